Background: an optimization exercise with open tools, aiming at small area and a short achievable clock period. Do not read the settings as production practice. At most, simulation tests tie the RTL to the original design; equivalence was not proved. Runs are listed by start time; runs that overlapped did not see each other's results, and the first one shown may already differ from the original design. Not every run is shown, and edits may drop behaviour that the tests do not exercise. For runs 2 to 13, 17, 23, 25 to 28, 32, 33, 37 to 39 and 43 to 46, only the layout was checked, not whether the RTL still works. The clock cells of runs 16 to 52 come from the design's own scripts or RTL, not from TritonCTS. The clock input has no modelled driver; a real chip could not lean on it and would need a root buffer or a full tree. Power and IR drop assume default switching activity.

$ cat flow/run.sh
#!/bin/bash
# synth_recipe.tcl (not shown) runs the flow's synth.tcl, then flattens the netlist and writes it again
# the make line also repeats each setting of config.mk as NAME=value (left out here)
make -C /OpenROAD-flow-scripts/flow DESIGN_CONFIG=/design/flow/config.mk WORK_HOME=/design/flow/orfs CLKGATE_MAP_FILE= SYNTH_SCRIPT=/design/flow/synth_recipe.tcl finish
$ cat flow/config.mk
export PLATFORM = sky130hd
export DESIGN_NAME = alu_top
export DESIGN_NICKNAME = alu_top
export VERILOG_FILES = /design/flow/design.v
export SDC_FILE = /design/flow/constraint.sdc
export NUM_CORES = 4
export LEC_CHECK = 0
export CAP_MARGIN = 20
export CORE_MARGIN = 2
export CORE_UTILIZATION = 40
export SLEW_MARGIN = 20
$ cat flow/constraint.sdc
create_clock -name core_clock -period 14.5 [get_ports {clk}]
set_input_delay 2.9000 -clock core_clock [delete_from_list [all_inputs] [get_ports {clk}]]
set_output_delay 2.9000 -clock core_clock [all_outputs]
set_load 0.01 [all_outputs]
$ cat flow/design.v
module alu_top(clk, a, b, op, out, carry_out, over_flow, zero);
input clk;
input [31:0] a, b;
input [2:0] op;
output reg [31:0] out;
output reg carry_out, over_flow, zero;
reg [31:0] a_r, b_r;
reg [2:0] op_r;
wire [31:0] alu_out;
wire alu_carry_out, alu_over_flow, alu_zero;
ALU alu_core(a_r, b_r, op_r, alu_out, alu_carry_out, alu_over_flow, alu_zero);
always @(posedge clk) begin
	a_r <= a;
	b_r <= b;
	op_r <= op;
	out <= alu_out;
	carry_out <= alu_carry_out;
	over_flow <= alu_over_flow;
	zero <= alu_zero;
end
endmodule

module xorgate(a, b, out);
output[31:0] out;
input wire[31:0] a, b;
generate  
genvar index;
for (index = 0; index<32; index = index + 1)
	begin: xorgen
		xor xor1(out[index], a[index], b[index]);
	end
endgenerate
endmodule
module andgate(a, b, out);
output[31:0] out;
input[31:0] a, b;
generate  
genvar index;
for (index = 0; index<32; index = index + 1)
	begin: andgen
		and and1(out[index], a[index], b[index]);  
	end
endgenerate
endmodule
module orgate(a, b, out);
output[31:0] out;
input[31:0] a, b;
generate  
genvar index;
for (index = 0; index<32; index = index + 1)
	begin: orgen
		or or1(out[index], a[index], b[index]);
	end
endgenerate
endmodule
module adder(sum, carryout, a, b, carryin);
output sum, carryout;
input a, b, carryin;
xor sumbit(sum, a, b, carryin);
and bc(b_c, b, carryin);
and ac(a_c, a, carryin);
and ab(a_b, a, b);
or cout(carryout, b_c, a_c, a_b);
endmodule
module adder32Bit(addo, carryout, over_flow, A, B, carry_in);
output[31:0] addo;  
output carryout;  
output over_flow;  
input[31:0] A;  
input[31:0] B;  
input carry_in;
wire[31:0] carry_oarray;
adder adder_init (addo[0], carry_oarray[0], A[0], B[0], carry_in);
adder adder1 (addo[1], carry_oarray[1], A[1], B[1], carry_oarray[0]);
generate  
genvar index;
for (index = 2; index<32; index = index + 1)
	begin: add32b
	adder addergen (addo[index], carry_oarray[index], A[index], B[index], carry_oarray[index-1]);
	end
endgenerate
assign carryout = carry_oarray[31];
wire abxor, abcoutxor;
xor xor1(abxor, A[31], B[31]);
xor xor2(abcoutxor, carryout, abxor);
xor xor3(over_flow, addo[31], abcoutxor);
endmodule 
module slt(sum, overflow, slto);
input[31:0] sum;
input overflow;
output slto;
xor slt_xor(slto, sum[31], overflow);
endmodule
module structuralMultiplexer(out, mux_command, ando, oro, xoro, addo, slto);
output[31:0] out;
input[2:0] mux_command;  
input[31:0] ando;  
input[31:0] oro;  
input[31:0] xoro;  
input[31:0] addo;  
input slto;  
wire[2:0] inv_command;
wire[31:0] enableand, enableor, enablexor, enableadd;  
wire enableslt;  
not notCommand0(inv_command[0], mux_command[0]);  
not notCommand1(inv_command[1], mux_command[1]);
not notCommand2(inv_command[2], mux_command[2]);
and slt_and(enableslt, slto, inv_command[2], mux_command[1], inv_command[0]);
generate
genvar index;
for (index = 0; index<32; index = index + 1)
	begin: muxgen 
		and ando_and(enableand[index], ando[index], inv_command[2], mux_command[1], mux_command[0]);  
		and oro_and(enableor[index], oro[index], mux_command[2], inv_command[1], inv_command[0]);  
		and xoro_and(enablexor[index], xoro[index], inv_command[2], inv_command[1], mux_command[0]);  
		and addo_and(enableadd[index], addo[index], inv_command[2], inv_command[1], inv_command[0]);  
		or or1(out[index], enableand[index],  enableor[index], enablexor[index], enableadd[index], enableslt);  
	end
endgenerate
endmodule
module LUT(mux_command, a_inv, b_inv, carry_in, allow_overflow, addr);
output reg[2:0] mux_command;
output reg a_inv;
output reg b_inv;
output reg carry_in;
output reg allow_overflow;
input[2:0] addr;
always @ (addr) begin
	case(addr)
	3'd0: begin mux_command = 3'b000; a_inv = 0; b_inv = 0; carry_in = 0; allow_overflow = 1; end  
	3'd1: begin mux_command = 3'b000; a_inv = 0; b_inv = 1; carry_in = 1; allow_overflow = 1; end  
	3'd2: begin mux_command = 3'b001; a_inv = 0; b_inv = 0; carry_in = 0; allow_overflow = 1; end  
	3'd3: begin mux_command = 3'b010; a_inv = 0; b_inv = 1; carry_in = 1; allow_overflow = 0; end  
	3'd4: begin mux_command = 3'b011; a_inv = 0; b_inv = 0; carry_in = 0; allow_overflow = 1; end  
	3'd6: begin mux_command = 3'b011; a_inv = 1; b_inv = 1; carry_in = 0; allow_overflow = 1; end  
	3'd7: begin mux_command = 3'b100; a_inv = 0; b_inv = 0; carry_in = 0; allow_overflow = 1; end  
	3'd5: begin mux_command = 3'b100; a_inv = 1; b_inv = 1; carry_in = 0; allow_overflow = 1; end  
default: $display("Please check inputs");
endcase
end
endmodule
module ALU(a, b, addr, out, carry_out, over_flow, zero);
input[31:0] a, b;
input[2:0] addr;  
output[31:0] out;
output carry_out, over_flow, zero;
wire carry_in, b_inv;  
wire a_inv, allow_overflow;  
wire[2:0] mux_command;
wire[31:0] A, B;  
wire[31:0] addo, xoro, ando, oro;
wire slto;
LUT lookuptable(mux_command, a_inv, b_inv, carry_in, allow_overflow, addr);
generate
genvar index;
for (index = 0; index<32; index = index + 1)
	begin: abinv_gen
		xor a_invgen(A[index], a[index], a_inv);  
		xor b_invgen(B[index], b[index], b_inv);  
	end
endgenerate
andgate and_gate(A, B, ando);  
orgate or_gate(A, B, oro);  
xorgate xor_gate(A, B, xoro);  
adder32Bit add_gate(addo, carry_out, over_flow, A, B, carry_in);  
slt slt_gate(addo, over_flow, slto);
and allowoverflow_and(overflow, over_flow, allow_overflow);
structuralMultiplexer mux_structure(out, mux_command, ando, oro, xoro, addo, slto);
wire[31:0] equal;
generate  
genvar index1;
for (index1 = 0; index1 <32; index1 = index1+1)begin
                nor nor1(equal[index1], out[index1], 0);
end
endgenerate
and and1(zero, equal[0], equal[1], equal[2], equal[3],equal[4],equal[5],equal[6],equal[7],equal[8],equal[9],equal[10],equal[11],equal[12],equal[13],equal[14],equal[15],equal[16],equal[17],equal[18],equal[19],equal[20],equal[21],equal[22],equal[23],equal[24],equal[25],equal[26],equal[27],equal[28],equal[29],equal[30],equal[31]);
endmodule
==> results.txt, run 1 <==
final worst slack: 417.3 ps
Critical Path Most Common Cell: fa_2
Setup violations, final: 0
CTS clk-pin slew, worst paths: 60 ps
I/O Buffers: 102
worst-case vdd ir drop: 0.06425 mV
critical path fanouts, max: 3
clk sinks: 105
initial antenna violation count: 0
Unique masters post-synth: 60
htree depth: 3
Clk Latency, worst-skew pair: 350 ps
leakage: 3.606 nW
synthesized area per cell: 9.623 sq um
pwr dens: 130.9 nW/um^2
Area Growth Syn to Fin: 27.77%
NumNets Final: 912
Final Power: 0.001032 W
critical path type: flip-flop to flip-flop
total routed wirelength: 15770 microns
DIE HEIGHT: 128.2 microns
Setup WS pre-CTS: -459.0 ps
RR Endpoint: zero$_DFF_P_
CTS tree: done
vias in the first global route: 4801
Hold Path Stages: 5
main flop type after synthesis: dfxtp_1
Post-Synthesis Cells: 641
Slowest-stage cell, CP: mux4_2
global route overflow: 0
Fill cells: 1390
vias post-DR: 4679
skew final: 5.738 ps
Vias/cell: 4.988
largest stage delay on the critical path: 460 ps
R2R Setup Slk: 420 ps
status: finished clean
Worst slew margin: 0.3825
global-route wire length before repair: 24740 microns
DRC: 0
core region area: 15150 sq um
# diodes: 0
worst flop-to-flop path startpoint: alu_core.a_inv$_SDFF_PN0_
worst min-delay path startpoint: a_r[25]$_DFF_P_
fin crit period: 14080 ps
number of hold violations in the final report: 0
share of layout cells above drive strength 1: 0.1413
starting density of the core: 0.4073
synthesized cell area: 6168 sq um
Synth Register Bits: 105
Critical Path Start Type: flip-flop
Tot GR Track Use: 0.1982
post-DP HPWL: 11940 microns
die area: 16430 sq um
Final ANT Viol Nets: 0
Post CTS Setup Buffer Count: 0
register area share after synthesis: 0.3408
row count: 45
Async SR Flop Fraction: 0
worst reg2reg path depth: 41
Max Cap Viol: 0
Min-Delay Path Class: flip-flop to flip-flop
Min-Delay Endpoint: out[25]$_DFF_P_
CTS Buffer Depth: 2
GPL Wtd Cong: 0.8676
Pre-Repair DR Iteration Count: 5
Worst EP required: 14790 ps
synth warn: 6
Critical Path AT: 14380 ps
routed len/inst: 16.82 microns
Slew @ Worst Pin: 926.2 ps
Root Driver: clkbuf_16
Worst Setup End Kind: flip-flop
Ports: 103
upper clock frequency limit: 0.07101 GHz
DR iter-0 viols: 466
cts bufs inserted: 9
max-slew violation count: 0
Post-synth EDFFs: 0
Final Cycle Share: 0.9712
largest net degree at the start of global routing: 66
die width: 128.2 microns
[critical path, delay by kind of cell, from the launching register on]
kind	cells	cell delay, ps
flip-flops	1	340
AO/OA/AOI/OAI	2	580
XOR/XNOR	1	150
buffers and inverters	3	240
multiplexers	1	460
AND/OR/NAND/NOR	2	380
adder cells (fa/ha/maj)	32	11870
[state kept, by name, summed over array words and instances, names as in the netlist]
| signal | cells |
|---|---|
| over_flow | 1 |
| zero | 1 |
| carry_out | 1 |
| alu_core.add_gate.adder_init.carryin | 1 |
| alu_core.a_inv | 1 |
| alu_core.b_inv | 1 |
| alu_core.mux_structure.mux_command | 3 |
| out | 32 |
| a_r | 32 |
| b_r | 32 |
[where the power goes]
group	leakage (nW)	switching [W]	internal [W]	total, W
clock network	0.149	0.000101	0.000135	0.000236
registers	0.886	0.0000124	0.000331	0.000343
logic	2.57	0.000234	0.000219	0.000453
[cells in the final DEF, fill, tap and decap left out, types with 3 or more instances in the layout]
master,netlist,routed
or2_2,4,4
nor2b_1,5,5
o21ai_1,2,4
o21a_1,5,5
o31a_1,3,3
o21ai_0,45,43
dfxtp_1,105,99
ha_1,66,66
a222oi_1,7,7
a22oi_1,8,8
clkbuf_16,0,9
mux4_2,5,5
nand4_1,5,5
clkbuf_8,0,4
a221oi_1,3,3
nor3_1,3,3
nor2_1,32,32
inv_1,78,78
nand2_1,55,55
nand3_1,8,8
mux2_2,6,6
dfxtp_2,0,6
nand2b_1,9,8
buf_4,1,29
fa_2,0,31
a211oi_1,3,3
a21oi_1,6,6
clkdlybuf4s50_1,0,102
xor2_1,64,62
a31oi_1,5,5
[per-layer routing]
layer | wire, microns | vias to the layer above | global-route usage
li1 | - | 2293 | -
met4 | 305 | 0 | 0.06270
met5 | 0 | - | 0
met1 | 7181 | 2191 | 0.2678
met3 | 931 | 23 | 0.04174
met2 | 7355 | 172 | 0.3179
[cell type report]
class	instances	area, sq um	share of cell area
clock inverters	2	10.01	0.001270
multi-input cells	419	3707	0.4704
clock buffers	14	284.0	0.03604
well taps	188	235.2	0.02985
flip-flops and latches	105	2110	0.2677
inverters	79	296.5	0.03762
repair buffers	131	1239	0.1572
[synthesized netlist by cell type, types with 5 or more instances]
cell type	instances	share of area
a222oi_1	7	0.011
nand2b_1	9	0.0091
xor2_1	64	0.091
o21a_1	5	0.0061
fa_1	33	0.11
ha_1	66	0.13
buf_1	10	0.0061
nor2b_1	5	0.0051
clkbuf_1	17	0.010
inv_1	78	0.047
a22oi_1	8	0.0097
nor2_1	32	0.019
a21oi_1	6	0.0049
dfxtp_1	105	0.34
nand4_1	5	0.0051
mux2_2	6	0.011
a31oi_1	5	0.0051
o21ai_0	45	0.037
nand2_1	55	0.033
mux4_2	5	0.018
nand3_1	8	0.0065
buf_2	9	0.0073
[timing repair]
item | CTS | global route
hold buffers | 0 | 0
endpoints found under the setup margin | 15 | 8
resized for setup | 14 | 4
pin swaps | 3 | 10
gates cloned | 0 | 0
[stage by stage]
step / std cells / TNS, ps / utilization / hold slack [ps] / instance area [sq um]
2_1_floorplan: 641 / 0 / - / 656.9 / 6241
3_3_place_gp: 922 / -304.7 / 0.4977 / 886.2 / 7538
3_5_place_dp: 922 / -1148 / 0.4977 / 877.8 / 7538
4_1_cts: 938 / 0 / 0.5199 / 917.2 / 7874
5_1_grt: 938 / -5.740 / 0.5204 / 945.2 / 7881
6_report: 938 / 0 / 0.5204 / 919.6 / 7881
[worst max-delay path by stage]
stage,startpoint,end,cells after the start
4_1_cts,alu_core.a_inv$_SDFF_PN0_,zero$_DFF_P_,42
3_3_place_gp,a_r[0]$_DFF_P_,zero$_DFF_P_,42
2_1_floorplan,alu_core.a_inv$_SDFF_PN0_,zero$_DFF_P_,43
3_5_place_dp,a_r[0]$_DFF_P_,zero$_DFF_P_,42
5_1_grt,alu_core.a_inv$_SDFF_PN0_,zero$_DFF_P_,41
6_report,alu_core.a_inv$_SDFF_PN0_,zero$_DFF_P_,41
[cell families after synthesis]
kind of cell	synth area share
buf+inv	0.07485
simple gates	0.1000
fa+ha+maj	0.2410
flops	0.3408
compound gates	0.1150
mux	0.03610
xor+xnor	0.09229
==> run 2: changes to the inputs <==
==> flow/design.v (replaced) <==
module alu_top(clk, a, b, op, out, carry_out, over_flow, zero);
input clk;
input [31:0] a, b;
input [2:0] op;
output reg [31:0] out;
output reg carry_out, over_flow, zero;
reg [31:0] a_r, b_r;
reg [2:0] op_r;
wire [31:0] alu_out;
wire alu_carry_out, alu_over_flow, alu_zero;
ALU alu_core(a_r, b_r, op_r, alu_out, alu_carry_out, alu_over_flow, alu_zero);
always @(posedge clk) begin
	a_r <= a;
	b_r <= b;
	op_r <= op;
	out <= alu_out;
	carry_out <= alu_carry_out;
	over_flow <= alu_over_flow;
	zero <= alu_zero;
end
endmodule

module ALU(a, b, addr, out, carry_out, over_flow, zero);
input [31:0] a, b;
input [2:0] addr;
output [31:0] out;
output carry_out, over_flow, zero;
wire op0 = (addr == 3'd0), op1 = (addr == 3'd1), op2 = (addr == 3'd2), op3 = (addr == 3'd3);
wire op4 = (addr == 3'd4), op5 = (addr == 3'd5), op6 = (addr == 3'd6), op7 = (addr == 3'd7);
wire bi  = op1 | op3;
wire inv = op5 | op6;
wire ci  = bi | inv;
wire ep  = op0 | op1 | op2 | op6 | op7;
wire eg  = addr[2];
wire ec  = op0 | op1;
wire [31:0] B = b ^ {32{bi}};
wire [31:0] p = a ^ B;
wire [31:0] g = a & B;
reg [31:0] G, P;
integer l, i;
always @(*) begin
	G = g;
	P = p;
	G[0] = g[0] | (p[0] & ci);
	for (l = 0; l < 5; l = l + 1)
		for (i = (2 << l) - 1; i < 32; i = i + (2 << l)) begin
			G[i] = G[i] | (P[i] & G[i - (1 << l)]);
			P[i] = P[i] & P[i - (1 << l)];
		end
	for (l = 3; l >= 0; l = l - 1)
		for (i = 3 * (1 << l) - 1; i < 32; i = i + (2 << l)) begin
			G[i] = G[i] | (P[i] & G[i - (1 << l)]);
			P[i] = P[i] & P[i - (1 << l)];
		end
end
wire [31:0] c = {G[30:0], ci};
wire c32 = G[31];
assign carry_out = c32 ^ inv;
assign over_flow = c[31] ^ c32;
wire slt = p[31] ^ c32;
wire k = (op3 & slt) | inv;
assign out = ((p & {32{ep}}) | (g & {32{eg}})) ^ ((c & {32{ec}}) | {32{k}});
assign zero = ~|out;
endmodule
==> results.txt, run 2 <==
status: finished clean
hold bufs inserted after CTS: 0
critical path type: flip-flop to flip-flop
area leader, netlist: dfxtp_1
initial antenna violation count: 0
die width: 111.9 microns
worst-case vdd ir drop: 0.1009 mV
Ports: 103
Tot GR Track Use: 0.1822
Async SR Flop Fraction: 0
post-synth top area share: 0.4381
# diodes: 0
top-count cell post-synth: dfxtp_1
multi-input logic area: 2497 sq um
Area Growth Syn to Fin: 30.55%
skew final: 8.164 ps
DR iter-0 viols: 198
Worst slew margin: 0.3195
vias in the first global route: 3742
routed len/inst: 16.18 microns
leakage: 2.438 nW
register area share after synthesis: 0.4381
fin crit period: 5081 ps
cts bufs inserted: 9
CTS tree: done
DRC: 0
post-CTS resize count: 0
die area: 12530 sq um
Vias/cell: 5.318
Worst Setup End Kind: flip-flop
GPL Wtd Cong: 0.8102
CTS Buffer Depth: 2
DIE HEIGHT: 111.9 microns
Critical Path AT: 5360 ps
starting density of the core: 0.4082
Pre-Repair DR Iteration Count: 4
I/O Buffers: 102
Fill cells: 1045
Min-Delay Path Class: flip-flop to flip-flop
vias post-DR: 3659
NumNets Final: 640
Post CTS Setup Buffer Count: 0
number of hold violations in the final report: 0
largest cells by area after synthesis: dfxtp_1, xnor2_1, ha_1, a22oi_1, a21oi_1
synthesized cell area: 4661 sq um
Post-Synthesis Cells: 444
synth warn: 2
Sequential Area: 2042 sq um
total routed wirelength: 11130 microns
share of layout cells above drive strength 1: 0.09358
Worst EP required: 14780 ps
Synth Register Bits: 102
Top Registers: a_r x32, b_r x32, out x32
htree depth: 3
global route overflow: 0
post-DP HPWL: 8342 microns
global-route wire length before repair: 18310 microns
Final Cycle Share: 0.3504
pwr dens: 134.4 nW/um^2
Slew @ Worst Pin: 1021 ps
critical path fanouts, max: 41
Clk Latency, worst-skew pair: 340 ps
Max Cap Viol: 0
Final ANT Viol Nets: 0
row count: 39
core region area: 11420 sq um
clk sinks: 102
main flop type after synthesis: dfxtp_1
max-slew violation count: 0
synthesized area per cell: 10.50 sq um
Root Driver: clkbuf_16
Setup violations, final: 0
Unique masters post-synth: 68
RSZ-0062 raised after global routing: no
Final Power: 0.0008176 W
largest net degree at the start of global routing: 42
Post-synth top cells: dfxtp_1, xnor2_1, ha_1, a22oi_1, a21oi_1
Critical Path Start Type: flip-flop
upper clock frequency limit: 0.1968 GHz
CTS clk-pin slew, worst paths: 60 ps
setup TNS: 0 ps
Post-synth EDFFs: 0
most frequent cells in the layout: dfxtp_1, clkdlybuf4s50_1, xnor2_1
[run 2: area by class of cell]
cell class                      count  share of cell area
Tap cell                          143             0.02941
Timing Repair Buffer              105              0.1715
Clock inverter                      6             0.01008
Inverter                            6            0.003701
Multi-Input combinational cell    316              0.4104
Clock buffer                       10             0.03928
Sequential cell                   102              0.3356
[run 2: through the flow]
step | setup WS [ps] | util | area, sq um | hold slack (ps) | instances
2_1_floorplan | 9804 | - | 4661 | 654.2 | 444
3_3_place_gp | 9618 | 0.5066 | 5784 | 741.2 | 672
3_5_place_dp | 9470 | 0.5066 | 5784 | 746.9 | 672
4_1_cts | 9425 | 0.5329 | 6085 | 758.4 | 688
5_1_grt | 9038 | 0.5329 | 6085 | 812.1 | 688
6_report | 9419 | 0.5329 | 6085 | 755.9 | 688
[run 2: logic make-up after synthesis]
group | after synthesis | synth area share
simple gates | 96 | 0.1229
fa+ha+maj | 32 | 0.08591
compound gates | 126 | 0.2086
flops | 102 | 0.4381
mux | 2 | 0.004295
xor+xnor | 60 | 0.1128
buf+inv | 26 | 0.02738
[run 2: routing by layer]
| layer | global-route usage | share of wire | wire length (microns) | vias to the layer above |
|---|---|---|---|---|
| li1 | - | - | - | 1824 |
| met2 | 0.2966 | 0.47 | 5233 | 117 |
| met5 | 0 | 0 | 0 | - |
| met4 | 0.07154 | 0.022 | 246 | 0 |
| met3 | 0.04409 | 0.059 | 656 | 24 |
| met1 | 0.2343 | 0.45 | 4993 | 1694 |
[run 2: path summary, 6_finish.rpt]
check,start,to,slack (ps),depth (start not counted)
worst min register to register,op_r[0]$_DFF_P_,out[0]$_DFF_P_,760,2
worst max-delay path,op_r[2]$_DFF_P_,zero$_DFF_P_,9420,14
worst max register to register,op_r[2]$_DFF_P_,zero$_DFF_P_,9420,14
worst min-delay path,op_r[0]$_DFF_P_,out[0]$_DFF_P_,760,2
[run 2: report_power, final]
group          switching, W  internal (W)
registers         0.0000125      0.000318
clock network      0.000100      0.000138
logic              0.000122      0.000127
[run 2: critical path, cell delays in order, from the launching register on]
cell      delay (ps)
dfxtp_1          310
buf_4            390
nand2b_2         890
xnor2_1          180
ha_1             360
and3_4           200
and2_4           160
a221oi_4         280
o221ai_2         190
a22oi_4          630
nor2_2            90
xor2_1           200
or4_1            540
nor4_1           320
and4b_1          240
==> run 3: changes to the inputs <==
==> flow/flow/run.sh (new file) <==
#!/bin/bash
export BUFFER_PORTS_ARGS="-buffer_cell sky130_fd_sc_hd__buf_1"
export SETUP_SLACK_MARGIN=10.8
bash standard.sh > standard.log 2>&1
==> flow/standard.sh (new file) <==
#!/bin/bash
# synth_recipe.tcl (not shown) runs the flow's synth.tcl, then flattens the netlist and writes it again
# the make line also repeats each setting of config.mk as NAME=value (left out here)
make -C /OpenROAD-flow-scripts/flow DESIGN_CONFIG=/design/flow/config.mk WORK_HOME=/design/flow/orfs CLKGATE_MAP_FILE= SYNTH_SCRIPT=/design/flow/synth_recipe.tcl "${@:-finish}"
removed: flow/run.sh
==> results.txt, run 3 <==
status: finished clean
Worst slew margin: 0.3627
Root Driver: clkbuf_16
Setup violations, final: 0
critical path fanouts, max: 7
fin crit period: 3730 ps
Clk Latency, worst-skew pair: 350 ps
Critical Path Start Type: flip-flop
DRC: 0
CP Cell Sequence: nand2b_4, clkbuf_16, xnor2_2, ha_1, and3_4, and2_4, a221oi_4, o221ai_4, a22o_4, o21ai_0, xnor2_1, or4_4, nor4_4, and4b_1
Ports: 103
area leader, netlist: dfxtp_1
Critical Path AT: 4020 ps
Post-Synthesis Cells: 444
Post-synth top cells: dfxtp_1, xnor2_1, ha_1, a22oi_1, a21oi_1
Async SR Flop Fraction: 0
die area: 12530 sq um
cts bufs inserted: 9
row count: 39
I/O Buffers: 102
core region area: 11420 sq um
largest net degree at the start of global routing: 22
main combinational cell family by area after synthesis: compound AO/OA/AOI/OAI gates
Tot GR Track Use: 0.1915
Pre-Repair DR Iteration Count: 5
Post-Synth Adder-Cell Area: 0.08591
setup TNS: 0 ps
synth warn: 2
final worst slack: 10770 ps
hold bufs inserted after CTS: 0
vias post-DR: 3897
Slew @ Worst Pin: 937.5 ps
Worst EP required: 14790 ps
fin cells: 725
largest cells by area after synthesis: dfxtp_1, xnor2_1, ha_1, a22oi_1, a21oi_1
upper clock frequency limit: 0.2681 GHz
Synth Area in Compound Gates: 0.2086
NumNets Final: 677
Worst Setup End Kind: flip-flop
Top Registers: a_r x32, b_r x32, out x32
post-synthesis xor/xnor area fraction: 0.1128
placed cell areas: 5160 sq um
Slowest-stage cell, CP: or4_4
clk sinks: 102
die width: 111.9 microns
RSZ-0062 raised after global routing: yes
number of hold violations in the final report: 0
Synth Register Bits: 102
Vias/cell: 5.375
Area Growth Syn to Fin: 33.99%
post-DP HPWL: 8021 microns
routed len/inst: 16.78 microns
post-synth top area share: 0.4381
CTS clk-pin slew, worst paths: 70 ps
Final Cell Area: 6245 sq um
top-count cell post-synth: dfxtp_1
max-slew violation count: 0
CTS tree: done
DR iter-0 viols: 296
leakage: 2.594 nW
synthesized area per cell: 10.50 sq um
Final Cycle Share: 0.2572
DIE HEIGHT: 111.9 microns
Min-Delay Path Class: flip-flop to flip-flop
Setup WS pre-CTS: 9664 ps
initial antenna violation count: 0
main flop type after synthesis: dfxtp_1
Placed Cells: 671
Unique masters post-synth: 68
# diodes: 0
largest stage delay on the critical path: 550 ps
total routed wirelength: 12160 microns
starting density of the core: 0.4082
Post-synth EDFFs: 0
Max Cap Viol: 0
Fill cells: 1015
CTS Buffer Depth: 2
critical path type: flip-flop to flip-flop
multiplexer share of the synthesized area: 0.004295
Hold WS: 779.5 ps
skew final: 8.618 ps
Final ANT Viol Nets: 0
synthesized cell area: 4661 sq um
vias in the first global route: 3871
global-route wire length before repair: 18840 microns
fin util: 0.5469
most frequent cells in the layout: dfxtp_1, buf_1, xnor2_1
pwr dens: 135.3 nW/um^2
htree depth: 3
most common cell after layout, fill and taps aside: dfxtp_1
GPL Wtd Cong: 0.8635
Final Power: 0.0008452 W
global route overflow: 0
share of layout cells above drive strength 1: 0.2904
worst-case vdd ir drop: 0.1034 mV
simple logic cell fraction of the synthesized area: 0.1230
register area share after synthesis: 0.4381
## run 3: cell count changes in the layout (fill, tap and decap cells not counted), moves of 3 or more
cell,change
clkdlybuf4s50_1,-102
buf_1,+67
buf_4,+27
buf_2,+20
buf_6,+17
dfxtp_1,-17
dfxtp_2,+15
a21oi_1,-4
buf_12,+4
xnor2_1,-4
a21oi_2,+3
nor4_1,-3
xnor2_2,+3
## run 3: path summary, 6_finish.rpt
check / from / to / slack, ps / depth (start not counted)
max reg2reg: op_r[2]$_DFF_P_ / zero$_DFF_P_ / 10770 / 14
max: op_r[2]$_DFF_P_ / zero$_DFF_P_ / 10770 / 14
min: a_r[29]$_DFF_P_ / out[29]$_DFF_P_ / 780 / 3
min reg2reg: a_r[29]$_DFF_P_ / out[29]$_DFF_P_ / 780 / 3
## run 3: layout make-up
type | count | area, sq um | area share
clock buffer | 12 | 266.5 | 0.04268
clock inverter | 4 | 51.30 | 0.008215
inverter | 6 | 22.52 | 0.003606
multi-input combinational | 318 | 2769 | 0.4434
sequential | 102 | 2068 | 0.3312
tap | 143 | 178.9 | 0.02865
timing repair buffer | 140 | 888.4 | 0.1423
## run 3: repair_timing
action                     CTS  global route
gates cloned                 2             1
resized for setup           66            43
pin swaps                    8            29
setup endpoints to repair   70            26
setup buffers               24            11
## run 3: logic make-up (layout without fill, tap and decap cells)
kind of cell	after synthesis	count (layout)
buffers and inverters	26	162
AOI/OAI and AO/OA	126	127
adders and majority gates	32	32
muxes	2	2
and+or+nand+nor	96	97
DFF	102	102
xor gates and xnor gates	60	60
## run 3: worst max-delay path: cells and delay by family, from the launching register on
| family | cells | cell delay, ps |
|---|---|---|
| and+or+nand+nor | 6 | 1580 |
| AOI/OAI and AO/OA | 4 | 940 |
| DFF | 1 | 360 |
| adders and majority gates | 1 | 330 |
| xor gates and xnor gates | 2 | 280 |
| buffers and inverters | 1 | 190 |
## run 3: power breakdown
part | switching [W] | internal (W) | total [W]
registers | 0.0000146 | 0.000320 | 0.000335
logic | 0.000138 | 0.000125 | 0.000262
clock network | 0.0000998 | 0.000148 | 0.000248
total | 0.000252 | 0.000593 | 0.000845
## run 3: metal layers
| metal | track usage | routed length, microns | vias up | part of all wire |
|---|---|---|---|---|
| met5 | 0 | 0 | - | 0 |
| met4 | 0.08862 | 362 | 0 | 0.030 |
| met3 | 0.04845 | 690 | 23 | 0.057 |
| met2 | 0.3107 | 5830 | 138 | 0.48 |
| met1 | 0.2400 | 5280 | 1834 | 0.43 |
| li1 | - | - | 1902 | - |
==> run 4: changes to the inputs <==
==> flow/flow/run.sh (replaced) <==
#!/bin/bash
export BUFFER_PORTS_ARGS="-buffer_cell sky130_fd_sc_hd__buf_1"
bash standard.sh > standard.log 2>&1
--- a/flow/config.mk
+++ b/flow/config.mk
@@ -7,2 +7,3 @@
 export LEC_CHECK = 0
+export ABC_CLOCK_PERIOD_IN_PS = 3000
 export CAP_MARGIN = 20
==> results.txt, run 4 <==
# diodes: 0
upper clock frequency limit: 0.2007 GHz
NumNets Final: 640
area leader, netlist: dfxtp_1
post-CTS resize count: 0
Min-Delay Path Class: flip-flop to flip-flop
clk sinks: 102
initial antenna violation count: 0
CTS tree: done
routed len/inst: 15.91 microns
Synth Register Bits: 102
Slew @ Worst Pin: 1019 ps
Slowest-stage cell, CP: nand2b_2
critical path fanouts, max: 41
setup TNS: 0 ps
Post-Synthesis Cells: 444
Clk Latency, worst-skew pair: 360 ps
starting density of the core: 0.4082
die area: 12530 sq um
Max Cap Viol: 0
Unique masters post-synth: 68
post-DP HPWL: 8149 microns
vias in the first global route: 3630
RSZ-0062 raised after global routing: no
Sequential Area: 2042 sq um
top-count cell post-synth: dfxtp_1
share of layout cells above drive strength 1: 0.09358
Final Cycle Share: 0.3437
worst-case vdd ir drop: 0.1133 mV
largest cells by area after synthesis: dfxtp_1, xnor2_1, ha_1, a22oi_1, a21oi_1
CTS clk-pin slew, worst paths: 70 ps
I/O Buffers: 102
Worst slew margin: 0.3207
DR iter-0 viols: 202
row count: 39
global route overflow: 0
post-synth top area share: 0.4381
htree depth: 3
Setup WS pre-CTS: 9517 ps
largest stage delay on the critical path: 890 ps
max-slew violation count: 0
Ports: 103
number of hold violations in the final report: 0
critical path's top delay family: simple AND/OR/NAND/NOR gates
Top Registers: a_r x32, b_r x32, out x32
GPL Wtd Cong: 0.8299
Post-synth EDFFs: 0
Post CTS Setup Buffer Count: 0
leakage: 2.164 nW
pwr dens: 143.0 nW/um^2
most frequent cells in the layout: dfxtp_1, buf_1, xnor2_1
Async SR Flop Fraction: 0
hold bufs inserted after CTS: 0
Final ANT Viol Nets: 0
Vias/cell: 5.269
Critical Path Start Type: flip-flop
multi-input logic area: 2497 sq um
final worst slack: 9516 ps
global-route wire length before repair: 17920 microns
register area share after synthesis: 0.4381
CP Cell Sequence: buf_4, nand2b_2, xnor2_1, ha_1, a21o_1, a21oi_1, and4bb_2, o221ai_2, a22oi_4, nor2_2, xor2_1, or4_1, nor4_1, and4b_1
synth warn: 2
fin crit period: 4984 ps
Root Driver: clkbuf_16
cts bufs inserted: 9
skew final: 10.67 ps
Worst EP required: 14800 ps
Pre-Repair DR Iteration Count: 5
main flop type after synthesis: dfxtp_1
CTS Buffer Depth: 2
Setup violations, final: 0
Fill cells: 1108
total routed wirelength: 10950 microns
Post-synth top cells: dfxtp_1, xnor2_1, ha_1, a22oi_1, a21oi_1
Buf+Inv Stages, Crit Path: 1
synthesized cell area: 4661 sq um
die width: 111.9 microns
core region area: 11420 sq um
largest net degree at the start of global routing: 42
DRC: 0
Critical Path AT: 5280 ps
vias post-DR: 3625
DIE HEIGHT: 111.9 microns
Worst Setup End Kind: flip-flop
Tot GR Track Use: 0.1807
critical path type: flip-flop to flip-flop
Area Growth Syn to Fin: 17.21%
synthesized area per cell: 10.50 sq um
fin util: 0.4784
status: finished clean
run 4: cell types whose count changed in the layout (fill, tap and decap cells not counted), sizes merged:
| cell | delta |
|---|---|
| clkbuf | -4 |
| buf | -34 |
| a22oi | -1 |
| inv | +2 |
| nand2b | -1 |
| clkinv | +1 |
run 4: cells by family after synthesis:
group	Yosys count	share of synthesized area
DFF	102	0.4381
xor gates and xnor gates	60	0.1128
adders and majority gates	32	0.08591
muxes	2	0.004295
and+or+nand+nor	96	0.1229
buffers and inverters	26	0.02738
AOI/OAI and AO/OA	126	0.2086
run 4: final cells by class:
class / count / area share
clock buffers: 9 / 0.04123
repair buffers: 105 / 0.07421
inverters: 6 / 0.004123
flip-flops and latches: 102 / 0.3738
clock inverters: 7 / 0.01672
multi-input cells: 316 / 0.4572
well taps: 143 / 0.03275
run 4: metal layers:
layer	routed length, microns	GRT usage	vias to the layer above
met1	4945	0.2319	1670
li1	-	-	1836
met2	5284	0.2954	108
met4	161	0.06423	0
met3	554	0.04682	11
met5	0	0	-
run 4: final timing paths:
kind,startpoint,end,slack [ps],cells past startpoint
worst max-delay path,op_r[2]$_DFF_P_,zero$_DFF_P_,9520,14
worst min-delay path,op_r[0]$_DFF_P_,out[0]$_DFF_P_,760,2
worst max register to register,op_r[2]$_DFF_P_,zero$_DFF_P_,9520,14
worst min register to register,op_r[0]$_DFF_P_,out[0]$_DFF_P_,760,2
run 4: metrics by stage:
step | std cells | hold WS [ps] | cell area (sq um) | total power [W]
2_1_floorplan | 444 | 654.2 | 4661 | 0.0004784
3_5_place_dp | 672 | 754.4 | 5146 | 0.0005393
6_report | 688 | 759.7 | 5463 | 0.0007810
5_1_grt | 688 | 858.4 | 5463 | 0.0008248
3_3_place_gp | 672 | 749.8 | 5146 | 0.0005371
4_1_cts | 688 | 760.1 | 5463 | 0.0007888
run 4: tightest hold or removal path: stages (launching register included):
cell and delay (ps):
dfxtp_1 410, a21oi_1 170, a21oi_1 110
run 4: report_power, final:
part	internal, W	leakage (nW)	switching, W
combinational	0.0000820	1.15	0.000121
sequential	0.000318	0.860	0.0000129
clock	0.000138	0.151	0.000109
total	0.000538	2.16	0.000243
==> run 5: changes to the inputs <==
--- a/flow/design.v
+++ b/flow/design.v
@@ -61,4 +61,7 @@
 wire k = (op3 & slt) | inv;
-assign out = ((p & {32{ep}}) | (g & {32{eg}})) ^ ((c & {32{ec}}) | {32{k}});
-assign zero = ~|out;
+wire [31:0] L = (p & {32{ep}}) | (g & {32{eg}});
+assign out = L ^ ((c & {32{ec}}) | {32{k}});
+wire [31:0] t = {a[30:0] | B[30:0], ci};
+wire [31:0] zt = L ^ ((t & {32{ec}}) | {32{inv}});
+assign zero = ~|zt & ~(op3 & slt);
 endmodule
==> flow/flow/run.sh (replaced) <==
#!/bin/bash
export BUFFER_PORTS_ARGS="-buffer_cell sky130_fd_sc_hd__buf_1"
export SETUP_SLACK_MARGIN=10.8
bash standard.sh > standard.log 2>&1
--- a/flow/config.mk
+++ b/flow/config.mk
@@ -7,3 +7,2 @@
 export LEC_CHECK = 0
-export ABC_CLOCK_PERIOD_IN_PS = 3000
 export CAP_MARGIN = 20
@@ -11,2 +10,3 @@
 export CORE_UTILIZATION = 40
+export CTS_BUF_LIST = sky130_fd_sc_hd__clkbuf_4 sky130_fd_sc_hd__clkbuf_8
 export SLEW_MARGIN = 20
==> results.txt, run 5 <==
starting density of the core: 0.4062
worst flop-to-flop path startpoint: op_r[2]$_DFF_P_
area leader, netlist: dfxtp_1
register area share after synthesis: 0.3331
vias post-DR: 5233
DR iter-0 viols: 477
# diodes: 0
synth warn: 2
Worst Setup End Kind: output pin
pwr dens: 113.0 nW/um^2
main flop type after synthesis: dfxtp_1
Final Cycle Share: 0.2610
Area Growth Syn to Fin: 20.45%
simple logic cell fraction of the synthesized area: 0.1335
upper clock frequency limit: 0.2642 GHz
Worst EP required: 11600 ps
worst-case vdd ir drop: 0.07398 mV
Async SR Flop Fraction: 0
largest net degree at the start of global routing: 58
most common cell after layout, fill and taps aside: dfxtp_1
die area: 16330 sq um
DIE HEIGHT: 127.8 microns
CTS Buffer Depth: 2
Synth Area in Compound Gates: 0.2229
cell depth of the worst setup path: 1
CTS clk-pin slew, worst paths: 110 ps
Unique masters post-synth: 59
post-synth top area share: 0.3331
number of hold violations in the final report: 0
Synth Register Bits: 102
total routed wirelength: 16690 microns
status: finished clean
DRC: 0
top-count cell post-synth: dfxtp_1
Net Switching: 0.0002826 W
skew final: 19.85 ps
synthesized area per cell: 8.732 sq um
Clk Latency, worst-skew pair: 400 ps
worst reg2reg path depth: 17
initial antenna violation count: 0
fin util: 0.4893
post-synthesis xor/xnor area fraction: 0.1000
Post-Synthesis Cells: 702
Post-Synth Adder-Cell Area: 0.1286
Tot GR Track Use: 0.2036
leakage: 3.255 nW
post-DP HPWL: 11500 microns
max-slew violation count: 0
critical path's top delay family: flip-flops
main combinational cell family by area after synthesis: compound AO/OA/AOI/OAI gates
global-route wire length before repair: 25650 microns
htree depth: 3
vias in the first global route: 4813
Critical Path AT: 880 ps
Vias/cell: 5.307
Max Cap Viol: 0
Clock power frac: 0.230
Pre-Repair DR Iteration Count: 5
setup TNS: 0 ps
global route overflow: 0
Internal: 0.0005516 W
critical path fanouts, max: 1
RSZ-0062 raised after global routing: yes
routed len/inst: 16.93 microns
NumNets Final: 925
combinational power share: 0.352
Hold WS: 616.4 ps
core region area: 15090 sq um
die width: 127.8 microns
Post-synth top cells: dfxtp_1, inv_1, ha_1, xor2_1, o21ai_0
clk sinks: 102
Final ANT Viol Nets: 0
Ports: 103
Setup violations, final: 0
worst min-delay path startpoint: op_r[0]$_DFF_P_
Slew @ Worst Pin: 1133 ps
I/O Buffers: 102
largest stage delay on the critical path: 370 ps
multiplexer share of the synthesized area: 0.01102
Top Registers: a_r x32, b_r x32, out x32
cts bufs inserted: 9
Post-synth EDFFs: 0
Min-Delay Path Class: flip-flop to flip-flop
synthesized cell area: 6130 sq um
CP Cell Sequence: buf_6
share of layout cells above drive strength 1: 0.1867
Root Driver: clkbuf_8
Hold Path Stages: 1
CTS tree: done
Buf+Inv Stages, Crit Path: 1
Critical Path Start Type: flip-flop
switch share: 0.3388
largest cells by area after synthesis: dfxtp_1, ha_1, xor2_1, inv_1, o21ai_0
row count: 45
GPL Wtd Cong: 0.8327
Worst slew margin: 0.2444
fin crit period: 3785 ps
Slowest-stage cell, CP: dfxtp_2
hold bufs inserted after CTS: 0
critical path type: flip-flop to output pin
Critical path origin: out[20]$_DFF_P_
most frequent cells in the layout: dfxtp_1, inv_1, buf_1
Flop pwr share: 0.418
-- run 5: cell count changes in the layout (fill, tap and decap cells not counted), sizes merged, moves of 15 or more --
cell,delta
inv,+59
xnor2,-30
xor2,+40
nor3,+22
ha,+31
nand2,+15
nor2,+27
o21ai,+25
-- run 5: final cells by class --
type	count	area, sq um
tap	188	235.2
multi-input combinational	501	3841
clock inverter	4	53.80
inverter	67	251.5
sequential	102	2083
clock buffer	11	151.4
fill	1474	7706
timing repair buffer	113	767.0
-- run 5: logic make-up after synthesis --
| kind of cell | count (synthesis) |
|---|---|
| adder cells (fa/ha/maj) | 63 |
| buffers and inverters | 100 |
| XOR/XNOR | 70 |
| AO/OA/AOI/OAI | 197 |
| multiplexers | 6 |
| AND/OR/NAND/NOR | 164 |
| flip-flops | 102 |
-- run 5: path summary, 6_finish.rpt --
kind / to / slack, ps
setup / recovery: out[20] / 10720
hold / removal: out[0]$_DFF_P_ / 620
setup reg to reg: out[26]$_DFF_P_ / 10950
hold reg to reg: out[0]$_DFF_P_ / 620
-- run 5: power groups by stage --
| stage | clock (W) | combinational, W | sequential [W] |
|---|---|---|---|
| after floorplan | 0 | 0.000164 | 0.000349 |
| after global placement | 0 | 0.000240 | 0.000346 |
| after detailed placement | 0 | 0.000241 | 0.000345 |
| after CTS | 0.000198 | 0.000281 | 0.000349 |
| after global routing | 0.000208 | 0.000320 | 0.000352 |
| final | 0.000192 | 0.000293 | 0.000349 |
-- run 5: stage by stage --
stage / std cells / setup slack [ps] / area, sq um / total power, W
after floorplan: 702 / 10820 / 6136 / 0.0005131
after global placement: 965 / 9549 / 6618 / 0.0005863
after detailed placement: 965 / 9437 / 6618 / 0.0005861
after CTS: 986 / 10710 / 7203 / 0.0008283
after global routing: 986 / 10690 / 7383 / 0.0008799
final: 986 / 10720 / 7383 / 0.0008343
-- run 5: metal layers --
| metal | part of all wire | track usage | routed length (microns) | up-vias |
|---|---|---|---|---|
| li1 | - | - | - | 2632 |
| met1 | 0.47 | 0.2769 | 7770 | 2419 |
| met2 | 0.46 | 0.3224 | 7695 | 160 |
| met3 | 0.056 | 0.04800 | 943 | 22 |
| met4 | 0.017 | 0.05947 | 283 | 0 |
| met5 | 0 | 0 | 0 | - |
-- run 5: what timing repair did --
| action | in CTS | in global routing |
|---|---|---|
| cloned | 1 | 0 |
| resized for setup | 109 | 38 |
| setup endpoints to repair | 70 | 70 |
| setup buffers | 5 | 0 |
| pin swaps | 3 | 5 |
==> run 6: changes to the inputs <==
--- a/flow/config.mk
+++ b/flow/config.mk
@@ -10,3 +10,2 @@
 export CORE_UTILIZATION = 40
-export CTS_BUF_LIST = sky130_fd_sc_hd__clkbuf_4 sky130_fd_sc_hd__clkbuf_8
 export SLEW_MARGIN = 20
==> results.txt, run 6 <==
status: finished clean
Synth Register Bits: 102
row count: 45
max-slew violation count: 0
Ports: 103
Worst Setup End Kind: output pin
Top Registers: a_r x32, b_r x32, out x32
GPL Wtd Cong: 0.8327
post-DP HPWL: 11500 microns
share of layout cells above drive strength 1: 0.1903
htree depth: 3
Fill cells: 1469
RSZ-0062 raised after global routing: yes
I/O Buffers: 102
Clk Latency, worst-skew pair: 360 ps
final worst slack: 10770 ps
Pre-Repair DR Iteration Count: 6
synthesized area per cell: 8.732 sq um
post-synth top area share: 0.3331
Post-synth top cells: dfxtp_1, inv_1, ha_1, xor2_1, o21ai_0
global-route wire length before repair: 25830 microns
register area share after synthesis: 0.3331
die area: 16330 sq um
total routed wirelength: 16950 microns
critical path type: flip-flop to output pin
area leader, netlist: dfxtp_1
Final Power: 0.0008973 W
leakage: 3.327 nW
DRC: 0
initial antenna violation count: 0
Vias/cell: 5.363
Critical Path Start Type: flip-flop
vias post-DR: 5320
Tot GR Track Use: 0.2046
most common cell after layout, fill and taps aside: dfxtp_1
Root Driver: clkbuf_16
DIE HEIGHT: 127.8 microns
die width: 127.8 microns
critical path's top delay family: flip-flops
# diodes: 0
core region area: 15090 sq um
most frequent cells in the layout: dfxtp_1, inv_1, buf_1
main flop type after synthesis: dfxtp_1
Async SR Flop Fraction: 0
CP Cell Sequence: buf_6
Setup WS pre-CTS: 9437 ps
Worst EP required: 11600 ps
starting density of the core: 0.4062
Setup violations, final: 0
Post-Synthesis Cells: 702
global route overflow: 0
Slew @ Worst Pin: 1182 ps
Worst slew margin: 0.2121
Buf+Inv Stages, Crit Path: 1
largest cells by area after synthesis: dfxtp_1, ha_1, xor2_1, inv_1, o21ai_0
vias in the first global route: 4905
routed len/inst: 17.08 microns
hold bufs inserted after CTS: 0
CTS clk-pin slew, worst paths: 70 ps
CTS Buffer Depth: 2
cts bufs inserted: 9
Slowest-stage cell, CP: dfxtp_2
clk sinks: 102
largest net degree at the start of global routing: 58
worst-case vdd ir drop: 0.06844 mV
pwr dens: 119.4 nW/um^2
skew final: 15.03 ps
Post-synth EDFFs: 0
Final Cycle Share: 0.2573
Area Growth Syn to Fin: 22.62%
upper clock frequency limit: 0.2680 GHz
fin crit period: 3731 ps
Critical Path AT: 830 ps
critical path fanouts, max: 1
top-count cell post-synth: dfxtp_1
synth warn: 2
largest stage delay on the critical path: 360 ps
Final ANT Viol Nets: 0
CTS tree: done
number of hold violations in the final report: 0
NumNets Final: 931
Unique masters post-synth: 59
Max Cap Viol: 0
DR iter-0 viols: 437
setup TNS: 0 ps
Min-Delay Path Class: flip-flop to flip-flop
synthesized cell area: 6130 sq um
run 6: cell counts after synthesis:
Identical to the previous run, type by type.
run 6: through the flow:
stage	utilization	hold slack [ps]	instance area, sq um	instances
5_1_grt	0.4981	739.7	7516	992
2_1_floorplan	-	698.9	6136	702
6_report	0.4981	685.9	7516	992
4_1_cts	0.4856	615.2	7327	988
3_5_place_dp	0.4386	787.7	6618	965
3_3_place_gp	0.4386	748.0	6618	965
run 6: worst reg2reg max path: stages (launching register included):
cell,delay [ps]
dfxtp_1,330
buf_12,190
nor2b_4,220
buf_12,130
buf_12,170
xor2_1,210
inv_1,70
ha_1,350
a21oi_1,240
o21ai_2,130
nor2b_1,160
o21bai_2,190
o22a_1,200
a31oi_4,130
o21ai_0,230
nand3_1,230
and3_4,310
run 6: timing repair:
item,in CTS,in global routing
pin swaps,5,4
endpoints found under the setup margin,70,67
hold endpoints to repair,0,0
setup buffers,7,4
cloned,1,0
gates resized for setup,110,33
run 6: cell type report:
cell class                      instances  area [sq um]  share of cell area
Multi-Input combinational cell        501          3822              0.5086
Sequential cell                       102          2083              0.2772
Timing Repair Buffer                  119         817.0              0.1087
Clock buffer                           11         252.7             0.03363
Inverter                               67         251.5             0.03346
Tap cell                              188         235.2             0.03130
Clock inverter                          4         53.80            0.007158
run 6: report_power, final:
part	switching, W	internal (W)
registers	0.0000249	0.000323
logic	0.000155	0.000140
clock network	0.000111	0.000143
run 6: final timing paths:
check | from | end | slack (ps) | cells past startpoint
worst max register to register | op_r[2]$_DFF_P_ | zero$_DFF_P_ | 10920 | 16
worst min register to register | op_r[0]$_DFF_P_ | out[31]$_DFF_P_ | 690 | 2
worst min-delay path | op_r[0]$_DFF_P_ | out[31]$_DFF_P_ | 690 | 2
worst max-delay path | out[20]$_DFF_P_ | out[20] | 10770 | 1
run 6: cell families (layout without fill, tap and decap cells):
family / count (synthesis) / count (layout) / synth area share
AO/OA/AOI/OAI: 197 / 197 / 0.2229
XOR/XNOR: 70 / 70 / 0.1000
adder cells (fa/ha/maj): 63 / 63 / 0.1286
buffers and inverters: 100 / 201 / 0.07083
flip-flops: 102 / 102 / 0.3331
multiplexers: 6 / 6 / 0.01102
AND/OR/NAND/NOR: 164 / 165 / 0.1335
run 6: layer usage:
layer  GRT usage  routed length [microns]  vias up
li1            -                        -     2646
met1      0.2776                     7697     2418
met2      0.3256                     7669      225
met3     0.04048                     1201       31
met4     0.06981                      380        0
met5           0                        0        -
## Run 7: large edit since run 6, in outline
flow/design.v: 67 -> 657 lines; modules unchanged: 1
  lf_aoi21: new, 5 lines, not shown
  lf_inv: new, 5 lines, not shown
  lf_nand2: new, 5 lines, not shown
  lf_nand4: new, 5 lines, not shown
  lf_nor2: new, 5 lines, not shown
  lf_nor4: new, 5 lines, not shown
  lf_oai21: new, 5 lines, not shown
  and 4 more new or edited modules, 0 of them shown
new, not shown: flow/flow/downsize.tcl
==> flow/flow/run.sh (replaced) <==
#!/bin/bash
# The standard layout (standard.sh) with three changes to how it is made:
#  - the port buffers are sky130 buf_1 rather than the resizer's default pick;
#  - before floorplanning every combinational cell is set to drive strength 1
#    (flow/downsize.tcl), so only the resizer's timing repair sizes cells up;
#  - the timing repair aims at a setup slack margin of SETUP_MARGIN ns.
# Each tool's output goes to ORFS's own per-step logs under orfs/logs; make's
# output goes to standard.log.
export BUFFER_PORTS_ARGS="-buffer_cell sky130_fd_sc_hd__buf_1"
export SETUP_SLACK_MARGIN=${SETUP_MARGIN:-10.7}
export PRE_FLOORPLAN_TCL=$PWD/flow/downsize.tcl
bash standard.sh > standard.log 2>&1
--- a/flow/config.mk
+++ b/flow/config.mk
@@ -11 +11,2 @@
 export SLEW_MARGIN = 20
+export SYNTH_HIERARCHICAL = 1
==> results.txt, run 7 <==
critical path type: flip-flop to output pin
critical path's top delay family: flip-flops
Post-Synthesis Cells: 417
vias post-DR: 3331
largest net degree at the start of global routing: 34
Clk Latency, worst-skew pair: 360 ps
global-route wire length before repair: 14570 microns
max-slew violation count: 0
global route overflow: 0
total routed wirelength: 9104 microns
Slew @ Worst Pin: 1020 ps
htree depth: 3
DRC: 0
gr busiest metal: met2
Ports: 103
CTS Buffer Depth: 2
most frequent cells in the layout: dfxtp_1, buf_1, xnor2_1
post-DP HPWL: 6411 microns
status: finished clean
leakage: 2.032 nW
GR Layer Usage met3: 0.04279
worst-case vdd ir drop: 0.05594 mV
met1 Track Usage GR: 0.2124
RSZ-0062 raised after global routing: yes
initial antenna violation count: 0
routed len/inst: 13.16 microns
skew final: 13.48 ps
largest stage delay on the critical path: 370 ps
DR iter-0 viols: 99
Final ANT Viol Nets: 0
die area: 10740 sq um
row count: 36
Slowest-stage cell, CP: dfxtp_1
Root Driver: clkbuf_8
synth warn: 7
Worst EP required: 11600 ps
die width: 103.6 microns
hold bufs inserted after CTS: 0
Tot GR Track Use: 0.1679
most common cell after layout, fill and taps aside: dfxtp_1
Pre-Repair DR Iteration Count: 4
# diodes: 0
Worst slew margin: 0.3158
Setup violations, final: 0
final worst slack: 10730 ps
CTS clk-pin slew, worst paths: 90 ps
share of layout cells above drive strength 1: 0.1538
R2R Setup Slk: 10740 ps
critical path fanouts, max: 1
upper clock frequency limit: 0.2649 GHz
setup TNS: 0 ps
GRT met2 Usage: 0.2772
I/O Buffers: 102
number of hold violations in the final report: 0
pwr dens: 133.4 nW/um^2
DIE HEIGHT: 103.6 microns
NumNets Final: 625
Max Cap Viol: 0
Min-Delay Path Class: flip-flop to flip-flop
cts bufs inserted: 9
starting density of the core: 0.4101
clk sinks: 102
Top Registers: a_r x32, b_r x32, out x32
core region area: 9684 sq um
Critical Path Start Type: flip-flop
CTS tree: done
Final Cycle Share: 0.2603
vias in the first global route: 3249
Setup WS pre-CTS: 9589 ps
GPL Wtd Cong: 0.8465
Critical Path AT: 870 ps
Vias/cell: 4.814
fin crit period: 3774 ps
Buf+Inv Stages, Crit Path: 1
CP Cell Sequence: clkbuf_2
Worst Setup End Kind: output pin
[run 7: final timing paths]
kind | startpoint | endpoint | cells after the start
max | zero$_DFF_P_ | zero | 1
min | a_r[9]$_DFF_P_ | out[9]$_DFF_P_ | 3
max reg2reg | op_r[0]$_DFF_P_ | zero$_DFF_P_ | 19
min reg2reg | a_r[9]$_DFF_P_ | out[9]$_DFF_P_ | 3
[run 7: per-layer routing]
layer / vias to the layer above / part of all wire
li1: 1714 / -
met2: 103 / 0.49
met1: 1499 / 0.43
met4: 0 / 0.016
met3: 15 / 0.063
met5: - / 0
[run 7: metrics by stage]
| stage | cell area, sq um | power, W | std cells | hold WS, ps | util |
|---|---|---|---|---|---|
| after detailed placement | 4588 | 0.0005228 | 654 | 656.2 | 0.4738 |
| after CTS | 4881 | 0.0006800 | 673 | 671.1 | 0.5040 |
| final | 5266 | 0.0007024 | 692 | 667.0 | 0.5438 |
| after global routing | 5266 | 0.0007439 | 692 | 723.6 | 0.5438 |
| after global placement | 4588 | 0.0005204 | 654 | 650.4 | 0.4738 |
| after floorplan | 4020 | 0.0004668 | 417 | 604.0 | - |
[run 7: where the power goes]
part	internal [W]	switching, W
Clock	0.0000595	0.0000871
Sequential	0.000320	0.0000167
Combinational	0.0000923	0.000126
[run 7: timing repair]
item,CTS,global route
pin swaps,3,25
gates cloned,1,1
buffers inserted,5,18
setup endpoints to repair,34,8
gates resized for setup,12,45
[run 7: layout make-up]
type / instances / area [sq um]
repair buffers: 128 / 653.1
inverters: 13 / 48.80
fillers: 921 / 4418
clock buffers: 9 / 123.9
flip-flops and latches: 102 / 2051
well taps: 133 / 166.4
multi-input cells: 303 / 2196
clock inverters: 4 / 27.53
==> run 8: too many edits to list; what changed since run 7 <==
flow/design.v: 657 -> 827 lines; modules unchanged: 11
  ALU: edited, 585 -> 755 lines, shown in part
==> module ALU, changes in run 8, first 60 of 761 lines <==
@@ -143,8 +143,8 @@
 wire P_129;
-wire G_130;
+wire i_130;
 wire G_131;
-wire P_132;
-wire G_133;
-wire P_134;
-wire G_135;
+wire G_132;
+wire i_133;
+wire G_134;
+wire i_135;
 wire P_136;
@@ -152,5 +152,5 @@
 wire P_138;
-wire G_139;
-wire P_140;
-wire G_141;
+wire i_139;
+wire G_140;
+wire i_141;
 wire P_142;
@@ -158,32 +158,32 @@
 wire P_144;
-wire G_145;
+wire i_145;
 wire G_146;
-wire P_147;
-wire G_148;
-wire P_149;
-wire G_150;
-wire P_151;
+wire i_147;
+wire P_148;
+wire G_149;
+wire P_150;
+wire i_151;
 wire G_152;
-wire G_153;
+wire i_153;
 wire P_154;
 wire G_155;
-wire i_156;
-wire G_157;
-wire i_158;
-wire G_159;
-wire G_160;
+wire P_156;
+wire i_157;
+wire G_158;
+wire i_159;
+wire P_160;
 wire G_161;
-wire i_162;
-wire G_163;
+wire P_162;
+wire i_163;
 wire G_164;
-wire G_165;
==> results.txt, run 8 <==
DIE HEIGHT: 107.9 microns
Ports: 103
GR Layer Usage met3: 0.02663
CP Cell Sequence: buf_1
# diodes: 0
routed len/inst: 13.91 microns
upper clock frequency limit: 0.2650 GHz
critical path type: flip-flop to output pin
Pre-Repair DR Iteration Count: 4
Worst slew margin: 0.5371
most frequent cells in the layout: dfxtp_1, buf_1, o21ai_1
Setup WS pre-CTS: 9552 ps
critical path's top delay family: flip-flops
Worst EP required: 11600 ps
GPL Wtd Cong: 0.9225
Max Cap Viol: 0
CTS clk-pin slew, worst paths: 100 ps
Vias/cell: 4.837
NumNets Final: 711
die width: 107.9 microns
starting density of the core: 0.4147
number of hold violations in the final report: 0
initial antenna violation count: 0
cts bufs inserted: 9
vias post-DR: 3792
critical path fanouts, max: 1
global-route wire length before repair: 16350 microns
Final Cell Area: 6068 sq um
skew final: 10.01 ps
DRC: 0
die area: 11640 sq um
Buf+Inv Stages, Crit Path: 1
DR iter-0 viols: 100
total routed wirelength: 10910 microns
Final ANT Viol Nets: 0
setup TNS: 0 ps
post-DP HPWL: 7292 microns
Worst Setup End Kind: output pin
CTS Buffer Depth: 2
Slowest-stage cell, CP: dfxtp_1
gr busiest metal: met2
htree depth: 3
Critical Path AT: 870 ps
Min-Delay Path Class: flip-flop to flip-flop
fin util: 0.5826
row count: 37
fin crit period: 3773 ps
CTS tree: done
Slew @ Worst Pin: 680.8 ps
synth warn: 7
leakage: 2.447 nW
Post-Synthesis Cells: 502
Setup violations, final: 0
final worst slack: 10730 ps
Clk Latency, worst-skew pair: 370 ps
Top Registers: a_r x32, b_r x32, out x32
share of layout cells above drive strength 1: 0.2037
worst-case vdd ir drop: 0.05654 mV
clk sinks: 102
GRT met2 Usage: 0.3073
largest stage delay on the critical path: 350 ps
Final Cycle Share: 0.2602
pwr dens: 129.6 nW/um^2
Hold WS: 688.3 ps
status: finished clean
Critical Path Start Type: flip-flop
I/O Buffers: 102
placed cell areas: 4989 sq um
largest net degree at the start of global routing: 34
Root Driver: clkbuf_8
max-slew violation count: 0
met1 Track Usage GR: 0.2239
global route overflow: 0
vias in the first global route: 3490
most common cell after layout, fill and taps aside: dfxtp_1
RSZ-0062 raised after global routing: yes
core region area: 10420 sq um
Tot GR Track Use: 0.1818
[run 8: path summary, 6_finish.rpt]
kind	slack, ps	depth (start not counted)	endpoint	startpoint
min reg2reg	690	2	out[0]$_DFF_P_	op_r[0]$_DFF_P_
max reg2reg	10850	20	zero$_DFF_P_	op_r[0]$_DFF_P_
max	10730	1	out[18]	out[18]$_DFF_P_
min	690	2	out[0]$_DFF_P_	op_r[0]$_DFF_P_
[run 8: what timing repair did]
action                                  in CTS  in global routing
pin swaps                                    8                 17
endpoints found under the setup margin      33                  5
hold buffers                                 0                  0
cloned                                       1                  2
buffers inserted                             7                 15
gates resized for setup                     23                 76
[run 8: power by group]
part           switching, W  internal, W  leakage, nW
clock             0.0000940     0.000102        0.110
sequential        0.0000181     0.000320        0.861
combinational      0.000149     0.000103         1.48
[run 8: worst reg2reg max path, stage by stage (launching register included)]
cell and delay, ps:
dfxtp_4 380, nor2b_4 130, buf_4 150, buf_12 130, clkbuf_16 180, xor2_4 200
xnor2_2 240, o21ai_4 110, a21oi_4 210, o21ai_4 90, a21oi_4 180, o21ai_4 90
xor2_4 170, o31ai_4 210, buf_6 150, buf_4 150, a21oi_1 60, xnor2_1 190
nor4_1 330, nand4_1 130, nor2_1 110
[run 8: stage by stage]
step / std cells / power (W)
CTS: 766 / 0.0007566
floorplan: 502 / 0.0004854
finish: 784 / 0.0007867
global route: 784 / 0.0008285
global placement: 742 / 0.0005442
detailed placement: 742 / 0.0005468
[run 8: layout make-up]
cell class                      instances  area [sq um]
Inverter                               52         195.2
Multi-Input combinational cell        348          2715
Clock inverter                          5         81.33
Tap cell                              136         170.2
Clock buffer                           11         141.4
Timing Repair Buffer                  130         714.4
Fill cell                             939          4348
Sequential cell                       102          2051
[run 8: routing by layer]
layer | up-vias | wire length (microns) | share of wire
met1 | 1749 | 4710 | 0.43
met3 | 20 | 460 | 0.042
li1 | 1939 | - | -
met5 | - | 0 | 0
met2 | 84 | 5444 | 0.50
met4 | 0 | 293 | 0.027
==> run 9: too many edits to list; what changed since run 8 <==
flow/design.v: 827 -> 671 lines; modules unchanged: 11
  lf_mux2: new, 5 lines
  lf_mux2i: new, 5 lines
  ALU: edited, 755 -> 589 lines, not shown
==> module lf_mux2 as of run 9 <==
module lf_mux2(s, a, b, y);
input s, a, b;
output y;
assign y = s ? b : a;
endmodule
==> module lf_mux2i as of run 9 <==
module lf_mux2i(s, a, b, y);
input s, a, b;
output y;
assign y = ~(s ? b : a);
endmodule
--- a/flow/flow/run.sh
+++ b/flow/flow/run.sh
@@ -9,3 +9,3 @@
 export BUFFER_PORTS_ARGS="-buffer_cell sky130_fd_sc_hd__buf_1"
-export SETUP_SLACK_MARGIN=${SETUP_MARGIN:-10.7}
+export SETUP_SLACK_MARGIN=${SETUP_MARGIN:-10.5}
 export PRE_FLOORPLAN_TCL=$PWD/flow/downsize.tcl
==> results.txt, run 9 <==
status: finished clean
RSZ-0062 raised after global routing: no
Min-Delay Path Class: flip-flop to flip-flop
vias in the first global route: 3206
initial antenna violation count: 0
number of hold violations in the final report: 0
# diodes: 0
Sequential Area: 2044 sq um
global route overflow: 0
Hold Path Stages: 2
critical path fanouts, max: 1
Internal: 0.0004963 W
Critical Path Start Type: flip-flop
largest stage delay on the critical path: 360 ps
die area: 10820 sq um
Setup violations, final: 0
fin crit period: 3798 ps
most common cell after layout, fill and taps aside: buf_1
Clock power frac: 0.237
Clk Latency, worst-skew pair: 370 ps
Slowest-stage cell, CP: dfxtp_1
Tot GR Track Use: 0.1688
Critical Path AT: 900 ps
worst flop-to-flop path startpoint: op_r[2]$_DFF_P_
routed len/inst: 13.40 microns
switch share: 0.3417
skew final: 8.616 ps
critical path's top delay family: flip-flops
Fill cells: 923
Post-Synthesis Cells: 422
largest net degree at the start of global routing: 34
I/O Buffers: 102
CTS clk-pin slew, worst paths: 100 ps
Buf+Inv Stages, Crit Path: 1
combinational power share: 0.301
die width: 104.0 microns
critical path type: flip-flop to output pin
Max Cap Viol: 0
Worst Setup End Kind: output pin
NumNets Final: 610
multi-input logic area: 2042 sq um
synth warn: 7
row count: 36
pwr dens: 152.1 nW/um^2
CP Cell Sequence: buf_1
share of layout cells above drive strength 1: 0.07861
Worst slew margin: 0.2822
CTS tree: done
Vias/cell: 4.831
Pre-Repair DR Iteration Count: 4
total routed wirelength: 9115 microns
DR iter-0 viols: 135
htree depth: 3
DRC: 0
Root Driver: clkbuf_8
clk sinks: 102
worst min-delay path startpoint: op_r[2]$_DFF_P_
Min-Delay Endpoint: carry_out$_DFF_P_
most frequent cells in the layout: buf_1, dfxtp_1, xnor2_1
Ports: 103
leakage: 1.886 nW
Top Registers: a_r x32, b_r x32, out x32
upper clock frequency limit: 0.2633 GHz
core region area: 9729 sq um
Flop pwr share: 0.462
starting density of the core: 0.4113
setup TNS: 0 ps
Net Switching: 0.0002576 W
post-DP HPWL: 6491 microns
Worst EP required: 11600 ps
worst-case vdd ir drop: 0.07940 mV
Setup WS pre-CTS: 9577 ps
Slew @ Worst Pin: 1075 ps
RR Endpoint: zero$_DFF_P_
global-route wire length before repair: 14790 microns
R2R Setup Slk: 10710 ps
GPL Wtd Cong: 0.8544
vias post-DR: 3285
cts bufs inserted: 9
worst reg2reg path depth: 17
Final Cycle Share: 0.2619
final worst slack: 10700 ps
DIE HEIGHT: 104.0 microns
max-slew violation count: 0
Final ANT Viol Nets: 0
CTS Buffer Depth: 2
-- run 9: cell count changes in the layout (fill, tap and decap cells not counted), moves of 6 or more --
cell and delta:
nand2_1 -6, xor2_2 -7, a21oi_2 -6, xor2_4 -8
inv_1 -37, xnor2_2 -16, xnor2_1 +21, buf_4 -16
nor2_2 -10, xor2_1 +10, o21ai_1 -11
-- run 9: area by class of cell --
class                   instances  share of cell area
flip-flops and latches        102              0.4125
repair buffers                108             0.09139
clock buffers                  10             0.02575
clock inverters                 6             0.01414
well taps                     133             0.03358
multi-input cells             307              0.4120
inverters                      14             0.01060
-- run 9: routing by layer --
layer  track usage  vias to the layer above  part of all wire
met2        0.2862                       96              0.48
met5             0                        -                 0
met4       0.04344                        0             0.011
met1        0.2067                     1492              0.45
met3       0.05514                        8             0.059
li1              -                     1689                 -
-- run 9: through the flow --
step / util / total power, W / instances / hold slack, ps / instance area [sq um]
finish: 0.5094 / 0.0007539 / 680 / 648.1 / 4956
global route: 0.5094 / 0.0007975 / 680 / 672.0 / 4956
CTS: 0.4992 / 0.0007504 / 680 / 672.7 / 4857
detailed placement: 0.4691 / 0.0005657 / 658 / 633.1 / 4564
global placement: 0.4691 / 0.0005646 / 658 / 600.6 / 4564
floorplan: - / 0.0004974 / 422 / 527.8 / 4004
-- run 9: worst max-delay path by stage --
stage	from	end	slack, ps	cells after the start
CTS	op_r[0]$_DFF_P_	zero$_DFF_P_	10550	16
finish	out[12]$_DFF_P_	out[12]	10700	1
floorplan	op_r[0]$_DFF_P_	zero$_DFF_P_	10580	16
global placement	op_r[0]$_DFF_P_	zero$_DFF_P_	9760	16
global route	op_r[2]$_DFF_P_	zero$_DFF_P_	10510	19
detailed placement	op_r[0]$_DFF_P_	zero$_DFF_P_	9580	16
-- run 9: what timing repair did --
| action | CTS | global route |
|---|---|---|
| gates cloned | 1 | 0 |
| pin swaps | 1 | 1 |
| buffers inserted | 5 | 0 |
| setup endpoints to repair | 32 | 1 |
| gates resized for setup | 7 | 17 |
| hold buffers | 0 | 0 |
-- run 9: worst min-delay path, delay by kind of cell (launching register included) --
kind	cells	cell delay [ps]
xor gates and xnor gates	1	100
DFF	1	370
and+or+nand+nor	1	130
-- run 9: power by group through the flow --
stage	clock network [W]	logic, W	registers, W
floorplan	0	0.000128	0.000370
global placement	0	0.000209	0.000355
detailed placement	0	0.000212	0.000354
CTS	0.000183	0.000219	0.000348
global route	0.000194	0.000250	0.000353
finish	0.000179	0.000227	0.000348
==> run 10: changes to the inputs <==
--- a/flow/flow/run.sh
+++ b/flow/flow/run.sh
@@ -9,3 +9,3 @@
 export BUFFER_PORTS_ARGS="-buffer_cell sky130_fd_sc_hd__buf_1"
-export SETUP_SLACK_MARGIN=${SETUP_MARGIN:-10.5}
+export SETUP_SLACK_MARGIN=${SETUP_MARGIN:-10.7}
 export PRE_FLOORPLAN_TCL=$PWD/flow/downsize.tcl
==> results.txt, run 10 <==
NumNets Final: 625
placed cell areas: 4568 sq um
RSZ-0062 raised after global routing: yes
Min-Delay Endpoint: carry_out$_DFF_P_
pwr dens: 153.4 nW/um^2
global-route wire length before repair: 15170 microns
Root Driver: clkbuf_8
synth warn: 7
Placed Cells: 658
Buf+Inv Stages, Crit Path: 1
global route overflow: 0
initial antenna violation count: 0
Critical Path AT: 880 ps
worst reg2reg path depth: 17
routed len/inst: 13.86 microns
largest net degree at the start of global routing: 34
leakage: 2.030 nW
Min-Delay Path Class: flip-flop to flip-flop
critical path fanouts, max: 1
Final ANT Viol Nets: 0
fin util: 0.5363
die width: 104.0 microns
critical path type: flip-flop to output pin
Final Cycle Share: 0.2604
DIE HEIGHT: 104.0 microns
worst-case vdd ir drop: 0.05976 mV
Slowest-stage cell, CP: dfxtp_1
htree depth: 3
skew final: 13.52 ps
core region area: 9729 sq um
critical path's top delay family: flip-flops
Top Registers: a_r x32, b_r x32, out x32
vias in the first global route: 3292
total routed wirelength: 9635 microns
largest stage delay on the critical path: 360 ps
cts bufs inserted: 9
setup TNS: 0 ps
GPL Wtd Cong: 0.8573
final worst slack: 10720 ps
Max Cap Viol: 0
share of layout cells above drive strength 1: 0.1441
most common cell after layout, fill and taps aside: dfxtp_1
worst flop-to-flop path startpoint: op_r[2]$_DFF_P_
Pre-Repair DR Iteration Count: 4
worst min-delay path startpoint: op_r[2]$_DFF_P_
Final Cell Area: 5218 sq um
Critical Path Start Type: flip-flop
most frequent cells in the layout: dfxtp_1, buf_1, xnor2_1
CTS tree: done
Post-Synthesis Cells: 422
Clk Latency, worst-skew pair: 370 ps
upper clock frequency limit: 0.2648 GHz
status: finished clean
CTS Buffer Depth: 2
fin cells: 695
post-DP HPWL: 6372 microns
fin crit period: 3777 ps
hold bufs inserted after CTS: 0
DRC: 0
CTS clk-pin slew, worst paths: 100 ps
R2R Setup Slk: 10850 ps
Worst slew margin: 0.2625
max-slew violation count: 0
Slew @ Worst Pin: 1105 ps
row count: 36
Vias/cell: 4.954
# diodes: 0
die area: 10820 sq um
Hold Path Stages: 2
I/O Buffers: 102
CP Cell Sequence: clkbuf_2
Ports: 103
vias post-DR: 3443
number of hold violations in the final report: 0
clk sinks: 102
Setup violations, final: 0
Setup WS pre-CTS: 9780 ps
starting density of the core: 0.4113
Worst Setup End Kind: output pin
Worst EP required: 11600 ps
RR Endpoint: zero$_DFF_P_
Tot GR Track Use: 0.1730
DR iter-0 viols: 123
-- run 10: layer usage --
metal | track usage | routed length (microns)
met5 | 0 | 0
met4 | 0.06371 | 190
met3 | 0.04261 | 568
met2 | 0.2890 | 4756
met1 | 0.2164 | 4120
-- run 10: power by group --
group | switching, W | internal, W | total (W)
logic | 0.000151 | 0.0000978 | 0.000249
registers | 0.0000187 | 0.000329 | 0.000348
clock network | 0.0000958 | 0.000108 | 0.000204
total | 0.000265 | 0.000535 | 0.000801
-- run 10: worst max path at each step --
stage | slack [ps] | end | from | cells past startpoint
after detailed placement | 9780 | zero$_DFF_P_ | op_r[0]$_DFF_P_ | 16
final | 10720 | out[4] | out[4]$_DFF_P_ | 1
after global routing | 10620 | zero$_DFF_P_ | op_r[2]$_DFF_P_ | 17
after floorplan | 10730 | zero$_DFF_P_ | op_r[0]$_DFF_P_ | 16
after CTS | 10700 | out[4] | out[4]$_DFF_P_ | 1
after global placement | 10050 | zero$_DFF_P_ | op_r[0]$_DFF_P_ | 16
-- run 10: stage by stage --
stage / power, W / hold slack (ps)
finish: 0.0008006 / 640.0
global route: 0.0008420 / 681.4
CTS: 0.0007786 / 669.3
detailed placement: 0.0005665 / 613.2
global placement: 0.0005650 / 601.3
floorplan: 0.0004980 / 527.8
-- run 10: cell type report --
class / instances / area [sq um]
well taps: 133 / 166.4
clock buffers: 11 / 151.4
flip-flops and latches: 102 / 2048
repair buffers: 121 / 555.5
inverters: 14 / 52.55
fillers: 937 / 4512
clock inverters: 5 / 86.33
multi-input cells: 309 / 2157
-- run 10: what timing repair did --
item / 4_1_cts / 5_1_grt
gates resized for setup: 11 / 40
setup endpoints to repair: 34 / 8
cloned: 1 / 2
buffers inserted: 7 / 11
pin swaps: 2 / 5
-- run 10: worst min-delay path: cells and delay by family (launching register included) --
kind,cells,cell delay (ps)
flops,1,380
xor+xnor,1,90
simple gates,1,110
==> run 11: changes to the inputs <==
--- a/flow/flow/run.sh
+++ b/flow/flow/run.sh
@@ -9,3 +9,3 @@
 export BUFFER_PORTS_ARGS="-buffer_cell sky130_fd_sc_hd__buf_1"
-export SETUP_SLACK_MARGIN=${SETUP_MARGIN:-10.7}
+export SETUP_SLACK_MARGIN=${SETUP_MARGIN:-10.3}
 export PRE_FLOORPLAN_TCL=$PWD/flow/downsize.tcl
==> results.txt, run 11 <==
synth warn: 7
vias post-DR: 3336
Fill cells: 992
CTS clk-pin slew, worst paths: 90 ps
total routed wirelength: 8944 microns
Critical Path Start Type: flip-flop
Post-Synthesis Cells: 422
GPL Wtd Cong: 0.8438
htree depth: 3
cts bufs inserted: 9
routed len/inst: 13.13 microns
Slew @ Worst Pin: 688.8 ps
critical path type: flip-flop to flip-flop
die width: 104.0 microns
worst min-delay path startpoint: op_r[2]$_DFF_P_
Final Cycle Share: 0.2645
initial antenna violation count: 0
hold bufs inserted after CTS: 0
worst flop-to-flop path startpoint: op_r[2]$_DFF_P_
post-DP HPWL: 6400 microns
row count: 36
R2R Setup Slk: 10660 ps
Min-Delay Path Class: flip-flop to flip-flop
vias in the first global route: 3280
Min-Delay Endpoint: carry_out$_DFF_P_
Setup WS pre-CTS: 9342 ps
CTS Buffer Depth: 2
share of layout cells above drive strength 1: 0.06204
most frequent cells in the layout: buf_1, dfxtp_1, xnor2_1
max-slew violation count: 0
DR iter-0 viols: 140
Final Power: 0.0007344 W
I/O Buffers: 102
critical path fanouts, max: 10
Hold Path Stages: 2
Top Registers: a_r x32, b_r x32, out x32
Hold WS: 653.5 ps
leakage: 1.879 nW
core region area: 9729 sq um
Tot GR Track Use: 0.1654
RR Endpoint: zero$_DFF_P_
Ports: 103
DRC: 0
Pre-Repair DR Iteration Count: 4
RSZ-0062 raised after global routing: no
number of hold violations in the final report: 0
setup TNS: 0 ps
final worst slack: 10660 ps
worst-case vdd ir drop: 0.08105 mV
Vias/cell: 4.899
Worst Setup End Kind: flip-flop
pwr dens: 150.8 nW/um^2
NumNets Final: 611
Setup violations, final: 0
most common cell after layout, fill and taps aside: buf_1
global route overflow: 0
# diodes: 0
Worst EP required: 14800 ps
largest net degree at the start of global routing: 34
global-route wire length before repair: 14520 microns
DIE HEIGHT: 104.0 microns
Clk Latency, worst-skew pair: 360 ps
Root Driver: clkbuf_8
Max Cap Viol: 0
Critical Path AT: 4140 ps
clk sinks: 102
upper clock frequency limit: 0.2607 GHz
fin util: 0.5005
fin crit period: 3836 ps
CTS tree: done
Final ANT Viol Nets: 0
die area: 10820 sq um
worst reg2reg path depth: 17
status: finished clean
starting density of the core: 0.4113
Worst slew margin: 0.5403
skew final: 10.85 ps
## run 11: worst max-delay path, stage by stage (launching register included)
cell and delay, ps:
dfxtp_2 370, and2b_4 290, xor2_1 240, nand2_1 100
o21ai_1 120, inv_1 60, o21ai_1 260, a21oi_2 150
o21ai_2 270, a21oi_2 150, o21ai_2 160, buf_4 150
mux2i_4 390, o21ai_1 140, xor2_1 210, nor4_1 440
nand4_1 140, nor2_1 110
## run 11: repair_timing
item / 4_1_cts / 5_1_grt
hold endpoints to repair: 0 / 0
gates resized for setup: 6 / 6
pin swaps: 1 / 0
buffers inserted: 5 / 0
endpoints found under the setup margin: 32 / 1
gates cloned: 1 / 0
## run 11: cell type report
cell class / count / area (sq um) / share of cell area
Timing Repair Buffer: 109 / 467.9 / 0.09609
Multi-Input combinational cell: 307 / 1953 / 0.4011
Tap cell: 133 / 166.4 / 0.03417
Clock buffer: 12 / 155.1 / 0.03186
Sequential cell: 102 / 2044 / 0.4198
Clock inverter: 4 / 30.03 / 0.006166
Inverter: 14 / 52.55 / 0.01079
## run 11: through the flow
stage	instances	instance area (sq um)
after global routing	681	4870
final	681	4870
after CTS	680	4840
after floorplan	422	4003
after global placement	658	4563
after detailed placement	658	4563
## run 11: report_power, final
part | internal, W | total (W) | switching [W]
Combinational | 0.0000838 | 0.000221 | 0.000137
Clock | 0.0000725 | 0.000166 | 0.0000930
Sequential | 0.000329 | 0.000348 | 0.0000195
Total | 0.000485 | 0.000734 | 0.000249
## run 11: worst max-delay path by stage
stage	from	endpoint	slack, ps	depth (start not counted)
after floorplan	op_r[0]$_DFF_P_	zero$_DFF_P_	10410	16
after CTS	op_r[0]$_DFF_P_	zero$_DFF_P_	10490	15
after detailed placement	op_r[0]$_DFF_P_	zero$_DFF_P_	9340	16
after global routing	op_r[2]$_DFF_P_	zero$_DFF_P_	10380	19
after global placement	op_r[0]$_DFF_P_	zero$_DFF_P_	9470	16
final	op_r[2]$_DFF_P_	zero$_DFF_P_	10660	17
## run 11: routing by layer
metal / track usage / vias to the layer above / wire (microns)
met5: 0 / - / 0
met4: 0.06564 / 0 / 180
met3: 0.05138 / 15 / 611
met2: 0.2810 / 103 / 4256
met1: 0.1944 / 1516 / 3896
li1: - / 1702 / -
==> run 12: changes to the inputs <==
--- a/flow/flow/run.sh
+++ b/flow/flow/run.sh
@@ -9,3 +9,3 @@
 export BUFFER_PORTS_ARGS="-buffer_cell sky130_fd_sc_hd__buf_1"
-export SETUP_SLACK_MARGIN=${SETUP_MARGIN:-10.3}
+export SETUP_SLACK_MARGIN=${SETUP_MARGIN:-10.0}
 export PRE_FLOORPLAN_TCL=$PWD/flow/downsize.tcl
==> results.txt, run 12 <==
pwr dens: 153.0 nW/um^2
vias in the first global route: 3262
RSZ-0062 raised after global routing: no
htree depth: 3
global route overflow: 0
critical path fanouts, max: 21
DIE HEIGHT: 104.0 microns
# diodes: 0
largest net degree at the start of global routing: 34
largest stage delay on the critical path: 560 ps
upper clock frequency limit: 0.2399 GHz
initial antenna violation count: 0
hold bufs inserted after CTS: 0
Tot GR Track Use: 0.1739
most frequent cells in the layout: dfxtp_1, buf_1, xnor2_1
routed len/inst: 13.34 microns
Final Cell Area: 4892 sq um
DR iter-0 viols: 70
CTS clk-pin slew, worst paths: 90 ps
row count: 36
Worst Setup End Kind: flip-flop
vias post-DR: 3320
starting density of the core: 0.4113
post-DP HPWL: 6582 microns
Slowest-stage cell, CP: mux2_2
Top Registers: a_r x32, b_r x32, out x32
placed cell areas: 4563 sq um
number of hold violations in the final report: 0
Vias/cell: 4.847
synth warn: 7
total routed wirelength: 9137 microns
max-slew violation count: 0
die area: 10820 sq um
Setup violations, final: 0
fin util: 0.5028
CTS tree: done
core region area: 9729 sq um
NumNets Final: 615
CTS Buffer Depth: 2
GPL Wtd Cong: 0.8595
global-route wire length before repair: 15070 microns
skew final: 8.985 ps
share of layout cells above drive strength 1: 0.05978
Pre-Repair DR Iteration Count: 4
Min-Delay Path Class: flip-flop to flip-flop
cts bufs inserted: 9
CP Cell Sequence: and2b_4, xor2_1, nand2_1, o21ai_1, inv_1, o21ai_1, a21oi_1, o21ai_1, a21oi_2, o21ai_2, mux2_2, a21oi_1, xnor2_1, nor4_1, nand4_1, nor2_1
setup TNS: 0 ps
Root Driver: clkbuf_8
fin crit period: 4168 ps
Final ANT Viol Nets: 0
Worst slew margin: 0.3800
Critical Path Start Type: flip-flop
DRC: 0
critical path type: flip-flop to flip-flop
Clk Latency, worst-skew pair: 360 ps
clk sinks: 102
status: finished clean
Critical Path Most Common Cell: o21ai_1
worst-case vdd ir drop: 0.06426 mV
Post-Synthesis Cells: 422
Slew @ Worst Pin: 930.0 ps
Hold WS: 675.7 ps
leakage: 1.900 nW
die width: 104.0 microns
Ports: 103
I/O Buffers: 102
Worst EP required: 14810 ps
Final Cycle Share: 0.2875
Critical Path AT: 4470 ps
Max Cap Viol: 0
run 12: timing repair:
item                                    4_1_cts  5_1_grt
pin swaps                                     0        1
endpoints found under the setup margin       15        1
setup buffers                                 0        9
cloned                                        1        0
gates resized for setup                       4        2
run 12: where the power goes:
part	leakage, nW	total, W	switching [W]	internal (W)
logic	0.941	0.000221	0.000137	0.0000836
registers	0.860	0.000347	0.0000187	0.000329
clock network	0.0993	0.000180	0.0000950	0.0000853
total	1.90	0.000748	0.000251	0.000498
run 12: metrics by stage:
stage	total power, W	setup slack [ps]	std cells
floorplan	0.0004972	10020	422
global placement	0.0005636	9527	658
detailed placement	0.0005659	9330	658
CTS	0.0007501	10010	675
global route	0.0007968	10010	685
finish	0.0007485	10330	685
run 12: routing by layer:
metal  wire, microns  vias up  GRT usage  part of all wire
met5               0        -          0                 0
met4             136        0    0.06178             0.015
met3             603       12    0.05952             0.066
met2            4469      108     0.2961              0.49
met1            3927     1494     0.2034              0.43
li1                -     1706          -                 -
run 12: layout make-up:
type / instances / area, sq um
flip-flops and latches: 102 / 2042
fillers: 984 / 4837
clock buffers: 10 / 137.6
multi-input cells: 307 / 1941
inverters: 14 / 52.55
well taps: 133 / 166.4
repair buffers: 113 / 485.5
clock inverters: 6 / 67.56
run 12: final timing paths:
path | to | from | depth (start not counted) | slack [ps]
worst max-delay path | zero$_DFF_P_ | op_r[0]$_DFF_P_ | 16 | 10330
worst min-delay path | out[15]$_DFF_P_ | a_r[15]$_DFF_P_ | 3 | 680
worst max register to register | zero$_DFF_P_ | op_r[0]$_DFF_P_ | 16 | 10330
worst min register to register | out[15]$_DFF_P_ | a_r[15]$_DFF_P_ | 3 | 680
run 12: critical path: cells and delay by family, from the launching register on:
kind / cells / cell delay (ps)
buffers and inverters: 1 / 60
AND/OR/NAND/NOR: 5 / 1030
XOR/XNOR: 2 / 350
flip-flops: 1 / 500
AO/OA/AOI/OAI: 7 / 1600
multiplexers: 1 / 560
==> run 13: too many edits to list; what changed since run 12 <==
flow/design.v: 671 -> 698 lines; modules unchanged: 13
  lf_andn: new, 5 lines
  ALU: edited, 589 -> 611 lines, not shown
==> module lf_andn as of run 13 <==
module lf_andn(a, b, y);
input a, b;
output y;
assign y = ~a & b;
endmodule
--- a/flow/flow/run.sh
+++ b/flow/flow/run.sh
@@ -9,3 +9,3 @@
 export BUFFER_PORTS_ARGS="-buffer_cell sky130_fd_sc_hd__buf_1"
-export SETUP_SLACK_MARGIN=${SETUP_MARGIN:-10.0}
+export SETUP_SLACK_MARGIN=${SETUP_MARGIN:-10.5}
 export PRE_FLOORPLAN_TCL=$PWD/flow/downsize.tcl
==> results.txt, run 13 <==
setup TNS: 0 ps
Final ANT Viol Nets: 0
hold bufs inserted after CTS: 0
DRC: 0
# diodes: 0
number of hold violations in the final report: 0
max-slew violation count: 0
Clk Latency, worst-skew pair: 370 ps
Buf+Inv Stages, Crit Path: 1
Setup violations, final: 0
status: finished clean
upper clock frequency limit: 0.2638 GHz
skew final: 12.64 ps
RR Endpoint: zero$_DFF_P_
fin crit period: 3791 ps
Vias/cell: 4.851
global route overflow: 0
Post-Synthesis Cells: 432
Ports: 103
die area: 11060 sq um
combinational power share: 0.312
Worst EP required: 11600 ps
switch share: 0.3462
Clock power frac: 0.215
NumNets Final: 621
Final Cycle Share: 0.2614
RSZ-0062 raised after global routing: no
Min-Delay Path Class: flip-flop to flip-flop
global-route wire length before repair: 14720 microns
DIE HEIGHT: 105.2 microns
synth warn: 7
CTS tree: done
Critical Path AT: 890 ps
most common cell after layout, fill and taps aside: buf_1
Worst slew margin: 0.4106
multi-input logic area: 2120 sq um
share of layout cells above drive strength 1: 0.07885
Worst Setup End Kind: output pin
routed len/inst: 12.89 microns
die width: 105.2 microns
core region area: 9864 sq um
Fill cells: 971
pwr dens: 146.9 nW/um^2
Tot GR Track Use: 0.1632
DR iter-0 viols: 89
cts bufs inserted: 9
CTS Buffer Depth: 2
starting density of the core: 0.4151
worst-case vdd ir drop: 0.05941 mV
clk sinks: 102
vias post-DR: 3352
Net Switching: 0.0002547 W
Pre-Repair DR Iteration Count: 4
leakage: 1.930 nW
largest stage delay on the critical path: 360 ps
post-DP HPWL: 6540 microns
worst flop-to-flop path startpoint: op_r[0]$_DFF_P_
worst reg2reg path depth: 17
Internal: 0.0004810 W
CP Cell Sequence: buf_1
Worst setup endpoint: out[7]
Top Registers: a_r x32, b_r x32, out x32
Critical Path Start Type: flip-flop
R2R Setup Slk: 10920 ps
most frequent cells in the layout: buf_1, dfxtp_1, xnor2_1
row count: 36
Root Driver: clkbuf_8
Slew @ Worst Pin: 876.7 ps
initial antenna violation count: 0
CTS clk-pin slew, worst paths: 100 ps
I/O Buffers: 102
GPL Wtd Cong: 0.8857
Slowest-stage cell, CP: dfxtp_1
fin util: 0.5076
critical path's top delay family: flip-flops
Sequential Area: 2047 sq um
htree depth: 3
Hold WS: 678.4 ps
vias in the first global route: 3284
largest net degree at the start of global routing: 34
critical path type: flip-flop to output pin
Critical path origin: out[7]$_DFF_P_
cell depth of the worst setup path: 1
Max Cap Viol: 0
Flop pwr share: 0.473
critical path fanouts, max: 1
total routed wirelength: 8905 microns
run 13: cell count changes in the layout (fill, tap and decap cells not counted), moves of 3 or more:
cell / change
xor2_2: +4
mux2_1: +4
mux2i_1: +4
nor2b_4: +4
xor2_1: -4
a21oi_1: -3
run 13: repair_timing:
action                     4_1_cts  5_1_grt
setup endpoints to repair       34        1
pin swaps                        2        1
setup buffers                    8        0
cloned                           0        0
gates resized for setup          8       18
run 13: per-stage QoR:
stage	instances	setup WS, ps	power [W]	instance area [sq um]
floorplan	432	10640	0.0005022	4099
global placement	667	9892	0.0005675	4656
detailed placement	667	9600	0.0005691	4656
CTS	691	10560	0.0007359	4917
global route	691	10480	0.0007817	5007
finish	691	10710	0.0007357	5007
run 13: layer usage:
| metal | vias to the layer above | part of all wire | track usage | wire length [microns] |
|---|---|---|---|---|
| li1 | 1737 | - | - | - |
| met1 | 1520 | 0.47 | 0.2109 | 4185 |
| met2 | 82 | 0.47 | 0.2668 | 4151 |
| met3 | 13 | 0.050 | 0.04180 | 446 |
| met4 | 0 | 0.013 | 0.04952 | 120 |
| met5 | - | 0 | 0 | 0 |
run 13: power groups by stage:
stage / registers (W) / clock network [W] / logic, W
after floorplan: 0.000370 / 0 / 0.000133
after global placement: 0.000354 / 0 / 0.000213
after detailed placement: 0.000354 / 0 / 0.000215
after CTS: 0.000348 / 0.000164 / 0.000223
after global routing: 0.000352 / 0.000175 / 0.000254
final: 0.000348 / 0.000158 / 0.000230
run 13: layout make-up:
| class | count | share of cell area |
|---|---|---|
| multi-input cells | 316 | 0.4233 |
| flip-flops and latches | 102 | 0.4088 |
| repair buffers | 111 | 0.08996 |
| well taps | 133 | 0.03323 |
| clock buffers | 10 | 0.02549 |
| inverters | 13 | 0.01049 |
| clock inverters | 6 | 0.008746 |
run 13: worst min-delay path by stage:
stage                         start           endpoint  slack (ps)  cells after the start
finish               a_r[7]$_DFF_P_     out[7]$_DFF_P_         680                      3
global placement     a_r[7]$_DFF_P_     out[7]$_DFF_P_         650                      3
CTS                 a_r[25]$_DFF_P_    out[25]$_DFF_P_         680                      3
detailed placement  a_r[31]$_DFF_P_    out[31]$_DFF_P_         660                      3
global route         a_r[7]$_DFF_P_     out[7]$_DFF_P_         720                      3
floorplan           op_r[2]$_DFF_P_  carry_out$_DFF_P_         590                      2
==> run 14: changes to the inputs <==
--- a/flow/design.v
+++ b/flow/design.v
@@ -22,2 +22,7 @@
 
+module lf_and2(a, b, y);
+input a, b;
+output y;
+assign y = a & b;
+endmodule
 module lf_andn(a, b, y);
@@ -62,7 +67,2 @@
 endmodule
-module lf_nor4(a, b, c, d, y);
-input a, b, c, d;
-output y;
-assign y = ~(a | b | c | d);
-endmodule
 module lf_oai21(a, b, c, y);
@@ -377,2 +377,14 @@
 wire z_276;
+wire z_277;
+wire z_278;
+wire z_279;
+wire z_280;
+wire z_281;
+wire z_282;
+wire z_283;
+wire z_284;
+wire z_285;
+wire z_286;
+wire z_287;
+wire z_288;
 wire mb0;
@@ -685,13 +697,25 @@
   lf_xnor2 u297 (.a(L_265), .b(M_266), .y(out[31]));
-  lf_nor4 u298 (.a(out[0]), .b(out[1]), .c(out[2]), .d(out[3]), .y(z_267));
-  lf_nor4 u299 (.a(out[4]), .b(out[5]), .c(out[6]), .d(out[7]), .y(z_268));
-  lf_nor4 u300 (.a(out[8]), .b(out[9]), .c(out[10]), .d(out[11]), .y(z_269));
-  lf_nor4 u301 (.a(out[12]), .b(out[13]), .c(out[14]), .d(out[15]), .y(z_270));
-  lf_nor4 u302 (.a(out[16]), .b(out[17]), .c(out[18]), .d(out[19]), .y(z_271));
-  lf_nor4 u303 (.a(out[20]), .b(out[21]), .c(out[22]), .d(out[23]), .y(z_272));
-  lf_nor4 u304 (.a(out[24]), .b(out[25]), .c(out[26]), .d(out[27]), .y(z_273));
-  lf_nor4 u305 (.a(out[28]), .b(out[29]), .c(out[30]), .d(out[31]), .y(z_274));
-  lf_nand4 u306 (.a(z_267), .b(z_268), .c(z_269), .d(z_270), .y(z_275));
-  lf_nand4 u307 (.a(z_271), .b(z_272), .c(z_273), .d(z_274), .y(z_276));
-  lf_nor2 u308 (.a(z_275), .b(z_276), .y(zero));
+  lf_nor2 u298 (.a(out[0]), .b(out[1]), .y(z_267));
+  lf_nor2 u299 (.a(out[2]), .b(out[3]), .y(z_268));
+  lf_nor2 u300 (.a(out[4]), .b(out[5]), .y(z_269));
+  lf_nor2 u301 (.a(out[6]), .b(out[7]), .y(z_270));
+  lf_nor2 u302 (.a(out[8]), .b(out[9]), .y(z_271));
+  lf_nor2 u303 (.a(out[10]), .b(out[11]), .y(z_272));
+  lf_nor2 u304 (.a(out[12]), .b(out[13]), .y(z_273));
+  lf_nor2 u305 (.a(out[14]), .b(out[15]), .y(z_274));
+  lf_nor2 u306 (.a(out[16]), .b(out[17]), .y(z_275));
+  lf_nor2 u307 (.a(out[18]), .b(out[19]), .y(z_276));
+  lf_nor2 u308 (.a(out[20]), .b(out[21]), .y(z_277));
+  lf_nor2 u309 (.a(out[22]), .b(out[23]), .y(z_278));
+  lf_nor2 u310 (.a(out[24]), .b(out[25]), .y(z_279));
+  lf_nor2 u311 (.a(out[26]), .b(out[27]), .y(z_280));
+  lf_nor2 u312 (.a(out[28]), .b(out[29]), .y(z_281));
+  lf_nor2 u313 (.a(out[30]), .b(out[31]), .y(z_282));
+  lf_nand4 u314 (.a(z_267), .b(z_268), .c(z_269), .d(z_270), .y(z_283));
+  lf_nand4 u315 (.a(z_271), .b(z_272), .c(z_273), .d(z_274), .y(z_284));
+  lf_nand4 u316 (.a(z_275), .b(z_276), .c(z_277), .d(z_278), .y(z_285));
+  lf_nand4 u317 (.a(z_279), .b(z_280), .c(z_281), .d(z_282), .y(z_286));
+  lf_nor2 u318 (.a(z_283), .b(z_284), .y(z_287));
+  lf_nor2 u319 (.a(z_285), .b(z_286), .y(z_288));
+  lf_and2 u320 (.a(z_287), .b(z_288), .y(zero));
 lf_mux2 um (.s(c32), .a(m0), .b(m1), .y(mb0));   
==> results.txt, run 14 <==
Tot GR Track Use: 0.1629
# diodes: 0
critical path type: flip-flop to output pin
setup TNS: 0 ps
NumNets Final: 631
CTS Buffer Depth: 2
starting density of the core: 0.4053
Top Registers: a_r x32, b_r x32, out x32
critical path fanouts, max: 1
max-slew violation count: 0
Worst Setup End Kind: output pin
vias post-DR: 3409
most frequent cells in the layout: buf_1, dfxtp_1, xnor2_1
largest stage delay on the critical path: 360 ps
Buf+Inv Stages, Crit Path: 1
upper clock frequency limit: 0.2651 GHz
Worst slew margin: 0.3195
core region area: 10180 sq um
pwr dens: 150.8 nW/um^2
fin cells: 703
global route overflow: 0
DIE HEIGHT: 105.6 microns
Min-Delay Path Class: flip-flop to flip-flop
die area: 11150 sq um
critical path's top delay family: flip-flops
number of hold violations in the final report: 0
Slowest-stage cell, CP: dfxtp_1
multi-input logic area: 2098 sq um
worst-case vdd ir drop: 0.05638 mV
global-route wire length before repair: 14660 microns
most common cell after layout, fill and taps aside: buf_1
Max Cap Viol: 0
fin crit period: 3773 ps
DRC: 0
total routed wirelength: 9003 microns
Worst EP required: 11600 ps
Final Cycle Share: 0.2602
skew final: 13.79 ps
RSZ-0062 raised after global routing: no
GPL Wtd Cong: 0.8668
initial antenna violation count: 0
die width: 105.6 microns
Fill cells: 1011
I/O Buffers: 102
share of layout cells above drive strength 1: 0.06173
Vias/cell: 4.849
Final ANT Viol Nets: 0
Clk Latency, worst-skew pair: 360 ps
routed len/inst: 12.81 microns
row count: 37
CTS clk-pin slew, worst paths: 90 ps
Pre-Repair DR Iteration Count: 4
synth warn: 7
cts bufs inserted: 9
Sequential Area: 2044 sq um
CP Cell Sequence: buf_1
CTS tree: done
clk sinks: 102
Critical Path AT: 870 ps
Slew @ Worst Pin: 1014 ps
htree depth: 3
leakage: 1.952 nW
Setup violations, final: 0
Critical Path Start Type: flip-flop
Ports: 103
DR iter-0 viols: 97
status: finished clean
vias in the first global route: 3343
largest net degree at the start of global routing: 34
Root Driver: clkbuf_8
Placed Cells: 682
Post-Synthesis Cells: 444
hold bufs inserted after CTS: 0
post-DP HPWL: 6507 microns
==> run 14: changes by cell type in the layout (fill, tap and decap cells not counted), moves of 3 or more <==
cell,before,now
nor2_1,20,37
nor4_1,7,0
buf_4,9,5
xor2_1,42,45
xor2_2,4,1
==> run 14: per-stage QoR <==
step                power [W]  worst slack [ps]  area, sq um  hold slack, ps  utilization
floorplan           0.0005066             10680         4131           585.5            -
global placement    0.0005717              9922         4692           655.4       0.4607
detailed placement  0.0005739              9734         4692           654.8       0.4607
CTS                 0.0007595             10520         4972           670.5       0.4882
global route        0.0008025             10580         5019           707.6       0.4928
finish              0.0007569             10730         5019           671.7       0.4928
==> run 14: final cells by class <==
| type | count | share of cell area |
|---|---|---|
| well taps | 136 | 0.03391 |
| clock inverters | 5 | 0.01172 |
| flip-flops and latches | 102 | 0.4074 |
| inverters | 13 | 0.009723 |
| clock buffers | 10 | 0.02742 |
| multi-input cells | 328 | 0.4181 |
| repair buffers | 109 | 0.09175 |
==> run 14: repair_timing <==
item | 4_1_cts | 5_1_grt
resized for setup | 5 | 10
pin swaps | 1 | 1
setup endpoints to repair | 34 | 1
buffers inserted | 5 | 1
gates cloned | 0 | 0
==> run 14: layer usage <==
layer | track usage | vias to the layer above | share of wire
met4 | 0.06297 | 0 | 0.019
met1 | 0.2026 | 1545 | 0.45
li1 | - | 1754 | -
met2 | 0.2756 | 93 | 0.48
met5 | 0 | - | 0
met3 | 0.03525 | 17 | 0.047
==> run 14: final timing paths <==
check / startpoint / slack (ps) / end / depth (start not counted)
setup / recovery: out[5]$_DFF_P_ / 10730 / out[5] / 1
hold / removal: op_r[2]$_DFF_P_ / 670 / carry_out$_DFF_P_ / 2
setup reg to reg: op_r[0]$_DFF_P_ / 10900 / zero$_DFF_P_ / 16
hold reg to reg: op_r[2]$_DFF_P_ / 670 / carry_out$_DFF_P_ / 2
==> run 14: where the power goes <==
| group | internal, W | switching (W) |
|---|---|---|
| logic | 0.0000909 | 0.000142 |
| registers | 0.000329 | 0.0000189 |
| clock network | 0.0000839 | 0.0000932 |
==> run 15: changes to the inputs <==
--- a/flow/flow/run.sh
+++ b/flow/flow/run.sh
@@ -11,2 +11,3 @@
 export PRE_FLOORPLAN_TCL=$PWD/flow/downsize.tcl
+export CTS_ARGS="-sink_clustering_enable -repair_clock_nets -dont_use_dummy_load -sink_clustering_size 40 -sink_clustering_max_diameter 150"
 bash standard.sh > standard.log 2>&1
--- a/flow/config.mk
+++ b/flow/config.mk
@@ -10,2 +10,4 @@
 export CORE_UTILIZATION = 40
+export CTS_CLUSTER_DIAMETER = 150
+export CTS_CLUSTER_SIZE = 40
 export SLEW_MARGIN = 20
==> results.txt, run 15 <==
vias in the first global route: 3306
CTS Buffer Depth: 2
total routed wirelength: 8948 microns
Max Cap Viol: 0
number of hold violations in the final report: 0
Net Switching: 0.0002422 W
combinational power share: 0.324
Slowest-stage cell, CP: dfxtp_1
routed len/inst: 12.84 microns
Post-Synthesis Cells: 444
Min-Delay Path Class: flip-flop to flip-flop
largest net degree at the start of global routing: 34
global route overflow: 0
GPL Wtd Cong: 0.8668
die width: 105.6 microns
Buf+Inv Stages, Crit Path: 1
NumNets Final: 631
Top Registers: a_r x32, b_r x32, out x32
Tot GR Track Use: 0.1619
row count: 37
Critical Path Start Type: flip-flop
Final ANT Viol Nets: 0
GRT met2 Usage: 0.2737
vias post-DR: 3380
die area: 11150 sq um
Worst slew margin: 0.3193
Worst EP required: 11600 ps
setup TNS: 0 ps
met1 Track Usage GR: 0.2015
# diodes: 0
synth warn: 7
largest stage delay on the critical path: 350 ps
post-DP HPWL: 6507 microns
global-route wire length before repair: 14520 microns
switch share: 0.3376
critical path type: flip-flop to output pin
gr busiest metal: met2
Setup violations, final: 0
most frequent cells in the layout: buf_1, dfxtp_1, xnor2_1
Internal: 0.0004752 W
starting density of the core: 0.4053
DR iter-0 viols: 83
worst-case vdd ir drop: 0.05446 mV
leakage: 1.922 nW
skew final: 22.47 ps
critical path fanouts, max: 1
Worst Setup End Kind: output pin
upper clock frequency limit: 0.2660 GHz
status: finished clean
CTS tree: done
Critical Path AT: 860 ps
Pre-Repair DR Iteration Count: 4
DRC: 0
share of layout cells above drive strength 1: 0.04991
htree depth: 3
Ports: 103
Clk Latency, worst-skew pair: 360 ps
RSZ-0062 raised after global routing: no
critical path's top delay family: flip-flops
Slew @ Worst Pin: 1015 ps
Root Driver: clkbuf_8
initial antenna violation count: 0
Vias/cell: 4.849
Clock power frac: 0.192
Flop pwr share: 0.484
core region area: 10180 sq um
CTS clk-pin slew, worst paths: 80 ps
GR Layer Usage met3: 0.03711
DIE HEIGHT: 105.6 microns
max-slew violation count: 0
most common cell after layout, fill and taps aside: buf_1
cts bufs inserted: 9
pwr dens: 145.1 nW/um^2
clk sinks: 102
Setup WS pre-CTS: 9734 ps
I/O Buffers: 102
CP Cell Sequence: buf_1
final worst slack: 10740 ps
fin crit period: 3759 ps
Final Cycle Share: 0.2593
==> run 15: power by group through the flow <==
stage / clock network, W / registers, W / logic (W)
after floorplan: 0 / 0.000370 / 0.000137
after global placement: 0 / 0.000354 / 0.000218
after detailed placement: 0 / 0.000354 / 0.000220
after CTS: 0.000143 / 0.000348 / 0.000229
after global routing: 0.000152 / 0.000352 / 0.000257
final: 0.000138 / 0.000347 / 0.000232
==> run 15: timing repair <==
item / 4_1_cts / 5_1_grt
cloned: 0 / 0
pin swaps: 1 / 1
setup buffers: 5 / 1
endpoints found under the setup margin: 34 / 1
resized for setup: 5 / 9
hold buffers: 0 / 0
==> run 15: area by class of cell <==
type                            count  area [sq um]
Sequential cell                   102          2044
Tap cell                          136         170.2
Timing Repair Buffer              109         460.4
Multi-Input combinational cell    328          2095
Inverter                           13         48.80
Fill cell                        1027          5243
Clock buffer                        9         123.9
==> run 15: metal layers <==
metal	vias up	share of wire
met1	1523	0.44
met5	-	0
met3	17	0.049
met4	0	0.019
li1	1750	-
met2	90	0.49
==> run 15: worst paths after layout <==
check / end / start / cells after the start / slack (ps)
worst max-delay path: out[5] / out[5]$_DFF_P_ / 1 / 10740
worst min-delay path: out[19]$_DFF_P_ / a_r[19]$_DFF_P_ / 3 / 670
worst max register to register: zero$_DFF_P_ / op_r[0]$_DFF_P_ / 18 / 10880
worst min register to register: out[19]$_DFF_P_ / a_r[19]$_DFF_P_ / 3 / 670
==> run 15: per-stage QoR <==
stage	util	area, sq um	instances	hold WS, ps	power (W)
detailed placement	0.4607	4692	682	654.8	0.0005739
floorplan	-	4131	444	585.5	0.0005066
global placement	0.4607	4692	682	655.4	0.0005717
finish	0.4853	4942	697	672.3	0.0007174
CTS	0.4811	4900	696	670.5	0.0007197
global route	0.4853	4942	697	709.3	0.0007617
==> run 16: changes to the inputs <==
--- a/flow/flow/run.sh
+++ b/flow/flow/run.sh
@@ -5,3 +5,5 @@
 #    (flow/downsize.tcl), so only the resizer's timing repair sizes cells up;
-#  - the timing repair aims at a setup slack margin of SETUP_MARGIN ns.
+#  - the timing repair aims at a setup slack margin of SETUP_MARGIN ns;
+#  - the clock port drives MCTS_K buffers that each drive the flip-flops of
+#    one region (flow/cts_hook.tcl), instead of TritonCTS's two-level tree.
 # Each tool's output goes to ORFS's own per-step logs under orfs/logs; make's
@@ -11,3 +13,5 @@
 export PRE_FLOORPLAN_TCL=$PWD/flow/downsize.tcl
-export CTS_ARGS="-sink_clustering_enable -repair_clock_nets -dont_use_dummy_load -sink_clustering_size 40 -sink_clustering_max_diameter 150"
+export MCTS_K=${MCTS_K:-4}
+export MCTS_CELL=${MCTS_CELL:-sky130_fd_sc_hd__buf_12}
+export PRE_CTS_TCL=$PWD/flow/cts_hook.tcl
 bash standard.sh > standard.log 2>&1
==> flow/flow/cts_hook.tcl (new file) <==
# Clock distribution with one level of buffers: the clock port drives
# K buffer cells, each driving the flip-flops of one region of the
# core (the flip-flops split into K groups of equal size by position).
proc manual_cts {K {cell sky130_fd_sc_hd__clkbuf_16}} {
  set block [ord::get_db_block]
  set clknet [$block findNet clk]
  set master [[ord::get_db] findMaster $cell]
  set sinks {}
  foreach it [$clknet getITerms] {
    set inst [$it getInst]
    set xy [$inst getLocation]
    lappend sinks [list $it [lindex $xy 0] [lindex $xy 1]]
  }
  # split along the longer side of the sinks' bounding box
  set xs [lsort -integer [lmap s $sinks {lindex $s 1}]]
  set ys [lsort -integer [lmap s $sinks {lindex $s 2}]]
  set idx [expr {([lindex $xs end] - [lindex $xs 0]) >= ([lindex $ys end] - [lindex $ys 0]) ? 1 : 2}]
  set sinks [lsort -integer -index $idx $sinks]
  set n [llength $sinks]
  for {set g 0} {$g < $K} {incr g} {
    set lo [expr {$g * $n / $K}]
    set hi [expr {($g + 1) * $n / $K - 1}]
    set grp [lrange $sinks $lo $hi]
    set inst [odb::dbInst_create $block $master "clkbuf_m_$g"]
    set net [odb::dbNet_create $block "clk_m_$g"]
    $net setSigType CLOCK
    [$inst findITerm A] connect $clknet
    [$inst findITerm X] connect $net
    set sx 0; set sy 0
    foreach s $grp {
      set it [lindex $s 0]
      $it disconnect
      $it connect $net
      incr sx [lindex $s 1]; incr sy [lindex $s 2]
    }
    set m [llength $grp]
    $inst setLocation [expr {$sx / $m}] [expr {$sy / $m}]
    $inst setPlacementStatus PLACED
  }
}

# Used as the PRE_CTS hook of the standard flow: build the one-level clock
# distribution here, then let cts.tcl go on (detailed placement, timing
# repair) with TritonCTS's own tree building turned into a no-op.
manual_cts $::env(MCTS_K) $::env(MCTS_CELL)
set_propagated_clock [all_clocks]
rename clock_tree_synthesis tritoncts_clock_tree_synthesis
proc clock_tree_synthesis {args} {
  puts "cts_hook.tcl: clock_tree_synthesis skipped (one-level clock buffers built in the PRE_CTS hook)"
}
--- a/flow/config.mk
+++ b/flow/config.mk
@@ -10,4 +10,2 @@
 export CORE_UTILIZATION = 40
-export CTS_CLUSTER_DIAMETER = 150
-export CTS_CLUSTER_SIZE = 40
 export SLEW_MARGIN = 20
==> results.txt, run 16 <==
Slew @ Worst Pin: 1049 ps
Min-Delay Path Class: flip-flop to flip-flop
CP Cell Sequence: nor2b_4, buf_12, xor2_1, o21ai_1, a21oi_2, o21ai_2, a21oi_4, inv_1, a21oi_1, o21ai_1, a21oi_1, o21ai_1, a21oi_1, xnor2_1, nor2_1, nand4_1, nor2_1, and2_1
Final Power: 0.0006919 W
Final Cycle Share: 0.2498
worst-case vdd ir drop: 0.05932 mV
critical path's top delay family: compound AO/OA/AOI/OAI gates
most frequent cells in the layout: buf_1, dfxtp_1, xnor2_1
Critical Path AT: 3710 ps
core region area: 10180 sq um
DRC: 0
fin util: 0.4810
die width: 105.6 microns
Ports: 103
pwr dens: 141.2 nW/um^2
initial antenna violation count: 0
Worst EP required: 14580 ps
DR iter-0 viols: 90
GR Layer Usage met3: 0.009895
post-DP HPWL: 6507 microns
largest stage delay on the critical path: 460 ps
largest net degree at the start of global routing: 34
Vias/cell: 4.825
vias post-DR: 3339
die area: 11150 sq um
global route overflow: 0
final worst slack: 10880 ps
Clk Latency, worst-skew pair: 140 ps
vias in the first global route: 3253
Max Cap Viol: 0
setup TNS: 0 ps
leakage: 1.895 nW
row count: 37
Critical Path Start Type: flip-flop
share of layout cells above drive strength 1: 0.04137
critical path type: flip-flop to flip-flop
Worst Setup End Kind: flip-flop
Slowest-stage cell, CP: dfxtp_2
Buf+Inv Stages, Crit Path: 2
starting density of the core: 0.4053
Top Registers: a_r x32, b_r x32, out x32
Pre-Repair DR Iteration Count: 4
status: finished clean
CTS clk-pin slew, worst paths: 110 ps
routed len/inst: 12.70 microns
upper clock frequency limit: 0.2760 GHz
Final ANT Viol Nets: 0
skew final: 16.76 ps
RSZ-0062 raised after global routing: no
global-route wire length before repair: 14330 microns
critical path fanouts, max: 10
max-slew violation count: 0
I/O Buffers: 102
Fill cells: 1038
DIE HEIGHT: 105.6 microns
Worst slew margin: 0.2964
GRT met2 Usage: 0.2714
NumNets Final: 626
met1 Track Usage GR: 0.2042
number of hold violations in the final report: 0
# diodes: 0
GPL Wtd Cong: 0.8668
Post-Synthesis Cells: 444
Setup WS pre-CTS: 9734 ps
synth warn: 7
total routed wirelength: 8785 microns
Tot GR Track Use: 0.1513
fin crit period: 3623 ps
gr busiest metal: met2
Hold WS: 666.0 ps
most common cell after layout, fill and taps aside: buf_1
Setup violations, final: 0
run 16: worst reg2reg max path, stage by stage, from the launching register on:
cell     delay, ps
dfxtp_2        460
nor2b_4        260
buf_12         150
xor2_1         220
o21ai_1        140
a21oi_2        240
o21ai_2        130
a21oi_4        250
inv_1           70
a21oi_1        310
o21ai_1        170
a21oi_1        210
o21ai_1        130
a21oi_1        190
xnor2_1        120
nor2_1         120
nand4_1        130
nor2_1         140
and2_1         120
run 16: what timing repair did:
| action | in CTS | in global routing |
|---|---|---|
| hold buffers | 0 | 0 |
| pin swaps | 1 | 1 |
| setup endpoints to repair | 34 | 1 |
| gates resized for setup | 5 | 9 |
| buffers inserted | 5 | 1 |
| cloned | 0 | 0 |
| hold endpoints to repair | 0 | 0 |
run 16: per-stage QoR:
stage	instances	cell area (sq um)
after floorplan	444	4131
after global placement	682	4692
after detailed placement	682	4692
after CTS	691	4856
after global routing	692	4898
final	692	4898
run 16: routing by layer:
layer,vias up,wire [microns]
li1,1744,-
met1,1479,3966
met2,107,4223
met3,9,483
met4,0,112
met5,-,0
run 16: where the power goes:
group	internal [W]	switching, W	total [W]
Sequential	0.000329	0.0000188	0.000347
Clock	0.0000450	0.0000677	0.000113
Combinational	0.0000907	0.000141	0.000232
Total	0.000464	0.000228	0.000692
run 16: cell type report:
type	count	area, sq um	share of cell area
well taps	136	170.2	0.03474
multi-input cells	328	2095	0.4276
flip-flops and latches	102	2044	0.4174
repair buffers	109	460.4	0.09400
inverters	13	48.80	0.009962
plain buffers	4	80.08	0.01635
run 16: final timing paths:
path | from | to | slack (ps) | depth (start not counted)
min | a_r[19]$_DFF_P_ | out[19]$_DFF_P_ | 670 | 3
min reg2reg | a_r[19]$_DFF_P_ | out[19]$_DFF_P_ | 670 | 3
max | op_r[0]$_DFF_P_ | zero$_DFF_P_ | 10880 | 18
max reg2reg | op_r[0]$_DFF_P_ | zero$_DFF_P_ | 10880 | 18
==> run 17: too many edits to list; what changed since run 16 <==
flow/design.v: 722 -> 768 lines; modules unchanged: 13
  lf_nor4: new, 5 lines
  ALU: edited, 635 -> 681 lines, not shown
  removed: lf_and2
==> module lf_nor4 as of run 17 <==
module lf_nor4(a, b, c, d, y);
input a, b, c, d;
output y;
assign y = ~(a | b | c | d);
endmodule
--- a/flow/flow/run.sh
+++ b/flow/flow/run.sh
@@ -11,3 +11,3 @@
 export BUFFER_PORTS_ARGS="-buffer_cell sky130_fd_sc_hd__buf_1"
-export SETUP_SLACK_MARGIN=${SETUP_MARGIN:-10.5}
+export SETUP_SLACK_MARGIN=${SETUP_MARGIN:-10.8}
 export PRE_FLOORPLAN_TCL=$PWD/flow/downsize.tcl
==> results.txt, run 17 <==
status: finished clean
pwr dens: 136.0 nW/um^2
Slowest-stage cell, CP: dfxtp_1
Final Cycle Share: 0.2459
Worst slew margin: 0.4309
setup TNS: 0 ps
CTS clk-pin slew, worst paths: 100 ps
RR Endpoint: zero$_DFF_P_
Post-Synthesis Cells: 467
global-route wire length before repair: 14490 microns
Clk Latency, worst-skew pair: 130 ps
most common cell after layout, fill and taps aside: buf_1
leakage: 2.054 nW
Sequential Area: 2049 sq um
DR iter-0 viols: 154
RSZ-0062 raised after global routing: no
Final ANT Viol Nets: 0
global route overflow: 0
total routed wirelength: 9291 microns
max-slew violation count: 0
Worst Setup End Kind: output pin
Setup WS pre-CTS: 9849 ps
number of hold violations in the final report: 0
Critical Path Start Type: flip-flop
Pre-Repair DR Iteration Count: 4
placed cell areas: 4797 sq um
Fill cells: 1020
I/O Buffers: 102
Worst EP required: 11600 ps
fin crit period: 3565 ps
Final Cell Area: 5215 sq um
vias in the first global route: 3219
Min-Delay Endpoint: out[7]$_DFF_P_
Setup violations, final: 0
most frequent cells in the layout: buf_1, dfxtp_1, xnor2_1
initial antenna violation count: 0
Max Cap Viol: 0
CP Cell Sequence: buf_1
upper clock frequency limit: 0.2805 GHz
worst-case vdd ir drop: 0.05791 mV
die area: 11400 sq um
fin util: 0.5074
Tot GR Track Use: 0.1518
critical path fanouts, max: 1
Min-Delay Path Class: flip-flop to flip-flop
critical path type: flip-flop to output pin
share of layout cells above drive strength 1: 0.08149
Buf+Inv Stages, Crit Path: 1
row count: 37
worst flop-to-flop path startpoint: op_r[0]$_DFF_P_
hold bufs inserted after CTS: 0
Top Registers: a_r x32, b_r x32, out x32
DRC: 0
die width: 106.8 microns
# diodes: 0
starting density of the core: 0.4112
routed len/inst: 12.82 microns
multi-input logic area: 2266 sq um
final worst slack: 10930 ps
synth warn: 7
worst reg2reg path depth: 17
largest stage delay on the critical path: 360 ps
Ports: 103
Slew @ Worst Pin: 846.4 ps
post-DP HPWL: 6838 microns
skew final: 8.106 ps
Hold Path Stages: 3
Vias/cell: 4.857
Final Power: 0.0007091 W
worst min-delay path startpoint: a_r[7]$_DFF_P_
NumNets Final: 659
R2R Setup Slk: 11040 ps
critical path's top delay family: flip-flops
Critical Path AT: 670 ps
core region area: 10280 sq um
vias post-DR: 3521
DIE HEIGHT: 106.8 microns
GPL Wtd Cong: 0.8416
largest net degree at the start of global routing: 34
-- run 17: layer usage --
layer	vias to the layer above	global-route usage	wire length, microns
li1	1823	-	-
met1	1594	0.2044	4225
met2	98	0.2789	4485
met3	6	0.009119	490
met4	0	0.01206	89
met5	-	0	0
-- run 17: cell type report --
cell class	instances	share of cell area
Timing Repair Buffer	119	0.1058
Buffer	4	0.01536
Sequential cell	102	0.3930
Tap cell	136	0.03263
Inverter	26	0.01871
Multi-Input combinational cell	338	0.4345
-- run 17: worst max path at each step --
| stage | cells past startpoint | slack (ps) | endpoint | start |
|---|---|---|---|---|
| final | 1 | 10930 | zero | zero$_DFF_P_ |
| after CTS | 14 | 10810 | zero$_DFF_P_ | op_r[0]$_DFF_P_ |
| after global routing | 16 | 10780 | zero$_DFF_P_ | op_r[0]$_DFF_P_ |
| after detailed placement | 14 | 9850 | zero$_DFF_P_ | op_r[0]$_DFF_P_ |
| after global placement | 14 | 9990 | zero$_DFF_P_ | op_r[0]$_DFF_P_ |
| after floorplan | 14 | 10850 | zero$_DFF_P_ | op_r[2]$_DFF_P_ |
-- run 17: through the flow --
step                      instances  hold slack (ps)
after CTS                       716            668.1
final                           725            662.9
after floorplan                 467            595.4
after detailed placement        705            655.5
after global routing            725            707.4
after global placement          705            658.6
-- run 17: report_power, final --
group | internal (W) | total, W | switching, W
Clock | 0.0000450 | 0.000113 | 0.0000680
Sequential | 0.000328 | 0.000346 | 0.0000180
Combinational | 0.0000995 | 0.000250 | 0.000150
Total | 0.000473 | 0.000709 | 0.000236
-- run 17: timing repair --
action | in CTS | in global routing
gates resized for setup | 14 | 21
setup endpoints to repair | 33 | 1
pin swaps | 2 | 3
gates cloned | 0 | 0
setup buffers | 7 | 9
--- run 18: outline of the changes from run 17 ---
flow/design.v: 768 -> 716 lines; modules unchanged: 14
  ALU: edited, 681 -> 629 lines, not shown
--- a/flow/flow/run.sh
+++ b/flow/flow/run.sh
@@ -11,3 +11,3 @@
 export BUFFER_PORTS_ARGS="-buffer_cell sky130_fd_sc_hd__buf_1"
-export SETUP_SLACK_MARGIN=${SETUP_MARGIN:-10.8}
+export SETUP_SLACK_MARGIN=${SETUP_MARGIN:-10.65}
 export PRE_FLOORPLAN_TCL=$PWD/flow/downsize.tcl
==> results.txt, run 18 <==
setup TNS: 0 ps
Ports: 103
total routed wirelength: 9095 microns
Vias/cell: 4.793
largest net degree at the start of global routing: 34
upper clock frequency limit: 0.2795 GHz
R2R Setup Slk: 10920 ps
Max Cap Viol: 0
Setup violations, final: 0
global-route wire length before repair: 14860 microns
core region area: 10180 sq um
vias post-DR: 3350
status: finished clean
row count: 37
worst flop-to-flop path startpoint: op_r[0]$_DFF_P_
routed len/inst: 13.01 microns
Final ANT Viol Nets: 0
Worst slew margin: 0.4380
DIE HEIGHT: 105.5 microns
Final Cycle Share: 0.2468
Critical Path AT: 3630 ps
Top Registers: a_r x32, b_r x32, out x32
critical path fanouts, max: 10
post-DP HPWL: 6738 microns
max-slew violation count: 0
RR Endpoint: zero$_DFF_P_
pwr dens: 138.5 nW/um^2
Worst Setup End Kind: flip-flop
Final Power: 0.0006994 W
hold bufs inserted after CTS: 0
RSZ-0062 raised after global routing: no
most common cell after layout, fill and taps aside: buf_1
NumNets Final: 633
CTS clk-pin slew, worst paths: 100 ps
synth warn: 7
initial antenna violation count: 0
Tot GR Track Use: 0.1581
die area: 11130 sq um
global route overflow: 0
starting density of the core: 0.4047
worst-case vdd ir drop: 0.05662 mV
Slew @ Worst Pin: 834.1 ps
skew final: 12.65 ps
Min-Delay Endpoint: out[17]$_DFF_P_
worst min-delay path startpoint: a_r[17]$_DFF_P_
number of hold violations in the final report: 0
worst reg2reg path depth: 15
Worst EP required: 14560 ps
critical path type: flip-flop to flip-flop
fin crit period: 3578 ps
vias in the first global route: 3345
most frequent cells in the layout: buf_1, dfxtp_1, xnor2_1
Pre-Repair DR Iteration Count: 4
Critical path origin: op_r[0]$_DFF_P_
die width: 105.5 microns
Critical Path Start Type: flip-flop
I/O Buffers: 102
DRC: 0
Post-Synthesis Cells: 441
DR iter-0 viols: 142
Min-Delay Path Class: flip-flop to flip-flop
Hold Path Stages: 3
share of layout cells above drive strength 1: 0.07460
leakage: 1.957 nW
Clk Latency, worst-skew pair: 140 ps
GPL Wtd Cong: 0.8587
# diodes: 0
==> run 18: critical path, stage by stage, from the launching register on <==
cell	delay, ps
dfxtp_4	420
nor2b_4	300
xor2_1	310
nand2_1	140
o21ai_1	200
a21oi_1	110
o21ai_1	240
a21oi_4	90
o21ai_4	270
buf_4	160
mux2_1	390
a21oi_1	180
xnor2_1	120
nor2_1	130
nand4_1	160
nor4_2	260
==> run 18: power by group <==
group / internal (W) / total, W / switching [W]
logic: 0.0000948 / 0.000238 / 0.000143
registers: 0.000328 / 0.000348 / 0.0000197
clock network: 0.0000449 / 0.000113 / 0.0000682
total: 0.000468 / 0.000699 / 0.000231
==> run 18: layout make-up <==
| cell class | instances | area [sq um] |
|---|---|---|
| fillers | 1022 | 5136 |
| multi-input cells | 326 | 2165 |
| flip-flops and latches | 102 | 2049 |
| repair buffers | 119 | 535.5 |
| well taps | 136 | 170.2 |
| plain buffers | 4 | 80.08 |
| inverters | 12 | 48.80 |
==> run 18: what timing repair did <==
action | 4_1_cts | 5_1_grt
buffers inserted | 3 | 13
endpoints found under the hold margin | 0 | 0
gates resized for setup | 13 | 16
gates cloned | 0 | 0
endpoints found under the setup margin | 34 | 1
pin swaps | 0 | 3
==> run 18: metrics by stage <==
step	instance area, sq um	setup WS, ps	hold WS [ps]	std cells	util
6_report	5049	10920	657.9	699	0.4957
5_1_grt	5049	10650	721.0	699	0.4957
4_1_cts	4850	10670	663.9	686	0.4762
3_5_place_dp	4686	9627	651.4	679	0.4601
3_3_place_gp	4686	9867	655.3	679	0.4601
2_1_floorplan	4125	10710	585.5	441	-
==> run 18: worst max path at each step <==
stage,endpoint,slack [ps]
after global routing,zero$_DFF_P_,10650
after detailed placement,zero$_DFF_P_,9630
final,zero$_DFF_P_,10920
after floorplan,zero$_DFF_P_,10710
after global placement,zero$_DFF_P_,9870
after CTS,zero$_DFF_P_,10670
==> run 18: layer usage <==
| layer | vias to the layer above | share of wire | GRT usage |
|---|---|---|---|
| li1 | 1751 | - | - |
| met2 | 72 | 0.49 | 0.2857 |
| met5 | - | 0 | 0 |
| met1 | 1524 | 0.46 | 0.2097 |
| met4 | 0 | 0.0054 | 0.02162 |
| met3 | 3 | 0.044 | 0.01484 |
==> run 19: changes to the inputs <==
--- a/flow/flow/run.sh
+++ b/flow/flow/run.sh
@@ -11,3 +11,3 @@
 export BUFFER_PORTS_ARGS="-buffer_cell sky130_fd_sc_hd__buf_1"
-export SETUP_SLACK_MARGIN=${SETUP_MARGIN:-10.65}
+export SETUP_SLACK_MARGIN=${SETUP_MARGIN:-10.5}
 export PRE_FLOORPLAN_TCL=$PWD/flow/downsize.tcl
==> results.txt, run 19 <==
Final Cycle Share: 0.2523
fin cells: 692
NumNets Final: 626
most frequent cells in the layout: buf_1, dfxtp_1, xnor2_1
critical path fanouts, max: 10
Worst slew margin: 0.2506
Critical path origin: op_r[0]$_DFF_P_
row count: 37
global-route wire length before repair: 14880 microns
DIE HEIGHT: 105.5 microns
GPL Wtd Cong: 0.8587
I/O Buffers: 102
Setup violations, final: 0
most common cell after layout, fill and taps aside: buf_1
Placed Cells: 679
worst-case vdd ir drop: 0.05747 mV
Ports: 103
CTS clk-pin slew, worst paths: 110 ps
Tot GR Track Use: 0.1583
leakage: 1.917 nW
fin crit period: 3659 ps
global route overflow: 0
Slew @ Worst Pin: 1117 ps
starting density of the core: 0.4047
total routed wirelength: 9127 microns
routed len/inst: 13.19 microns
largest net degree at the start of global routing: 34
worst flop-to-flop path startpoint: op_r[0]$_DFF_P_
hold bufs inserted after CTS: 0
status: finished clean
post-DP HPWL: 6738 microns
skew final: 14.95 ps
share of layout cells above drive strength 1: 0.05755
core region area: 10180 sq um
Critical Path Start Type: flip-flop
Worst Setup End Kind: flip-flop
Post-Synthesis Cells: 441
worst reg2reg path depth: 15
Min-Delay Path Class: flip-flop to flip-flop
R2R Setup Slk: 10840 ps
critical path type: flip-flop to flip-flop
Max Cap Viol: 0
Final ANT Viol Nets: 0
Worst EP required: 14540 ps
DR iter-0 viols: 118
Pre-Repair DR Iteration Count: 4
RR Endpoint: zero$_DFF_P_
number of hold violations in the final report: 0
Clk Latency, worst-skew pair: 140 ps
Fill cells: 1030
die area: 11130 sq um
Final Power: 0.0006955 W
Top Registers: a_r x32, b_r x32, out x32
vias in the first global route: 3354
# diodes: 0
synth warn: 7
Worst setup endpoint: zero$_DFF_P_
placed cell areas: 4686 sq um
Critical Path AT: 3700 ps
pwr dens: 140.3 nW/um^2
setup TNS: 0 ps
vias post-DR: 3368
Final Cell Area: 4956 sq um
RSZ-0062 raised after global routing: no
die width: 105.5 microns
upper clock frequency limit: 0.2733 GHz
max-slew violation count: 0
Vias/cell: 4.867
DRC: 0
initial antenna violation count: 0
## run 19: stage by stage
step / hold slack, ps / setup slack, ps / util
6_report: 651.0 / 10840 / 0.4866
2_1_floorplan: 585.5 / 10710 / -
3_5_place_dp: 651.4 / 9627 / 0.4601
3_3_place_gp: 655.3 / 9867 / 0.4601
4_1_cts: 663.9 / 10510 / 0.4756
5_1_grt: 721.0 / 10550 / 0.4866
## run 19: where the power goes
part	internal, W	total (W)	switching (W)
combinational	0.0000914	0.000233	0.000142
clock	0.0000450	0.000114	0.0000692
sequential	0.000329	0.000348	0.0000196
total	0.000465	0.000695	0.000231
## run 19: per-layer routing
layer / track usage / part of all wire
met4: 0.02162 / 0.0078
met5: 0 / 0
met3: 0.01484 / 0.048
met2: 0.2871 / 0.49
met1: 0.2089 / 0.46
## run 19: how the worst min path moves through the flow
stage                                    to            start  slack [ps]  cells past startpoint
final                       out[17]$_DFF_P_  a_r[17]$_DFF_P_         650                      3
after detailed placement    out[19]$_DFF_P_  a_r[19]$_DFF_P_         650                      3
after global routing        out[13]$_DFF_P_  a_r[13]$_DFF_P_         720                      3
after CTS                   out[17]$_DFF_P_  a_r[17]$_DFF_P_         660                      3
after floorplan           carry_out$_DFF_P_  op_r[2]$_DFF_P_         590                      2
after global placement      out[21]$_DFF_P_  a_r[21]$_DFF_P_         660                      3
## run 19: area by class of cell
class	count	area (sq um)	share of cell area
multi-input cells	326	2143	0.4325
flip-flops and latches	102	2047	0.4130
repair buffers	112	470.5	0.09493
well taps	136	170.2	0.03433
plain buffers	4	80.08	0.01616
inverters	12	45.04	0.009089
## run 19: worst max-delay path, stage by stage, from the launching register on
cell     delay (ps)
dfxtp_4         420
nor2b_4         330
xor2_1          310
nand2_1         140
o21ai_1         200
a21oi_1         110
o21ai_1         250
a21oi_4         100
o21ai_4         290
buf_4           170
mux2_1          390
a21oi_1         190
xnor2_1         120
nor2_1          130
nand4_1         150
nor4_1          280
## run 19: timing repair
action,4_1_cts,5_1_grt
cloned,0,0
setup buffers,3,6
endpoints found under the setup margin,34,1
gates resized for setup,10,14
pin swaps,0,2
==> run 20: changes to the inputs <==
--- a/flow/flow/run.sh
+++ b/flow/flow/run.sh
@@ -11,3 +11,3 @@
 export BUFFER_PORTS_ARGS="-buffer_cell sky130_fd_sc_hd__buf_1"
-export SETUP_SLACK_MARGIN=${SETUP_MARGIN:-10.5}
+export SETUP_SLACK_MARGIN=${SETUP_MARGIN:-11.0}
 export PRE_FLOORPLAN_TCL=$PWD/flow/downsize.tcl
==> results.txt, run 20 <==
status: finished clean
I/O Buffers: 102
Top Registers: a_r x32, b_r x32, out x32
setup TNS: 0 ps
critical path fanouts, max: 1
Final Power: 0.0007580 W
final worst slack: 11020 ps
met3 routed WL: 432 microns
Worst Setup End Kind: output pin
Final ANT Viol Nets: 0
Slew @ Worst Pin: 1009 ps
global route overflow: 0
Fill cells: 967
WL met2: 4642 microns
Slowest-stage cell, CP: dfxtp_2
vias post-DR: 3416
global-route wire length before repair: 14830 microns
Pre-Repair DR Iteration Count: 4
initial antenna violation count: 0
Final Cycle Share: 0.2401
worst flop-to-flop path startpoint: op_r[0]$_DFF_P_
routed len/inst: 13.22 microns
skew final: 6.163 ps
Critical Path Start Type: flip-flop
critical path's top delay family: flip-flops
upper clock frequency limit: 0.2873 GHz
pwr dens: 137.0 nW/um^2
post-DP HPWL: 6569 microns
Vias/cell: 4.825
Setup violations, final: 0
core region area: 10180 sq um
critical path type: flip-flop to output pin
Post-Synthesis Cells: 441
Critical Path AT: 580 ps
Buf+Inv Stages, Crit Path: 1
total routed wirelength: 9361 microns
top routing layer in use: met4
fin crit period: 3481 ps
Max Cap Viol: 0
Critical path origin: out[18]$_DFF_P_
largest net degree at the start of global routing: 34
# diodes: 0
share of layout cells above drive strength 1: 0.2465
vias in the first global route: 3248
worst min-delay path startpoint: a_r[7]$_DFF_P_
CP Cell Sequence: buf_6
CTS clk-pin slew, worst paths: 100 ps
worst-case vdd ir drop: 0.06393 mV
hold bufs inserted after CTS: 0
DR iter-0 viols: 132
DRC: 0
Worst slew margin: 0.3217
GPL Wtd Cong: 0.8359
Worst EP required: 11600 ps
largest stage delay on the critical path: 340 ps
die width: 105.5 microns
number of hold violations in the final report: 0
die area: 11130 sq um
Ports: 103
DIE HEIGHT: 105.5 microns
most common cell after layout, fill and taps aside: dfxtp_1
Tot GR Track Use: 0.1559
most frequent cells in the layout: dfxtp_1, buf_1, xnor2_1
Met1 Wirelength: 4131 microns
leakage: 2.180 nW
starting density of the core: 0.4047
Setup WS pre-CTS: 10130 ps
RSZ-0062 raised after global routing: yes
NumNets Final: 642
row count: 37
synth warn: 7
Clk Latency, worst-skew pair: 130 ps
Min-Delay Path Class: flip-flop to flip-flop
max-slew violation count: 0
-- run 20: through the flow --
| stage | hold WS [ps] | cell area, sq um | utilization | instances |
|---|---|---|---|---|
| final | 663.7 | 5533 | 0.5432 | 708 |
| after floorplan | 617.7 | 4144 | - | 441 |
| after detailed placement | 656.8 | 4705 | 0.4619 | 679 |
| after global placement | 658.5 | 4705 | 0.4619 | 679 |
| after global routing | 712.3 | 5533 | 0.5432 | 708 |
| after CTS | 669.4 | 5012 | 0.4921 | 693 |
-- run 20: per-layer routing --
layer / GRT usage / vias to the layer above
li1: - / 1759
met1: 0.2114 / 1553
met2: 0.2742 / 92
met3: 0.01299 / 12
met4: 0.02820 / 0
met5: 0 / -
-- run 20: final cells by class --
cell class	instances	area, sq um	area share
multi-input cells	326	2384	0.4308
well taps	136	170.2	0.03076
repair buffers	128	778.2	0.1407
plain buffers	4	80.08	0.01447
flip-flops and latches	102	2072	0.3745
inverters	12	48.80	0.008820
-- run 20: path summary, 6_finish.rpt --
kind | cells after the start | endpoint | slack, ps
max | 1 | out[18] | 11020
min | 3 | out[7]$_DFF_P_ | 660
max reg2reg | 16 | zero$_DFF_P_ | 11120
min reg2reg | 3 | out[7]$_DFF_P_ | 660
-- run 20: what timing repair did --
action	CTS	global route
setup endpoints to repair	58	26
pin swaps	5	13
setup buffers	10	15
resized for setup	53	94
-- run 20: power by group --
| part | leakage, nW | internal (W) | total, W | switching (W) |
|---|---|---|---|---|
| Combinational | 1.28 | 0.000138 | 0.000292 | 0.000153 |
| Sequential | 0.862 | 0.000332 | 0.000354 | 0.0000214 |
| Clock | 0.0376 | 0.0000449 | 0.000113 | 0.0000677 |
| Total | 2.18 | 0.000516 | 0.000758 | 0.000242 |
==> run 21: changes to the inputs <==
--- a/flow/flow/run.sh
+++ b/flow/flow/run.sh
@@ -11,3 +11,3 @@
 export BUFFER_PORTS_ARGS="-buffer_cell sky130_fd_sc_hd__buf_1"
-export SETUP_SLACK_MARGIN=${SETUP_MARGIN:-11.0}
+export SETUP_SLACK_MARGIN=${SETUP_MARGIN:-10.9}
 export PRE_FLOORPLAN_TCL=$PWD/flow/downsize.tcl
==> results.txt, run 21 <==
status: finished clean
global-route wire length before repair: 15200 microns
synth warn: 7
starting density of the core: 0.4047
Post-Synthesis Cells: 441
Critical Path AT: 660 ps
Ports: 103
Hold Path Stages: 2
initial antenna violation count: 0
most common cell after layout, fill and taps aside: buf_1
Top Registers: a_r x32, b_r x32, out x32
die width: 105.5 microns
critical path's top delay family: flip-flops
leakage: 1.966 nW
Worst Setup End Kind: output pin
fin crit period: 3557 ps
die area: 11130 sq um
Max Cap Viol: 0
Min-Delay Path Class: flip-flop to flip-flop
Final Cycle Share: 0.2453
RSZ-0062 raised after global routing: yes
Vias/cell: 4.905
fin cells: 698
post-DP HPWL: 6692 microns
DRC: 0
setup TNS: 0 ps
total routed wirelength: 9255 microns
number of hold violations in the final report: 0
global route overflow: 0
vias post-DR: 3424
upper clock frequency limit: 0.2811 GHz
Worst slew margin: 0.4191
Buf+Inv Stages, Crit Path: 1
largest net degree at the start of global routing: 34
core region area: 10180 sq um
DIE HEIGHT: 105.5 microns
Slew @ Worst Pin: 863.9 ps
share of layout cells above drive strength 1: 0.09786
# diodes: 0
vias in the first global route: 3301
worst reg2reg path depth: 17
Slowest-stage cell, CP: dfxtp_1
NumNets Final: 632
Worst EP required: 11600 ps
routed len/inst: 13.26 microns
Setup violations, final: 0
pwr dens: 137.4 nW/um^2
top routing layer in use: met4
Critical Path Start Type: flip-flop
CP Cell Sequence: buf_1
Clk Latency, worst-skew pair: 140 ps
critical path type: flip-flop to output pin
worst-case vdd ir drop: 0.06110 mV
met3 routed WL: 479 microns
Met1 Wirelength: 4096 microns
max-slew violation count: 0
Placed Cells: 679
skew final: 12.15 ps
largest stage delay on the critical path: 370 ps
Tot GR Track Use: 0.1603
Pre-Repair DR Iteration Count: 4
Final ANT Viol Nets: 0
cell depth of the worst setup path: 1
GPL Wtd Cong: 0.8424
I/O Buffers: 102
critical path fanouts, max: 1
most frequent cells in the layout: buf_1, dfxtp_1, xnor2_1
CTS clk-pin slew, worst paths: 100 ps
row count: 37
DR iter-0 viols: 74
WL met2: 4528 microns
## run 21: cell type report
class | instances | area [sq um]
Tap cell | 136 | 170.2
Timing Repair Buffer | 118 | 520.5
Multi-Input combinational cell | 326 | 2256
Buffer | 4 | 80.08
Inverter | 12 | 48.80
Fill cell | 1008 | 5060
Sequential cell | 102 | 2049
## run 21: metrics by stage
| stage | cell area [sq um] | power (W) | setup WS [ps] | hold slack (ps) | util |
|---|---|---|---|---|---|
| 2_1_floorplan | 4128 | 0.0005065 | 10910 | 595.4 | - |
| 3_3_place_gp | 4688 | 0.0005737 | 9976 | 649.0 | 0.4603 |
| 3_5_place_dp | 4688 | 0.0005747 | 9868 | 653.0 | 0.4603 |
| 4_1_cts | 4868 | 0.0006943 | 10910 | 668.5 | 0.4780 |
| 5_1_grt | 5125 | 0.0007480 | 10820 | 709.2 | 0.5032 |
| 6_report | 5125 | 0.0007043 | 10940 | 664.9 | 0.5032 |
## run 21: power breakdown
group          total (W)  switching (W)  leakage [nW]  internal (W)
Clock           0.000112      0.0000674        0.0376     0.0000450
Combinational   0.000244       0.000148          1.07     0.0000958
Sequential      0.000348      0.0000194         0.861      0.000328
Total           0.000704       0.000235          1.97      0.000469
## run 21: what timing repair did
item                                    CTS  global route
hold buffers                              0             0
gates resized for setup                  14            33
buffers inserted                          6             9
pin swaps                                 2             3
endpoints found under the setup margin   34            14
cloned                                    0             0
## run 21: final timing paths
path / start / end / slack, ps
min reg2reg: op_r[2]$_DFF_P_ / carry_out$_DFF_P_ / 660
min: op_r[2]$_DFF_P_ / carry_out$_DFF_P_ / 660
max reg2reg: op_r[0]$_DFF_P_ / zero$_DFF_P_ / 11040
max: out[4]$_DFF_P_ / out[4] / 10940
## run 21: metal layers
metal  track usage  vias to the layer above
met5             0                        -
met2        0.2797                      106
met3       0.01237                       12
met1        0.2209                     1567
li1              -                     1739
met4       0.02632                        0
==> run 22: changes to the inputs <==
--- a/flow/flow/run.sh
+++ b/flow/flow/run.sh
@@ -11,3 +11,3 @@
 export BUFFER_PORTS_ARGS="-buffer_cell sky130_fd_sc_hd__buf_1"
-export SETUP_SLACK_MARGIN=${SETUP_MARGIN:-10.9}
+export SETUP_SLACK_MARGIN=${SETUP_MARGIN:-10.8}
 export PRE_FLOORPLAN_TCL=$PWD/flow/downsize.tcl
==> results.txt, run 22 <==
status: finished clean
Min-Delay Path Class: flip-flop to flip-flop
Vias/cell: 4.878
max-slew violation count: 0
global route overflow: 0
Fill cells: 1021
Clk Latency, worst-skew pair: 130 ps
critical path type: flip-flop to output pin
worst-case vdd ir drop: 0.06035 mV
Slowest-stage cell, CP: dfxtp_1
Tot GR Track Use: 0.1602
Final Cycle Share: 0.2458
most frequent cells in the layout: buf_1, dfxtp_1, xnor2_1
Buf+Inv Stages, Crit Path: 1
CP Cell Sequence: buf_1
global-route wire length before repair: 15170 microns
synth warn: 7
total routed wirelength: 9093 microns
Worst EP required: 11600 ps
Critical Path Start Type: flip-flop
Ports: 103
Critical Path AT: 660 ps
Max Cap Viol: 0
CTS clk-pin slew, worst paths: 100 ps
Setup WS pre-CTS: 9868 ps
Pre-Repair DR Iteration Count: 4
Top Registers: a_r x32, b_r x32, out x32
row count: 37
critical path fanouts, max: 1
DR iter-0 viols: 95
critical path's top delay family: flip-flops
core region area: 10180 sq um
RSZ-0062 raised after global routing: no
die area: 11130 sq um
vias post-DR: 3390
hold bufs inserted after CTS: 0
Sequential Area: 2049 sq um
Worst slew margin: 0.4770
Final ANT Viol Nets: 0
initial antenna violation count: 0
GPL Wtd Cong: 0.8424
Post-Synthesis Cells: 441
final worst slack: 10940 ps
fin crit period: 3564 ps
post-DP HPWL: 6692 microns
skew final: 12.62 ps
Slew @ Worst Pin: 777.9 ps
Setup violations, final: 0
largest net degree at the start of global routing: 34
# diodes: 0
NumNets Final: 629
leakage: 1.937 nW
largest stage delay on the critical path: 370 ps
starting density of the core: 0.4047
DIE HEIGHT: 105.5 microns
upper clock frequency limit: 0.2806 GHz
DRC: 0
pwr dens: 138.7 nW/um^2
number of hold violations in the final report: 0
most common cell after layout, fill and taps aside: buf_1
die width: 105.5 microns
routed len/inst: 13.08 microns
Worst Setup End Kind: output pin
I/O Buffers: 102
share of layout cells above drive strength 1: 0.08050
multi-input logic area: 2205 sq um
vias in the first global route: 3299
setup TNS: 0 ps
==> run 22: final cells by class <==
| type | instances | area share |
|---|---|---|
| plain buffers | 4 | 0.01591 |
| well taps | 136 | 0.03381 |
| flip-flops and latches | 102 | 0.4072 |
| inverters | 12 | 0.009694 |
| repair buffers | 115 | 0.09545 |
| multi-input cells | 326 | 0.4380 |
==> run 22: per-layer routing <==
metal / routed length [microns] / vias up / track usage
met5: 0 / - / 0
met4: 151 / 0 / 0.02444
met3: 463 / 10 / 0.01299
met2: 4443 / 91 / 0.2811
met1: 4035 / 1554 / 0.2198
li1: - / 1735 / -
==> run 22: final timing paths <==
| path | start | to | slack [ps] | cells after the start |
|---|---|---|---|---|
| worst min register to register | op_r[2]$_DFF_P_ | carry_out$_DFF_P_ | 660 | 2 |
| worst max register to register | op_r[0]$_DFF_P_ | zero$_DFF_P_ | 10990 | 17 |
| worst max-delay path | zero$_DFF_P_ | zero | 10940 | 1 |
| worst min-delay path | op_r[2]$_DFF_P_ | carry_out$_DFF_P_ | 660 | 2 |
==> run 22: repair_timing <==
action	in CTS	in global routing
pin swaps	1	2
setup buffers	5	7
resized for setup	14	23
endpoints found under the setup margin	34	1
hold endpoints to repair	0	0
==> run 22: where the power goes <==
group	switching (W)	internal, W	total (W)
Clock	0.0000666	0.0000450	0.000112
Combinational	0.000146	0.0000931	0.000239
Sequential	0.0000194	0.000328	0.000348
==> run 22: metrics by stage <==
stage               hold WS [ps]  cells  instance area, sq um  utilization  power (W)
floorplan                  595.4    441                  4128            -  0.0005065
global placement           649.0    679                  4688       0.4603  0.0005737
detailed placement         653.0    679                  4688       0.4603  0.0005747
CTS                        668.5    688                  4861       0.4773  0.0006935
global route               710.3    695                  5034       0.4942  0.0007429
finish                     656.9    695                  5034       0.4942  0.0006981
==> run 23: too many edits to list; what changed since run 22 <==
flow/design.v: 716 -> 708 lines; modules unchanged: 14
  ALU: edited, 629 -> 621 lines, not shown
--- a/flow/flow/run.sh
+++ b/flow/flow/run.sh
@@ -1,3 +1,3 @@
 #!/bin/bash
-# The standard layout (standard.sh) with three changes to how it is made:
+# The standard layout (standard.sh) with these changes to how it is made:
 #  - the port buffers are sky130 buf_1 rather than the resizer's default pick;
==> results.txt, run 23 <==
Critical Path Start Type: flip-flop
worst min-delay path startpoint: op_r[2]$_DFF_P_
pwr dens: 138.5 nW/um^2
post-DP HPWL: 6674 microns
synth warn: 7
Final Cycle Share: 0.2440
Critical Path AT: 640 ps
CP Cell Sequence: buf_1
RSZ-0062 raised after global routing: no
vias in the first global route: 3152
largest stage delay on the critical path: 340 ps
# diodes: 0
critical path fanouts, max: 1
Worst slew margin: 0.3931
NumNets Final: 627
starting density of the core: 0.4154
setup TNS: 0 ps
Final ANT Viol Nets: 0
global route overflow: 0
global-route wire length before repair: 14750 microns
max-slew violation count: 0
Vias/cell: 4.786
Ports: 103
Slowest-stage cell, CP: dfxtp_1
die area: 11020 sq um
Slew @ Worst Pin: 902.6 ps
Worst EP required: 11600 ps
Max Cap Viol: 0
share of layout cells above drive strength 1: 0.09156
Min-Delay Endpoint: carry_out$_DFF_P_
largest net degree at the start of global routing: 34
fin crit period: 3539 ps
Top Registers: a_r x32, b_r x32, out x32
Worst Setup End Kind: output pin
upper clock frequency limit: 0.2826 GHz
initial antenna violation count: 0
Pre-Repair DR Iteration Count: 4
status: finished clean
most common cell after layout, fill and taps aside: buf_1
most frequent cells in the layout: buf_1, dfxtp_1, xnor2_1
I/O Buffers: 102
die width: 105.0 microns
critical path type: flip-flop to output pin
Min-Delay Path Class: flip-flop to flip-flop
DR iter-0 viols: 110
skew final: 7.773 ps
worst flop-to-flop path startpoint: op_r[0]$_DFF_P_
critical path's top delay family: flip-flops
Clk Latency, worst-skew pair: 140 ps
routed len/inst: 13.36 microns
Post-Synthesis Cells: 437
worst-case vdd ir drop: 0.05822 mV
worst reg2reg path depth: 16
total routed wirelength: 9221 microns
Buf+Inv Stages, Crit Path: 1
GPL Wtd Cong: 0.8066
CTS clk-pin slew, worst paths: 100 ps
number of hold violations in the final report: 0
DRC: 0
row count: 36
leakage: 1.949 nW
RR Endpoint: zero$_DFF_P_
DIE HEIGHT: 105.0 microns
Tot GR Track Use: 0.1560
Setup violations, final: 0
Hold Path Stages: 2
vias post-DR: 3302
core region area: 9819 sq um
Final Power: 0.0007033 W
R2R Setup Slk: 11030 ps
==> run 23: cell count changes in the layout (fill, tap and decap cells not counted), moves of 2 or more <==
| cell | delta |
|---|---|
| mux2_4 | +3 |
| xor2_1 | -2 |
| mux2i_2 | +2 |
| mux2i_1 | -4 |
| mux2_2 | -2 |
| buf_4 | -3 |
| buf_12 | +2 |
| mux2_1 | -2 |
==> run 23: where the power goes <==
part           switching, W  total (W)  internal [W]  leakage [nW]
Combinational      0.000146   0.000242     0.0000964          1.05
Sequential        0.0000182   0.000347      0.000328         0.861
Clock             0.0000698   0.000115     0.0000450        0.0376
Total              0.000234   0.000703      0.000470          1.95
==> run 23: repair_timing <==
item	4_1_cts	5_1_grt
gates resized for setup	19	27
endpoints found under the hold margin	0	0
hold buffers	0	0
gates cloned	0	1
pin swaps	1	4
setup buffers	4	8
setup endpoints to repair	34	1
==> run 23: area by class of cell <==
type	instances	area [sq um]
timing repair buffer	116	514.2
sequential	102	2049
inverter	12	45.04
tap	133	166.4
fill	988	4742
buffer	4	80.08
multi-input combinational	323	2222
==> run 23: worst max path at each step <==
stage / from / end / slack [ps] / cells after the start
6_report: zero$_DFF_P_ / zero / 10960 / 1
5_1_grt: op_r[0]$_DFF_P_ / zero$_DFF_P_ / 10800 / 15
4_1_cts: op_r[0]$_DFF_P_ / zero$_DFF_P_ / 10830 / 17
3_5_place_dp: op_r[0]$_DFF_P_ / zero$_DFF_P_ / 9700 / 14
3_3_place_gp: op_r[0]$_DFF_P_ / zero$_DFF_P_ / 9880 / 14
2_1_floorplan: op_r[2]$_DFF_P_ / zero$_DFF_P_ / 10850 / 14
==> run 23: per-layer routing <==
layer	vias to the layer above	track usage	part of all wire
li1	1722	-	-
met1	1488	0.2169	0.47
met2	83	0.2732	0.47
met3	9	0.01248	0.044
met4	0	0.01619	0.014
met5	-	0	0
==> run 23: metrics by stage <==
step | instances | area [sq um] | hold slack (ps) | setup slack [ps] | utilization
floorplan | 437 | 4081 | 595.4 | 10850 | -
global placement | 673 | 4646 | 652.6 | 9877 | 0.4731
detailed placement | 673 | 4646 | 659.6 | 9699 | 0.4731
CTS | 681 | 4831 | 673.4 | 10830 | 0.4920
global route | 690 | 5077 | 681.9 | 10800 | 0.5171
finish | 690 | 5077 | 658.0 | 10960 | 0.5171
==> run 24: changes to the inputs <==
==> flow/design.v: back to that of run 18 <==
--- a/flow/flow/run.sh
+++ b/flow/flow/run.sh
@@ -1,3 +1,3 @@
 #!/bin/bash
-# The standard layout (standard.sh) with these changes to how it is made:
+# The standard layout (standard.sh) with three changes to how it is made:
 #  - the port buffers are sky130 buf_1 rather than the resizer's default pick;
--- a/flow/config.mk
+++ b/flow/config.mk
@@ -9,3 +9,4 @@
 export CORE_MARGIN = 2
-export CORE_UTILIZATION = 40
+export CORE_UTILIZATION = 65
+export PLACE_DENSITY = 0.75
 export SLEW_MARGIN = 20
==> results.txt, run 24 <==
status: finished clean
Critical Path Start Type: flip-flop
Buf+Inv Stages, Crit Path: 1
total routed wirelength: 9018 microns
synth warn: 7
GPL Wtd Cong: 0.9274
share of layout cells above drive strength 1: 0.09609
Slowest-stage cell, CP: dfxtp_1
I/O Buffers: 102
hold bufs inserted after CTS: 0
largest net degree at the start of global routing: 34
setup TNS: 0 ps
Vias/cell: 5.498
worst-case vdd ir drop: 0.09196 mV
largest stage delay on the critical path: 380 ps
routed len/inst: 14.11 microns
# diodes: 0
vias in the first global route: 3264
die width: 83.63 microns
fin util: 0.8204
DIE HEIGHT: 83.63 microns
max-slew violation count: 0
Clk Latency, worst-skew pair: 140 ps
Min-Delay Path Class: flip-flop to flip-flop
leakage: 1.981 nW
die area: 6994 sq um
met1 Track Usage GR: 0.3148
pwr dens: 138.3 nW/um^2
Top Registers: a_r x32, b_r x32, out x32
global-route wire length before repair: 14150 microns
upper clock frequency limit: 0.2790 GHz
CTS clk-pin slew, worst paths: 100 ps
Max Cap Viol: 0
critical path's top delay family: flip-flops
GR Layer Usage met3: 0.01286
Worst EP required: 11600 ps
global route overflow: 0
fin crit period: 3584 ps
Worst Setup End Kind: output pin
RSZ-0062 raised after global routing: no
vias post-DR: 3513
Hold WS: 661.1 ps
most frequent cells in the layout: buf_1, dfxtp_1, xnor2_1
GRT met2 Usage: 0.4364
initial antenna violation count: 0
row count: 29
starting density of the core: 0.6604
gr busiest metal: met2
Worst slew margin: 0.3586
Pre-Repair DR Iteration Count: 4
CP Cell Sequence: buf_1
core region area: 6241 sq um
NumNets Final: 632
number of hold violations in the final report: 0
critical path fanouts, max: 1
Post-Synthesis Cells: 441
Final Cycle Share: 0.2472
skew final: 11.12 ps
Slew @ Worst Pin: 953.9 ps
DR iter-0 viols: 215
Setup violations, final: 0
Critical Path AT: 680 ps
most common cell after layout, fill and taps aside: buf_1
Final ANT Viol Nets: 0
Ports: 103
Tot GR Track Use: 0.2373
post-DP HPWL: 6459 microns
critical path type: flip-flop to output pin
DRC: 0
Final Power: 0.0007079 W
## run 24: final timing paths
path,start,to,slack (ps),cells past startpoint
worst max-delay path,zero$_DFF_P_,zero,10920,1
worst min-delay path,op_r[2]$_DFF_P_,carry_out$_DFF_P_,660,2
worst max register to register,op_r[0]$_DFF_P_,zero$_DFF_P_,10970,16
worst min register to register,op_r[2]$_DFF_P_,carry_out$_DFF_P_,660,2
## run 24: cell type report
type | count | area [sq um]
Fill cell | 423 | 1121
Sequential cell | 102 | 2049
Multi-Input combinational cell | 326 | 2268
Buffer | 4 | 80.08
Inverter | 12 | 45.04
Timing Repair Buffer | 118 | 580.6
Tap cell | 77 | 96.34
## run 24: through the flow
stage	worst slack [ps]	cell area, sq um	cells
floorplan	10910	4128	441
global placement	10060	4614	620
detailed placement	9819	4614	620
CTS	10830	4800	629
global route	10720	5120	639
finish	10920	5120	639
## run 24: worst register-to-register path: stages (launching register included)
cell	delay (ps)
dfxtp_4	420
nor2b_4	210
buf_6	190
xor2_2	270
nand2_1	160
o21ai_1	270
a21oi_2	110
o21ai_4	130
a21oi_4	110
o21ai_4	150
buf_4	180
mux2_1	390
a21oi_1	180
xnor2_1	120
nor2_1	120
nand4_1	130
nor4_2	290
## run 24: repair_timing
action,in CTS,in global routing
resized for setup,14,32
setup buffers,5,9
endpoints found under the setup margin,34,1
pin swaps,1,4
## run 24: metal layers
layer  wire, microns  part of all wire
met3             516             0.057
met4             116             0.013
met5               0                 0
met2            4612              0.51
met1            3772              0.42
## run 24: where the power goes
| part | internal (W) | switching (W) | leakage [nW] |
|---|---|---|---|
| clock network | 0.0000450 | 0.0000691 | 0.0376 |
| logic | 0.0000994 | 0.000148 | 1.08 |
| registers | 0.000328 | 0.0000183 | 0.861 |
| total | 0.000473 | 0.000235 | 1.98 |
## Run 25: large edit since run 24, in outline
flow/design.v: 716 -> 712 lines; modules unchanged: 14
  ALU: edited, 629 -> 625 lines, not shown
--- a/flow/flow/run.sh
+++ b/flow/flow/run.sh
@@ -1,3 +1,3 @@
 #!/bin/bash
-# The standard layout (standard.sh) with three changes to how it is made:
+# The standard layout (standard.sh) with these changes to how it is made:
 #  - the port buffers are sky130 buf_1 rather than the resizer's default pick;
--- a/flow/config.mk
+++ b/flow/config.mk
@@ -9,4 +9,3 @@
 export CORE_MARGIN = 2
-export CORE_UTILIZATION = 65
-export PLACE_DENSITY = 0.75
+export CORE_UTILIZATION = 40
 export SLEW_MARGIN = 20
==> results.txt, run 25 <==
Fill cells: 972
critical path type: flip-flop to output pin
R2R Setup Slk: 10970 ps
number of hold violations in the final report: 0
setup TNS: 0 ps
Top Registers: a_r x32, b_r x32, out x32
Slew @ Worst Pin: 792.4 ps
die area: 11100 sq um
skew final: 10.83 ps
upper clock frequency limit: 0.2795 GHz
RSZ-0062 raised after global routing: no
synth warn: 7
GPL Wtd Cong: 0.8626
Vias/cell: 4.896
Setup violations, final: 0
switch share: 0.3312
max-slew violation count: 0
die width: 105.4 microns
fin crit period: 3578 ps
CTS clk-pin slew, worst paths: 100 ps
Final Power: 0.0007030 W
total routed wirelength: 9036 microns
I/O Buffers: 102
Ports: 103
DIE HEIGHT: 105.4 microns
Tot GR Track Use: 0.1532
DRC: 0
worst reg2reg path depth: 16
post-DP HPWL: 6671 microns
Flop pwr share: 0.493
Worst Setup End Kind: output pin
Min-Delay Endpoint: out[7]$_DFF_P_
NumNets Final: 628
routed len/inst: 13.08 microns
largest net degree at the start of global routing: 34
vias in the first global route: 3242
Post-Synthesis Cells: 439
Internal: 0.0004702 W
share of layout cells above drive strength 1: 0.07885
Critical Path Start Type: flip-flop
leakage: 1.957 nW
RR Endpoint: zero$_DFF_P_
most frequent cells in the layout: buf_1, dfxtp_1, xnor2_1
Max Cap Viol: 0
global route overflow: 0
row count: 36
fin util: 0.5157
status: finished clean
worst min-delay path startpoint: a_r[7]$_DFF_P_
largest stage delay on the critical path: 380 ps
hold bufs inserted after CTS: 0
pwr dens: 138.2 nW/um^2
Pre-Repair DR Iteration Count: 4
Critical Path AT: 680 ps
Min-Delay Path Class: flip-flop to flip-flop
global-route wire length before repair: 14460 microns
DR iter-0 viols: 167
Critical path origin: zero$_DFF_P_
Net Switching: 0.0002328 W
vias post-DR: 3383
Slowest-stage cell, CP: dfxtp_1
worst-case vdd ir drop: 0.06142 mV
core region area: 9864 sq um
worst flop-to-flop path startpoint: op_r[0]$_DFF_P_
Hold Path Stages: 3
starting density of the core: 0.4165
Worst EP required: 11600 ps
Clock power frac: 0.159
Clk Latency, worst-skew pair: 140 ps
most common cell after layout, fill and taps aside: buf_1
critical path fanouts, max: 1
CP Cell Sequence: buf_1
Final ANT Viol Nets: 0
critical path's top delay family: flip-flops
initial antenna violation count: 0
Worst slew margin: 0.4672
Buf+Inv Stages, Crit Path: 1
# diodes: 0
Final Cycle Share: 0.2468
combinational power share: 0.348
## run 25: routing by layer
layer  vias to the layer above  wire length (microns)  track usage
met5                         -                      0            0
met4                         0                    157      0.02952
met3                        11                    474     0.009895
met2                       101                   4415       0.2751
met1                      1541                   3989       0.2030
li1                       1730                      -            -
## run 25: stage by stage
stage / std cells / worst slack, ps / area [sq um] / hold WS (ps)
floorplan: 439 / 10860 / 4123 / 603.1
global placement: 674 / 10110 / 4679 / 655.5
detailed placement: 674 / 9967 / 4679 / 661.5
CTS: 686 / 10880 / 4907 / 672.7
global route: 691 / 10800 / 5087 / 713.9
finish: 691 / 10920 / 5087 / 666.3
## run 25: worst max path at each step
| stage | end | slack (ps) | depth (start not counted) |
|---|---|---|---|
| floorplan | zero$_DFF_P_ | 10860 | 14 |
| global placement | zero$_DFF_P_ | 10110 | 14 |
| detailed placement | zero$_DFF_P_ | 9970 | 14 |
| CTS | zero$_DFF_P_ | 10880 | 17 |
| global route | zero$_DFF_P_ | 10800 | 17 |
| finish | zero | 10920 | 1 |
## run 25: power by group through the flow
stage	Clock [W]	Sequential (W)	Combinational (W)
3_5_place_dp	0	0.000354	0.000221
4_1_cts	0.000116	0.000348	0.000233
6_report	0.000112	0.000347	0.000244
3_3_place_gp	0	0.000355	0.000219
5_1_grt	0.000127	0.000351	0.000270
2_1_floorplan	0	0.000370	0.000137
## run 25: cell type report
| cell class | count | area (sq um) | area share |
|---|---|---|---|
| flip-flops and latches | 102 | 2047 | 0.4024 |
| repair buffers | 116 | 565.5 | 0.1112 |
| well taps | 133 | 166.4 | 0.03271 |
| multi-input cells | 324 | 2183 | 0.4292 |
| plain buffers | 4 | 80.08 | 0.01574 |
| inverters | 12 | 45.04 | 0.008854 |
## run 25: what timing repair did
action | 4_1_cts | 5_1_grt
pin swaps | 2 | 5
buffers inserted | 8 | 4
endpoints found under the setup margin | 34 | 1
gates resized for setup | 9 | 20
hold endpoints to repair | 0 | 0
--- run 26: outline of the changes from run 25 ---
flow/design.v: 712 -> 760 lines; modules unchanged: 14
  ALU: edited, 625 -> 673 lines, not shown
==> results.txt, run 26 <==
status: finished clean
worst min-delay path startpoint: a_r[27]$_DFF_P_
DRC: 0
synth warn: 7
row count: 37
most frequent cells in the layout: buf_1, dfxtp_1, xnor2_1
Min-Delay Endpoint: out[27]$_DFF_P_
setup TNS: 0 ps
Net Switching: 0.0002321 W
global-route wire length before repair: 14560 microns
I/O Buffers: 102
initial antenna violation count: 0
Vias/cell: 4.791
most common cell after layout, fill and taps aside: buf_1
largest net degree at the start of global routing: 34
Critical Path Start Type: flip-flop
worst reg2reg path depth: 17
Worst EP required: 11600 ps
post-DP HPWL: 6920 microns
die area: 11290 sq um
CTS clk-pin slew, worst paths: 100 ps
leakage: 2.013 nW
upper clock frequency limit: 0.2789 GHz
critical path type: flip-flop to output pin
vias post-DR: 3445
Slowest-stage cell, CP: dfxtp_1
GPL Wtd Cong: 0.8224
Fill cells: 1025
R2R Setup Slk: 11100 ps
die width: 106.3 microns
RR Endpoint: zero$_DFF_P_
WL met2: 4442 microns
max-slew violation count: 0
Pre-Repair DR Iteration Count: 4
routed len/inst: 12.71 microns
gr busiest metal: met2
pwr dens: 137.6 nW/um^2
met3 routed WL: 401 microns
largest stage delay on the critical path: 390 ps
GRT met2 Usage: 0.2761
Ports: 103
Setup WS pre-CTS: 9880 ps
RSZ-0062 raised after global routing: no
fin crit period: 3586 ps
Post-Synthesis Cells: 463
core region area: 10230 sq um
Internal: 0.0004694 W
Buf+Inv Stages, Crit Path: 1
Flop pwr share: 0.495
Clock power frac: 0.160
Slew @ Worst Pin: 981.5 ps
Hold Path Stages: 3
Max Cap Viol: 0
worst flop-to-flop path startpoint: op_r[2]$_DFF_P_
combinational power share: 0.345
total routed wirelength: 9135 microns
Worst slew margin: 0.3327
skew final: 9.870 ps
vias in the first global route: 3255
Tot GR Track Use: 0.1526
Critical Path AT: 690 ps
NumNets Final: 653
hold bufs inserted after CTS: 0
met1 Track Usage GR: 0.2071
DR iter-0 viols: 102
CP Cell Sequence: buf_1
Top Registers: a_r x32, b_r x32, out x32
Worst Setup End Kind: output pin
starting density of the core: 0.4090
worst-case vdd ir drop: 0.05456 mV
Min-Delay Path Class: flip-flop to flip-flop
critical path fanouts, max: 1
number of hold violations in the final report: 0
GR Layer Usage met3: 0.006131
Final ANT Viol Nets: 0
# diodes: 0
Setup violations, final: 0
top routing layer in use: met4
Met1 Wirelength: 4158 microns
Final Cycle Share: 0.2473
switch share: 0.3309
share of layout cells above drive strength 1: 0.07547
global route overflow: 0
Clk Latency, worst-skew pair: 130 ps
DIE HEIGHT: 106.3 microns
final worst slack: 10910 ps
critical path's top delay family: flip-flops
[run 26: cell count changes in the layout (fill, tap and decap cells not counted), moves of 4 or more]
cell,before,now
inv_1,12,25
a21oi_1,33,40
buf_4,8,14
xor2_2,12,7
mux2_1,5,1
mux2i_1,5,1
nand2_1,44,48
[run 26: worst max path at each step]
stage / slack, ps / cells past startpoint / to / from
6_report: 10910 / 1 / zero / zero$_DFF_P_
5_1_grt: 10790 / 15 / zero$_DFF_P_ / op_r[0]$_DFF_P_
4_1_cts: 10810 / 16 / zero$_DFF_P_ / op_r[0]$_DFF_P_
3_5_place_dp: 9880 / 14 / zero$_DFF_P_ / op_r[0]$_DFF_P_
3_3_place_gp: 10000 / 14 / zero$_DFF_P_ / op_r[0]$_DFF_P_
2_1_floorplan: 10930 / 14 / zero$_DFF_P_ / op_r[2]$_DFF_P_
[run 26: cell type report]
class | count | area [sq um] | area share
Multi-Input combinational cell | 334 | 2195 | 0.4303
Timing Repair Buffer | 117 | 508.0 | 0.09961
Sequential cell | 102 | 2049 | 0.4019
Tap cell | 136 | 170.2 | 0.03337
Inverter | 26 | 97.59 | 0.01914
Buffer | 4 | 80.08 | 0.01570
[run 26: tightest hold or removal path: cells and delay by family (launching register included)]
family	cells	cell delay, ps
xor gates and xnor gates	1	140
and+or+nand+nor	1	80
DFF	1	330
AOI/OAI and AO/OA	1	70
[run 26: power by group through the flow]
stage	sequential [W]	clock, W	combinational (W)
after floorplan	0.000370	0	0.000140
after global placement	0.000355	0	0.000221
after detailed placement	0.000355	0	0.000224
after CTS	0.000349	0.000117	0.000232
after global routing	0.000352	0.000128	0.000267
final	0.000347	0.000112	0.000242
[run 26: what timing repair did]
| action | 4_1_cts | 5_1_grt |
|---|---|---|
| buffers inserted | 6 | 8 |
| gates resized for setup | 16 | 16 |
| endpoints found under the setup margin | 33 | 1 |
| pin swaps | 2 | 3 |
| gates cloned | 0 | 0 |
[run 26: per-stage QoR]
stage | instance area (sq um) | hold slack, ps | total power [W] | utilization | std cells
after global placement | 4755 | 654.1 | 0.0005764 | 0.4647 | 701
after CTS | 4956 | 673.4 | 0.0006973 | 0.4844 | 711
after detailed placement | 4755 | 650.1 | 0.0005790 | 0.4647 | 701
final | 5100 | 666.4 | 0.0007015 | 0.4985 | 719
after global routing | 5100 | 701.6 | 0.0007470 | 0.4985 | 719
after floorplan | 4194 | 595.3 | 0.0005093 | - | 463
==> run 27: too many edits to list; what changed since run 26 <==
flow/design.v: 760 -> 704 lines; modules unchanged: 14
  ALU: edited, 673 -> 617 lines, shown in part
==> module ALU, changes in run 27, first 61 of 584 lines <==
@@ -161,25 +161,25 @@
 wire P_147;
-wire i_148;
+wire G_148;
 wire G_149;
-wire G_150;
-wire i_151;
-wire G_152;
-wire i_153;
+wire P_150;
+wire G_151;
+wire P_152;
+wire G_153;
 wire P_154;
 wire G_155;
-wire P_156;
-wire i_157;
+wire G_156;
+wire P_157;
 wire G_158;
 wire i_159;
-wire P_160;
-wire G_161;
-wire P_162;
-wire i_163;
+wire G_160;
+wire i_161;
+wire G_162;
+wire G_163;
 wire G_164;
 wire i_165;
-wire P_166;
+wire G_166;
 wire G_167;
-wire P_168;
-wire G_169;
-wire i_170;
+wire G_168;
+wire i_169;
+wire G_170;
 wire G_171;
@@ -188,14 +188,14 @@
 wire G_174;
-wire G_175;
-wire P_176;
-wire i_177;
+wire i_175;
+wire G_176;
+wire G_177;
 wire G_178;
 wire i_179;
-wire P_180;
-wire i_181;
-wire G_182;
-wire i_183;
-wire P_184;
+wire G_180;
+wire G_181;
+wire i_182;
+wire G_183;
+wire G_184;
==> results.txt, run 27 <==
die width: 104.7 microns
switch share: 0.3321
pwr dens: 137.6 nW/um^2
initial antenna violation count: 0
combinational power share: 0.347
Sequential Area: 2049 sq um
Tot GR Track Use: 0.1605
largest net degree at the start of global routing: 34
DR iter-0 viols: 123
I/O Buffers: 102
skew final: 8.595 ps
fin cells: 698
Min-Delay Path Class: flip-flop to flip-flop
Critical Path Start Type: flip-flop
Buf+Inv Stages, Crit Path: 1
setup TNS: 0 ps
Worst EP required: 11600 ps
die area: 10970 sq um
max-slew violation count: 0
Final ANT Viol Nets: 0
NumNets Final: 635
critical path type: flip-flop to output pin
hold bufs inserted after CTS: 0
multi-input logic area: 2167 sq um
Min-Delay Endpoint: out[29]$_DFF_P_
most common cell after layout, fill and taps aside: buf_1
DRC: 0
worst reg2reg path depth: 18
upper clock frequency limit: 0.2800 GHz
status: finished clean
vias in the first global route: 3288
CP Cell Sequence: buf_1
Clock power frac: 0.160
R2R Setup Slk: 10990 ps
Final Cycle Share: 0.2463
core region area: 9819 sq um
most frequent cells in the layout: buf_1, dfxtp_1, xnor2_1
worst-case vdd ir drop: 0.06000 mV
RR Endpoint: zero$_DFF_P_
number of hold violations in the final report: 0
DIE HEIGHT: 104.7 microns
GPL Wtd Cong: 0.8337
routed len/inst: 13.32 microns
global route overflow: 0
leakage: 1.985 nW
Worst slew margin: 0.3572
Vias/cell: 4.861
Slew @ Worst Pin: 945.5 ps
row count: 36
share of layout cells above drive strength 1: 0.1009
worst min-delay path startpoint: a_r[29]$_DFF_P_
largest stage delay on the critical path: 360 ps
Max Cap Viol: 0
critical path fanouts, max: 1
Worst Setup End Kind: output pin
Flop pwr share: 0.494
fin crit period: 3572 ps
post-DP HPWL: 6654 microns
synth warn: 7
Setup violations, final: 0
vias post-DR: 3393
Hold Path Stages: 3
Placed Cells: 671
starting density of the core: 0.4132
Final Power: 0.0007029 W
worst flop-to-flop path startpoint: op_r[0]$_DFF_P_
CTS clk-pin slew, worst paths: 100 ps
Ports: 103
Critical Path AT: 670 ps
Slowest-stage cell, CP: dfxtp_1
Post-Synthesis Cells: 435
total routed wirelength: 9298 microns
Top Registers: a_r x32, b_r x32, out x32
Pre-Repair DR Iteration Count: 4
RSZ-0062 raised after global routing: no
critical path's top delay family: flip-flops
Net Switching: 0.0002334 W
Fill cells: 991
Internal: 0.0004695 W
# diodes: 0
Clk Latency, worst-skew pair: 130 ps
global-route wire length before repair: 14990 microns
[run 27: how the worst max path moves through the flow]
stage | depth (start not counted) | start | end
floorplan | 14 | op_r[2]$_DFF_P_ | zero$_DFF_P_
global placement | 14 | op_r[0]$_DFF_P_ | zero$_DFF_P_
detailed placement | 14 | op_r[0]$_DFF_P_ | zero$_DFF_P_
CTS | 15 | op_r[0]$_DFF_P_ | zero$_DFF_P_
global route | 18 | op_r[0]$_DFF_P_ | zero$_DFF_P_
finish | 1 | zero$_DFF_P_ | zero
[run 27: layer usage]
metal	wire (microns)	vias up	global-route usage
li1	-	1739	-
met1	4425	1543	0.2236
met2	4347	101	0.2806
met3	411	10	0.01185
met4	114	0	0.02000
met5	0	-	0
[run 27: area by class of cell]
type | count | share of cell area
plain buffers | 4 | 0.01567
repair buffers | 126 | 0.1176
inverters | 12 | 0.008817
well taps | 133 | 0.03257
multi-input cells | 321 | 0.4242
flip-flops and latches | 102 | 0.4012
[run 27: what timing repair did]
action | CTS | global route
buffers inserted | 3 | 19
gates resized for setup | 17 | 21
pin swaps | 1 | 2
endpoints found under the setup margin | 34 | 1
cloned | 0 | 1
hold endpoints to repair | 0 | 0
[run 27: power by group through the flow]
stage / combinational, W / sequential, W / clock, W
after floorplan: 0.000132 / 0.000370 / 0
after global placement: 0.000215 / 0.000354 / 0
after detailed placement: 0.000217 / 0.000353 / 0
after CTS: 0.000224 / 0.000347 / 0.000115
after global routing: 0.000269 / 0.000352 / 0.000126
final: 0.000244 / 0.000347 / 0.000112
[run 27: metrics by stage]
stage	setup WS, ps	util	cell area [sq um]	hold WS, ps
floorplan	10830	-	4060	595.4
global placement	9820	0.4709	4624	655.2
detailed placement	9636	0.4709	4624	662.1
CTS	10800	0.4875	4787	677.1
global route	10740	0.5203	5109	709.9
finish	10930	0.5203	5109	672.9
--- run 28: outline of the changes from run 27 ---
flow/design.v: 704 -> 704 lines; modules unchanged: 14
  ALU: edited, 617 -> 617 lines, shown in part
==> module ALU, changes in run 28, first 60 of 291 lines <==
@@ -182,9 +182,9 @@
 wire G_168;
-wire i_169;
+wire G_169;
 wire G_170;
-wire G_171;
-wire i_172;
+wire i_171;
+wire G_172;
 wire G_173;
-wire G_174;
-wire i_175;
+wire i_174;
+wire G_175;
 wire G_176;
@@ -192,24 +192,24 @@
 wire G_178;
-wire i_179;
-wire G_180;
+wire G_179;
+wire i_180;
 wire G_181;
-wire i_182;
+wire G_182;
 wire G_183;
 wire G_184;
-wire G_185;
+wire i_185;
 wire G_186;
-wire i_187;
+wire G_187;
 wire G_188;
 wire G_189;
-wire G_190;
+wire i_190;
 wire G_191;
-wire i_192;
-wire G_193;
-wire G_194;
-wire L_195;
-wire L_196;
-wire kn_197;
-wire M_198;
-wire L_199;
-wire k_200;
+wire G_192;
+wire L_193;
+wire L_194;
+wire kn_195;
+wire M_196;
+wire L_197;
+wire k_198;
+wire M_199;
+wire L_200;
 wire M_201;
@@ -240,6 +240,6 @@
 wire L_226;
-wire M_227;
-wire L_228;
-wire M_229;
==> results.txt, run 28 <==
setup TNS: 0 ps
GRT met2 Usage: 0.2769
routed len/inst: 13.20 microns
Critical Path Start Type: flip-flop
Pre-Repair DR Iteration Count: 4
most frequent cells in the layout: buf_1, dfxtp_1, xnor2_1
Min-Delay Path Class: flip-flop to flip-flop
NumNets Final: 625
cell depth of the worst setup path: 1
fin crit period: 3568 ps
DIE HEIGHT: 104.9 microns
Critical Path AT: 670 ps
CTS clk-pin slew, worst paths: 100 ps
skew final: 8.074 ps
Slowest-stage cell, CP: dfxtp_1
critical path's top delay family: flip-flops
number of hold violations in the final report: 0
status: finished clean
Post-Synthesis Cells: 435
critical path fanouts, max: 1
fin cells: 688
Buf+Inv Stages, Crit Path: 1
synth warn: 7
Top Registers: a_r x32, b_r x32, out x32
pwr dens: 138.8 nW/um^2
Placed Cells: 671
largest stage delay on the critical path: 370 ps
RSZ-0062 raised after global routing: no
Ports: 103
DRC: 0
upper clock frequency limit: 0.2803 GHz
R2R Setup Slk: 11040 ps
critical path type: flip-flop to output pin
Tot GR Track Use: 0.1588
Max Cap Viol: 0
Hold Path Stages: 2
Vias/cell: 4.814
Clock power frac: 0.162
CP Cell Sequence: buf_1
max-slew violation count: 0
global-route wire length before repair: 14930 microns
GR Layer Usage met3: 0.01061
placed cell areas: 4638 sq um
Final ANT Viol Nets: 0
Slew @ Worst Pin: 751.3 ps
Final Cycle Share: 0.2461
largest net degree at the start of global routing: 33
Final Cell Area: 5054 sq um
post-DP HPWL: 6712 microns
row count: 36
Setup violations, final: 0
hold bufs inserted after CTS: 0
met1 Track Usage GR: 0.2217
core region area: 9819 sq um
share of layout cells above drive strength 1: 0.09189
initial antenna violation count: 0
switch share: 0.3308
Worst EP required: 11600 ps
total routed wirelength: 9079 microns
worst-case vdd ir drop: 0.05544 mV
gr busiest metal: met2
DR iter-0 viols: 88
worst reg2reg path depth: 16
starting density of the core: 0.4146
Clk Latency, worst-skew pair: 140 ps
die width: 104.9 microns
Hold WS: 650.7 ps
vias post-DR: 3312
Setup WS pre-CTS: 9681 ps
Net Switching: 0.0002320 W
GPL Wtd Cong: 0.8192
most common cell after layout, fill and taps aside: buf_1
global route overflow: 0
Flop pwr share: 0.494
vias in the first global route: 3224
Internal: 0.0004692 W
I/O Buffers: 102
Worst Setup End Kind: output pin
die area: 11000 sq um
leakage: 1.932 nW
final worst slack: 10930 ps
combinational power share: 0.344
# diodes: 0
Worst slew margin: 0.4986
[run 28: per-layer routing]
layer | part of all wire | vias up | wire, microns
met2 | 0.48 | 88 | 4348
li1 | - | 1722 | -
met5 | 0 | - | 0
met3 | 0.045 | 9 | 405
met1 | 0.46 | 1493 | 4211
met4 | 0.013 | 0 | 114
[run 28: power groups by stage]
stage / sequential, W / combinational, W / clock (W)
2_1_floorplan: 0.000370 / 0.000133 / 0
4_1_cts: 0.000347 / 0.000231 / 0.000118
3_5_place_dp: 0.000354 / 0.000218 / 0
3_3_place_gp: 0.000353 / 0.000216 / 0
5_1_grt: 0.000351 / 0.000267 / 0.000129
6_report: 0.000346 / 0.000241 / 0.000114
[run 28: final cells by class]
type | count | area [sq um]
Tap cell | 133 | 166.4
Timing Repair Buffer | 117 | 524.3
Buffer | 4 | 80.08
Fill cell | 994 | 4766
Inverter | 10 | 37.54
Sequential cell | 102 | 2049
Multi-Input combinational cell | 322 | 2196
[run 28: through the flow]
step	total power [W]	utilization
6_report	0.0007012	0.5147
5_1_grt	0.0007463	0.5147
4_1_cts	0.0006960	0.4948
3_5_place_dp	0.0005711	0.4724
3_3_place_gp	0.0005693	0.4724
2_1_floorplan	0.0005028	-
[run 28: path summary, 6_finish.rpt]
path,start,end
worst max-delay path,zero$_DFF_P_,zero
worst min-delay path,op_r[2]$_DFF_P_,carry_out$_DFF_P_
worst max register to register,op_r[0]$_DFF_P_,zero$_DFF_P_
worst min register to register,op_r[2]$_DFF_P_,carry_out$_DFF_P_
[run 28: repair_timing]
action | 4_1_cts | 5_1_grt
gates resized for setup | 20 | 24
setup endpoints to repair | 34 | 1
pin swaps | 3 | 4
endpoints found under the hold margin | 0 | 0
buffers inserted | 6 | 7
## Run 29: large edit since run 28, in outline
flow/design.v: 704 -> 712 lines; modules unchanged: 14
  ALU: edited, 617 -> 625 lines, not shown
--- a/flow/config.mk
+++ b/flow/config.mk
@@ -7,6 +7,6 @@
 export LEC_CHECK = 0
-export CAP_MARGIN = 20
+export CAP_MARGIN = 0
 export CORE_MARGIN = 2
 export CORE_UTILIZATION = 40
-export SLEW_MARGIN = 20
+export SLEW_MARGIN = 0
 export SYNTH_HIERARCHICAL = 1
==> results.txt, run 29 <==
Slowest-stage cell, CP: dfxtp_1
NumNets Final: 627
Fill cells: 976
Tot GR Track Use: 0.1560
Worst Setup End Kind: output pin
global route overflow: 0
routed len/inst: 13.42 microns
leakage: 1.920 nW
# diodes: 0
worst-case vdd ir drop: 0.05648 mV
DR iter-0 viols: 142
DIE HEIGHT: 105.2 microns
die width: 105.2 microns
Hold WS: 659.3 ps
synth warn: 7
I/O Buffers: 102
GPL Wtd Cong: 0.8164
CTS clk-pin slew, worst paths: 100 ps
setup TNS: 0 ps
row count: 36
critical path type: flip-flop to output pin
Final Cycle Share: 0.2452
Slew @ Worst Pin: 777.8 ps
number of hold violations in the final report: 0
Critical Path AT: 660 ps
core region area: 9864 sq um
Sequential Area: 2049 sq um
vias post-DR: 3336
Min-Delay Path Class: flip-flop to flip-flop
CP Cell Sequence: buf_1
critical path fanouts, max: 1
total routed wirelength: 9260 microns
pwr dens: 138.9 nW/um^2
DRC: 0
post-DP HPWL: 6831 microns
multi-input logic area: 2217 sq um
fin crit period: 3555 ps
Vias/cell: 4.835
Max Cap Viol: 0
Final ANT Viol Nets: 0
vias in the first global route: 3208
most common cell after layout, fill and taps aside: buf_1
max-slew violation count: 0
Top Registers: a_r x32, b_r x32, out x32
initial antenna violation count: 0
largest stage delay on the critical path: 360 ps
RSZ-0062 raised after global routing: no
starting density of the core: 0.4153
global-route wire length before repair: 14650 microns
Pre-Repair DR Iteration Count: 4
Setup violations, final: 0
upper clock frequency limit: 0.2813 GHz
Critical Path Start Type: flip-flop
critical path's top delay family: flip-flops
Ports: 103
Post-Synthesis Cells: 439
hold bufs inserted after CTS: 0
Worst slew margin: 0.4809
most frequent cells in the layout: buf_1, dfxtp_1, xnor2_1
status: finished clean
largest net degree at the start of global routing: 34
skew final: 12.83 ps
Worst EP required: 11600 ps
share of layout cells above drive strength 1: 0.09156
Buf+Inv Stages, Crit Path: 1
die area: 11070 sq um
Clk Latency, worst-skew pair: 140 ps
## run 29: where the power goes
part	internal, W	leakage [nW]	switching (W)	total (W)
clock	0.0000449	0.0376	0.0000695	0.000114
sequential	0.000328	0.861	0.0000190	0.000347
combinational	0.0000922	1.02	0.000144	0.000237
## run 29: cell type report
| type | count | area share |
|---|---|---|
| Timing Repair Buffer | 115 | 0.09505 |
| Inverter | 10 | 0.007465 |
| Multi-Input combinational cell | 326 | 0.4409 |
| Tap cell | 133 | 0.03309 |
| Sequential cell | 102 | 0.4076 |
| Buffer | 4 | 0.01592 |
## run 29: per-stage QoR
stage                     instances  worst slack (ps)  area, sq um  total power (W)  utilization
after floorplan                 439             10920         4096        0.0005032            -
after detailed placement        675              9886         4661        0.0005725       0.4725
after CTS                       679             10850         4816        0.0006913       0.4882
after global routing            690             10760         5029        0.0007418       0.5098
after global placement          675             10060         4661        0.0005710       0.4725
final                           690             10940         5029        0.0006984       0.5098
## run 29: per-layer routing
| metal | GRT usage | vias up | part of all wire |
|---|---|---|---|
| li1 | - | 1726 | - |
| met1 | 0.2132 | 1510 | 0.46 |
| met2 | 0.2737 | 90 | 0.48 |
| met3 | 0.009357 | 10 | 0.046 |
| met4 | 0.02762 | 0 | 0.016 |
| met5 | 0 | - | 0 |
## run 29: final timing paths
| path | start | end | slack (ps) | cells past startpoint |
|---|---|---|---|---|
| worst max-delay path | out[1]$_DFF_P_ | out[1] | 10940 | 1 |
| worst min-delay path | a_r[21]$_DFF_P_ | out[21]$_DFF_P_ | 660 | 3 |
| worst max register to register | op_r[2]$_DFF_P_ | zero$_DFF_P_ | 11060 | 17 |
| worst min register to register | a_r[21]$_DFF_P_ | out[21]$_DFF_P_ | 660 | 3 |
## run 29: timing repair
item | CTS | global route
setup endpoints to repair | 34 | 2
pin swaps | 1 | 5
resized for setup | 19 | 25
buffers inserted | 0 | 11
==> run 30: changes to the inputs <==
--- a/flow/flow/run.sh
+++ b/flow/flow/run.sh
@@ -11,3 +11,3 @@
 export BUFFER_PORTS_ARGS="-buffer_cell sky130_fd_sc_hd__buf_1"
-export SETUP_SLACK_MARGIN=${SETUP_MARGIN:-10.8}
+export SETUP_SLACK_MARGIN=${SETUP_MARGIN:-10.7}
 export PRE_FLOORPLAN_TCL=$PWD/flow/downsize.tcl
--- a/flow/config.mk
+++ b/flow/config.mk
@@ -7,6 +7,6 @@
 export LEC_CHECK = 0
-export CAP_MARGIN = 0
+export CAP_MARGIN = 20
 export CORE_MARGIN = 2
 export CORE_UTILIZATION = 40
-export SLEW_MARGIN = 0
+export SLEW_MARGIN = 20
 export SYNTH_HIERARCHICAL = 1
==> results.txt, run 30 <==
status: finished clean
final worst slack: 10940 ps
initial antenna violation count: 0
die area: 11070 sq um
Hold Path Stages: 3
vias post-DR: 3335
global route overflow: 0
Final ANT Viol Nets: 0
R2R Setup Slk: 10980 ps
DRC: 0
max-slew violation count: 0
die width: 105.2 microns
post-DP HPWL: 6831 microns
worst-case vdd ir drop: 0.05663 mV
fin crit period: 3564 ps
Fill cells: 975
Placed Cells: 675
largest stage delay on the critical path: 370 ps
Pre-Repair DR Iteration Count: 4
most frequent cells in the layout: buf_1, dfxtp_1, xnor2_1
Final Cycle Share: 0.2458
# diodes: 0
Worst slew margin: 0.5241
share of layout cells above drive strength 1: 0.08094
Ports: 103
I/O Buffers: 102
skew final: 11.44 ps
vias in the first global route: 3193
DIE HEIGHT: 105.2 microns
GPL Wtd Cong: 0.8164
pwr dens: 139.6 nW/um^2
CTS clk-pin slew, worst paths: 100 ps
largest net degree at the start of global routing: 34
Setup WS pre-CTS: 9886 ps
critical path fanouts, max: 1
Min-Delay Endpoint: out[21]$_DFF_P_
Min-Delay Path Class: flip-flop to flip-flop
most common cell after layout, fill and taps aside: buf_1
Critical Path AT: 660 ps
Tot GR Track Use: 0.1555
number of hold violations in the final report: 0
upper clock frequency limit: 0.2806 GHz
Slew @ Worst Pin: 713.0 ps
Worst Setup End Kind: output pin
row count: 36
worst reg2reg path depth: 17
critical path type: flip-flop to output pin
Final Cell Area: 4981 sq um
placed cell areas: 4661 sq um
Clk Latency, worst-skew pair: 140 ps
Post-Synthesis Cells: 439
Slowest-stage cell, CP: dfxtp_1
setup TNS: 0 ps
Setup violations, final: 0
DR iter-0 viols: 128
Worst EP required: 11600 ps
starting density of the core: 0.4153
total routed wirelength: 9226 microns
CP Cell Sequence: buf_1
fin cells: 689
Critical Path Start Type: flip-flop
Top Registers: a_r x32, b_r x32, out x32
worst min-delay path startpoint: a_r[21]$_DFF_P_
Buf+Inv Stages, Crit Path: 1
RR Endpoint: zero$_DFF_P_
Vias/cell: 4.840
leakage: 1.909 nW
core region area: 9864 sq um
NumNets Final: 626
critical path's top delay family: flip-flops
Max Cap Viol: 0
routed len/inst: 13.39 microns
worst flop-to-flop path startpoint: op_r[2]$_DFF_P_
RSZ-0062 raised after global routing: no
Final Power: 0.0006953 W
synth warn: 7
global-route wire length before repair: 14590 microns
[run 30: worst max path at each step]
stage | from | cells past startpoint | end
final | out[1]$_DFF_P_ | 1 | out[1]
after global routing | op_r[0]$_DFF_P_ | 17 | zero$_DFF_P_
after CTS | op_r[0]$_DFF_P_ | 14 | zero$_DFF_P_
after detailed placement | op_r[0]$_DFF_P_ | 14 | zero$_DFF_P_
after global placement | op_r[0]$_DFF_P_ | 14 | zero$_DFF_P_
after floorplan | op_r[2]$_DFF_P_ | 14 | zero$_DFF_P_
[run 30: layout make-up]
class | count | area, sq um | area share
inverter | 10 | 37.54 | 0.007536
buffer | 4 | 80.08 | 0.01608
sequential | 102 | 2049 | 0.4115
timing repair buffer | 114 | 467.9 | 0.09395
multi-input combinational | 326 | 2180 | 0.4376
tap | 133 | 166.4 | 0.03341
[run 30: layer usage]
layer,GRT usage,share of wire,vias to the layer above
met5,0,0,-
met1,0.2106,0.45,1502
li1,-,-,1733
met2,0.2747,0.48,90
met4,0.02762,0.016,0
met3,0.009357,0.051,10
[run 30: report_power, final]
part | total, W | switching, W | internal, W
Sequential | 0.000348 | 0.0000193 | 0.000328
Combinational | 0.000233 | 0.000142 | 0.0000907
Clock | 0.000114 | 0.0000695 | 0.0000449
Total | 0.000695 | 0.000231 | 0.000464
[run 30: through the flow]
stage | utilization | hold slack, ps
2_1_floorplan | - | 622.2
3_3_place_gp | 0.4725 | 656.6
3_5_place_dp | 0.4725 | 650.9
4_1_cts | 0.4857 | 666.2
5_1_grt | 0.5049 | 706.0
6_report | 0.5049 | 659.3
[run 30: repair_timing]
item	CTS	global route
resized for setup	14	24
setup buffers	0	10
pin swaps	0	4
endpoints found under the setup margin	34	2
hold buffers	0	0
endpoints found under the hold margin	0	0
==> run 31: changes to the inputs <==
--- a/flow/flow/run.sh
+++ b/flow/flow/run.sh
@@ -11,3 +11,3 @@
 export BUFFER_PORTS_ARGS="-buffer_cell sky130_fd_sc_hd__buf_1"
-export SETUP_SLACK_MARGIN=${SETUP_MARGIN:-10.7}
+export SETUP_SLACK_MARGIN=${SETUP_MARGIN:-10.8}
 export PRE_FLOORPLAN_TCL=$PWD/flow/downsize.tcl
==> results.txt, run 31 <==
placed cell areas: 4661 sq um
Slowest-stage cell, CP: dfxtp_1
I/O Buffers: 102
most frequent cells in the layout: buf_1, dfxtp_1, xnor2_1
Pre-Repair DR Iteration Count: 4
Ports: 103
largest stage delay on the critical path: 360 ps
Critical Path AT: 660 ps
DIE HEIGHT: 105.2 microns
die area: 11070 sq um
GPL Wtd Cong: 0.8164
pwr dens: 138.9 nW/um^2
hold bufs inserted after CTS: 0
RR Endpoint: zero$_DFF_P_
Vias/cell: 4.835
share of layout cells above drive strength 1: 0.09156
critical path type: flip-flop to output pin
upper clock frequency limit: 0.2813 GHz
most common cell after layout, fill and taps aside: buf_1
Min-Delay Endpoint: out[21]$_DFF_P_
row count: 36
DRC: 0
Setup violations, final: 0
global route overflow: 0
skew final: 12.83 ps
Min-Delay Path Class: flip-flop to flip-flop
Final Cycle Share: 0.2452
post-DP HPWL: 6831 microns
die width: 105.2 microns
R2R Setup Slk: 11060 ps
initial antenna violation count: 0
Clk Latency, worst-skew pair: 140 ps
starting density of the core: 0.4153
Final Cell Area: 5029 sq um
leakage: 1.920 nW
Worst Setup End Kind: output pin
NumNets Final: 627
Buf+Inv Stages, Crit Path: 1
Final ANT Viol Nets: 0
vias post-DR: 3336
worst reg2reg path depth: 17
Tot GR Track Use: 0.1560
Critical Path Start Type: flip-flop
Worst slew margin: 0.4809
routed len/inst: 13.42 microns
synth warn: 7
total routed wirelength: 9260 microns
fin crit period: 3555 ps
worst flop-to-flop path startpoint: op_r[2]$_DFF_P_
DR iter-0 viols: 142
max-slew violation count: 0
critical path's top delay family: flip-flops
setup TNS: 0 ps
Max Cap Viol: 0
number of hold violations in the final report: 0
core region area: 9864 sq um
Fill cells: 976
worst-case vdd ir drop: 0.05648 mV
# diodes: 0
CTS clk-pin slew, worst paths: 100 ps
CP Cell Sequence: buf_1
largest net degree at the start of global routing: 34
critical path fanouts, max: 1
status: finished clean
Worst EP required: 11600 ps
Hold Path Stages: 3
Top Registers: a_r x32, b_r x32, out x32
vias in the first global route: 3208
worst min-delay path startpoint: a_r[21]$_DFF_P_
Post-Synthesis Cells: 439
global-route wire length before repair: 14650 microns
Slew @ Worst Pin: 777.8 ps
RSZ-0062 raised after global routing: no
run 31: cell count changes in the layout (fill, tap and decap cells not counted), sizes merged:
cell,before,now
clkbuf,0,1
run 31: worst max path at each step:
stage / end / depth (start not counted) / slack [ps] / startpoint
3_3_place_gp: zero$_DFF_P_ / 14 / 10060 / op_r[0]$_DFF_P_
3_5_place_dp: zero$_DFF_P_ / 14 / 9890 / op_r[0]$_DFF_P_
2_1_floorplan: zero$_DFF_P_ / 14 / 10920 / op_r[2]$_DFF_P_
6_report: out[1] / 1 / 10940 / out[1]$_DFF_P_
5_1_grt: zero$_DFF_P_ / 17 / 10760 / op_r[0]$_DFF_P_
4_1_cts: zero$_DFF_P_ / 17 / 10850 / op_r[0]$_DFF_P_
run 31: report_power, final:
group	leakage [nW]	internal [W]	switching (W)	total, W
Combinational	1.02	0.0000922	0.000144	0.000237
Sequential	0.861	0.000328	0.0000190	0.000347
Clock	0.0376	0.0000449	0.0000695	0.000114
run 31: layout make-up:
cell class	instances	area (sq um)	area share
Sequential cell	102	2049	0.4076
Buffer	4	80.08	0.01592
Inverter	10	37.54	0.007465
Tap cell	133	166.4	0.03309
Multi-Input combinational cell	326	2217	0.4409
Timing Repair Buffer	115	478.0	0.09505
run 31: per-layer routing:
metal | vias up | share of wire | GRT usage
li1 | 1726 | - | -
met1 | 1510 | 0.46 | 0.2132
met2 | 90 | 0.48 | 0.2737
met3 | 10 | 0.046 | 0.009357
met4 | 0 | 0.016 | 0.02762
met5 | - | 0 | 0
run 31: stage by stage:
stage	util	hold slack (ps)	std cells	total power [W]	setup slack [ps]
6_report	0.5098	659.3	690	0.0006984	10940
5_1_grt	0.5098	706.0	690	0.0007418	10760
4_1_cts	0.4882	666.2	679	0.0006913	10850
3_5_place_dp	0.4725	650.9	675	0.0005725	9886
3_3_place_gp	0.4725	656.6	675	0.0005710	10060
2_1_floorplan	-	622.2	439	0.0005032	10920
run 31: worst reg2reg max path: stages (launching register included):
cell and delay, ps:
dfxtp_4 420, nor2b_4 210, xor2_2 240, mux2i_2 300
o21ai_2 140, a21oi_4 200, o21ai_4 110, a21oi_4 250
inv_1 130, a21oi_4 200, o21ai_1 150, a21oi_2 180
o21ai_1 140, a21oi_2 150, xnor2_1 110, nor2_1 110
nand4_1 120, nor4_2 210
run 31: what timing repair did:
action                     4_1_cts  5_1_grt
cloned                           0        0
pin swaps                        1        5
setup buffers                    0       11
setup endpoints to repair       34        2
resized for setup               19       25
==> run 32: changes to the inputs <==
--- a/flow/design.v
+++ b/flow/design.v
@@ -32,2 +32,7 @@
 endmodule
+module lf_g0(a, b, ci, inv, bi, y);
+input a, b, ci, inv, bi;
+output y;
+assign y = ~(a ? (b | ci) : (b ? inv : bi));
+endmodule
 module lf_inv(a, y);
@@ -498,3 +503,3 @@
   lf_nand2 u103 (.a(a[31]), .b(pn_72), .y(gn_104));
-  lf_mux2i u104 (.s(pn_41), .a(ci), .b(a[0]), .y(G_105));
+  lf_g0 u104 (.a(a[0]), .b(b[0]), .ci(ci), .inv(inv), .bi(bi), .y(G_105));
   lf_oai21 u105 (.a(pn_42), .b(G_105), .c(gn_74), .y(G_106));
==> results.txt, run 32 <==
status: finished clean
fin cells: 693
critical path's top delay family: flip-flops
largest net degree at the start of global routing: 34
DRC: 0
die area: 11100 sq um
CTS clk-pin slew, worst paths: 100 ps
most frequent cells in the layout: buf_1, dfxtp_1, xnor2_1
Buf+Inv Stages, Crit Path: 1
global route overflow: 0
Setup violations, final: 0
Pre-Repair DR Iteration Count: 4
Worst EP required: 11600 ps
switch share: 0.3354
Slowest-stage cell, CP: dfxtp_1
Min-Delay Path Class: flip-flop to flip-flop
Max Cap Viol: 0
upper clock frequency limit: 0.2803 GHz
Tot GR Track Use: 0.1631
global-route wire length before repair: 15190 microns
row count: 36
Worst slew margin: 0.4919
Final Power: 0.0007031 W
DIE HEIGHT: 105.4 microns
number of hold violations in the final report: 0
Critical Path AT: 670 ps
Placed Cells: 678
share of layout cells above drive strength 1: 0.08036
skew final: 12.94 ps
most common cell after layout, fill and taps aside: buf_1
Top Registers: a_r x32, b_r x32, out x32
core region area: 9864 sq um
Ports: 103
Fill cells: 948
Critical Path Start Type: flip-flop
starting density of the core: 0.4165
Slew @ Worst Pin: 761.3 ps
Vias/cell: 4.935
leakage: 1.937 nW
critical path fanouts, max: 1
DR iter-0 viols: 88
synth warn: 7
Internal: 0.0004673 W
die width: 105.4 microns
largest stage delay on the critical path: 360 ps
post-DP HPWL: 7152 microns
# diodes: 0
Final ANT Viol Nets: 0
max-slew violation count: 0
RSZ-0062 raised after global routing: no
initial antenna violation count: 0
routed len/inst: 13.94 microns
vias in the first global route: 3299
Clk Latency, worst-skew pair: 140 ps
vias post-DR: 3420
Final Cycle Share: 0.2460
I/O Buffers: 102
critical path type: flip-flop to output pin
CP Cell Sequence: buf_1
total routed wirelength: 9662 microns
Clock power frac: 0.162
Net Switching: 0.0002358 W
Flop pwr share: 0.493
Worst Setup End Kind: output pin
pwr dens: 139.8 nW/um^2
Post-Synthesis Cells: 442
combinational power share: 0.345
fin crit period: 3568 ps
worst-case vdd ir drop: 0.06391 mV
GPL Wtd Cong: 0.8329
setup TNS: 0 ps
NumNets Final: 630
## run 32: final timing paths
| kind | slack [ps] | cells after the start | start | end |
|---|---|---|---|---|
| setup / recovery | 10930 | 1 | zero$_DFF_P_ | zero |
| hold / removal | 660 | 3 | a_r[11]$_DFF_P_ | out[11]$_DFF_P_ |
| setup reg to reg | 10970 | 18 | op_r[1]$_DFF_P_ | zero$_DFF_P_ |
| hold reg to reg | 660 | 3 | a_r[11]$_DFF_P_ | out[11]$_DFF_P_ |
## run 32: power by group through the flow
| stage | sequential, W | combinational [W] | clock, W |
|---|---|---|---|
| after floorplan | 0.000370 | 0.000133 | 0 |
| after global placement | 0.000354 | 0.000219 | 0 |
| after detailed placement | 0.000354 | 0.000220 | 0 |
| after CTS | 0.000347 | 0.000230 | 0.000117 |
| after global routing | 0.000351 | 0.000265 | 0.000128 |
| final | 0.000346 | 0.000243 | 0.000114 |
## run 32: stage by stage
stage,setup WS [ps],hold slack (ps),instance area (sq um),util
global route,10740,695.0,5029,0.5098
CTS,10810,664.6,4862,0.4929
detailed placement,9835,649.6,4669,0.4734
floorplan,10800,622.2,4109,-
finish,10930,663.2,5029,0.5098
global placement,9986,655.6,4669,0.4734
## run 32: timing repair
item,4_1_cts,5_1_grt
endpoints found under the hold margin,0,0
resized for setup,21,21
setup endpoints to repair,34,1
hold buffers,0,0
pin swaps,3,5
buffers inserted,5,5
## run 32: layer usage
layer | wire (microns) | vias up | GRT usage
met2 | 4694 | 97 | 0.2926
li1 | - | 1744 | -
met5 | 0 | - | 0
met1 | 4400 | 1571 | 0.2186
met4 | 121 | 0 | 0.02571
met3 | 447 | 8 | 0.01051
## run 32: layout make-up
| type | instances | area (sq um) | share of cell area |
|---|---|---|---|
| Multi-Input combinational cell | 328 | 2191 | 0.4357 |
| Inverter | 12 | 45.04 | 0.008957 |
| Timing Repair Buffer | 114 | 493.0 | 0.09803 |
| Tap cell | 133 | 166.4 | 0.03309 |
| Buffer | 4 | 80.08 | 0.01592 |
| Sequential cell | 102 | 2053 | 0.4083 |
--- run 33: outline of the changes from run 32 ---
flow/design.v: 717 -> 759 lines; modules unchanged: 15
  ALU: edited, 625 -> 667 lines, shown in part
==> module ALU, changes in run 33, first 61 of 620 lines <==
@@ -165,40 +165,40 @@
 wire P_151;
-wire G_152;
+wire i_152;
 wire G_153;
-wire P_154;
-wire G_155;
-wire P_156;
-wire G_157;
+wire G_154;
+wire i_155;
+wire G_156;
+wire i_157;
 wire P_158;
 wire G_159;
-wire G_160;
-wire P_161;
+wire P_160;
+wire i_161;
 wire G_162;
 wire i_163;
-wire G_164;
-wire i_165;
-wire G_166;
-wire G_167;
+wire P_164;
+wire G_165;
+wire P_166;
+wire i_167;
 wire G_168;
 wire i_169;
-wire G_170;
+wire P_170;
 wire G_171;
-wire G_172;
+wire P_172;
 wire G_173;
-wire G_174;
-wire i_175;
+wire i_174;
+wire G_175;
 wire G_176;
 wire G_177;
-wire i_178;
-wire G_179;
-wire G_180;
+wire G_178;
+wire P_179;
+wire i_180;
 wire G_181;
-wire G_182;
-wire G_183;
-wire i_184;
-wire G_185;
+wire i_182;
+wire P_183;
+wire G_184;
+wire P_185;
 wire G_186;
-wire G_187;
-wire G_188;
==> results.txt, run 33 <==
Final Power: 0.0007089 W
Critical Path Start Type: flip-flop
synth warn: 7
NumNets Final: 655
vias post-DR: 3538
Clk Latency, worst-skew pair: 140 ps
Fill cells: 1011
row count: 37
pwr dens: 136.5 nW/um^2
global-route wire length before repair: 15210 microns
DIE HEIGHT: 106.4 microns
routed len/inst: 13.38 microns
most common cell after layout, fill and taps aside: buf_1
Sequential Area: 2051 sq um
Post-Synthesis Cells: 463
global route overflow: 0
Final ANT Viol Nets: 0
largest net degree at the start of global routing: 34
Final Cycle Share: 0.2469
GPL Wtd Cong: 0.8330
most frequent cells in the layout: buf_1, dfxtp_1, xnor2_1
post-DP HPWL: 7111 microns
# diodes: 0
multi-input logic area: 2286 sq um
Pre-Repair DR Iteration Count: 4
Slew @ Worst Pin: 825.4 ps
Tot GR Track Use: 0.1603
leakage: 2.025 nW
Critical Path AT: 680 ps
GR Layer Usage met3: 0.007357
worst-case vdd ir drop: 0.05463 mV
I/O Buffers: 102
Worst EP required: 11600 ps
R2R Setup Slk: 11000 ps
core region area: 10230 sq um
critical path type: flip-flop to output pin
Min-Delay Path Class: flip-flop to flip-flop
critical path's top delay family: flip-flops
Buf+Inv Stages, Crit Path: 1
fin util: 0.5076
Setup violations, final: 0
gr busiest metal: met2
Vias/cell: 4.907
largest stage delay on the critical path: 370 ps
setup TNS: 0 ps
share of layout cells above drive strength 1: 0.09231
skew final: 11.17 ps
DR iter-0 viols: 132
DRC: 0
initial antenna violation count: 0
CTS clk-pin slew, worst paths: 100 ps
Ports: 103
Max Cap Viol: 0
GRT met2 Usage: 0.2839
hold bufs inserted after CTS: 0
die area: 11320 sq um
CP Cell Sequence: buf_1
Top Registers: a_r x32, b_r x32, out x32
total routed wirelength: 9649 microns
fin crit period: 3580 ps
max-slew violation count: 0
starting density of the core: 0.4101
met1 Track Usage GR: 0.2181
upper clock frequency limit: 0.2793 GHz
die width: 106.4 microns
status: finished clean
RSZ-0062 raised after global routing: no
number of hold violations in the final report: 0
vias in the first global route: 3294
Worst slew margin: 0.4439
Worst Setup End Kind: output pin
critical path fanouts, max: 1
Slowest-stage cell, CP: dfxtp_1
==> run 33: worst register-to-register path, stage by stage (launching register included) <==
cell     delay, ps
dfxtp_4        400
buf_4          150
nor2b_4        230
xor2_2         230
nand2_1        130
o21ai_1        190
a21oi_2         80
o21ai_4        230
a21oi_4        130
o21ai_4        350
mux2_4         400
a21oi_1        180
xnor2_1        120
nor2_1         150
nand4_1        180
nor4_1         270
==> run 33: metal layers <==
metal / up-vias / share of wire
met5: - / 0
met4: 0 / 0.017
met3: 12 / 0.046
met2: 104 / 0.49
met1: 1620 / 0.45
li1: 1802 / -
==> run 33: report_power, final <==
| part | leakage [nW] | switching (W) | internal, W |
|---|---|---|---|
| clock network | 0.0376 | 0.0000694 | 0.0000450 |
| registers | 0.861 | 0.0000197 | 0.000329 |
| logic | 1.13 | 0.000149 | 0.0000973 |
| total | 2.02 | 0.000238 | 0.000471 |
==> run 33: final timing paths <==
| check | cells after the start | end | startpoint |
|---|---|---|---|
| max | 1 | zero | zero$_DFF_P_ |
| min reg2reg | 3 | out[3]$_DFF_P_ | a_r[3]$_DFF_P_ |
| min | 3 | out[3]$_DFF_P_ | a_r[3]$_DFF_P_ |
| max reg2reg | 15 | zero$_DFF_P_ | op_r[2]$_DFF_P_ |
==> run 33: layout make-up <==
cell class,instances,area share
multi-input cells,341,0.4401
well taps,136,0.03276
repair buffers,117,0.1017
inverters,21,0.01518
plain buffers,4,0.01542
flip-flops and latches,102,0.3948
==> run 33: metrics by stage <==
step	area, sq um	instances	setup slack, ps	hold WS [ps]
6_report	5194	721	10920	669.5
5_1_grt	5194	721	10780	709.4
4_1_cts	4916	706	10810	670.8
3_5_place_dp	4760	702	9827	656.1
3_3_place_gp	4760	702	9993	651.9
2_1_floorplan	4195	463	10800	622.2
==> run 33: repair_timing <==
item                       CTS  global route
pin swaps                    0             4
resized for setup           21            25
setup endpoints to repair   33             1
gates cloned                 0             1
setup buffers                0            13
==> run 34: changes to the inputs <==
==> flow/design.v: back to that of run 29 <==
--- a/flow/flow/run.sh
+++ b/flow/flow/run.sh
@@ -11,3 +11,3 @@
 export BUFFER_PORTS_ARGS="-buffer_cell sky130_fd_sc_hd__buf_1"
-export SETUP_SLACK_MARGIN=${SETUP_MARGIN:-10.8}
+export SETUP_SLACK_MARGIN=${SETUP_MARGIN:-10.2}
 export PRE_FLOORPLAN_TCL=$PWD/flow/downsize.tcl
==> results.txt, run 34 <==
status: finished clean
Final Cycle Share: 0.2699
most frequent cells in the layout: buf_1, dfxtp_1, xnor2_1
RR Endpoint: zero$_DFF_P_
Worst Setup End Kind: flip-flop
number of hold violations in the final report: 0
DR iter-0 viols: 121
share of layout cells above drive strength 1: 0.03114
worst-case vdd ir drop: 0.05633 mV
critical path fanouts, max: 14
Post CTS Setup Buffer Count: 0
CP Cell Sequence: nor2b_1, xor2_1, nand2_1, o21ai_1, a21oi_1, o21ai_1, a21oi_4, o21ai_4, mux2i_1, o21ai_1, xor2_1, nor2_1, nand4_1, nor4_1
Hold Path Stages: 3
worst reg2reg path depth: 14
Tot GR Track Use: 0.1544
Worst slew margin: 0.5282
fin crit period: 3914 ps
Max Cap Viol: 0
Critical Path Most Common Cell: o21ai_1
die width: 105.2 microns
setup TNS: 0 ps
leakage: 1.835 nW
row count: 36
skew final: 12.24 ps
Worst EP required: 14550 ps
Post-Synthesis Cells: 439
Slew @ Worst Pin: 706.9 ps
routed len/inst: 13.19 microns
largest net degree at the start of global routing: 34
global-route wire length before repair: 14500 microns
core region area: 9864 sq um
fin util: 0.4858
Clk Latency, worst-skew pair: 140 ps
GPL Wtd Cong: 0.8164
# diodes: 0
Min-Delay Path Class: flip-flop to flip-flop
initial antenna violation count: 0
pwr dens: 142.5 nW/um^2
R2R Setup Slk: 10590 ps
Setup violations, final: 0
Vias/cell: 4.820
Top Registers: a_r x32, b_r x32, out x32
Setup WS pre-CTS: 9886 ps
starting density of the core: 0.4153
CTS clk-pin slew, worst paths: 100 ps
DRC: 0
max-slew violation count: 0
worst flop-to-flop path startpoint: op_r[0]$_DFF_P_
Ports: 103
vias post-DR: 3273
final worst slack: 10590 ps
DIE HEIGHT: 105.2 microns
Placed Cells: 675
Slowest-stage cell, CP: mux2i_1
hold bufs inserted after CTS: 0
largest stage delay on the critical path: 500 ps
worst min-delay path startpoint: a_r[21]$_DFF_P_
global route overflow: 0
die area: 11070 sq um
Min-Delay Endpoint: out[21]$_DFF_P_
Final ANT Viol Nets: 0
most common cell after layout, fill and taps aside: buf_1
Critical Path AT: 3960 ps
critical path's top delay family: simple AND/OR/NAND/NOR gates
Pre-Repair DR Iteration Count: 4
critical path type: flip-flop to flip-flop
total routed wirelength: 8955 microns
vias in the first global route: 3188
upper clock frequency limit: 0.2555 GHz
NumNets Final: 616
I/O Buffers: 102
post-DP HPWL: 6831 microns
Critical Path Start Type: flip-flop
Buf+Inv Stages, Crit Path: 0
fin cells: 679
RSZ-0062 raised after global routing: no
synth warn: 7
==> run 34: cell type report <==
class	instances	area [sq um]
plain buffers	4	80.08
flip-flops and latches	102	2044
inverters	10	37.54
repair buffers	104	397.9
well taps	133	166.4
fillers	993	5072
multi-input cells	326	2066
==> run 34: per-stage QoR <==
| step | instance area, sq um | hold WS (ps) | total power, W |
|---|---|---|---|
| 6_report | 4792 | 659.2 | 0.0006831 |
| 5_1_grt | 4792 | 706.0 | 0.0007270 |
| 4_1_cts | 4752 | 666.2 | 0.0006864 |
| 3_5_place_dp | 4661 | 650.9 | 0.0005725 |
| 3_3_place_gp | 4661 | 656.6 | 0.0005710 |
| 2_1_floorplan | 4096 | 622.2 | 0.0005032 |
==> run 34: repair_timing <==
| action | CTS | global route |
|---|---|---|
| gates cloned | 0 | 0 |
| hold endpoints to repair | 0 | 0 |
| setup endpoints to repair | 1 | 2 |
| resized for setup | 4 | 9 |
==> run 34: worst max path at each step <==
stage                    to  cells after the start  slack (ps)            start
2_1_floorplan  zero$_DFF_P_                     14       10920  op_r[2]$_DFF_P_
3_3_place_gp   zero$_DFF_P_                     14       10060  op_r[0]$_DFF_P_
3_5_place_dp   zero$_DFF_P_                     14        9890  op_r[0]$_DFF_P_
4_1_cts        zero$_DFF_P_                     14       10320  op_r[2]$_DFF_P_
5_1_grt        zero$_DFF_P_                     14       10250  op_r[0]$_DFF_P_
6_report       zero$_DFF_P_                     14       10590  op_r[0]$_DFF_P_
==> run 34: worst reg2reg max path, delay by kind of cell (launching register included) <==
family / cells / cell delay (ps)
AOI/OAI and AO/OA: 6 / 1100
muxes: 1 / 500
and+or+nand+nor: 5 / 1200
xor gates and xnor gates: 2 / 540
DFF: 1 / 490
==> run 34: per-layer routing <==
metal	share of wire	global-route usage	up-vias
met5	0	0	-
met4	0.020	0.03048	0
met3	0.042	0.009357	12
met2	0.47	0.2724	83
met1	0.46	0.2081	1467
li1	-	-	1711
==> run 34: report_power, final <==
| part | internal (W) | switching [W] |
|---|---|---|
| clock | 0.0000449 | 0.0000691 |
| combinational | 0.0000835 | 0.000138 |
| sequential | 0.000329 | 0.0000193 |
| total | 0.000457 | 0.000226 |
==> run 35: changes to the inputs <==
--- a/flow/flow/run.sh
+++ b/flow/flow/run.sh
@@ -11,3 +11,3 @@
 export BUFFER_PORTS_ARGS="-buffer_cell sky130_fd_sc_hd__buf_1"
-export SETUP_SLACK_MARGIN=${SETUP_MARGIN:-10.2}
+export SETUP_SLACK_MARGIN=${SETUP_MARGIN:-10.8}
 export PRE_FLOORPLAN_TCL=$PWD/flow/downsize.tcl
@@ -16,2 +16,3 @@
 export PRE_CTS_TCL=$PWD/flow/cts_hook.tcl
+export REMOVE_ABC_BUFFERS=1
 bash standard.sh > standard.log 2>&1
==> results.txt, run 35 <==
synth warn: 7
core region area: 9864 sq um
most frequent cells in the layout: buf_1, dfxtp_1, xnor2_1
worst-case vdd ir drop: 0.06213 mV
Worst Setup End Kind: output pin
Worst slew margin: 0.4875
DR iter-0 viols: 149
worst min-delay path startpoint: a_r[7]$_DFF_P_
worst flop-to-flop path startpoint: op_r[2]$_DFF_P_
Worst EP required: 11600 ps
die area: 11070 sq um
Max Cap Viol: 0
Net Switching: 0.0002351 W
Slew @ Worst Pin: 762.3 ps
vias in the first global route: 3173
most common cell after layout, fill and taps aside: buf_1
Final ANT Viol Nets: 0
Setup violations, final: 0
row count: 36
CP Cell Sequence: buf_1
starting density of the core: 0.4153
vias post-DR: 3391
status: finished clean
max-slew violation count: 0
combinational power share: 0.336
number of hold violations in the final report: 0
NumNets Final: 622
global route overflow: 0
routed len/inst: 13.70 microns
leakage: 1.911 nW
DRC: 0
Tot GR Track Use: 0.1579
Clock power frac: 0.166
Met1 Wirelength: 4396 microns
Vias/cell: 4.950
share of layout cells above drive strength 1: 0.08514
RR Endpoint: zero$_DFF_P_
Fill cells: 938
Post-Synthesis Cells: 439
RSZ-0062 raised after global routing: no
top routing layer in use: met4
DIE HEIGHT: 105.2 microns
critical path fanouts, max: 1
Clk Latency, worst-skew pair: 140 ps
post-DP HPWL: 7012 microns
Min-Delay Endpoint: out[7]$_DFF_P_
GPL Wtd Cong: 0.8109
Critical Path Start Type: flip-flop
pwr dens: 139.4 nW/um^2
Critical Path AT: 650 ps
WL met2: 4350 microns
die width: 105.2 microns
global-route wire length before repair: 14800 microns
Min-Delay Path Class: flip-flop to flip-flop
Flop pwr share: 0.498
largest stage delay on the critical path: 350 ps
# diodes: 0
largest net degree at the start of global routing: 34
fin crit period: 3552 ps
Ports: 103
critical path type: flip-flop to output pin
initial antenna violation count: 0
skew final: 12.24 ps
CTS clk-pin slew, worst paths: 100 ps
Slowest-stage cell, CP: dfxtp_1
total routed wirelength: 9387 microns
upper clock frequency limit: 0.2815 GHz
Pre-Repair DR Iteration Count: 4
switch share: 0.3361
Hold Path Stages: 3
Top Registers: a_r x32, b_r x32, out x32
critical path's top delay family: flip-flops
Final Cycle Share: 0.2450
Internal: 0.0004644 W
R2R Setup Slk: 10980 ps
I/O Buffers: 102
worst reg2reg path depth: 16
Hold WS: 672.1 ps
met3 routed WL: 454 microns
Buf+Inv Stages, Crit Path: 1
setup TNS: 0 ps
[run 35: how the worst max path moves through the flow]
stage                         start      endpoint  slack [ps]  cells after the start
finish              out[24]$_DFF_P_       out[24]       10950                      1
global route        op_r[2]$_DFF_P_  zero$_DFF_P_       10770                     16
CTS                 op_r[0]$_DFF_P_  zero$_DFF_P_       10810                     17
detailed placement  op_r[0]$_DFF_P_  zero$_DFF_P_        9910                     14
global placement    op_r[0]$_DFF_P_  zero$_DFF_P_       10110                     14
floorplan           op_r[0]$_DFF_P_  zero$_DFF_P_       10800                     14
[run 35: through the flow]
stage	util	total power [W]	setup WS [ps]	area, sq um	std cells
final	0.5088	0.0006995	10950	5019	685
after global routing	0.5088	0.0007408	10770	5019	685
after CTS	0.4869	0.0006920	10810	4803	680
after detailed placement	0.4725	0.0005736	9907	4661	675
after global placement	0.4725	0.0005715	10110	4661	675
after floorplan	-	0.0005031	10800	4093	438
[run 35: layout make-up]
cell class | count | area, sq um | share of cell area
Tap cell | 133 | 166.4 | 0.03316
Timing Repair Buffer | 110 | 437.9 | 0.08726
Multi-Input combinational cell | 326 | 2247 | 0.4478
Sequential cell | 102 | 2049 | 0.4084
Inverter | 10 | 37.54 | 0.007479
Buffer | 4 | 80.08 | 0.01596
[run 35: what timing repair did]
action                                  CTS  global route
endpoints found under the setup margin   34             1
pin swaps                                 1             5
gates resized for setup                  16            33
hold buffers                              0             0
setup buffers                             1             5
[run 35: layer usage]
| metal | track usage | vias to the layer above |
|---|---|---|
| met2 | 0.2687 | 107 |
| met3 | 0.01185 | 13 |
| li1 | - | 1718 |
| met1 | 0.2190 | 1553 |
| met4 | 0.03333 | 0 |
| met5 | 0 | - |
[run 35: power groups by stage]
stage / Sequential [W] / Combinational [W] / Clock, W
floorplan: 0.000370 / 0.000133 / 0
global placement: 0.000355 / 0.000216 / 0
detailed placement: 0.000356 / 0.000218 / 0
CTS: 0.000349 / 0.000224 / 0.000119
global route: 0.000352 / 0.000260 / 0.000128
finish: 0.000348 / 0.000235 / 0.000116
==> run 36: changes to the inputs <==
--- a/flow/flow/run.sh
+++ b/flow/flow/run.sh
@@ -16,3 +16,3 @@
 export PRE_CTS_TCL=$PWD/flow/cts_hook.tcl
-export REMOVE_ABC_BUFFERS=1
+export SKIP_GATE_CLONING=1
 bash standard.sh > standard.log 2>&1
==> results.txt, run 36 <==
Clk Latency, worst-skew pair: 140 ps
number of hold violations in the final report: 0
max-slew violation count: 0
Tot GR Track Use: 0.1560
die area: 11070 sq um
DIE HEIGHT: 105.2 microns
CP Cell Sequence: buf_1
synth warn: 7
CTS clk-pin slew, worst paths: 100 ps
starting density of the core: 0.4153
Vias/cell: 4.835
Final ANT Viol Nets: 0
vias post-DR: 3336
critical path type: flip-flop to output pin
pwr dens: 138.9 nW/um^2
global-route wire length before repair: 14650 microns
NumNets Final: 627
Min-Delay Path Class: flip-flop to flip-flop
Critical Path AT: 660 ps
global route overflow: 0
row count: 36
Max Cap Viol: 0
post-DP HPWL: 6831 microns
skew final: 12.83 ps
largest net degree at the start of global routing: 34
Critical Path Start Type: flip-flop
Top Registers: a_r x32, b_r x32, out x32
most common cell after layout, fill and taps aside: buf_1
Worst EP required: 11600 ps
status: finished clean
Worst Setup End Kind: output pin
Final Cell Area: 5029 sq um
Ports: 103
DRC: 0
routed len/inst: 13.42 microns
GPL Wtd Cong: 0.8164
most frequent cells in the layout: buf_1, dfxtp_1, xnor2_1
die width: 105.2 microns
Slowest-stage cell, CP: dfxtp_1
Worst slew margin: 0.4809
RSZ-0062 raised after global routing: no
vias in the first global route: 3208
# diodes: 0
Final Cycle Share: 0.2452
core region area: 9864 sq um
DR iter-0 viols: 142
Post-Synthesis Cells: 439
worst-case vdd ir drop: 0.05648 mV
Slew @ Worst Pin: 777.8 ps
initial antenna violation count: 0
share of layout cells above drive strength 1: 0.09156
upper clock frequency limit: 0.2813 GHz
leakage: 1.920 nW
fin crit period: 3555 ps
critical path fanouts, max: 1
placed cell areas: 4661 sq um
Setup violations, final: 0
I/O Buffers: 102
Pre-Repair DR Iteration Count: 4
Buf+Inv Stages, Crit Path: 1
total routed wirelength: 9260 microns
critical path's top delay family: flip-flops
largest stage delay on the critical path: 360 ps
setup TNS: 0 ps
==> run 36: routing by layer <==
layer / track usage / wire, microns / up-vias
met5: 0 / 0 / -
met4: 0.02762 / 149 / 0
met3: 0.009357 / 428 / 10
met2: 0.2737 / 4443 / 90
met1: 0.2132 / 4238 / 1510
li1: - / - / 1726
==> run 36: what timing repair did <==
action                                 in CTS  in global routing
hold buffers                                0                  0
buffers inserted                            0                 11
gates resized for setup                    19                 25
setup endpoints to repair                  34                  2
pin swaps                                   1                  5
endpoints found under the hold margin       0                  0
==> run 36: final cells by class <==
type / instances / area [sq um]
Fill cell: 976 / 4836
Multi-Input combinational cell: 326 / 2217
Sequential cell: 102 / 2049
Timing Repair Buffer: 115 / 478.0
Tap cell: 133 / 166.4
Buffer: 4 / 80.08
Inverter: 10 / 37.54
==> run 36: where the power goes <==
part           leakage, nW  switching (W)  internal [W]
logic                 1.02       0.000144     0.0000922
registers            0.861      0.0000190      0.000328
clock network       0.0376      0.0000695     0.0000449
total                 1.92       0.000233      0.000466
==> run 36: worst paths after layout <==
kind | start | to | slack [ps] | cells after the start
hold / removal | a_r[21]$_DFF_P_ | out[21]$_DFF_P_ | 660 | 3
hold reg to reg | a_r[21]$_DFF_P_ | out[21]$_DFF_P_ | 660 | 3
setup reg to reg | op_r[2]$_DFF_P_ | zero$_DFF_P_ | 11060 | 17
setup / recovery | out[1]$_DFF_P_ | out[1] | 10940 | 1
==> run 36: per-stage QoR <==
| step | total power (W) | instances | hold WS (ps) | util | setup slack, ps |
|---|---|---|---|---|---|
| 2_1_floorplan | 0.0005032 | 439 | 622.2 | - | 10920 |
| 3_3_place_gp | 0.0005710 | 675 | 656.6 | 0.4725 | 10060 |
| 3_5_place_dp | 0.0005725 | 675 | 650.9 | 0.4725 | 9886 |
| 4_1_cts | 0.0006913 | 679 | 666.2 | 0.4882 | 10850 |
| 5_1_grt | 0.0007418 | 690 | 706.0 | 0.5098 | 10760 |
| 6_report | 0.0006984 | 690 | 659.3 | 0.5098 | 10940 |
==> run 37: changes to the inputs <==
--- a/flow/design.v
+++ b/flow/design.v
@@ -22,7 +22,2 @@
 
-module lf_andn(a, b, y);
-input a, b;
-output y;
-assign y = ~a & b;
-endmodule
 module lf_aoi21(a, b, c, y);
@@ -57,2 +52,7 @@
 endmodule
+module lf_nandn(a, b, y);
+input a, b;
+output y;
+assign y = ~(~a & b);
+endmodule
 module lf_nor2(a, b, y);
@@ -133,10 +133,10 @@
 wire q_32;
-wire bi_33;
-wire bi_34;
-wire bi_35;
-wire bi_36;
-wire bi_37;
-wire bi_38;
-wire bi_39;
-wire bi_40;
+wire bin_33;
+wire bin_34;
+wire bin_35;
+wire bin_36;
+wire bin_37;
+wire bin_38;
+wire bin_39;
+wire bin_40;
 wire pn_41;
@@ -426,42 +426,42 @@
   lf_xnor2 u31 (.a(a[31]), .b(b[31]), .y(q_32));
-  lf_andn u32 (.a(addr[2]), .b(addr[0]), .y(bi_33));
-  lf_andn u33 (.a(addr[2]), .b(addr[0]), .y(bi_34));
-  lf_andn u34 (.a(addr[2]), .b(addr[0]), .y(bi_35));
-  lf_andn u35 (.a(addr[2]), .b(addr[0]), .y(bi_36));
-  lf_andn u36 (.a(addr[2]), .b(addr[0]), .y(bi_37));
-  lf_andn u37 (.a(addr[2]), .b(addr[0]), .y(bi_38));
-  lf_andn u38 (.a(addr[2]), .b(addr[0]), .y(bi_39));
-  lf_andn u39 (.a(addr[2]), .b(addr[0]), .y(bi_40));
-  lf_xor2 u40 (.a(q_1), .b(bi_33), .y(pn_41));
-  lf_xor2 u41 (.a(q_2), .b(bi_33), .y(pn_42));
-  lf_xor2 u42 (.a(q_3), .b(bi_33), .y(pn_43));
-  lf_xor2 u43 (.a(q_4), .b(bi_33), .y(pn_44));
-  lf_xor2 u44 (.a(q_5), .b(bi_34), .y(pn_45));
-  lf_xor2 u45 (.a(q_6), .b(bi_34), .y(pn_46));
-  lf_xor2 u46 (.a(q_7), .b(bi_34), .y(pn_47));
-  lf_xor2 u47 (.a(q_8), .b(bi_34), .y(pn_48));
-  lf_xor2 u48 (.a(q_9), .b(bi_35), .y(pn_49));
-  lf_xor2 u49 (.a(q_10), .b(bi_35), .y(pn_50));
-  lf_xor2 u50 (.a(q_11), .b(bi_35), .y(pn_51));
-  lf_xor2 u51 (.a(q_12), .b(bi_35), .y(pn_52));
-  lf_xor2 u52 (.a(q_13), .b(bi_36), .y(pn_53));
-  lf_xor2 u53 (.a(q_14), .b(bi_36), .y(pn_54));
-  lf_xor2 u54 (.a(q_15), .b(bi_36), .y(pn_55));
-  lf_xor2 u55 (.a(q_16), .b(bi_36), .y(pn_56));
-  lf_xor2 u56 (.a(q_17), .b(bi_37), .y(pn_57));
-  lf_xor2 u57 (.a(q_18), .b(bi_37), .y(pn_58));
-  lf_xor2 u58 (.a(q_19), .b(bi_37), .y(pn_59));
-  lf_xor2 u59 (.a(q_20), .b(bi_37), .y(pn_60));
-  lf_xor2 u60 (.a(q_21), .b(bi_38), .y(pn_61));
-  lf_xor2 u61 (.a(q_22), .b(bi_38), .y(pn_62));
-  lf_xor2 u62 (.a(q_23), .b(bi_38), .y(pn_63));
-  lf_xor2 u63 (.a(q_24), .b(bi_38), .y(pn_64));
-  lf_xor2 u64 (.a(q_25), .b(bi_39), .y(pn_65));
-  lf_xor2 u65 (.a(q_26), .b(bi_39), .y(pn_66));
-  lf_xor2 u66 (.a(q_27), .b(bi_39), .y(pn_67));
-  lf_xor2 u67 (.a(q_28), .b(bi_39), .y(pn_68));
-  lf_xor2 u68 (.a(q_29), .b(bi_40), .y(pn_69));
-  lf_xor2 u69 (.a(q_30), .b(bi_40), .y(pn_70));
-  lf_xor2 u70 (.a(q_31), .b(bi_40), .y(pn_71));
-  lf_xor2 u71 (.a(q_32), .b(bi_40), .y(pn_72));
+  lf_nandn u32 (.a(addr[2]), .b(addr[0]), .y(bin_33));
+  lf_nandn u33 (.a(addr[2]), .b(addr[0]), .y(bin_34));
+  lf_nandn u34 (.a(addr[2]), .b(addr[0]), .y(bin_35));
+  lf_nandn u35 (.a(addr[2]), .b(addr[0]), .y(bin_36));
+  lf_nandn u36 (.a(addr[2]), .b(addr[0]), .y(bin_37));
+  lf_nandn u37 (.a(addr[2]), .b(addr[0]), .y(bin_38));
+  lf_nandn u38 (.a(addr[2]), .b(addr[0]), .y(bin_39));
+  lf_nandn u39 (.a(addr[2]), .b(addr[0]), .y(bin_40));
+  lf_xnor2 u40 (.a(q_1), .b(bin_33), .y(pn_41));
+  lf_xnor2 u41 (.a(q_2), .b(bin_33), .y(pn_42));
+  lf_xnor2 u42 (.a(q_3), .b(bin_33), .y(pn_43));
+  lf_xnor2 u43 (.a(q_4), .b(bin_33), .y(pn_44));
+  lf_xnor2 u44 (.a(q_5), .b(bin_34), .y(pn_45));
+  lf_xnor2 u45 (.a(q_6), .b(bin_34), .y(pn_46));
+  lf_xnor2 u46 (.a(q_7), .b(bin_34), .y(pn_47));
+  lf_xnor2 u47 (.a(q_8), .b(bin_34), .y(pn_48));
+  lf_xnor2 u48 (.a(q_9), .b(bin_35), .y(pn_49));
+  lf_xnor2 u49 (.a(q_10), .b(bin_35), .y(pn_50));
+  lf_xnor2 u50 (.a(q_11), .b(bin_35), .y(pn_51));
+  lf_xnor2 u51 (.a(q_12), .b(bin_35), .y(pn_52));
+  lf_xnor2 u52 (.a(q_13), .b(bin_36), .y(pn_53));
+  lf_xnor2 u53 (.a(q_14), .b(bin_36), .y(pn_54));
+  lf_xnor2 u54 (.a(q_15), .b(bin_36), .y(pn_55));
+  lf_xnor2 u55 (.a(q_16), .b(bin_36), .y(pn_56));
+  lf_xnor2 u56 (.a(q_17), .b(bin_37), .y(pn_57));
+  lf_xnor2 u57 (.a(q_18), .b(bin_37), .y(pn_58));
+  lf_xnor2 u58 (.a(q_19), .b(bin_37), .y(pn_59));
+  lf_xnor2 u59 (.a(q_20), .b(bin_37), .y(pn_60));
+  lf_xnor2 u60 (.a(q_21), .b(bin_38), .y(pn_61));
+  lf_xnor2 u61 (.a(q_22), .b(bin_38), .y(pn_62));
+  lf_xnor2 u62 (.a(q_23), .b(bin_38), .y(pn_63));
+  lf_xnor2 u63 (.a(q_24), .b(bin_38), .y(pn_64));
+  lf_xnor2 u64 (.a(q_25), .b(bin_39), .y(pn_65));
+  lf_xnor2 u65 (.a(q_26), .b(bin_39), .y(pn_66));
+  lf_xnor2 u66 (.a(q_27), .b(bin_39), .y(pn_67));
+  lf_xnor2 u67 (.a(q_28), .b(bin_39), .y(pn_68));
+  lf_xnor2 u68 (.a(q_29), .b(bin_40), .y(pn_69));
+  lf_xnor2 u69 (.a(q_30), .b(bin_40), .y(pn_70));
+  lf_xnor2 u70 (.a(q_31), .b(bin_40), .y(pn_71));
+  lf_xnor2 u71 (.a(q_32), .b(bin_40), .y(pn_72));
   lf_nand2 u72 (.a(a[0]), .b(pn_41), .y(gn_73));
--- a/flow/flow/run.sh
+++ b/flow/flow/run.sh
@@ -16,3 +16,2 @@
 export PRE_CTS_TCL=$PWD/flow/cts_hook.tcl
-export SKIP_GATE_CLONING=1
 bash standard.sh > standard.log 2>&1
==> results.txt, run 37 <==
Max Cap Viol: 0
CP Cell Sequence: buf_1
setup TNS: 0 ps
final worst slack: 10950 ps
row count: 36
Hold WS: 628.8 ps
Worst EP required: 11600 ps
global-route wire length before repair: 14800 microns
# diodes: 0
Vias/cell: 4.921
DRC: 0
Top Registers: a_r x32, b_r x32, out x32
Final ANT Viol Nets: 0
Worst slew margin: 0.4825
max-slew violation count: 0
DIE HEIGHT: 105.2 microns
status: finished clean
global route overflow: 0
vias post-DR: 3381
most common cell after layout, fill and taps aside: buf_1
largest net degree at the start of global routing: 34
die area: 11070 sq um
die width: 105.2 microns
Final Cell Area: 4955 sq um
DR iter-0 viols: 99
hold bufs inserted after CTS: 0
most frequent cells in the layout: buf_1, dfxtp_1, xnor2_1
Critical Path Start Type: flip-flop
Critical Path AT: 650 ps
RSZ-0062 raised after global routing: no
I/O Buffers: 102
total routed wirelength: 9093 microns
share of layout cells above drive strength 1: 0.07401
vias in the first global route: 3260
Tot GR Track Use: 0.1570
Final Cycle Share: 0.2448
Min-Delay Path Class: flip-flop to flip-flop
fin crit period: 3550 ps
Worst Setup End Kind: output pin
Slew @ Worst Pin: 775.4 ps
post-DP HPWL: 6869 microns
Buf+Inv Stages, Crit Path: 1
NumNets Final: 624
placed cell areas: 4661 sq um
worst-case vdd ir drop: 0.05450 mV
pwr dens: 141.5 nW/um^2
skew final: 10.04 ps
Ports: 103
routed len/inst: 13.24 microns
critical path's top delay family: flip-flops
CTS clk-pin slew, worst paths: 100 ps
starting density of the core: 0.4153
Sequential Area: 2049 sq um
leakage: 1.836 nW
Pre-Repair DR Iteration Count: 4
initial antenna violation count: 0
synth warn: 7
critical path fanouts, max: 1
number of hold violations in the final report: 0
largest stage delay on the critical path: 360 ps
critical path type: flip-flop to output pin
multi-input logic area: 2163 sq um
Setup violations, final: 0
upper clock frequency limit: 0.2817 GHz
Clk Latency, worst-skew pair: 140 ps
Setup WS pre-CTS: 9963 ps
Slowest-stage cell, CP: dfxtp_1
Fill cells: 960
GPL Wtd Cong: 0.8174
core region area: 9864 sq um
Post-Synthesis Cells: 439
run 37: cell count changes in the layout (fill, tap and decap cells not counted), sizes merged:
cell and change:
buf -2, nand2b +8, xnor2 +32, clkbuf -1, xor2 -32, nor2b -8
run 37: area by class of cell:
class,instances,area share
plain buffers,4,0.01616
inverters,10,0.007576
multi-input cells,326,0.4366
repair buffers,112,0.09242
well taps,133,0.03359
flip-flops and latches,102,0.4136
run 37: report_power, final:
group / total [W] / internal (W) / switching [W] / leakage (nW)
Sequential: 0.000347 / 0.000328 / 0.0000188 / 0.861
Combinational: 0.000241 / 0.0000969 / 0.000144 / 0.938
Clock: 0.000113 / 0.0000450 / 0.0000682 / 0.0376
Total: 0.000701 / 0.000470 / 0.000231 / 1.84
run 37: repair_timing:
action                                  CTS  global route
pin swaps                                 1             6
buffers inserted                          2             6
endpoints found under the setup margin   34             1
gates resized for setup                  13            20
run 37: final timing paths:
check	end	start	cells past startpoint	slack [ps]
worst max-delay path	out[16]	out[16]$_DFF_P_	1	10950
worst min-delay path	carry_out$_DFF_P_	op_r[2]$_DFF_P_	2	630
worst max register to register	zero$_DFF_P_	op_r[0]$_DFF_P_	16	10980
worst min register to register	carry_out$_DFF_P_	op_r[2]$_DFF_P_	2	630
run 37: layer usage:
layer | share of wire | up-vias | GRT usage
met2 | 0.47 | 87 | 0.2774
met3 | 0.042 | 17 | 0.01185
met4 | 0.022 | 0 | 0.03333
met5 | 0 | - | 0
met1 | 0.46 | 1542 | 0.2090
li1 | - | 1735 | -
run 37: per-stage QoR:
stage / util / total power (W) / std cells
after floorplan: - / 0.0005067 / 439
after global placement: 0.4725 / 0.0005739 / 675
after detailed placement: 0.4725 / 0.0005757 / 675
after CTS: 0.4867 / 0.0006924 / 681
after global routing: 0.5023 / 0.0007456 / 687
final: 0.5023 / 0.0007012 / 687
==> run 38: changes to the inputs <==
--- a/flow/design.v
+++ b/flow/design.v
@@ -315,8 +315,8 @@
 wire L_214;
-wire M_215;
-wire L_216;
-wire M_217;
-wire L_218;
-wire M_219;
-wire L_220;
+wire k_215;
+wire M_216;
+wire L_217;
+wire M_218;
+wire L_219;
+wire kn_220;
 wire M_221;
@@ -331,8 +331,8 @@
 wire L_230;
-wire kn_231;
-wire M_232;
-wire L_233;
-wire k_234;
-wire M_235;
-wire L_236;
+wire M_231;
+wire L_232;
+wire kn_233;
+wire M_234;
+wire L_235;
+wire k_236;
 wire M_237;
@@ -351,6 +351,6 @@
 wire L_250;
-wire M_251;
-wire L_252;
-wire M_253;
-wire L_254;
+wire kn_251;
+wire M_252;
+wire L_253;
+wire k_254;
 wire M_255;
@@ -364,6 +364,6 @@
 wire M_263;
-wire z_264;
-wire z_265;
-wire z_266;
-wire z_267;
+wire L_264;
+wire M_265;
+wire L_266;
+wire M_267;
 wire z_268;
@@ -384,2 +384,6 @@
 wire z_283;
+wire z_284;
+wire z_285;
+wire z_286;
+wire z_287;
 wire mb0;
@@ -616,96 +620,100 @@
   lf_oai22 u221 (.a(pn_49), .b(epn), .c(gn_81), .d(egn), .y(L_214));
-  lf_aoi21 u222 (.a(G_152), .b(ec), .c(k_202), .y(M_215));
-  lf_xnor2 u223 (.a(L_214), .b(M_215), .y(out[8]));
-  lf_oai22 u224 (.a(pn_50), .b(epn), .c(gn_82), .d(egn), .y(L_216));
-  lf_aoi21 u225 (.a(G_182), .b(ec), .c(k_202), .y(M_217));
-  lf_xnor2 u226 (.a(L_216), .b(M_217), .y(out[9]));
-  lf_oai22 u227 (.a(pn_51), .b(epn), .c(gn_83), .d(egn), .y(L_218));
-  lf_oai21 u228 (.a(G_171), .b(ecn), .c(kn_199), .y(M_219));
-  lf_xor2 u229 (.a(L_218), .b(M_219), .y(out[10]));
-  lf_oai22 u230 (.a(pn_52), .b(epn), .c(gn_84), .d(egn), .y(L_220));
-  lf_aoi21 u231 (.a(G_183), .b(ec), .c(k_202), .y(M_221));
-  lf_xnor2 u232 (.a(L_220), .b(M_221), .y(out[11]));
-  lf_oai22 u233 (.a(pn_53), .b(epn), .c(gn_85), .d(egn), .y(L_222));
-  lf_aoi21 u234 (.a(G_166), .b(ec), .c(k_202), .y(M_223));
-  lf_xnor2 u235 (.a(L_222), .b(M_223), .y(out[12]));
-  lf_oai22 u236 (.a(pn_54), .b(epn), .c(gn_86), .d(egn), .y(L_224));
-  lf_aoi21 u237 (.a(G_185), .b(ec), .c(k_202), .y(M_225));
-  lf_xnor2 u238 (.a(L_224), .b(M_225), .y(out[13]));
-  lf_oai22 u239 (.a(pn_55), .b(epn), .c(gn_87), .d(egn), .y(L_226));
-  lf_oai21 u240 (.a(G_172), .b(ecn), .c(kn_199), .y(M_227));
-  lf_xor2 u241 (.a(L_226), .b(M_227), .y(out[14]));
-  lf_oai22 u242 (.a(pn_56), .b(epn), .c(gn_88), .d(egn), .y(L_228));
-  lf_aoi21 u243 (.a(G_186), .b(ec), .c(k_202), .y(M_229));
-  lf_xnor2 u244 (.a(L_228), .b(M_229), .y(out[15]));
-  lf_oai22 u245 (.a(pn_57), .b(epn), .c(gn_89), .d(egn), .y(L_230));
-  lf_mux2i u246 (.s(G_162), .a(k0), .b(k1), .y(kn_231));
-  lf_oai21 u247 (.a(G_159), .b(ecn), .c(kn_231), .y(M_232));
-  lf_xor2 u248 (.a(L_230), .b(M_232), .y(out[16]));
-  lf_oai22 u249 (.a(pn_58), .b(epn), .c(gn_90), .d(egn), .y(L_233));
-  lf_mux2 u250 (.s(G_162), .a(k0), .b(k1), .y(k_234));
-  lf_aoi21 u251 (.a(G_187), .b(ec), .c(k_234), .y(M_235));
-  lf_xnor2 u252 (.a(L_233), .b(M_235), .y(out[17]));
-  lf_oai22 u253 (.a(pn_59), .b(epn), .c(gn_91), .d(egn), .y(L_236));
-  lf_oai21 u254 (.a(G_173), .b(ecn), .c(kn_231), .y(M_237));
-  lf_xor2 u255 (.a(L_236), .b(M_237), .y(out[18]));
-  lf_oai22 u256 (.a(pn_60), .b(epn), .c(gn_92), .d(egn), .y(L_238));
-  lf_aoi21 u257 (.a(G_188), .b(ec), .c(k_234), .y(M_239));
-  lf_xnor2 u258 (.a(L_238), .b(M_239), .y(out[19]));
-  lf_oai22 u259 (.a(pn_61), .b(epn), .c(gn_93), .d(egn), .y(L_240));
-  lf_aoi21 u260 (.a(G_167), .b(ec), .c(k_234), .y(M_241));
-  lf_xnor2 u261 (.a(L_240), .b(M_241), .y(out[20]));
-  lf_oai22 u262 (.a(pn_62), .b(epn), .c(gn_94), .d(egn), .y(L_242));
-  lf_aoi21 u263 (.a(G_190), .b(ec), .c(k_234), .y(M_243));
-  lf_xnor2 u264 (.a(L_242), .b(M_243), .y(out[21]));
-  lf_oai22 u265 (.a(pn_63), .b(epn), .c(gn_95), .d(egn), .y(L_244));
-  lf_oai21 u266 (.a(G_174), .b(ecn), .c(kn_231), .y(M_245));
-  lf_xor2 u267 (.a(L_244), .b(M_245), .y(out[22]));
-  lf_oai22 u268 (.a(pn_64), .b(epn), .c(gn_96), .d(egn), .y(L_246));
-  lf_aoi21 u269 (.a(G_191), .b(ec), .c(k_234), .y(M_247));
-  lf_xnor2 u270 (.a(L_246), .b(M_247), .y(out[23]));
-  lf_oai22 u271 (.a(pn_65), .b(epn), .c(gn_97), .d(egn), .y(L_248));
-  lf_oai21 u272 (.a(G_164), .b(ecn), .c(kn_231), .y(M_249));
-  lf_xor2 u273 (.a(L_248), .b(M_249), .y(out[24]));
-  lf_oai22 u274 (.a(pn_66), .b(epn), .c(gn_98), .d(egn), .y(L_250));
-  lf_aoi21 u275 (.a(G_192), .b(ec), .c(k_234), .y(M_251));
-  lf_xnor2 u276 (.a(L_250), .b(M_251), .y(out[25]));
-  lf_oai22 u277 (.a(pn_67), .b(epn), .c(gn_99), .d(egn), .y(L_252));
-  lf_oai21 u278 (.a(G_176), .b(ecn), .c(kn_231), .y(M_253));
-  lf_xor2 u279 (.a(L_252), .b(M_253), .y(out[26]));
-  lf_oai22 u280 (.a(pn_68), .b(epn), .c(gn_100), .d(egn), .y(L_254));
-  lf_aoi21 u281 (.a(G_193), .b(ec), .c(k_234), .y(M_255));
-  lf_xnor2 u282 (.a(L_254), .b(M_255), .y(out[27]));
-  lf_oai22 u283 (.a(pn_69), .b(epn), .c(gn_101), .d(egn), .y(L_256));
-  lf_aoi21 u284 (.a(G_168), .b(ec), .c(k_234), .y(M_257));
-  lf_xnor2 u285 (.a(L_256), .b(M_257), .y(out[28]));
-  lf_oai22 u286 (.a(pn_70), .b(epn), .c(gn_102), .d(egn), .y(L_258));
-  lf_aoi21 u287 (.a(G_195), .b(ec), .c(k_234), .y(M_259));
-  lf_xnor2 u288 (.a(L_258), .b(M_259), .y(out[29]));
-  lf_oai22 u289 (.a(pn_71), .b(epn), .c(gn_103), .d(egn), .y(L_260));
-  lf_oai21 u290 (.a(G_177), .b(ecn), .c(kn_231), .y(M_261));
-  lf_xor2 u291 (.a(L_260), .b(M_261), .y(out[30]));
-  lf_oai22 u292 (.a(pn_72), .b(epn), .c(gn_104), .d(egn), .y(L_262));
-  lf_aoi21 u293 (.a(G_196), .b(ec), .c(k_234), .y(M_263));
-  lf_xnor2 u294 (.a(L_262), .b(M_263), .y(out[31]));
-  lf_nor2 u295 (.a(out[0]), .b(out[1]), .y(z_264));
-  lf_nor2 u296 (.a(out[2]), .b(out[3]), .y(z_265));
-  lf_nor2 u297 (.a(out[4]), .b(out[5]), .y(z_266));
-  lf_nor2 u298 (.a(out[6]), .b(out[7]), .y(z_267));
-  lf_nor2 u299 (.a(out[8]), .b(out[9]), .y(z_268));
-  lf_nor2 u300 (.a(out[10]), .b(out[11]), .y(z_269));
-  lf_nor2 u301 (.a(out[12]), .b(out[13]), .y(z_270));
-  lf_nor2 u302 (.a(out[14]), .b(out[15]), .y(z_271));
-  lf_nor2 u303 (.a(out[16]), .b(out[17]), .y(z_272));
-  lf_nor2 u304 (.a(out[18]), .b(out[19]), .y(z_273));
-  lf_nor2 u305 (.a(out[20]), .b(out[21]), .y(z_274));
-  lf_nor2 u306 (.a(out[22]), .b(out[23]), .y(z_275));
-  lf_nor2 u307 (.a(out[24]), .b(out[25]), .y(z_276));
-  lf_nor2 u308 (.a(out[26]), .b(out[27]), .y(z_277));
-  lf_nor2 u309 (.a(out[28]), .b(out[29]), .y(z_278));
-  lf_nor2 u310 (.a(out[30]), .b(out[31]), .y(z_279));
-  lf_nand4 u311 (.a(z_264), .b(z_265), .c(z_266), .d(z_267), .y(z_280));
-  lf_nand4 u312 (.a(z_268), .b(z_269), .c(z_270), .d(z_271), .y(z_281));
-  lf_nand4 u313 (.a(z_272), .b(z_273), .c(z_274), .d(z_275), .y(z_282));
-  lf_nand4 u314 (.a(z_276), .b(z_277), .c(z_278), .d(z_279), .y(z_283));
-  lf_nor4 u315 (.a(z_280), .b(z_281), .c(z_282), .d(z_283), .y(zero));
+  lf_mux2 u222 (.s(G_162), .a(k0), .b(k1), .y(k_215));
+  lf_aoi21 u223 (.a(G_152), .b(ec), .c(k_215), .y(M_216));
+  lf_xnor2 u224 (.a(L_214), .b(M_216), .y(out[8]));
+  lf_oai22 u225 (.a(pn_50), .b(epn), .c(gn_82), .d(egn), .y(L_217));
+  lf_aoi21 u226 (.a(G_182), .b(ec), .c(k_215), .y(M_218));
+  lf_xnor2 u227 (.a(L_217), .b(M_218), .y(out[9]));
+  lf_oai22 u228 (.a(pn_51), .b(epn), .c(gn_83), .d(egn), .y(L_219));
+  lf_mux2i u229 (.s(G_162), .a(k0), .b(k1), .y(kn_220));
+  lf_oai21 u230 (.a(G_171), .b(ecn), .c(kn_220), .y(M_221));
+  lf_xor2 u231 (.a(L_219), .b(M_221), .y(out[10]));
+  lf_oai22 u232 (.a(pn_52), .b(epn), .c(gn_84), .d(egn), .y(L_222));
+  lf_aoi21 u233 (.a(G_183), .b(ec), .c(k_215), .y(M_223));
+  lf_xnor2 u234 (.a(L_222), .b(M_223), .y(out[11]));
+  lf_oai22 u235 (.a(pn_53), .b(epn), .c(gn_85), .d(egn), .y(L_224));
+  lf_aoi21 u236 (.a(G_166), .b(ec), .c(k_215), .y(M_225));
+  lf_xnor2 u237 (.a(L_224), .b(M_225), .y(out[12]));
+  lf_oai22 u238 (.a(pn_54), .b(epn), .c(gn_86), .d(egn), .y(L_226));
+  lf_aoi21 u239 (.a(G_185), .b(ec), .c(k_215), .y(M_227));
+  lf_xnor2 u240 (.a(L_226), .b(M_227), .y(out[13]));
+  lf_oai22 u241 (.a(pn_55), .b(epn), .c(gn_87), .d(egn), .y(L_228));
+  lf_oai21 u242 (.a(G_172), .b(ecn), .c(kn_220), .y(M_229));
+  lf_xor2 u243 (.a(L_228), .b(M_229), .y(out[14]));
+  lf_oai22 u244 (.a(pn_56), .b(epn), .c(gn_88), .d(egn), .y(L_230));
+  lf_aoi21 u245 (.a(G_186), .b(ec), .c(k_215), .y(M_231));
+  lf_xnor2 u246 (.a(L_230), .b(M_231), .y(out[15]));
+  lf_oai22 u247 (.a(pn_57), .b(epn), .c(gn_89), .d(egn), .y(L_232));
+  lf_mux2i u248 (.s(G_162), .a(k0), .b(k1), .y(kn_233));
+  lf_oai21 u249 (.a(G_159), .b(ecn), .c(kn_233), .y(M_234));
+  lf_xor2 u250 (.a(L_232), .b(M_234), .y(out[16]));
+  lf_oai22 u251 (.a(pn_58), .b(epn), .c(gn_90), .d(egn), .y(L_235));
+  lf_mux2 u252 (.s(G_162), .a(k0), .b(k1), .y(k_236));
+  lf_aoi21 u253 (.a(G_187), .b(ec), .c(k_236), .y(M_237));
+  lf_xnor2 u254 (.a(L_235), .b(M_237), .y(out[17]));
+  lf_oai22 u255 (.a(pn_59), .b(epn), .c(gn_91), .d(egn), .y(L_238));
+  lf_oai21 u256 (.a(G_173), .b(ecn), .c(kn_233), .y(M_239));
+  lf_xor2 u257 (.a(L_238), .b(M_239), .y(out[18]));
+  lf_oai22 u258 (.a(pn_60), .b(epn), .c(gn_92), .d(egn), .y(L_240));
+  lf_aoi21 u259 (.a(G_188), .b(ec), .c(k_236), .y(M_241));
+  lf_xnor2 u260 (.a(L_240), .b(M_241), .y(out[19]));
+  lf_oai22 u261 (.a(pn_61), .b(epn), .c(gn_93), .d(egn), .y(L_242));
+  lf_aoi21 u262 (.a(G_167), .b(ec), .c(k_236), .y(M_243));
+  lf_xnor2 u263 (.a(L_242), .b(M_243), .y(out[20]));
+  lf_oai22 u264 (.a(pn_62), .b(epn), .c(gn_94), .d(egn), .y(L_244));
+  lf_aoi21 u265 (.a(G_190), .b(ec), .c(k_236), .y(M_245));
+  lf_xnor2 u266 (.a(L_244), .b(M_245), .y(out[21]));
+  lf_oai22 u267 (.a(pn_63), .b(epn), .c(gn_95), .d(egn), .y(L_246));
+  lf_oai21 u268 (.a(G_174), .b(ecn), .c(kn_233), .y(M_247));
+  lf_xor2 u269 (.a(L_246), .b(M_247), .y(out[22]));
+  lf_oai22 u270 (.a(pn_64), .b(epn), .c(gn_96), .d(egn), .y(L_248));
+  lf_aoi21 u271 (.a(G_191), .b(ec), .c(k_236), .y(M_249));
+  lf_xnor2 u272 (.a(L_248), .b(M_249), .y(out[23]));
+  lf_oai22 u273 (.a(pn_65), .b(epn), .c(gn_97), .d(egn), .y(L_250));
+  lf_mux2i u274 (.s(G_162), .a(k0), .b(k1), .y(kn_251));
+  lf_oai21 u275 (.a(G_164), .b(ecn), .c(kn_251), .y(M_252));
+  lf_xor2 u276 (.a(L_250), .b(M_252), .y(out[24]));
+  lf_oai22 u277 (.a(pn_66), .b(epn), .c(gn_98), .d(egn), .y(L_253));
+  lf_mux2 u278 (.s(G_162), .a(k0), .b(k1), .y(k_254));
+  lf_aoi21 u279 (.a(G_192), .b(ec), .c(k_254), .y(M_255));
+  lf_xnor2 u280 (.a(L_253), .b(M_255), .y(out[25]));
+  lf_oai22 u281 (.a(pn_67), .b(epn), .c(gn_99), .d(egn), .y(L_256));
+  lf_oai21 u282 (.a(G_176), .b(ecn), .c(kn_251), .y(M_257));
+  lf_xor2 u283 (.a(L_256), .b(M_257), .y(out[26]));
+  lf_oai22 u284 (.a(pn_68), .b(epn), .c(gn_100), .d(egn), .y(L_258));
+  lf_aoi21 u285 (.a(G_193), .b(ec), .c(k_254), .y(M_259));
+  lf_xnor2 u286 (.a(L_258), .b(M_259), .y(out[27]));
+  lf_oai22 u287 (.a(pn_69), .b(epn), .c(gn_101), .d(egn), .y(L_260));
+  lf_aoi21 u288 (.a(G_168), .b(ec), .c(k_254), .y(M_261));
+  lf_xnor2 u289 (.a(L_260), .b(M_261), .y(out[28]));
+  lf_oai22 u290 (.a(pn_70), .b(epn), .c(gn_102), .d(egn), .y(L_262));
+  lf_aoi21 u291 (.a(G_195), .b(ec), .c(k_254), .y(M_263));
+  lf_xnor2 u292 (.a(L_262), .b(M_263), .y(out[29]));
+  lf_oai22 u293 (.a(pn_71), .b(epn), .c(gn_103), .d(egn), .y(L_264));
+  lf_oai21 u294 (.a(G_177), .b(ecn), .c(kn_251), .y(M_265));
+  lf_xor2 u295 (.a(L_264), .b(M_265), .y(out[30]));
+  lf_oai22 u296 (.a(pn_72), .b(epn), .c(gn_104), .d(egn), .y(L_266));
+  lf_aoi21 u297 (.a(G_196), .b(ec), .c(k_254), .y(M_267));
+  lf_xnor2 u298 (.a(L_266), .b(M_267), .y(out[31]));
+  lf_nor2 u299 (.a(out[0]), .b(out[1]), .y(z_268));
+  lf_nor2 u300 (.a(out[2]), .b(out[3]), .y(z_269));
+  lf_nor2 u301 (.a(out[4]), .b(out[5]), .y(z_270));
+  lf_nor2 u302 (.a(out[6]), .b(out[7]), .y(z_271));
+  lf_nor2 u303 (.a(out[8]), .b(out[9]), .y(z_272));
+  lf_nor2 u304 (.a(out[10]), .b(out[11]), .y(z_273));
+  lf_nor2 u305 (.a(out[12]), .b(out[13]), .y(z_274));
+  lf_nor2 u306 (.a(out[14]), .b(out[15]), .y(z_275));
+  lf_nor2 u307 (.a(out[16]), .b(out[17]), .y(z_276));
+  lf_nor2 u308 (.a(out[18]), .b(out[19]), .y(z_277));
+  lf_nor2 u309 (.a(out[20]), .b(out[21]), .y(z_278));
+  lf_nor2 u310 (.a(out[22]), .b(out[23]), .y(z_279));
+  lf_nor2 u311 (.a(out[24]), .b(out[25]), .y(z_280));
+  lf_nor2 u312 (.a(out[26]), .b(out[27]), .y(z_281));
+  lf_nor2 u313 (.a(out[28]), .b(out[29]), .y(z_282));
+  lf_nor2 u314 (.a(out[30]), .b(out[31]), .y(z_283));
+  lf_nand4 u315 (.a(z_268), .b(z_269), .c(z_270), .d(z_271), .y(z_284));
+  lf_nand4 u316 (.a(z_272), .b(z_273), .c(z_274), .d(z_275), .y(z_285));
+  lf_nand4 u317 (.a(z_276), .b(z_277), .c(z_278), .d(z_279), .y(z_286));
+  lf_nand4 u318 (.a(z_280), .b(z_281), .c(z_282), .d(z_283), .y(z_287));
+  lf_nor4 u319 (.a(z_284), .b(z_285), .c(z_286), .d(z_287), .y(zero));
 lf_mux2 um (.s(c32), .a(m0), .b(m1), .y(mb0));   
==> results.txt, run 38 <==
die width: 105.7 microns
Worst Setup End Kind: output pin
Clk Latency, worst-skew pair: 140 ps
die area: 11180 sq um
Max Cap Viol: 0
Tot GR Track Use: 0.1561
Final Power: 0.0007089 W
largest stage delay on the critical path: 370 ps
Final ANT Viol Nets: 0
# diodes: 0
critical path's top delay family: flip-flops
DRC: 0
most common cell after layout, fill and taps aside: buf_1
Slowest-stage cell, CP: dfxtp_1
Post-Synthesis Cells: 443
global-route wire length before repair: 14700 microns
Worst slew margin: 0.4364
Vias/cell: 4.927
DIE HEIGHT: 105.7 microns
share of layout cells above drive strength 1: 0.09319
upper clock frequency limit: 0.2805 GHz
GPL Wtd Cong: 0.8712
CTS clk-pin slew, worst paths: 100 ps
CP Cell Sequence: buf_1
largest net degree at the start of global routing: 34
I/O Buffers: 102
Min-Delay Path Class: flip-flop to flip-flop
status: finished clean
fin cells: 694
fin crit period: 3565 ps
Final Cycle Share: 0.2459
initial antenna violation count: 0
starting density of the core: 0.4064
Buf+Inv Stages, Crit Path: 1
NumNets Final: 628
row count: 37
skew final: 12.59 ps
vias post-DR: 3419
Slew @ Worst Pin: 838.2 ps
R2R Setup Slk: 10990 ps
worst reg2reg path depth: 16
pwr dens: 139.3 nW/um^2
vias in the first global route: 3318
worst-case vdd ir drop: 0.05812 mV
top routing layer in use: met4
routed len/inst: 13.59 microns
number of hold violations in the final report: 0
max-slew violation count: 0
Setup violations, final: 0
met3 routed WL: 405 microns
Hold Path Stages: 2
RSZ-0062 raised after global routing: no
Top Registers: a_r x32, b_r x32, out x32
synth warn: 7
leakage: 1.917 nW
setup TNS: 0 ps
WL met2: 4668 microns
Critical Path AT: 670 ps
total routed wirelength: 9429 microns
global route overflow: 0
critical path fanouts, max: 1
Placed Cells: 681
most frequent cells in the layout: buf_1, dfxtp_1, xnor2_1
Ports: 103
Met1 Wirelength: 4184 microns
Worst EP required: 11600 ps
Pre-Repair DR Iteration Count: 4
DR iter-0 viols: 181
critical path type: flip-flop to output pin
cell depth of the worst setup path: 1
Critical Path Start Type: flip-flop
core region area: 10180 sq um
post-DP HPWL: 6985 microns
[run 38: layout make-up]
| type | count | area [sq um] |
|---|---|---|
| sequential | 102 | 2049 |
| multi-input combinational | 330 | 2295 |
| tap | 136 | 170.2 |
| buffer | 4 | 80.08 |
| inverter | 10 | 37.54 |
| fill | 1004 | 5095 |
| timing repair buffer | 112 | 457.9 |
[run 38: final timing paths]
kind                   start                 to
max           out[7]$_DFF_P_             out[7]
min          op_r[2]$_DFF_P_  carry_out$_DFF_P_
max reg2reg  op_r[2]$_DFF_P_       zero$_DFF_P_
min reg2reg  op_r[2]$_DFF_P_  carry_out$_DFF_P_
[run 38: power by group]
group / switching [W] / total [W] / internal [W]
logic: 0.000148 / 0.000248 / 0.000100
registers: 0.0000201 / 0.000349 / 0.000328
clock network: 0.0000675 / 0.000112 / 0.0000449
[run 38: layer usage]
layer,vias up,GRT usage
met5,-,0
met4,0,0.03571
met3,12,0.01113
met2,92,0.2797
met1,1569,0.2051
li1,1746,-
[run 38: metrics by stage]
| stage | util | instance area (sq um) | hold WS (ps) | setup slack [ps] |
|---|---|---|---|---|
| finish | 0.4998 | 5090 | 630.0 | 10930 |
| global route | 0.4998 | 5090 | 674.2 | 10720 |
| CTS | 0.4748 | 4836 | 637.4 | 10820 |
| detailed placement | 0.4614 | 4700 | 658.2 | 9810 |
| global placement | 0.4614 | 4700 | 652.7 | 10010 |
| floorplan | - | 4139 | 594.4 | 10850 |
[run 38: repair_timing]
item,4_1_cts,5_1_grt
hold buffers,0,0
hold endpoints to repair,0,0
pin swaps,3,5
endpoints found under the setup margin,34,1
gates resized for setup,11,33
cloned,0,0
setup buffers,2,7
==> run 39: changes to the inputs <==
--- a/flow/design.v
+++ b/flow/design.v
@@ -315,8 +315,8 @@
 wire L_214;
-wire k_215;
-wire M_216;
-wire L_217;
-wire M_218;
-wire L_219;
-wire kn_220;
+wire M_215;
+wire L_216;
+wire M_217;
+wire L_218;
+wire M_219;
+wire L_220;
 wire M_221;
@@ -331,8 +331,8 @@
 wire L_230;
-wire M_231;
-wire L_232;
-wire kn_233;
-wire M_234;
-wire L_235;
-wire k_236;
+wire kn_231;
+wire M_232;
+wire L_233;
+wire k_234;
+wire M_235;
+wire L_236;
 wire M_237;
@@ -351,6 +351,6 @@
 wire L_250;
-wire kn_251;
-wire M_252;
-wire L_253;
-wire k_254;
+wire M_251;
+wire L_252;
+wire M_253;
+wire L_254;
 wire M_255;
@@ -364,6 +364,6 @@
 wire M_263;
-wire L_264;
-wire M_265;
-wire L_266;
-wire M_267;
+wire z_264;
+wire z_265;
+wire z_266;
+wire z_267;
 wire z_268;
@@ -374,16 +374,2 @@
 wire z_273;
-wire z_274;
-wire z_275;
-wire z_276;
-wire z_277;
-wire z_278;
-wire z_279;
-wire z_280;
-wire z_281;
-wire z_282;
-wire z_283;
-wire z_284;
-wire z_285;
-wire z_286;
-wire z_287;
 wire mb0;
@@ -620,100 +606,86 @@
   lf_oai22 u221 (.a(pn_49), .b(epn), .c(gn_81), .d(egn), .y(L_214));
-  lf_mux2 u222 (.s(G_162), .a(k0), .b(k1), .y(k_215));
-  lf_aoi21 u223 (.a(G_152), .b(ec), .c(k_215), .y(M_216));
-  lf_xnor2 u224 (.a(L_214), .b(M_216), .y(out[8]));
-  lf_oai22 u225 (.a(pn_50), .b(epn), .c(gn_82), .d(egn), .y(L_217));
-  lf_aoi21 u226 (.a(G_182), .b(ec), .c(k_215), .y(M_218));
-  lf_xnor2 u227 (.a(L_217), .b(M_218), .y(out[9]));
-  lf_oai22 u228 (.a(pn_51), .b(epn), .c(gn_83), .d(egn), .y(L_219));
-  lf_mux2i u229 (.s(G_162), .a(k0), .b(k1), .y(kn_220));
-  lf_oai21 u230 (.a(G_171), .b(ecn), .c(kn_220), .y(M_221));
-  lf_xor2 u231 (.a(L_219), .b(M_221), .y(out[10]));
-  lf_oai22 u232 (.a(pn_52), .b(epn), .c(gn_84), .d(egn), .y(L_222));
-  lf_aoi21 u233 (.a(G_183), .b(ec), .c(k_215), .y(M_223));
-  lf_xnor2 u234 (.a(L_222), .b(M_223), .y(out[11]));
-  lf_oai22 u235 (.a(pn_53), .b(epn), .c(gn_85), .d(egn), .y(L_224));
-  lf_aoi21 u236 (.a(G_166), .b(ec), .c(k_215), .y(M_225));
-  lf_xnor2 u237 (.a(L_224), .b(M_225), .y(out[12]));
-  lf_oai22 u238 (.a(pn_54), .b(epn), .c(gn_86), .d(egn), .y(L_226));
-  lf_aoi21 u239 (.a(G_185), .b(ec), .c(k_215), .y(M_227));
-  lf_xnor2 u240 (.a(L_226), .b(M_227), .y(out[13]));
-  lf_oai22 u241 (.a(pn_55), .b(epn), .c(gn_87), .d(egn), .y(L_228));
-  lf_oai21 u242 (.a(G_172), .b(ecn), .c(kn_220), .y(M_229));
-  lf_xor2 u243 (.a(L_228), .b(M_229), .y(out[14]));
-  lf_oai22 u244 (.a(pn_56), .b(epn), .c(gn_88), .d(egn), .y(L_230));
-  lf_aoi21 u245 (.a(G_186), .b(ec), .c(k_215), .y(M_231));
-  lf_xnor2 u246 (.a(L_230), .b(M_231), .y(out[15]));
-  lf_oai22 u247 (.a(pn_57), .b(epn), .c(gn_89), .d(egn), .y(L_232));
-  lf_mux2i u248 (.s(G_162), .a(k0), .b(k1), .y(kn_233));
-  lf_oai21 u249 (.a(G_159), .b(ecn), .c(kn_233), .y(M_234));
-  lf_xor2 u250 (.a(L_232), .b(M_234), .y(out[16]));
-  lf_oai22 u251 (.a(pn_58), .b(epn), .c(gn_90), .d(egn), .y(L_235));
-  lf_mux2 u252 (.s(G_162), .a(k0), .b(k1), .y(k_236));
-  lf_aoi21 u253 (.a(G_187), .b(ec), .c(k_236), .y(M_237));
-  lf_xnor2 u254 (.a(L_235), .b(M_237), .y(out[17]));
-  lf_oai22 u255 (.a(pn_59), .b(epn), .c(gn_91), .d(egn), .y(L_238));
-  lf_oai21 u256 (.a(G_173), .b(ecn), .c(kn_233), .y(M_239));
-  lf_xor2 u257 (.a(L_238), .b(M_239), .y(out[18]));
-  lf_oai22 u258 (.a(pn_60), .b(epn), .c(gn_92), .d(egn), .y(L_240));
-  lf_aoi21 u259 (.a(G_188), .b(ec), .c(k_236), .y(M_241));
-  lf_xnor2 u260 (.a(L_240), .b(M_241), .y(out[19]));
-  lf_oai22 u261 (.a(pn_61), .b(epn), .c(gn_93), .d(egn), .y(L_242));
-  lf_aoi21 u262 (.a(G_167), .b(ec), .c(k_236), .y(M_243));
-  lf_xnor2 u263 (.a(L_242), .b(M_243), .y(out[20]));
-  lf_oai22 u264 (.a(pn_62), .b(epn), .c(gn_94), .d(egn), .y(L_244));
-  lf_aoi21 u265 (.a(G_190), .b(ec), .c(k_236), .y(M_245));
-  lf_xnor2 u266 (.a(L_244), .b(M_245), .y(out[21]));
-  lf_oai22 u267 (.a(pn_63), .b(epn), .c(gn_95), .d(egn), .y(L_246));
-  lf_oai21 u268 (.a(G_174), .b(ecn), .c(kn_233), .y(M_247));
-  lf_xor2 u269 (.a(L_246), .b(M_247), .y(out[22]));
-  lf_oai22 u270 (.a(pn_64), .b(epn), .c(gn_96), .d(egn), .y(L_248));
-  lf_aoi21 u271 (.a(G_191), .b(ec), .c(k_236), .y(M_249));
-  lf_xnor2 u272 (.a(L_248), .b(M_249), .y(out[23]));
-  lf_oai22 u273 (.a(pn_65), .b(epn), .c(gn_97), .d(egn), .y(L_250));
-  lf_mux2i u274 (.s(G_162), .a(k0), .b(k1), .y(kn_251));
-  lf_oai21 u275 (.a(G_164), .b(ecn), .c(kn_251), .y(M_252));
-  lf_xor2 u276 (.a(L_250), .b(M_252), .y(out[24]));
-  lf_oai22 u277 (.a(pn_66), .b(epn), .c(gn_98), .d(egn), .y(L_253));
-  lf_mux2 u278 (.s(G_162), .a(k0), .b(k1), .y(k_254));
-  lf_aoi21 u279 (.a(G_192), .b(ec), .c(k_254), .y(M_255));
-  lf_xnor2 u280 (.a(L_253), .b(M_255), .y(out[25]));
-  lf_oai22 u281 (.a(pn_67), .b(epn), .c(gn_99), .d(egn), .y(L_256));
-  lf_oai21 u282 (.a(G_176), .b(ecn), .c(kn_251), .y(M_257));
-  lf_xor2 u283 (.a(L_256), .b(M_257), .y(out[26]));
-  lf_oai22 u284 (.a(pn_68), .b(epn), .c(gn_100), .d(egn), .y(L_258));
-  lf_aoi21 u285 (.a(G_193), .b(ec), .c(k_254), .y(M_259));
-  lf_xnor2 u286 (.a(L_258), .b(M_259), .y(out[27]));
-  lf_oai22 u287 (.a(pn_69), .b(epn), .c(gn_101), .d(egn), .y(L_260));
-  lf_aoi21 u288 (.a(G_168), .b(ec), .c(k_254), .y(M_261));
-  lf_xnor2 u289 (.a(L_260), .b(M_261), .y(out[28]));
-  lf_oai22 u290 (.a(pn_70), .b(epn), .c(gn_102), .d(egn), .y(L_262));
-  lf_aoi21 u291 (.a(G_195), .b(ec), .c(k_254), .y(M_263));
-  lf_xnor2 u292 (.a(L_262), .b(M_263), .y(out[29]));
-  lf_oai22 u293 (.a(pn_71), .b(epn), .c(gn_103), .d(egn), .y(L_264));
-  lf_oai21 u294 (.a(G_177), .b(ecn), .c(kn_251), .y(M_265));
-  lf_xor2 u295 (.a(L_264), .b(M_265), .y(out[30]));
-  lf_oai22 u296 (.a(pn_72), .b(epn), .c(gn_104), .d(egn), .y(L_266));
-  lf_aoi21 u297 (.a(G_196), .b(ec), .c(k_254), .y(M_267));
-  lf_xnor2 u298 (.a(L_266), .b(M_267), .y(out[31]));
-  lf_nor2 u299 (.a(out[0]), .b(out[1]), .y(z_268));
-  lf_nor2 u300 (.a(out[2]), .b(out[3]), .y(z_269));
-  lf_nor2 u301 (.a(out[4]), .b(out[5]), .y(z_270));
-  lf_nor2 u302 (.a(out[6]), .b(out[7]), .y(z_271));
-  lf_nor2 u303 (.a(out[8]), .b(out[9]), .y(z_272));
-  lf_nor2 u304 (.a(out[10]), .b(out[11]), .y(z_273));
-  lf_nor2 u305 (.a(out[12]), .b(out[13]), .y(z_274));
-  lf_nor2 u306 (.a(out[14]), .b(out[15]), .y(z_275));
-  lf_nor2 u307 (.a(out[16]), .b(out[17]), .y(z_276));
-  lf_nor2 u308 (.a(out[18]), .b(out[19]), .y(z_277));
-  lf_nor2 u309 (.a(out[20]), .b(out[21]), .y(z_278));
-  lf_nor2 u310 (.a(out[22]), .b(out[23]), .y(z_279));
-  lf_nor2 u311 (.a(out[24]), .b(out[25]), .y(z_280));
-  lf_nor2 u312 (.a(out[26]), .b(out[27]), .y(z_281));
-  lf_nor2 u313 (.a(out[28]), .b(out[29]), .y(z_282));
-  lf_nor2 u314 (.a(out[30]), .b(out[31]), .y(z_283));
-  lf_nand4 u315 (.a(z_268), .b(z_269), .c(z_270), .d(z_271), .y(z_284));
-  lf_nand4 u316 (.a(z_272), .b(z_273), .c(z_274), .d(z_275), .y(z_285));
-  lf_nand4 u317 (.a(z_276), .b(z_277), .c(z_278), .d(z_279), .y(z_286));
-  lf_nand4 u318 (.a(z_280), .b(z_281), .c(z_282), .d(z_283), .y(z_287));
-  lf_nor4 u319 (.a(z_284), .b(z_285), .c(z_286), .d(z_287), .y(zero));
+  lf_aoi21 u222 (.a(G_152), .b(ec), .c(k_202), .y(M_215));
+  lf_xnor2 u223 (.a(L_214), .b(M_215), .y(out[8]));
+  lf_oai22 u224 (.a(pn_50), .b(epn), .c(gn_82), .d(egn), .y(L_216));
+  lf_aoi21 u225 (.a(G_182), .b(ec), .c(k_202), .y(M_217));
+  lf_xnor2 u226 (.a(L_216), .b(M_217), .y(out[9]));
+  lf_oai22 u227 (.a(pn_51), .b(epn), .c(gn_83), .d(egn), .y(L_218));
+  lf_oai21 u228 (.a(G_171), .b(ecn), .c(kn_199), .y(M_219));
+  lf_xor2 u229 (.a(L_218), .b(M_219), .y(out[10]));
+  lf_oai22 u230 (.a(pn_52), .b(epn), .c(gn_84), .d(egn), .y(L_220));
+  lf_aoi21 u231 (.a(G_183), .b(ec), .c(k_202), .y(M_221));
+  lf_xnor2 u232 (.a(L_220), .b(M_221), .y(out[11]));
+  lf_oai22 u233 (.a(pn_53), .b(epn), .c(gn_85), .d(egn), .y(L_222));
+  lf_aoi21 u234 (.a(G_166), .b(ec), .c(k_202), .y(M_223));
+  lf_xnor2 u235 (.a(L_222), .b(M_223), .y(out[12]));
+  lf_oai22 u236 (.a(pn_54), .b(epn), .c(gn_86), .d(egn), .y(L_224));
+  lf_aoi21 u237 (.a(G_185), .b(ec), .c(k_202), .y(M_225));
+  lf_xnor2 u238 (.a(L_224), .b(M_225), .y(out[13]));
+  lf_oai22 u239 (.a(pn_55), .b(epn), .c(gn_87), .d(egn), .y(L_226));
+  lf_oai21 u240 (.a(G_172), .b(ecn), .c(kn_199), .y(M_227));
+  lf_xor2 u241 (.a(L_226), .b(M_227), .y(out[14]));
+  lf_oai22 u242 (.a(pn_56), .b(epn), .c(gn_88), .d(egn), .y(L_228));
+  lf_aoi21 u243 (.a(G_186), .b(ec), .c(k_202), .y(M_229));
+  lf_xnor2 u244 (.a(L_228), .b(M_229), .y(out[15]));
+  lf_oai22 u245 (.a(pn_57), .b(epn), .c(gn_89), .d(egn), .y(L_230));
+  lf_mux2i u246 (.s(G_162), .a(k0), .b(k1), .y(kn_231));
+  lf_oai21 u247 (.a(G_159), .b(ecn), .c(kn_231), .y(M_232));
+  lf_xor2 u248 (.a(L_230), .b(M_232), .y(out[16]));
+  lf_oai22 u249 (.a(pn_58), .b(epn), .c(gn_90), .d(egn), .y(L_233));
+  lf_mux2 u250 (.s(G_162), .a(k0), .b(k1), .y(k_234));
+  lf_aoi21 u251 (.a(G_187), .b(ec), .c(k_234), .y(M_235));
+  lf_xnor2 u252 (.a(L_233), .b(M_235), .y(out[17]));
+  lf_oai22 u253 (.a(pn_59), .b(epn), .c(gn_91), .d(egn), .y(L_236));
+  lf_oai21 u254 (.a(G_173), .b(ecn), .c(kn_231), .y(M_237));
+  lf_xor2 u255 (.a(L_236), .b(M_237), .y(out[18]));
+  lf_oai22 u256 (.a(pn_60), .b(epn), .c(gn_92), .d(egn), .y(L_238));
+  lf_aoi21 u257 (.a(G_188), .b(ec), .c(k_234), .y(M_239));
+  lf_xnor2 u258 (.a(L_238), .b(M_239), .y(out[19]));
+  lf_oai22 u259 (.a(pn_61), .b(epn), .c(gn_93), .d(egn), .y(L_240));
+  lf_aoi21 u260 (.a(G_167), .b(ec), .c(k_234), .y(M_241));
+  lf_xnor2 u261 (.a(L_240), .b(M_241), .y(out[20]));
+  lf_oai22 u262 (.a(pn_62), .b(epn), .c(gn_94), .d(egn), .y(L_242));
+  lf_aoi21 u263 (.a(G_190), .b(ec), .c(k_234), .y(M_243));
+  lf_xnor2 u264 (.a(L_242), .b(M_243), .y(out[21]));
+  lf_oai22 u265 (.a(pn_63), .b(epn), .c(gn_95), .d(egn), .y(L_244));
+  lf_oai21 u266 (.a(G_174), .b(ecn), .c(kn_231), .y(M_245));
+  lf_xor2 u267 (.a(L_244), .b(M_245), .y(out[22]));
+  lf_oai22 u268 (.a(pn_64), .b(epn), .c(gn_96), .d(egn), .y(L_246));
+  lf_aoi21 u269 (.a(G_191), .b(ec), .c(k_234), .y(M_247));
+  lf_xnor2 u270 (.a(L_246), .b(M_247), .y(out[23]));
+  lf_oai22 u271 (.a(pn_65), .b(epn), .c(gn_97), .d(egn), .y(L_248));
+  lf_oai21 u272 (.a(G_164), .b(ecn), .c(kn_231), .y(M_249));
+  lf_xor2 u273 (.a(L_248), .b(M_249), .y(out[24]));
+  lf_oai22 u274 (.a(pn_66), .b(epn), .c(gn_98), .d(egn), .y(L_250));
+  lf_aoi21 u275 (.a(G_192), .b(ec), .c(k_234), .y(M_251));
+  lf_xnor2 u276 (.a(L_250), .b(M_251), .y(out[25]));
+  lf_oai22 u277 (.a(pn_67), .b(epn), .c(gn_99), .d(egn), .y(L_252));
+  lf_oai21 u278 (.a(G_176), .b(ecn), .c(kn_231), .y(M_253));
+  lf_xor2 u279 (.a(L_252), .b(M_253), .y(out[26]));
+  lf_oai22 u280 (.a(pn_68), .b(epn), .c(gn_100), .d(egn), .y(L_254));
+  lf_aoi21 u281 (.a(G_193), .b(ec), .c(k_234), .y(M_255));
+  lf_xnor2 u282 (.a(L_254), .b(M_255), .y(out[27]));
+  lf_oai22 u283 (.a(pn_69), .b(epn), .c(gn_101), .d(egn), .y(L_256));
+  lf_aoi21 u284 (.a(G_168), .b(ec), .c(k_234), .y(M_257));
+  lf_xnor2 u285 (.a(L_256), .b(M_257), .y(out[28]));
+  lf_oai22 u286 (.a(pn_70), .b(epn), .c(gn_102), .d(egn), .y(L_258));
+  lf_aoi21 u287 (.a(G_195), .b(ec), .c(k_234), .y(M_259));
+  lf_xnor2 u288 (.a(L_258), .b(M_259), .y(out[29]));
+  lf_oai22 u289 (.a(pn_71), .b(epn), .c(gn_103), .d(egn), .y(L_260));
+  lf_oai21 u290 (.a(G_177), .b(ecn), .c(kn_231), .y(M_261));
+  lf_xor2 u291 (.a(L_260), .b(M_261), .y(out[30]));
+  lf_oai22 u292 (.a(pn_72), .b(epn), .c(gn_104), .d(egn), .y(L_262));
+  lf_aoi21 u293 (.a(G_196), .b(ec), .c(k_234), .y(M_263));
+  lf_xnor2 u294 (.a(L_262), .b(M_263), .y(out[31]));
+  lf_nor4 u295 (.a(out[0]), .b(out[1]), .c(out[2]), .d(out[3]), .y(z_264));
+  lf_nor4 u296 (.a(out[4]), .b(out[5]), .c(out[6]), .d(out[7]), .y(z_265));
+  lf_nor4 u297 (.a(out[8]), .b(out[9]), .c(out[10]), .d(out[11]), .y(z_266));
+  lf_nor4 u298 (.a(out[12]), .b(out[13]), .c(out[14]), .d(out[15]), .y(z_267));
+  lf_nor4 u299 (.a(out[16]), .b(out[17]), .c(out[18]), .d(out[19]), .y(z_268));
+  lf_nor4 u300 (.a(out[20]), .b(out[21]), .c(out[22]), .d(out[23]), .y(z_269));
+  lf_nor4 u301 (.a(out[24]), .b(out[25]), .c(out[26]), .d(out[27]), .y(z_270));
+  lf_nor4 u302 (.a(out[28]), .b(out[29]), .c(out[30]), .d(out[31]), .y(z_271));
+  lf_nand4 u303 (.a(z_264), .b(z_265), .c(z_266), .d(z_267), .y(z_272));
+  lf_nand4 u304 (.a(z_268), .b(z_269), .c(z_270), .d(z_271), .y(z_273));
+  lf_nor2 u305 (.a(z_272), .b(z_273), .y(zero));
 lf_mux2 um (.s(c32), .a(m0), .b(m1), .y(mb0));   
==> results.txt, run 39 <==
upper clock frequency limit: 0.2780 GHz
post-DP HPWL: 6918 microns
die area: 11000 sq um
placed cell areas: 4628 sq um
Final Cycle Share: 0.2480
worst flop-to-flop path startpoint: op_r[2]$_DFF_P_
Hold Path Stages: 2
setup TNS: 0 ps
synth warn: 7
Worst slew margin: 0.4428
skew final: 15.29 ps
# diodes: 0
global-route wire length before repair: 14780 microns
Worst EP required: 14570 ps
critical path type: flip-flop to flip-flop
RSZ-0062 raised after global routing: no
DRC: 0
worst reg2reg path depth: 15
initial antenna violation count: 0
pwr dens: 141.1 nW/um^2
row count: 36
NumNets Final: 613
leakage: 1.817 nW
worst min-delay path startpoint: op_r[2]$_DFF_P_
share of layout cells above drive strength 1: 0.08287
CP Cell Sequence: nand2b_4, xnor2_4, mux2i_1, o21ai_1, a21oi_2, o21ai_4, a21oi_4, o21ai_4, buf_12, mux2_4, a21oi_1, xnor2_1, nor4_2, nand4_1, nor2_1
vias post-DR: 3390
global route overflow: 0
Min-Delay Path Class: flip-flop to flip-flop
Min-Delay Endpoint: carry_out$_DFF_P_
Ports: 103
Worst Setup End Kind: flip-flop
DIE HEIGHT: 104.9 microns
worst-case vdd ir drop: 0.07016 mV
Tot GR Track Use: 0.1573
die width: 104.9 microns
Slew @ Worst Pin: 828.7 ps
Fill cells: 982
core region area: 9819 sq um
max-slew violation count: 0
Pre-Repair DR Iteration Count: 5
number of hold violations in the final report: 0
routed len/inst: 13.73 microns
Top Registers: a_r x32, b_r x32, out x32
Critical Path AT: 3670 ps
most common cell after layout, fill and taps aside: buf_1
Max Cap Viol: 0
total routed wirelength: 9284 microns
most frequent cells in the layout: buf_1, dfxtp_1, xnor2_1
largest net degree at the start of global routing: 34
Critical Path Most Common Cell: o21ai_4
Post-Synthesis Cells: 429
I/O Buffers: 102
starting density of the core: 0.4146
RR Endpoint: zero$_DFF_P_
status: finished clean
vias in the first global route: 3215
Final Cell Area: 5010 sq um
Slowest-stage cell, CP: dfxtp_4
Vias/cell: 5.015
Critical Path Start Type: flip-flop
critical path's top delay family: compound AO/OA/AOI/OAI gates
Clk Latency, worst-skew pair: 140 ps
R2R Setup Slk: 10900 ps
DR iter-0 viols: 159
largest stage delay on the critical path: 410 ps
Setup violations, final: 0
CTS clk-pin slew, worst paths: 110 ps
Final ANT Viol Nets: 0
GPL Wtd Cong: 0.8710
critical path fanouts, max: 15
Buf+Inv Stages, Crit Path: 1
fin crit period: 3597 ps
run 39: metrics by stage:
stage	utilization	power (W)	setup WS (ps)	std cells	hold WS, ps
after CTS	0.4879	0.0006901	10820	671	646.0
after global routing	0.5102	0.0007464	10730	676	691.0
after global placement	0.4713	0.0005680	9993	664	657.3
after detailed placement	0.4713	0.0005698	9716	664	663.9
final	0.5102	0.0007068	10900	676	660.8
after floorplan	-	0.0005023	11000	429	594.4
run 39: area by class of cell:
cell class,count,area [sq um],area share
Buffer,4,80.08,0.01598
Inverter,10,41.29,0.008242
Multi-Input combinational cell,316,2210,0.4411
Sequential cell,102,2049,0.4091
Tap cell,133,166.4,0.03322
Timing Repair Buffer,111,462.9,0.09241
run 39: where the power goes:
part,switching [W],leakage (nW),internal [W],total (W)
Sequential,0.0000180,0.861,0.000328,0.000346
Clock,0.0000699,0.0376,0.0000450,0.000115
Combinational,0.000147,0.918,0.0000983,0.000246
run 39: worst max-delay path by stage:
stage	cells after the start	endpoint	from	slack [ps]
floorplan	14	zero$_DFF_P_	op_r[2]$_DFF_P_	11000
global placement	14	zero$_DFF_P_	op_r[0]$_DFF_P_	9990
detailed placement	14	zero$_DFF_P_	op_r[0]$_DFF_P_	9720
CTS	14	zero$_DFF_P_	op_r[2]$_DFF_P_	10820
global route	17	zero$_DFF_P_	op_r[2]$_DFF_P_	10730
finish	15	zero$_DFF_P_	op_r[2]$_DFF_P_	10900
run 39: worst reg2reg max path, stage by stage, from the launching register on:
cell	delay (ps)
dfxtp_4	410
nand2b_4	210
xnor2_4	210
mux2i_1	250
o21ai_1	160
a21oi_2	300
o21ai_4	130
a21oi_4	250
o21ai_4	100
buf_12	150
mux2_4	360
a21oi_1	160
xnor2_1	130
nor4_2	370
nand4_1	200
nor2_1	130
run 39: per-layer routing:
metal / track usage / up-vias / share of wire
li1: - / 1707 / -
met1: 0.2162 / 1554 / 0.46
met2: 0.2792 / 119 / 0.48
met3: 0.01061 / 10 / 0.054
met4: 0.01810 / 0 / 0.011
met5: 0 / - / 0
run 39: what timing repair did:
item / CTS / global route
endpoints found under the setup margin: 34 / 1
buffers inserted: 3 / 5
hold buffers: 0 / 0
gates resized for setup: 16 / 27
pin swaps: 2 / 4
==> run 40: changes to the inputs <==
--- a/flow/design.v
+++ b/flow/design.v
@@ -22,2 +22,7 @@
 
+module lf_and2(a, b, y);
+input a, b;
+output y;
+assign y = a & b;
+endmodule
 module lf_aoi21(a, b, c, y);
@@ -62,7 +67,2 @@
 endmodule
-module lf_nor4(a, b, c, d, y);
-input a, b, c, d;
-output y;
-assign y = ~(a | b | c | d);
-endmodule
 module lf_oai21(a, b, c, y);
@@ -374,2 +374,14 @@
 wire z_273;
+wire z_274;
+wire z_275;
+wire z_276;
+wire z_277;
+wire z_278;
+wire z_279;
+wire z_280;
+wire z_281;
+wire z_282;
+wire z_283;
+wire z_284;
+wire z_285;
 wire mb0;
@@ -679,13 +691,25 @@
   lf_xnor2 u294 (.a(L_262), .b(M_263), .y(out[31]));
-  lf_nor4 u295 (.a(out[0]), .b(out[1]), .c(out[2]), .d(out[3]), .y(z_264));
-  lf_nor4 u296 (.a(out[4]), .b(out[5]), .c(out[6]), .d(out[7]), .y(z_265));
-  lf_nor4 u297 (.a(out[8]), .b(out[9]), .c(out[10]), .d(out[11]), .y(z_266));
-  lf_nor4 u298 (.a(out[12]), .b(out[13]), .c(out[14]), .d(out[15]), .y(z_267));
-  lf_nor4 u299 (.a(out[16]), .b(out[17]), .c(out[18]), .d(out[19]), .y(z_268));
-  lf_nor4 u300 (.a(out[20]), .b(out[21]), .c(out[22]), .d(out[23]), .y(z_269));
-  lf_nor4 u301 (.a(out[24]), .b(out[25]), .c(out[26]), .d(out[27]), .y(z_270));
-  lf_nor4 u302 (.a(out[28]), .b(out[29]), .c(out[30]), .d(out[31]), .y(z_271));
-  lf_nand4 u303 (.a(z_264), .b(z_265), .c(z_266), .d(z_267), .y(z_272));
-  lf_nand4 u304 (.a(z_268), .b(z_269), .c(z_270), .d(z_271), .y(z_273));
-  lf_nor2 u305 (.a(z_272), .b(z_273), .y(zero));
+  lf_nor2 u295 (.a(out[0]), .b(out[1]), .y(z_264));
+  lf_nor2 u296 (.a(out[2]), .b(out[3]), .y(z_265));
+  lf_nor2 u297 (.a(out[4]), .b(out[5]), .y(z_266));
+  lf_nor2 u298 (.a(out[6]), .b(out[7]), .y(z_267));
+  lf_nor2 u299 (.a(out[8]), .b(out[9]), .y(z_268));
+  lf_nor2 u300 (.a(out[10]), .b(out[11]), .y(z_269));
+  lf_nor2 u301 (.a(out[12]), .b(out[13]), .y(z_270));
+  lf_nor2 u302 (.a(out[14]), .b(out[15]), .y(z_271));
+  lf_nor2 u303 (.a(out[16]), .b(out[17]), .y(z_272));
+  lf_nor2 u304 (.a(out[18]), .b(out[19]), .y(z_273));
+  lf_nor2 u305 (.a(out[20]), .b(out[21]), .y(z_274));
+  lf_nor2 u306 (.a(out[22]), .b(out[23]), .y(z_275));
+  lf_nor2 u307 (.a(out[24]), .b(out[25]), .y(z_276));
+  lf_nor2 u308 (.a(out[26]), .b(out[27]), .y(z_277));
+  lf_nor2 u309 (.a(out[28]), .b(out[29]), .y(z_278));
+  lf_nor2 u310 (.a(out[30]), .b(out[31]), .y(z_279));
+  lf_nand4 u311 (.a(z_264), .b(z_265), .c(z_266), .d(z_267), .y(z_280));
+  lf_nand4 u312 (.a(z_268), .b(z_269), .c(z_270), .d(z_271), .y(z_281));
+  lf_nand4 u313 (.a(z_272), .b(z_273), .c(z_274), .d(z_275), .y(z_282));
+  lf_nand4 u314 (.a(z_276), .b(z_277), .c(z_278), .d(z_279), .y(z_283));
+  lf_nor2 u315 (.a(z_280), .b(z_281), .y(z_284));
+  lf_nor2 u316 (.a(z_282), .b(z_283), .y(z_285));
+  lf_and2 u317 (.a(z_284), .b(z_285), .y(zero));
 lf_mux2 um (.s(c32), .a(m0), .b(m1), .y(mb0));   
==> results.txt, run 40 <==
Critical Path AT: 660 ps
Ports: 103
pwr dens: 141.4 nW/um^2
number of hold violations in the final report: 0
initial antenna violation count: 0
critical path's top delay family: flip-flops
Clock power frac: 0.161
Min-Delay Path Class: flip-flop to flip-flop
core region area: 9864 sq um
Final Cycle Share: 0.2452
# diodes: 0
setup TNS: 0 ps
combinational power share: 0.340
row count: 36
switch share: 0.3306
max-slew violation count: 0
multi-input logic area: 2191 sq um
Flop pwr share: 0.499
Post-Synthesis Cells: 441
Worst slew margin: 0.4870
fin crit period: 3556 ps
CTS clk-pin slew, worst paths: 100 ps
NumNets Final: 619
die width: 105.3 microns
placed cell areas: 4661 sq um
Setup violations, final: 0
Critical Path Start Type: flip-flop
Sequential Area: 2047 sq um
Worst EP required: 11600 ps
CP Cell Sequence: buf_1
Fill cells: 988
RSZ-0062 raised after global routing: no
Max Cap Viol: 0
Final Power: 0.0006966 W
starting density of the core: 0.4160
status: finished clean
GPL Wtd Cong: 0.8295
most common cell after layout, fill and taps aside: buf_1
upper clock frequency limit: 0.2812 GHz
Final Cell Area: 4927 sq um
global route overflow: 0
Clk Latency, worst-skew pair: 130 ps
DRC: 0
Slew @ Worst Pin: 768.7 ps
worst-case vdd ir drop: 0.06202 mV
critical path type: flip-flop to output pin
most frequent cells in the layout: buf_1, dfxtp_1, xnor2_1
DR iter-0 viols: 105
Final ANT Viol Nets: 0
Pre-Repair DR Iteration Count: 4
Worst Setup End Kind: output pin
routed len/inst: 13.41 microns
share of layout cells above drive strength 1: 0.06922
largest stage delay on the critical path: 360 ps
I/O Buffers: 102
DIE HEIGHT: 105.3 microns
leakage: 1.814 nW
post-DP HPWL: 6889 microns
Top Registers: a_r x32, b_r x32, out x32
Buf+Inv Stages, Crit Path: 1
Slowest-stage cell, CP: dfxtp_1
skew final: 7.673 ps
vias in the first global route: 3171
vias post-DR: 3306
synth warn: 7
largest net degree at the start of global routing: 34
total routed wirelength: 9148 microns
Internal: 0.0004663 W
critical path fanouts, max: 1
Tot GR Track Use: 0.1572
die area: 11090 sq um
Vias/cell: 4.848
global-route wire length before repair: 14700 microns
Net Switching: 0.0002303 W
[run 40: path summary, 6_finish.rpt]
check                        from                 to  slack, ps  cells after the start
hold / removal    op_r[2]$_DFF_P_  carry_out$_DFF_P_        640                      2
hold reg to reg   op_r[2]$_DFF_P_  carry_out$_DFF_P_        640                      2
setup / recovery  out[13]$_DFF_P_            out[13]      10940                      1
setup reg to reg  op_r[2]$_DFF_P_       zero$_DFF_P_      11060                     15
[run 40: per-stage QoR]
step,setup slack (ps),hold slack [ps],instances,utilization
after global routing,10820,697.5,682,0.4995
after global placement,10220,657.6,676,0.4725
final,10940,636.1,682,0.4995
after floorplan,11050,594.4,441,-
after detailed placement,10060,659.7,676,0.4725
after CTS,10800,633.0,681,0.4855
[run 40: layout make-up]
class	count	area share
well taps	133	0.03377
flip-flops and latches	102	0.4154
plain buffers	4	0.01625
inverters	10	0.007618
multi-input cells	328	0.4446
repair buffers	105	0.08228
[run 40: what timing repair did]
action / 4_1_cts / 5_1_grt
buffers inserted: 1 / 1
resized for setup: 12 / 23
pin swaps: 1 / 5
endpoints found under the setup margin: 34 / 1
hold buffers: 0 / 0
[run 40: power groups by stage]
stage | logic, W | registers, W | clock network (W)
2_1_floorplan | 0.000137 | 0.000370 | 0
4_1_cts | 0.000227 | 0.000348 | 0.000117
3_5_place_dp | 0.000221 | 0.000355 | 0
5_1_grt | 0.000261 | 0.000351 | 0.000126
6_report | 0.000237 | 0.000347 | 0.000112
3_3_place_gp | 0.000221 | 0.000354 | 0
[run 40: per-layer routing]
layer | global-route usage | part of all wire | up-vias | wire length, microns
met5 | 0 | 0 | - | 0
met4 | 0.02190 | 0.013 | 0 | 115
met3 | 0.009895 | 0.037 | 8 | 342
met2 | 0.2668 | 0.46 | 75 | 4170
met1 | 0.2250 | 0.49 | 1501 | 4521
li1 | - | - | 1722 | -
==> run 41: changes to the inputs <==
--- a/flow/flow/run.sh
+++ b/flow/flow/run.sh
@@ -11,3 +11,3 @@
 export BUFFER_PORTS_ARGS="-buffer_cell sky130_fd_sc_hd__buf_1"
-export SETUP_SLACK_MARGIN=${SETUP_MARGIN:-10.8}
+export SETUP_SLACK_MARGIN=${SETUP_MARGIN:-10.6}
 export PRE_FLOORPLAN_TCL=$PWD/flow/downsize.tcl
==> results.txt, run 41 <==
# diodes: 0
Fill cells: 989
Final Power: 0.0006894 W
Flop pwr share: 0.504
largest net degree at the start of global routing: 34
pwr dens: 142.9 nW/um^2
critical path type: flip-flop to flip-flop
Worst slew margin: 0.4916
Clk Latency, worst-skew pair: 140 ps
Tot GR Track Use: 0.1573
Slew @ Worst Pin: 761.7 ps
core region area: 9864 sq um
die area: 11090 sq um
Ports: 103
Sequential Area: 2047 sq um
Placed Cells: 676
share of layout cells above drive strength 1: 0.03832
combinational power share: 0.332
total routed wirelength: 9016 microns
Final ANT Viol Nets: 0
NumNets Final: 618
DR iter-0 viols: 124
R2R Setup Slk: 10930 ps
RR Endpoint: zero$_DFF_P_
Pre-Repair DR Iteration Count: 4
upper clock frequency limit: 0.2799 GHz
status: finished clean
max-slew violation count: 0
multi-input logic area: 2095 sq um
Setup WS pre-CTS: 10060 ps
Critical Path Start Type: flip-flop
Net Switching: 0.0002274 W
Worst EP required: 14540 ps
DIE HEIGHT: 105.3 microns
Post-Synthesis Cells: 441
starting density of the core: 0.4160
I/O Buffers: 102
row count: 36
Critical Path AT: 3610 ps
Worst Setup End Kind: flip-flop
switch share: 0.3299
worst reg2reg path depth: 15
worst flop-to-flop path startpoint: op_r[2]$_DFF_P_
Clock power frac: 0.164
initial antenna violation count: 0
placed cell areas: 4661 sq um
die width: 105.3 microns
Critical path origin: op_r[2]$_DFF_P_
number of hold violations in the final report: 0
synth warn: 7
vias in the first global route: 3174
most frequent cells in the layout: buf_1, dfxtp_1, xnor2_1
Worst setup endpoint: zero$_DFF_P_
setup TNS: 0 ps
leakage: 1.754 nW
DRC: 0
CTS clk-pin slew, worst paths: 100 ps
most common cell after layout, fill and taps aside: buf_1
fin util: 0.4890
Vias/cell: 4.818
Max Cap Viol: 0
global-route wire length before repair: 14720 microns
Min-Delay Path Class: flip-flop to flip-flop
worst-case vdd ir drop: 0.06205 mV
routed len/inst: 13.24 microns
Setup violations, final: 0
global route overflow: 0
Final Cell Area: 4823 sq um
post-DP HPWL: 6889 microns
critical path fanouts, max: 15
vias post-DR: 3281
hold bufs inserted after CTS: 0
Top Registers: a_r x32, b_r x32, out x32
RSZ-0062 raised after global routing: no
Hold WS: 640.4 ps
Internal: 0.0004620 W
final worst slack: 10930 ps
fin crit period: 3573 ps
Final Cycle Share: 0.2464
fin cells: 681
GPL Wtd Cong: 0.8295
skew final: 10.06 ps
==> run 41: changes by cell type in the layout (fill, tap and decap cells not counted), sizes merged <==
cell,previous run,this run
buf,109,108
==> run 41: worst max-delay path, stage by stage (launching register included) <==
cell and delay, ps:
dfxtp_2 400, nand2b_1 280, xnor2_1 370, nand2_1 150, o21ai_1 210, a21oi_1 110, o21ai_1 240, a21oi_4 70
o21ai_4 300, mux2_1 540, a21oi_1 220, xnor2_1 190, nor2_1 80, nand4_1 120, nor2_1 60, and2_1 120
==> run 41: worst min path at each step <==
| stage | from | to | slack, ps | depth (start not counted) |
|---|---|---|---|---|
| after floorplan | op_r[2]$_DFF_P_ | carry_out$_DFF_P_ | 590 | 2 |
| after global placement | a_r[5]$_DFF_P_ | out[5]$_DFF_P_ | 660 | 3 |
| after detailed placement | a_r[7]$_DFF_P_ | out[7]$_DFF_P_ | 660 | 3 |
| after CTS | op_r[2]$_DFF_P_ | carry_out$_DFF_P_ | 630 | 2 |
| after global routing | op_r[2]$_DFF_P_ | carry_out$_DFF_P_ | 700 | 2 |
| final | op_r[2]$_DFF_P_ | carry_out$_DFF_P_ | 640 | 2 |
==> run 41: layout make-up <==
type                    instances  area share
flip-flops and latches        102      0.4244
well taps                     133     0.03450
repair buffers                104     0.08249
multi-input cells             328      0.4342
inverters                      10    0.007782
plain buffers                   4     0.01660
==> run 41: what timing repair did <==
action / in CTS / in global routing
buffers inserted: 1 / 0
pin swaps: 1 / 2
gates resized for setup: 9 / 8
setup endpoints to repair: 28 / 1
gates cloned: 0 / 0
==> run 41: power groups by stage <==
stage | Combinational [W] | Clock (W) | Sequential, W
floorplan | 0.000137 | 0 | 0.000370
global placement | 0.000221 | 0 | 0.000354
detailed placement | 0.000221 | 0 | 0.000355
CTS | 0.000227 | 0.000117 | 0.000348
global route | 0.000254 | 0.000126 | 0.000351
finish | 0.000229 | 0.000113 | 0.000347
==> run 41: routing by layer <==
layer / track usage / vias to the layer above / part of all wire
met1: 0.2254 / 1479 / 0.49
met4: 0.02190 / 0 / 0.013
li1: - / 1715 / -
met5: 0 / - / 0
met3: 0.009895 / 8 / 0.040
met2: 0.2668 / 79 / 0.45
==> run 42: changes to the inputs <==
--- a/flow/flow/run.sh
+++ b/flow/flow/run.sh
@@ -11,3 +11,3 @@
 export BUFFER_PORTS_ARGS="-buffer_cell sky130_fd_sc_hd__buf_1"
-export SETUP_SLACK_MARGIN=${SETUP_MARGIN:-10.6}
+export SETUP_SLACK_MARGIN=${SETUP_MARGIN:-10.7}
 export PRE_FLOORPLAN_TCL=$PWD/flow/downsize.tcl
==> results.txt, run 42 <==
status: finished clean
Final Power: 0.0006928 W
setup TNS: 0 ps
synth warn: 7
GPL Wtd Cong: 0.8295
core region area: 9864 sq um
Final ANT Viol Nets: 0
RSZ-0062 raised after global routing: no
max-slew violation count: 0
switch share: 0.3300
DIE HEIGHT: 105.3 microns
Vias/cell: 4.870
multi-input logic area: 2137 sq um
share of layout cells above drive strength 1: 0.05100
Net Switching: 0.0002286 W
Setup violations, final: 0
Internal: 0.0004641 W
most common cell after layout, fill and taps aside: buf_1
Critical Path AT: 660 ps
Ports: 103
Critical Path Start Type: flip-flop
met1 Track Usage GR: 0.2250
most frequent cells in the layout: buf_1, dfxtp_1, xnor2_1
Tot GR Track Use: 0.1572
Pre-Repair DR Iteration Count: 4
skew final: 7.915 ps
largest net degree at the start of global routing: 34
leakage: 1.784 nW
vias in the first global route: 3171
upper clock frequency limit: 0.2811 GHz
Buf+Inv Stages, Crit Path: 1
critical path fanouts, max: 1
Worst EP required: 11600 ps
pwr dens: 142.2 nW/um^2
Final Cycle Share: 0.2454
Sequential Area: 2047 sq um
DR iter-0 viols: 104
worst-case vdd ir drop: 0.06206 mV
Clk Latency, worst-skew pair: 130 ps
GR Layer Usage met3: 0.009895
Min-Delay Path Class: flip-flop to flip-flop
# diodes: 0
starting density of the core: 0.4160
critical path type: flip-flop to output pin
global route overflow: 0
total routed wirelength: 9093 microns
vias post-DR: 3321
largest stage delay on the critical path: 360 ps
Slew @ Worst Pin: 766.6 ps
Worst slew margin: 0.4884
Top Registers: a_r x32, b_r x32, out x32
row count: 36
critical path's top delay family: flip-flops
DRC: 0
Worst Setup End Kind: output pin
number of hold violations in the final report: 0
post-DP HPWL: 6889 microns
fin crit period: 3558 ps
NumNets Final: 619
die width: 105.3 microns
CP Cell Sequence: buf_1
initial antenna violation count: 0
Hold WS: 635.6 ps
Fill cells: 990
global-route wire length before repair: 14700 microns
routed len/inst: 13.33 microns
combinational power share: 0.336
Max Cap Viol: 0
Flop pwr share: 0.501
Post-Synthesis Cells: 441
gr busiest metal: met2
GRT met2 Usage: 0.2668
Slowest-stage cell, CP: dfxtp_1
CTS clk-pin slew, worst paths: 100 ps
Clock power frac: 0.162
hold bufs inserted after CTS: 0
die area: 11090 sq um
fin util: 0.4940
I/O Buffers: 102
-- run 42: metal layers --
layer | part of all wire | vias to the layer above | wire (microns)
met1 | 0.49 | 1509 | 4479
met4 | 0.013 | 0 | 115
met3 | 0.040 | 8 | 367
met5 | 0 | - | 0
li1 | - | 1721 | -
met2 | 0.45 | 83 | 4130
-- run 42: metrics by stage --
| stage | setup slack, ps | cell area, sq um | instances |
|---|---|---|---|
| after CTS | 10760 | 4787 | 681 |
| after global placement | 10220 | 4661 | 676 |
| after detailed placement | 10060 | 4661 | 676 |
| after floorplan | 11050 | 4104 | 441 |
| after global routing | 10710 | 4873 | 682 |
| final | 10940 | 4873 | 682 |
-- run 42: repair_timing --
item | CTS | global route
hold endpoints to repair | 0 | 0
buffers inserted | 1 | 1
pin swaps | 1 | 2
setup endpoints to repair | 33 | 1
resized for setup | 11 | 13
-- run 42: path summary, 6_finish.rpt --
| path | start | end | slack (ps) | depth (start not counted) |
|---|---|---|---|---|
| worst max register to register | op_r[2]$_DFF_P_ | zero$_DFF_P_ | 10990 | 15 |
| worst min register to register | op_r[2]$_DFF_P_ | carry_out$_DFF_P_ | 640 | 2 |
| worst min-delay path | op_r[2]$_DFF_P_ | carry_out$_DFF_P_ | 640 | 2 |
| worst max-delay path | out[13]$_DFF_P_ | out[13] | 10940 | 1 |
-- run 42: tightest hold or removal path: stages (launching register included) --
cell and delay (ps):
dfxtp_2 400, nand2_1 130, xnor2_1 70
-- run 42: final cells by class --
cell class              count  area share
repair buffers            105     0.08318
plain buffers               4     0.01643
well taps                 133     0.03415
flip-flops and latches    102      0.4200
inverters                  10    0.007702
multi-input cells         328      0.4385
-- run 42: power by group through the flow --
stage / logic, W / registers [W] / clock network [W]
after global placement: 0.000221 / 0.000354 / 0
after floorplan: 0.000137 / 0.000370 / 0
after detailed placement: 0.000221 / 0.000355 / 0
after CTS: 0.000227 / 0.000348 / 0.000117
after global routing: 0.000257 / 0.000351 / 0.000126
final: 0.000233 / 0.000347 / 0.000113
==> run 43: too many edits to list; what changed since run 42 <==
flow/design.v: 716 -> 720 lines; modules unchanged: 14
  ALU: edited, 629 -> 633 lines, not shown
==> results.txt, run 43 <==
status: finished clean
max-slew violation count: 0
critical path type: flip-flop to output pin
Critical Path Start Type: flip-flop
post-DP HPWL: 6752 microns
Min-Delay Endpoint: out[5]$_DFF_P_
largest net degree at the start of global routing: 34
critical path's top delay family: flip-flops
worst min-delay path startpoint: a_r[5]$_DFF_P_
pwr dens: 141.2 nW/um^2
CP Cell Sequence: buf_1
Buf+Inv Stages, Crit Path: 1
Vias/cell: 4.807
Min-Delay Path Class: flip-flop to flip-flop
Pre-Repair DR Iteration Count: 4
hold bufs inserted after CTS: 0
CTS clk-pin slew, worst paths: 100 ps
GPL Wtd Cong: 0.8979
Worst EP required: 11600 ps
I/O Buffers: 102
WL met2: 4205 microns
largest stage delay on the critical path: 370 ps
R2R Setup Slk: 11050 ps
fin crit period: 3562 ps
worst flop-to-flop path startpoint: op_r[0]$_DFF_P_
total routed wirelength: 8840 microns
vias in the first global route: 3120
placed cell areas: 4682 sq um
RSZ-0062 raised after global routing: no
Met1 Wirelength: 4191 microns
# diodes: 0
initial antenna violation count: 0
global route overflow: 0
die area: 11120 sq um
routed len/inst: 12.81 microns
NumNets Final: 624
Final Cell Area: 4893 sq um
share of layout cells above drive strength 1: 0.05235
number of hold violations in the final report: 0
Worst slew margin: 0.5203
critical path fanouts, max: 1
Slew @ Worst Pin: 718.7 ps
leakage: 1.775 nW
core region area: 10140 sq um
row count: 37
most frequent cells in the layout: buf_1, dfxtp_1, xnor2_1
top routing layer in use: met4
Worst Setup End Kind: output pin
setup TNS: 0 ps
worst-case vdd ir drop: 0.05970 mV
Setup violations, final: 0
upper clock frequency limit: 0.2807 GHz
Max Cap Viol: 0
die width: 105.5 microns
DRC: 0
Post-Synthesis Cells: 444
most common cell after layout, fill and taps aside: buf_1
Clk Latency, worst-skew pair: 130 ps
met3 routed WL: 356 microns
Hold Path Stages: 3
multi-input logic area: 2121 sq um
starting density of the core: 0.4061
DR iter-0 viols: 110
synth warn: 7
DIE HEIGHT: 105.5 microns
worst reg2reg path depth: 17
Final Cycle Share: 0.2457
RR Endpoint: zero$_DFF_P_
Slowest-stage cell, CP: dfxtp_1
Top Registers: a_r x32, b_r x32, out x32
Tot GR Track Use: 0.1532
Ports: 103
Sequential Area: 2048 sq um
Final ANT Viol Nets: 0
global-route wire length before repair: 14280 microns
skew final: 5.253 ps
Fill cells: 1055
vias post-DR: 3317
Critical Path AT: 660 ps
-- run 43: how the worst max path moves through the flow --
stage,startpoint,end,slack (ps),cells past startpoint
finish,out[6]$_DFF_P_,out[6],10940,1
global placement,op_r[0]$_DFF_P_,zero$_DFF_P_,10090,17
floorplan,op_r[0]$_DFF_P_,zero$_DFF_P_,10870,17
CTS,op_r[0]$_DFF_P_,zero$_DFF_P_,10710,20
global route,op_r[0]$_DFF_P_,zero$_DFF_P_,10710,20
detailed placement,op_r[0]$_DFF_P_,zero$_DFF_P_,9950,17
-- run 43: final cells by class --
type / count / share of cell area
timing repair buffer: 106 / 0.08693
sequential: 102 / 0.4186
inverter: 12 / 0.009972
buffer: 4 / 0.01636
multi-input combinational: 330 / 0.4334
tap: 136 / 0.03477
-- run 43: layer usage --
metal | up-vias | track usage
li1 | 1742 | -
met1 | 1481 | 0.2110
met2 | 88 | 0.2742
met3 | 6 | 0.008658
met4 | 0 | 0.01429
met5 | - | 0
-- run 43: power breakdown --
group,total [W],switching [W],internal [W]
registers,0.000349,0.0000206,0.000329
clock network,0.000112,0.0000674,0.0000450
logic,0.000229,0.000138,0.0000912
-- run 43: timing repair --
item / 4_1_cts / 5_1_grt
pin swaps: 1 / 3
cloned: 0 / 0
resized for setup: 9 / 17
endpoints found under the setup margin: 32 / 1
buffers inserted: 1 / 2
-- run 43: metrics by stage --
stage,cells,util,worst slack (ps),total power (W),hold slack (ps)
after global placement,683,0.4618,10090,0.0005733,649.2
final,690,0.4827,10940,0.0006909,668.0
after CTS,688,0.4733,10710,0.0006895,671.8
after detailed placement,683,0.4618,9949,0.0005751,655.4
after global routing,690,0.4827,10710,0.0007387,715.4
after floorplan,444,-,10870,0.0005068,606.8
==> run 44: too many edits to list; what changed since run 43 <==
flow/design.v: 720 -> 744 lines; modules unchanged: 14
  lf_aoi21b: new, 5 lines
  lf_oai21b: new, 5 lines
  ALU: edited, 633 -> 647 lines, not shown
==> module lf_aoi21b as of run 44 <==
module lf_aoi21b(a, b, c, y);
input a, b, c;
output y;
assign y = ~((a & b) | ~c);
endmodule
==> module lf_oai21b as of run 44 <==
module lf_oai21b(a, b, c, y);
input a, b, c;
output y;
assign y = ~((a | b) & ~c);
endmodule
==> results.txt, run 44 <==
DRC: 0
Vias/cell: 4.855
Min-Delay Endpoint: carry_out$_DFF_P_
global route overflow: 0
share of layout cells above drive strength 1: 0.03922
Min-Delay Path Class: flip-flop to flip-flop
routed len/inst: 13.16 microns
die width: 106.2 microns
setup TNS: 0 ps
Critical Path Start Type: flip-flop
Ports: 103
vias in the first global route: 3235
R2R Setup Slk: 11000 ps
Worst slew margin: 0.4370
worst reg2reg path depth: 18
Post-Synthesis Cells: 451
worst flop-to-flop path startpoint: op_r[0]$_DFF_P_
GPL Wtd Cong: 0.8383
Critical Path AT: 660 ps
I/O Buffers: 102
skew final: 8.425 ps
starting density of the core: 0.4087
critical path fanouts, max: 1
Final Power: 0.0006972 W
pwr dens: 140.8 nW/um^2
core region area: 10230 sq um
Clk Latency, worst-skew pair: 130 ps
critical path's top delay family: flip-flops
max-slew violation count: 0
upper clock frequency limit: 0.2812 GHz
Tot GR Track Use: 0.1552
vias post-DR: 3384
Top Registers: a_r x32, b_r x32, out x32
row count: 37
CTS clk-pin slew, worst paths: 100 ps
Final ANT Viol Nets: 0
RR Endpoint: zero$_DFF_P_
Pre-Repair DR Iteration Count: 4
Slowest-stage cell, CP: dfxtp_1
Worst EP required: 11600 ps
Setup violations, final: 0
most frequent cells in the layout: buf_1, dfxtp_1, xnor2_1
Final Cycle Share: 0.2453
fin crit period: 3556 ps
leakage: 1.844 nW
post-DP HPWL: 6834 microns
most common cell after layout, fill and taps aside: buf_1
number of hold violations in the final report: 0
status: finished clean
Worst Setup End Kind: output pin
worst-case vdd ir drop: 0.05443 mV
RSZ-0062 raised after global routing: no
largest net degree at the start of global routing: 34
hold bufs inserted after CTS: 0
die area: 11290 sq um
synth warn: 7
largest stage delay on the critical path: 370 ps
Buf+Inv Stages, Crit Path: 1
total routed wirelength: 9173 microns
critical path type: flip-flop to output pin
Hold WS: 666.5 ps
initial antenna violation count: 0
Hold Path Stages: 2
Slew @ Worst Pin: 835.6 ps
DR iter-0 viols: 54
worst min-delay path startpoint: op_r[2]$_DFF_P_
fin util: 0.4840
Max Cap Viol: 0
NumNets Final: 631
CP Cell Sequence: buf_1
# diodes: 0
global-route wire length before repair: 14720 microns
DIE HEIGHT: 106.2 microns
[run 44: layout make-up]
type	count	area [sq um]
inverter	19	71.32
fill	1014	5279
sequential	102	2048
buffer	4	80.08
timing repair buffer	106	432.9
tap	136	170.2
multi-input combinational	330	2150
[run 44: stage by stage]
step / setup slack, ps / instance area [sq um] / std cells
2_1_floorplan: 10820 / 4182 / 451
3_3_place_gp: 10070 / 4746 / 690
3_5_place_dp: 9850 / 4746 / 690
4_1_cts: 10710 / 4883 / 695
5_1_grt: 10710 / 4952 / 697
6_report: 10940 / 4952 / 697
[run 44: layer usage]
metal | up-vias | track usage | part of all wire
met3 | 7 | 0.01042 | 0.041
met5 | - | 0 | 0
li1 | 1751 | - | -
met2 | 74 | 0.2743 | 0.47
met4 | 0 | 0.01504 | 0.0095
met1 | 1552 | 0.2157 | 0.48
[run 44: power breakdown]
group	internal [W]	total (W)	switching [W]
sequential	0.000329	0.000349	0.0000198
combinational	0.0000940	0.000235	0.000141
clock	0.0000450	0.000113	0.0000681
[run 44: tightest hold or removal path, stage by stage, from the launching register on]
cell,delay [ps]
dfxtp_2,400
nand2_1,150
xnor2_1,70
[run 44: worst max path at each step]
stage                    startpoint            to  slack [ps]  cells past startpoint
floorplan           op_r[0]$_DFF_P_  zero$_DFF_P_       10820                     17
global placement    op_r[0]$_DFF_P_  zero$_DFF_P_       10070                     17
detailed placement  op_r[0]$_DFF_P_  zero$_DFF_P_        9850                     17
CTS                 op_r[0]$_DFF_P_  zero$_DFF_P_       10710                     19
global route        op_r[2]$_DFF_P_  zero$_DFF_P_       10710                     16
finish                 zero$_DFF_P_          zero       10940                      1
[run 44: what timing repair did]
item                                   CTS  global route
setup endpoints to repair               32             1
gates resized for setup                 13             8
buffers inserted                         1             1
gates cloned                             0             0
endpoints found under the hold margin    0             0
pin swaps                                1             1
## Run 45: large edit since run 44, in outline
flow/design.v: 744 -> 708 lines; modules unchanged: 14
  ALU: edited, 647 -> 621 lines, not shown
  removed: lf_aoi21b, lf_oai21b
==> results.txt, run 45 <==
critical path type: flip-flop to output pin
CTS clk-pin slew, worst paths: 100 ps
max-slew violation count: 0
Worst Setup End Kind: output pin
critical path fanouts, max: 1
worst flop-to-flop path startpoint: op_r[2]$_DFF_P_
fin util: 0.4997
total routed wirelength: 9076 microns
Ports: 103
routed len/inst: 13.39 microns
Max Cap Viol: 0
RSZ-0062 raised after global routing: no
# diodes: 0
Tot GR Track Use: 0.1536
Slew @ Worst Pin: 756.0 ps
placed cell areas: 4636 sq um
Final Cycle Share: 0.2441
global route overflow: 0
skew final: 9.638 ps
Final ANT Viol Nets: 0
most common cell after layout, fill and taps aside: buf_1
NumNets Final: 615
R2R Setup Slk: 10970 ps
RR Endpoint: zero$_DFF_P_
GPL Wtd Cong: 0.8597
Vias/cell: 4.841
critical path's top delay family: flip-flops
setup TNS: 0 ps
Worst slew margin: 0.4954
vias in the first global route: 3079
worst-case vdd ir drop: 0.05666 mV
worst reg2reg path depth: 15
DIE HEIGHT: 105.0 microns
status: finished clean
number of hold violations in the final report: 0
Min-Delay Path Class: flip-flop to flip-flop
DRC: 0
hold bufs inserted after CTS: 0
leakage: 1.815 nW
I/O Buffers: 102
CP Cell Sequence: buf_1
Setup WS pre-CTS: 9934 ps
Final Cell Area: 4907 sq um
pwr dens: 141.5 nW/um^2
Critical Path Start Type: flip-flop
Critical Path AT: 640 ps
upper clock frequency limit: 0.2826 GHz
row count: 36
largest stage delay on the critical path: 350 ps
Worst EP required: 11600 ps
post-DP HPWL: 6814 microns
most frequent cells in the layout: buf_1, dfxtp_1, xnor2_1
Pre-Repair DR Iteration Count: 4
Buf+Inv Stages, Crit Path: 1
die area: 11020 sq um
Slowest-stage cell, CP: dfxtp_1
Hold Path Stages: 2
final worst slack: 10960 ps
Min-Delay Endpoint: carry_out$_DFF_P_
global-route wire length before repair: 14370 microns
largest net degree at the start of global routing: 34
vias post-DR: 3282
share of layout cells above drive strength 1: 0.06055
starting density of the core: 0.4154
Post-Synthesis Cells: 437
Critical path origin: out[14]$_DFF_P_
initial antenna violation count: 0
die width: 105.0 microns
core region area: 9819 sq um
synth warn: 7
Top Registers: a_r x32, b_r x32, out x32
DR iter-0 viols: 132
fin crit period: 3539 ps
worst min-delay path startpoint: op_r[2]$_DFF_P_
Setup violations, final: 0
Final Power: 0.0006945 W
Clk Latency, worst-skew pair: 140 ps
## run 45: final cells by class
cell class | count | area [sq um]
multi-input combinational | 324 | 2151
sequential | 102 | 2047
inverter | 10 | 37.54
tap | 133 | 166.4
timing repair buffer | 105 | 425.4
fill | 1005 | 4912
buffer | 4 | 80.08
## run 45: worst max path at each step
stage	cells past startpoint	slack, ps	to
2_1_floorplan	15	10950	zero$_DFF_P_
3_3_place_gp	15	10180	zero$_DFF_P_
3_5_place_dp	15	9930	zero$_DFF_P_
4_1_cts	18	10720	zero$_DFF_P_
5_1_grt	15	10680	zero$_DFF_P_
6_report	1	10960	out[14]
## run 45: repair_timing
item | 4_1_cts | 5_1_grt
endpoints found under the hold margin | 0 | 0
endpoints found under the setup margin | 34 | 2
buffers inserted | 1 | 0
pin swaps | 1 | 3
resized for setup | 10 | 21
## run 45: routing by layer
layer / GRT usage / share of wire / vias up
met4: 0.01429 / 0.010 / 0
met3: 0.008110 / 0.044 / 6
met1: 0.2169 / 0.48 / 1480
met5: 0 / 0 / -
li1: - / - / 1715
met2: 0.2686 / 0.47 / 81
## run 45: per-stage QoR
step,hold slack (ps),instances
6_report,609.3,678
3_5_place_dp,630.7,672
3_3_place_gp,629.7,672
4_1_cts,647.3,677
5_1_grt,647.8,678
2_1_floorplan,565.4,437
## run 45: power by group
group          switching (W)  internal (W)  leakage (nW)
Clock              0.0000696     0.0000450        0.0376
Combinational       0.000141     0.0000915         0.917
Sequential         0.0000186      0.000328         0.861
==> run 46: too many edits to list; what changed since run 45 <==
flow/design.v: 708 -> 712 lines; modules unchanged: 14
  ALU: edited, 621 -> 625 lines, not shown
==> results.txt, run 46 <==
Post-Synthesis Cells: 439
total routed wirelength: 8956 microns
Pre-Repair DR Iteration Count: 4
die area: 11030 sq um
I/O Buffers: 102
CTS clk-pin slew, worst paths: 100 ps
max-slew violation count: 0
DR iter-0 viols: 140
DRC: 0
Clock power frac: 0.163
DIE HEIGHT: 105.0 microns
Internal: 0.0004651 W
Setup violations, final: 0
Top Registers: a_r x32, b_r x32, out x32
Worst Setup End Kind: output pin
core region area: 9819 sq um
worst-case vdd ir drop: 0.05486 mV
Buf+Inv Stages, Crit Path: 1
Ports: 103
share of layout cells above drive strength 1: 0.04719
Vias/cell: 4.890
placed cell areas: 4639 sq um
critical path fanouts, max: 1
row count: 36
Setup WS pre-CTS: 9903 ps
critical path's top delay family: flip-flops
CP Cell Sequence: buf_1
largest stage delay on the critical path: 350 ps
setup TNS: 0 ps
vias in the first global route: 3110
Tot GR Track Use: 0.1555
routed len/inst: 13.09 microns
# diodes: 0
Placed Cells: 674
vias post-DR: 3345
pwr dens: 142.1 nW/um^2
Slowest-stage cell, CP: dfxtp_1
leakage: 1.780 nW
Worst EP required: 11600 ps
Max Cap Viol: 0
skew final: 7.873 ps
Final Cycle Share: 0.2444
most frequent cells in the layout: buf_1, dfxtp_1, xnor2_1
Critical Path AT: 640 ps
Worst slew margin: 0.3645
post-DP HPWL: 6662 microns
Slew @ Worst Pin: 934.8 ps
most common cell after layout, fill and taps aside: buf_1
Flop pwr share: 0.502
Fill cells: 971
number of hold violations in the final report: 0
fin cells: 684
Critical Path Start Type: flip-flop
GPL Wtd Cong: 0.8709
global-route wire length before repair: 14630 microns
Net Switching: 0.0002269 W
RSZ-0062 raised after global routing: no
final worst slack: 10960 ps
combinational power share: 0.335
Final Power: 0.0006920 W
upper clock frequency limit: 0.2822 GHz
starting density of the core: 0.4158
Min-Delay Path Class: flip-flop to flip-flop
die width: 105.0 microns
NumNets Final: 621
status: finished clean
critical path type: flip-flop to output pin
hold bufs inserted after CTS: 0
switch share: 0.3279
initial antenna violation count: 0
largest net degree at the start of global routing: 34
Final ANT Viol Nets: 0
Clk Latency, worst-skew pair: 130 ps
fin crit period: 3544 ps
synth warn: 7
Final Cell Area: 4868 sq um
global route overflow: 0
run 46: through the flow:
stage	hold WS, ps	utilization
after floorplan	594.4	-
after global placement	653.5	0.4725
after detailed placement	664.4	0.4725
after CTS	681.7	0.4866
after global routing	711.1	0.4958
final	680.8	0.4958
run 46: final timing paths:
path                endpoint            start  cells past startpoint  slack, ps
max                  out[15]  out[15]$_DFF_P_                      1      10960
min          out[21]$_DFF_P_  a_r[21]$_DFF_P_                      3        680
max reg2reg     zero$_DFF_P_  op_r[0]$_DFF_P_                     15      10970
min reg2reg  out[21]$_DFF_P_  a_r[21]$_DFF_P_                      3        680
run 46: repair_timing:
action | in CTS | in global routing
resized for setup | 13 | 7
pin swaps | 1 | 3
setup buffers | 1 | 4
setup endpoints to repair | 32 | 1
run 46: power groups by stage:
stage	Clock (W)	Combinational, W	Sequential (W)
3_5_place_dp	0	0.000220	0.000354
5_1_grt	0.000128	0.000258	0.000351
6_report	0.000113	0.000232	0.000347
4_1_cts	0.000117	0.000226	0.000347
2_1_floorplan	0	0.000135	0.000370
3_3_place_gp	0	0.000218	0.000354
run 46: layout make-up:
cell class | count | area [sq um] | share of cell area
buffer | 4 | 80.08 | 0.01645
inverter | 10 | 37.54 | 0.007710
multi-input combinational | 326 | 2079 | 0.4271
sequential | 102 | 2049 | 0.4210
tap | 133 | 166.4 | 0.03418
timing repair buffer | 109 | 455.4 | 0.09355
run 46: layer usage:
metal	part of all wire	GRT usage	wire length, microns
met1	0.48	0.2237	4296
met2	0.46	0.2579	4110
met3	0.047	0.01310	425
met4	0.014	0.02571	124
met5	0	0	0
==> run 47: changes to the inputs <==
==> flow/design.v: back to that of run 40 <==
--- a/flow/config.mk
+++ b/flow/config.mk
@@ -10,2 +10,3 @@
 export CORE_UTILIZATION = 40
+export GPL_TIMING_DRIVEN = 1
 export SLEW_MARGIN = 20
==> results.txt, run 47 <==
RSZ-0062 raised after global routing: no
most frequent cells in the layout: buf_1, dfxtp_1, xnor2_1
row count: 36
global route overflow: 0
largest net degree at the start of global routing: 34
Pre-Repair DR Iteration Count: 4
share of layout cells above drive strength 1: 0.05100
fin crit period: 3558 ps
Critical path origin: out[13]$_DFF_P_
leakage: 1.784 nW
critical path's top delay family: flip-flops
Slowest-stage cell, CP: dfxtp_1
largest stage delay on the critical path: 360 ps
initial antenna violation count: 0
vias post-DR: 3321
hold bufs inserted after CTS: 0
Worst setup endpoint: out[13]
Critical Path Start Type: flip-flop
pwr dens: 142.2 nW/um^2
Worst slew margin: 0.4884
Setup violations, final: 0
Final ANT Viol Nets: 0
upper clock frequency limit: 0.2811 GHz
cell depth of the worst setup path: 1
worst flop-to-flop path startpoint: op_r[2]$_DFF_P_
Critical Path AT: 660 ps
RR Endpoint: zero$_DFF_P_
Sequential Area: 2047 sq um
final worst slack: 10940 ps
Fill cells: 990
CTS clk-pin slew, worst paths: 100 ps
Clk Latency, worst-skew pair: 130 ps
die area: 11090 sq um
critical path type: flip-flop to output pin
Buf+Inv Stages, Crit Path: 1
Post-Synthesis Cells: 441
number of hold violations in the final report: 0
multi-input logic area: 2137 sq um
CP Cell Sequence: buf_1
routed len/inst: 13.33 microns
post-DP HPWL: 6889 microns
R2R Setup Slk: 10990 ps
critical path fanouts, max: 1
Ports: 103
Slew @ Worst Pin: 766.6 ps
# diodes: 0
total routed wirelength: 9093 microns
Min-Delay Path Class: flip-flop to flip-flop
I/O Buffers: 102
vias in the first global route: 3171
Worst EP required: 11600 ps
skew final: 7.915 ps
synth warn: 7
DIE HEIGHT: 105.3 microns
Top Registers: a_r x32, b_r x32, out x32
core region area: 9864 sq um
die width: 105.3 microns
global-route wire length before repair: 14700 microns
worst-case vdd ir drop: 0.06206 mV
Setup WS pre-CTS: 10060 ps
most common cell after layout, fill and taps aside: buf_1
Worst Setup End Kind: output pin
status: finished clean
NumNets Final: 619
DRC: 0
Tot GR Track Use: 0.1572
setup TNS: 0 ps
max-slew violation count: 0
Final Cycle Share: 0.2454
GPL Wtd Cong: 0.8295
worst reg2reg path depth: 15
Max Cap Viol: 0
starting density of the core: 0.4160
Vias/cell: 4.870
DR iter-0 viols: 104
-- run 47: cell types whose count changed in the layout (fill, tap and decap cells not counted), moves of 2 or more --
cell | previous run | this run
o21ai_4 | 0 | 2
o21ai_2 | 2 | 0
buf_4 | 6 | 3
a21oi_2 | 3 | 1
xnor2_2 | 3 | 7
xnor2_1 | 83 | 79
nand2b_2 | 0 | 3
nand2b_1 | 8 | 6
-- run 47: area by class of cell --
class,instances,area share
buffer,4,0.01643
inverter,10,0.007702
multi-input combinational,328,0.4385
sequential,102,0.4200
tap,133,0.03415
timing repair buffer,105,0.08318
-- run 47: power by group --
part	switching (W)	internal, W	leakage, nW	total, W
registers	0.0000188	0.000329	0.861	0.000347
clock network	0.0000676	0.0000450	0.0376	0.000113
logic	0.000142	0.0000906	0.886	0.000233
-- run 47: routing by layer --
layer	routed length, microns	global-route usage
met2	4130	0.2668
met3	367	0.009895
met5	0	0
met4	115	0.02190
met1	4479	0.2250
-- run 47: worst min path at each step --
stage	start	endpoint	cells past startpoint
after floorplan	op_r[2]$_DFF_P_	carry_out$_DFF_P_	2
after global placement	a_r[5]$_DFF_P_	out[5]$_DFF_P_	3
after detailed placement	a_r[7]$_DFF_P_	out[7]$_DFF_P_	3
after CTS	op_r[2]$_DFF_P_	carry_out$_DFF_P_	2
after global routing	op_r[2]$_DFF_P_	carry_out$_DFF_P_	2
final	op_r[2]$_DFF_P_	carry_out$_DFF_P_	2
-- run 47: timing repair --
item	CTS	global route
setup endpoints to repair	33	1
buffers inserted	1	1
pin swaps	1	2
gates resized for setup	11	13
-- run 47: through the flow --
stage	area, sq um	total power (W)	cells	hold slack, ps	utilization
after detailed placement	4661	0.0005763	676	659.7	0.4725
after global routing	4873	0.0007344	682	697.9	0.4940
after global placement	4661	0.0005753	676	657.6	0.4725
final	4873	0.0006928	682	635.6	0.4940
after floorplan	4104	0.0005067	441	594.4	-
after CTS	4787	0.0006923	681	632.9	0.4853
-- run 47: tightest hold or removal path, stage by stage, from the launching register on --
cell and delay, ps:
dfxtp_2 400, nand2_1 130, xnor2_1 70
==> run 48: changes to the inputs <==
--- a/flow/config.mk
+++ b/flow/config.mk
@@ -10,3 +10,3 @@
 export CORE_UTILIZATION = 40
-export GPL_TIMING_DRIVEN = 1
+export PLACE_DENSITY = 0.75
 export SLEW_MARGIN = 20
==> results.txt, run 48 <==
initial antenna violation count: 0
synth warn: 7
CP Cell Sequence: nand2b_1, xnor2_1, nand2_1, o21ai_1, a21oi_1, o21ai_1, a21oi_1, o21ai_4, mux2i_2, o21ai_1, xor2_1, nor2_1, nand4_1, nor2_1, and2_1
max-slew violation count: 0
Final Cycle Share: 0.2492
upper clock frequency limit: 0.2767 GHz
DRC: 0
multi-input logic area: 2171 sq um
I/O Buffers: 102
Clk Latency, worst-skew pair: 130 ps
critical path type: flip-flop to flip-flop
number of hold violations in the final report: 0
Top Registers: a_r x32, b_r x32, out x32
met3 routed WL: 354 microns
Worst EP required: 14590 ps
hold bufs inserted after CTS: 0
core region area: 9864 sq um
pwr dens: 142.1 nW/um^2
Ports: 103
Sequential Area: 2049 sq um
top routing layer in use: met4
global route overflow: 0
CTS clk-pin slew, worst paths: 100 ps
most frequent cells in the layout: buf_1, dfxtp_1, xnor2_1
fin crit period: 3614 ps
Worst Setup End Kind: flip-flop
DR iter-0 viols: 151
# diodes: 0
Max Cap Viol: 0
starting density of the core: 0.4160
largest stage delay on the critical path: 470 ps
total routed wirelength: 9561 microns
share of layout cells above drive strength 1: 0.06341
post-DP HPWL: 7200 microns
global-route wire length before repair: 15040 microns
leakage: 1.827 nW
Tot GR Track Use: 0.1606
routed len/inst: 13.96 microns
setup TNS: 0 ps
vias in the first global route: 3236
worst-case vdd ir drop: 0.04996 mV
GPL Wtd Cong: 0.8867
Min-Delay Path Class: flip-flop to flip-flop
critical path's top delay family: compound AO/OA/AOI/OAI gates
row count: 36
Final Cell Area: 4932 sq um
Setup WS pre-CTS: 9986 ps
Pre-Repair DR Iteration Count: 4
Critical Path Most Common Cell: o21ai_1
Met1 Wirelength: 4301 microns
Critical Path AT: 3700 ps
Final ANT Viol Nets: 0
Post-Synthesis Cells: 441
die width: 105.3 microns
skew final: 3.960 ps
Hold WS: 643.2 ps
Buf+Inv Stages, Crit Path: 0
most common cell after layout, fill and taps aside: buf_1
Setup violations, final: 0
Slew @ Worst Pin: 1064 ps
RSZ-0062 raised after global routing: no
Slowest-stage cell, CP: dfxtp_4
die area: 11090 sq um
DIE HEIGHT: 105.3 microns
critical path fanouts, max: 14
Vias/cell: 4.949
Fill cells: 944
status: finished clean
final worst slack: 10890 ps
placed cell areas: 4661 sq um
Critical Path Start Type: flip-flop
NumNets Final: 622
vias post-DR: 3390
WL met2: 4721 microns
Worst slew margin: 0.2865
largest net degree at the start of global routing: 34
==> run 48: layout make-up <==
class | count | share of cell area
Timing Repair Buffer | 108 | 0.08676
Multi-Input combinational cell | 328 | 0.4401
Tap cell | 133 | 0.03374
Inverter | 10 | 0.007610
Buffer | 4 | 0.01624
Sequential cell | 102 | 0.4155
==> run 48: layer usage <==
metal	up-vias	GRT usage
met5	-	0
met1	1553	0.2133
met2	94	0.2903
met3	16	0.008658
met4	0	0.02857
li1	1727	-
==> run 48: worst register-to-register path, delay by kind of cell, from the launching register on <==
family / cells / cell delay [ps]
AOI/OAI and AO/OA: 6 / 1100
and+or+nand+nor: 6 / 970
xor gates and xnor gates: 2 / 590
DFF: 1 / 470
muxes: 1 / 440
==> run 48: path summary, 6_finish.rpt <==
| kind | startpoint | endpoint | slack (ps) | cells past startpoint |
|---|---|---|---|---|
| max | op_r[0]$_DFF_P_ | zero$_DFF_P_ | 10890 | 15 |
| min | op_r[2]$_DFF_P_ | carry_out$_DFF_P_ | 640 | 2 |
| max reg2reg | op_r[0]$_DFF_P_ | zero$_DFF_P_ | 10890 | 15 |
| min reg2reg | op_r[2]$_DFF_P_ | carry_out$_DFF_P_ | 640 | 2 |
==> run 48: per-stage QoR <==
step | power, W | utilization | cells
after global placement | 0.0005731 | 0.4725 | 676
final | 0.0007010 | 0.5000 | 685
after floorplan | 0.0005067 | - | 441
after global routing | 0.0007420 | 0.5000 | 685
after detailed placement | 0.0005778 | 0.4725 | 676
after CTS | 0.0006951 | 0.4864 | 682
==> run 48: power by group <==
| part | switching, W | internal, W |
|---|---|---|
| Combinational | 0.000144 | 0.0000932 |
| Sequential | 0.0000217 | 0.000329 |
| Clock | 0.0000688 | 0.0000450 |
| Total | 0.000234 | 0.000467 |
==> run 48: repair_timing <==
item,4_1_cts,5_1_grt
buffers inserted,2,3
pin swaps,1,5
endpoints found under the setup margin,33,1
resized for setup,12,18
==> run 49: changes to the inputs <==
--- a/flow/config.mk
+++ b/flow/config.mk
@@ -9,4 +9,3 @@
 export CORE_MARGIN = 2
-export CORE_UTILIZATION = 40
-export PLACE_DENSITY = 0.75
+export CORE_UTILIZATION = 55
 export SLEW_MARGIN = 20
==> results.txt, run 49 <==
status: finished clean
critical path type: flip-flop to flip-flop
most common cell after layout, fill and taps aside: buf_1
# diodes: 0
I/O Buffers: 102
Min-Delay Path Class: flip-flop to flip-flop
worst min-delay path startpoint: op_r[2]$_DFF_P_
starting density of the core: 0.5658
Ports: 103
Critical path origin: a_r[0]$_DFF_P_
routed len/inst: 12.93 microns
setup TNS: 0 ps
GPL Wtd Cong: 0.8843
Max Cap Viol: 0
Post-Synthesis Cells: 441
die area: 8169 sq um
critical path's top delay family: compound AO/OA/AOI/OAI gates
Hold WS: 642.5 ps
Buf+Inv Stages, Crit Path: 1
Setup violations, final: 0
upper clock frequency limit: 0.2764 GHz
worst-case vdd ir drop: 0.06310 mV
Worst EP required: 14590 ps
synth warn: 7
die width: 90.38 microns
vias post-DR: 3334
RSZ-0062 raised after global routing: no
Top Registers: a_r x32, b_r x32, out x32
worst flop-to-flop path startpoint: a_r[0]$_DFF_P_
Placed Cells: 642
Tot GR Track Use: 0.1982
row count: 31
Critical Path Start Type: flip-flop
Final ANT Viol Nets: 0
Worst slew margin: 0.5272
placed cell areas: 4618 sq um
Vias/cell: 5.106
fin crit period: 3618 ps
number of hold violations in the final report: 0
Final Cycle Share: 0.2496
DRC: 0
Critical Path AT: 3710 ps
Slew @ Worst Pin: 708.5 ps
leakage: 1.833 nW
fin cells: 653
hold bufs inserted after CTS: 0
skew final: 9.516 ps
total routed wirelength: 8443 microns
Clk Latency, worst-skew pair: 140 ps
Final Power: 0.0006933 W
NumNets Final: 624
global-route wire length before repair: 13920 microns
Final Cell Area: 4908 sq um
most frequent cells in the layout: buf_1, dfxtp_1, xnor2_1
DR iter-0 viols: 129
Pre-Repair DR Iteration Count: 4
critical path fanouts, max: 10
core region area: 7253 sq um
Worst Setup End Kind: flip-flop
pwr dens: 141.2 nW/um^2
largest net degree at the start of global routing: 34
share of layout cells above drive strength 1: 0.06679
vias in the first global route: 3070
post-DP HPWL: 6388 microns
DIE HEIGHT: 90.38 microns
global route overflow: 0
max-slew violation count: 0
initial antenna violation count: 0
largest stage delay on the critical path: 480 ps
CTS clk-pin slew, worst paths: 100 ps
Slowest-stage cell, CP: mux2_2
CP Cell Sequence: xnor2_1, xnor2_2, mux2i_1, o21ai_1, a21oi_2, o21ai_2, a21oi_2, buf_4, o21ai_4, mux2_2, a21oi_1, xnor2_1, nor2_1, nand4_1, nor2_1, and2_1
## run 49: cell types whose count changed in the layout (fill, tap and decap cells not counted)
cell / before / now
o21ai_2: 2 / 1
buf_4: 6 / 7
xnor2_1: 75 / 76
mux2_2: 1 / 2
o21ai_1: 47 / 48
xnor2_2: 11 / 10
mux2i_2: 1 / 3
mux2i_4: 1 / 0
mux2i_1: 2 / 1
buf_16: 0 / 1
mux2_1: 2 / 1
## run 49: final cells by class
cell class                      instances  area [sq um]
Fill cell                             632          2345
Multi-Input combinational cell        328          2155
Sequential cell                       102          2049
Timing Repair Buffer                  110         462.9
Tap cell                               99         123.9
Buffer                                  4         80.08
Inverter                               10         37.54
## run 49: final timing paths
| check | end | slack [ps] | cells after the start |
|---|---|---|---|
| setup / recovery | zero$_DFF_P_ | 10880 | 16 |
| hold / removal | carry_out$_DFF_P_ | 640 | 2 |
| setup reg to reg | zero$_DFF_P_ | 10880 | 16 |
| hold reg to reg | carry_out$_DFF_P_ | 640 | 2 |
## run 49: tightest hold or removal path, cell delays in order (launching register included)
cell and delay [ps]:
dfxtp_4 400, nand2_1 120, xnor2_1 80
## run 49: report_power, final
group          internal [W]  switching, W
Sequential         0.000328     0.0000174
Clock             0.0000450     0.0000680
Combinational     0.0000948      0.000140
Total              0.000468      0.000225
## run 49: repair_timing
action                                  CTS  global route
pin swaps                                 1             3
setup buffers                             1             5
endpoints found under the setup margin   33             1
cloned                                    0             0
gates resized for setup                   9            20
hold endpoints to repair                  0             0
## run 49: layer usage
metal,share of wire,track usage,vias to the layer above
met5,0,0,-
met4,0.0085,0.02051,0
met3,0.051,0.01169,5
met2,0.47,0.3421,106
met1,0.47,0.2852,1484
li1,-,-,1739
## run 49: stage by stage
step | setup slack [ps] | util
3_3_place_gp | 10260 | 0.6367
4_1_cts | 10740 | 0.6536
2_1_floorplan | 11050 | -
5_1_grt | 10650 | 0.6767
6_report | 10880 | 0.6767
3_5_place_dp | 10080 | 0.6367
==> run 50: changes to the inputs <==
--- a/flow/config.mk
+++ b/flow/config.mk
@@ -9,3 +9,3 @@
 export CORE_MARGIN = 2
-export CORE_UTILIZATION = 55
+export CORE_UTILIZATION = 30
 export SLEW_MARGIN = 20
==> results.txt, run 50 <==
status: finished clean
critical path's top delay family: flip-flops
worst flop-to-flop path startpoint: op_r[2]$_DFF_P_
Post-Synthesis Cells: 441
Tot GR Track Use: 0.1315
Vias/cell: 4.670
# diodes: 0
most common cell after layout, fill and taps aside: buf_1
critical path fanouts, max: 1
GPL Wtd Cong: 0.8262
Ports: 103
synth warn: 7
CP Cell Sequence: buf_1
WL met2: 4863 microns
DIE HEIGHT: 121.0 microns
post-DP HPWL: 7612 microns
initial antenna violation count: 0
Worst slew margin: 0.3659
Met1 Wirelength: 4556 microns
Critical Path Start Type: flip-flop
fin util: 0.3749
vias in the first global route: 3294
global-route wire length before repair: 15860 microns
DRC: 0
Top Registers: a_r x32, b_r x32, out x32
setup TNS: 0 ps
NumNets Final: 624
critical path type: flip-flop to output pin
fin crit period: 3586 ps
hold bufs inserted after CTS: 0
R2R Setup Slk: 11010 ps
Fill cells: 1338
multi-input logic area: 2155 sq um
Final Cycle Share: 0.2473
routed len/inst: 13.78 microns
number of hold violations in the final report: 0
most frequent cells in the layout: buf_1, dfxtp_1, xnor2_1
die area: 14630 sq um
leakage: 1.820 nW
max-slew violation count: 0
Min-Delay Path Class: flip-flop to flip-flop
worst min-delay path startpoint: op_r[2]$_DFF_P_
starting density of the core: 0.3087
core region area: 13300 sq um
largest stage delay on the critical path: 380 ps
DR iter-0 viols: 169
Final ANT Viol Nets: 0
vias post-DR: 3409
Critical Path AT: 690 ps
row count: 42
Clk Latency, worst-skew pair: 140 ps
Sequential Area: 2049 sq um
Hold WS: 676.6 ps
Buf+Inv Stages, Crit Path: 1
top routing layer in use: met4
Setup violations, final: 0
Slew @ Worst Pin: 932.7 ps
Pre-Repair DR Iteration Count: 4
RSZ-0062 raised after global routing: no
Max Cap Viol: 0
share of layout cells above drive strength 1: 0.06318
CTS clk-pin slew, worst paths: 110 ps
met3 routed WL: 428 microns
die width: 121.0 microns
I/O Buffers: 102
Worst EP required: 11600 ps
largest net degree at the start of global routing: 34
skew final: 11.88 ps
Slowest-stage cell, CP: dfxtp_1
worst-case vdd ir drop: 0.04029 mV
global route overflow: 0
upper clock frequency limit: 0.2789 GHz
Worst Setup End Kind: output pin
total routed wirelength: 10060 microns
Critical path origin: out[26]$_DFF_P_
pwr dens: 141.3 nW/um^2
[run 50: cell types whose count changed in the layout (fill, tap and decap cells not counted), sizes merged]
cell,delta
inv,+1
clkinv,-1
[run 50: metal layers]
metal,global-route usage,up-vias
met1,0.1850,1579
met3,0.007989,13
met4,0.02980,0
li1,-,1735
met5,0,-
met2,0.2212,82
[run 50: stage by stage]
step | total power, W | setup WS (ps) | area (sq um) | cells
after floorplan | 0.0005067 | 11050 | 4104 | 441
after global placement | 0.0005810 | 10140 | 4722 | 720
after detailed placement | 0.0005815 | 9993 | 4722 | 720
after CTS | 0.0007010 | 10760 | 4845 | 725
after global routing | 0.0007492 | 10690 | 4985 | 730
final | 0.0007043 | 10910 | 4985 | 730
[run 50: path summary, 6_finish.rpt]
path	to	cells past startpoint
worst max-delay path	out[26]	1
worst min-delay path	carry_out$_DFF_P_	2
worst max register to register	zero$_DFF_P_	18
worst min register to register	carry_out$_DFF_P_	2
[run 50: what timing repair did]
item,in CTS,in global routing
buffers inserted,1,5
endpoints found under the setup margin,33,1
pin swaps,1,2
resized for setup,12,17
[run 50: final cells by class]
class / instances / share of cell area
inverters: 10 / 0.007530
plain buffers: 4 / 0.01606
well taps: 176 / 0.04418
flip-flops and latches: 102 / 0.4111
multi-input cells: 328 / 0.4322
repair buffers: 110 / 0.08886
[run 50: power by group]
part	switching (W)	internal [W]
Sequential	0.0000223	0.000329
Combinational	0.000144	0.0000938
Clock	0.0000705	0.0000450
==> run 51: changes to the inputs <==
--- a/flow/config.mk
+++ b/flow/config.mk
@@ -9,4 +9,5 @@
 export CORE_MARGIN = 2
-export CORE_UTILIZATION = 30
+export CORE_UTILIZATION = 40
 export SLEW_MARGIN = 20
 export SYNTH_HIERARCHICAL = 1
+export TNS_END_PERCENT = 0
==> results.txt, run 51 <==
number of hold violations in the final report: 0
Critical Path AT: 660 ps
Vias/cell: 4.870
upper clock frequency limit: 0.2811 GHz
DIE HEIGHT: 105.3 microns
Slew @ Worst Pin: 766.6 ps
Pre-Repair DR Iteration Count: 4
critical path fanouts, max: 1
routed len/inst: 13.33 microns
Internal: 0.0004641 W
largest net degree at the start of global routing: 34
fin cells: 682
Top Registers: a_r x32, b_r x32, out x32
Placed Cells: 676
worst-case vdd ir drop: 0.06206 mV
RSZ-0062 raised after global routing: no
skew final: 7.915 ps
DR iter-0 viols: 104
met1 Track Usage GR: 0.2250
Slowest-stage cell, CP: dfxtp_1
leakage: 1.784 nW
I/O Buffers: 102
most common cell after layout, fill and taps aside: buf_1
Worst Setup End Kind: output pin
max-slew violation count: 0
die area: 11090 sq um
NumNets Final: 619
# diodes: 0
Critical Path Start Type: flip-flop
critical path type: flip-flop to output pin
Final Power: 0.0006928 W
GPL Wtd Cong: 0.8295
pwr dens: 142.2 nW/um^2
Net Switching: 0.0002286 W
DRC: 0
vias post-DR: 3321
Buf+Inv Stages, Crit Path: 1
switch share: 0.3300
final worst slack: 10940 ps
Final ANT Viol Nets: 0
critical path's top delay family: flip-flops
core region area: 9864 sq um
initial antenna violation count: 0
most frequent cells in the layout: buf_1, dfxtp_1, xnor2_1
CTS clk-pin slew, worst paths: 100 ps
Post-Synthesis Cells: 441
starting density of the core: 0.4160
total routed wirelength: 9093 microns
Tot GR Track Use: 0.1572
Flop pwr share: 0.501
Worst slew margin: 0.4884
hold bufs inserted after CTS: 0
setup TNS: 0 ps
vias in the first global route: 3171
Ports: 103
gr busiest metal: met2
Clock power frac: 0.162
status: finished clean
fin crit period: 3558 ps
Clk Latency, worst-skew pair: 130 ps
global route overflow: 0
CP Cell Sequence: buf_1
GRT met2 Usage: 0.2668
synth warn: 7
global-route wire length before repair: 14700 microns
Max Cap Viol: 0
largest stage delay on the critical path: 360 ps
Final Cycle Share: 0.2454
Worst EP required: 11600 ps
Min-Delay Path Class: flip-flop to flip-flop
GR Layer Usage met3: 0.009895
Setup WS pre-CTS: 10060 ps
row count: 36
combinational power share: 0.336
share of layout cells above drive strength 1: 0.05100
post-DP HPWL: 6889 microns
Setup violations, final: 0
die width: 105.3 microns
[run 51: area by class of cell]
| class | instances | area (sq um) |
|---|---|---|
| Multi-Input combinational cell | 328 | 2137 |
| Fill cell | 990 | 4991 |
| Sequential cell | 102 | 2047 |
| Buffer | 4 | 80.08 |
| Timing Repair Buffer | 105 | 405.4 |
| Tap cell | 133 | 166.4 |
| Inverter | 10 | 37.54 |
[run 51: stage by stage]
step	cell area, sq um	utilization	hold slack, ps
6_report	4873	0.4940	635.6
5_1_grt	4873	0.4940	697.9
4_1_cts	4787	0.4853	632.9
3_5_place_dp	4661	0.4725	659.7
3_3_place_gp	4661	0.4725	657.6
2_1_floorplan	4104	-	594.4
[run 51: final timing paths]
kind	slack (ps)	cells past startpoint	endpoint	startpoint
worst max register to register	10990	15	zero$_DFF_P_	op_r[2]$_DFF_P_
worst max-delay path	10940	1	out[13]	out[13]$_DFF_P_
worst min-delay path	640	2	carry_out$_DFF_P_	op_r[2]$_DFF_P_
worst min register to register	640	2	carry_out$_DFF_P_	op_r[2]$_DFF_P_
[run 51: what timing repair did]
action,CTS,global route
endpoints found under the setup margin,33,1
pin swaps,1,2
setup buffers,1,1
resized for setup,11,13
[run 51: metal layers]
layer	up-vias	routed length, microns
li1	1721	-
met1	1509	4479
met2	83	4130
met3	8	367
met4	0	115
met5	-	0
[run 51: power groups by stage]
stage          logic, W  registers (W)  clock network (W)
2_1_floorplan  0.000137       0.000370                  0
3_3_place_gp   0.000221       0.000354                  0
3_5_place_dp   0.000221       0.000355                  0
4_1_cts        0.000227       0.000348           0.000117
5_1_grt        0.000257       0.000351           0.000126
6_report       0.000233       0.000347           0.000113
==> run 52: changes to the inputs <==
--- a/flow/config.mk
+++ b/flow/config.mk
@@ -12,2 +12,2 @@
 export SYNTH_HIERARCHICAL = 1
-export TNS_END_PERCENT = 0
+export TNS_END_PERCENT = 20
==> results.txt, run 52 <==
status: finished clean
Top Registers: a_r x32, b_r x32, out x32
most frequent cells in the layout: buf_1, dfxtp_1, xnor2_1
starting density of the core: 0.4160
skew final: 7.915 ps
GRT met2 Usage: 0.2668
Slowest-stage cell, CP: dfxtp_1
Final ANT Viol Nets: 0
Buf+Inv Stages, Crit Path: 1
total routed wirelength: 9093 microns
Post-Synthesis Cells: 441
pwr dens: 142.2 nW/um^2
initial antenna violation count: 0
Final Cycle Share: 0.2454
CTS clk-pin slew, worst paths: 100 ps
die area: 11090 sq um
largest net degree at the start of global routing: 34
worst-case vdd ir drop: 0.06206 mV
I/O Buffers: 102
gr busiest metal: met2
fin cells: 682
GPL Wtd Cong: 0.8295
Worst slew margin: 0.4884
max-slew violation count: 0
fin crit period: 3558 ps
Max Cap Viol: 0
vias post-DR: 3321
global-route wire length before repair: 14700 microns
Critical Path AT: 660 ps
Flop pwr share: 0.501
Tot GR Track Use: 0.1572
Worst Setup End Kind: output pin
post-DP HPWL: 6889 microns
Ports: 103
critical path's top delay family: flip-flops
Vias/cell: 4.870
Clk Latency, worst-skew pair: 130 ps
hold bufs inserted after CTS: 0
met1 Track Usage GR: 0.2250
Worst EP required: 11600 ps
NumNets Final: 619
Net Switching: 0.0002286 W
global route overflow: 0
combinational power share: 0.336
core region area: 9864 sq um
upper clock frequency limit: 0.2811 GHz
synth warn: 7
number of hold violations in the final report: 0
routed len/inst: 13.33 microns
setup TNS: 0 ps
switch share: 0.3300
Placed Cells: 676
leakage: 1.784 nW
DRC: 0
die width: 105.3 microns
RSZ-0062 raised after global routing: no
Min-Delay Path Class: flip-flop to flip-flop
most common cell after layout, fill and taps aside: buf_1
Clock power frac: 0.162
row count: 36
critical path fanouts, max: 1
DIE HEIGHT: 105.3 microns
largest stage delay on the critical path: 360 ps
Slew @ Worst Pin: 766.6 ps
CP Cell Sequence: buf_1
# diodes: 0
Internal: 0.0004641 W
Critical Path Start Type: flip-flop
vias in the first global route: 3171
DR iter-0 viols: 104
share of layout cells above drive strength 1: 0.05100
Setup violations, final: 0
GR Layer Usage met3: 0.009895
Pre-Repair DR Iteration Count: 4
critical path type: flip-flop to output pin
-- run 52: worst min-delay path, cell delays in order, from the launching register on --
cell	delay (ps)
dfxtp_2	400
nand2_1	130
xnor2_1	70
-- run 52: stage by stage --
step	power, W	setup slack [ps]	area, sq um	hold slack, ps	util
final	0.0006928	10940	4873	635.6	0.4940
after global routing	0.0007344	10710	4873	697.9	0.4940
after CTS	0.0006923	10760	4787	632.9	0.4853
after detailed placement	0.0005763	10060	4661	659.7	0.4725
after global placement	0.0005753	10220	4661	657.6	0.4725
after floorplan	0.0005067	11050	4104	594.4	-
-- run 52: metal layers --
| metal | vias to the layer above | share of wire |
|---|---|---|
| met3 | 8 | 0.040 |
| met2 | 83 | 0.45 |
| met5 | - | 0 |
| met4 | 0 | 0.013 |
| met1 | 1509 | 0.49 |
| li1 | 1721 | - |
-- run 52: layout make-up --
cell class | count | area, sq um
buffer | 4 | 80.08
sequential | 102 | 2047
multi-input combinational | 328 | 2137
timing repair buffer | 105 | 405.4
inverter | 10 | 37.54
tap | 133 | 166.4
fill | 990 | 4991
-- run 52: worst paths after layout --
kind	depth (start not counted)	from	end	slack [ps]
setup / recovery	1	out[13]$_DFF_P_	out[13]	10940
hold / removal	2	op_r[2]$_DFF_P_	carry_out$_DFF_P_	640
setup reg to reg	15	op_r[2]$_DFF_P_	zero$_DFF_P_	10990
hold reg to reg	2	op_r[2]$_DFF_P_	carry_out$_DFF_P_	640
-- run 52: timing repair --
item | CTS | global route
setup buffers | 1 | 1
endpoints found under the setup margin | 33 | 1
pin swaps | 1 | 2
gates resized for setup | 11 | 13
-- run 52: power by group through the flow --
stage / clock network, W / registers [W] / logic, W
floorplan: 0 / 0.000370 / 0.000137
global placement: 0 / 0.000354 / 0.000221
detailed placement: 0 / 0.000355 / 0.000221
CTS: 0.000117 / 0.000348 / 0.000227
global route: 0.000126 / 0.000351 / 0.000257
finish: 0.000113 / 0.000347 / 0.000233

## afterwards: timing with drivers on the ports
The flow's constraints put no driver on any port. The routed layouts listed below were extracted and timed again, unchanged, in two steps. Step 1 assumes that a clkbuf_16 drives the clock port and a buf_2 every other input. Step 2 also shifts input and output timing later by t, the mid clock arrival at the registers, as if the neighbouring blocks saw the same clock. Slacks: no drivers / after step 1 / after step 2; pairs: no drivers / after step 1.
run	t (ns)	setup WS [ns]	pins driven straight from the clock port
run 1	0.392	0.417 / 0.417 / 0.417	1
run 2	0.380	9.419 / 9.419 / 9.419	1
run 3	0.389	10.770 / 10.748 / 10.770	1
run 4	0.394	9.516 / 9.516 / 9.516	1
run 5	0.432	10.715 / 10.677 / 10.951	1
run 6	0.400	10.769 / 10.725 / 10.923	1
run 7	0.388	10.726 / 10.694 / 10.740	1
run 8	0.396	10.727 / 10.696 / 10.850	1
run 9	0.395	10.702 / 10.669 / 10.710	1
run 10	0.393	10.724 / 10.693 / 10.846	1
run 11	0.389	10.664 / 10.664 / 10.664	1
run 12	0.392	10.332 / 10.332 / 10.332	1
run 13	0.397	10.709 / 10.677 / 10.921	1
run 14	0.386	10.727 / 10.696 / 10.900	1
run 15	0.379	10.741 / 10.711 / 10.883	1
run 16	0.206	10.877 / 10.863 / 10.877	4
run 17	0.207	10.935 / 10.858 / 11.044	4
run 18	0.210	10.922 / 10.849 / 10.922	4
run 19	0.211	10.841 / 10.841 / 10.841	4
run 20	0.210	11.019 / 10.940 / 11.118	4
run 21	0.208	10.943 / 10.864 / 11.041	4
run 22	0.207	10.936 / 10.858 / 10.987	4
run 23	0.208	10.961 / 10.886 / 11.033	4
run 24	0.207	10.916 / 10.841 / 10.973	4
run 25	0.207	10.922 / 10.845 / 10.967	4
run 26	0.207	10.914 / 10.836 / 11.043	4
run 27	0.208	10.928 / 10.851 / 10.994	4
run 28	0.205	10.932 / 10.858 / 11.042	4
run 29	0.212	10.945 / 10.865 / 11.058	4
run 30	0.212	10.936 / 10.856 / 10.976	4
run 31	0.212	10.945 / 10.865 / 11.058	4
run 32	0.209	10.932 / 10.855 / 10.969	4
run 33	0.209	10.920 / 10.843 / 11.002	4
run 34	0.211	10.586 / 10.586 / 10.586	4
run 35	0.208	10.948 / 10.873 / 10.983	4
run 36	0.212	10.945 / 10.865 / 11.058	4
run 37	0.208	10.950 / 10.873 / 10.977	4
run 38	0.210	10.935 / 10.856 / 10.990	4
run 39	0.211	10.903 / 10.876 / 10.903	4
run 40	0.204	10.944 / 10.869 / 11.060	4
run 41	0.205	10.927 / 10.866 / 10.927	4
run 42	0.204	10.942 / 10.867 / 10.994	4
run 43	0.206	10.938 / 10.861 / 11.046	4
run 44	0.207	10.944 / 10.868 / 11.004	4
run 45	0.210	10.961 / 10.882 / 10.969	4
run 46	0.207	10.956 / 10.879 / 10.967	4
run 47	0.204	10.942 / 10.867 / 10.994	4
run 48	0.208	10.886 / 10.858 / 10.886	4
run 49	0.206	10.881 / 10.870 / 10.881	4
run 50	0.216	10.914 / 10.832 / 11.014	4
run 51	0.204	10.942 / 10.867 / 10.994	4
run 52	0.204	10.942 / 10.867 / 10.994	4
After both steps every run listed still meets setup and hold.
